This is an optimization exercise on Yosys and OpenROAD, whose aim is small area and a short achievable clock period, not a production implementation.
Where RTL was checked, it was by simulation tests only, not by an equivalence proof against the original.
The runs stand in the order in which they began. Some may have run side by side, so a run need not build on the results above it, and the first need not be the original design.
The series may have gaps, and a smaller design here may also do less where the tests do not look.
For runs 2 to 6, 10 to 12 and 15, only the layout was checked, not whether the RTL still works.
No activity file was given, so power comes from the tool's default toggle rates.

==> design.v <==
module Unid_Control (
input wire          clk,
input wire          Reset_In,
input wire [5:0]    Opcode,
input wire [15:0]   IMMEDIATE,
input wire          Overflow,
input wire          Zero_Div,
input wire          MultStop,
input wire          DivStop,
input wire          DivZero,
output reg          Mux_WD_Memory,
output reg          Mux_High,
output reg          Mux_Low,
output reg          Mux_Extend,
output reg          Mux_B,
output reg          Mux_Entrada,
output reg          Mux_N,
output reg [1:0]    Mux_A,                
output reg [1:0]    Mux_ALU1,             
output reg [1:0]    Mux_ALU2,             
output reg [1:0]    Mux_PC,               
output reg [1:0]    Mux_WR_Registers,     
output reg [2:0]    Mux_Address,          
output reg [2:0]    Mux_WD_Registers,     
output reg          Adress_RG_Load,
output reg          EPC_Load,
output reg          MDR_Load,
output reg          IR_Load,
output reg          High_Load,
output reg          Low_Load,
output reg          A_Load,
output reg          B_Load,
output reg          ALUOut_Load,
output reg          Store_Size,
output reg [1:0]    Load_Size,
output reg          Memory_WR,
output reg          Reg_WR,
output reg          PCWrite,
output reg          IsBEQ,               
output reg          IsBNE,
output reg          IsBLE,
output reg          IsBGT,
output reg [2:0]    ULA,
output reg [2:0]    Shift,
output reg          MultInit,
output reg          DivInit,
output wire [5:0]   State_Out,
output wire [4:0]   Counter_Out
);
reg [5:0] states;  
reg [4:0] counter;  
wire [5:0] Funct;
assign Funct = IMMEDIATE[5:0];
assign State_Out = states;
assign Counter_Out = counter;
parameter State_Reset       =       6'b000000;
parameter State_Fetch       =       6'b000001;
parameter State_Decode      =       6'b000010;
parameter State_Overflow    =       6'b000011;
parameter State_Opcode404   =       6'b000100;
parameter State_Div0        =       6'b000101;
parameter State_Add         =       6'b000110;
parameter State_And         =       6'b000111;
parameter State_Div         =       6'b001000;
parameter State_Mult        =       6'b001001;
parameter State_Jr          =       6'b001010;
parameter State_Mfhi        =       6'b001011;
parameter State_Mflo        =       6'b001100;
parameter State_Sll         =       6'b001101;
parameter State_Sllv        =       6'b001110;
parameter State_Slt         =       6'b001111;
parameter State_Sra         =       6'b010000;
parameter State_Srav        =       6'b010001;
parameter State_Srl         =       6'b010010;
parameter State_Sub         =       6'b010011;
parameter State_Break       =       6'b010100;
parameter State_RTE         =       6'b010101;
parameter State_Addm        =       6'b010110;
parameter State_Addi        =       6'b010111;
parameter State_Addiu       =       6'b011000;
parameter State_Beq         =       6'b011001;
parameter State_Bne         =       6'b011010;
parameter State_Ble         =       6'b011011;
parameter State_Bgt         =       6'b011100;
parameter State_Sllm        =       6'b011101;
parameter State_Lb          =       6'b011110;
parameter State_Lh          =       6'b011111;
parameter State_Lui         =       6'b100000;
parameter State_Lw          =       6'b100001;
parameter State_Sb          =       6'b100010;
parameter State_Sh          =       6'b100011;
parameter State_Slti        =       6'b100100;
parameter State_Sw          =       6'b100101;
parameter State_J           =       6'b100110;
parameter State_Jal         =       6'b100111;
parameter Op_Type_r         =       6'b000000;
parameter Op_Addi           =       6'b001000;
parameter Op_Addiu          =       6'b001001;
parameter Op_Beq            =       6'b000100;
parameter Op_Bne            =       6'b000101;
parameter Op_Ble            =       6'b000110;
parameter Op_Bgt            =       6'b000111;
parameter Op_Sllm           =       6'b000001;
parameter Op_Lb             =       6'b100000;
parameter Op_Lh             =       6'b100001;
parameter Op_Lui            =       6'b001111;
parameter Op_Lw             =       6'b100011;
parameter Op_Sb             =       6'b101000;
parameter Op_Sh             =       6'b101001;
parameter Op_Slti           =       6'b001010; 
parameter Op_Sw             =       6'b101011;
parameter Op_J              =       6'b000010;
parameter Op_Jal            =       6'b000011;
parameter Funct_Add         =       6'b100000;
parameter Funct_And         =       6'b100100;
parameter Funct_Div         =       6'b011010;
parameter Funct_Mult        =       6'b011000;
parameter Funct_Jr          =       6'b001000;
parameter Funct_Mfhi        =       6'b010000;
parameter Funct_Mflo        =       6'b010010; 
parameter Funct_Sll         =       6'b000000;
parameter Funct_Sllv        =       6'b000100;
parameter Funct_Slt         =       6'b101010;
parameter Funct_Sra         =       6'b000011;
parameter Funct_Srav        =       6'b000111;
parameter Funct_Srl         =       6'b000010;
parameter Funct_Sub         =       6'b100010;
parameter Funct_Break       =       6'b001101; 
parameter Funct_RTE         =       6'b010011;
parameter Funct_Addm        =       6'b000101;
always @(posedge clk) begin
    if ((Reset_In == 1'b1)) begin
        Mux_WR_Registers    <=   2'b01;        
        Mux_WD_Registers    <=   3'b000;       
        Adress_RG_Load      <=   1'b0;
        EPC_Load            <=   1'b0;
        MDR_Load            <=   1'b0;
        IR_Load             <=   1'b0;
        High_Load           <=   1'b0;
        Low_Load            <=   1'b0;
        A_Load              <=   1'b0;
        B_Load              <=   1'b0;
        ALUOut_Load         <=   1'b0;
        Memory_WR           <=   1'b0;
        Reg_WR              <=   1'b1;         
        PCWrite             <=   1'b0;
        IsBEQ               <=   1'b0;
        IsBNE               <=   1'b0;
        IsBLE               <=   1'b0;
        IsBGT               <=   1'b0;
        MultInit            <=   1'b0;
        DivInit             <=   1'b0;
        Mux_Address         <=   3'b000;
        states <= State_Fetch;
        counter <= 5'b00000;
    end else begin
        case (states)  
            State_Fetch: begin
                if (counter == 5'b00000 || counter == 5'b00001 || counter == 5'b00010) begin
                    Mux_Address         <=   3'b000;  
                    Mux_ALU1            <=   2'b00;  
                    Mux_ALU2            <=   2'b01;  
                    ULA                 <=   3'b001;  
                    Adress_RG_Load      <=   1'b1;  
                    EPC_Load            <=   1'b0;
                    MDR_Load            <=   1'b0;
                    IR_Load             <=   1'b0;
                    High_Load           <=   1'b0;
                    Low_Load            <=   1'b0;
                    A_Load              <=   1'b0;
                    B_Load              <=   1'b0;
                    ALUOut_Load         <=   1'b1;  
                    Memory_WR           <=   1'b0;
                    Reg_WR              <=   1'b0;
                    PCWrite             <=   1'b0;
                    IsBEQ               <=   1'b0;
                    IsBNE               <=   1'b0;
                    IsBLE               <=   1'b0;
                    IsBGT               <=   1'b0;
                    MultInit            <=   1'b0;
                    DivInit             <=   1'b0;
                    states <= State_Fetch;
                    counter <= counter + 5'b00001;
                end else if (counter == 5'b00011) begin
                    Mux_PC              <=   2'b10;  
                    Adress_RG_Load      <=   1'b0;
                    EPC_Load            <=   1'b0;
                    MDR_Load            <=   1'b0;
                    IR_Load             <=   1'b1;  
                    High_Load           <=   1'b0;
                    Low_Load            <=   1'b0;
                    A_Load              <=   1'b0;
                    B_Load              <=   1'b0;
                    ALUOut_Load         <=   1'b0;
                    Memory_WR           <=   1'b0;
                    Reg_WR              <=   1'b0;
                    PCWrite             <=   1'b1;  
                    IsBEQ               <=   1'b0;
                    IsBNE               <=   1'b0;
                    IsBLE               <=   1'b0;
                    IsBGT               <=   1'b0;
                    MultInit            <=   1'b0;
                    DivInit             <=   1'b0;
                    states <= State_Decode;
                    counter <= 5'b00000;
                    end
            end 
            State_Decode: begin
                if (counter == 5'b00000) begin
                    Mux_Extend          <=   1'b1;  
                    Mux_ALU1            <=   2'b00;  
                    Mux_ALU2            <=   2'b11;  
                    ULA                 <=   3'b001;  
                    Adress_RG_Load      <=   1'b0;
                    EPC_Load            <=   1'b0;
                    MDR_Load            <=   1'b0;
                    IR_Load             <=   1'b0;
                    High_Load           <=   1'b0;
                    Low_Load            <=   1'b0;
                    A_Load              <=   1'b0;
                    B_Load              <=   1'b0;
                    ALUOut_Load         <=   1'b1;  
                    Memory_WR           <=   1'b0;
                    Reg_WR              <=   1'b0;
                    PCWrite             <=   1'b0;
                    IsBEQ               <=   1'b0;
                    IsBNE               <=   1'b0;
                    IsBLE               <=   1'b0;
                    IsBGT               <=   1'b0;
                    MultInit            <=   1'b0;
                    DivInit             <=   1'b0;
                    states <= State_Decode;
                    counter <= counter + 5'b00001;
                end else if (counter == 5'b00001) begin
                    Mux_A               <=   2'b01;  
                    Mux_B               <=   1'b0;  
                    Adress_RG_Load      <=   1'b0;
                    EPC_Load            <=   1'b0;
                    MDR_Load            <=   1'b0;
                    IR_Load             <=   1'b0;
                    High_Load           <=   1'b0;
                    Low_Load            <=   1'b0;
                    A_Load              <=   1'b1;  
                    B_Load              <=   1'b1;  
                    ALUOut_Load         <=   1'b0;
                    Memory_WR           <=   1'b0;
                    Reg_WR              <=   1'b0;
                    PCWrite             <=   1'b0;
                    IsBEQ               <=   1'b0;
                    IsBNE               <=   1'b0;
                    IsBLE               <=   1'b0;
                    IsBGT               <=   1'b0;
                    MultInit            <=   1'b0;
                    DivInit             <=   1'b0;
                    counter <= 5'b00000;
                    case (Opcode)  
                        Op_Type_r: begin
                            case (Funct)  
                                Funct_Add: begin
                                    states <= State_Add;
                                end
                                Funct_And: begin
                                    states <= State_And;
                                end
                                Funct_Div: begin
                                    states <= State_Div;
                                end
                                Funct_Mult: begin
                                    states <= State_Mult;
                                end
                                Funct_Jr: begin
                                    states <= State_Jr;
                                end
                                Funct_Mfhi: begin
                                    states <= State_Mfhi;
                                end
                                Funct_Mflo: begin
                                    states <= State_Mflo;
                                end
                                Funct_Sll: begin
                                    states <= State_Sll;
                                end
                                Funct_Sllv: begin
                                    states <= State_Sllv;
                                end
                                Funct_Slt: begin
                                    states <= State_Slt;
                                end
                                Funct_Sra: begin
                                    states <= State_Sra;
                                end
                                Funct_Srav: begin
                                    states <= State_Srav;
                                end
                                Funct_Srl: begin
                                    states <= State_Srl;
                                end
                                Funct_Sub: begin
                                    states <= State_Sub;
                                end
                                Funct_Break: begin
                                    states <= State_Break;
                                end
                                Funct_RTE: begin
                                    states <= State_RTE;
                                end
                                Funct_Addm: begin
                                    states <= State_Addm;
                                end
                                default:  
                                    states <= State_Opcode404;
                            endcase
                        end
                        Op_Addi: begin
                            states <= State_Addi;
                        end
                        Op_Addiu: begin
                            states <= State_Addiu;
                        end
                        Op_Beq: begin
                            states <= State_Beq;
                        end
                        Op_Bne: begin
                            states <= State_Bne;
                        end
                        Op_Ble: begin
                            states <= State_Ble;
                        end
                        Op_Bgt: begin
                            states <= State_Bgt;
                        end
                        Op_Sllm: begin
                            states <= State_Sllm;
                        end
                        Op_Lb: begin
                            states <= State_Lb;
                        end
                        Op_Lh: begin
                            states <= State_Lh;
                        end
                        Op_Lui: begin
                            states <= State_Lui;
                        end
                        Op_Lw: begin
                            states <= State_Lw;
                        end
                        Op_Sb: begin
                            states <= State_Sb;
                        end
                        Op_Sh: begin
                            states <= State_Sh;
                        end
                        Op_Slti: begin
                            states <= State_Slti;
                        end
                        Op_Sw: begin
                            states <= State_Sw;
                        end
                        Op_J: begin
                            states <= State_J;
                        end
                        Op_Jal: begin
                            states <= State_Jal;
                        end
                        default:
                            states <= State_Opcode404;
                    endcase
                end
            end
            State_Overflow: begin
                if (counter == 5'b00000 || counter == 5'b00001 || counter == 5'b00010) begin
                    Mux_Address         <=   3'b011;  
                    Adress_RG_Load      <=   1'b0;
                    EPC_Load            <=   1'b0;
                    MDR_Load            <=   1'b0;
                    IR_Load             <=   1'b0;
                    High_Load           <=   1'b0;
                    Low_Load            <=   1'b0;
                    A_Load              <=   1'b0;
                    B_Load              <=   1'b0;
                    ALUOut_Load         <=   1'b0;
                    Memory_WR           <=   1'b0;
                    Reg_WR              <=   1'b0;
                    PCWrite             <=   1'b0;
                    IsBEQ               <=   1'b0;
                    IsBNE               <=   1'b0;
                    IsBLE               <=   1'b0;
                    IsBGT               <=   1'b0;
                    MultInit            <=   1'b0;
                    DivInit             <=   1'b0;
                    states <= State_Overflow;
                    counter <= counter + 5'b00001;
                end else if (counter == 5'b00011) begin
                    Adress_RG_Load      <=   1'b0;
                    EPC_Load            <=   1'b1;  
                    MDR_Load            <=   1'b1;  
                    IR_Load             <=   1'b0;
                    High_Load           <=   1'b0;
                    Low_Load            <=   1'b0;
                    A_Load              <=   1'b0;
                    B_Load              <=   1'b0;
                    ALUOut_Load         <=   1'b0;
                    Memory_WR           <=   1'b0;
                    Reg_WR              <=   1'b0;
                    PCWrite             <=   1'b0;
                    IsBEQ               <=   1'b0;
                    IsBNE               <=   1'b0;
                    IsBLE               <=   1'b0;
                    IsBGT               <=   1'b0;
                    MultInit            <=   1'b0;
                    DivInit             <=   1'b0;
                    states <= State_Overflow;
                    counter <= counter + 5'b00001;
                end else if (counter == 5'b00100) begin
                    Mux_Extend          <=   1'b0;  
                    Mux_ALU1            <=   2'b10;  
                    Mux_ALU2            <=   2'b10;  
                    Mux_PC              <=   2'b01;  
                    ULA                 <=   3'b001;  
                    Adress_RG_Load      <=   1'b0;
                    EPC_Load            <=   1'b0;
                    MDR_Load            <=   1'b0;
                    IR_Load             <=   1'b0;
                    High_Load           <=   1'b0;
                    Low_Load            <=   1'b0;
                    A_Load              <=   1'b0;
                    B_Load              <=   1'b0;
                    ALUOut_Load         <=   1'b0;
                    Memory_WR           <=   1'b0;
                    Reg_WR              <=   1'b0;
                    PCWrite             <=   1'b1;  
                    IsBEQ               <=   1'b0;
                    IsBNE               <=   1'b0;
                    IsBLE               <=   1'b0;
                    IsBGT               <=   1'b0;
                    MultInit            <=   1'b0;
                    DivInit             <=   1'b0;
                    states <= State_Fetch;
                    counter <= 5'b00000;
                end
            end
            State_Opcode404: begin
                if (counter == 5'b00000 || counter == 5'b00001 || counter == 5'b00010) begin
                    Mux_Address         <=   3'b010;  
                    Adress_RG_Load      <=   1'b0;
                    EPC_Load            <=   1'b0;
                    MDR_Load            <=   1'b0;
                    IR_Load             <=   1'b0;
                    High_Load           <=   1'b0;
                    Low_Load            <=   1'b0;
                    A_Load              <=   1'b0;
                    B_Load              <=   1'b0;
                    ALUOut_Load         <=   1'b0;
                    Memory_WR           <=   1'b0;
                    Reg_WR              <=   1'b0;
                    PCWrite             <=   1'b0;
                    IsBEQ               <=   1'b0;
                    IsBNE               <=   1'b0;
                    IsBLE               <=   1'b0;
                    IsBGT               <=   1'b0;
                    MultInit            <=   1'b0;
                    DivInit             <=   1'b0;
                    states <= State_Opcode404;
                    counter <= counter + 5'b00001;
                end else if (counter == 5'b00011) begin
                    Adress_RG_Load      <=   1'b0;
                    EPC_Load            <=   1'b1;  
                    MDR_Load            <=   1'b1;  
                    IR_Load             <=   1'b0;
                    High_Load           <=   1'b0;
                    Low_Load            <=   1'b0;
                    A_Load              <=   1'b0;
                    B_Load              <=   1'b0;
                    ALUOut_Load         <=   1'b0;
                    Memory_WR           <=   1'b0;
                    Reg_WR              <=   1'b0;
                    PCWrite             <=   1'b0;
                    IsBEQ               <=   1'b0;
                    IsBNE               <=   1'b0;
                    IsBLE               <=   1'b0;
                    IsBGT               <=   1'b0;
                    MultInit            <=   1'b0;
                    DivInit             <=   1'b0;
                    states <= State_Opcode404;
                    counter <= counter + 5'b00001;
                end else if (counter == 5'b00100) begin
                    Mux_Extend          <=   1'b0;  
                    Mux_ALU1            <=   2'b10;  
                    Mux_ALU2            <=   2'b10;  
                    Mux_PC              <=   2'b01;  
                    ULA                 <=   3'b001;  
                    Adress_RG_Load      <=   1'b0;
                    EPC_Load            <=   1'b0;
                    MDR_Load            <=   1'b0;
                    IR_Load             <=   1'b0;
                    High_Load           <=   1'b0;
                    Low_Load            <=   1'b0;
                    A_Load              <=   1'b0;
                    B_Load              <=   1'b0;
                    ALUOut_Load         <=   1'b0;
                    Memory_WR           <=   1'b0;
                    Reg_WR              <=   1'b0;
                    PCWrite             <=   1'b1;  
                    IsBEQ               <=   1'b0;
                    IsBNE               <=   1'b0;
                    IsBLE               <=   1'b0;
                    IsBGT               <=   1'b0;
                    MultInit            <=   1'b0;
                    DivInit             <=   1'b0;
                    states <= State_Fetch;
                    counter <= 5'b00000;
                end
            end
            State_Div0: begin
                if (counter == 5'b00000 || counter == 5'b00001 || counter == 5'b00010) begin
                    Mux_Address         <=   3'b100;  
                    Adress_RG_Load      <=   1'b0;
                    EPC_Load            <=   1'b0;
                    MDR_Load            <=   1'b0;
                    IR_Load             <=   1'b0;
                    High_Load           <=   1'b0;
                    Low_Load            <=   1'b0;
                    A_Load              <=   1'b0;
                    B_Load              <=   1'b0;
                    ALUOut_Load         <=   1'b0;
                    Memory_WR           <=   1'b0;
                    Reg_WR              <=   1'b0;
                    PCWrite             <=   1'b0;
                    IsBEQ               <=   1'b0;
                    IsBNE               <=   1'b0;
                    IsBLE               <=   1'b0;
                    IsBGT               <=   1'b0;
                    MultInit            <=   1'b0;
                    DivInit             <=   1'b0;
                    states <= State_Div0;
                    counter <= counter + 5'b00001;
                end else if (counter == 5'b00011) begin
                    Adress_RG_Load      <=   1'b0;
                    EPC_Load            <=   1'b1;  
                    MDR_Load            <=   1'b1;  
                    IR_Load             <=   1'b0;
                    High_Load           <=   1'b0;
                    Low_Load            <=   1'b0;
                    A_Load              <=   1'b0;
                    B_Load              <=   1'b0;
                    ALUOut_Load         <=   1'b0;
                    Memory_WR           <=   1'b0;
                    Reg_WR              <=   1'b0;
                    PCWrite             <=   1'b0;
                    IsBEQ               <=   1'b0;
                    IsBNE               <=   1'b0;
                    IsBLE               <=   1'b0;
                    IsBGT               <=   1'b0;
                    MultInit            <=   1'b0;
                    DivInit             <=   1'b0;
                    states <= State_Div0;
                    counter <= counter + 5'b00001;
                end else if (counter == 5'b00100) begin
                    Mux_Extend          <=   1'b0;  
                    Mux_ALU1            <=   2'b10;  
                    Mux_ALU2            <=   2'b10;  
                    Mux_PC              <=   2'b01;  
                    ULA                 <=   3'b001;  
                    Adress_RG_Load      <=   1'b0;
                    EPC_Load            <=   1'b0;
                    MDR_Load            <=   1'b0;
                    IR_Load             <=   1'b0;
                    High_Load           <=   1'b0;
                    Low_Load            <=   1'b0;
                    A_Load              <=   1'b0;
                    B_Load              <=   1'b0;
                    ALUOut_Load         <=   1'b0;
                    Memory_WR           <=   1'b0;
                    Reg_WR              <=   1'b0;
                    PCWrite             <=   1'b1;  
                    IsBEQ               <=   1'b0;
                    IsBNE               <=   1'b0;
                    IsBLE               <=   1'b0;
                    IsBGT               <=   1'b0;
                    MultInit            <=   1'b0;
                    DivInit             <=   1'b0;
                    states <= State_Fetch;
                    counter <= 5'b00000;
                end
            end
            State_Add: begin
                if (counter == 5'b00000) begin
                    Mux_ALU1            <=   2'b01;  
                    Mux_ALU2            <=   2'b00;  
                    ULA                 <=   3'b001;  
                    Adress_RG_Load      <=   1'b0;
                    EPC_Load            <=   1'b0;
                    MDR_Load            <=   1'b0;
                    IR_Load             <=   1'b0;
                    High_Load           <=   1'b0;
                    Low_Load            <=   1'b0;
                    A_Load              <=   1'b0;
                    B_Load              <=   1'b0;
                    ALUOut_Load         <=   1'b1;  
                    Memory_WR           <=   1'b0;
                    Reg_WR              <=   1'b0;
                    PCWrite             <=   1'b0;
                    IsBEQ               <=   1'b0;
                    IsBNE               <=   1'b0;
                    IsBLE               <=   1'b0;
                    IsBGT               <=   1'b0;
                    MultInit            <=   1'b0;
                    DivInit             <=   1'b0;
                    states <= State_Add;
                    counter <= counter + 5'b00001;
                end else if (Overflow && counter == 5'b00001) begin
                    states <= State_Overflow;
                    counter <= 5'b00000;
                end else if (counter == 5'b00001) begin
                    Mux_WR_Registers    <=   2'b11;  
                    Mux_WD_Registers    <=   3'b010;  
                    Adress_RG_Load      <=   1'b0;
                    EPC_Load            <=   1'b0;
                    MDR_Load            <=   1'b0;
                    IR_Load             <=   1'b0;
                    High_Load           <=   1'b0;
                    Low_Load            <=   1'b0;
                    A_Load              <=   1'b0;
                    B_Load              <=   1'b0;
                    ALUOut_Load         <=   1'b0;
                    Memory_WR           <=   1'b0;
                    Reg_WR              <=   1'b1;  
                    PCWrite             <=   1'b0;
                    IsBEQ               <=   1'b0;
                    IsBNE               <=   1'b0;
                    IsBLE               <=   1'b0;
                    IsBGT               <=   1'b0;
                    MultInit            <=   1'b0;
                    DivInit             <=   1'b0;
                    states <= State_Fetch;
                    counter <= 5'b00000;
                end
            end
            State_And: begin
                if (counter == 5'b00000) begin
                    Mux_ALU1            <=   2'b01;  
                    Mux_ALU2            <=   2'b00;  
                    ULA                 <=   3'b011;  
                    Adress_RG_Load      <=   1'b0;
                    EPC_Load            <=   1'b0;
                    MDR_Load            <=   1'b0;
                    IR_Load             <=   1'b0;
                    High_Load           <=   1'b0;
                    Low_Load            <=   1'b0;
                    A_Load              <=   1'b0;
                    B_Load              <=   1'b0;
                    ALUOut_Load         <=   1'b1;  
                    Memory_WR           <=   1'b0;
                    Reg_WR              <=   1'b0;
                    PCWrite             <=   1'b0;
                    IsBEQ               <=   1'b0;
                    IsBNE               <=   1'b0;
                    IsBLE               <=   1'b0;
                    IsBGT               <=   1'b0;
                    MultInit            <=   1'b0;
                    DivInit             <=   1'b0;
                    states <= State_And;
                    counter <= counter + 5'b00001;
                end else if (counter == 5'b00001) begin
                    Mux_WR_Registers    <=   2'b11;  
                    Mux_WD_Registers    <=   3'b010;  
                    Adress_RG_Load      <=   1'b0;
                    EPC_Load            <=   1'b0;
                    MDR_Load            <=   1'b0;
                    IR_Load             <=   1'b0;
                    High_Load           <=   1'b0;
                    Low_Load            <=   1'b0;
                    A_Load              <=   1'b0;
                    B_Load              <=   1'b0;
                    ALUOut_Load         <=   1'b0;
                    Memory_WR           <=   1'b0;
                    Reg_WR              <=   1'b1;  
                    PCWrite             <=   1'b0;
                    IsBEQ               <=   1'b0;
                    IsBNE               <=   1'b0;
                    IsBLE               <=   1'b0;
                    IsBGT               <=   1'b0;
                    MultInit            <=   1'b0;
                    DivInit             <=   1'b0;
                    states <= State_Fetch;
                    counter <= 5'b00000;
                end
            end
            State_Div: begin
                Mux_ALU1            <=   2'b00;
                Mux_ALU2            <=   2'b00;
                ULA                 <=   3'b000;
                Mux_PC              <=   2'b00;
                Adress_RG_Load      <=   1'b0;
                EPC_Load            <=   1'b0;
                MDR_Load            <=   1'b0;
                IR_Load             <=   1'b0;
                High_Load           <=   1'b0;
                Low_Load            <=   1'b0;
                A_Load              <=   1'b0;
                B_Load              <=   1'b0;
                ALUOut_Load         <=   1'b0; 
                Memory_WR           <=   1'b0;
                Reg_WR              <=   1'b0;
                PCWrite             <=   1'b0;
                IsBEQ               <=   1'b0;
                IsBNE               <=   1'b0;
                IsBLE               <=   1'b0;
                IsBGT               <=   1'b0;
                MultInit            <=   1'b0;
                DivInit             <=   1'b1;
                if(DivZero)begin
                    DivInit             <=   1'b0;
                    states <= State_Div0;
                end
                else if(!DivStop)begin
                    states <= State_Div;
                end
                else begin
                    Mux_High            <=   1'b1;
                    Mux_Low             <=   1'b1;
                    High_Load           <=   1'b1;
                    Low_Load            <=   1'b1;
                    DivInit             <=   1'b0;
                    states              <=   State_Fetch;
                end
            end
            State_Mult: begin
                Mux_ALU1            <=   2'b00;
                Mux_ALU2            <=   2'b00;
                ULA                 <=   3'b000;
                Mux_PC              <=   2'b00;
                Adress_RG_Load      <=   1'b0;
                EPC_Load            <=   1'b0;
                MDR_Load            <=   1'b0;
                IR_Load             <=   1'b0;
                High_Load           <=   1'b0;
                Low_Load            <=   1'b0;
                A_Load              <=   1'b0;
                B_Load              <=   1'b0;
                ALUOut_Load         <=   1'b0; 
                Memory_WR           <=   1'b0;
                Reg_WR              <=   1'b0;
                PCWrite             <=   1'b0;
                IsBEQ               <=   1'b0;
                IsBNE               <=   1'b0;
                IsBLE               <=   1'b0;
                IsBGT               <=   1'b0;
                MultInit            <=   1'b1;
                DivInit             <=   1'b0;
                states <= State_Mult;
                if (!MultStop)begin
                    states <= State_Mult;
                end
                else begin
                    Mux_High            <=   1'b0;
                    Mux_Low             <=   1'b0;
                    High_Load           <=   1'b1;
                    Low_Load            <=   1'b1;
                    MultInit            <=   1'b0;
                    states              <=   State_Fetch;
                end
            end
            State_Jr: begin
                if (counter == 5'b00000) begin
                    Mux_ALU1            <=   2'b01;  
                    Mux_ALU2            <=   2'b00;  
                    ULA                 <=   3'b000;  
                    Mux_PC              <=   2'b01;  
                    Adress_RG_Load      <=   1'b0;
                    EPC_Load            <=   1'b0;
                    MDR_Load            <=   1'b0;
                    IR_Load             <=   1'b0;
                    High_Load           <=   1'b0;
                    Low_Load            <=   1'b0;
                    A_Load              <=   1'b0;
                    B_Load              <=   1'b0;
                    ALUOut_Load         <=   1'b0; 
                    Memory_WR           <=   1'b0;
                    Reg_WR              <=   1'b0;
                    PCWrite             <=   1'b1;  
                    IsBEQ               <=   1'b0;
                    IsBNE               <=   1'b0;
                    IsBLE               <=   1'b0;
                    IsBGT               <=   1'b0;
                    MultInit            <=   1'b0;
                    DivInit             <=   1'b0;
                    states <= State_Fetch;
                    counter <= 5'b00000;
                end 
            end
            State_Mfhi: begin
                if (counter == 5'b00000) begin
                    Mux_WR_Registers    <=   2'b11;  
                    Mux_WD_Registers    <=   3'b100;  
                    Adress_RG_Load      <=   1'b0;
                    EPC_Load            <=   1'b0;
                    MDR_Load            <=   1'b0;
                    IR_Load             <=   1'b0;
                    High_Load           <=   1'b0;
                    Low_Load            <=   1'b0;
                    A_Load              <=   1'b0;
                    B_Load              <=   1'b0;
                    ALUOut_Load         <=   1'b0;
                    Memory_WR           <=   1'b0;
                    Reg_WR              <=   1'b1;  
                    PCWrite             <=   1'b0;
                    IsBEQ               <=   1'b0;
                    IsBNE               <=   1'b0;
                    IsBLE               <=   1'b0;
                    IsBGT               <=   1'b0;
                    MultInit            <=   1'b0;
                    DivInit             <=   1'b0;
                    states <= State_Fetch;
                    counter <= 5'b00000;
                end
            end
            State_Mflo: begin
                if (counter == 5'b00000) begin
                    Mux_WR_Registers    <=   2'b11;  
                    Mux_WD_Registers    <=   3'b011;  
                    Adress_RG_Load      <=   1'b0;
                    EPC_Load            <=   1'b0;
                    MDR_Load            <=   1'b0;
                    IR_Load             <=   1'b0;
                    High_Load           <=   1'b0;
                    Low_Load            <=   1'b0;
                    A_Load              <=   1'b0;
                    B_Load              <=   1'b0;
                    ALUOut_Load         <=   1'b0;
                    Memory_WR           <=   1'b0;
                    Reg_WR              <=   1'b1;  
                    PCWrite             <=   1'b0;
                    IsBEQ               <=   1'b0;
                    IsBNE               <=   1'b0;
                    IsBLE               <=   1'b0;
                    IsBGT               <=   1'b0;
                    MultInit            <=   1'b0;
                    DivInit             <=   1'b0;
                    states <= State_Fetch;
                    counter <= 5'b00000;
                end
            end
            State_Sll: begin
                if (counter == 5'b00000) begin
                    Mux_Entrada         <=   1'b1;  
                    Mux_N               <=   1'b1;  
                    Shift               <=   3'b001;  
                    Adress_RG_Load      <=   1'b0;
                    EPC_Load            <=   1'b0;
                    MDR_Load            <=   1'b0;
                    IR_Load             <=   1'b0;
                    High_Load           <=   1'b0;
                    Low_Load            <=   1'b0;
                    A_Load              <=   1'b0;
                    B_Load              <=   1'b0;
                    ALUOut_Load         <=   1'b0;
                    Memory_WR           <=   1'b0;
                    Reg_WR              <=   1'b0;
                    PCWrite             <=   1'b0;
                    IsBEQ               <=   1'b0;
                    IsBNE               <=   1'b0;
                    IsBLE               <=   1'b0;
                    IsBGT               <=   1'b0;
                    MultInit            <=   1'b0;
                    DivInit             <=   1'b0;
                    states <= State_Sll;
                    counter <= counter + 5'b00001;
                end else if (counter == 5'b00001) begin
                    Mux_WR_Registers    <=   2'b11;  
                    Mux_WD_Registers    <=   3'b101;  
                    Shift               <=   3'b010;  
                    Adress_RG_Load      <=   1'b0;
                    EPC_Load            <=   1'b0;
                    MDR_Load            <=   1'b0;
                    IR_Load             <=   1'b0;
                    High_Load           <=   1'b0;
                    Low_Load            <=   1'b0;
                    A_Load              <=   1'b0;
                    B_Load              <=   1'b0;
                    ALUOut_Load         <=   1'b0;
                    Memory_WR           <=   1'b0;
                    Reg_WR              <=   1'b0;  
                    PCWrite             <=   1'b0;
                    IsBEQ               <=   1'b0;
                    IsBNE               <=   1'b0;
                    IsBLE               <=   1'b0;
                    IsBGT               <=   1'b0;
                    MultInit            <=   1'b0;
                    DivInit             <=   1'b0;
                    states <= State_Sll;
                    counter <= counter + 5'b00001;
                end else if (counter == 5'b00010) begin
                    Shift               <=   3'b000;  
                    Adress_RG_Load      <=   1'b0;
                    EPC_Load            <=   1'b0;
                    MDR_Load            <=   1'b0;
                    IR_Load             <=   1'b0;
                    High_Load           <=   1'b0;
                    Low_Load            <=   1'b0;
                    A_Load              <=   1'b0;
                    B_Load              <=   1'b0;
                    ALUOut_Load         <=   1'b0;
                    Memory_WR           <=   1'b0;
                    Reg_WR              <=   1'b1;
                    PCWrite             <=   1'b0;
                    IsBEQ               <=   1'b0;
                    IsBNE               <=   1'b0;
                    IsBLE               <=   1'b0;
                    IsBGT               <=   1'b0;
                    MultInit            <=   1'b0;
                    DivInit             <=   1'b0;
                    states <= State_Fetch;
                    counter <= 5'b00000;
                end
            end
            State_Sllv: begin
                if (counter == 5'b00000) begin
                    Mux_Entrada         <=   1'b0;  
                    Mux_N               <=   1'b0;  
                    Shift               <=   3'b001;  
                    Adress_RG_Load      <=   1'b0;
                    EPC_Load            <=   1'b0;
                    MDR_Load            <=   1'b0;
                    IR_Load             <=   1'b0;
                    High_Load           <=   1'b0;
                    Low_Load            <=   1'b0;
                    A_Load              <=   1'b0;
                    B_Load              <=   1'b0;
                    ALUOut_Load         <=   1'b0;
                    Memory_WR           <=   1'b0;
                    Reg_WR              <=   1'b0;
                    PCWrite             <=   1'b0;
                    IsBEQ               <=   1'b0;
                    IsBNE               <=   1'b0;
                    IsBLE               <=   1'b0;
                    IsBGT               <=   1'b0;
                    MultInit            <=   1'b0;
                    DivInit             <=   1'b0;
                    states <= State_Sllv;
                    counter <= counter + 5'b00001;
                end else if (counter == 5'b00001) begin
                    Mux_WR_Registers    <=   2'b11;  
                    Mux_WD_Registers    <=   3'b101;  
                    Shift               <=   3'b010;  
                    Adress_RG_Load      <=   1'b0;
                    EPC_Load            <=   1'b0;
                    MDR_Load            <=   1'b0;
                    IR_Load             <=   1'b0;
                    High_Load           <=   1'b0;
                    Low_Load            <=   1'b0;
                    A_Load              <=   1'b0;
                    B_Load              <=   1'b0;
                    ALUOut_Load         <=   1'b0;
                    Memory_WR           <=   1'b0;
                    Reg_WR              <=   1'b0; 
                    PCWrite             <=   1'b0;
                    IsBEQ               <=   1'b0;
                    IsBNE               <=   1'b0;
                    IsBLE               <=   1'b0;
                    IsBGT               <=   1'b0;
                    MultInit            <=   1'b0;
                    DivInit             <=   1'b0;
                    states <= State_Sllv;
                    counter <= counter + 5'b00001;
                end else if (counter == 5'b00010) begin
                    Shift               <=   3'b000;  
                    Adress_RG_Load      <=   1'b0;
                    EPC_Load            <=   1'b0;
                    MDR_Load            <=   1'b0;
                    IR_Load             <=   1'b0;
                    High_Load           <=   1'b0;
                    Low_Load            <=   1'b0;
                    A_Load              <=   1'b0;
                    B_Load              <=   1'b0;
                    ALUOut_Load         <=   1'b0;
                    Memory_WR           <=   1'b0;
                    Reg_WR              <=   1'b1; 
                    PCWrite             <=   1'b0;
                    IsBEQ               <=   1'b0;
                    IsBNE               <=   1'b0;
                    IsBLE               <=   1'b0;
                    IsBGT               <=   1'b0;
                    MultInit            <=   1'b0;
                    DivInit             <=   1'b0;
                    states <= State_Fetch;
                    counter <= 5'b00000;
                end
            end
            State_Slt: begin
                if (counter == 5'b00000) begin
                    Mux_ALU1            <=   2'b01;  
                    Mux_ALU2            <=   2'b00;  
                    ULA                 <=   3'b111;  
                    Adress_RG_Load      <=   1'b0;
                    EPC_Load            <=   1'b0;
                    MDR_Load            <=   1'b0;
                    IR_Load             <=   1'b0;
                    High_Load           <=   1'b0;
                    Low_Load            <=   1'b0;
                    A_Load              <=   1'b0;
                    B_Load              <=   1'b0;
                    ALUOut_Load         <=   1'b0;
                    Memory_WR           <=   1'b0;
                    Reg_WR              <=   1'b0;
                    PCWrite             <=   1'b0;
                    IsBEQ               <=   1'b0;
                    IsBNE               <=   1'b0;
                    IsBLE               <=   1'b0;
                    IsBGT               <=   1'b0;
                    MultInit            <=   1'b0;
                    DivInit             <=   1'b0;
                    states <= State_Slt;
                    counter <= counter + 5'b00001;
                end else if (counter == 5'b00001) begin
                    Mux_WR_Registers    <=   2'b11;  
                    Mux_WD_Registers    <=   3'b110;  
                    Adress_RG_Load      <=   1'b0;
                    EPC_Load            <=   1'b0;
                    MDR_Load            <=   1'b0;
                    IR_Load             <=   1'b0;
                    High_Load           <=   1'b0;
                    Low_Load            <=   1'b0;
                    A_Load              <=   1'b0;
                    B_Load              <=   1'b0;
                    ALUOut_Load         <=   1'b0;
                    Memory_WR           <=   1'b0;
                    Reg_WR              <=   1'b1;  
                    PCWrite             <=   1'b0;
                    IsBEQ               <=   1'b0;
                    IsBNE               <=   1'b0;
                    IsBLE               <=   1'b0;
                    IsBGT               <=   1'b0;
                    MultInit            <=   1'b0;
                    DivInit             <=   1'b0;
                    states <= State_Fetch;
                    counter <= 5'b00000;
                end
            end
            State_Sra: begin
                if (counter == 5'b00000) begin
                    Mux_Entrada         <=   1'b1;  
                    Mux_N               <=   1'b1;  
                    Shift               <=   3'b001;  
                    Adress_RG_Load      <=   1'b0;
                    EPC_Load            <=   1'b0;
                    MDR_Load            <=   1'b0;
                    IR_Load             <=   1'b0;
                    High_Load           <=   1'b0;
                    Low_Load            <=   1'b0;
                    A_Load              <=   1'b0;
                    B_Load              <=   1'b0;
                    ALUOut_Load         <=   1'b0;
                    Memory_WR           <=   1'b0;
                    Reg_WR              <=   1'b0;
                    PCWrite             <=   1'b0;
                    IsBEQ               <=   1'b0;
                    IsBNE               <=   1'b0;
                    IsBLE               <=   1'b0;
                    IsBGT               <=   1'b0;
                    MultInit            <=   1'b0;
                    DivInit             <=   1'b0;
                    states <= State_Sra;
                    counter <= counter + 5'b00001;
                end else if (counter == 5'b00001) begin
                    Mux_WR_Registers    <=   2'b11;  
                    Mux_WD_Registers    <=   3'b101;  
                    Shift               <=   3'b100;  
                    Adress_RG_Load      <=   1'b0;
                    EPC_Load            <=   1'b0;
                    MDR_Load            <=   1'b0;
                    IR_Load             <=   1'b0;
                    High_Load           <=   1'b0;
                    Low_Load            <=   1'b0;
                    A_Load              <=   1'b0;
                    B_Load              <=   1'b0;
                    ALUOut_Load         <=   1'b0;
                    Memory_WR           <=   1'b0;
                    Reg_WR              <=   1'b0;
                    PCWrite             <=   1'b0;
                    IsBEQ               <=   1'b0;
                    IsBNE               <=   1'b0;
                    IsBLE               <=   1'b0;
                    IsBGT               <=   1'b0;
                    MultInit            <=   1'b0;
                    DivInit             <=   1'b0;
                    states <= State_Sra;
                    counter <= counter + 5'b00001;
                end else if (counter == 5'b00010) begin
                    Shift               <=   3'b000;  
                    Adress_RG_Load      <=   1'b0;
                    EPC_Load            <=   1'b0;
                    MDR_Load            <=   1'b0;
                    IR_Load             <=   1'b0;
                    High_Load           <=   1'b0;
                    Low_Load            <=   1'b0;
                    A_Load              <=   1'b0;
                    B_Load              <=   1'b0;
                    ALUOut_Load         <=   1'b0;
                    Memory_WR           <=   1'b0;
                    Reg_WR              <=   1'b1;  
                    PCWrite             <=   1'b0;
                    IsBEQ               <=   1'b0;
                    IsBNE               <=   1'b0;
                    IsBLE               <=   1'b0;
                    IsBGT               <=   1'b0;
                    MultInit            <=   1'b0;
                    DivInit             <=   1'b0;
                    states <= State_Fetch;
                    counter <= 5'b00000;
                end
            end
            State_Srav: begin
                if (counter == 5'b00000) begin 
                    Mux_Entrada         <=   1'b0;  
                    Mux_N               <=   1'b0;  
                    Shift               <=   3'b001;  
                    Adress_RG_Load      <=   1'b0;
                    EPC_Load            <=   1'b0;
                    MDR_Load            <=   1'b0;
                    IR_Load             <=   1'b0;
                    High_Load           <=   1'b0;
                    Low_Load            <=   1'b0;
                    A_Load              <=   1'b0;
                    B_Load              <=   1'b0;
                    ALUOut_Load         <=   1'b0;
                    Memory_WR           <=   1'b0;
                    Reg_WR              <=   1'b0;
                    PCWrite             <=   1'b0;
                    IsBEQ               <=   1'b0;
                    IsBNE               <=   1'b0;
                    IsBLE               <=   1'b0;
                    IsBGT               <=   1'b0;
                    MultInit            <=   1'b0;
                    DivInit             <=   1'b0;
                    states <= State_Srav;
                    counter <= counter + 5'b00001;
                end else if (counter == 5'b00001) begin
                    Mux_WR_Registers    <=   2'b11;  
                    Mux_WD_Registers    <=   3'b101;  
                    Shift               <=   3'b100;  
                    Adress_RG_Load      <=   1'b0;
                    EPC_Load            <=   1'b0;
                    MDR_Load            <=   1'b0;
                    IR_Load             <=   1'b0;
                    High_Load           <=   1'b0;
                    Low_Load            <=   1'b0;
                    A_Load              <=   1'b0;
                    B_Load              <=   1'b0;
                    ALUOut_Load         <=   1'b0;
                    Memory_WR           <=   1'b0;
                    Reg_WR              <=   1'b0;
                    PCWrite             <=   1'b0;
                    IsBEQ               <=   1'b0;
                    IsBNE               <=   1'b0;
                    IsBLE               <=   1'b0;
                    IsBGT               <=   1'b0;
                    MultInit            <=   1'b0;
                    DivInit             <=   1'b0;
                    states <= State_Srav;
                    counter <= counter + 5'b00001;
                end else if (counter == 5'b00010) begin
                    Shift               <=   3'b000;  
                    Adress_RG_Load      <=   1'b0;
                    EPC_Load            <=   1'b0;
                    MDR_Load            <=   1'b0;
                    IR_Load             <=   1'b0;
                    High_Load           <=   1'b0;
                    Low_Load            <=   1'b0;
                    A_Load              <=   1'b0;
                    B_Load              <=   1'b0;
                    ALUOut_Load         <=   1'b0;
                    Memory_WR           <=   1'b0;
                    Reg_WR              <=   1'b1;  
                    PCWrite             <=   1'b0;
                    IsBEQ               <=   1'b0;
                    IsBNE               <=   1'b0;
                    IsBLE               <=   1'b0;
                    IsBGT               <=   1'b0;
                    MultInit            <=   1'b0;
                    DivInit             <=   1'b0;
                    states <= State_Fetch;
                    counter <= 5'b00000;
                end
            end
            State_Srl: begin
                if (counter == 5'b00000) begin
                    Mux_Entrada         <=   1'b1;  
                    Mux_N               <=   1'b1;  
                    Shift               <=   3'b001;  
                    Adress_RG_Load      <=   1'b0;
                    EPC_Load            <=   1'b0;
                    MDR_Load            <=   1'b0;
                    IR_Load             <=   1'b0;
                    High_Load           <=   1'b0;
                    Low_Load            <=   1'b0;
                    A_Load              <=   1'b0;
                    B_Load              <=   1'b0;
                    ALUOut_Load         <=   1'b0;
                    Memory_WR           <=   1'b0;
                    Reg_WR              <=   1'b0;
                    PCWrite             <=   1'b0;
                    IsBEQ               <=   1'b0;
                    IsBNE               <=   1'b0;
                    IsBLE               <=   1'b0;
                    IsBGT               <=   1'b0;
                    MultInit            <=   1'b0;
                    DivInit             <=   1'b0;
                    states <= State_Srl;
                    counter <= counter + 5'b00001;
                end else if (counter == 5'b00001) begin
                    Mux_WR_Registers    <=   2'b11;  
                    Mux_WD_Registers    <=   3'b101;  
                    Shift               <=   3'b011;  
                    Adress_RG_Load      <=   1'b0;
                    EPC_Load            <=   1'b0;
                    MDR_Load            <=   1'b0;
                    IR_Load             <=   1'b0;
                    High_Load           <=   1'b0;
                    Low_Load            <=   1'b0;
                    A_Load              <=   1'b0;
                    B_Load              <=   1'b0;
                    ALUOut_Load         <=   1'b0;
                    Memory_WR           <=   1'b0;
                    Reg_WR              <=   1'b0;  
                    PCWrite             <=   1'b0;
                    IsBEQ               <=   1'b0;
                    IsBNE               <=   1'b0;
                    IsBLE               <=   1'b0;
                    IsBGT               <=   1'b0;
                    MultInit            <=   1'b0;
                    DivInit             <=   1'b0;
                    states <= State_Srl;
                    counter <= counter + 5'b00001;
                end else if (counter == 5'b00010) begin
                    Shift               <=   3'b000;  
                    Adress_RG_Load      <=   1'b0;
                    EPC_Load            <=   1'b0;
                    MDR_Load            <=   1'b0;
                    IR_Load             <=   1'b0;
                    High_Load           <=   1'b0;
                    Low_Load            <=   1'b0;
                    A_Load              <=   1'b0;
                    B_Load              <=   1'b0;
                    ALUOut_Load         <=   1'b0;
                    Memory_WR           <=   1'b0;
                    Reg_WR              <=   1'b1;  
                    PCWrite             <=   1'b0;
                    IsBEQ               <=   1'b0;
                    IsBNE               <=   1'b0;
                    IsBLE               <=   1'b0;
                    IsBGT               <=   1'b0;
                    MultInit            <=   1'b0;
                    DivInit             <=   1'b0;
                    states <= State_Fetch;
                    counter <= 5'b00000;
                end
            end
            State_Sub: begin
                if (counter == 5'b00000) begin
                    Mux_ALU1            <=   2'b01;  
                    Mux_ALU2            <=   2'b00;  
                    ULA                 <=   3'b010;  
                    Adress_RG_Load      <=   1'b0;
                    EPC_Load            <=   1'b0;
                    MDR_Load            <=   1'b0;
                    IR_Load             <=   1'b0;
                    High_Load           <=   1'b0;
                    Low_Load            <=   1'b0;
                    A_Load              <=   1'b0;
                    B_Load              <=   1'b0;
                    ALUOut_Load         <=   1'b1;  
                    Memory_WR           <=   1'b0;
                    Reg_WR              <=   1'b0;
                    PCWrite             <=   1'b0;
                    IsBEQ               <=   1'b0;
                    IsBNE               <=   1'b0;
                    IsBLE               <=   1'b0;
                    IsBGT               <=   1'b0;
                    MultInit            <=   1'b0;
                    DivInit             <=   1'b0;
                    states <= State_Sub;
                    counter <= counter + 5'b00001;
                end else if (Overflow && counter == 5'b00001) begin
                    states <= State_Overflow;
                    counter <= 5'b00000;
                end else if (counter == 5'b00001) begin
                    Mux_WR_Registers    <=   2'b11;  
                    Mux_WD_Registers    <=   3'b010;  
                    Adress_RG_Load      <=   1'b0;
                    EPC_Load            <=   1'b0;
                    MDR_Load            <=   1'b0;
                    IR_Load             <=   1'b0;
                    High_Load           <=   1'b0;
                    Low_Load            <=   1'b0;
                    A_Load              <=   1'b0;
                    B_Load              <=   1'b0;
                    ALUOut_Load         <=   1'b0;
                    Memory_WR           <=   1'b0;
                    Reg_WR              <=   1'b1;  
                    PCWrite             <=   1'b0;
                    IsBEQ               <=   1'b0;
                    IsBNE               <=   1'b0;
                    IsBLE               <=   1'b0;
                    IsBGT               <=   1'b0;
                    MultInit            <=   1'b0;
                    DivInit             <=   1'b0;
                    states <= State_Fetch;
                    counter <= 5'b00000;
                end
            end
            State_Break: begin
                if (counter == 5'b00000) begin
                    Mux_ALU1            <=   2'b00;  
                    Mux_ALU2            <=   2'b01;  
                    Mux_PC              <=   2'b01;  
                    ULA                 <=   3'b010;  
                    Adress_RG_Load      <=   1'b0;
                    EPC_Load            <=   1'b0;
                    MDR_Load            <=   1'b0;
                    IR_Load             <=   1'b0;
                    High_Load           <=   1'b0;
                    Low_Load            <=   1'b0;
                    A_Load              <=   1'b0;
                    B_Load              <=   1'b0;
                    ALUOut_Load         <=   1'b0;
                    Memory_WR           <=   1'b0;
                    Reg_WR              <=   1'b0;
                    PCWrite             <=   1'b1;  
                    IsBEQ               <=   1'b0;
                    IsBNE               <=   1'b0;
                    IsBLE               <=   1'b0;
                    IsBGT               <=   1'b0;
                    MultInit            <=   1'b0;
                    DivInit             <=   1'b0;
                    states <= State_Fetch;
                    counter <= 5'b00000;
                end
            end
            State_RTE: begin
                if (counter == 5'b00000) begin
                    Mux_PC              <=   2'b00;  
                    Adress_RG_Load      <=   1'b0;
                    EPC_Load            <=   1'b0;
                    MDR_Load            <=   1'b0;
                    IR_Load             <=   1'b0;
                    High_Load           <=   1'b0;
                    Low_Load            <=   1'b0;
                    A_Load              <=   1'b0;
                    B_Load              <=   1'b0;
                    ALUOut_Load         <=   1'b0;
                    Memory_WR           <=   1'b0;
                    Reg_WR              <=   1'b0;
                    PCWrite             <=   1'b1;  
                    IsBEQ               <=   1'b0;
                    IsBNE               <=   1'b0;
                    IsBLE               <=   1'b0;
                    IsBGT               <=   1'b0;
                    MultInit            <=   1'b0;
                    DivInit             <=   1'b0;
                    states <= State_Fetch;
                    counter <= 5'b00000;
                end
            end
            State_Addm: begin
                if (counter == 5'b00000) begin
                    Mux_ALU1            <=   2'b01;  
                    Mux_ALU2            <=   2'b00;  
                    ULA                 <=   3'b000;  
                    Adress_RG_Load      <=   1'b0;
                    EPC_Load            <=   1'b0;
                    MDR_Load            <=   1'b0;
                    IR_Load             <=   1'b0;
                    High_Load           <=   1'b0;
                    Low_Load            <=   1'b0;
                    A_Load              <=   1'b0;
                    B_Load              <=   1'b0;
                    ALUOut_Load         <=   1'b1;  
                    Memory_WR           <=   1'b0;
                    Reg_WR              <=   1'b0;
                    PCWrite             <=   1'b0;
                    IsBEQ               <=   1'b0;
                    IsBNE               <=   1'b0;
                    IsBLE               <=   1'b0;
                    IsBGT               <=   1'b0;
                    MultInit            <=   1'b0;
                    DivInit             <=   1'b0;
                    states <= State_Addm;
                    counter <= counter + 5'b00001;
                end else if (counter == 5'b00001 || counter == 5'b00010 || counter == 5'b00011) begin
                    Mux_Address         <=   3'b001;  
                    Adress_RG_Load      <=   1'b0;
                    EPC_Load            <=   1'b0;
                    MDR_Load            <=   1'b0;
                    IR_Load             <=   1'b0;
                    High_Load           <=   1'b0;
                    Low_Load            <=   1'b0;
                    A_Load              <=   1'b0;
                    B_Load              <=   1'b0;
                    ALUOut_Load         <=   1'b0;
                    Memory_WR           <=   1'b0;
                    Reg_WR              <=   1'b0;
                    PCWrite             <=   1'b0;
                    IsBEQ               <=   1'b0;
                    IsBNE               <=   1'b0;
                    IsBLE               <=   1'b0;
                    IsBGT               <=   1'b0;
                    MultInit            <=   1'b0;
                    DivInit             <=   1'b0;
                    states <= State_Addm;
                    counter <= counter + 5'b00001;
                end else if (counter == 5'b00100) begin
                    Mux_A               <=   2'b00;  
                    Adress_RG_Load      <=   1'b0;
                    EPC_Load            <=   1'b0;
                    MDR_Load            <=   1'b0;
                    IR_Load             <=   1'b0;
                    High_Load           <=   1'b0;
                    Low_Load            <=   1'b0;
                    A_Load              <=   1'b1;  
                    B_Load              <=   1'b0;
                    ALUOut_Load         <=   1'b0;
                    Memory_WR           <=   1'b0;
                    Reg_WR              <=   1'b0;
                    PCWrite             <=   1'b0;
                    IsBEQ               <=   1'b0;
                    IsBNE               <=   1'b0;
                    IsBLE               <=   1'b0;
                    IsBGT               <=   1'b0;
                    MultInit            <=   1'b0;
                    DivInit             <=   1'b0;
                    states <= State_Addm;
                    counter <= counter + 5'b00001;
                end else if (counter == 5'b00101) begin
                    Mux_ALU1            <=   2'b10;  
                    Mux_ALU2            <=   2'b00;  
                    ULA                 <=   3'b001;  
                    Adress_RG_Load      <=   1'b0;
                    EPC_Load            <=   1'b0;
                    MDR_Load            <=   1'b0;
                    IR_Load             <=   1'b0;
                    High_Load           <=   1'b0;
                    Low_Load            <=   1'b0;
                    A_Load              <=   1'b0;
                    B_Load              <=   1'b0;
                    ALUOut_Load         <=   1'b1;  
                    Memory_WR           <=   1'b0;
                    Reg_WR              <=   1'b0;
                    PCWrite             <=   1'b0;
                    IsBEQ               <=   1'b0;
                    IsBNE               <=   1'b0;
                    IsBLE               <=   1'b0;
                    IsBGT               <=   1'b0;
                    MultInit            <=   1'b0;
                    DivInit             <=   1'b0;
                    states <= State_Addm;
                    counter <= counter + 5'b00001;
                end else if (counter == 5'b00110 || counter == 5'b00111 || counter == 5'b01000) begin
                    Mux_Address         <=   3'b001;  
                    Adress_RG_Load      <=   1'b0;
                    EPC_Load            <=   1'b0;
                    MDR_Load            <=   1'b0;
                    IR_Load             <=   1'b0;
                    High_Load           <=   1'b0;
                    Low_Load            <=   1'b0;
                    A_Load              <=   1'b0;
                    B_Load              <=   1'b0;
                    ALUOut_Load         <=   1'b0;
                    Memory_WR           <=   1'b0;
                    Reg_WR              <=   1'b0;
                    PCWrite             <=   1'b0;
                    IsBEQ               <=   1'b0;
                    IsBNE               <=   1'b0;
                    IsBLE               <=   1'b0;
                    IsBGT               <=   1'b0;
                    MultInit            <=   1'b0;
                    DivInit             <=   1'b0;
                    states <= State_Addm;
                    counter <= counter + 5'b00001;
                end else if (counter == 5'b01001) begin
                    Mux_B               <=   1'b1;  
                    Adress_RG_Load      <=   1'b0;
                    EPC_Load            <=   1'b0;
                    MDR_Load            <=   1'b0;
                    IR_Load             <=   1'b0;
                    High_Load           <=   1'b0;
                    Low_Load            <=   1'b0;
                    A_Load              <=   1'b0;
                    B_Load              <=   1'b1;  
                    ALUOut_Load         <=   1'b0;
                    Memory_WR           <=   1'b0;
                    Reg_WR              <=   1'b0;
                    PCWrite             <=   1'b0;
                    IsBEQ               <=   1'b0;
                    IsBNE               <=   1'b0;
                    IsBLE               <=   1'b0;
                    IsBGT               <=   1'b0;
                    MultInit            <=   1'b0;
                    DivInit             <=   1'b0;
                    states <= State_Addm;
                    counter <= counter + 5'b00001;
                end else if (counter == 5'b01010) begin
                    Mux_ALU1            <=   2'b01;  
                    Mux_ALU2            <=   2'b00;  
                    ULA                 <=   3'b001;  
                    Adress_RG_Load      <=   1'b0;
                    EPC_Load            <=   1'b0;
                    MDR_Load            <=   1'b0;
                    IR_Load             <=   1'b0;
                    High_Load           <=   1'b0;
                    Low_Load            <=   1'b0;
                    A_Load              <=   1'b0;
                    B_Load              <=   1'b0;
                    ALUOut_Load         <=   1'b1;  
                    Memory_WR           <=   1'b0;
                    Reg_WR              <=   1'b0;
                    PCWrite             <=   1'b0;
                    IsBEQ               <=   1'b0;
                    IsBNE               <=   1'b0;
                    IsBLE               <=   1'b0;
                    IsBGT               <=   1'b0;
                    MultInit            <=   1'b0;
                    DivInit             <=   1'b0;
                    states <= State_Addm;
                    counter <= counter + 5'b00001;
                end else if (Overflow && counter == 5'b01011) begin
                    states <= State_Overflow;
                    counter <= 5'b00000;
                end else if (counter == 5'b01011) begin
                    Mux_WR_Registers    <=   2'b11;  
                    Mux_WD_Registers    <=   3'b010;  
                    Adress_RG_Load      <=   1'b0;
                    EPC_Load            <=   1'b0;
                    MDR_Load            <=   1'b0;
                    IR_Load             <=   1'b0;
                    High_Load           <=   1'b0;
                    Low_Load            <=   1'b0;
                    A_Load              <=   1'b0;
                    B_Load              <=   1'b0;
                    ALUOut_Load         <=   1'b0;
                    Memory_WR           <=   1'b0;
                    Reg_WR              <=   1'b1;  
                    PCWrite             <=   1'b0;
                    IsBEQ               <=   1'b0;
                    IsBNE               <=   1'b0;
                    IsBLE               <=   1'b0;
                    IsBGT               <=   1'b0;
                    MultInit            <=   1'b0;
                    DivInit             <=   1'b0;
                    states <= State_Fetch;
                    counter <= 5'b00000;
                end
            end
            State_Addi: begin
                if (counter == 5'b00000) begin
                    Mux_ALU1            <=   2'b01;  
                    Mux_ALU2            <=   2'b10;  
                    Mux_Extend          <=   1'b1;  
                    ULA                 <=   3'b001;  
                    Adress_RG_Load      <=   1'b0;
                    EPC_Load            <=   1'b0;
                    MDR_Load            <=   1'b0;
                    IR_Load             <=   1'b0;
                    High_Load           <=   1'b0;
                    Low_Load            <=   1'b0;
                    A_Load              <=   1'b0;
                    B_Load              <=   1'b0;
                    ALUOut_Load         <=   1'b1;  
                    Memory_WR           <=   1'b0;
                    Reg_WR              <=   1'b0;
                    PCWrite             <=   1'b0;
                    IsBEQ               <=   1'b0;
                    IsBNE               <=   1'b0;
                    IsBLE               <=   1'b0;
                    IsBGT               <=   1'b0;
                    MultInit            <=   1'b0;
                    DivInit             <=   1'b0;
                    states <= State_Addi;
                    counter <= counter + 5'b00001;
                end else if (Overflow && counter == 5'b00001) begin
                    states <= State_Overflow;
                    counter <= 5'b00000;
                end else if (counter == 5'b00001) begin
                    Mux_WR_Registers    <=   2'b00;  
                    Mux_WD_Registers    <=   3'b010;  
                    Adress_RG_Load      <=   1'b0;
                    EPC_Load            <=   1'b0;
                    MDR_Load            <=   1'b0;
                    IR_Load             <=   1'b0;
                    High_Load           <=   1'b0;
                    Low_Load            <=   1'b0;
                    A_Load              <=   1'b0;
                    B_Load              <=   1'b0;
                    ALUOut_Load         <=   1'b0;
                    Memory_WR           <=   1'b0;
                    Reg_WR              <=   1'b1;  
                    PCWrite             <=   1'b0;
                    IsBEQ               <=   1'b0;
                    IsBNE               <=   1'b0;
                    IsBLE               <=   1'b0;
                    IsBGT               <=   1'b0;
                    MultInit            <=   1'b0;
                    DivInit             <=   1'b0;
                    states <= State_Fetch;
                    counter <= 5'b00000;
                end
            end
            State_Addiu: begin
                if (counter == 5'b00000) begin
                    Mux_ALU1            <=   2'b01;  
                    Mux_ALU2            <=   2'b10;  
                    Mux_Extend          <=   1'b1;  
                    ULA                 <=   3'b001;  
                    Adress_RG_Load      <=   1'b0;
                    EPC_Load            <=   1'b0;
                    MDR_Load            <=   1'b0;
                    IR_Load             <=   1'b0;
                    High_Load           <=   1'b0;
                    Low_Load            <=   1'b0;
                    A_Load              <=   1'b0;
                    B_Load              <=   1'b0;
                    ALUOut_Load         <=   1'b1;  
                    Memory_WR           <=   1'b0;
                    Reg_WR              <=   1'b0;
                    PCWrite             <=   1'b0;
                    IsBEQ               <=   1'b0;
                    IsBNE               <=   1'b0;
                    IsBLE               <=   1'b0;
                    IsBGT               <=   1'b0;
                    MultInit            <=   1'b0;
                    DivInit             <=   1'b0;
                    states <= State_Addiu;
                    counter <= counter + 5'b00001;
                end else if (counter == 5'b00001) begin
                    Mux_WR_Registers    <=   2'b00;  
                    Mux_WD_Registers    <=   3'b010;  
                    Adress_RG_Load      <=   1'b0;
                    EPC_Load            <=   1'b0;
                    MDR_Load            <=   1'b0;
                    IR_Load             <=   1'b0;
                    High_Load           <=   1'b0;
                    Low_Load            <=   1'b0;
                    A_Load              <=   1'b0;
                    B_Load              <=   1'b0;
                    ALUOut_Load         <=   1'b0;
                    Memory_WR           <=   1'b0;
                    Reg_WR              <=   1'b1;  
                    PCWrite             <=   1'b0;
                    IsBEQ               <=   1'b0;
                    IsBNE               <=   1'b0;
                    IsBLE               <=   1'b0;
                    IsBGT               <=   1'b0;
                    MultInit            <=   1'b0;
                    DivInit             <=   1'b0;
                    states <= State_Fetch;
                    counter <= 5'b00000;
                end
            end
            State_Beq: begin
                if (counter == 5'b00000) begin
                    Mux_ALU1            <=   2'b01;  
                    Mux_ALU2            <=   2'b00;  
                    Mux_PC              <=   2'b10;  
                    ULA                 <=   3'b010;  
                    Adress_RG_Load      <=   1'b0;
                    EPC_Load            <=   1'b0;
                    MDR_Load            <=   1'b0;
                    IR_Load             <=   1'b0;
                    High_Load           <=   1'b0;
                    Low_Load            <=   1'b0;
                    A_Load              <=   1'b0;
                    B_Load              <=   1'b0;
                    ALUOut_Load         <=   1'b0;
                    Memory_WR           <=   1'b0;
                    Reg_WR              <=   1'b0;
                    PCWrite             <=   1'b0;
                    IsBEQ               <=   1'b1;  
                    IsBNE               <=   1'b0;
                    IsBLE               <=   1'b0;
                    IsBGT               <=   1'b0;
                    MultInit            <=   1'b0;
                    DivInit             <=   1'b0;
                    states <= State_Fetch;
                    counter <= 5'b00000;
                end
            end
            State_Bne: begin
                if (counter == 5'b00000) begin
                    Mux_ALU1            <=   2'b01;  
                    Mux_ALU2            <=   2'b00;  
                    Mux_PC              <=   2'b10;  
                    ULA                 <=   3'b010;  
                    Adress_RG_Load      <=   1'b0;
                    EPC_Load            <=   1'b0;
                    MDR_Load            <=   1'b0;
                    IR_Load             <=   1'b0;
                    High_Load           <=   1'b0;
                    Low_Load            <=   1'b0;
                    A_Load              <=   1'b0;
                    B_Load              <=   1'b0;
                    ALUOut_Load         <=   1'b0;
                    Memory_WR           <=   1'b0;
                    Reg_WR              <=   1'b0;
                    PCWrite             <=   1'b0;
                    IsBEQ               <=   1'b0;
                    IsBNE               <=   1'b1;  
                    IsBLE               <=   1'b0;
                    IsBGT               <=   1'b0;
                    MultInit            <=   1'b0;
                    DivInit             <=   1'b0;
                    states <= State_Fetch;
                    counter <= 5'b00000;
                end
            end
            State_Ble: begin
                if (counter == 5'b00000) begin
                    Mux_ALU1            <=   2'b01;  
                    Mux_ALU2            <=   2'b00;  
                    Mux_PC              <=   2'b10;  
                    ULA                 <=   3'b111;  
                    Adress_RG_Load      <=   1'b0;
                    EPC_Load            <=   1'b0;
                    MDR_Load            <=   1'b0;
                    IR_Load             <=   1'b0;
                    High_Load           <=   1'b0;
                    Low_Load            <=   1'b0;
                    A_Load              <=   1'b0;
                    B_Load              <=   1'b0;
                    ALUOut_Load         <=   1'b0;
                    Memory_WR           <=   1'b0;
                    Reg_WR              <=   1'b0;
                    PCWrite             <=   1'b0;
                    IsBEQ               <=   1'b0;
                    IsBNE               <=   1'b0;
                    IsBLE               <=   1'b1;  
                    IsBGT               <=   1'b0;
                    MultInit            <=   1'b0;
                    DivInit             <=   1'b0;
                    states <= State_Fetch;
                    counter <= 5'b00000;
                end
            end
            State_Bgt: begin
                if (counter == 5'b00000) begin
                    Mux_ALU1            <=   2'b01;  
                    Mux_ALU2            <=   2'b00;  
                    Mux_PC              <=   2'b10;  
                    ULA                 <=   3'b111;  
                    Adress_RG_Load      <=   1'b0;
                    EPC_Load            <=   1'b0;
                    MDR_Load            <=   1'b0;
                    IR_Load             <=   1'b0;
                    High_Load           <=   1'b0;
                    Low_Load            <=   1'b0;
                    A_Load              <=   1'b0;
                    B_Load              <=   1'b0;
                    ALUOut_Load         <=   1'b0;
                    Memory_WR           <=   1'b0;
                    Reg_WR              <=   1'b0;
                    PCWrite             <=   1'b0;
                    IsBEQ               <=   1'b0;
                    IsBNE               <=   1'b0;
                    IsBLE               <=   1'b0;
                    IsBGT               <=   1'b1;  
                    MultInit            <=   1'b0;
                    DivInit             <=   1'b0;
                    states <= State_Fetch;
                    counter <= 5'b00000;
                end
            end
            State_Sllm: begin
                if (counter == 5'b00000) begin
                    Mux_ALU1            <=   2'b01;  
                    Mux_ALU2            <=   2'b10;  
                    Mux_Extend          <=   1'b1;  
                    ULA                 <=   3'b001;  
                    Adress_RG_Load      <=   1'b0;
                    EPC_Load            <=   1'b0;
                    MDR_Load            <=   1'b0;
                    IR_Load             <=   1'b0;
                    High_Load           <=   1'b0;
                    Low_Load            <=   1'b0;
                    A_Load              <=   1'b0;
                    B_Load              <=   1'b0;
                    ALUOut_Load         <=   1'b1;  
                    Memory_WR           <=   1'b0;
                    Reg_WR              <=   1'b0;
                    PCWrite             <=   1'b0;
                    IsBEQ               <=   1'b0;
                    IsBNE               <=   1'b0;
                    IsBLE               <=   1'b0;
                    IsBGT               <=   1'b0;
                    MultInit            <=   1'b0;
                    DivInit             <=   1'b0;
                    states <= State_Sllm;
                    counter <= counter + 5'b00001;
                end else if (Overflow && counter == 5'b00001) begin
                    states <= State_Overflow;
                    counter <= 5'b00000;
                end else if (counter == 5'b00001 || counter == 5'b00010 || counter == 5'b00011) begin
                    Mux_Address         <=   3'b001;  
                    Adress_RG_Load      <=   1'b0;
                    EPC_Load            <=   1'b0;
                    MDR_Load            <=   1'b0;
                    IR_Load             <=   1'b0;
                    High_Load           <=   1'b0;
                    Low_Load            <=   1'b0;
                    A_Load              <=   1'b0;
                    B_Load              <=   1'b0;
                    ALUOut_Load         <=   1'b0;
                    Memory_WR           <=   1'b0;
                    Reg_WR              <=   1'b0;
                    PCWrite             <=   1'b0;
                    IsBEQ               <=   1'b0;
                    IsBNE               <=   1'b0;
                    IsBLE               <=   1'b0;
                    IsBGT               <=   1'b0;
                    MultInit            <=   1'b0;
                    DivInit             <=   1'b0;
                    states <= State_Sllm;
                    counter <= counter + 5'b00001;
                end else if (counter == 5'b00100) begin
                    Mux_A               <=   2'b10;  
                    Mux_B               <=   1'b1;  
                    Adress_RG_Load      <=   1'b0;
                    EPC_Load            <=   1'b0;
                    MDR_Load            <=   1'b0;
                    IR_Load             <=   1'b0;
                    High_Load           <=   1'b0;
                    Low_Load            <=   1'b0;
                    A_Load              <=   1'b1;  
                    B_Load              <=   1'b1;  
                    ALUOut_Load         <=   1'b0;
                    Memory_WR           <=   1'b0;
                    Reg_WR              <=   1'b0;
                    PCWrite             <=   1'b0;
                    IsBEQ               <=   1'b0;
                    IsBNE               <=   1'b0;
                    IsBLE               <=   1'b0;
                    IsBGT               <=   1'b0;
                    MultInit            <=   1'b0;
                    DivInit             <=   1'b0;
                    states <= State_Sllm;
                    counter <= counter + 5'b00001;
                end else if (counter == 5'b00101) begin
                    Mux_Entrada         <=   1'b0;  
                    Mux_N               <=   1'b0;  
                    Shift               <=   3'b001;  
                    Adress_RG_Load      <=   1'b0;
                    EPC_Load            <=   1'b0;
                    MDR_Load            <=   1'b0;
                    IR_Load             <=   1'b0;
                    High_Load           <=   1'b0;
                    Low_Load            <=   1'b0;
                    A_Load              <=   1'b0;
                    B_Load              <=   1'b0; 
                    ALUOut_Load         <=   1'b0;
                    Memory_WR           <=   1'b0;
                    Reg_WR              <=   1'b0;
                    PCWrite             <=   1'b0;
                    IsBEQ               <=   1'b0;
                    IsBNE               <=   1'b0;
                    IsBLE               <=   1'b0;
                    IsBGT               <=   1'b0;
                    MultInit            <=   1'b0;
                    DivInit             <=   1'b0;
                    states <= State_Sllm;
                    counter <= counter + 5'b00001;
                end else if (counter == 5'b00110) begin
                    Mux_WR_Registers    <=   2'b00;  
                    Mux_WD_Registers    <=   3'b101;  
                    Shift               <=   3'b010;  
                    Adress_RG_Load      <=   1'b0;
                    EPC_Load            <=   1'b0;
                    MDR_Load            <=   1'b0;
                    IR_Load             <=   1'b0;
                    High_Load           <=   1'b0;
                    Low_Load            <=   1'b0;
                    A_Load              <=   1'b0;
                    B_Load              <=   1'b0;
                    ALUOut_Load         <=   1'b0;
                    Memory_WR           <=   1'b0;
                    Reg_WR              <=   1'b0;  
                    PCWrite             <=   1'b0;
                    IsBEQ               <=   1'b0;
                    IsBNE               <=   1'b0;
                    IsBLE               <=   1'b0;
                    IsBGT               <=   1'b0;
                    MultInit            <=   1'b0;
                    DivInit             <=   1'b0;
                    states <= State_Sllm;
                    counter <= counter + 5'b00001;
                end else if (counter == 5'b00111) begin
                    Shift               <=   3'b000;  
                    Adress_RG_Load      <=   1'b0;
                    EPC_Load            <=   1'b0;
                    MDR_Load            <=   1'b0;
                    IR_Load             <=   1'b0;
                    High_Load           <=   1'b0;
                    Low_Load            <=   1'b0;
                    A_Load              <=   1'b0;
                    B_Load              <=   1'b0;
                    ALUOut_Load         <=   1'b0;
                    Memory_WR           <=   1'b0;
                    Reg_WR              <=   1'b1;  
                    PCWrite             <=   1'b0;
                    IsBEQ               <=   1'b0;
                    IsBNE               <=   1'b0;
                    IsBLE               <=   1'b0;
                    IsBGT               <=   1'b0;
                    MultInit            <=   1'b0;
                    DivInit             <=   1'b0;
                    states <= State_Fetch;
                    counter <= 5'b00000;
                end
            end
            State_Lb: begin
                if (counter == 5'b00000) begin
                    Mux_ALU1            <=   2'b01;  
                    Mux_ALU2            <=   2'b10;  
                    Mux_Extend          <=   1'b1;  
                    ULA                 <=   3'b001;  
                    Adress_RG_Load      <=   1'b0;
                    EPC_Load            <=   1'b0;
                    MDR_Load            <=   1'b0;
                    IR_Load             <=   1'b0;
                    High_Load           <=   1'b0;
                    Low_Load            <=   1'b0;
                    A_Load              <=   1'b0;
                    B_Load              <=   1'b0;
                    ALUOut_Load         <=   1'b1;  
                    Memory_WR           <=   1'b0;
                    Reg_WR              <=   1'b0;
                    PCWrite             <=   1'b0;
                    IsBEQ               <=   1'b0;
                    IsBNE               <=   1'b0;
                    IsBLE               <=   1'b0;
                    IsBGT               <=   1'b0;
                    MultInit            <=   1'b0;
                    DivInit             <=   1'b0;
                    states <= State_Lb;
                    counter <= counter + 5'b00001;
                end else if (Overflow && counter == 5'b00001) begin
                    states <= State_Overflow;
                    counter <= 5'b00000;
                end else if (counter == 5'b00001 || counter == 5'b00010 || counter == 5'b00011) begin
                    Mux_Address         <=   3'b001;  
                    Adress_RG_Load      <=   1'b0;
                    EPC_Load            <=   1'b0;
                    MDR_Load            <=   1'b0;
                    IR_Load             <=   1'b0;
                    High_Load           <=   1'b0;
                    Low_Load            <=   1'b0;
                    A_Load              <=   1'b0;
                    B_Load              <=   1'b0;
                    ALUOut_Load         <=   1'b0;
                    Memory_WR           <=   1'b0;
                    Reg_WR              <=   1'b0;
                    PCWrite             <=   1'b0;
                    IsBEQ               <=   1'b0;
                    IsBNE               <=   1'b0;
                    IsBLE               <=   1'b0;
                    IsBGT               <=   1'b0;
                    MultInit            <=   1'b0;
                    DivInit             <=   1'b0;
                    states <= State_Lb;
                    counter <= counter + 5'b00001;
                end else if (counter == 5'b00100) begin
                    Adress_RG_Load      <=   1'b0;
                    EPC_Load            <=   1'b0;
                    MDR_Load            <=   1'b1;  
                    IR_Load             <=   1'b0;
                    High_Load           <=   1'b0;
                    Low_Load            <=   1'b0;
                    A_Load              <=   1'b0;
                    B_Load              <=   1'b0;
                    ALUOut_Load         <=   1'b0;
                    Memory_WR           <=   1'b0;
                    Reg_WR              <=   1'b0;
                    PCWrite             <=   1'b0;
                    IsBEQ               <=   1'b0;
                    IsBNE               <=   1'b0;
                    IsBLE               <=   1'b0;
                    IsBGT               <=   1'b0;
                    MultInit            <=   1'b0;
                    DivInit             <=   1'b0;
                    states <= State_Lb;
                    counter <= counter + 5'b00001;
                end else if (counter == 5'b00101) begin
                    Load_Size           <=   2'b00;  
                    Mux_WR_Registers    <=   2'b00;  
                    Mux_WD_Registers    <=   3'b001;  
                    Adress_RG_Load      <=   1'b0;
                    EPC_Load            <=   1'b0;
                    MDR_Load            <=   1'b0;
                    IR_Load             <=   1'b0;
                    High_Load           <=   1'b0;
                    Low_Load            <=   1'b0;
                    A_Load              <=   1'b0;
                    B_Load              <=   1'b0;
                    ALUOut_Load         <=   1'b0;
                    Memory_WR           <=   1'b0;
                    Reg_WR              <=   1'b1;  
                    PCWrite             <=   1'b0;
                    IsBEQ               <=   1'b0;
                    IsBNE               <=   1'b0;
                    IsBLE               <=   1'b0;
                    IsBGT               <=   1'b0;
                    MultInit            <=   1'b0;
                    DivInit             <=   1'b0;
                    states <= State_Fetch;
                    counter <= 5'b00000;
                end
            end
            State_Lh: begin
                if (counter == 5'b00000) begin
                    Mux_ALU1            <=   2'b01;  
                    Mux_ALU2            <=   2'b10;  
                    Mux_Extend          <=   1'b1;  
                    ULA                 <=   3'b001;  
                    Adress_RG_Load      <=   1'b0;
                    EPC_Load            <=   1'b0;
                    MDR_Load            <=   1'b0;
                    IR_Load             <=   1'b0;
                    High_Load           <=   1'b0;
                    Low_Load            <=   1'b0;
                    A_Load              <=   1'b0;
                    B_Load              <=   1'b0;
                    ALUOut_Load         <=   1'b1;  
                    Memory_WR           <=   1'b0;
                    Reg_WR              <=   1'b0;
                    PCWrite             <=   1'b0;
                    IsBEQ               <=   1'b0;
                    IsBNE               <=   1'b0;
                    IsBLE               <=   1'b0;
                    IsBGT               <=   1'b0;
                    MultInit            <=   1'b0;
                    DivInit             <=   1'b0;
                    states <= State_Lh;
                    counter <= counter + 5'b00001;
                end else if (Overflow && counter == 5'b00001) begin
                    states <= State_Overflow;
                    counter <= 5'b00000;
                end else if (counter == 5'b00001 || counter == 5'b00010 || counter == 5'b00011) begin
                    Mux_Address         <=   3'b001;  
                    Adress_RG_Load      <=   1'b0;
                    EPC_Load            <=   1'b0;
                    MDR_Load            <=   1'b0;
                    IR_Load             <=   1'b0;
                    High_Load           <=   1'b0;
                    Low_Load            <=   1'b0;
                    A_Load              <=   1'b0;
                    B_Load              <=   1'b0;
                    ALUOut_Load         <=   1'b0;
                    Memory_WR           <=   1'b0;
                    Reg_WR              <=   1'b0;
                    PCWrite             <=   1'b0;
                    IsBEQ               <=   1'b0;
                    IsBNE               <=   1'b0;
                    IsBLE               <=   1'b0;
                    IsBGT               <=   1'b0;
                    MultInit            <=   1'b0;
                    DivInit             <=   1'b0;
                    states <= State_Lh;
                    counter <= counter + 5'b00001;
                end else if (counter == 5'b00100) begin
                    Adress_RG_Load      <=   1'b0;
                    EPC_Load            <=   1'b0;
                    MDR_Load            <=   1'b1;  
                    IR_Load             <=   1'b0;
                    High_Load           <=   1'b0;
                    Low_Load            <=   1'b0;
                    A_Load              <=   1'b0;
                    B_Load              <=   1'b0;
                    ALUOut_Load         <=   1'b0;
                    Memory_WR           <=   1'b0;
                    Reg_WR              <=   1'b0;
                    PCWrite             <=   1'b0;
                    IsBEQ               <=   1'b0;
                    IsBNE               <=   1'b0;
                    IsBLE               <=   1'b0;
                    IsBGT               <=   1'b0;
                    MultInit            <=   1'b0;
                    DivInit             <=   1'b0;
                    states <= State_Lh;
                    counter <= counter + 5'b00001;
                end else if (counter == 5'b00101) begin
                    Load_Size           <=   2'b01;  
                    Mux_WR_Registers    <=   2'b00;  
                    Mux_WD_Registers    <=   3'b001;  
                    Adress_RG_Load      <=   1'b0;
                    EPC_Load            <=   1'b0;
                    MDR_Load            <=   1'b0;
                    IR_Load             <=   1'b0;
                    High_Load           <=   1'b0;
                    Low_Load            <=   1'b0;
                    A_Load              <=   1'b0;
                    B_Load              <=   1'b0;
                    ALUOut_Load         <=   1'b0;
                    Memory_WR           <=   1'b0;
                    Reg_WR              <=   1'b1;  
                    PCWrite             <=   1'b0;
                    IsBEQ               <=   1'b0;
                    IsBNE               <=   1'b0;
                    IsBLE               <=   1'b0;
                    IsBGT               <=   1'b0;
                    MultInit            <=   1'b0;
                    DivInit             <=   1'b0;
                    states <= State_Fetch;
                    counter <= 5'b00000;
                end
            end
            State_Lui: begin
                if (counter == 5'b00000) begin
                    Mux_WR_Registers    <=   2'b00;  
                    Mux_WD_Registers    <=   3'b111;  
                    Adress_RG_Load      <=   1'b0;
                    EPC_Load            <=   1'b0;
                    MDR_Load            <=   1'b0;
                    IR_Load             <=   1'b0;
                    High_Load           <=   1'b0;
                    Low_Load            <=   1'b0;
                    A_Load              <=   1'b0;
                    B_Load              <=   1'b0;
                    ALUOut_Load         <=   1'b0;
                    Memory_WR           <=   1'b0;
                    Reg_WR              <=   1'b1;  
                    PCWrite             <=   1'b0;
                    IsBEQ               <=   1'b0;
                    IsBNE               <=   1'b0;
                    IsBLE               <=   1'b0;
                    IsBGT               <=   1'b0;
                    MultInit            <=   1'b0;
                    DivInit             <=   1'b0;
                    states <= State_Fetch;
                    counter <= 5'b00000;
                end
            end
            State_Lw: begin
                if (counter == 5'b00000) begin
                    Mux_ALU1            <=   2'b01;  
                    Mux_ALU2            <=   2'b10;  
                    Mux_Extend          <=   1'b1;  
                    ULA                 <=   3'b001;  
                    Adress_RG_Load      <=   1'b0;
                    EPC_Load            <=   1'b0;
                    MDR_Load            <=   1'b0;
                    IR_Load             <=   1'b0;
                    High_Load           <=   1'b0;
                    Low_Load            <=   1'b0;
                    A_Load              <=   1'b0;
                    B_Load              <=   1'b0;
                    ALUOut_Load         <=   1'b1;  
                    Memory_WR           <=   1'b0;
                    Reg_WR              <=   1'b0;
                    PCWrite             <=   1'b0;
                    IsBEQ               <=   1'b0;
                    IsBNE               <=   1'b0;
                    IsBLE               <=   1'b0;
                    IsBGT               <=   1'b0;
                    MultInit            <=   1'b0;
                    DivInit             <=   1'b0;
                    states <= State_Lw;
                    counter <= counter + 5'b00001;
                end else if (Overflow && counter == 5'b00001) begin
                    states <= State_Overflow;
                    counter <= 5'b00000;
                end else if (counter == 5'b00001 || counter == 5'b00010 || counter == 5'b00011) begin
                    Mux_Address         <=   3'b001;  
                    Adress_RG_Load      <=   1'b0;
                    EPC_Load            <=   1'b0;
                    MDR_Load            <=   1'b0;
                    IR_Load             <=   1'b0;
                    High_Load           <=   1'b0;
                    Low_Load            <=   1'b0;
                    A_Load              <=   1'b0;
                    B_Load              <=   1'b0;
                    ALUOut_Load         <=   1'b0;
                    Memory_WR           <=   1'b0;
                    Reg_WR              <=   1'b0;
                    PCWrite             <=   1'b0;
                    IsBEQ               <=   1'b0;
                    IsBNE               <=   1'b0;
                    IsBLE               <=   1'b0;
                    IsBGT               <=   1'b0;
                    MultInit            <=   1'b0;
                    DivInit             <=   1'b0;
                    states <= State_Lw;
                    counter <= counter + 5'b00001;
                end else if (counter == 5'b00100) begin
                    Adress_RG_Load      <=   1'b0;
                    EPC_Load            <=   1'b0;
                    MDR_Load            <=   1'b1;  
                    IR_Load             <=   1'b0;
                    High_Load           <=   1'b0;
                    Low_Load            <=   1'b0;
                    A_Load              <=   1'b0;
                    B_Load              <=   1'b0;
                    ALUOut_Load         <=   1'b0;
                    Memory_WR           <=   1'b0;
                    Reg_WR              <=   1'b0;
                    PCWrite             <=   1'b0;
                    IsBEQ               <=   1'b0;
                    IsBNE               <=   1'b0;
                    IsBLE               <=   1'b0;
                    IsBGT               <=   1'b0;
                    MultInit            <=   1'b0;
                    DivInit             <=   1'b0;
                    states <= State_Lw;
                    counter <= counter + 5'b00001;
                end else if (counter == 5'b00101) begin
                    Load_Size           <=   2'b10;  
                    Mux_WR_Registers    <=   2'b00;  
                    Mux_WD_Registers    <=   3'b001;  
                    Adress_RG_Load      <=   1'b0;
                    EPC_Load            <=   1'b0;
                    MDR_Load            <=   1'b0;
                    IR_Load             <=   1'b0;
                    High_Load           <=   1'b0;
                    Low_Load            <=   1'b0;
                    A_Load              <=   1'b0;
                    B_Load              <=   1'b0;
                    ALUOut_Load         <=   1'b0;
                    Memory_WR           <=   1'b0;
                    Reg_WR              <=   1'b1;  
                    PCWrite             <=   1'b0;
                    IsBEQ               <=   1'b0;
                    IsBNE               <=   1'b0;
                    IsBLE               <=   1'b0;
                    IsBGT               <=   1'b0;
                    MultInit            <=   1'b0;
                    DivInit             <=   1'b0;
                    states <= State_Fetch;
                    counter <= 5'b00000;
                end
            end
            State_Sb: begin
                if (counter == 5'b00000) begin
                    Mux_ALU1            <=   2'b01;  
                    Mux_ALU2            <=   2'b10;  
                    Mux_Extend          <=   1'b1;  
                    ULA                 <=   3'b001;  
                    Adress_RG_Load      <=   1'b0;
                    EPC_Load            <=   1'b0;
                    MDR_Load            <=   1'b0;
                    IR_Load             <=   1'b0;
                    High_Load           <=   1'b0;
                    Low_Load            <=   1'b0;
                    A_Load              <=   1'b0;
                    B_Load              <=   1'b0;
                    ALUOut_Load         <=   1'b1;  
                    Memory_WR           <=   1'b0;
                    Reg_WR              <=   1'b0;
                    PCWrite             <=   1'b0;
                    IsBEQ               <=   1'b0;
                    IsBNE               <=   1'b0;
                    IsBLE               <=   1'b0;
                    IsBGT               <=   1'b0;
                    MultInit            <=   1'b0;
                    DivInit             <=   1'b0;
                    states <= State_Sb;
                    counter <= counter + 5'b00001;
                end else if (Overflow && counter == 5'b00001) begin
                    states <= State_Overflow;
                    counter <= 5'b00000;
                end else if (counter == 5'b00001 || counter == 5'b00010 || counter == 5'b00011) begin
                    Mux_Address         <=   3'b001;  
                    Adress_RG_Load      <=   1'b0;
                    EPC_Load            <=   1'b0;
                    MDR_Load            <=   1'b0;
                    IR_Load             <=   1'b0;
                    High_Load           <=   1'b0;
                    Low_Load            <=   1'b0;
                    A_Load              <=   1'b0;
                    B_Load              <=   1'b0;
                    ALUOut_Load         <=   1'b0;
                    Memory_WR           <=   1'b0;
                    Reg_WR              <=   1'b0;
                    PCWrite             <=   1'b0;
                    IsBEQ               <=   1'b0;
                    IsBNE               <=   1'b0;
                    IsBLE               <=   1'b0;
                    IsBGT               <=   1'b0;
                    MultInit            <=   1'b0;
                    DivInit             <=   1'b0;
                    states <= State_Sb;
                    counter <= counter + 5'b00001;
                end else if (counter == 5'b00100) begin
                    Adress_RG_Load      <=   1'b0;
                    EPC_Load            <=   1'b0;
                    MDR_Load            <=   1'b1;  
                    IR_Load             <=   1'b0;
                    High_Load           <=   1'b0;
                    Low_Load            <=   1'b0;
                    A_Load              <=   1'b0;
                    B_Load              <=   1'b0;
                    ALUOut_Load         <=   1'b0;
                    Memory_WR           <=   1'b0;
                    Reg_WR              <=   1'b0;
                    PCWrite             <=   1'b0;
                    IsBEQ               <=   1'b0;
                    IsBNE               <=   1'b0;
                    IsBLE               <=   1'b0;
                    IsBGT               <=   1'b0;
                    MultInit            <=   1'b0;
                    DivInit             <=   1'b0;
                    states <= State_Sb;
                    counter <= counter + 5'b00001;
                end else if (counter == 5'b00101) begin
                    Mux_Address         <=   3'b001;  
                    Mux_WD_Memory       <=   1'b1;  
                    Store_Size          <=   1'b0;  
                    Adress_RG_Load      <=   1'b0;
                    EPC_Load            <=   1'b0;
                    MDR_Load            <=   1'b0;
                    IR_Load             <=   1'b0;
                    High_Load           <=   1'b0;
                    Low_Load            <=   1'b0;
                    A_Load              <=   1'b0;
                    B_Load              <=   1'b0;
                    ALUOut_Load         <=   1'b0;
                    Memory_WR           <=   1'b1;  
                    Reg_WR              <=   1'b0;
                    PCWrite             <=   1'b0;
                    IsBEQ               <=   1'b0;
                    IsBNE               <=   1'b0;
                    IsBLE               <=   1'b0;
                    IsBGT               <=   1'b0;
                    MultInit            <=   1'b0;
                    DivInit             <=   1'b0;
                    states <= State_Fetch;
                    counter <= 5'b00000;
                end
            end
            State_Sh: begin
                if (counter == 5'b00000) begin
                    Mux_ALU1            <=   2'b01;  
                    Mux_ALU2            <=   2'b10;  
                    Mux_Extend          <=   1'b1;  
                    ULA                 <=   3'b001;  
                    Adress_RG_Load      <=   1'b0;
                    EPC_Load            <=   1'b0;
                    MDR_Load            <=   1'b0;
                    IR_Load             <=   1'b0;
                    High_Load           <=   1'b0;
                    Low_Load            <=   1'b0;
                    A_Load              <=   1'b0;
                    B_Load              <=   1'b0;
                    ALUOut_Load         <=   1'b1;  
                    Memory_WR           <=   1'b0;
                    Reg_WR              <=   1'b0;
                    PCWrite             <=   1'b0;
                    IsBEQ               <=   1'b0;
                    IsBNE               <=   1'b0;
                    IsBLE               <=   1'b0;
                    IsBGT               <=   1'b0;
                    MultInit            <=   1'b0;
                    DivInit             <=   1'b0;
                    states <= State_Sh;
                    counter <= counter + 5'b00001;
                end else if (Overflow && counter == 5'b00001) begin
                    states <= State_Overflow;
                    counter <= 5'b00000;
                end else if (counter == 5'b00001 || counter == 5'b00010 || counter == 5'b00011) begin
                    Mux_Address         <=   3'b001;  
                    Adress_RG_Load      <=   1'b0;
                    EPC_Load            <=   1'b0;
                    MDR_Load            <=   1'b0;
                    IR_Load             <=   1'b0;
                    High_Load           <=   1'b0;
                    Low_Load            <=   1'b0;
                    A_Load              <=   1'b0;
                    B_Load              <=   1'b0;
                    ALUOut_Load         <=   1'b0;
                    Memory_WR           <=   1'b0;
                    Reg_WR              <=   1'b0;
                    PCWrite             <=   1'b0;
                    IsBEQ               <=   1'b0;
                    IsBNE               <=   1'b0;
                    IsBLE               <=   1'b0;
                    IsBGT               <=   1'b0;
                    MultInit            <=   1'b0;
                    DivInit             <=   1'b0;
                    states <= State_Sh;
                    counter <= counter + 5'b00001;
                end else if (counter == 5'b00100) begin
                    Adress_RG_Load      <=   1'b0;
                    EPC_Load            <=   1'b0;
                    MDR_Load            <=   1'b1;  
                    IR_Load             <=   1'b0;
                    High_Load           <=   1'b0;
                    Low_Load            <=   1'b0;
                    A_Load              <=   1'b0;
                    B_Load              <=   1'b0;
                    ALUOut_Load         <=   1'b0;
                    Memory_WR           <=   1'b0;
                    Reg_WR              <=   1'b0;
                    PCWrite             <=   1'b0;
                    IsBEQ               <=   1'b0;
                    IsBNE               <=   1'b0;
                    IsBLE               <=   1'b0;
                    IsBGT               <=   1'b0;
                    MultInit            <=   1'b0;
                    DivInit             <=   1'b0;
                    states <= State_Sh;
                    counter <= counter + 5'b00001;
                end else if (counter == 5'b00101) begin
                    Mux_Address         <=   3'b001;  
                    Mux_WD_Memory       <=   1'b1;  
                    Store_Size          <=   1'b1;  
                    Adress_RG_Load      <=   1'b0;
                    EPC_Load            <=   1'b0;
                    MDR_Load            <=   1'b0;
                    IR_Load             <=   1'b0;
                    High_Load           <=   1'b0;
                    Low_Load            <=   1'b0;
                    A_Load              <=   1'b0;
                    B_Load              <=   1'b0;
                    ALUOut_Load         <=   1'b0;
                    Memory_WR           <=   1'b1;  
                    Reg_WR              <=   1'b0;
                    PCWrite             <=   1'b0;
                    IsBEQ               <=   1'b0;
                    IsBNE               <=   1'b0;
                    IsBLE               <=   1'b0;
                    IsBGT               <=   1'b0;
                    MultInit            <=   1'b0;
                    DivInit             <=   1'b0;
                    states <= State_Fetch;
                    counter <= 5'b00000;
                end
            end
            State_Slti: begin
                if (counter == 5'b00000) begin
                    Mux_ALU1            <=   2'b01;  
                    Mux_ALU2            <=   2'b10;  
                    Mux_Extend          <=   1'b1;  
                    ULA                 <=   3'b111;  
                    Adress_RG_Load      <=   1'b0;
                    EPC_Load            <=   1'b0;
                    MDR_Load            <=   1'b0;
                    IR_Load             <=   1'b0;
                    High_Load           <=   1'b0;
                    Low_Load            <=   1'b0;
                    A_Load              <=   1'b0;
                    B_Load              <=   1'b0;
                    ALUOut_Load         <=   1'b0;
                    Memory_WR           <=   1'b0;
                    Reg_WR              <=   1'b0;
                    PCWrite             <=   1'b0;
                    IsBEQ               <=   1'b0;
                    IsBNE               <=   1'b0;
                    IsBLE               <=   1'b0;
                    IsBGT               <=   1'b0;
                    MultInit            <=   1'b0;
                    DivInit             <=   1'b0;
                    states <= State_Slti;
                    counter <= counter + 5'b00001;
                end else if (counter == 5'b00001) begin
                    Mux_WR_Registers    <=   2'b00;  
                    Mux_WD_Registers    <=   3'b110;  
                    Adress_RG_Load      <=   1'b0;
                    EPC_Load            <=   1'b0;
                    MDR_Load            <=   1'b0;
                    IR_Load             <=   1'b0;
                    High_Load           <=   1'b0;
                    Low_Load            <=   1'b0;
                    A_Load              <=   1'b0;
                    B_Load              <=   1'b0;
                    ALUOut_Load         <=   1'b0;
                    Memory_WR           <=   1'b0;
                    Reg_WR              <=   1'b1;  
                    PCWrite             <=   1'b0;
                    IsBEQ               <=   1'b0;
                    IsBNE               <=   1'b0;
                    IsBLE               <=   1'b0;
                    IsBGT               <=   1'b0;
                    MultInit            <=   1'b0;
                    DivInit             <=   1'b0;
                    states <= State_Fetch;
                    counter <= 5'b00000;
                end
            end
            State_Sw: begin
                if (counter == 5'b00000) begin
                    Mux_ALU1            <=   2'b01;  
                    Mux_ALU2            <=   2'b10;  
                    Mux_Extend          <=   1'b1;  
                    ULA                 <=   3'b001;  
                    Adress_RG_Load      <=   1'b0;
                    EPC_Load            <=   1'b0;
                    MDR_Load            <=   1'b0;
                    IR_Load             <=   1'b0;
                    High_Load           <=   1'b0;
                    Low_Load            <=   1'b0;
                    A_Load              <=   1'b0;
                    B_Load              <=   1'b0;
                    ALUOut_Load         <=   1'b1;  
                    Memory_WR           <=   1'b0;
                    Reg_WR              <=   1'b0;
                    PCWrite             <=   1'b0;
                    IsBEQ               <=   1'b0;
                    IsBNE               <=   1'b0;
                    IsBLE               <=   1'b0;
                    IsBGT               <=   1'b0;
                    MultInit            <=   1'b0;
                    DivInit             <=   1'b0;
                    states <= State_Sw;
                    counter <= counter + 5'b00001;
                end else if (Overflow && counter == 5'b00001) begin
                    states <= State_Overflow;
                    counter <= 5'b00000;
                end else if (counter == 5'b00001) begin
                    Mux_Address         <=   3'b001;  
                    Mux_WD_Memory       <=   1'b0;  
                    Adress_RG_Load      <=   1'b0;
                    EPC_Load            <=   1'b0;
                    MDR_Load            <=   1'b0;
                    IR_Load             <=   1'b0;
                    High_Load           <=   1'b0;
                    Low_Load            <=   1'b0;
                    A_Load              <=   1'b0;
                    B_Load              <=   1'b0;
                    ALUOut_Load         <=   1'b0;
                    Memory_WR           <=   1'b1;  
                    Reg_WR              <=   1'b0;
                    PCWrite             <=   1'b0;
                    IsBEQ               <=   1'b0;
                    IsBNE               <=   1'b0;
                    IsBLE               <=   1'b0;
                    IsBGT               <=   1'b0;
                    MultInit            <=   1'b0;
                    DivInit             <=   1'b0;
                    states <= State_Fetch;
                    counter <= 5'b00000;
                end
            end
            State_J: begin
                if (counter == 5'b00000) begin
                    Mux_PC              <=   2'b11;  
                    Adress_RG_Load      <=   1'b0;
                    EPC_Load            <=   1'b0;
                    MDR_Load            <=   1'b0;
                    IR_Load             <=   1'b0; 
                    High_Load           <=   1'b0;
                    Low_Load            <=   1'b0;
                    A_Load              <=   1'b0;
                    B_Load              <=   1'b0;
                    ALUOut_Load         <=   1'b0;
                    Memory_WR           <=   1'b0;
                    Reg_WR              <=   1'b0;
                    PCWrite             <=   1'b1;  
                    IsBEQ               <=   1'b0;
                    IsBNE               <=   1'b0;
                    IsBLE               <=   1'b0;
                    IsBGT               <=   1'b0;
                    MultInit            <=   1'b0;
                    DivInit             <=   1'b0;
                    states <= State_Fetch;
                    counter <= 5'b00000;
                end
            end
            State_Jal: begin
                if (counter == 5'b00000) begin
                    Mux_ALU1            <=   2'b00;  
                    Mux_ALU2            <=   2'b00;  
                    ULA                 <=   3'b000;   
                    Adress_RG_Load      <=   1'b0;
                    EPC_Load            <=   1'b0;
                    MDR_Load            <=   1'b0;
                    IR_Load             <=   1'b0; 
                    High_Load           <=   1'b0;
                    Low_Load            <=   1'b0;
                    A_Load              <=   1'b0;
                    B_Load              <=   1'b0;
                    ALUOut_Load         <=   1'b1;   
                    Memory_WR           <=   1'b0;
                    Reg_WR              <=   1'b0;
                    PCWrite             <=   1'b0;
                    IsBEQ               <=   1'b0;
                    IsBNE               <=   1'b0;
                    IsBLE               <=   1'b0;
                    IsBGT               <=   1'b0;
                    MultInit            <=   1'b0;
                    DivInit             <=   1'b0;
                    states <= State_Jal;
                    counter <= counter + 5'b00001;
                end else if (counter == 5'b00001) begin
                    Mux_PC              <=   2'b11;  
                    Mux_WD_Registers    <=   3'b010;  
                    Mux_WR_Registers    <=   2'b10;  
                    Adress_RG_Load      <=   1'b0;
                    EPC_Load            <=   1'b0;
                    MDR_Load            <=   1'b0;
                    IR_Load             <=   1'b0; 
                    High_Load           <=   1'b0;
                    Low_Load            <=   1'b0;
                    A_Load              <=   1'b0;
                    B_Load              <=   1'b0;
                    ALUOut_Load         <=   1'b0;
                    Memory_WR           <=   1'b0;
                    Reg_WR              <=   1'b1;  
                    PCWrite             <=   1'b1;  
                    IsBEQ               <=   1'b0;
                    IsBNE               <=   1'b0;
                    IsBLE               <=   1'b0;
                    IsBGT               <=   1'b0;
                    MultInit            <=   1'b0;
                    DivInit             <=   1'b0;
                    states <= State_Fetch;
                    counter <= 5'b00000;
                end
            end
        endcase
    end
end
endmodule
module ula32 (
    input  wire [31:0] A,
    input  wire [31:0] B,
    input  wire [2:0]  Seletor,
    output reg  [31:0] S,
    output wire        Overflow,
    output wire        Negativo,
    output wire        z,
    output wire        Igual,
    output wire        Maior,
    output wire        Menor
);
    reg  [31:0] novo_B;
    wire [31:0] soma_temp;
    wire        carry31;
    wire        carry30;
    always @(*) begin
        case (Seletor)
            3'b001:  novo_B = B;
            3'b100:  novo_B = 32'd1;
            default: novo_B = ~B;
        endcase
    end
    assign {carry31, soma_temp} = {1'b0, A} + {1'b0, novo_B} + {32'b0, Seletor[1]};
    assign carry30 = A[31] ^ novo_B[31] ^ soma_temp[31];
    always @(*) begin
        case (Seletor)
            3'b000:  S = A;
            3'b001:  S = soma_temp;
            3'b010:  S = soma_temp;
            3'b011:  S = A & B;
            3'b110:  S = A ^ B;
            3'b101:  S = ~A;
            3'b100:  S = soma_temp;
            default: S = 32'b0;
        endcase
    end
    assign Overflow = carry31 ^ carry30;
    assign Negativo = S[31];
    assign z        = (S == 32'b0);
    assign Igual    = (soma_temp == 32'b0) ? ~Overflow : 1'b0;
    assign Maior    = ((~soma_temp[31] & ~Overflow) | (Overflow & ~A[31])) & ~Igual;
    assign Menor    = (soma_temp[31] & ~Overflow) | (Overflow & A[31]);
endmodule
module cpu (
    input  wire        clk,
    input  wire        reset,
    output wire [7:0]  mem_addr,
    output wire [31:0] mem_wdata,
    output wire        mem_we,
    input  wire [31:0] mem_rdata
);
    localparam [5:0] ST_DECODE = 6'd2,  ST_SLL = 6'd13, ST_SLLV = 6'd14,
                     ST_SRA = 6'd16, ST_SRAV = 6'd17, ST_SRL = 6'd18,
                     ST_SLLM = 6'd29, ST_SB = 6'd34, ST_SH = 6'd35;
    wire        Mux_WD_Memory_selector, Mux_High_selector, Mux_Low_selector;
    wire        Mux_Extend_selector, Mux_B_selector, Mux_Entrada_selector, Mux_N_selector;
    wire [1:0]  Mux_A_selector, Mux_ALU1_selector, Mux_ALU2_selector;
    wire [1:0]  Mux_PC_selector, Mux_WR_Registers_selector;
    wire [2:0]  Mux_Address_selector, Mux_WD_Registers_selector;
    wire        Address_RG_Load, EPC_Load, MDR_Load, IR_Load, High_Load, Low_Load;
    wire        A_Load, B_Load, ALUOut_Load;
    wire        Store_Size_selector;
    wire [1:0]  Load_Size_selector;
    wire        Memory_WR, Reg_WR, PCWrite, IsBEQ, IsBNE, IsBLE, IsBGT;
    wire [2:0]  ALU_selector, Shift_selector;
    wire        MultInit, DivInit;
    wire [5:0]  st;
    wire [4:0]  cnt;
    wire        OVERFLOW, NEGATIVE, ZERO, EQUAL, GT, LESS;
    wire        MultStop, DivStop, DivZero;
    reg  [31:0] PC, EPC, ALUOut, A, B, IR;
    wire [5:0]  OPCODE    = IR[31:26];
    wire [4:0]  RS        = IR[25:21];
    wire [4:0]  RT        = IR[20:16];
    wire [15:0] IMMEDIATE = IR[15:0];
    Unid_Control unid_control_ (
        clk, reset, OPCODE, IMMEDIATE, OVERFLOW, 1'b0, MultStop, DivStop, DivZero,
        Mux_WD_Memory_selector, Mux_High_selector, Mux_Low_selector,
        Mux_Extend_selector, Mux_B_selector, Mux_Entrada_selector, Mux_N_selector,
        Mux_A_selector, Mux_ALU1_selector, Mux_ALU2_selector, Mux_PC_selector,
        Mux_WR_Registers_selector,
        Mux_Address_selector, Mux_WD_Registers_selector,
        Address_RG_Load, EPC_Load, MDR_Load, IR_Load, High_Load, Low_Load,
        A_Load, B_Load, ALUOut_Load,
        Store_Size_selector, Load_Size_selector, Memory_WR, Reg_WR,
        PCWrite, IsBEQ, IsBNE, IsBLE, IsBGT,
        ALU_selector, Shift_selector, MultInit, DivInit,
        st, cnt
    );
    reg  [31:0] rf [0:31];
    reg  [31:0] rf_valid;
    wire [4:0]  raddr = (st == ST_DECODE || Mux_A_selector[1]) ? RT : RS;
    wire [31:0] rdata = rf_valid[raddr] ? rf[raddr] : 32'd0;
    wire [4:0]  waddr = Mux_WR_Registers_selector[1]
                      ? (Mux_WR_Registers_selector[0] ? IMMEDIATE[15:11] : 5'd31)
                      : (Mux_WR_Registers_selector[0] ? 5'd29 : RT);
    reg  [1:0]  hl_src;
    reg  [31:0] m_acc, m_q;
    reg  [31:0] d_rem, d_dq;
    wire [31:0] HI = hl_src[0] ? m_acc : (hl_src[1] ? d_rem : 32'd0);
    wire [31:0] LO = hl_src[0] ? m_q   : (hl_src[1] ? d_dq  : 32'd0);
    reg  [31:0] load_data;
    always @(*) begin
        case (Load_Size_selector)
            2'b00:   load_data = {24'd0, B[7:0]};
            2'b01:   load_data = {16'd0, B[15:0]};
            default: load_data = B;
        endcase
    end
    reg  [31:0] wd;
    always @(*) begin
        case (Mux_WD_Registers_selector)
            3'b000: wd = 32'd227;
            3'b001: wd = load_data;
            3'b010: wd = ALUOut;
            3'b011: wd = LO;
            3'b100: wd = HI;
            3'b101: wd = B;
            3'b110: wd = {31'd0, LESS};
            default: wd = {IMMEDIATE, 16'd0};
        endcase
    end
    always @(posedge clk) begin
        if (Reg_WR)
            rf[waddr] <= wd;
    end
    always @(posedge clk) begin
        if (reset)
            rf_valid <= 32'd0;
        else if (Reg_WR)
            rf_valid[waddr] <= 1'b1;
    end
    wire [15:0] ext_in = Mux_Extend_selector ? IMMEDIATE : {8'd0, B[31:24]};
    wire [31:0] sext   = {{16{ext_in[15]}}, ext_in};
    wire [1:0]  a1sel  = EPC_Load ? 2'b00  : Mux_ALU1_selector;
    wire [1:0]  a2sel  = EPC_Load ? 2'b01  : Mux_ALU2_selector;
    wire [2:0]  ulasel = EPC_Load ? 3'b010 : ALU_selector;
    wire [31:0] alu_a = a1sel[1] ? 32'd0 : (a1sel[0] ? A : PC);
    wire [31:0] alu_b = a2sel[1] ? (a2sel[0] ? {sext[29:0], 2'b00} : sext)
                                 : (a2sel[0] ? 32'd4 : B);
    wire [31:0] ALU_Result;
    ula32 ALU_ (alu_a, alu_b, ulasel, ALU_Result, OVERFLOW, NEGATIVE, ZERO, EQUAL, GT, LESS);
    wire PC_Load = (ZERO && IsBEQ) || (!ZERO && IsBNE) || (!GT && IsBLE) || (GT && IsBGT) || PCWrite;
    reg  [31:0] pc_next;
    always @(*) begin
        case (Mux_PC_selector)
            2'b00:   pc_next = EPC;
            2'b01:   pc_next = ALU_Result;
            2'b10:   pc_next = ALUOut;
            default: pc_next = {PC[31:28], IR[25:0], 2'b00};
        endcase
    end
    wire sh_var   = (st == ST_SLLV) || (st == ST_SRAV) || (st == ST_SLLM);
    wire sh_left  = (st == ST_SLL) || (st == ST_SLLV) || (st == ST_SLLM);
    wire sh_arith = (st == ST_SRA) || (st == ST_SRAV);
    wire sh_now   = (((st == ST_SLL) || (st == ST_SLLV) || (st == ST_SRA) ||
                      (st == ST_SRAV) || (st == ST_SRL)) && cnt == 5'd2) ||
                    ((st == ST_SLLM) && cnt == 5'd7);
    wire [31:0] sh_in = sh_var ? A : B;
    wire [4:0]  sh_n  = sh_var ? B[4:0] : IMMEDIATE[10:6];
    wire [31:0] sh_sra = $signed(sh_in) >>> sh_n;
    wire [31:0] sh_res = sh_left ? (sh_in << sh_n) : (sh_arith ? sh_sra : (sh_in >> sh_n));
    always @(posedge clk) begin
        if (reset)
            PC <= 32'd0;
        else if (PC_Load)
            PC <= pc_next;
        if (reset)
            EPC <= 32'd0;
        else if (EPC_Load)
            EPC <= ALU_Result;
        if (ALUOut_Load)
            ALUOut <= ALU_Result;
        if (IR_Load)
            IR <= mem_rdata;
        if (A_Load)
            A <= (Mux_A_selector == 2'b00) ? mem_rdata : rdata;
        if (st == ST_DECODE && cnt == 5'd1)
            B <= rdata;
        else if (B_Load && Mux_B_selector)
            B <= mem_rdata;
        else if (sh_now)
            B <= sh_res;
        else if (MDR_Load) begin
            B[31:16] <= mem_rdata[31:16];
            if (st != ST_SH)
                B[15:8] <= mem_rdata[15:8];
            if (st != ST_SH && st != ST_SB)
                B[7:0] <= mem_rdata[7:0];
        end
        if (reset)
            hl_src <= 2'd0;
        else if (High_Load)
            hl_src <= Mux_High_selector ? 2'd2 : 2'd1;
    end
    reg        m_q1, m_run, m_fim, m_stop;
    reg        d_run, d_fim, d_stop, d_zero;
    reg  [5:0] md_cnt;
    assign MultStop = m_stop;
    assign DivStop  = d_stop;
    assign DivZero  = d_zero;
    wire [31:0] m_sum = m_acc + ((m_q[0] & ~m_q1) ? ~A : A) + {31'd0, m_q[0] & ~m_q1};
    wire [31:0] m_new = (m_q[0] != m_q1) ? m_sum : m_acc;
    wire [31:0] d_sh  = {d_rem[30:0], d_dq[31]};
    wire [32:0] d_sub = {1'b0, d_sh} - {1'b0, B};
    wire        d_ge  = ~d_sub[32];
    always @(posedge clk) begin
        if (reset) begin
            m_run  <= 1'b0;
            m_fim  <= 1'b0;
            m_stop <= 1'b0;
        end else if (MultInit) begin
            if (m_run) begin
                if (!md_cnt[5]) begin
                    m_acc  <= {m_new[31], m_new[31:1]};
                    m_q    <= {m_new[0], m_q[31:1]};
                    m_q1   <= m_q[0];
                    md_cnt <= md_cnt + 6'd1;
                end else begin
                    m_run  <= 1'b0;
                    m_fim  <= 1'b1;
                    m_stop <= 1'b1;
                end
            end else if (!m_fim) begin
                m_acc  <= 32'd0;
                m_q    <= B;
                m_q1   <= 1'b0;
                md_cnt <= 6'd0;
                m_run  <= 1'b1;
            end else begin
                m_fim  <= 1'b0;
            end
        end
        if (d_zero) begin
            d_zero <= 1'b0;
        end else if (d_stop) begin
            d_stop <= 1'b0;
        end else if (reset) begin
            d_rem  <= 32'd0;
            d_fim  <= 1'b0;
            d_run  <= 1'b0;
            d_stop <= 1'b0;
        end else if (DivInit) begin
            if (d_run) begin
                if (!md_cnt[5]) begin
                    d_rem  <= d_ge ? d_sub[31:0] : d_sh;
                    d_dq   <= {d_dq[30:0], d_ge};
                    md_cnt <= md_cnt + 6'd1;
                end else begin
                    d_run  <= 1'b0;
                    d_fim  <= 1'b1;
                    d_stop <= 1'b1;
                end
            end else if (!d_fim) begin
                if (B == 32'd0) begin
                    d_zero <= 1'b1;
                end else begin
                    d_dq   <= A;
                    md_cnt <= 6'd0;
                    d_run  <= 1'b1;
                end
            end else begin
                d_fim  <= 1'b0;
            end
        end
    end
    wire       addr_const = Mux_Address_selector[2] | Mux_Address_selector[1];
    wire [7:0] addr_sel   = Mux_Address_selector[2] ? 8'd255
                          : Mux_Address_selector[1] ? (Mux_Address_selector[0] ? 8'd254 : 8'd253)
                          : (Mux_Address_selector[0] ? ALUOut[7:0] : PC[7:0]);
    assign mem_addr  = (reset && !addr_const) ? 8'd0 : addr_sel;
    assign mem_we    = Memory_WR;
    assign mem_wdata = reset ? 32'd0 : B;
endmodule
==> run.sh <==
#!/bin/bash
# synth_recipe.tcl (not shown) runs the flow's synth.tcl, then flattens the netlist and writes it again
# the make line also repeats each setting of config.mk as NAME=value (left out here)
make -C /OpenROAD-flow-scripts/flow DESIGN_CONFIG=/design/flow/config.mk WORK_HOME=/design/flow/orfs CLKGATE_MAP_FILE= SYNTH_SCRIPT=/design/flow/synth_recipe.tcl finish
==> config.mk <==
export PLATFORM = sky130hd
export DESIGN_NAME = cpu
export DESIGN_NICKNAME = cpu
export VERILOG_FILES = /design/flow/design.v
export SDC_FILE = /design/flow/constraint.sdc
export NUM_CORES = 4
export LEC_CHECK = 0
export CAP_MARGIN = 20
export CORE_MARGIN = 2
export CORE_UTILIZATION = 35
export SLEW_MARGIN = 20
==> constraint.sdc <==
create_clock -name core_clock -period 8.0 [get_ports {clk}]
set_input_delay 1.6000 -clock core_clock [delete_from_list [all_inputs] [get_ports {clk}]]
set_output_delay 1.6000 -clock core_clock [all_outputs]
set_load 0.01 [all_outputs]
==> results of run 1 <==
worst max-delay path, cell delays in order, from the launching register on:
cell and delay [ns]:
sky130_fd_sc_hd__edfxtp_1 0.72, sky130_fd_sc_hd__inv_1 0.21, sky130_fd_sc_hd__a2111oi_0 0.55, sky130_fd_sc_hd__nor2_1 0.21, sky130_fd_sc_hd__mux2i_1 0.19, sky130_fd_sc_hd__fa_1 0.47
sky130_fd_sc_hd__fa_1 0.43, sky130_fd_sc_hd__nand2b_1 0.20, sky130_fd_sc_hd__a21boi_1 0.37, sky130_fd_sc_hd__o21a_1 0.24, sky130_fd_sc_hd__a211oi_2 0.13, sky130_fd_sc_hd__a2111oi_1 0.39
sky130_fd_sc_hd__buf_4 0.21, sky130_fd_sc_hd__a211o_1 0.14, sky130_fd_sc_hd__nand2_1 0.34, sky130_fd_sc_hd__and4_1 0.39, sky130_fd_sc_hd__a221oi_1 0.56, sky130_fd_sc_hd__nand2_1 0.53
sky130_fd_sc_hd__or3_1 0.49, sky130_fd_sc_hd__a21oi_1 0.14
cell families after synthesis:
kind of cell | Yosys count | share of synthesized area
AO/OA/AOI/OAI | 1681 | 0.1471
flip-flops | 1447 | 0.5565
adder cells (fa/ha/maj) | 147 | 0.02472
AND/OR/NAND/NOR | 1956 | 0.1171
buffers and inverters | 591 | 0.03129
XOR/XNOR | 107 | 0.01243
multiplexers | 474 | 0.1108
sequential cells by signal, indices dropped and copies added, names as in the netlist, 3 cells and up, named ones only:
name	cells
B	32
m_q	32
PC	32
ALUOut	32
unid_control_.states	6
unid_control_.counter	5
rf_valid	32
A	32
EPC	32
m_acc	31
d_rem	32
unid_control_.Mux_Address	3
unid_control_.ULA	3
unid_control_.Mux_WD_Registers	3
rf	1024
d_dq	32
IR	32
md_cnt	6
metal layers:
metal,GRT usage,vias to the layer above,share of wire
met5,0,-,0.00016
met4,0.1340,8,0.056
met3,0.05202,596,0.10
met2,0.3937,3511,0.44
met1,0.3611,29440,0.40
li1,-,24790,-
worst min path at each step:
stage,depth (start not counted),to,start
2_1_floorplan,2,rf_valid[13],rf_valid[13]
3_3_place_gp,2,rf_valid[31],rf_valid[31]
3_5_place_dp,2,rf_valid[9],rf_valid[9]
4_1_cts,2,rf_valid[9],rf_valid[9]
5_1_grt,2,rf_valid[9],rf_valid[9]
6_report,2,rf_valid[9],rf_valid[9]
power by group through the flow:
stage / combinational, mW / clock [mW] / sequential, mW
after floorplan: 7.47 / 0 / 10.2
after global placement: 11.8 / 0 / 10.5
after detailed placement: 11.8 / 0 / 10.5
after CTS: 11.9 / 7.46 / 10.4
after global routing: 12.9 / 7.76 / 10.4
final: 12.2 / 7.37 / 10.4
placed cells by master (no fill, tap or decap), types with 45 or more instances in the layout:
cell and n:
sky130_fd_sc_hd__edfxtp_1 1299, sky130_fd_sc_hd__nand2_1 708, sky130_fd_sc_hd__nor2_1 532, sky130_fd_sc_hd__a21oi_1 428, sky130_fd_sc_hd__mux4_2 282, sky130_fd_sc_hd__o21ai_0 279
sky130_fd_sc_hd__buf_4 222, sky130_fd_sc_hd__nand3_1 194, sky130_fd_sc_hd__clkbuf_16 157, sky130_fd_sc_hd__dfxtp_1 141, sky130_fd_sc_hd__ha_1 140, sky130_fd_sc_hd__inv_1 121
sky130_fd_sc_hd__mux2i_1 119, sky130_fd_sc_hd__a211oi_1 116, sky130_fd_sc_hd__nor3_1 99, sky130_fd_sc_hd__a31oi_1 95, sky130_fd_sc_hd__a22oi_1 84, sky130_fd_sc_hd__a21o_1 79
sky130_fd_sc_hd__clkdlybuf4s50_1 73, sky130_fd_sc_hd__and3_1 70, sky130_fd_sc_hd__mux2_2 65, sky130_fd_sc_hd__o31ai_1 62, sky130_fd_sc_hd__o22ai_1 58, sky130_fd_sc_hd__o211ai_1 55
sky130_fd_sc_hd__xor2_1 54, sky130_fd_sc_hd__xnor2_1 53, sky130_fd_sc_hd__nor4_1 51, sky130_fd_sc_hd__a311oi_1 47, sky130_fd_sc_hd__nor2b_1 45
cell type report:
cell class	instances	area, sq um
multi-input combinational	4365	31750
sequential	1447	41980
tap	2838	3551
timing repair buffer	314	2784
clock inverter	93	1101
antenna	8	20.02
clock buffer	192	4110
inverter	125	471.7
fill	20240	128600
stage by stage:
step                      setup WS, ns    util
after floorplan                  2.272       -
after global placement           1.201  0.3753
after detailed placement         1.119  0.3756
after CTS                        1.117  0.3999
after global routing            0.4648  0.4000
final                           0.9615  0.4001
==> run notes, run 1 <==
The capture point of the worst reg-to-reg path is unid_control_.IsBLE. Counting the buffers created by CTS gives 156. For the initial antenna violation count, the log shows 22. The wire length reported by the detailed router was 294700 um; the highest clock rate was 142.1 MHz. The most used flip-flop cell after synthesis is sky130_fd_sc_hd__edfxtp_1. In this run the critical register-to-register path is launched from unid_control_.Mux_ALU2[1]. For this run the aggregate overflow at the end of global routing stands at 0.

Routability-driven placement finished with a final weighted congestion of 1.030. The number of warning messages in the yosys log is 3, and the total count of max-transition violations in the final report is 0. The floorplan step defined a die boundary enclosing 219200 sq um. The run finished with no timing, DRC or antenna violations. The setup slack of the worst register-to-register path is 0.96 ns. The floorplan row count was 170; the global-route wire length before repair was 415400 um. In this run, the number of DRC markers left after iteration 0 of detailed routing was 8811.

The synthesized netlist occupies a cell area of 75420 sq um. After synthesis the netlist holds a flip-flop and latch count of 1447. No sink is reached through more buffers than the 3 on the longest clock path. For the combinational share of power, the log shows 0.407. Across the run, the number of max-cap violations was 0. Layout cell share with drive strength beyond 1: 0.1504.

The number of ports placed on the die boundary is 75. The run gives 0 as the post-route antenna net violation count. For the number of standard cells after synthesis, the log shows 6403.

The final hold slack was 0.4632 ns. The number of synthesized flops with an enable pin works out to 1299. The net switching share of the total power was 0.4083.

The largest total area in the synthesized netlist belongs to sky130_fd_sc_hd__edfxtp_1. The area of all placed cells without fillers is 85770 sq um. The start point of the critical path is unid_control_.Mux_ALU2[1]. The hold buffer count at cts was 0; the total chip power was 29.96 mW. For the worst setup path, the data required time is 8.69 ns.

Measured in cells, the most critical reg-to-reg path has a length of 19. Entering global routing, the biggest net connects 129 pins. The share of power burned in registers is 0.347. Once placement finished, the instance area stood at 80540 sq um. The transition time at the pin with the least slew margin is 1.201 ns, and the die boundary width is 468.2 um. The number of input and output port buffers inserted came out at 74. After synthesis, the netlist uses 103 different library cells. The tools report the cell count after placement as 9089. Gates resized during post-CTS repair numbered 0. The clock reaches the later pin of the worst-skew pair after 0.84 ns. A synthesized cell averages 11.78 sq um.

Worst min-delay path category: reg2reg. Of all nets on the critical path, the largest fanout is 19. Clock share of power: 0.246.

The internal portion of the total power is 17.73 mW. Before antenna repair, the detailed router went through 9 iterations. Sorting the synthesized cells by area gives the leading types as sky130_fd_sc_hd__edfxtp_1, sky130_fd_sc_hd__mux4_2, sky130_fd_sc_hd__dfxtp_1. The class of the most critical setup path is reg2reg. The portion of the clock cycle consumed by the worst path in the final layout is 0.8798. The worst endpoint data arrival time is 7.73 ns, and the vertical die dimension is 468.2 um. Setup repair after global routing left no endpoint under its margin. The total setup buffers inserted after CTS is 0. In the routed layout, each cell is associated on average with a via count of 6.219. The core region is 214400 sq um. The tools report the overall global routing resource usage as 0.2628. The share of the synthesized area in the top cell type is 0.5172. TritonCTS built the clock tree. The non-filler instance count after layout is 9382, and the post-synthesis net count is 6582.

The type of destination of the critical path is a register. The proportion of synthesized chip area in sequential cells was 0.5565; the tightest slew margin relative to the limit was 0.1908. In the synthesized netlist, the cells that appear most often are sky130_fd_sc_hd__edfxtp_1, sky130_fd_sc_hd__nand2_1, sky130_fd_sc_hd__nor2_1. The power density over cell area is 349.3 nW/um^2.

From synthesis to final layout, the design area changed by 13.73%. CTS placed an instance of sky130_fd_sc_hd__clkbuf_16 at the clock tree root. Starting utilization of the core area: 0.3518.

The critical path ends at unid_control_.IsBLE. The detailed-route via count was 58350; the async set-reset flop share out of synthesis was 0. The tools report the total half-perimeter wirelength after legalization and detailed placement as 199000 um. For the number of endpoints with negative hold slack in the final report, the log shows 0. The library cell with the highest instance count after synthesis was sky130_fd_sc_hd__edfxtp_1.

For this design the static power due to leakage is 28.93 nW. Across the routed clock network, the largest skew measured is 0.08088 ns. IR analysis of the VDD net gives a maximum drop of 0.2170 mV. Setup total negative slack on the finished layout was measured at 0 ns.

The category of the worst setup path launch point was a register. The clock net in this run drives a total of 1447 sinks. The analysis attributes to net switching a power of 12.23 mW. The number of global-route vias before repair was 54890; the post-route DRC violation count was 0. Clock-pin slew was measured on the worst setup and hold paths at 0.06 ns. The routed length per instance was 31.42 um; the final net count was 6588.

After layout, the minimum clock period comes to 7.038 ns. Setup violations remaining at the end of the flow were counted as 0. The H-tree was split into 4 levels.
==> inputs of run 2 (changes only) <==
--- a/design.v
+++ b/design.v
@@ -2616,48 +2616,4 @@
 end
 endmodule
-module ula32 (
-    input  wire [31:0] A,
-    input  wire [31:0] B,
-    input  wire [2:0]  Seletor,
-    output reg  [31:0] S,
-    output wire        Overflow,
-    output wire        Negativo,
-    output wire        z,
-    output wire        Igual,
-    output wire        Maior,
-    output wire        Menor
-);
-    reg  [31:0] novo_B;
-    wire [31:0] soma_temp;
-    wire        carry31;
-    wire        carry30;
-    always @(*) begin
-        case (Seletor)
-            3'b001:  novo_B = B;
-            3'b100:  novo_B = 32'd1;
-            default: novo_B = ~B;
-        endcase
-    end
-    assign {carry31, soma_temp} = {1'b0, A} + {1'b0, novo_B} + {32'b0, Seletor[1]};
-    assign carry30 = A[31] ^ novo_B[31] ^ soma_temp[31];
-    always @(*) begin
-        case (Seletor)
-            3'b000:  S = A;
-            3'b001:  S = soma_temp;
-            3'b010:  S = soma_temp;
-            3'b011:  S = A & B;
-            3'b110:  S = A ^ B;
-            3'b101:  S = ~A;
-            3'b100:  S = soma_temp;
-            default: S = 32'b0;
-        endcase
-    end
-    assign Overflow = carry31 ^ carry30;
-    assign Negativo = S[31];
-    assign z        = (S == 32'b0);
-    assign Igual    = (soma_temp == 32'b0) ? ~Overflow : 1'b0;
-    assign Maior    = ((~soma_temp[31] & ~Overflow) | (Overflow & ~A[31])) & ~Igual;
-    assign Menor    = (soma_temp[31] & ~Overflow) | (Overflow & A[31]);
-endmodule
 module cpu (
     input  wire        clk,
@@ -2668,5 +2624,5 @@
     input  wire [31:0] mem_rdata
 );
-    localparam [5:0] ST_DECODE = 6'd2,  ST_SLL = 6'd13, ST_SLLV = 6'd14,
+    localparam [5:0] ST_FETCH = 6'd1, ST_DECODE = 6'd2, ST_SLT = 6'd15, ST_SLTI = 6'd36,  ST_SLL = 6'd13, ST_SLLV = 6'd14,
                      ST_SRA = 6'd16, ST_SRAV = 6'd17, ST_SRL = 6'd18,
                      ST_SLLM = 6'd29, ST_SB = 6'd34, ST_SH = 6'd35;
@@ -2685,5 +2641,5 @@
     wire [5:0]  st;
     wire [4:0]  cnt;
-    wire        OVERFLOW, NEGATIVE, ZERO, EQUAL, GT, LESS;
+    wire        OVERFLOW, ZERO, GT, LESS;
     wire        MultStop, DivStop, DivZero;
     reg  [31:0] PC, EPC, ALUOut, A, B, IR;
@@ -2706,11 +2662,27 @@
         st, cnt
     );
-    reg  [31:0] rf [0:31];
+    reg  [31:0] ring [0:31];
     reg  [31:0] rf_valid;
+    reg  [4:0]  phase;
+    reg         wpend;
     wire [4:0]  raddr = (st == ST_DECODE || Mux_A_selector[1]) ? RT : RS;
-    wire [31:0] rdata = rf_valid[raddr] ? rf[raddr] : 32'd0;
+    wire [4:0]  rpos  = raddr + phase;
+    reg  [31:0] rsel;
+    reg  [31:0] rword;
+    integer q;
+    always @(*) begin
+        rsel  = 32'd0;
+        rsel[rpos] = 1'b1;
+        rword = 32'd0;
+        for (q = 0; q < 32; q = q + 1)
+            rword = rword | (ring[q] & {32{rsel[q]}});
+    end
+    wire [31:0] rdata = rf_valid[raddr] ? rword : 32'd0;
     wire [4:0]  waddr = Mux_WR_Registers_selector[1]
                       ? (Mux_WR_Registers_selector[0] ? IMMEDIATE[15:11] : 5'd31)
                       : (Mux_WR_Registers_selector[0] ? 5'd29 : RT);
+    wire [4:0]  wpos  = waddr + phase + 5'd1;
+    wire        wreq  = Reg_WR | wpend;
+    wire        wcommit = wreq && (wpos[1:0] == 2'b00);
     reg  [1:0]  hl_src;
     reg  [31:0] m_acc, m_q;
@@ -2735,17 +2707,27 @@
             3'b100: wd = HI;
             3'b101: wd = B;
-            3'b110: wd = {31'd0, LESS};
+            3'b110: wd = ALUOut;    
             default: wd = {IMMEDIATE, 16'd0};
         endcase
     end
+    integer p;
     always @(posedge clk) begin
-        if (Reg_WR)
-            rf[waddr] <= wd;
+        phase <= phase + 5'd1;
+        for (p = 0; p < 32; p = p + 1) begin
+            if (p % 4 == 0 && wcommit && wpos[4:2] == p / 4)
+                ring[p] <= wd;
+            else
+                ring[p] <= ring[(p + 31) % 32];
+        end
     end
     always @(posedge clk) begin
-        if (reset)
+        if (reset) begin
             rf_valid <= 32'd0;
-        else if (Reg_WR)
-            rf_valid[waddr] <= 1'b1;
+            wpend    <= 1'b0;
+        end else begin
+            if (wcommit)
+                rf_valid[waddr] <= 1'b1;
+            wpend <= wreq && !wcommit;
+        end
     end
     wire [15:0] ext_in = Mux_Extend_selector ? IMMEDIATE : {8'd0, B[31:24]};
@@ -2757,6 +2739,20 @@
     wire [31:0] alu_b = a2sel[1] ? (a2sel[0] ? {sext[29:0], 2'b00} : sext)
                                  : (a2sel[0] ? 32'd4 : B);
-    wire [31:0] ALU_Result;
-    ula32 ALU_ (alu_a, alu_b, ulasel, ALU_Result, OVERFLOW, NEGATIVE, ZERO, EQUAL, GT, LESS);
+    wire        alu_sub = ulasel[1];
+    wire [31:0] alu_bx  = alu_sub ? ~alu_b : alu_b;
+    wire [32:0] alu_sum = {1'b0, alu_a} + {1'b0, alu_bx} + {32'd0, alu_sub};
+    wire        alu_c30 = alu_a[31] ^ alu_bx[31] ^ alu_sum[31];
+    assign OVERFLOW = alu_sum[32] ^ alu_c30;
+    assign LESS     = (alu_sum[31] & ~OVERFLOW) | (OVERFLOW & alu_a[31]);
+    assign ZERO     = (A == B);
+    assign GT       = ~LESS & ~ZERO;
+    reg  [31:0] ALU_Result;
+    always @(*) begin
+        case (ulasel[1:0])
+            2'b00:   ALU_Result = alu_a;
+            2'b11:   ALU_Result = ulasel[2] ? {31'd0, LESS} : (alu_a & alu_b);
+            default: ALU_Result = alu_sum[31:0];
+        endcase
+    end
     wire PC_Load = (ZERO && IsBEQ) || (!ZERO && IsBNE) || (!GT && IsBLE) || (GT && IsBGT) || PCWrite;
     reg  [31:0] pc_next;
@@ -2783,10 +2779,11 @@
             PC <= 32'd0;
         else if (PC_Load)
-            PC <= pc_next;
+            PC <= (st == ST_DECODE) ? ALU_Result : pc_next;    
         if (reset)
             EPC <= 32'd0;
         else if (EPC_Load)
             EPC <= ALU_Result;
-        if (ALUOut_Load)
+        if ((ALUOut_Load && st != ST_FETCH) ||
+            ((st == ST_SLT || st == ST_SLTI) && cnt == 5'd1))
             ALUOut <= ALU_Result;
         if (IR_Load)
--- a/config.mk
+++ b/config.mk
@@ -6,6 +6,8 @@
 export NUM_CORES = 4
 export LEC_CHECK = 0
+export ABC_CLOCK_PERIOD_IN_PS = 4000
 export CAP_MARGIN = 20
 export CORE_MARGIN = 2
 export CORE_UTILIZATION = 35
+export SETUP_SLACK_MARGIN = 4.0
 export SLEW_MARGIN = 20
==> run 2 against run 1 <==
Core utilization grew 5.4 points; sequential share of layout area down 11 points; global-route usage up 5.1 points; first-iteration DRC count up 11%; die area down 14%; count of clock-buffer cells in the layout increased by 22.
==> run notes, run 2 <==
Data on the critical path is required at its endpoint by 8.55 ns. The worst hold path begins at ring[16][31]. The async set-reset flop share out of synthesis was 0.

Once placement finished, the instance area stood at 69070 sq um. The leading cell type in the layout, fill and taps excluded was sky130_fd_sc_hd__dfxtp_1. In this run, placement finished with an instance count of 9248.

The run gives 10 as the initial antenna violation count. After detailed routing, the average wire length per cell comes to 31.30 um. No sink is reached through more buffers than the 3 on the longest clock path. In the layout the commonest cells are sky130_fd_sc_hd__dfxtp_1, sky130_fd_sc_hd__nand2_1, sky130_fd_sc_hd__nor2_1. Once detail routing completed, the nets flagged for antenna violations numbered 0.

Counting flops and latches in the post-synthesis netlist gives 1453. At the later pin of the worst-skew pair, clock insertion delay measures 0.84 ns. The proportion of synthesized chip area in sequential cells is 0.4901, and the vertical die dimension is 434.8 um. Dividing total power by cell area gives a power density of 314.3 nW/um^2.

For the post-route DRC violation count, the log shows 0. STA classifies the critical path startpoint as a register. Clock tree synthesis selected as its root buffer the cell sky130_fd_sc_hd__clkbuf_16. The logs give 184800 sq um for the core footprint and 4 for the number of levels in the clock H-tree. The number of endpoints with negative hold slack in the final report is 0, and the final net count is 7611. The run gives 0.4545 as the final standard cell utilization of the core. After detailed routing, the total wire length is 315000 um. The endpoint identified for the worst register-to-register timing path is B[8]. The portion of the clock cycle consumed by the worst path in the final layout is 0.6224. In the routed layout, each cell is associated on average with a via count of 6.286. The reported max-cap violation count is 0, and the critical path buffer and inverter count is 4.

Type of destination of the critical path: a register. The mapped netlist covers 64960 sq um. Grouping stages by cell kind, the critical path spends the most delay in compound AO/OA/AOI/OAI gates. For the final RePlAce weighted congestion, the log shows 1.019.

The largest individual stage delay along the critical path comes from the cell sky130_fd_sc_hd__or4_4. For the clock skew, the log shows 0.06723 ns. The worst reg2reg path startpoint is unid_control_.states[0]. Setup repair after global routing could not meet its margin everywhere. Pin count of the biggest net entering global routing: 72.

Ranked by flip-flop count, first place goes to ring. Share of the synthesized area in the top cell type: 0.3630. Buffers inserted during clock tree synthesis total 153. The finished layout holds 10060 standard cells, fillers aside.

Pin placement for this block handled 75 I/O pins. The run gives 59080 as the number of global-route vias before repair. The HPWL after detailed placement is 197500 um. The number of distinct library cell variants in the gate-level netlist after synthesis was 96. The cell depth of the worst flop-to-flop path was 17; the leakage power summed over all cells was 31.46 nW. Final hold slack: 0.3336 ns. Along the worst path, the maximum fanout reaches 17. A synthesized cell averages 9.230 sq um. The first global-routing pass estimated 435900 um of wire.

TritonCTS built the clock tree. The class of the most critical setup path is reg2reg. The total count of max-transition violations in the final report came out at 0. The floorplan step defined a die boundary enclosing 189100 sq um. The transition time at the pin with the least slew margin was 1.303 ns. Walking the worst path, the cells encountered are nor2_2, a31oi_4, buf_12, mux2i_4, inv_2, ha_4, fa_2, inv_2, ha_2, and3_4, a32oi_4, nor2_4, buf_12, a222oi_1, nand3_1, or4_4, a221o_1.

At the worst endpoint, the arrival time is 5.53 ns. Adding up every negative setup slack in the final design gives 0 ns. Overall global routing resource usage: 0.3137.

The run finished with no timing, DRC or antenna violations. Number of warning messages in the yosys log: 3. The total chip power was 26.40 mW. The starting utilization of the core area was 0.3515.

Number of input and output port buffers inserted: 74. The tools report the number of clock sinks as 1453. By area the synthesized netlist is led by sky130_fd_sc_hd__dfxtp_1, sky130_fd_sc_hd__edfxtp_1, sky130_fd_sc_hd__a21oi_1. The total congestion overflow after global routing is 0. Setup violations remaining at the end of the flow were counted as 0.

For this run, the top clock speed supported by timing is 200.8 MHz. The largest total area in the synthesized netlist belongs to sky130_fd_sc_hd__dfxtp_1. After layout, the minimum clock period comes to 4.979 ns.

The tightest slew margin relative to the limit was 0.1295. Among all flip-flop cells after synthesis, the most frequent one is sky130_fd_sc_hd__dfxtp_1. Ranked by instance count, the synthesized netlist is headed by sky130_fd_sc_hd__dfxtp_1, sky130_fd_sc_hd__nand2_1, sky130_fd_sc_hd__nor2_1.

The number of cells on the worst hold path was 0; the worst setup timing slack at the placement stage was 1.453 ns. The worst hold path belongs to the class reg2reg. Summing over every cut layer, the via total after detailed routing is 63250. The layout cell share with drive strength beyond 1 was 0.2269; the number of synthesized flops with an enable pin was 275. The register with the most flip-flops in the layout has 1024 of them. The most common cell in the synthesized netlist is sky130_fd_sc_hd__dfxtp_1. Final setup slack of the worst path: 3.021 ns.

The setup slack of the worst register-to-register path was 3.02 ns; the layout overhead on the synthesized area was 29.32%. The logs give 7199 for the post-synthesis net count and 7038 for the number of standard cells after synthesis. Summing all non-filler instances in the final layout gives an area of 84010 sq um. The total of fill cells in the finished design came out at 17090.

The peak ir drop on the vdd network came out at 0.2101 mV. The clock-pin slew of the registers on the worst-case setup and hold paths was 0.07 ns; the floorplan row count was 158. Endpoint of the worst hold path: ring[17][31]. In this design, the stage delay of the slowest critical-path cell is 0.61 ns.

Number of DRC markers in iteration 0: 9771. The floorplan step set the die width to 434.8 um. The pre-antenna-repair detailed-routing pass consisted of 10 iterations.
run 2: routing by layer:
metal / GRT usage / wire length, um
met1: 0.3924 / 118500
met2: 0.4706 / 134500
met3: 0.08602 / 36380
met4: 0.2115 / 25550
met5: 0 / 32
run 2: cells by family (layout without fill, tap and decap cells):
group	count (synthesis)	count (layout)	share of synthesized area
fa+ha+maj	127	127	0.02492
simple gates	2060	2070	0.1435
buf+inv	663	1185	0.03912
compound gates	2310	2312	0.2364
flops	1453	1453	0.4901
xor+xnor	187	187	0.02604
mux	238	239	0.03993
other cells	0	9	0
run 2: worst max-delay path by stage:
stage | start | endpoint | slack [ns] | depth (start not counted)
finish | unid_control_.states[0] | B[8] | 3.02 | 17
global route | unid_control_.Mux_A[1] | B[8] | 2.96 | 16
CTS | unid_control_.Mux_A[1] | B[8] | 3.15 | 19
detailed placement | unid_control_.Mux_Extend | PC[31] | 1.45 | 17
global placement | unid_control_.Mux_Extend | PC[31] | 1.49 | 18
floorplan | unid_control_.states[1] | A[24] | 3.26 | 20
run 2: final cells by class:
class / count / area, sq um / area share
timing repair buffer: 776 / 8414 / 0.1002
multi-input combinational: 4935 / 34670 / 0.4126
antenna: 9 / 22.52 / 0.0002681
sequential: 1453 / 31860 / 0.3793
clock buffer: 214 / 4436 / 0.05280
tap: 2480 / 3103 / 0.03694
clock inverter: 64 / 984.7 / 0.01172
inverter: 131 / 521.8 / 0.006211
run 2: report_power, final:
part / internal, mW / switching [mW] / total [mW]
Sequential: 7.90 / 0.456 / 8.35
Clock: 4.42 / 3.22 / 7.63
Combinational: 3.99 / 6.42 / 10.4
Total: 16.3 / 10.1 / 26.4
run 2: timing repair:
action	in CTS	in global routing
buffers inserted	347	138
hold buffers	0	0
endpoints found under the setup margin	472	471
gates resized for setup	686	381
gates cloned	35	6
pin swaps	241	254
run 2: worst register-to-register path, delay by kind of cell, from the launching register on:
family,cells,cell delay [ns]
flops,1,0.38
simple gates,5,1.22
fa+ha+maj,3,1.03
mux,1,0.28
compound gates,4,1.26
buf+inv,4,0.52
==> inputs of run 3 (changes only) <==
==> design.v (replaced) <==
module cpu (
    input  wire        clk,
    input  wire        reset,
    output wire [7:0]  mem_addr,
    output wire [31:0] mem_wdata,
    output wire        mem_we,
    input  wire [31:0] mem_rdata
);
    localparam [5:0] S_RESET = 6'd0,  S_FETCH = 6'd1,  S_DECODE = 6'd2,
                     S_OVF   = 6'd3,  S_404   = 6'd4,  S_DIV0   = 6'd5,
                     S_ADD   = 6'd6,  S_AND   = 6'd7,  S_DIV    = 6'd8,
                     S_MULT  = 6'd9,  S_JR    = 6'd10, S_MFHI   = 6'd11,
                     S_MFLO  = 6'd12, S_SLL   = 6'd13, S_SLLV   = 6'd14,
                     S_SLT   = 6'd15, S_SRA   = 6'd16, S_SRAV   = 6'd17,
                     S_SRL   = 6'd18, S_SUB   = 6'd19, S_BREAK  = 6'd20,
                     S_RTE   = 6'd21, S_ADDM  = 6'd22, S_ADDI   = 6'd23,
                     S_ADDIU = 6'd24, S_BEQ   = 6'd25, S_BNE    = 6'd26,
                     S_BLE   = 6'd27, S_BGT   = 6'd28, S_SLLM   = 6'd29,
                     S_LB    = 6'd30, S_LH    = 6'd31, S_LUI    = 6'd32,
                     S_LW    = 6'd33, S_SB    = 6'd34, S_SH     = 6'd35,
                     S_SLTI  = 6'd36, S_SW    = 6'd37, S_J      = 6'd38,
                     S_JAL   = 6'd39;
    reg  [5:0]  st;       
    reg  [3:0]  cnt;      
    reg  [5:0]  last;     
    reg  [31:0] PC, EPC, ALUOut, A, B, IR;
    wire [5:0]  OPCODE = IR[31:26];
    wire [4:0]  RS     = IR[25:21];
    wire [4:0]  RT     = IR[20:16];
    wire [4:0]  RD     = IR[15:11];
    wire [15:0] IMM    = IR[15:0];
    wire [5:0]  FUNCT  = IR[5:0];
    wire        OVERFLOW, LESS, GT, ZERO;
    wire        MultStop, DivStop, DivZero;
    wire c0 = (cnt == 4'd0);
    wire c1 = (cnt == 4'd1);
    wire c2 = (cnt == 4'd2);
    wire c4 = (cnt == 4'd4);
    wire c5 = (cnt == 4'd5);
    wire f0  = (st == S_FETCH) && c0;
    wire d0  = (st == S_DECODE) && c0;
    wire d1  = (st == S_DECODE) && c1;
    wire exc = (st == S_OVF) || (st == S_404) || (st == S_DIV0);
    wire st_ldst  = (st == S_LB) || (st == S_LH) || (st == S_LW) || (st == S_SB) || (st == S_SH);
    wire st_immop = st_ldst || (st == S_ADDI) || (st == S_ADDIU) || (st == S_SLTI) ||
                    (st == S_SW) || (st == S_SLLM);
    wire st_shift = (st == S_SLL) || (st == S_SLLV) || (st == S_SRA) || (st == S_SRAV) || (st == S_SRL);
    wire l_rd   = (last == S_ADD) || (last == S_AND) || (last == S_SUB) || (last == S_ADDM) ||
                  (last == S_SLT) || (last == S_MFHI) || (last == S_MFLO) || (last == S_SLL) ||
                  (last == S_SLLV) || (last == S_SRA) || (last == S_SRAV) || (last == S_SRL);
    wire l_rt   = (last == S_ADDI) || (last == S_ADDIU) || (last == S_SLTI) || (last == S_SLLM) ||
                  (last == S_LB) || (last == S_LH) || (last == S_LW) || (last == S_LUI);
    wire l_aluo = (last == S_ADD) || (last == S_AND) || (last == S_SUB) || (last == S_ADDM) ||
                  (last == S_ADDI) || (last == S_ADDIU) || (last == S_SLT) || (last == S_SLTI) ||
                  (last == S_JAL);
    wire l_b    = (last == S_SLL) || (last == S_SLLV) || (last == S_SRA) || (last == S_SRAV) ||
                  (last == S_SRL) || (last == S_SLLM) || (last == S_LW);
    wire l_store = (last == S_SB) || (last == S_SH) || (last == S_SW);
    wire l_exc  = (last == S_OVF) || (last == S_404) || (last == S_DIV0);
    wire l_maddr = (last == S_ADDM) || (last == S_SLLM) || (last == S_LB) || (last == S_LH) ||
                   (last == S_LW) || (last == S_SB) || (last == S_SH) || (last == S_SW);
    wire l_write = l_rd || l_rt || (last == S_JAL) || (last == S_RESET);
    reg  [5:0] st_n;
    reg  [3:0] cnt_n;
    reg  [5:0] dec_st;
    always @(*) begin
        case (OPCODE)
            6'b000000:
                case (FUNCT)
                    6'b100000: dec_st = S_ADD;
                    6'b100100: dec_st = S_AND;
                    6'b011010: dec_st = S_DIV;
                    6'b011000: dec_st = S_MULT;
                    6'b001000: dec_st = S_JR;
                    6'b010000: dec_st = S_MFHI;
                    6'b010010: dec_st = S_MFLO;
                    6'b000000: dec_st = S_SLL;
                    6'b000100: dec_st = S_SLLV;
                    6'b101010: dec_st = S_SLT;
                    6'b000011: dec_st = S_SRA;
                    6'b000111: dec_st = S_SRAV;
                    6'b000010: dec_st = S_SRL;
                    6'b100010: dec_st = S_SUB;
                    6'b001101: dec_st = S_BREAK;
                    6'b010011: dec_st = S_RTE;
                    6'b000101: dec_st = S_ADDM;
                    default:   dec_st = S_404;
                endcase
            6'b001000: dec_st = S_ADDI;
            6'b001001: dec_st = S_ADDIU;
            6'b000100: dec_st = S_BEQ;
            6'b000101: dec_st = S_BNE;
            6'b000110: dec_st = S_BLE;
            6'b000111: dec_st = S_BGT;
            6'b000001: dec_st = S_SLLM;
            6'b100000: dec_st = S_LB;
            6'b100001: dec_st = S_LH;
            6'b001111: dec_st = S_LUI;
            6'b100011: dec_st = S_LW;
            6'b101000: dec_st = S_SB;
            6'b101001: dec_st = S_SH;
            6'b001010: dec_st = S_SLTI;
            6'b101011: dec_st = S_SW;
            6'b000010: dec_st = S_J;
            6'b000011: dec_st = S_JAL;
            default:   dec_st = S_404;
        endcase
    end
    always @(*) begin
        st_n  = st;
        cnt_n = cnt + 4'd1;
        case (st)
            S_FETCH:
                if (cnt == 4'd3) begin st_n = S_DECODE; cnt_n = 4'd0; end
            S_DECODE:
                if (c1) begin st_n = dec_st; cnt_n = 4'd0; end
            S_OVF, S_404, S_DIV0:
                if (c4) begin st_n = S_FETCH; cnt_n = 4'd0; end
            S_ADD, S_SUB, S_ADDI, S_SW:
                if (c1) begin st_n = OVERFLOW ? S_OVF : S_FETCH; cnt_n = 4'd0; end
            S_AND, S_SLT, S_SLTI, S_ADDIU, S_JAL:
                if (c1) begin st_n = S_FETCH; cnt_n = 4'd0; end
            S_DIV: begin
                cnt_n = 4'd1;
                if (DivZero)      begin st_n = S_DIV0;  cnt_n = 4'd0; end
                else if (DivStop) begin st_n = S_FETCH; cnt_n = 4'd0; end
            end
            S_MULT: begin
                cnt_n = 4'd1;
                if (MultStop) begin st_n = S_FETCH; cnt_n = 4'd0; end
            end
            S_JR, S_MFHI, S_MFLO, S_BREAK, S_RTE, S_BEQ, S_BNE, S_BLE, S_BGT, S_LUI, S_J:
                begin st_n = S_FETCH; cnt_n = 4'd0; end
            S_SLL, S_SLLV, S_SRA, S_SRAV, S_SRL:
                if (c2) begin st_n = S_FETCH; cnt_n = 4'd0; end
            S_ADDM:
                if (cnt == 4'd11) begin st_n = OVERFLOW ? S_OVF : S_FETCH; cnt_n = 4'd0; end
            S_SLLM:
                if (c1 && OVERFLOW)     begin st_n = S_OVF;   cnt_n = 4'd0; end
                else if (cnt == 4'd7)   begin st_n = S_FETCH; cnt_n = 4'd0; end
            S_LB, S_LH, S_LW, S_SB, S_SH:
                if (c1 && OVERFLOW)     begin st_n = S_OVF;   cnt_n = 4'd0; end
                else if (c5)            begin st_n = S_FETCH; cnt_n = 4'd0; end
            default: begin st_n = st; cnt_n = cnt; end
        endcase
    end
    always @(posedge clk) begin
        if (reset) begin
            st   <= S_FETCH;
            cnt  <= 4'd0;
            last <= S_RESET;
        end else begin
            st   <= st_n;
            cnt  <= cnt_n;
            if (st != S_FETCH && st != S_DECODE)
                last <= st;
        end
    end
    reg  [32:0] ring [0:31];
    reg  [4:0]  phase;
    reg  [4:0]  rpos;     
    reg         wpend;
    wire [4:0]  rp_field = d0 ? mem_rdata[20:16] : ((st == S_SLLM && cnt == 4'd4) ? RT : RS);
    reg  [31:0] rsel;
    reg  [32:0] rword;
    integer q;
    always @(*) begin
        rsel  = 32'd0;
        rsel[rpos] = 1'b1;
        rword = 33'd0;
        for (q = 0; q < 32; q = q + 1)
            rword = rword | (ring[q] & {33{rsel[q]}});
    end
    wire [31:0] rdata = rword[32] ? rword[31:0] : 32'd0;
    wire [4:0]  waddr = l_rd ? RD : l_rt ? RT : (last == S_JAL) ? 5'd31 : 5'd29;
    wire [4:0]  wpos  = waddr + phase + 5'd1;
    wire        wreq  = (f0 && l_write) || wpend;
    wire        wcommit = wreq && (wpos[1:0] == 2'b00);
    reg  [1:0]  hl_src;
    reg  [31:0] m_acc, m_q;
    reg  [31:0] d_rem, d_dq;
    wire [31:0] HI = hl_src[0] ? m_acc : (hl_src[1] ? d_rem : 32'd0);
    wire [31:0] LO = hl_src[0] ? m_q   : (hl_src[1] ? d_dq  : 32'd0);
    wire [31:0] wd = l_aluo            ? ALUOut :
                     l_b               ? B :
                     (last == S_LB)    ? {24'd0, B[7:0]} :
                     (last == S_LH)    ? {16'd0, B[15:0]} :
                     (last == S_MFHI)  ? HI :
                     (last == S_MFLO)  ? LO :
                     (last == S_LUI)   ? {IMM, 16'd0} : 32'd227;
    integer p;
    always @(posedge clk) begin
        phase <= phase + 5'd1;
        rpos  <= rp_field + phase + 5'd1;
        for (p = 0; p < 32; p = p + 1) begin
            if (p % 4 == 0 && wcommit && wpos[4:2] == p / 4)
                ring[p] <= {!reset, wd};
            else
                ring[p] <= {ring[(p + 31) % 32][32] && !reset, ring[(p + 31) % 32][31:0]};
        end
    end
    always @(posedge clk) begin
        if (reset)
            wpend <= 1'b0;
        else
            wpend <= wreq && !wcommit;
    end
    wire [31:0] sext = {{16{IMM[15]}}, IMM};
    wire l_break = (last == S_BREAK);
    wire n_d0    = (st == S_FETCH) && (cnt == 4'd3);
    wire n_pcm4  = (exc && (cnt == 4'd3)) || ((st == S_BREAK) && c0);
    wire n_x1    = c0 && (st >= S_ADD);
    reg  a_pc, a_zero, b_4, b_sx2, b_sx, op_sub, op_and, op_a, op_lt, m_step, d_step;
    reg  aluout_ld, ir_ld, epc_ld, a_ld_rf, a_ld_mem, b_ld_rf, b_ld_mem, b_ld_sh, b_mdr;
    reg  mdr_sb, mdr_sh, sh_var, sh_left, sh_arith;
    always @(posedge clk) begin
        a_pc      <= n_d0 || d0 || (n_x1 && st == S_JAL) || n_pcm4;
        a_zero    <= (st == S_ADDM) && c5;
        b_4       <= n_d0 || n_pcm4;
        b_sx2     <= d0;
        b_sx      <= n_x1 && st_immop;
        op_sub    <= (n_x1 && (st == S_SUB || st == S_SLT || st == S_SLTI ||
                               st == S_BLE || st == S_BGT)) || n_pcm4;
        op_and    <= n_x1 && (st == S_AND);
        op_a      <= n_x1 && (st == S_JAL || st == S_ADDM);
        op_lt     <= n_x1 && (st == S_SLT || st == S_SLTI);
        aluout_ld <= d0 || (n_x1 && (st == S_ADD || st == S_SUB || st == S_AND || st == S_ADDIU ||
                                     st == S_SLT || st == S_JAL || st == S_ADDM || st_immop)) ||
                     ((st == S_ADDM) && (c5 || cnt == 4'd10));
        ir_ld     <= n_d0;
        a_ld_rf   <= d1 || ((st == S_SLLM) && c4);
        a_ld_mem  <= (st == S_ADDM) && c4;
        b_ld_rf   <= d0;
        b_ld_mem  <= ((st == S_ADDM) && cnt == 4'd9) || ((st == S_SLLM) && c4);
        b_ld_sh   <= (st_shift && c1) || ((st == S_SLLM) && cnt == 4'd6);
        mdr_sb    <= (st == S_SB);
        mdr_sh    <= (st == S_SH);
        sh_var    <= (st == S_SLLV) || (st == S_SRAV) || (st == S_SLLM);
        sh_left   <= (st == S_SLL) || (st == S_SLLV) || (st == S_SLLM);
        sh_arith  <= (st == S_SRA) || (st == S_SRAV);
        if (reset) begin
            m_step <= 1'b0;
            d_step <= 1'b0;
            epc_ld <= 1'b0;
            b_mdr  <= 1'b0;
        end else begin
            m_step <= (st == S_MULT) && !MultStop;
            d_step <= (st == S_DIV) && !DivZero && !DivStop;
            epc_ld <= exc && (cnt == 4'd3);
            b_mdr  <= (exc && (cnt == 4'd3)) || (st_ldst && c4);
        end
    end
    wire        m_add  = m_q[0] ^ m_q1;             
    wire        m_sub  = m_q[0] & ~m_q1;
    wire [31:0] d_sh   = {d_rem[30:0], d_dq[31]};
    wire        a_a    = !a_pc && !a_zero && !m_step && !d_step;
    wire [31:0] alu_a  = ({32{a_pc}} & PC) | ({32{a_a}} & A) |
                         ({32{m_step}} & m_acc) | ({32{d_step}} & d_sh);
    wire        b_b    = !b_4 && !b_sx2 && !b_sx && !m_step;
    wire [31:0] alu_b  = ({32{b_4}} & 32'd4) | ({32{b_sx2}} & {sext[29:0], 2'b00}) |
                         ({32{b_sx}} & sext) | ({32{b_b}} & B) | ({32{m_step && m_add}} & A);
    wire        a_sub  = op_sub || (m_step && m_sub) || d_step;
    wire [31:0] alu_bx  = a_sub ? ~alu_b : alu_b;
    wire [32:0] alu_sum = {1'b0, alu_a} + {1'b0, alu_bx} + {32'd0, a_sub};
    wire        alu_c30 = alu_a[31] ^ alu_bx[31] ^ alu_sum[31];
    assign OVERFLOW = alu_sum[32] ^ alu_c30;
    assign LESS     = (alu_sum[31] & ~OVERFLOW) | (OVERFLOW & alu_a[31]);
    assign ZERO     = (A == B);
    assign GT       = ~LESS & ~ZERO;
    wire [31:0] ALU_Result = op_a   ? alu_a :
                             op_and ? (alu_a & alu_b) :
                             op_lt  ? {31'd0, LESS} : alu_sum[31:0];
    wire [31:0] sh_in  = sh_var ? A : B;
    wire [4:0]  sh_n   = sh_var ? B[4:0] : IMM[10:6];
    wire [31:0] sh_x, sh_res;
    genvar g;
    generate
        for (g = 0; g < 32; g = g + 1) begin : shrev
            assign sh_x[g]   = sh_left ? sh_in[31 - g] : sh_in[g];
            assign sh_res[g] = sh_left ? sh_r[31 - g] : sh_r[g];
        end
    endgenerate
    wire        sh_fill = sh_arith & sh_in[31];
    wire [63:0] sh_ext  = {{32{sh_fill}}, sh_x};
    wire [63:0] sh_r64  = sh_ext >> sh_n;
    wire [31:0] sh_r    = sh_r64[31:0];
    wire br_take = (last == S_BEQ && ZERO) || (last == S_BNE && !ZERO) ||
                   (last == S_BLE && !GT)  || (last == S_BGT && GT);
    wire pc_jump = (last == S_J) || (last == S_JAL);
    wire pc_ld   = d0 || (f0 && (br_take || pc_jump || l_exc || l_break ||
                                 last == S_JR || last == S_RTE));
    wire [31:0] pc_next = d0 || l_break      ? ALU_Result :
                          (last == S_JR)     ? A :
                          (last == S_RTE)    ? EPC :
                          pc_jump            ? {PC[31:28], IR[25:0], 2'b00} :
                          l_exc              ? {24'd0, B[31:24]} : ALUOut;
    always @(posedge clk) begin
        if (reset)
            PC <= 32'd0;
        else if (pc_ld)
            PC <= pc_next;
        if (reset)
            EPC <= 32'd0;
        else if (epc_ld)
            EPC <= ALU_Result;
        if (aluout_ld)
            ALUOut <= ALU_Result;
        if (ir_ld)
            IR <= mem_rdata;
        if (a_ld_mem)
            A <= mem_rdata;
        else if (a_ld_rf)
            A <= rdata;
        if (b_ld_rf)
            B <= rdata;
        else if (b_ld_mem)
            B <= mem_rdata;
        else if (b_ld_sh)
            B <= sh_res;
        else if (b_mdr) begin
            B[31:16] <= mem_rdata[31:16];
            if (!mdr_sh)
                B[15:8] <= mem_rdata[15:8];
            if (!mdr_sh && !mdr_sb)
                B[7:0] <= mem_rdata[7:0];
        end
        if (reset)
            hl_src <= 2'd0;
        else if (f0 && last == S_MULT)
            hl_src <= 2'd1;
        else if (f0 && last == S_DIV)
            hl_src <= 2'd2;
    end
    wire       MultInit = m_step;
    wire       DivInit  = d_step;
    reg        m_q1, m_run, m_fim, m_stop;
    reg        d_run, d_fim, d_stop, d_zero;
    reg  [5:0] md_cnt;
    assign MultStop = m_stop;
    assign DivStop  = d_stop;
    assign DivZero  = d_zero;
    wire [31:0] m_new = alu_sum[31:0];
    wire        d_ge  = alu_sum[32];
    always @(posedge clk) begin
        if (reset) begin
            m_run  <= 1'b0;
            m_fim  <= 1'b0;
            m_stop <= 1'b0;
        end else if (MultInit) begin
            if (m_run) begin
                if (!md_cnt[5]) begin
                    m_acc  <= {m_new[31], m_new[31:1]};
                    m_q    <= {m_new[0], m_q[31:1]};
                    m_q1   <= m_q[0];
                    md_cnt <= md_cnt + 6'd1;
                end else begin
                    m_run  <= 1'b0;
                    m_fim  <= 1'b1;
                    m_stop <= 1'b1;
                end
            end else if (!m_fim) begin
                m_acc  <= 32'd0;
                m_q    <= B;
                m_q1   <= 1'b0;
                md_cnt <= 6'd0;
                m_run  <= 1'b1;
            end else begin
                m_fim  <= 1'b0;
            end
        end
        if (d_zero) begin
            d_zero <= 1'b0;
        end else if (d_stop) begin
            d_stop <= 1'b0;
        end else if (reset) begin
            d_rem  <= 32'd0;
            d_fim  <= 1'b0;
            d_run  <= 1'b0;
            d_stop <= 1'b0;
        end else if (DivInit) begin
            if (d_run) begin
                if (!md_cnt[5]) begin
                    d_rem  <= d_ge ? alu_sum[31:0] : d_sh;
                    d_dq   <= {d_dq[30:0], d_ge};
                    md_cnt <= md_cnt + 6'd1;
                end else begin
                    d_run  <= 1'b0;
                    d_fim  <= 1'b1;
                    d_stop <= 1'b1;
                end
            end else if (!d_fim) begin
                if (B == 32'd0) begin
                    d_zero <= 1'b1;
                end else begin
                    d_dq   <= A;
                    md_cnt <= 6'd0;
                    d_run  <= 1'b1;
                end
            end else begin
                d_fim  <= 1'b0;
            end
        end
    end
    reg        am_ex, am_aluo, we_q;
    reg  [1:0] am_lo;
    reg        am_ex_n, am_aluo_n;
    reg  [1:0] am_lo_n;
    always @(*) begin
        am_ex_n   = exc;
        am_lo_n   = (st == S_404) ? 2'b01 : (st == S_OVF) ? 2'b10 : 2'b11;
        am_aluo_n = 1'b0;
        case (st)
            S_ADDM:                         am_aluo_n = !c0;
            S_SLLM, S_LB, S_LH, S_LW, S_SB, S_SH:
                                            am_aluo_n = (cnt >= 4'd2) || (c1 && !OVERFLOW);
            S_SW:                           am_aluo_n = c1 && !OVERFLOW;
            default:                        am_aluo_n = 1'b0;
        endcase
    end
    always @(posedge clk) begin
        if (reset) begin
            am_ex   <= 1'b0;
            am_aluo <= 1'b0;
            we_q    <= 1'b0;
        end else begin
            am_ex   <= am_ex_n;
            am_aluo <= am_aluo_n;
            we_q    <= ((st == S_SW) && c1 && !OVERFLOW) || ((st == S_SB || st == S_SH) && c5);
        end
        am_lo <= am_lo_n;
    end
    wire [7:0] addr_sel = am_ex ? {6'b111111, am_lo} : am_aluo ? ALUOut[7:0] : PC[7:0];
    assign mem_addr  = (reset && !am_ex) ? 8'd0 : addr_sel;
    assign mem_we    = we_q;
    assign mem_wdata = reset ? 32'd0 : B;
endmodule
--- a/config.mk
+++ b/config.mk
@@ -6,8 +6,9 @@
 export NUM_CORES = 4
 export LEC_CHECK = 0
-export ABC_CLOCK_PERIOD_IN_PS = 4000
 export CAP_MARGIN = 20
 export CORE_MARGIN = 2
-export CORE_UTILIZATION = 35
+export CORE_UTILIZATION = 50
+export CTS_BUF_LIST = sky130_fd_sc_hd__clkbuf_8
+export CTS_CLUSTER_SIZE = 30
 export SETUP_SLACK_MARGIN = 4.0
 export SLEW_MARGIN = 20
==> run 3 against run 2 <==
Still clean; global-route usage is 7.7 points higher; core utilization rose by 15 points; via count down 20%; clock power is 13% lower; sequential cell count fell by 1; register-to-register slack improved by 0.08 ns; synthesized cell count decreased by 21%; die area is 38% lower; wire length shrank 24%; cell area down 18%.
==> run notes, run 3 <==
Counting the buffers created by CTS gives 224. VDD sags by at most 0.1870 mV. For the worst flop-to-flop path, the logic depth is 20.

At the later pin of the worst-skew pair, clock insertion delay measures 0.96 ns. For the initial antenna violation count, the log shows 15. The number of nets in the synthesized netlist is 5621. The logs give 117200 sq um for the area enclosed by the die boundary and 0 for the number of endpoints with negative hold slack in the final report. The logs give 0 for the post-route antenna net violation count and 93 for the number of distinct library cell variants in the gate-level netlist after synthesis. Summed over all layers, the routed wires come to 239400 um. Layout overhead on the synthesized area: 20.21%. The synthesized netlist occupies a cell area of 57230 sq um. Across the run, the number of max-cap violations was 0. Data on the critical path is required at its endpoint by 8.75 ns. Highest clock rate: 204.1 MHz. Ranked by instance count, the synthesized netlist is headed by sky130_fd_sc_hd__dfxtp_1, sky130_fd_sc_hd__nand2_1, sky130_fd_sc_hd__o21ai_0. The layout cell share with drive strength beyond 1 was 0.1972; the final net count was 5877. The analysis attributes to cell leakage a power of 25.14 nW. The H-tree was split into 4 levels.

The flow ran to the end and the layout has no timing, DRC or antenna violations. Data on the critical path arrives at its endpoint at 5.65 ns. The number of clock sinks was 1452.

The routed design could run at a clock period as short as 4.898 ns. The length of the first detailed-routing pass in iterations is 8. Summing over every cut layer, the via total after detailed routing is 50400.

Summed over all nets, the half-perimeter wirelength after detailed placement is 143300 um. Sorting the synthesized cells by area gives the leading types as sky130_fd_sc_hd__dfxtp_1, sky130_fd_sc_hd__edfxtp_1, sky130_fd_sc_hd__a22oi_1. Pin count of the biggest net entering global routing: 73. Yosys printed 2 warnings.

The async set-reset flop share out of synthesis was 0. Category of the worst setup path launch point: a register. The run gives 0.5532 as the proportion of synthesized chip area in sequential cells. In this run the worst hold path is classified as reg2reg. The run gives 59990 sq um as the standard cell area after detailed placement. The leading cell type in the layout, fill and taps excluded was sky130_fd_sc_hd__dfxtp_1. The per-instance average area after synthesis came out at 10.35 sq um. TritonCTS built the clock tree.

The tools report the total setup violations reported at the end of the flow as 0. The die is 342.3 um wide. The library cells used most frequently in the layout, excluding fill and tap cells, are sky130_fd_sc_hd__dfxtp_1, sky130_fd_sc_hd__nand2_1, sky130_fd_sc_hd__o21ai_0. By instance count, the leading cell after synthesis is sky130_fd_sc_hd__dfxtp_1. The finished cells cover 68800 sq um. In this run the most critical hold path is launched from ring[20][24]. Final RePlAce weighted congestion: 0.9881.

The global-route wire length before repair was 332500 um. The post-route DRC violation count came out at 0. The most critical setup path has its startpoint at m_q[0].

Along the worst path, the maximum fanout reaches 19. The vertical die dimension was 342.3 um; the total count of max-transition violations in the final report was 0. In the synthesized netlist, the number of instances is 5530. Fill cells in the final layout number 9578.

The share of the synthesized area in the top cell type is 0.4173, and the total congestion overflow after global routing is 0. The number of DRC markers in iteration 0 is 8179, and the flip-flop count of the largest register after layout is 1056. The number of input and output port buffers inserted is 74, and the number of cells on the worst hold path is 0. The portion of the clock cycle consumed by the worst path in the final layout is 0.6123, and the core footprint is 113900 sq um.

Using the TritonRoute via totals, the vias-per-cell ratio works out to 6.727. Most flop-heavy register: ring. The worst setup path is of the reg2reg kind. Across the routed clock network, the largest skew measured is 0.06218 ns.

The clock-pin slew of the registers on the worst-case setup and hold paths is 0.06 ns. The total of flip-flops plus latches after synthesis came out at 1452. The starting utilization of the core area is 0.5026, and the sum of negative setup slack is 0 ns. Setup repair after global routing could not meet its margin everywhere. Dividing total power by cell area gives a power density of 275.7 nW/um^2. The most used flip-flop cell after synthesis is sky130_fd_sc_hd__dfxtp_1.

In the final routed layout, each cell accounts on average for 31.95 um. The overall global routing resource usage is 0.3905. The transition time at the pin with the least slew margin was 1.317 ns; the number of ports placed on the die boundary was 75. Counting flops with a built-in enable in the synthesized netlist gives 259. The clock root buffer is sky130_fd_sc_hd__clkbuf_8. The worst reg2reg path startpoint was m_q[0]. For the clock tree buffer depth, the log shows 3.

The worst setup path is captured at a register. The number of global-route vias before repair was 46670; the tightest slew margin relative to the limit was 0.1209. The synthesized design spends more area on one cell type than any other, namely sky130_fd_sc_hd__dfxtp_1. The tools report the floorplan row count as 124.
[run 3: where the power goes]
group | internal [mW] | switching (mW)
clock | 3.51 | 3.09
sequential | 7.60 | 0.145
combinational | 1.84 | 2.78
total | 13.0 | 6.02
[run 3: cells by family after synthesis]
group,share of synthesized area
AND/OR/NAND/NOR,0.1068
flip-flops,0.5532
multiplexers,0.05706
XOR/XNOR,0.01727
AO/OA/AOI/OAI,0.2158
buffers and inverters,0.03686
adder cells (fa/ha/maj),0.01307
[run 3: per-layer routing]
metal  wire length [um]  up-vias  global-route usage
li1                   -    21280                   -
met1              97210    24510              0.5541
met2              94510     3883              0.5275
met3              35530      707              0.1401
met4              11900       16              0.1735
met5                212        -            0.007353
[run 3: area by class of cell]
| type | instances | area (sq um) | share of cell area |
|---|---|---|---|
| Antenna cell | 6 | 15.01 | 0.0002182 |
| Clock buffer | 290 | 3991 | 0.05801 |
| Clock inverter | 124 | 847.1 | 0.01231 |
| Inverter | 99 | 377.9 | 0.005492 |
| Multi-Input combinational cell | 3548 | 25440 | 0.3698 |
| Sequential cell | 1452 | 31720 | 0.4611 |
| Tap cell | 1512 | 1892 | 0.02750 |
| Timing Repair Buffer | 461 | 4512 | 0.06558 |
[run 3: worst paths after layout]
check / end / slack [ns]
worst max-delay path: PC[16] / 3.10
worst min-delay path: ring[21][24] / 0.32
worst max register to register: PC[16] / 3.10
worst min register to register: ring[21][24] / 0.32
[run 3: timing repair]
action	4_1_cts	5_1_grt
hold buffers	0	0
pin swaps	87	75
setup buffers	152	42
setup endpoints to repair	525	469
gates cloned	18	7
resized for setup	292	169
[run 3: critical path, stage by stage, from the launching register on]
cell and delay, ns:
sky130_fd_sc_hd__edfxtp_1 0.44, sky130_fd_sc_hd__ha_4 0.33, sky130_fd_sc_hd__nor2b_4 0.07, sky130_fd_sc_hd__buf_6 0.13, sky130_fd_sc_hd__a222oi_1 0.44, sky130_fd_sc_hd__xor2_1 0.19
sky130_fd_sc_hd__fa_2 0.38, sky130_fd_sc_hd__a21o_1 0.19, sky130_fd_sc_hd__a221oi_2 0.26, sky130_fd_sc_hd__nand2b_4 0.19, sky130_fd_sc_hd__o21ai_2 0.06, sky130_fd_sc_hd__a211o_1 0.36
sky130_fd_sc_hd__o221ai_4 0.30, sky130_fd_sc_hd__buf_6 0.16, sky130_fd_sc_hd__buf_6 0.09, sky130_fd_sc_hd__mux2_4 0.29, sky130_fd_sc_hd__and4b_4 0.22, sky130_fd_sc_hd__o21a_4 0.24
sky130_fd_sc_hd__buf_12 0.17, sky130_fd_sc_hd__o211ai_1 0.09, sky130_fd_sc_hd__a21oi_1 0.09
[run 3: stage by stage]
step                      power, mW  hold slack (ns)  setup slack [ns]  cells  utilization
after detailed placement      11.08           0.3363             1.830   6853       0.5267
after global placement        11.09           0.3330             1.948   6852       0.5265
after global routing          19.47           0.3234             3.064   7488       0.6041
final                         18.97           0.3189             3.102   7492       0.6042
after floorplan               9.931           0.3298             3.614   5530            -
after CTS                     18.33           0.3212             3.367   7437       0.5935
==> inputs of run 4 (changes only) <==
--- a/config.mk
+++ b/config.mk
@@ -11,4 +11,4 @@
 export CTS_BUF_LIST = sky130_fd_sc_hd__clkbuf_8
 export CTS_CLUSTER_SIZE = 30
-export SETUP_SLACK_MARGIN = 4.0
+export SETUP_SLACK_MARGIN = 3.0
 export SLEW_MARGIN = 20
==> run 4 against run 3 <==
Still clean on timing, DRC and antenna; cell count decreased by 2.4%; sequential cell count unchanged; clock power barely moved; core utilization shrank 3.0 points; critical path depth decreased by 1; wire length fell by 5.7%; count of clock-buffer cells in the layout decreased by 4; area after synthesis did not move; setup slack lost 0.096 ns; synthesized cell count did not move; global-route usage down 1.8 points; critical endpoint is now st[5]; largest cell class unchanged.
==> run notes, run 4 <==
The cell depth of the worst flop-to-flop path was 19; the largest stage delay on the critical path was 0.47 ns. Setup slack on the worst reg-to-reg path comes out at 3.01 ns. For the tightest slew margin relative to the limit, the log shows 0.1202. At the pin with the least slew margin, the transition time is 1.313 ns.

The tools report the post-route DRC violation count as 0. Hold path startpoint: ring[25][9]. Along the worst hold path, the cell count comes to 0. Summed over all instances, the cell type with the most area after synthesis is sky130_fd_sc_hd__dfxtp_1. The final period demand of the worst path is 4.995 ns, and the hold buffer count at cts is 0.

The number of levels in the clock H-tree was 4. Yosys instantiated no cell more often than sky130_fd_sc_hd__dfxtp_1. Slowest cell on the critical path: sky130_fd_sc_hd__a221o_1. The run gives 0.3723 as the overall global routing resource usage. The async set-reset flop share out of synthesis came out at 0. The run gives 84 as the pin count of the biggest net entering global routing.

The root buffer cell chosen for the clock tree is sky130_fd_sc_hd__clkbuf_8. The run gives 0.5026 as the starting utilization of the core area. Synthesis inferred 1452 register bits.

The worst setup path is captured at a register. The tools report the post-synthesis net count as 5621. The power density over cell area was 272.0 nW/um^2; the final net count was 5685. Yosys attributes the largest share of cell area to sky130_fd_sc_hd__dfxtp_1, sky130_fd_sc_hd__edfxtp_1, sky130_fd_sc_hd__a22oi_1.

The design draws 17.80 mW. TritonCTS built the clock tree. Leaving out fill and tap cells, the most frequent cells in the layout are sky130_fd_sc_hd__dfxtp_1, sky130_fd_sc_hd__nand2_1, sky130_fd_sc_hd__o21ai_0.

Layout cell share with drive strength beyond 1: 0.1385. The mapped netlist covers 57230 sq um. At the later pin of the worst-skew pair, clock insertion delay measures 0.97 ns.

The sum of negative setup slack came out at 0 ns. Routability-driven placement finished with a final weighted congestion of 1.012. The number of clock sinks is 1452, and the floorplan row count is 124. The logs give 2 for the number of warning messages in the yosys log and 23.72 nW for the leakage power summed over all cells. The final hold slack came out at 0.3069 ns. Reported max-cap violation count: 0. The library cell used most frequently in the layout, excluding fill and tap cells, is sky130_fd_sc_hd__dfxtp_1. For this run, the detailed router's first-pass iteration total came to 9. The number of different library cells used by synthesis comes to 93. For the number of global-route vias before repair, the log shows 45860.

The logs give 117200 sq um for the area enclosed by the die boundary and 0 for the total setup violations reported at the end of the flow. The share of the synthesized area in the top cell type is 0.4173. Class of the most critical setup path: reg2reg. The number of endpoints with negative hold slack in the final report was 0. Dividing the detail-routed wire length by the instance count gives 30.89 um. The portion of the clock cycle consumed by the worst path in the final layout came out at 0.6243. In the synthesized netlist the dominant register cell turns out to be sky130_fd_sc_hd__dfxtp_1. Peak ir drop on the vdd network: 0.1940 mV. Setup repair after global routing left no endpoint under its margin.

Number of ports placed on the die boundary: 75. The register with the most flip-flops in the final layout is ring. The logs give 0 for the total count of max-transition violations in the final report and 0 for the total congestion overflow after global routing. The tools report the number of standard cells after synthesis as 5530.

The endpoint of the worst hold path is ring[26][9]. The logs give 0.08016 ns for the clock skew and 3 for the clock tree buffer depth. The tools report the worst reg2reg path startpoint as m_q[0]. The die is 342.3 um tall. Summed over all layers, the routed wires come to 225700 um.

The critical path required time was 8.83 ns. The post-route antenna net violation count was 0. The final standard cell utilization of the core came out at 0.5745. The top fanout value on the critical path was 15; the total half-perimeter wirelength after legalization and detailed placement was 142900 um. The critical path goes through ha_4, nor2b_4, buf_4, a221o_1, xnor2_1, ha_1, o21ai_0, o21bai_1, a2111oi_1, o21bai_1, a211o_2, o221ai_4, buf_12, xor2_4, buf_12, nand3_4, a221o_1, nor2_4, mux2i_1. The run gives 0.5532 as the proportion of synthesized chip area in sequential cells. The number of synthesized flops with an enable pin works out to 259. The total of fill cells in the finished design came out at 10020.

The floorplan step set the die width to 342.3 um. Dividing the synthesized area by the synthesized cell count gives 10.35 sq um. The number of vias per cell is 6.656.

Detailed routing inserted a total of 48650 vias. Based on the critical path, the design can be clocked at up to 200.2 MHz. The area growth from synthesis to layout is 14.32%. The number of input and output port buffers inserted came out at 74. Worst min-delay path category: reg2reg. After the first detailed-routing iteration, the DRC count stood at 6987. In this run the critical register-to-register path is captured at st[5]. The global-route wire length before repair is 320200 um, and the flip-flop count of the largest register after layout is 1056. For the worst setup path, the data arrival time is 5.83 ns. The run finished with no timing, DRC or antenna violations.

The core footprint came out at 113900 sq um. The tools report the category of the worst setup path launch point as a register. The commonest cells after synthesis are sky130_fd_sc_hd__dfxtp_1, sky130_fd_sc_hd__nand2_1, sky130_fd_sc_hd__o21ai_0. After clock tree synthesis, the clock-pin slew on the worst setup and hold paths is 0.07 ns. For the initial antenna violation count, the log shows 13. The CTS buffer count came out at 227.
run 4: cell counts after synthesis:
No cell type changed its count.
run 4: power by group:
group | internal, mW | leakage [nW] | total (mW) | switching (mW)
registers | 7.60 | 12.0 | 7.78 | 0.175
clock network | 3.48 | 2.84 | 6.61 | 3.13
logic | 1.18 | 8.88 | 3.41 | 2.23
run 4: metrics by stage:
| stage | cell area (sq um) | std cells | setup WS, ns |
|---|---|---|---|
| 6_report | 65430 | 7309 | 3.005 |
| 5_1_grt | 65420 | 7304 | 2.942 |
| 3_3_place_gp | 59800 | 6841 | 1.572 |
| 2_1_floorplan | 57230 | 5530 | 3.125 |
| 3_5_place_dp | 59810 | 6842 | 1.493 |
| 4_1_cts | 65050 | 7286 | 2.857 |
run 4: what timing repair did:
action	4_1_cts	5_1_grt
cloned	3	3
pin swaps	10	15
gates resized for setup	32	39
buffers inserted	16	13
setup endpoints to repair	175	291
run 4: layout make-up:
cell class,instances,area (sq um),share of cell area
Sequential cell,1452,31690,0.4844
Tap cell,1512,1892,0.02891
Inverter,99,372.9,0.005699
Multi-Input combinational cell,3542,24200,0.3699
Antenna cell,7,17.52,0.0002677
Timing Repair Buffer,272,2380,0.03637
Clock inverter,139,935.9,0.01430
Clock buffer,286,3936,0.06016
run 4: kinds of logic after synthesis:
| kind of cell | after synthesis | synth area share |
|---|---|---|
| fa+ha+maj | 59 | 0.01307 |
| mux | 273 | 0.05706 |
| xor+xnor | 112 | 0.01727 |
| simple gates | 1323 | 0.1068 |
| flops | 1452 | 0.5532 |
| buf+inv | 541 | 0.03686 |
| compound gates | 1770 | 0.2158 |
run 4: how the worst max path moves through the flow:
stage          cells past startpoint            to  startpoint
4_1_cts                           16  ring[12][24]     last[4]
6_report                          19         st[5]      m_q[0]
3_3_place_gp                      17         PC[0]      d_step
5_1_grt                           19         st[5]      m_q[0]
2_1_floorplan                      3      d_rem[0]       reset
3_5_place_dp                      17         PC[0]      d_step
run 4: metal layers:
| metal | vias to the layer above | wire [um] | track usage |
|---|---|---|---|
| li1 | 20870 | - | - |
| met1 | 23950 | 94520 | 0.5339 |
| met2 | 3296 | 91120 | 0.5142 |
| met3 | 522 | 30850 | 0.1221 |
| met4 | 6 | 9219 | 0.1475 |
| met5 | - | 42 | 0 |
run 4: worst max-delay path, delay by kind of cell, from the launching register on:
kind	cells	cell delay (ns)
flip-flops	1	0.46
adder cells (fa/ha/maj)	2	0.74
multiplexers	1	0.20
XOR/XNOR	2	0.30
AO/OA/AOI/OAI	8	2.27
AND/OR/NAND/NOR	3	0.38
buffers and inverters	3	0.50
==> inputs of run 5 (changes only) <==
--- a/design.v
+++ b/design.v
@@ -251,6 +251,5 @@
         end
     end
-    wire        m_add  = m_q[0] ^ m_q1;             
-    wire        m_sub  = m_q[0] & ~m_q1;
+    reg         ms_add, ms_sub;
     wire [31:0] d_sh   = {d_rem[30:0], d_dq[31]};
     wire        a_a    = !a_pc && !a_zero && !m_step && !d_step;
@@ -259,16 +258,37 @@
     wire        b_b    = !b_4 && !b_sx2 && !b_sx && !m_step;
     wire [31:0] alu_b  = ({32{b_4}} & 32'd4) | ({32{b_sx2}} & {sext[29:0], 2'b00}) |
-                         ({32{b_sx}} & sext) | ({32{b_b}} & B) | ({32{m_step && m_add}} & A);
-    wire        a_sub  = op_sub || (m_step && m_sub) || d_step;
+                         ({32{b_sx}} & sext) | ({32{b_b}} & B) | ({32{ms_add}} & A);
+    wire        a_sub  = op_sub || ms_sub || d_step;
     wire [31:0] alu_bx  = a_sub ? ~alu_b : alu_b;
-    wire [32:0] alu_sum = {1'b0, alu_a} + {1'b0, alu_bx} + {32'd0, a_sub};
-    wire        alu_c30 = alu_a[31] ^ alu_bx[31] ^ alu_sum[31];
-    assign OVERFLOW = alu_sum[32] ^ alu_c30;
+    wire [31:0] ag = alu_a & alu_bx;
+    wire [31:0] ap = alu_a ^ alu_bx;
+    wire [31:0] pg [0:5];
+    wire [31:0] pp [0:5];
+    assign pg[0] = {ag[31:1], ag[0] | (ap[0] & a_sub)};
+    assign pp[0] = ap;
+    genvar lv, bi;
+    generate
+        for (lv = 0; lv < 5; lv = lv + 1) begin : sk
+            for (bi = 0; bi < 32; bi = bi + 1) begin : bt
+                if ((bi >> lv) & 1) begin : comb
+                    localparam integer J = ((bi >> lv) << lv) - 1;
+                    assign pg[lv + 1][bi] = pg[lv][bi] | (pp[lv][bi] & pg[lv][J]);
+                    assign pp[lv + 1][bi] = pp[lv][bi] & pp[lv][J];
+                end else begin : pass
+                    assign pg[lv + 1][bi] = pg[lv][bi];
+                    assign pp[lv + 1][bi] = pp[lv][bi];
+                end
+            end
+        end
+    endgenerate
+    wire [32:0] ac = {pg[5], a_sub};
+    wire [32:0] alu_sum = {ac[32], ap ^ ac[31:0]};
+    assign OVERFLOW = ac[32] ^ ac[31];
     assign LESS     = (alu_sum[31] & ~OVERFLOW) | (OVERFLOW & alu_a[31]);
     assign ZERO     = (A == B);
-    assign GT       = ~LESS & ~ZERO;
-    wire [31:0] ALU_Result = op_a   ? alu_a :
-                             op_and ? (alu_a & alu_b) :
-                             op_lt  ? {31'd0, LESS} : alu_sum[31:0];
+    assign GT       = (A[31] != B[31]) ? B[31] : (A[30:0] > B[30:0]);
+    wire        op_sum = !op_a && !op_and && !op_lt;
+    wire [31:0] ALU_Result = ({32{op_sum}} & alu_sum[31:0]) | ({32{op_a}} & alu_a) |
+                             ({32{op_and}} & alu_a & alu_b) | {31'd0, op_lt & LESS};
     wire [31:0] sh_in  = sh_var ? A : B;
     wire [4:0]  sh_n   = sh_var ? B[4:0] : IMM[10:6];
@@ -342,5 +362,11 @@
     wire [31:0] m_new = alu_sum[31:0];
     wire        d_ge  = alu_sum[32];
+    wire m_do_step = MultInit && m_run && !md_cnt[5];
+    wire m_do_load = MultInit && !m_run && !m_fim;
+    wire m_q0_n    = m_do_step ? m_q[1] : m_do_load ? B[0] : m_q[0];
+    wire m_q1_n    = m_do_step ? m_q[0] : m_do_load ? 1'b0 : m_q1;
     always @(posedge clk) begin
+        ms_add <= !reset && (st == S_MULT) && !MultStop && (m_q0_n ^ m_q1_n);
+        ms_sub <= !reset && (st == S_MULT) && !MultStop && (m_q0_n & ~m_q1_n);
         if (reset) begin
             m_run  <= 1'b0;
==> run 5 against run 4 <==
Largest cell class unchanged; sequential cell count increased by 2; first-iteration DRC count rose by 11%; clock skew is 0.018 ns lower; via count up 6.6%; highest routed layer unchanged; die area up 2.9%; cell area is 2.5% higher; count of clock-buffer cells in the layout is 6 higher; global-route usage grew 3.6 points; clock power increased by 2%; setup slack worse by 0.069 ns.
==> run notes, run 5 <==
The flow ran to the end and the layout has no timing, DRC or antenna violations. The tools report the final RePlAce weighted congestion as 1.054. Ranked by total cell area, the synthesized netlist is headed by sky130_fd_sc_hd__dfxtp_1, sky130_fd_sc_hd__edfxtp_1, sky130_fd_sc_hd__nand2_1. The clock share of power is 0.382, and the overall global routing resource usage is 0.4084.

The vertical die dimension was 347.2 um; the final standard cell utilization of the core was 0.5753. The share of the synthesized area in the top cell type works out to 0.4062. The detailed router put a total of 97630 um of wire on met1. Pin count of the biggest net entering global routing: 72.

In this run the count of I/O pins placed on the die edge is 75. In this run the standard cell core region covers 116500 sq um. Sorting the synthesized cells by how often they occur yields sky130_fd_sc_hd__dfxtp_1, sky130_fd_sc_hd__nand2_1, sky130_fd_sc_hd__o21ai_0.

Synthesis handed over a netlist of 5925 instances. Dividing the detail-routed wire length by the instance count gives 32.73 um. The routed design has 253200 um of wire.

The proportion of synthesized chip area in sequential cells is 0.5382, and the transition time at the pin with the least slew margin is 1.207 ns. IR analysis of the VDD net gives a maximum drop of 0.2200 mV. Tightest slew margin relative to the limit: 0.1956. Synthesis produced a netlist with a net count of 6050.

The run gives 0.5055 as the starting utilization of the core area. The netlist uses 107 different library cells. Uppermost signal routing layer after detailed routing: met5. For the clock tree buffer depth, the log shows 3. The internal power of the cells totals 12.14 mW. The tools report the clock root buffer as sky130_fd_sc_hd__clkbuf_8. The switching power summed over all nets was 5.475 mW; the flip-flop count of the largest register after layout was 1056. The layout overhead on the synthesized area is 13.82%. The clock arrives with 0.06214 ns of skew. Synthesis inferred 1454 register bits. For this block, the initial DRC count from the detailed router was 7770. In the layout the commonest cells are sky130_fd_sc_hd__dfxtp_1, sky130_fd_sc_hd__nand2_1, sky130_fd_sc_hd__o21ai_0.

At the worst endpoint, the required time is 8.89 ns. The synthesized design spends more area on one cell type than any other, namely sky130_fd_sc_hd__dfxtp_1. The detailed-route via count is 51870, and the number of global-route vias before repair is 48740. The tools report the post-route antenna net violation count as 0. The clock tree synthesis step divided the H-tree into 4 levels. The number of input and output port buffers inserted was 74. After clock tree synthesis, the clock-pin slew on the worst setup and hold paths is 0.07 ns.

Summing every instance area after synthesis gives 58900 sq um. The net switching share of the total power is 0.3108, and the hold buffer count at cts is 0. The logs give 0 for the number of endpoints with negative hold slack in the final report and 10 for the length of the first detailed-routing pass in iterations.

The logs give 0.177 for the combinational share of power and 197.5 MHz for the highest clock rate. Library cell with the highest instance count after synthesis: sky130_fd_sc_hd__dfxtp_1. The leading cell type in the layout, fill and taps excluded is sky130_fd_sc_hd__dfxtp_1.

Summed over all nets, wire length on met2 after detailed routing comes to 109200 um. The type of destination of the critical path is a register. The most flop-heavy register is ring.

Setup repair after global routing could not meet its margin everywhere. The layout cell share with drive strength beyond 1 was 0.1267. For this run the aggregate overflow at the end of global routing stands at 0.

The clock net in this run drives a total of 1454 sinks. For this run, design rule violations remaining after detail routing come to 0. The floorplan row count was 125.

The run gives 0 ns as the sum of negative setup slack. Detailed placement finished with a half-perimeter wire length of 169400 um. The clock reaches the later pin of the worst-skew pair after 0.99 ns. TritonCTS built the clock tree.

The initial antenna violation count was 11. The share of power burned in registers is 0.441, and the portion of the clock cycle consumed by the worst path in the final layout is 0.6329. The per-instance average area after synthesis came out at 9.941 sq um. Class of the most critical setup path: reg2reg. The area enclosed by the die boundary is 120600 sq um, and the number of warning messages in the yosys log is 2.

The tightest min-delay check is of the reg2reg type. The async set-reset flop share out of synthesis is 0, and the total setup violations reported at the end of the flow is 0. Counting flops with a built-in enable in the synthesized netlist gives 259. The total count of max-transition violations in the final report is 0, and the die boundary width is 347.2 um.

The power density over cell area was 262.8 nW/um^2. The number of clock buffers added by TritonCTS is 226. Along the worst path, the maximum fanout reaches 36. After the last flow step, the layout net total stands at 6130. STA classifies the critical path startpoint as a register. The run gives 24.59 nW as the leakage power summed over all cells. For the worst endpoint data arrival time, the log shows 5.95 ns. The first global-routing pass estimated 356400 um of wire. Across the run, the number of max-cap violations was 0.

The met3 routed wirelength is 26510 um, and the number of vias per cell is 6.706. For this run, the leading register cell type out of synthesis is sky130_fd_sc_hd__dfxtp_1. The clock period could shrink to 5.063 ns.
==> run 5: changes by cell type after synthesis, sizes merged, moves of 44 or more <==
cell,change
nand2,+193
o21ai,+89
a22oi,+85
a221oi,-84
nand3,+72
clkbuf,-54
o22ai,+47
a22o,-44
==> run 5: kinds of logic after synthesis <==
kind of cell	count (synthesis)	share of synthesized area
and+or+nand+nor	1647	0.1280
muxes	223	0.04421
xor gates and xnor gates	75	0.01177
AOI/OAI and AO/OA	1882	0.2199
adders and majority gates	93	0.02046
buffers and inverters	551	0.03747
DFF	1454	0.5382
==> run 5: metal layers <==
metal  vias to the layer above  global-route usage
met2                      3429              0.6185
met1                     25290              0.5206
met4                         4              0.2787
met5                         -                   0
met3                       839             0.09177
li1                      22300                   -
==> run 5: layout make-up <==
type / count / area, sq um
Multi-Input combinational cell: 3920 / 25590
Antenna cell: 7 / 17.52
Fill cell: 10180 / 49480
Clock inverter: 134 / 954.7
Tap cell: 1524 / 1907
Timing Repair Buffer: 283 / 2380
Clock buffer: 292 / 4019
Sequential cell: 1454 / 31720
Inverter: 120 / 450.4
==> run 5: timing repair <==
| item | in CTS | in global routing |
|---|---|---|
| pin swaps | 5 | 2 |
| hold endpoints to repair | 0 | 0 |
| gates cloned | 0 | 1 |
| endpoints found under the setup margin | 181 | 204 |
| gates resized for setup | 14 | 30 |
| setup buffers | 6 | 0 |
==> run 5: power by group through the flow <==
stage | clock (mW) | sequential, mW | combinational [mW]
2_1_floorplan | 0 | 7.82 | 1.82
3_3_place_gp | 0 | 7.91 | 2.93
3_5_place_dp | 0 | 7.91 | 2.93
4_1_cts | 6.76 | 7.76 | 2.98
5_1_grt | 7.09 | 7.77 | 3.25
6_report | 6.73 | 7.77 | 3.12
==> run 5: worst paths after layout <==
check                    start  slack (ns)  cells past startpoint           end
setup / recovery       last[5]        2.94                     16    ring[8][5]
hold / removal    ring[14][21]        0.32                      0  ring[15][21]
setup reg to reg       last[5]        2.94                     16    ring[8][5]
hold reg to reg   ring[14][21]        0.32                      0  ring[15][21]
==> run 5: worst max-delay path, stage by stage, from the launching register on <==
cell                        delay, ns
sky130_fd_sc_hd__dfxtp_2         0.53
sky130_fd_sc_hd__inv_1           0.21
sky130_fd_sc_hd__or3_1           0.45
sky130_fd_sc_hd__nor2_1          0.10
sky130_fd_sc_hd__buf_4           0.32
sky130_fd_sc_hd__nand2_1         0.10
sky130_fd_sc_hd__a31oi_1         0.25
sky130_fd_sc_hd__ha_1            0.31
sky130_fd_sc_hd__a21o_1          0.24
sky130_fd_sc_hd__a21o_1          0.20
sky130_fd_sc_hd__a21oi_1         0.22
sky130_fd_sc_hd__xor3_1          0.27
sky130_fd_sc_hd__o2111ai_1       0.21
sky130_fd_sc_hd__or2_2           0.74
sky130_fd_sc_hd__buf_4           0.58
sky130_fd_sc_hd__nand2_1         0.13
sky130_fd_sc_hd__o21ai_0         0.09
==> run 5: metrics by stage <==
| stage | worst slack, ns | cells | hold slack [ns] | cell area, sq um | total power [mW] |
|---|---|---|---|---|---|
| after floorplan | 3.099 | 5925 | 0.3231 | 58900 | 9.636 |
| after global placement | 2.426 | 7294 | 0.3302 | 61750 | 10.84 |
| after detailed placement | 2.380 | 7294 | 0.3320 | 61760 | 10.84 |
| after CTS | 2.996 | 7726 | 0.3151 | 66880 | 17.49 |
| after global routing | 2.776 | 7730 | 0.3333 | 67030 | 18.10 |
| final | 2.937 | 7734 | 0.3203 | 67040 | 17.61 |
==> inputs of run 6 (changes only) <==
--- a/config.mk
+++ b/config.mk
@@ -11,4 +11,4 @@
 export CTS_BUF_LIST = sky130_fd_sc_hd__clkbuf_8
 export CTS_CLUSTER_SIZE = 30
-export SETUP_SLACK_MARGIN = 3.0
+export SETUP_SLACK_MARGIN = 3.6
 export SLEW_MARGIN = 20
==> run 6 against run 5 <==
Still clean; critical path type unchanged; global-route usage up 0.77 points; wire length up 3.7%; area after synthesis unchanged; total power up 0.23%; core utilization up 1.1 points.
==> run notes, run 6 <==
The flow ran to the end and the layout has no timing, DRC or antenna violations. The async set-reset flop share out of synthesis is 0, and the number of global-route vias before repair is 49720. The layout cell share with drive strength beyond 1 was 0.1467. By instance count, the leading cell after synthesis is sky130_fd_sc_hd__dfxtp_1. The top fanout value on the critical path was 36. The tightest min-delay check is of the reg2reg type. More flip-flops sit in one register than any other, and that register is ring. After technology mapping, the gate count stands at 5925. The wire length reported by the detailed router is 262400 um, and the pin count of the biggest net entering global routing is 73.

The starting utilization of the core area is 0.5055, and the total of flip-flops plus latches after synthesis is 1454. The register with the most flip-flops in the layout has 1056 of them. Summed over all instances, the cell type with the most area after synthesis is sky130_fd_sc_hd__dfxtp_1.

Total count of max-transition violations in the final report: 0. No sink is reached through more buffers than the 3 on the longest clock path. The clock drives 1454 sinks. Max-cap violations in this run came to 0. The first detailed-routing pass ran for 13 iterations. For this run the aggregate overflow at the end of global routing stands at 0. The most frequently used flop master after synthesis was sky130_fd_sc_hd__dfxtp_1. Measured along the y axis, the die boundary spans 347.2 um. The hold path startpoint is ring[17][2].

Input and output buffers added on the ports amount to 74. The leading cell type in the layout, fill and taps excluded was sky130_fd_sc_hd__dfxtp_1. Highest clock rate: 215.3 MHz. For the clock latency reported for the late side of the worst-skew pair, the log shows 0.98 ns.

Traced cell by cell, the critical path runs through inv_1, o32ai_1, a32oi_2, o22ai_1, a31oi_1, ha_1, a21o_1, xnor2_1, or3_4, buf_6, o21ai_0. Along the worst hold path, the cell count comes to 0. Clock root buffer: sky130_fd_sc_hd__clkbuf_8.

The overall global routing resource usage is 0.4161. Post-route antenna net violation count: 0. The number of warning messages in the yosys log was 2. The routed layout has 53030 vias. The worst endpoint data arrival time is 5.45 ns, and the cell count after placement is 7300.

The number of nets in the synthesized netlist is 6050. In the final design database the tool counted 6231 nets. Layout overhead on the synthesized area: 16.06%. In this run the worst setup path begins at last[5]. Setup repair after global routing could not meet its margin everywhere. The tools report the number of endpoints with negative hold slack in the final report as 0. The critical path required time was 8.80 ns; the total half-perimeter wirelength after legalization and detailed placement was 169500 um. The startpoint identified for the worst register-to-register timing path is last[5]. The number of synthesized flops with an enable pin is 259. The first routing iteration left 7909 violations. The worst-case IR drop observed on VDD is 0.2420 mV. The transition time at the pin with the least slew margin is 1.408 ns, and the global-route wire length before repair is 363000 um.

TritonCTS built the clock tree. The tools report the post-route DRC violation count as 0. Counting both buffers and inverters, the worst setup path holds a total of 2. The class of the most critical setup path was reg2reg. The largest individual stage delay along the critical path comes from the cell sky130_fd_sc_hd__xnor2_1.

The portion of the clock cycle consumed by the worst path in the final layout was 0.5806. The library cells used most frequently in the layout, excluding fill and tap cells, are sky130_fd_sc_hd__dfxtp_1, sky130_fd_sc_hd__nand2_1, sky130_fd_sc_hd__o21ai_0. In this run the critical register-to-register path is captured at ring[28][27]. Averaged over all synthesized cells, the footprint is 9.941 sq um. Counting instances in the post-synthesis netlist gives the leading cell types as sky130_fd_sc_hd__dfxtp_1, sky130_fd_sc_hd__nand2_1, sky130_fd_sc_hd__o21ai_0. The number of ports placed on the die boundary is 75, and the area of the mapped netlist is 58900 sq um. Hold buffer count at cts: 0. Yosys attributes the largest share of cell area to sky130_fd_sc_hd__dfxtp_1, sky130_fd_sc_hd__edfxtp_1, sky130_fd_sc_hd__nand2_1.

The logs give 25.27 nW for the leakage power summed over all cells and 1.056 for the final RePlAce weighted congestion. The cell family contributing the most delay on the critical path is compound AO/OA/AOI/OAI gates. The clock-pin slew of the registers on the worst-case setup and hold paths is 0.06 ns. The number of levels in the clock H-tree was 4; the setup slack of the worst register-to-register path was 3.36 ns.

Between clock sinks in the finished design, the worst skew comes to 0.06239 ns. Dividing the detail-routed wire length by the instance count gives 33.59 um. The initial antenna violation count was 12. The run gives 0.5382 as the proportion of synthesized chip area in sequential cells.

For the CTS buffer count, the log shows 226. The path with the worst hold slack has its endpoint at ring[18][2]. The category of the worst setup path launch point is a register.

The non-filler instance count after layout came out at 7813. The final period demand of the worst path works out to 4.645 ns. Using the TritonRoute via totals, the vias-per-cell ratio works out to 6.787.

The floorplan row count was 125. The sum of negative setup slack is 0 ns, and the number of distinct library cell variants in the gate-level netlist after synthesis is 107. Setup violations remaining at the end of the flow were counted as 0. The area enclosed by the die boundary is 120600 sq um. After floorplanning, the core was sized to cover 116500 sq um. The die boundary width is 347.2 um, and the power density over cell area is 258.3 nW/um^2. The share of the synthesized area in the top cell type works out to 0.4062. Type of destination of the critical path: a register.

Counting cells, the worst reg-to-reg path comes to 11. For this run, the slowest stage of the critical path takes 1.10 ns. The tightest slew margin relative to the limit came out at 0.05444.
## run 6: changes by cell type in the layout (fill, tap and decap cells not counted), sizes merged, moves of 4 or more
cell,before,now
buf,207,298
bufinv,9,5
clkbuf,295,290
clkdlybuf4s50,73,58
clkinv,46,34
dlygate4sd2,0,10
inv,196,201
or3,15,19
## run 6: area by class of cell
type | count | area (sq um)
Antenna cell | 4 | 10.01
Multi-Input combinational cell | 3927 | 26050
Timing Repair Buffer | 377 | 3430
Sequential cell | 1454 | 31740
Inverter | 120 | 450.4
Clock buffer | 285 | 3923
Tap cell | 1524 | 1907
Fill cell | 10070 | 48160
Clock inverter | 122 | 849.6
## run 6: metrics by stage
| step | hold WS [ns] | utilization | setup slack, ns | power, mW | instance area, sq um |
|---|---|---|---|---|---|
| floorplan | 0.3231 | - | 3.634 | 9.639 | 58920 |
| global placement | 0.3274 | 0.5306 | 2.101 | 10.89 | 61820 |
| detailed placement | 0.3307 | 0.5308 | 1.961 | 10.88 | 61840 |
| CTS | 0.3054 | 0.5789 | 3.496 | 17.42 | 67460 |
| global route | 0.3093 | 0.5866 | 3.325 | 18.12 | 68350 |
| finish | 0.3068 | 0.5867 | 3.355 | 17.65 | 68360 |
## run 6: where the power goes
group          leakage, nW  total (mW)  internal, mW  switching [mW]
clock                 2.73        6.53          3.40            3.13
sequential            12.0        7.74          7.60           0.134
combinational         10.6        3.38          1.04            2.34
total                 25.3        17.7          12.0            5.61
## run 6: worst max path at each step
stage	end	slack, ns	cells past startpoint
3_3_place_gp	d_rem[13]	2.10	14
6_report	ring[28][27]	3.36	11
2_1_floorplan	st[0]	3.63	15
4_1_cts	ring[8][17]	3.50	14
3_5_place_dp	d_rem[9]	1.96	14
5_1_grt	ring[28][27]	3.32	11
## run 6: logic make-up (layout without fill, tap and decap cells)
family,count (synthesis),in the layout,share of synthesized area
xor gates and xnor gates,75,75,0.01177
buffers and inverters,551,904,0.03747
other,0,4,0
muxes,223,223,0.04421
adders and majority gates,93,93,0.02046
and+or+nand+nor,1647,1653,0.1280
DFF,1454,1454,0.5382
AOI/OAI and AO/OA,1882,1883,0.2199
## run 6: worst reg2reg max path, cell delays in order (launching register included)
cell and delay [ns]:
sky130_fd_sc_hd__dfxtp_4 0.46, sky130_fd_sc_hd__inv_1 0.17, sky130_fd_sc_hd__o32ai_1 0.37, sky130_fd_sc_hd__a32oi_2 0.16, sky130_fd_sc_hd__o22ai_1 0.24, sky130_fd_sc_hd__a31oi_1 0.09
sky130_fd_sc_hd__ha_1 0.38, sky130_fd_sc_hd__a21o_1 0.26, sky130_fd_sc_hd__xnor2_1 1.10, sky130_fd_sc_hd__or3_4 0.65, sky130_fd_sc_hd__buf_6 0.46, sky130_fd_sc_hd__o21ai_0 0.19
## run 6: timing repair
item                                    4_1_cts  5_1_grt
gates resized for setup                     118       85
endpoints found under the setup margin      490      314
endpoints found under the hold margin         0        0
cloned                                        4       10
setup buffers                                40       48
pin swaps                                    19       22
## run 6: layer usage
layer	up-vias	share of wire	track usage
met5	-	0.00057	0
met3	995	0.11	0.1119
met2	3826	0.44	0.6362
met1	25670	0.37	0.5135
li1	22530	-	-
met4	14	0.082	0.2836
==> inputs of run 7 (changes only) <==
--- a/design.v
+++ b/design.v
@@ -159,13 +159,11 @@
     reg  [32:0] ring [0:31];
     reg  [4:0]  phase;
-    reg  [4:0]  rpos;     
+    reg  [31:0] rsel;     
     reg         wpend;
     wire [4:0]  rp_field = d0 ? mem_rdata[20:16] : ((st == S_SLLM && cnt == 4'd4) ? RT : RS);
-    reg  [31:0] rsel;
+    wire [4:0]  rp_next  = rp_field + phase + 5'd1;
     reg  [32:0] rword;
     integer q;
     always @(*) begin
-        rsel  = 32'd0;
-        rsel[rpos] = 1'b1;
         rword = 33'd0;
         for (q = 0; q < 32; q = q + 1)
@@ -173,8 +171,34 @@
     end
     wire [31:0] rdata = rword[32] ? rword[31:0] : 32'd0;
-    wire [4:0]  waddr = l_rd ? RD : l_rt ? RT : (last == S_JAL) ? 5'd31 : 5'd29;
-    wire [4:0]  wpos  = waddr + phase + 5'd1;
-    wire        wreq  = (f0 && l_write) || wpend;
-    wire        wcommit = wreq && (wpos[1:0] == 2'b00);
+    wire [5:0]  ci    = (st >= S_ADD) ? st : last;
+    wire ci_rd   = (ci == S_ADD) || (ci == S_AND) || (ci == S_SUB) || (ci == S_ADDM) ||
+                   (ci == S_SLT) || (ci == S_MFHI) || (ci == S_MFLO) || (ci == S_SLL) ||
+                   (ci == S_SLLV) || (ci == S_SRA) || (ci == S_SRAV) || (ci == S_SRL);
+    wire ci_rt   = (ci == S_ADDI) || (ci == S_ADDIU) || (ci == S_SLTI) || (ci == S_SLLM) ||
+                   (ci == S_LB) || (ci == S_LH) || (ci == S_LW) || (ci == S_LUI);
+    wire ci_aluo = (ci == S_ADD) || (ci == S_AND) || (ci == S_SUB) || (ci == S_ADDM) ||
+                   (ci == S_ADDI) || (ci == S_ADDIU) || (ci == S_SLT) || (ci == S_SLTI) ||
+                   (ci == S_JAL);
+    wire ci_b    = (ci == S_SLL) || (ci == S_SLLV) || (ci == S_SRA) || (ci == S_SRAV) ||
+                   (ci == S_SRL) || (ci == S_SLLM) || (ci == S_LW);
+    wire [4:0]  waddr_c = reset ? 5'd29 : ci_rd ? RD : ci_rt ? RT : (ci == S_JAL) ? 5'd31 : 5'd29;
+    wire [4:0]  wtap_c  = waddr_c + phase + 5'd2;    
+    reg  [7:0]  tsel;     
+    reg         ws_aluo, ws_b, ws_lb, ws_lh, ws_hi, ws_lo, ws_lui, ws_227;
+    integer k;
+    always @(posedge clk) begin
+        for (k = 0; k < 8; k = k + 1)
+            tsel[k] <= (wtap_c == 4 * k);
+        ws_aluo <= !reset && ci_aluo;
+        ws_b    <= !reset && ci_b;
+        ws_lb   <= !reset && (ci == S_LB);
+        ws_lh   <= !reset && (ci == S_LH);
+        ws_hi   <= !reset && (ci == S_MFHI);
+        ws_lo   <= !reset && (ci == S_MFLO);
+        ws_lui  <= !reset && (ci == S_LUI);
+        ws_227  <= reset || (ci == S_RESET);
+    end
+    wire        wreq = (f0 && l_write) || wpend;
+    wire [7:0]  wcommit = {8{wreq}} & tsel;
     reg  [1:0]  hl_src;
     reg  [31:0] m_acc, m_q;
@@ -182,17 +206,15 @@
     wire [31:0] HI = hl_src[0] ? m_acc : (hl_src[1] ? d_rem : 32'd0);
     wire [31:0] LO = hl_src[0] ? m_q   : (hl_src[1] ? d_dq  : 32'd0);
-    wire [31:0] wd = l_aluo            ? ALUOut :
-                     l_b               ? B :
-                     (last == S_LB)    ? {24'd0, B[7:0]} :
-                     (last == S_LH)    ? {16'd0, B[15:0]} :
-                     (last == S_MFHI)  ? HI :
-                     (last == S_MFLO)  ? LO :
-                     (last == S_LUI)   ? {IMM, 16'd0} : 32'd227;
+    wire [31:0] wd = ({32{ws_aluo}} & ALUOut) | ({32{ws_b}} & B) |
+                     ({32{ws_lb}} & {24'd0, B[7:0]}) | ({32{ws_lh}} & {16'd0, B[15:0]}) |
+                     ({32{ws_hi}} & HI) | ({32{ws_lo}} & LO) |
+                     ({32{ws_lui}} & {IMM, 16'd0}) | ({32{ws_227}} & 32'd227);
     integer p;
     always @(posedge clk) begin
         phase <= phase + 5'd1;
-        rpos  <= rp_field + phase + 5'd1;
+        for (q = 0; q < 32; q = q + 1)
+            rsel[q] <= (rp_next == q);
         for (p = 0; p < 32; p = p + 1) begin
-            if (p % 4 == 0 && wcommit && wpos[4:2] == p / 4)
+            if (p % 4 == 0 && wcommit[p / 4])
                 ring[p] <= {!reset, wd};
             else
@@ -204,5 +226,5 @@
             wpend <= 1'b0;
         else
-            wpend <= wreq && !wcommit;
+            wpend <= wreq && !(|tsel);
     end
     wire [31:0] sext = {{16{IMM[15]}}, IMM};
--- a/config.mk
+++ b/config.mk
@@ -8,5 +8,5 @@
 export CAP_MARGIN = 20
 export CORE_MARGIN = 2
-export CORE_UTILIZATION = 50
+export CORE_UTILIZATION = 55
 export CTS_BUF_LIST = sky130_fd_sc_hd__clkbuf_8
 export CTS_CLUSTER_SIZE = 30
==> run 7 against run 6 <==
Still clean; global-route usage up 0.86 points; count of clock-buffer cells in the layout down 1; register-to-register slack better by 0.26 ns; synthesized cell count down 3.9%.
==> run notes, run 7 <==
The flow ran to the end and the layout has no timing, DRC or antenna violations. The run gives 1.001 as the final RePlAce weighted congestion. The run gives 75 as the number of ports placed on the die boundary. The run gives 0.347 as the clock share of power. The most common cell in the synthesized netlist is sky130_fd_sc_hd__dfxtp_1. For the initial antenna violation count, the log shows 4. The critical path is of the in2out type. Endpoint of the worst hold path: ring[13][21]. The worst register-to-register path ends at PC[11]. From bottom edge to top edge, the die measures 329.1 um.

Global routing finished with a remaining overflow of 0. The critical path goes through buf_12, nor2b_1, clkdlybuf4s50_1. The worst min-delay path category is reg2reg.

After detailed routing, the number of remaining DRC violations is 0. The core footprint was 105100 sq um; the setup slack of the worst register-to-register path was 3.62 ns. The number of clock sinks is 1497. The logs give 0.4247 for the overall global routing resource usage and 5819 for the post-synthesis net count.

The share of the synthesized area in the top cell type was 0.4263; the leakage power summed over all cells was 24.43 nW. The starting utilization of the core area is 0.5531, and the worst endpoint data arrival time is 2.82 ns. After detailed routing, the average wire length per cell comes to 32.08 um. Buffers placed on the I/O ports in this run total 74. The pin count of the biggest net entering global routing is 66, and the number of endpoints with negative hold slack in the final report is 0. Layout cell share with drive strength beyond 1: 0.1335. The tools report the category of the worst setup path launch point as an input pin.

For this design the total switching power over the nets is 6.030 mW. The number of global-route vias before repair was 46940; the detailed-route via count was 50300. The portion of the clock cycle consumed by the worst path in the final layout was 0.5528.

The die boundary width came out at 329.1 um. For this run, the leading register cell type out of synthesis is sky130_fd_sc_hd__dfxtp_1. In this run the power density over the cells is 282.1 nW/um^2. The tools report the reported max-cap violation count as 0.

Row generation in the floorplan step produced 119 rows. Data on the critical path is required at its endpoint by 6.40 ns. For the final routed database, the setup TNS stands at 0 ns.

ring holds more flip-flops than any other register. Measured in cells, the most critical reg-to-reg path has a length of 12. CTS buffer count: 225. The share of power burned in registers is 0.443, and the flip-flop count of the largest register after layout is 1056. The root buffer cell chosen for the clock tree is sky130_fd_sc_hd__clkbuf_8.

The count of cells in the finished layout, fillers not included, comes to 7376. The worst register-to-register path begins at B[26]. From synthesis to final layout, the design area changed by 13.86%. In the layout the commonest cells are sky130_fd_sc_hd__dfxtp_1, sky130_fd_sc_hd__nand2_1, sky130_fd_sc_hd__o21ai_0. For the area of the mapped netlist, the log shows 58140 sq um. The run gives 0.06938 ns as the clock skew. The tools report the type of destination of the critical path as an output port.

The clock-pin slew of the registers on the worst-case setup and hold paths is 0.07 ns, and the total setup violations reported at the end of the flow is 0. The async set-reset flop share out of synthesis was 0; the peak ir drop on the vdd network was 0.1992 mV. Counting along the longest clock path gives a buffer depth of 3. By area the synthesized netlist is led by sky130_fd_sc_hd__dfxtp_1, sky130_fd_sc_hd__edfxtp_1, sky130_fd_sc_hd__a22oi_1. The number of DRC markers in iteration 0 came out at 8306.

Total power for the finished layout comes to 18.68 mW. The top fanout value on the critical path was 43. The post-route antenna net violation count was 0.

The per-instance average area after synthesis was 10.21 sq um; the tightest slew margin relative to the limit was 0.09009. TritonCTS built the clock tree. Synthesis handed over a netlist of 5693 instances. The first TritonRoute pass finished after 13 iterations. The proportion of synthesized chip area in sequential cells was 0.5600.

The net switching share of the total power is 0.3229, and the number of distinct library cell variants in the gate-level netlist after synthesis is 86. The logs give 0 for the total count of max-transition violations in the final report and 236600 um for the wire length reported by the detailed router. The final standard cell utilization of the core came out at 0.6298. Transition time at the pin with the least slew margin: 1.347 ns. In the synthesized netlist, the cells that appear most often are sky130_fd_sc_hd__dfxtp_1, sky130_fd_sc_hd__nand2_1, sky130_fd_sc_hd__o21ai_0. Hold path startpoint: ring[12][21].

The worst path in the final design needs a cycle of 4.423 ns, including I/O delays and setup. The later pin in the worst-skew pair is clocked with a latency of 0.95 ns. During synthesis, Yosys emitted a total of 2 warnings. The biggest area contributor in the post-synthesis netlist is sky130_fd_sc_hd__dfxtp_1. The largest stage delay on the critical path was 0.63 ns; the number of levels in the clock H-tree was 4. The synthesized design contains 1497 register bits. Leaving out fill and tap cells, the most frequent cell in the layout is sky130_fd_sc_hd__dfxtp_1.

Static timing analysis puts the maximum clock frequency at 226.1 MHz. The worst hold path passes through 0 cells. Setup repair after global routing left no endpoint under its margin. In this run, synthesis inferred 259 flip-flops with an integrated enable. The filler cells instantiated in the layout total 8750. On the critical path, the stage with the largest delay is an instance of sky130_fd_sc_hd__clkdlybuf4s50_1.

The first global-routing pass estimated 333500 um of wire. Area enclosed by the die boundary: 108300 sq um. The number of vias per cell was 6.820; the design internal power was 12.65 mW.

The final net count was 5908; the combinational share of power was 0.210. Hold is met by 0.3226 ns. The number of placed instances, taps included, is 6904.

The total half-perimeter wirelength after legalization and detailed placement was 151700 um.
run 7: changes by cell type after synthesis, sizes merged, moves of 43 or more:
cell,before,now
a22o,62,140
nand2,726,651
o21ai,487,436
a22oi,354,414
mux2i,142,92
dfxtp,1195,1238
o22ai,86,18
run 7: worst max-delay path by stage:
stage | start | to | cells past startpoint
finish | reset | mem_wdata[0] | 3
global route | b_4 | PC[17] | 19
CTS | st[2] | tsel[7] | 16
detailed placement | a_pc | d_rem[18] | 16
global placement | a_pc | d_rem[18] | 16
floorplan | d_step | PC[17] | 18
run 7: logic make-up after synthesis:
group                    synth area share
flip-flops                         0.5600
buffers and inverters             0.03404
multiplexers                      0.03985
adder cells (fa/ha/maj)           0.02107
XOR/XNOR                         0.009490
AO/OA/AOI/OAI                      0.2219
AND/OR/NAND/NOR                    0.1137
run 7: power groups by stage:
stage / Combinational [mW] / Sequential [mW] / Clock, mW
floorplan: 2.36 / 8.22 / 0
global placement: 3.49 / 8.40 / 0
detailed placement: 3.51 / 8.41 / 0
CTS: 3.64 / 8.25 / 6.47
global route: 4.15 / 8.27 / 6.81
finish: 3.93 / 8.28 / 6.47
run 7: worst max-delay path, delay by kind of cell:
family	cells	cell delay, ns
buffers and inverters	2	0.79
AND/OR/NAND/NOR	1	0.38
run 7: timing repair:
item / in CTS / in global routing
cloned: 2 / 1
resized for setup: 60 / 51
pin swaps: 6 / 10
hold buffers: 0 / 0
buffers inserted: 12 / 27
endpoints found under the setup margin: 215 / 123
run 7: cell type report:
class                      count  area (sq um)  area share
clock buffer                 284          3909     0.05904
sequential                  1497         32640      0.4930
multi-input combinational   3677         24260      0.3664
clock inverter               129         793.3     0.01198
timing repair buffer         272          2409     0.03638
tap                         1391          1740     0.02629
antenna                       17         42.54   0.0006426
inverter                     109         416.7    0.006294
run 7: per-stage QoR:
| stage | setup WS [ns] | instance area (sq um) |
|---|---|---|
| 6_report | 3.577 | 66200 |
| 5_1_grt | 3.581 | 66160 |
| 4_1_cts | 3.545 | 65710 |
| 3_5_place_dp | 1.918 | 60590 |
| 3_3_place_gp | 2.147 | 60560 |
| 2_1_floorplan | 3.616 | 58150 |
run 7: metal layers:
layer	share of wire	global-route usage	up-vias	routed length (um)
met5	0.00058	0.008261	-	138
met2	0.40	0.5877	3704	95780
met4	0.044	0.1743	2	10430
met1	0.40	0.5950	24550	95410
li1	-	-	21460	-
met3	0.15	0.1585	585	34870
==> inputs of run 8 (changes only) <==
--- a/config.mk
+++ b/config.mk
@@ -11,4 +11,4 @@
 export CTS_BUF_LIST = sky130_fd_sc_hd__clkbuf_8
 export CTS_CLUSTER_SIZE = 30
-export SETUP_SLACK_MARGIN = 3.6
+export SETUP_SLACK_MARGIN = 4.2
 export SLEW_MARGIN = 20
==> run 8 against run 7 <==
Sequential cell count is the same; sequential power decreased by 0.6%; setup slack better by 0.31 ns; count of clock-buffer cells in the layout grew 6.
==> run notes, run 8 <==
By instance count, the leading cell after synthesis is sky130_fd_sc_hd__dfxtp_1. The top fanout value on the critical path was 8; the leakage power summed over all cells was 25.94 nW. The clock latency reported for the late side of the worst-skew pair is 0.95 ns, and the power density over cell area is 290.0 nW/um^2. The layout overhead on the synthesized area was 19.92%.

For this run, design rule violations remaining after detail routing come to 0. The critical path is of the reg2reg type. Clock-pin slew was measured on the worst setup and hold paths at 0.07 ns. For the post-synthesis net count, the log shows 5819. The tools report the type of destination of the critical path as a register. The tools report the wire length reported by the detailed router as 248900 um. The total overflow left after global routing is 0. The run finished with no timing, DRC or antenna violations. From left edge to right edge, the die measures 329.1 um. For the starting utilization of the core area, the log shows 0.5531. The total of flip-flops plus latches after synthesis works out to 1497. The tools report the final standard cell utilization of the core as 0.6633.

The tightest hold path in the finished design has a slack of 0.3158 ns. At the worst endpoint, the arrival time is 4.80 ns. Setup violations remaining at the end of the flow were counted as 0.

Setup repair after global routing could not meet its margin everywhere. Across the routed clock network, the largest skew measured is 0.05659 ns. Leaving out fill and tap cells, the most frequent cells in the layout are sky130_fd_sc_hd__dfxtp_1, sky130_fd_sc_hd__nand2_1, sky130_fd_sc_hd__o21ai_0.

The CTS buffer count is 228. The largest area contributor in the netlist is sky130_fd_sc_hd__dfxtp_1. The total half-perimeter wirelength after legalization and detailed placement is 153000 um, and the standard cell area after detailed placement is 60940 sq um. The proportion of synthesized chip area in sequential cells was 0.5600; the overall global routing resource usage was 0.4417.

Dividing the synthesized area by the synthesized cell count gives 10.21 sq um. The worst-case IR drop observed on VDD is 0.2418 mV. The clock passes through at most 3 buffers.

Sorting the synthesized cells by area gives the leading types as sky130_fd_sc_hd__dfxtp_1, sky130_fd_sc_hd__edfxtp_1, sky130_fd_sc_hd__a22oi_1. 75 I/O pins were placed. The routed length per instance came out at 32.93 um. After detailed routing, the number of vias per cell comes to 6.940. After the last flow step, the layout net total stands at 6095. The async set-reset flop share out of synthesis was 0; the number of endpoints with negative hold slack in the final report was 0.

The length of the first detailed-routing pass in iterations is 14. Counting instances in the post-synthesis netlist gives the leading cell types as sky130_fd_sc_hd__dfxtp_1, sky130_fd_sc_hd__nand2_1, sky130_fd_sc_hd__o21ai_0. The number of hold buffers added after CTS was 0. The tools report the post-route antenna net violation count as 0. More flip-flops sit in one register than any other, and that register is ring. The final period demand of the worst path is 4.110 ns, and the area of all placed cells without fillers is 69720 sq um. For the initial antenna violation count, the log shows 11. Layout cell share with drive strength beyond 1: 0.2013. For flop-to-flop paths, the worst setup slack is 3.89 ns. The most frequently used flop master after synthesis is sky130_fd_sc_hd__dfxtp_1. In this run, synthesis inferred 259 flip-flops with an integrated enable.

Final setup slack of the worst path: 3.890 ns. Leaving out fill and tap cells, the most frequent cell in the layout is sky130_fd_sc_hd__dfxtp_1. The number of input and output port buffers inserted is 74, and the global-route wire length before repair is 345500 um. In this run the worst hold path is classified as reg2reg. Data on the critical path is required at its endpoint by 8.69 ns. For this run, the top clock speed supported by timing is 243.3 MHz. TritonCTS built the clock tree. In this run the vertical extent of the chip is 329.1 um.

The final route contains 52450 vias. Synthesis produced 5693 cells. For the tightest slew margin relative to the limit, the log shows 0.1378. For this design, the sink count on the clock tree is 1497.

At the pin with the least slew margin, the transition time is 1.277 ns. The area enclosed by the die boundary was 108300 sq um. Worst setup timing slack at the placement stage: 2.824 ns.

The portion of the clock cycle consumed by the worst path in the final layout was 0.5138. The number of warning messages in the yosys log was 2; the number of levels in the clock H-tree was 4. The number of DRC markers in iteration 0 was 8840; the floorplan row count was 119.

The logs give 0 ns for the sum of negative setup slack and 48740 for the number of global-route vias before repair. CTS placed an instance of sky130_fd_sc_hd__clkbuf_8 at the clock tree root. The worst setup path is launched from a register. The logs give 105100 sq um for the core footprint and 58140 sq um for the area of the mapped netlist.

The reported max-cap violation count was 0; the final RePlAce weighted congestion was 1.026. The register with the most flip-flops in the layout has 1056 of them. The share of the synthesized area in the top cell type is 0.4263, and the total count of max-transition violations in the final report is 0. The pin count of the biggest net entering global routing was 76. The number of distinct library cell variants in the gate-level netlist after synthesis is 86.
run 8: path summary, 6_finish.rpt:
path	start	to	depth (start not counted)
max reg2reg	b_sx	d_rem[9]	19
max	b_sx	d_rem[9]	19
min reg2reg	ring[6][0]	ring[7][0]	0
min	ring[6][0]	ring[7][0]	0
run 8: cell families after synthesis:
| logic type | share of synthesized area |
|---|---|
| buffers and inverters | 0.03404 |
| muxes | 0.03985 |
| DFF | 0.5600 |
| xor gates and xnor gates | 0.009490 |
| AOI/OAI and AO/OA | 0.2219 |
| and+or+nand+nor | 0.1137 |
| adders and majority gates | 0.02107 |
run 8: what timing repair did:
| action | CTS | global route |
|---|---|---|
| gates cloned | 20 | 4 |
| gates resized for setup | 409 | 218 |
| buffers inserted | 119 | 78 |
| pin swaps | 76 | 119 |
| endpoints found under the setup margin | 246 | 199 |
run 8: stage by stage:
stage,cells,total power [mW]
final,7558,20.22
after floorplan,5693,10.66
after CTS,7468,18.99
after detailed placement,6908,11.97
after global routing,7553,20.69
after global placement,6907,11.95
run 8: report_power, final:
part / internal [mW] / switching [mW] / total (mW)
logic: 2.20 / 3.32 / 5.53
clock network: 3.33 / 3.12 / 6.45
registers: 7.95 / 0.283 / 8.23
run 8: layer usage:
metal | track usage | routed length [um] | vias to the layer above
li1 | - | - | 21880
met1 | 0.6028 | 96420 | 25500
met2 | 0.6065 | 99200 | 4223
met3 | 0.1760 | 38890 | 837
met4 | 0.2131 | 14020 | 8
met5 | 0.008696 | 336 | -
run 8: critical path: stages (launching register included):
cell and delay (ns):
sky130_fd_sc_hd__dfxtp_4 0.36, sky130_fd_sc_hd__nor4_4 0.29, sky130_fd_sc_hd__buf_4 0.16, sky130_fd_sc_hd__buf_6 0.10, sky130_fd_sc_hd__buf_6 0.14, sky130_fd_sc_hd__a221o_1 0.21
sky130_fd_sc_hd__xnor2_1 0.16, sky130_fd_sc_hd__ha_1 0.29, sky130_fd_sc_hd__and3_4 0.18, sky130_fd_sc_hd__and2_4 0.16, sky130_fd_sc_hd__a221o_1 0.40, sky130_fd_sc_hd__and3_4 0.21
sky130_fd_sc_hd__a211oi_4 0.16, sky130_fd_sc_hd__buf_6 0.16, sky130_fd_sc_hd__a21boi_4 0.08, sky130_fd_sc_hd__or2_4 0.34, sky130_fd_sc_hd__buf_12 0.19, sky130_fd_sc_hd__buf_12 0.14
sky130_fd_sc_hd__nor2_4 0.07, sky130_fd_sc_hd__nor3_2 0.04
run 8: area by class of cell:
class	count	area (sq um)
inverter	109	440.4
tap	1391	1740
antenna	7	17.52
clock inverter	131	696.9
timing repair buffer	455	4395
multi-input combinational	3678	25790
sequential	1497	32650
clock buffer	290	3991
fill	8455	35390
==> inputs of run 9 (changes only) <==
==> flow/run.sh (new file) <==
#!/bin/bash
# Own flow: the standard layout (standard synthesis, floorplan, power grid,
# placement, CTS, routing), with two changes to how cells are chosen:
#  - timing repair may resize cells to other footprints (MATCH_CELL_FOOTPRINT=0),
#  - ports are buffered with sky130_fd_sc_hd__buf_4 instead of a delay cell.
# make's full output goes to standard_make.log; ORFS keeps each step's log
# under orfs/logs/.
set -euo pipefail
bash standard.sh MATCH_CELL_FOOTPRINT=0 \
    'BUFFER_PORTS_ARGS=-buffer_cell sky130_fd_sc_hd__buf_4' \
    finish > standard_make.log 2>&1
==> standard.sh (new file) <==
#!/bin/bash
# synth_recipe.tcl (not shown) runs the flow's synth.tcl, then flattens the netlist and writes it again
# the make line also repeats each setting of config.mk as NAME=value (left out here)
make -C /OpenROAD-flow-scripts/flow DESIGN_CONFIG=/design/flow/config.mk WORK_HOME=/design/flow/orfs CLKGATE_MAP_FILE= SYNTH_SCRIPT=/design/flow/synth_recipe.tcl "${@:-finish}"
--- a/config.mk
+++ b/config.mk
@@ -11,4 +11,4 @@
 export CTS_BUF_LIST = sky130_fd_sc_hd__clkbuf_8
 export CTS_CLUSTER_SIZE = 30
-export SETUP_SLACK_MARGIN = 4.2
+export SETUP_SLACK_MARGIN = 3.6
 export SLEW_MARGIN = 20
removed: run.sh
==> run 9 against run 8 <==
Clock skew is 0.0092 ns higher; setup slack worse by 0.33 ns; total power fell by 8.1%; first-iteration DRC count is 7.4% lower; critical path depth down 15; largest power group unchanged; cell area fell by 5.9%; critical path type is now in2out; hold slack improved by 0.0081 ns; clock power shrank 2%; critical endpoint is now mem_wdata[26].
==> run notes, run 9 <==
Async set-reset flop share out of synthesis: 0. The initial antenna violation count is 5, and the final period demand of the worst path is 4.436 ns. The floorplan step set the die width to 329.1 um. sky130_fd_sc_hd__dfxtp_1 takes more of the synthesized area than any other cell. In this run the count of I/O pins placed on the die edge is 75. The share of the synthesized area in the top cell type was 0.4263; the floorplan row count was 119. The logs give 58140 sq um for the area of the mapped netlist and 0.1696 for the tightest slew margin relative to the limit.

At the pin with the least slew margin, the transition time is 1.229 ns. The tightest min-delay check is of the reg2reg type. The number of clock sinks was 1497; the power density over cell area was 283.4 nW/um^2. The type of destination of the critical path was an output port. The run gives 236600 um as the wire length reported by the detailed router. For this run the aggregate overflow at the end of global routing stands at 0. The analysis attributes to cell leakage a power of 24.29 nW. The first global-routing pass estimated 335100 um of wire. By count the netlist is led by sky130_fd_sc_hd__dfxtp_1, sky130_fd_sc_hd__nand2_1, sky130_fd_sc_hd__o21ai_0.

The die covers 108300 sq um. In the synthesized netlist, the number of instances is 5693. The vertical die dimension came out at 329.1 um.

The library cells used most frequently in the layout, excluding fill and tap cells, are sky130_fd_sc_hd__dfxtp_1, sky130_fd_sc_hd__nand2_1, sky130_fd_sc_hd__o21ai_0. In the final timing run, aggregate negative setup slack is 0 ns. More flip-flops sit in one register than any other, and that register is ring.

The run gives 0 as the number of endpoints with negative hold slack in the final report. The critical path required time was 6.40 ns. The logs give 0.5531 for the starting utilization of the core area and 0 for the reported max-cap violation count. The layout cell share with drive strength beyond 1 was 0.1412. Clock-pin slew was measured on the worst setup and hold paths at 0.06 ns. The number of global-route vias before repair is 47320, and the routed length per instance is 32.22 um. Clock root buffer: sky130_fd_sc_hd__clkbuf_8. In this run, the number of DRC markers left after iteration 0 of detailed routing was 8188. Yosys printed 2 warnings. The final route contains 50420 vias. The number of vias per cell was 6.865. The number of distinct library cell variants in the gate-level netlist after synthesis is 86. Before CTS, the worst setup slack after placement is 2.144 ns. The run finished with no timing, DRC or antenna violations. The number of levels in the clock H-tree came out at 4. The total count of max-transition violations in the final report was 0; the per-instance average area after synthesis was 10.21 sq um.

For this run, the leading register cell type out of synthesis is sky130_fd_sc_hd__dfxtp_1. After the last flow step, the layout net total stands at 5895. Derived from the worst setup path, the maximum achievable clock frequency is 225.4 MHz.

The setup slack of the worst register-to-register path is 3.66 ns, and the pin count of the biggest net entering global routing is 72. The portion of the clock cycle consumed by the worst path in the final layout came out at 0.5545. The layout overhead on the synthesized area was 12.82%. The class of the most critical setup path is in2out. The final setup slack of the worst path is 3.564 ns. TritonCTS built the clock tree.

The tools report the proportion of synthesized chip area in sequential cells as 0.5600. By instance count, the leading cell after synthesis is sky130_fd_sc_hd__dfxtp_1. The top fanout value on the critical path is 54, and the final RePlAce weighted congestion is 1.004.

The run gives 14 as the length of the first detailed-routing pass in iterations. The clock latency reported for the late side of the worst-skew pair is 0.93 ns, and the CTS buffer count is 227. The post-synthesis net count was 5819; the total setup violations reported at the end of the flow was 0. Setup repair after global routing could not meet its margin everywhere. The run gives 0 as the post-route DRC violation count.

During placement, the flow inserted port buffers numbering 74. The overall global routing resource usage is 0.4255. No sink is reached through more buffers than the 3 on the longest clock path. The peak ir drop on the vdd network came out at 0.2107 mV. In this run, synthesis inferred 259 flip-flops with an integrated enable. The region available for standard cell placement spans 105100 sq um. The flip-flop count of the largest register after layout was 1056; the worst endpoint data arrival time was 2.84 ns. For the post-route antenna net violation count, the log shows 0. Leading cell type in the layout, fill and taps excluded: sky130_fd_sc_hd__dfxtp_1. The worst setup path is launched from an input pin. Ranked by total cell area, the synthesized netlist is headed by sky130_fd_sc_hd__dfxtp_1, sky130_fd_sc_hd__edfxtp_1, sky130_fd_sc_hd__a22oi_1.

The HPWL after detailed placement is 149500 um. For the final database, setup skew stands at 0.06574 ns. After clock tree synthesis, the flow added hold-fix buffers numbering 0. The total of flip-flops plus latches after synthesis works out to 1497.
[run 9: cell counts after synthesis]
No cell type changed its count.
[run 9: cell type report]
| cell class | instances | area [sq um] |
|---|---|---|
| fill | 8796 | 39520 |
| tap | 1391 | 1740 |
| inverter | 109 | 415.4 |
| clock buffer | 273 | 3757 |
| antenna | 4 | 10.01 |
| sequential | 1497 | 32640 |
| multi-input combinational | 3680 | 24260 |
| timing repair buffer | 254 | 1986 |
| clock inverter | 137 | 789.5 |
[run 9: cell families (layout without fill, tap and decap cells)]
group	Yosys count	in the layout	synth area share
AOI/OAI and AO/OA	1856	1858	0.2219
xor gates and xnor gates	63	63	0.009490
adders and majority gates	94	94	0.02107
buffers and inverters	519	773	0.03404
DFF	1497	1497	0.5600
muxes	184	184	0.03985
other	0	4	0
and+or+nand+nor	1480	1481	0.1137
[run 9: per-stage QoR]
stage,hold WS [ns],util,power [mW],area (sq um),instances
floorplan,0.3308,-,10.59,58150,5693
global placement,0.3322,0.5729,11.89,60220,6887
detailed placement,0.3364,0.5731,11.90,60240,6887
CTS,0.3262,0.6206,18.28,65230,7320
global route,0.3249,0.6240,19.14,65590,7342
finish,0.3238,0.6240,18.59,65600,7345
[run 9: report_power, final]
group / total (mW) / internal [mW] / switching [mW]
registers: 8.31 / 7.95 / 0.357
logic: 3.95 / 1.32 / 2.62
clock network: 6.33 / 3.23 / 3.10
total: 18.6 / 12.5 / 6.09
[run 9: worst paths after layout]
check	start	cells past startpoint	to
max	reset	4	mem_wdata[26]
min	ring[29][1]	0	ring[30][1]
max reg2reg	B[28]	14	PC[18]
min reg2reg	ring[29][1]	0	ring[30][1]
[run 9: metal layers]
layer | global-route usage | share of wire | vias to the layer above
li1 | - | - | 21430
met1 | 0.5920 | 0.40 | 24690
met2 | 0.5850 | 0.40 | 3694
met3 | 0.1629 | 0.15 | 607
met4 | 0.1879 | 0.048 | 10
met5 | 0 | 0.00032 | -
[run 9: critical path: stages]
cell and delay [ns]:
sky130_fd_sc_hd__buf_6 0.37, sky130_fd_sc_hd__buf_12 0.34, sky130_fd_sc_hd__nor2_1 0.22, sky130_fd_sc_hd__buf_4 0.21
[run 9: repair_timing]
item	in CTS	in global routing
endpoints found under the setup margin	213	144
gates cloned	5	0
pin swaps	8	12
resized for setup	61	49
buffers inserted	18	21
==> inputs of run 10 (changes only) <==
--- a/design.v
+++ b/design.v
@@ -183,11 +183,17 @@
                    (ci == S_SRL) || (ci == S_SLLM) || (ci == S_LW);
     wire [4:0]  waddr_c = reset ? 5'd29 : ci_rd ? RD : ci_rt ? RT : (ci == S_JAL) ? 5'd31 : 5'd29;
-    wire [4:0]  wtap_c  = waddr_c + phase + 5'd2;    
-    reg  [7:0]  tsel;     
+    reg  [4:0]  waddr;    
+    wire [4:0]  wtap = waddr + phase + 5'd1;    
+    wire [7:0]  tsel;     
+    genvar tk;
+    generate
+        for (tk = 0; tk < 8; tk = tk + 1) begin : taps
+            assign tsel[tk] = (wtap == 4 * tk);
+        end
+    endgenerate
     reg         ws_aluo, ws_b, ws_lb, ws_lh, ws_hi, ws_lo, ws_lui, ws_227;
     integer k;
     always @(posedge clk) begin
-        for (k = 0; k < 8; k = k + 1)
-            tsel[k] <= (wtap_c == 4 * k);
+        waddr   <= waddr_c;
         ws_aluo <= !reset && ci_aluo;
         ws_b    <= !reset && ci_b;
@@ -236,10 +242,19 @@
     reg  aluout_ld, ir_ld, epc_ld, a_ld_rf, a_ld_mem, b_ld_rf, b_ld_mem, b_ld_sh, b_mdr;
     reg  mdr_sb, mdr_sh, sh_var, sh_left, sh_arith;
+    reg  a_a, b_b;        
+    wire n_a_pc   = n_d0 || d0 || (n_x1 && st == S_JAL) || n_pcm4;
+    wire n_a_zero = (st == S_ADDM) && c5;
+    wire n_b_4    = n_d0 || n_pcm4;
+    wire n_b_sx   = n_x1 && st_immop;
+    wire n_m_step = !reset && (st == S_MULT) && !MultStop;
+    wire n_d_step = !reset && (st == S_DIV) && !DivZero && !DivStop;
     always @(posedge clk) begin
-        a_pc      <= n_d0 || d0 || (n_x1 && st == S_JAL) || n_pcm4;
-        a_zero    <= (st == S_ADDM) && c5;
-        b_4       <= n_d0 || n_pcm4;
+        a_pc      <= n_a_pc;
+        a_zero    <= n_a_zero;
+        b_4       <= n_b_4;
         b_sx2     <= d0;
-        b_sx      <= n_x1 && st_immop;
+        b_sx      <= n_b_sx;
+        a_a       <= !(n_a_pc || n_a_zero || n_m_step || n_d_step);
+        b_b       <= !(n_b_4 || d0 || n_b_sx || n_m_step);
         op_sub    <= (n_x1 && (st == S_SUB || st == S_SLT || st == S_SLTI ||
                                st == S_BLE || st == S_BGT)) || n_pcm4;
@@ -261,12 +276,10 @@
         sh_left   <= (st == S_SLL) || (st == S_SLLV) || (st == S_SLLM);
         sh_arith  <= (st == S_SRA) || (st == S_SRAV);
+        m_step    <= n_m_step;
+        d_step    <= n_d_step;
         if (reset) begin
-            m_step <= 1'b0;
-            d_step <= 1'b0;
             epc_ld <= 1'b0;
             b_mdr  <= 1'b0;
         end else begin
-            m_step <= (st == S_MULT) && !MultStop;
-            d_step <= (st == S_DIV) && !DivZero && !DivStop;
             epc_ld <= exc && (cnt == 4'd3);
             b_mdr  <= (exc && (cnt == 4'd3)) || (st_ldst && c4);
@@ -275,8 +288,6 @@
     reg         ms_add, ms_sub;
     wire [31:0] d_sh   = {d_rem[30:0], d_dq[31]};
-    wire        a_a    = !a_pc && !a_zero && !m_step && !d_step;
     wire [31:0] alu_a  = ({32{a_pc}} & PC) | ({32{a_a}} & A) |
                          ({32{m_step}} & m_acc) | ({32{d_step}} & d_sh);
-    wire        b_b    = !b_4 && !b_sx2 && !b_sx && !m_step;
     wire [31:0] alu_b  = ({32{b_4}} & 32'd4) | ({32{b_sx2}} & {sext[29:0], 2'b00}) |
                          ({32{b_sx}} & sext) | ({32{b_b}} & B) | ({32{ms_add}} & A);
@@ -308,6 +319,11 @@
     assign OVERFLOW = ac[32] ^ ac[31];
     assign LESS     = (alu_sum[31] & ~OVERFLOW) | (OVERFLOW & alu_a[31]);
-    assign ZERO     = (A == B);
-    assign GT       = (A[31] != B[31]) ? B[31] : (A[30:0] > B[30:0]);
+    reg  br_eq, br_gt;
+    always @(posedge clk) begin
+        br_eq <= (rdata == B);
+        br_gt <= (rdata[31] != B[31]) ? B[31] : (rdata[30:0] > B[30:0]);
+    end
+    assign ZERO     = br_eq;
+    assign GT       = br_gt;
     wire        op_sum = !op_a && !op_and && !op_lt;
     wire [31:0] ALU_Result = ({32{op_sum}} & alu_sum[31:0]) | ({32{op_a}} & alu_a) |
@@ -383,5 +399,5 @@
     assign DivZero  = d_zero;
     wire [31:0] m_new = alu_sum[31:0];
-    wire        d_ge  = alu_sum[32];
+    wire        d_ge  = (d_sh >= B);    
     wire m_do_step = MultInit && m_run && !md_cnt[5];
     wire m_do_load = MultInit && !m_run && !m_fim;
==> run.sh (new file) <==
#!/bin/bash
# synth_recipe.tcl (not shown) runs the flow's synth.tcl, then flattens the netlist and writes it again
# the make line also repeats each setting of config.mk as NAME=value (left out here)
make -C /OpenROAD-flow-scripts/flow DESIGN_CONFIG=/design/flow/config.mk WORK_HOME=/design/flow/orfs CLKGATE_MAP_FILE= SYNTH_SCRIPT=/design/flow/synth_recipe.tcl finish
--- a/config.mk
+++ b/config.mk
@@ -11,4 +11,4 @@
 export CTS_BUF_LIST = sky130_fd_sc_hd__clkbuf_8
 export CTS_CLUSTER_SIZE = 30
-export SETUP_SLACK_MARGIN = 3.6
+export SETUP_SLACK_MARGIN = 3.9
 export SLEW_MARGIN = 20
removed: flow/run.sh
removed: standard.sh
==> run 10 against run 9 <==
Synthesized cell count is 1.3% higher; via count grew 2.1%; critical path type is now reg2reg; maximum frequency is 6.0% higher; critical endpoint is now br_gt; count of clock-buffer cells in the layout is 13 higher; clock power is 3.6% higher; clock skew rose by 0.0045 ns.
==> run notes, run 10 <==
For this run the aggregate overflow at the end of global routing stands at 0. The number of distinct library cell variants in the gate-level netlist after synthesis is 98, and the layout overhead on the synthesized area is 14.70%. The portion of the clock cycle consumed by the worst path in the final layout was 0.5232. The register with the most flip-flops in the layout has 1056 of them.

The combinational share of power was 0.193. Counting flops and latches in the post-synthesis netlist gives 1497. The proportion of synthesized chip area in sequential cells was 0.5506. For the pin count of the biggest net entering global routing, the log shows 74. The critical path in this run is classified as reg2reg. The post-route DRC violation count is 0, and the wire length reported by the detailed router is 247400 um. The async set-reset flop share out of synthesis was 0; the number of warning messages in the yosys log was 2.

The final period demand of the worst path works out to 4.185 ns. Clock root buffer: sky130_fd_sc_hd__clkbuf_8. The cell count after synthesis came out at 5767. The run gives 1497 as the number of clock sinks. The starting utilization of the core area was 0.5532; the clock tree buffer depth was 3. The endpoint identified for the worst register-to-register timing path is br_gt. Buffers inserted during clock tree synthesis total 232. The setup slack of the worst register-to-register path is 3.81 ns, and the global-route wire length before repair is 348200 um.

The worst setup path is captured at a register. The path class of the tightest hold or removal check is reg2reg. The number of endpoints with negative hold slack in the final report was 0; the clock share of power was 0.361. In the final routed layout, each cell accounts on average for 32.80 um. For the final net count, the log shows 6095.

After synthesis, the cell types taking the most area are sky130_fd_sc_hd__dfxtp_1, sky130_fd_sc_hd__edfxtp_1, sky130_fd_sc_hd__a22oi_1. The top cell types in the final layout, fill and taps aside, are sky130_fd_sc_hd__dfxtp_1, sky130_fd_sc_hd__nand2_1, sky130_fd_sc_hd__a22oi_1. The die is 331.9 um wide. The most flop-heavy register was ring.

The H-tree was split into 4 levels. Buffers inserted to repair hold after CTS numbered 0. The number of ports placed on the die boundary was 75; the number of vias per cell was 6.824. The per-instance average area after synthesis came out at 10.26 sq um.

The first TritonRoute pass finished after 9 iterations. The clock latency reported for the late side of the worst-skew pair was 0.95 ns. Net switching share of the total power: 0.3140.

For the overall global routing resource usage, the log shows 0.4350. The path with the worst hold slack has its endpoint at ring[25][0]. Clock skew: 0.07028 ns. Static timing analysis puts the maximum clock frequency at 238.9 MHz.

The cell depth of the worst flop-to-flop path is 12. The total half-perimeter wirelength after legalization and detailed placement is 158700 um. The initial antenna violation count was 11; the number of global-route vias before repair was 48590.

The final RePlAce weighted congestion is 1.037, and the clock-pin slew of the registers on the worst-case setup and hold paths is 0.07 ns. In this run the most critical hold path is launched from ring[24][0]. Leaving out fill and tap cells, the most frequent cell in the layout is sky130_fd_sc_hd__dfxtp_1. The run gives 0 as the total setup violations reported at the end of the flow. The number of nets handed over by synthesis was 5921.

The count of nets left with antenna violations once routing finished came out at 0. For the total count of max-transition violations in the final report, the log shows 0. The share of the synthesized area in the top cell type was 0.4191. Counting instances in the post-synthesis netlist gives the leading cell types as sky130_fd_sc_hd__dfxtp_1, sky130_fd_sc_hd__nand2_1, sky130_fd_sc_hd__a22oi_1. The tightest slew margin relative to the limit is 0.1588.

The reported max-cap violation count was 0. In this run the critical register-to-register path is launched from rsel[1]. The tools report the worst endpoint data arrival time as 4.98 ns. The share of power burned in registers was 0.446. The number of cells on the worst hold path is 0, and the design internal power is 12.48 mW. The transition time at the pin with the least slew margin was 1.248 ns; the power density over cell area was 268.1 nW/um^2. The tools report the area enclosed by the die boundary as 110200 sq um. Hold is met by 0.2901 ns. The die is 331.9 um tall.

The largest area contributor in the netlist was sky130_fd_sc_hd__dfxtp_1. The core region is 106900 sq um. The total chip power is 18.19 mW. Number of input and output port buffers inserted: 74. The peak ir drop on the vdd network was 0.2204 mV; the layout cell share with drive strength beyond 1 was 0.1451. TritonCTS built the clock tree. The first routing iteration left 6931 violations.

The leakage power summed over all cells is 26.00 nW, and the standard cell area after detailed placement is 61300 sq um. Library cell with the highest instance count after synthesis: sky130_fd_sc_hd__dfxtp_1. For the detailed-route via count, the log shows 51480. The category of the worst setup path launch point was a register. Yosys mapped a number of flops with a built-in enable equal to 259. The switching power summed over all nets is 5.710 mW, and the area of the mapped netlist is 59140 sq um. For the sum of negative setup slack, the log shows 0 ns. Setup repair after global routing could not meet its margin everywhere. With fillers left out, the area of the finished cells amounts to 67840 sq um. Of all nets on the critical path, the largest fanout is 19.

Row generation in the floorplan step produced 120 rows. STA puts the critical path data required time at 8.79 ns. The most frequently used flop master after synthesis was sky130_fd_sc_hd__dfxtp_1. The run finished with no timing, DRC or antenna violations.
[run 10: cell types whose count changed in the layout (fill, tap and decap cells not counted), moves of 23 or more]
cell / before / now
sky130_fd_sc_hd__a21o_1: 24 / 61
sky130_fd_sc_hd__a21oi_1: 281 / 210
sky130_fd_sc_hd__a222oi_1: 75 / 20
sky130_fd_sc_hd__a22oi_1: 413 / 485
sky130_fd_sc_hd__clkdlybuf4s50_1: 0 / 33
sky130_fd_sc_hd__dlygate4sd2_1: 0 / 39
sky130_fd_sc_hd__ha_1: 84 / 113
sky130_fd_sc_hd__mux2i_1: 84 / 107
sky130_fd_sc_hd__nand2_1: 642 / 616
sky130_fd_sc_hd__nor3_1: 52 / 76
sky130_fd_sc_hd__o21ai_0: 432 / 315
sky130_fd_sc_hd__o21ai_1: 1 / 102
[run 10: final cells by class]
class                   instances  area (sq um)
fillers                      9088         39070
inverters                     107         439.2
well taps                    1403          1755
diodes                          6         15.01
clock buffers                 286          3936
repair buffers                343          3049
multi-input cells            3760         25140
flip-flops and latches       1497         32640
clock inverters               142         857.1
[run 10: critical path, cell delays in order (launching register included)]
cell and delay (ns):
sky130_fd_sc_hd__dfxtp_2 0.53, sky130_fd_sc_hd__buf_4 0.37, sky130_fd_sc_hd__a22o_1 0.27, sky130_fd_sc_hd__a221oi_1 0.20, sky130_fd_sc_hd__nand3_1 0.12, sky130_fd_sc_hd__o41ai_2 1.06, sky130_fd_sc_hd__inv_1 0.11, sky130_fd_sc_hd__ha_1 0.41
sky130_fd_sc_hd__nand4_1 0.11, sky130_fd_sc_hd__nor2_1 0.20, sky130_fd_sc_hd__nand3_1 0.12, sky130_fd_sc_hd__a21boi_0 0.15, sky130_fd_sc_hd__maj3_1 0.35
[run 10: through the flow]
stage | std cells | util | setup slack [ns]
after global routing | 7539 | 0.6344 | 3.731
after global placement | 6988 | 0.5732 | 3.168
final | 7544 | 0.6346 | 3.815
after floorplan | 5767 | - | 3.888
after detailed placement | 6989 | 0.5734 | 3.078
after CTS | 7467 | 0.6249 | 3.638
[run 10: worst max-delay path by stage]
stage / endpoint / startpoint / cells after the start / slack (ns)
after CTS: br_gt / rsel[23] / 14 / 3.64
after detailed placement: br_gt / rsel[13] / 19 / 3.08
after floorplan: mem_addr[0] / reset / 4 / 3.89
after global routing: br_gt / rsel[7] / 16 / 3.73
after global placement: mem_addr[5] / reset / 4 / 3.17
final: br_gt / rsel[1] / 12 / 3.81
[run 10: what timing repair did]
item                                    CTS  global route
endpoints found under the setup margin  217           108
gates cloned                              5             2
pin swaps                                 9            34
gates resized for setup                 109            75
setup buffers                            45            69
[run 10: logic make-up after synthesis]
| kind of cell | synth area share |
|---|---|
| buffers and inverters | 0.03618 |
| muxes | 0.04394 |
| xor gates and xnor gates | 0.009922 |
| AOI/OAI and AO/OA | 0.2156 |
| DFF | 0.5506 |
| and+or+nand+nor | 0.1175 |
| adders and majority gates | 0.02632 |
[run 10: power by group through the flow]
stage	clock (mW)	sequential, mW	combinational [mW]
after floorplan	0	8.14	2.14
after global placement	0	8.28	3.14
after detailed placement	0	8.28	3.15
after CTS	6.58	8.11	3.23
after global routing	6.90	8.11	3.69
final	6.56	8.12	3.51
[run 10: per-layer routing]
layer	wire length [um]	part of all wire	global-route usage	vias up
li1	-	-	-	21920
met1	92350	0.37	0.5528	24950
met2	106600	0.43	0.6603	3696
met3	28620	0.12	0.1020	909
met4	19810	0.080	0.2956	8
met5	46	0.00019	0	-
==> inputs of run 11 (changes only) <==
--- a/config.mk
+++ b/config.mk
@@ -11,4 +11,4 @@
 export CTS_BUF_LIST = sky130_fd_sc_hd__clkbuf_8
 export CTS_CLUSTER_SIZE = 30
-export SETUP_SLACK_MARGIN = 3.9
+export SETUP_SLACK_MARGIN = 4.4
 export SLEW_MARGIN = 20
==> run 11 against run 10 <==
Cell area increased by 5.1%; core utilization increased by 3.2 points; setup slack improved by 0.11 ns; count of clock-buffer cells in the layout increased by 4; largest power group unchanged; critical path type unchanged; clock power increased by 4.1%; synthesized cell count unchanged; cell count increased by 1.9%.
==> run notes, run 11 <==
The flow ran to the end and the layout has no timing, DRC or antenna violations. At the end of the flow, the number of nets in the layout was 6224. The post-synthesis share of cell area spent on xor and xnor gates came out at 0.009922.

The highest clock rate was 245.3 MHz. The library cell used most frequently in the layout, excluding fill and tap cells, is sky130_fd_sc_hd__dfxtp_1. The routed design could run at a clock period as short as 4.077 ns. Relative to the synthesized area, the layout overhead comes to 20.56%. The initial antenna violation count was 15. The tools report the wire length reported by the detailed router as 260600 um. Once routing completed, OpenROAD measured the worst setup slack at 3.923 ns. The per-instance average area after synthesis is 10.26 sq um.

In this run, CTS created clock tree buffers numbering 231. The share of synthesized area spent on multiplexers is 0.04394. The post-route DRC violation count came out at 0. The core region is 106900 sq um.

The hold buffer count at cts is 0, and the number of input and output port buffers inserted is 74. The run gives 59140 sq um as the area of the mapped netlist. At the worst endpoint, the required time is 8.86 ns. Yosys mapped a number of flops with a built-in enable equal to 259. The clock-pin slew of the registers on the worst-case setup and hold paths came out at 0.06 ns.

After detailed routing, the average wire length per cell comes to 33.89 um. The floorplan step set the die width to 331.9 um. The main combinational cell family by area after synthesis was compound AO/OA/AOI/OAI gates. In this run the static leakage power is 27.34 nW. The total half-perimeter wirelength after legalization and detailed placement is 160100 um. The run gives 0 ns as the sum of negative setup slack. TritonCTS built the clock tree.

The reported max-cap violation count was 0. The total setup violations reported at the end of the flow was 0. The run gives 0.5506 as the proportion of synthesized chip area in sequential cells. By area the synthesized netlist is led by sky130_fd_sc_hd__dfxtp_1, sky130_fd_sc_hd__edfxtp_1, sky130_fd_sc_hd__a22oi_1. Across the routed clock network, the largest skew measured is 0.09478 ns. The die covers 110200 sq um.

The total congestion overflow after global routing was 0; the number of DRC markers in iteration 0 was 7859. Clock latency reported for the late side of the worst-skew pair: 0.99 ns. The tightest slew margin relative to the limit is 0.08689. Type of destination of the critical path: a register. For the total count of max-transition violations in the final report, the log shows 0. OpenSTA, run right after detailed placement, puts the worst setup slack at 2.997 ns. The detailed router placed 52990 vias in this run. The most flop-heavy register was ring. The longest clock path from root to sink contains 3 buffers. The starting utilization of the core area was 0.5532. Across the VDD grid, the largest voltage drop is 0.2483 mV. From bottom edge to top edge, the die measures 331.9 um. Class of the most critical setup path: reg2reg.

Counting instances in the post-synthesis netlist gives the leading cell types as sky130_fd_sc_hd__dfxtp_1, sky130_fd_sc_hd__nand2_1, sky130_fd_sc_hd__a22oi_1. The tools report the clock root buffer as sky130_fd_sc_hd__clkbuf_8. The global-route wire length before repair is 362000 um, and the number of vias per cell is 6.890. The count of nets left with antenna violations once routing finished came out at 0.

The area of all placed cells without fillers is 71300 sq um. Power density over cell area: 275.6 nW/um^2. The netlist uses 98 different library cells.

The library cells used most frequently in the layout, excluding fill and tap cells, are sky130_fd_sc_hd__dfxtp_1, sky130_fd_sc_hd__nand2_1, sky130_fd_sc_hd__a22oi_1. The share of the synthesized area in the top cell type came out at 0.4191. By instance count, the leading cell after synthesis is sky130_fd_sc_hd__dfxtp_1. The portion of the clock cycle consumed by the worst path in the final layout was 0.5096.

The area fraction in compound gates after synthesis is 0.2156, and the number of clock sinks is 1497. Number of endpoints with negative hold slack in the final report: 0. The tools report the number of global-route vias before repair as 50340.

Number of levels in the clock H-tree: 4. The first detailed-routing pass took 10 iterations. Entering global routing, the biggest net connects 92 pins.

The worst hold path belongs to the class reg2reg. Setup repair after global routing could not meet its margin everywhere. Once placement finished, the instance area stood at 61660 sq um. Layout cell share with drive strength beyond 1: 0.2019. After technology mapping, the gate count stands at 5767. The adder-cell area share of the yosys netlist is 0.02632. The floorplan row count is 120. The simple-gate area share of the yosys netlist was 0.1175. The logs give 75 for the number of ports placed on the die boundary and 0.4532 for the overall global routing resource usage.

The tools report the final standard cell utilization of the core as 0.6669. The total of flip-flops plus latches after synthesis was 1497; the flip-flop count of the largest register after layout was 1056. The tools report the category of the worst setup path launch point as a register.

The most frequently used flop master after synthesis was sky130_fd_sc_hd__dfxtp_1. The top fanout value on the critical path was 17. Yosys printed 2 warnings. The async set-reset flop share out of synthesis was 0.

The transition time at the pin with the least slew margin was 1.370 ns. When the netlist entered floorplanning its net count stood at 5921. The biggest area contributor in the post-synthesis netlist is sky130_fd_sc_hd__dfxtp_1. The run gives 4.94 ns as the worst endpoint data arrival time. The congestion estimate from routability-driven global placement came to 1.015.
run 11: cell counts after synthesis:
No cell type changed its count.
run 11: per-layer routing:
metal	wire [um]	share of wire	vias to the layer above	track usage
met4	23930	0.092	6	0.3348
met5	50	0.00019	-	0
met2	112200	0.43	4110	0.6900
met1	92590	0.36	25540	0.5496
met3	31820	0.12	1167	0.1278
li1	-	-	22170	-
run 11: what timing repair did:
action                                  in CTS  in global routing
endpoints found under the setup margin     311                274
setup buffers                              161                 74
hold endpoints to repair                     0                  0
gates cloned                                14                  5
pin swaps                                  127                111
gates resized for setup                    506                175
run 11: per-stage QoR:
step | total power, mW | cells | hold slack [ns]
6_report | 19.65 | 7691 | 0.3154
2_1_floorplan | 10.35 | 5767 | 0.3308
3_5_place_dp | 11.53 | 6986 | 0.3354
5_1_grt | 20.14 | 7685 | 0.3180
4_1_cts | 18.97 | 7603 | 0.3100
3_3_place_gp | 11.52 | 6985 | 0.3326
run 11: critical path: stages, from the launching register on:
cell and delay, ns:
sky130_fd_sc_hd__dfxtp_1 0.32, sky130_fd_sc_hd__buf_12 0.16, sky130_fd_sc_hd__a222oi_1 0.50, sky130_fd_sc_hd__nand2_1 0.21, sky130_fd_sc_hd__xnor2_2 0.18, sky130_fd_sc_hd__ha_1 0.34
sky130_fd_sc_hd__a211oi_2 0.10, sky130_fd_sc_hd__o21a_2 0.26, sky130_fd_sc_hd__nor3_4 0.31, sky130_fd_sc_hd__o211ai_4 0.15, sky130_fd_sc_hd__a211oi_4 0.27, sky130_fd_sc_hd__buf_12 0.17
sky130_fd_sc_hd__buf_6 0.10, sky130_fd_sc_hd__nor4b_4 0.04, sky130_fd_sc_hd__buf_4 0.16, sky130_fd_sc_hd__o31ai_4 0.39, sky130_fd_sc_hd__nor3_2 0.06, sky130_fd_sc_hd__a31o_2 0.23
run 11: cell type report:
class	instances	area, sq um
multi-input cells	3762	26480
diodes	9	22.52
clock buffers	290	3991
inverters	107	429.2
fillers	8466	35600
clock inverters	152	1052
well taps	1403	1755
repair buffers	471	4875
flip-flops and latches	1497	32690
run 11: final timing paths:
path,from,end,cells after the start,slack [ns]
worst max-delay path,b_sx,st[5],17,3.92
worst min-delay path,ring[16][2],ring[17][2],0,0.32
worst max register to register,b_sx,st[5],17,3.92
worst min register to register,ring[16][2],ring[17][2],0,0.32
run 11: kinds of logic (layout without fill, tap and decap cells):
| logic type | count (synthesis) | in the layout |
|---|---|---|
| simple gates | 1536 | 1538 |
| fa+ha+maj | 121 | 121 |
| compound gates | 1826 | 1826 |
| buf+inv | 510 | 1020 |
| other cells | 0 | 9 |
| mux | 210 | 210 |
| flops | 1497 | 1497 |
| xor+xnor | 67 | 67 |
run 11: power by group:
group	internal, mW	switching [mW]	leakage, nW
Clock	3.58	3.26	2.93
Combinational	1.91	2.78	12.0
Sequential	7.88	0.240	12.4
Total	13.4	6.28	27.3
==> inputs of run 12 (changes only) <==
==> flow/run.sh (new file) <==
#!/bin/bash
# Own flow: the standard layout (standard synthesis, floorplan, power grid,
# placement, CTS, routing), with two changes to how cells are chosen:
#  - timing repair may resize cells to other footprints (MATCH_CELL_FOOTPRINT=0),
#  - ports are buffered with sky130_fd_sc_hd__buf_4 instead of a delay cell.
# make's full output goes to standard_make.log; ORFS keeps each step's log
# under orfs/logs/.
set -euo pipefail
bash standard.sh MATCH_CELL_FOOTPRINT=0 \
    'BUFFER_PORTS_ARGS=-buffer_cell sky130_fd_sc_hd__buf_4' \
    finish > standard_make.log 2>&1
==> standard.sh (new file) <==
#!/bin/bash
# synth_recipe.tcl (not shown) runs the flow's synth.tcl, then flattens the netlist and writes it again
# the make line also repeats each setting of config.mk as NAME=value (left out here)
make -C /OpenROAD-flow-scripts/flow DESIGN_CONFIG=/design/flow/config.mk WORK_HOME=/design/flow/orfs CLKGATE_MAP_FILE= SYNTH_SCRIPT=/design/flow/synth_recipe.tcl "${@:-finish}"
--- a/config.mk
+++ b/config.mk
@@ -11,4 +11,4 @@
 export CTS_BUF_LIST = sky130_fd_sc_hd__clkbuf_8
 export CTS_CLUSTER_SIZE = 30
-export SETUP_SLACK_MARGIN = 4.4
+export SETUP_SLACK_MARGIN = 4.2
 export SLEW_MARGIN = 20
removed: run.sh
==> run 12 against run 11 <==
Clock power increased by 1%; synthesized cell count unchanged; die area unchanged; critical endpoint is now mem_addr[0]; hold slack improved by 0.0033 ns; setup slack improved by 0.15 ns; global-route usage decreased by 0.13 points; cell count decreased by 0.36%; sequential share of layout area increased by 0.82 points; core utilization decreased by 1.3 points.
==> run notes, run 12 <==
The first global-routing pass estimated 360200 um of wire. The number of warning messages in the yosys log was 2; the initial antenna violation count was 12. The region available for standard cell placement spans 106900 sq um.

In this run the static leakage power is 26.84 nW. The clock latency reported for the late side of the worst-skew pair is 0.98 ns, and the total of flip-flops plus latches after synthesis is 1497. The worst setup path is captured at an output port. TritonCTS created 233 clock buffers. After clock tree synthesis, the flow added hold-fix buffers numbering 0. Setup repair after global routing could not meet its margin everywhere. The non-filler instance count after layout is 7663. Port buffering added 74 buffers. The worst endpoint data arrival time came out at 2.33 ns. The startpoint identified for the worst hold timing path is ring[12][28].

For the total congestion overflow after global routing, the log shows 0. Adding up every negative setup slack in the final design gives 0 ns. The flip-flop count of the largest register after layout came out at 1056. For the detailed-route via count, the log shows 52520.

The transition time at the pin with the least slew margin works out to 1.151 ns. Counting cells, the worst reg-to-reg path comes to 16. A synthesized cell averages 10.26 sq um. After technology mapping, the gate count stands at 5767.

Clock root buffer: sky130_fd_sc_hd__clkbuf_8. The run gives 4 as the number of levels in the clock H-tree. TritonCTS built the clock tree. The layout overhead on the synthesized area was 18.28%; the number of DRC markers in iteration 0 was 7736. The final period demand of the worst path came out at 3.929 ns.

In the layout the commonest cells are sky130_fd_sc_hd__dfxtp_1, sky130_fd_sc_hd__nand2_1, sky130_fd_sc_hd__a22oi_1. The run gives 0.2012 mV as the peak ir drop on the vdd network. The largest area contributor in the netlist is sky130_fd_sc_hd__dfxtp_1. The number of different library cells used by synthesis comes to 98.

At the placement stage, the worst setup path has a slack of 3.212 ns. Measured along the y axis, the die boundary spans 331.9 um. In the post-synthesis netlist, the cell with the most instances is sky130_fd_sc_hd__dfxtp_1. The routed design has 257400 um of wire. Entering global routing, the biggest net connects 93 pins. In the final routed layout, each cell accounts on average for 33.59 um. The highest clock rate is 254.5 MHz.

Class of the most critical setup path: in2out. In this run the critical register-to-register path is launched from A[2]. Final standard cell utilization of the core: 0.6544. For the final RePlAce weighted congestion, the log shows 1.009.

The first detailed-routing pass took 9 iterations. The detail route stage leaves a number of antenna-violating nets equal to 0. Post-synthesis net count: 5921. The clock tree buffer depth is 3, and the floorplan row count is 120. The leading cell type in the layout, fill and taps excluded was sky130_fd_sc_hd__dfxtp_1. The layout cell share with drive strength beyond 1 works out to 0.1856. Measured along the x axis, the die boundary spans 331.9 um.

The die covers 110200 sq um. After detailed routing, the number of vias per cell comes to 6.854. The number of ports placed on the die boundary is 75. The tools report the proportion of synthesized chip area in sequential cells as 0.5506. At the end of the flow, the number of nets in the layout was 6190. Counting flops per register, the top entry is ring.

The run gives 49830 as the number of global-route vias before repair. The number of clock sinks came out at 1497. The standard cell area after detailed placement was 61420 sq um. Summing internal, switching and leakage power gives 18.95 mW.

The share of the synthesized area in the top cell type was 0.4191; the area of the mapped netlist was 59140 sq um. The flow ran to the end and the layout has no timing, DRC or antenna violations. The worst hold path belongs to the class reg2reg.

The tool flagged a number of max-cap violations equal to 0. The finished cells cover 69950 sq um. The async set-reset flop share out of synthesis was 0; the post-route DRC violation count was 0. The overall global routing resource usage was 0.4519. The category of the worst setup path launch point is an input pin. The number of endpoints with negative hold slack in the final report was 0; the power density over cell area was 270.9 nW/um^2. By area the synthesized netlist is led by sky130_fd_sc_hd__dfxtp_1, sky130_fd_sc_hd__edfxtp_1, sky130_fd_sc_hd__a22oi_1. The clock skew was 0.07582 ns; the critical path required time was 6.40 ns.

The starting utilization of the core area came out at 0.5532. The total setup violations reported at the end of the flow is 0, and the clock-pin slew of the registers on the worst-case setup and hold paths is 0.07 ns. In this run the worst path has a maximum fanout of 6. The run gives 6984 as the cell count after placement. The most frequently used flop master after synthesis was sky130_fd_sc_hd__dfxtp_1. Setup slack on the critical path of the routed design comes to 4.071 ns. The synthesized design contains 259 enable-type register cells.

Tightest slew margin relative to the limit: 0.2324. Across all hold checks on the routed design, the worst slack comes to 0.3188 ns. The critical path starts at reset. The portion of the clock cycle consumed by the worst path in the final layout is 0.4911. The number of cells on the worst hold path is 0, and the total half-perimeter wirelength after legalization and detailed placement is 159100 um. Total count of max-transition violations in the final report: 0.

Ranked by instance count, the synthesized netlist is headed by sky130_fd_sc_hd__dfxtp_1, sky130_fd_sc_hd__nand2_1, sky130_fd_sc_hd__a22oi_1.
[run 12: routing by layer]
metal / vias to the layer above / global-route usage / share of wire
met2: 3899 / 0.6846 / 0.43
met3: 1103 / 0.1314 / 0.12
met4: 8 / 0.3321 / 0.089
li1: 22110 / - / -
met5: - / 0 / 0.00018
met1: 25400 / 0.5490 / 0.36
[run 12: worst max-delay path, stage by stage]
cell and delay [ns]:
sky130_fd_sc_hd__buf_16 0.15, sky130_fd_sc_hd__clkbuf_16 0.22, sky130_fd_sc_hd__o31ai_4 0.19, sky130_fd_sc_hd__buf_6 0.13
[run 12: timing repair]
action / CTS / global route
pin swaps: 55 / 53
setup buffers: 144 / 55
cloned: 17 / 4
resized for setup: 157 / 118
endpoints found under the setup margin: 216 / 159
[run 12: cells by family (layout without fill, tap and decap cells)]
family / count (synthesis) / in the layout / synth area share
AO/OA/AOI/OAI: 1826 / 1829 / 0.2156
AND/OR/NAND/NOR: 1536 / 1536 / 0.1175
flip-flops: 1497 / 1497 / 0.5506
buffers and inverters: 510 / 979 / 0.03618
multiplexers: 210 / 210 / 0.04394
adder cells (fa/ha/maj): 121 / 121 / 0.02632
XOR/XNOR: 67 / 67 / 0.009922
other: 0 / 21 / 0
[run 12: layout make-up]
type / count / area, sq um
inverter: 107 / 454.2
antenna: 21 / 52.55
sequential: 1497 / 32650
timing repair buffer: 434 / 4163
multi-input combinational: 3763 / 25780
clock inverter: 133 / 897.1
tap: 1403 / 1755
clock buffer: 305 / 4198
fill: 8677 / 36950
[run 12: final timing paths]
| check | end | slack, ns |
|---|---|---|
| max | mem_addr[0] | 4.07 |
| min | ring[13][28] | 0.32 |
| max reg2reg | st[3] | 4.09 |
| min reg2reg | ring[13][28] | 0.32 |
[run 12: power by group]
group | internal [mW] | switching [mW] | leakage, nW
combinational | 1.44 | 2.50 | 11.5
sequential | 7.89 | 0.216 | 12.4
clock | 3.67 | 3.23 | 2.95
==> inputs of run 13 (changes only) <==
--- a/design.v
+++ b/design.v
@@ -24,4 +24,6 @@
     reg  [3:0]  cnt;      
     reg  [5:0]  last;     
+    reg         ovf_chk;  
+    wire        ovf_trap;
     reg  [31:0] PC, EPC, ALUOut, A, B, IR;
     wire [5:0]  OPCODE = IR[31:26];
@@ -118,5 +120,5 @@
                 if (c4) begin st_n = S_FETCH; cnt_n = 4'd0; end
             S_ADD, S_SUB, S_ADDI, S_SW:
-                if (c1) begin st_n = OVERFLOW ? S_OVF : S_FETCH; cnt_n = 4'd0; end
+                if (c1) begin st_n = S_FETCH; cnt_n = 4'd0; end
             S_AND, S_SLT, S_SLTI, S_ADDIU, S_JAL:
                 if (c1) begin st_n = S_FETCH; cnt_n = 4'd0; end
@@ -135,11 +137,9 @@
                 if (c2) begin st_n = S_FETCH; cnt_n = 4'd0; end
             S_ADDM:
-                if (cnt == 4'd11) begin st_n = OVERFLOW ? S_OVF : S_FETCH; cnt_n = 4'd0; end
+                if (cnt == 4'd11) begin st_n = S_FETCH; cnt_n = 4'd0; end
             S_SLLM:
-                if (c1 && OVERFLOW)     begin st_n = S_OVF;   cnt_n = 4'd0; end
-                else if (cnt == 4'd7)   begin st_n = S_FETCH; cnt_n = 4'd0; end
+                if (cnt == 4'd7)        begin st_n = S_FETCH; cnt_n = 4'd0; end
             S_LB, S_LH, S_LW, S_SB, S_SH:
-                if (c1 && OVERFLOW)     begin st_n = S_OVF;   cnt_n = 4'd0; end
-                else if (c5)            begin st_n = S_FETCH; cnt_n = 4'd0; end
+                if (c5)                 begin st_n = S_FETCH; cnt_n = 4'd0; end
             default: begin st_n = st; cnt_n = cnt; end
         endcase
@@ -151,6 +151,6 @@
             last <= S_RESET;
         end else begin
-            st   <= st_n;
-            cnt  <= cnt_n;
+            st   <= ovf_trap ? S_OVF : st_n;
+            cnt  <= ovf_trap ? 4'd0 : cnt_n;
             if (st != S_FETCH && st != S_DECODE)
                 last <= st;
@@ -239,8 +239,9 @@
     wire n_pcm4  = (exc && (cnt == 4'd3)) || ((st == S_BREAK) && c0);
     wire n_x1    = c0 && (st >= S_ADD);
-    reg  a_pc, a_zero, b_4, b_sx2, b_sx, op_sub, op_and, op_a, op_lt, m_step, d_step;
+    reg  a_pc, a_zero, b_4, b_sx2, b_sx, op_and, op_a, op_lt, m_step, d_step;
     reg  aluout_ld, ir_ld, epc_ld, a_ld_rf, a_ld_mem, b_ld_rf, b_ld_mem, b_ld_sh, b_mdr;
-    reg  mdr_sb, mdr_sh, sh_var, sh_left, sh_arith;
-    reg  a_a, b_b;        
+    reg  mdr_sb, mdr_sh, sh_var, sh_left, sh_arith, b_prep;
+    reg  a_a;             
+    reg  bp_b, bn_b, bp_4, bn_4, bp_sx, bn_sx, a_sub;
     wire n_a_pc   = n_d0 || d0 || (n_x1 && st == S_JAL) || n_pcm4;
     wire n_a_zero = (st == S_ADDM) && c5;
@@ -256,7 +257,7 @@
         b_sx      <= n_b_sx;
         a_a       <= !(n_a_pc || n_a_zero || n_m_step || n_d_step);
-        b_b       <= !(n_b_4 || d0 || n_b_sx || n_m_step);
-        op_sub    <= (n_x1 && (st == S_SUB || st == S_SLT || st == S_SLTI ||
-                               st == S_BLE || st == S_BGT)) || n_pcm4;
+        ovf_chk   <= !reset && ((n_x1 && (st == S_ADD || st == S_SUB || st == S_ADDI || st == S_SW ||
+                                              st == S_SLLM || st_ldst)) ||
+                                    ((st == S_ADDM) && cnt == 4'd10));
         op_and    <= n_x1 && (st == S_AND);
         op_a      <= n_x1 && (st == S_JAL || st == S_ADDM);
@@ -271,4 +272,5 @@
         b_ld_mem  <= ((st == S_ADDM) && cnt == 4'd9) || ((st == S_SLLM) && c4);
         b_ld_sh   <= (st_shift && c1) || ((st == S_SLLM) && cnt == 4'd6);
+        b_prep    <= (st_shift && c0) || ((st == S_SLLM) && c5);
         mdr_sb    <= (st == S_SB);
         mdr_sh    <= (st == S_SH);
@@ -290,8 +292,9 @@
     wire [31:0] alu_a  = ({32{a_pc}} & PC) | ({32{a_a}} & A) |
                          ({32{m_step}} & m_acc) | ({32{d_step}} & d_sh);
-    wire [31:0] alu_b  = ({32{b_4}} & 32'd4) | ({32{b_sx2}} & {sext[29:0], 2'b00}) |
-                         ({32{b_sx}} & sext) | ({32{b_b}} & B) | ({32{ms_add}} & A);
-    wire        a_sub  = op_sub || ms_sub || d_step;
-    wire [31:0] alu_bx  = a_sub ? ~alu_b : alu_b;
+    wire [31:0] alu_bx = ({32{bp_b}} & B) | ({32{bn_b}} & ~B) |
+                         ({32{bp_4}} & 32'd4) | ({32{bn_4}} & ~32'd4) |
+                         ({32{bp_sx}} & sext) | ({32{bn_sx}} & ~sext) |
+                         ({32{b_sx2}} & {sext[29:0], 2'b00}) |
+                         ({32{ms_add}} & A) | ({32{ms_sub}} & ~A);
     wire [31:0] ag = alu_a & alu_bx;
     wire [31:0] ap = alu_a ^ alu_bx;
@@ -325,10 +328,13 @@
     end
     assign ZERO     = br_eq;
+    assign ovf_trap = ovf_chk && OVERFLOW;
     assign GT       = br_gt;
     wire        op_sum = !op_a && !op_and && !op_lt;
     wire [31:0] ALU_Result = ({32{op_sum}} & alu_sum[31:0]) | ({32{op_a}} & alu_a) |
-                             ({32{op_and}} & alu_a & alu_b) | {31'd0, op_lt & LESS};
+                             ({32{op_and}} & alu_a & B) | {31'd0, op_lt & LESS};
     wire [31:0] sh_in  = sh_var ? A : B;
     wire [4:0]  sh_n   = sh_var ? B[4:0] : IMM[10:6];
+    reg  [4:0]  sh_amt;
+    reg         sh_fill;
     wire [31:0] sh_x, sh_res;
     genvar g;
@@ -339,7 +345,6 @@
         end
     endgenerate
-    wire        sh_fill = sh_arith & sh_in[31];
-    wire [63:0] sh_ext  = {{32{sh_fill}}, sh_x};
-    wire [63:0] sh_r64  = sh_ext >> sh_n;
+    wire [63:0] sh_ext  = {{32{sh_fill}}, B};
+    wire [63:0] sh_r64  = sh_ext >> sh_amt;
     wire [31:0] sh_r    = sh_r64[31:0];
     wire br_take = (last == S_BEQ && ZERO) || (last == S_BNE && !ZERO) ||
@@ -374,6 +379,12 @@
         else if (b_ld_mem)
             B <= mem_rdata;
+        else if (b_prep)
+            B <= sh_x;
         else if (b_ld_sh)
             B <= sh_res;
+        if (b_prep) begin
+            sh_amt  <= sh_n;
+            sh_fill <= sh_arith & sh_in[31];
+        end
         else if (b_mdr) begin
             B[31:16] <= mem_rdata[31:16];
@@ -404,7 +415,20 @@
     wire m_q0_n    = m_do_step ? m_q[1] : m_do_load ? B[0] : m_q[0];
     wire m_q1_n    = m_do_step ? m_q[0] : m_do_load ? 1'b0 : m_q1;
+    wire n_ms_add  = n_m_step && !m_q0_n && m_q1_n;    
+    wire n_ms_sub  = n_m_step && m_q0_n && !m_q1_n;    
+    wire n_b_b     = !(n_b_4 || d0 || n_b_sx || n_m_step);
+    wire n_op_sub  = (n_x1 && (st == S_SUB || st == S_SLT || st == S_SLTI ||
+                               st == S_BLE || st == S_BGT)) || n_pcm4;
+    wire n_sub     = n_op_sub || n_ms_sub || n_d_step;
     always @(posedge clk) begin
-        ms_add <= !reset && (st == S_MULT) && !MultStop && (m_q0_n ^ m_q1_n);
-        ms_sub <= !reset && (st == S_MULT) && !MultStop && (m_q0_n & ~m_q1_n);
+        ms_add <= n_ms_add;
+        ms_sub <= n_ms_sub;
+        bp_b   <= n_b_b && !n_sub;
+        bn_b   <= n_b_b && n_sub;
+        bp_4   <= n_b_4 && !n_sub;
+        bn_4   <= n_b_4 && n_sub;
+        bp_sx  <= n_b_sx && !n_sub;
+        bn_sx  <= n_b_sx && n_sub;
+        a_sub  <= n_sub;
         if (reset) begin
             m_run  <= 1'b0;
@@ -477,6 +501,6 @@
             S_ADDM:                         am_aluo_n = !c0;
             S_SLLM, S_LB, S_LH, S_LW, S_SB, S_SH:
-                                            am_aluo_n = (cnt >= 4'd2) || (c1 && !OVERFLOW);
-            S_SW:                           am_aluo_n = c1 && !OVERFLOW;
+                                            am_aluo_n = (cnt >= 4'd2) || (c1 && !ovf_trap);
+            S_SW:                           am_aluo_n = c1 && !ovf_trap;
             default:                        am_aluo_n = 1'b0;
         endcase
@@ -490,5 +514,5 @@
             am_ex   <= am_ex_n;
             am_aluo <= am_aluo_n;
-            we_q    <= ((st == S_SW) && c1 && !OVERFLOW) || ((st == S_SB || st == S_SH) && c5);
+            we_q    <= ((st == S_SW) && c1 && !ovf_trap) || ((st == S_SB || st == S_SH) && c5);
         end
         am_lo <= am_lo_n;
--- a/config.mk
+++ b/config.mk
@@ -9,6 +9,7 @@
 export CORE_MARGIN = 2
 export CORE_UTILIZATION = 55
-export CTS_BUF_LIST = sky130_fd_sc_hd__clkbuf_8
-export CTS_CLUSTER_SIZE = 30
-export SETUP_SLACK_MARGIN = 4.2
+export CTS_BUF_LIST = sky130_fd_sc_hd__clkbuf_16
+export CTS_CLUSTER_DIAMETER = 100
+export CTS_CLUSTER_SIZE = 20
+export SETUP_SLACK_MARGIN = 4.0
 export SLEW_MARGIN = 20
==> run 13 against run 12 <==
Still clean on timing, DRC and antenna; maximum frequency down 4.6%; area after synthesis is 1.7% higher; wire length is 4.4% lower; critical path type is now reg2reg.
==> run notes, run 13 <==
In this run the most critical hold path is launched from ring[29][15]. STA classifies the critical path endpoint as a register. Library cell with the highest instance count after synthesis: sky130_fd_sc_hd__dfxtp_1.

Setup slack on the worst reg-to-reg path comes out at 3.88 ns. Largest area contributor in the netlist: sky130_fd_sc_hd__dfxtp_1. The async set-reset flop share out of synthesis is 0, and the final period demand of the worst path is 4.121 ns. Synthesis produced a netlist with a net count of 6020. The longest clock path from root to sink contains 3 buffers.

For the final database, setup skew stands at 0.06658 ns. The floorplan row count is 121. The average instance in the mapped netlist occupies 10.25 sq um. The flow ran to the end and the layout has no timing, DRC or antenna violations. The leading cell type in the layout, fill and taps excluded is sky130_fd_sc_hd__dfxtp_1.

The logs give 0.434 for the share of power burned in registers and 3.879 ns for the final setup slack of the worst path. The initial antenna violation count is 9. For this run, the detailed router's first-pass iteration total came to 9. Dividing the detail-routed wire length by the instance count gives 33.94 um. The first global-routing pass estimated 347700 um of wire. The tools report the number of endpoints with negative hold slack in the final report as 0. The cell family contributing the most delay on the critical path was compound AO/OA/AOI/OAI gates. Along the worst path, the maximum fanout reaches 25. The register with the most flip-flops in the layout has 1056 of them. The total congestion overflow after global routing is 0. In this run the critical register-to-register path is launched from B[12]. The most flop-heavy register is ring. Summed over all layers, the routed wires come to 246100 um. TritonCTS built the clock tree.

The logs give 60150 sq um for the area of the mapped netlist and 24.51 nW for the leakage power summed over all cells. For this run, design rule violations remaining after detail routing come to 0. The switching power summed over all nets is 7.328 mW. The run gives 3 as the number of levels in the clock H-tree. In this run the power density over the cells is 298.1 nW/um^2.

The library cells used most frequently in the layout, excluding fill and tap cells, are sky130_fd_sc_hd__dfxtp_1, sky130_fd_sc_hd__nand2_1, sky130_fd_sc_hd__o21ai_0. IR analysis of the VDD net gives a maximum drop of 0.2699 mV. The proportion of synthesized chip area in sequential cells was 0.5407.

Setup repair after global routing could not meet its margin everywhere. In this run, synthesis inferred 233 flip-flops with an integrated enable. Entering global routing, the biggest net connects 81 pins. In this run the worst setup path begins at B[12]. The detailed-route via count was 51380.

The clock share of power was 0.234. In this run the vertical extent of the chip is 334.7 um. The number of global-route vias before repair came out at 48490. The share of the synthesized area in the top cell type was 0.4244; the layout overhead on the synthesized area was 10.12%. For this run, the top clock speed supported by timing is 242.7 MHz. The worst hold path belongs to the class reg2reg. The number of DRC markers in iteration 0 is 7734, and the final RePlAce weighted congestion is 0.9968. The internal portion of the total power is 12.42 mW.

The net switching share of the total power is 0.3712, and the total count of max-transition violations in the final report is 0. In this run the count of I/O pins placed on the die edge is 75. Summed over all failing endpoints, the final setup total negative slack is 0 ns. For the worst setup path, the data arrival time is 4.61 ns.

Once detailed placement completed, the half-perimeter wirelength came to 153400 um. The CTS buffer count is 86. For the pin with the worst max-slew slack, the measured transition is 1.175 ns. The final standard cell utilization of the core is 0.6093, and the final net count is 5961. The layout cell share with drive strength beyond 1 is 0.1297.

The most frequently used flop master after synthesis was sky130_fd_sc_hd__dfxtp_1. The run gives 108700 sq um as the core footprint. The critical path goes through buf_4, inv_1, ha_1, nand4_1, nor2_1, o21ai_0, a21oi_1, o31a_1, o31ai_4, buf_12, buf_6, and4_1, a31o_2.

The total setup violations reported at the end of the flow is 0, and the standard cell area after detailed placement is 62320 sq um. For this run, the slowest stage of the critical path takes 0.48 ns. The tools report the tightest slew margin relative to the limit as 0.2167. The tools report the category of the worst setup path launch point as a register. The root buffer cell chosen for the clock tree is sky130_fd_sc_hd__clkbuf_16.

The number of clock sinks came out at 1508. Sorting the synthesized cells by area gives the leading types as sky130_fd_sc_hd__dfxtp_1, sky130_fd_sc_hd__edfxtp_1, sky130_fd_sc_hd__a22oi_1. After clock tree synthesis, the clock-pin slew on the worst setup and hold paths is 0.09 ns. The number of antenna repair diodes was 0.

Ranked by instance count, the synthesized netlist is headed by sky130_fd_sc_hd__dfxtp_1, sky130_fd_sc_hd__nand2_1, sky130_fd_sc_hd__o21ai_0. The number of warning messages in the yosys log came out at 2. The portion of the clock cycle consumed by the worst path in the final layout is 0.5151. On the critical path, the stage with the largest delay is an instance of sky130_fd_sc_hd__a21oi_1. The synthesized design contains 1508 register bits. The floorplan step set the die width to 334.7 um. By startpoint and endpoint, the worst setup path is classified as reg2reg.

Using the TritonRoute via totals, the vias-per-cell ratio works out to 7.086. Before CTS, the worst setup slack after placement is 3.191 ns. Max-cap violations in this run came to 0. The starting utilization of the core area is 0.5533, and the critical path required time is 8.48 ns. Counting both buffers and inverters, the worst setup path holds a total of 4. The number of different library cells used by synthesis comes to 99.

The overall global routing resource usage was 0.4264. The total chip power is 19.75 mW. The die covers 112000 sq um. Clock latency on the worst-skew pair, taken at its later pin, is 0.75 ns. The run gives 5866 as the number of standard cells after synthesis. The area of all placed cells without fillers was 66240 sq um; the post-route antenna net violation count was 0. The count of buffers added on input and output ports is 74.

For the combinational share of power, the log shows 0.332.
[run 13: changes by cell type in the layout (fill, tap and decap cells not counted), sizes merged, moves of 36 or more]
cell    delta
clkbuf   -221
buf      -115
a22oi    -107
nand2    -102
o21ai     +88
nor2      -78
a21oi     +44
mux4      +39
dfxtp     +37
mux2i     +36
[run 13: repair_timing]
action,4_1_cts,5_1_grt
hold buffers,0,0
pin swaps,9,18
hold endpoints to repair,0,0
endpoints found under the setup margin,191,118
cloned,4,5
resized for setup,102,81
setup buffers,21,42
[run 13: worst register-to-register path: stages, from the launching register on]
cell and delay [ns]:
sky130_fd_sc_hd__dfxtp_1 0.32, sky130_fd_sc_hd__buf_4 0.29, sky130_fd_sc_hd__inv_1 0.27, sky130_fd_sc_hd__ha_1 0.36, sky130_fd_sc_hd__nand4_1 0.18, sky130_fd_sc_hd__nor2_1 0.45
sky130_fd_sc_hd__o21ai_0 0.19, sky130_fd_sc_hd__a21oi_1 0.48, sky130_fd_sc_hd__o31a_1 0.36, sky130_fd_sc_hd__o31ai_4 0.12, sky130_fd_sc_hd__buf_12 0.19, sky130_fd_sc_hd__buf_6 0.22
sky130_fd_sc_hd__and4_1 0.24, sky130_fd_sc_hd__a31o_2 0.20
[run 13: logic make-up (layout without fill, tap and decap cells)]
family | after synthesis | in the layout | synth area share
AOI/OAI and AO/OA | 1918 | 1918 | 0.2174
DFF | 1508 | 1508 | 0.5407
and+or+nand+nor | 1396 | 1396 | 0.1082
buffers and inverters | 601 | 571 | 0.03848
muxes | 285 | 285 | 0.06380
adders and majority gates | 123 | 123 | 0.02634
xor gates and xnor gates | 35 | 35 | 0.005097
[run 13: area by class of cell]
class / instances / area [sq um]
fill: 9230 / 42470
sequential: 1508 / 32620
multi-input combinational: 3757 / 26160
timing repair buffer: 315 / 2748
clock buffer: 88 / 2202
tap: 1414 / 1769
inverter: 139 / 523.0
clock inverter: 29 / 211.5
[run 13: worst paths after layout]
check | end | cells past startpoint
worst max-delay path | d_rem[29] | 13
worst min-delay path | ring[30][15] | 0
worst max register to register | d_rem[29] | 13
worst min register to register | ring[30][15] | 0
[run 13: metrics by stage]
step,std cells,hold slack [ns]
floorplan,5866,0.3308
global placement,7058,0.3325
detailed placement,7060,0.3359
CTS,7202,0.3359
global route,7250,0.3448
finish,7250,0.3308
[run 13: per-layer routing]
| metal | up-vias | global-route usage | part of all wire |
|---|---|---|---|
| li1 | 21740 | - | - |
| met1 | 24990 | 0.5553 | 0.38 |
| met2 | 3711 | 0.6442 | 0.43 |
| met3 | 930 | 0.1009 | 0.12 |
| met4 | 8 | 0.2599 | 0.074 |
| met5 | - | 0 | 0.00018 |
[run 13: power by group through the flow]
stage          registers (mW)  clock network (mW)  logic [mW]
3_3_place_gp             8.71                   0        5.87
6_report                 8.57                4.61        6.56
3_5_place_dp             8.71                   0        5.90
5_1_grt                  8.57                4.89        6.92
2_1_floorplan            8.40                   0        3.95
4_1_cts                  8.54                4.60        6.05
==> inputs of run 14 (changes only) <==
--- a/config.mk
+++ b/config.mk
@@ -10,6 +10,6 @@
 export CORE_UTILIZATION = 55
 export CTS_BUF_LIST = sky130_fd_sc_hd__clkbuf_16
-export CTS_CLUSTER_DIAMETER = 100
-export CTS_CLUSTER_SIZE = 20
-export SETUP_SLACK_MARGIN = 4.0
+export CTS_CLUSTER_DIAMETER = 80
+export CTS_CLUSTER_SIZE = 16
+export SETUP_SLACK_MARGIN = 4.2
 export SLEW_MARGIN = 20
==> run 14 against run 13 <==
Combinational power grew 6.1%; register-to-register slack better by 0.26 ns; sequential share of layout area decreased by 1.2 points; critical endpoint is now mem_addr[3].
==> run notes, run 14 <==
The proportion of synthesized chip area in sequential cells came out at 0.5407. Once routing completed, OpenROAD measured the worst setup slack at 4.082 ns. The number of ports placed on the die boundary is 75. Counting flops with a built-in enable in the synthesized netlist gives 233.

From left edge to right edge, the die measures 334.7 um. Across all register-to-register paths, the minimum setup slack is 4.14 ns. The wire length reported by the detailed router was 249900 um. The critical path is of the reg2out type. Sorting the synthesized cells by how often they occur yields sky130_fd_sc_hd__dfxtp_1, sky130_fd_sc_hd__nand2_1, sky130_fd_sc_hd__o21ai_0. For the length of the first detailed-routing pass in iterations, the log shows 7. The number of clock sinks came out at 1508. Setup violations remaining at the end of the flow were counted as 0. The net count of the finished layout is 6023. For the area of the mapped netlist, the log shows 60150 sq um.

The run finished with no timing, DRC or antenna violations. Along the worst path, the maximum fanout reaches 8. The design internal power is 13.16 mW, and the floorplan row count is 121.

The initial antenna violation count came out at 12. The register with the most flip-flops in the layout has 1056 of them. sky130_fd_sc_hd__dfxtp_1 takes more of the synthesized area than any other cell. The worst setup timing slack at the placement stage was 3.165 ns. The number of hold buffers added after CTS was 0. The async set-reset flop share out of synthesis was 0; the final RePlAce weighted congestion was 1.033. Counting along the longest clock path gives a buffer depth of 3. The slowest cell on the critical path is sky130_fd_sc_hd__dfxtp_2.

TritonCTS created 106 clock buffers. The transition time at the pin with the least slew margin is 1.268 ns, and the clock latency reported for the late side of the worst-skew pair is 0.74 ns. Clock tree synthesis selected as its root buffer the cell sky130_fd_sc_hd__clkbuf_16. TritonCTS built the clock tree. The layout cell share with drive strength beyond 1 was 0.1539. By instance count, the leading cell after synthesis is sky130_fd_sc_hd__dfxtp_1.

Input and output buffers added on the ports amount to 74. The run gives 49690 as the number of global-route vias before repair. Worst min-delay path category: reg2reg.

Data arrives at the worst endpoint at 2.32 ns. The run gives 0.1545 as the tightest slew margin relative to the limit. The logs give 3 for the number of levels in the clock H-tree and 255.3 MHz for the highest clock rate. Counting flops and latches in the post-synthesis netlist gives 1508. Entering global routing, the biggest net connects 72 pins.

The clock skew is 0.03836 ns, and the number of DRC markers in iteration 0 is 7954. The largest stage delay on the critical path was 0.64 ns; the number of endpoints with negative hold slack in the final report was 0. The clock-pin slew of the registers on the worst-case setup and hold paths is 0.07 ns, and the share of power burned in registers is 0.412.

Overall global routing resource usage: 0.4331. Type of destination of the critical path: an output port. Detailed placement finished with a half-perimeter wire length of 153800 um.

The logs give 112000 sq um for the area enclosed by the die boundary and 0 ns for the sum of negative setup slack. The routed length per instance works out to 34.08 um. The tools report the clock share of power as 0.252. The area growth from synthesis to layout is 13.00%.

The post-synthesis net count was 6020. The total area inside the core boundary comes to 108700 sq um. The share of the synthesized area in the top cell type was 0.4244; the starting utilization of the core area was 0.5533. After global routing the overflow that remains totals 0.

Ranked by total cell area, the synthesized netlist is headed by sky130_fd_sc_hd__dfxtp_1, sky130_fd_sc_hd__edfxtp_1, sky130_fd_sc_hd__a22oi_1. The vertical die dimension is 334.7 um. The number of vias per cell was 7.098; the portion of the clock cycle consumed by the worst path in the final layout was 0.4897.

The worst-case IR drop observed on VDD is 0.3042 mV. Power spread over the standard cell area amounts to 304.8 nW/um^2. The total count of max-transition violations in the final report was 0; the net switching share of the total power was 0.3648.

The post-route antenna net violation count came out at 0. Among all flip-flop cells after synthesis, the most frequent one is sky130_fd_sc_hd__dfxtp_1. Synthesis produced 5866 cells.

The number of warning messages in the yosys log was 2. Ranked by flip-flop count, first place goes to ring. Final period demand of the worst path: 3.918 ns. The per-instance average area after synthesis was 10.25 sq um.

The leading cell type in the layout, fill and taps excluded was sky130_fd_sc_hd__dfxtp_1. For the switching power summed over all nets, the log shows 7.557 mW. The tools report the number of distinct library cell variants in the gate-level netlist after synthesis as 99.

Walking the worst path, the cells encountered are mux2i_1, o21bai_1, buf_4. The worst setup path is launched from a register. The top cell types in the final layout, fill and taps aside, are sky130_fd_sc_hd__dfxtp_1, sky130_fd_sc_hd__nand2_1, sky130_fd_sc_hd__o21ai_0. The combinational share of power was 0.336; the reported max-cap violation count was 0.

For this design the static power due to leakage is 25.23 nW. The run gives 52050 as the detailed-route via count. Setup repair after global routing could not meet its margin everywhere. The global-route wire length before repair was 352700 um; the post-route DRC violation count was 0. For the critical path required time, the log shows 6.40 ns.
## run 14: kinds of logic after synthesis
group / share of synthesized area
compound gates: 0.2174
xor+xnor: 0.005097
fa+ha+maj: 0.02634
buf+inv: 0.03848
flops: 0.5407
mux: 0.06380
simple gates: 0.1082
## run 14: stage by stage
step | hold WS (ns) | util | instances | instance area, sq um | power (mW)
floorplan | 0.3308 | - | 5866 | 60340 | 12.40
global placement | 0.3319 | 0.5740 | 7057 | 62400 | 14.63
detailed placement | 0.3354 | 0.5743 | 7060 | 62430 | 14.66
CTS | 0.3350 | 0.6150 | 7272 | 66850 | 20.03
global route | 0.3386 | 0.6250 | 7323 | 67940 | 21.37
finish | 0.3285 | 0.6252 | 7333 | 67960 | 20.72
## run 14: final timing paths
kind,startpoint,to,cells past startpoint
worst max-delay path,am_aluo,mem_addr[3],3
worst min-delay path,ring[28][11],ring[29][11],0
worst max register to register,B[25],d_rem[29],10
worst min register to register,ring[28][11],ring[29][11],0
## run 14: critical path: cells and delay by family, from the launching register on
| kind | cells | cell delay (ns) |
|---|---|---|
| compound gates | 1 | 0.16 |
| flops | 1 | 0.64 |
| mux | 1 | 0.59 |
| buf+inv | 1 | 0.17 |
## run 14: timing repair
item,4_1_cts,5_1_grt
resized for setup,159,158
cloned,12,1
buffers inserted,54,46
pin swaps,28,36
setup endpoints to repair,209,150
## run 14: routing by layer
| metal | vias to the layer above | GRT usage | part of all wire |
|---|---|---|---|
| li1 | 21920 | - | - |
| met1 | 25270 | 0.5515 | 0.37 |
| met2 | 3869 | 0.6557 | 0.43 |
| met3 | 994 | 0.1133 | 0.12 |
| met4 | 4 | 0.2750 | 0.076 |
| met5 | - | 0 | 0.00011 |
## run 14: final cells by class
class / count / area [sq um]
clock buffer: 111 / 2778
sequential: 1508 / 32630
multi-input combinational: 3757 / 26750
clock inverter: 35 / 254.0
tap: 1414 / 1769
timing repair buffer: 357 / 3219
antenna: 12 / 30.03
fill: 9027 / 40740
inverter: 139 / 540.5
## run 14: power by group through the flow
stage	registers (mW)	clock network [mW]	logic, mW
after floorplan	8.40	0	4.00
after global placement	8.67	0	5.96
after detailed placement	8.67	0	5.99
after CTS	8.49	5.21	6.33
after global routing	8.53	5.51	7.33
final	8.53	5.22	6.96
==> inputs of run 15 (changes only) <==
--- a/design.v
+++ b/design.v
@@ -66,8 +66,15 @@
     reg  [3:0] cnt_n;
     reg  [5:0] dec_st;
+    wire [5:0] d_op = mem_rdata[31:26];
+    wire [5:0] d_fn = mem_rdata[5:0];
+    reg  [5:0] dec_q;
+    always @(posedge clk) begin
+        if (d0)
+            dec_q <= dec_st;
+    end
     always @(*) begin
-        case (OPCODE)
+        case (d_op)
             6'b000000:
-                case (FUNCT)
+                case (d_fn)
                     6'b100000: dec_st = S_ADD;
                     6'b100100: dec_st = S_AND;
@@ -116,5 +123,5 @@
                 if (cnt == 4'd3) begin st_n = S_DECODE; cnt_n = 4'd0; end
             S_DECODE:
-                if (c1) begin st_n = dec_st; cnt_n = 4'd0; end
+                if (c1) begin st_n = dec_q; cnt_n = 4'd0; end
             S_OVF, S_404, S_DIV0:
                 if (c4) begin st_n = S_FETCH; cnt_n = 4'd0; end
--- a/config.mk
+++ b/config.mk
@@ -10,6 +10,6 @@
 export CORE_UTILIZATION = 55
 export CTS_BUF_LIST = sky130_fd_sc_hd__clkbuf_16
-export CTS_CLUSTER_DIAMETER = 80
-export CTS_CLUSTER_SIZE = 16
+export CTS_CLUSTER_DIAMETER = 100
+export CTS_CLUSTER_SIZE = 20
 export SETUP_SLACK_MARGIN = 4.2
 export SLEW_MARGIN = 20
==> run 15 against run 14 <==
Still clean on timing, DRC and antenna; global-route usage is 0.087 points lower; sequential cell count shrank 5; cell area rose by 0.32%; first-iteration DRC count down 1.6%; wire length is 0.30% higher; register-to-register slack got worse by 0.17 ns; synthesized cell count grew 0.24%; maximum frequency decreased by 2.8%; combinational power up 17%; setup slack got worse by 0.11 ns; total power is 2.8% higher; die area is 0.45% higher; critical endpoint is now PC[22]; largest cell class unchanged.
==> run notes, run 15 <==
The proportion of synthesized chip area in sequential cells was 0.5366. The die boundary width works out to 335.4 um. After legalization and detailed placement, the total HPWL measured 160400 um. The number of cells on the worst hold path was 0. Walking the worst path, the cells encountered are a22o_1, a221oi_1, inv_1, ha_1, a21o_1, a21o_1, a21oi_4, o21ai_1, or4_4, nand3_4, a21oi_4, a2111oi_2. The clock root buffer is sky130_fd_sc_hd__clkbuf_16. By count the netlist is led by sky130_fd_sc_hd__dfxtp_1, sky130_fd_sc_hd__nand2_1, sky130_fd_sc_hd__o21ai_0.

The first global-routing pass estimated 352700 um of wire. Of all nets on the critical path, the largest fanout is 6. STA puts the critical path data arrival time at 4.65 ns. CTS built an H-tree with a depth of 3. The number of cells on the worst reg-to-reg path is 12. The run gives 70 as the pin count of the biggest net entering global routing. In this run the register-to-register setup slack is 3.97 ns.

For the number of global-route vias before repair, the log shows 48990. The post-synthesis net count was 6033. The logs give 0 for the total congestion overflow after global routing and 0.2574 mV for the peak ir drop on the vdd network. The combinational share of power was 0.383; the final net count was 6035. Clock share of power: 0.215.

In the post-synthesis netlist, the biggest area contributors are sky130_fd_sc_hd__dfxtp_1, sky130_fd_sc_hd__edfxtp_1, sky130_fd_sc_hd__a22oi_1. The run finished with no timing, DRC or antenna violations. By instance count, the leading cell after synthesis is sky130_fd_sc_hd__dfxtp_1. The tightest slew margin relative to the limit came out at 0.1826.

The layout cell share with drive strength beyond 1 came out at 0.1594. The number of vias per cell was 7.100. In this run the power spent charging and discharging nets is 8.103 mW.

Across the run, the number of max-cap violations was 0. The overall global routing resource usage was 0.4322. At the worst endpoint, the required time is 8.62 ns. In this run, synthesis produced a sequential element count of 1503. The library cell used most frequently in the layout, excluding fill and tap cells, is sky130_fd_sc_hd__dfxtp_1. Cell internal power was estimated by the tool at 13.20 mW. The run gives 62750 sq um as the standard cell area after detailed placement. The total of fill cells in the finished design is 8925. The initial antenna violation count was 3; the clock-pin slew of the registers on the worst-case setup and hold paths was 0.10 ns. The transition time at the pin with the least slew margin is 1.226 ns. The share of power burned in registers was 0.402.

For this design the static power due to leakage is 24.85 nW. At the later pin of the worst-skew pair, clock insertion delay measures 0.74 ns. Leaving out fill and tap cells, the most frequent cells in the layout are sky130_fd_sc_hd__dfxtp_1, sky130_fd_sc_hd__nand2_1, sky130_fd_sc_hd__o21ai_0.

For this design the top-level I/O count stands at 75. Adding up every negative setup slack in the final design gives 0 ns. The worst setup path is captured at a register. The async set-reset flop share out of synthesis was 0; the number of warning messages in the yosys log was 2.

STA classifies the critical path startpoint as a register. The detailed router placed 52050 vias in this run. Clock tree buffer depth: 3.

The worst hold path begins at ring[13][5]. In this design, the stage delay of the slowest critical-path cell is 0.62 ns. The synthesized netlist occupies a cell area of 60420 sq um. The class of the most critical setup path was reg2reg. The portion of the clock cycle consumed by the worst path in the final layout is 0.5036, and the highest clock rate is 248.2 MHz. Among all stages on the critical path, the largest delay is contributed by sky130_fd_sc_hd__edfxtp_1.

The per-instance average area after synthesis is 10.28 sq um. The detailed router finished its first iteration with 7824 violations. For this design, the sink count on the clock tree is 1503. The logs give 0.5551 for the starting utilization of the core area and 0 for the post-route DRC violation count. Dividing the detail-routed wire length by the instance count gives 34.20 um. The sequential cell area is 32550 sq um, and the post-route antenna net violation count is 0.

Setup repair after global routing could not meet its margin everywhere. After synthesis, the netlist uses 106 different library cells. At the end of routability-driven placement, the weighted congestion stood at 0.9986. Worst reg2reg path startpoint: A[12]. Dividing total power by cell area gives a power density of 312.4 nW/um^2. The most used flip-flop cell after synthesis is sky130_fd_sc_hd__dfxtp_1. The total count of max-transition violations in the final report was 0.

The die covers 112500 sq um. Number of endpoints with negative hold slack in the final report: 0. Final period demand of the worst path: 4.029 ns. The share of the synthesized area in the top cell type is 0.4208. For this block, the routed nets add up to 250700 um of wire. The clock skew is 0.04946 ns. The initialized floorplan defines 121 standard-cell rows.

Layout overhead on the synthesized area: 12.85%. The net switching share of the total power was 0.3804; the core footprint was 108900 sq um. ring holds more flip-flops than any other register. Hold buffer count at cts: 0. After routing the design area is 68180 sq um. In this run the tool buffered the top-level ports with 74 buffer cells. The register with the most flip-flops in the layout has 1056 of them. Counting every instance in the synthesized netlist gives 5880. In this run, synthesis inferred 233 flip-flops with an integrated enable. The area of combinational cells with multiple inputs came out at 27340 sq um.

TritonCTS built the clock tree. The tools report the length of the first detailed-routing pass in iterations as 9. The path class of the tightest hold or removal check is reg2reg. The CTS buffer count was 85; the vertical die dimension was 335.4 um.

The tools report the capture point of the worst reg-to-reg path as PC[22]. The largest area contributor in the netlist is sky130_fd_sc_hd__dfxtp_1. Setup violations remaining at the end of the flow were counted as 0.

The worst hold path terminates at ring[14][5].
[run 15: routing by layer]
metal	share of wire	vias up	global-route usage
met4	0.073	2	0.2561
li1	-	22020	-
met2	0.43	3874	0.6460
met5	0.000052	-	0
met1	0.38	25280	0.5689
met3	0.12	870	0.1055
[run 15: power groups by stage]
stage | sequential [mW] | clock, mW | combinational (mW)
global placement | 8.71 | 0 | 6.51
floorplan | 8.42 | 0 | 4.36
finish | 8.55 | 4.59 | 8.16
CTS | 8.54 | 4.57 | 6.94
global route | 8.56 | 4.84 | 8.51
detailed placement | 8.71 | 0 | 6.53
[run 15: worst max path at each step]
stage	slack, ns	endpoint	start	cells past startpoint
finish	3.97	PC[22]	A[12]	12
global route	3.79	PC[16]	A[0]	17
CTS	4.05	PC[16]	A[0]	17
detailed placement	3.44	mem_addr[1]	reset	4
global placement	3.43	mem_wdata[0]	reset	4
floorplan	4.15	mem_wdata[11]	reset	5
[run 15: timing repair]
action	CTS	global route
cloned	12	5
gates resized for setup	158	237
pin swaps	18	86
setup endpoints to repair	165	165
setup buffers	49	65
[run 15: per-stage QoR]
step / hold WS, ns / worst slack, ns / instances / power [mW] / util
3_5_place_dp: 0.3355 / 3.435 / 7075 / 15.24 / 0.5765
5_1_grt: 0.3425 / 3.794 / 7324 / 21.91 / 0.6262
4_1_cts: 0.3368 / 4.049 / 7251 / 20.04 / 0.6106
6_report: 0.3404 / 3.971 / 7330 / 21.30 / 0.6264
2_1_floorplan: 0.3308 / 4.155 / 5880 / 12.78 / -
3_3_place_gp: 0.3323 / 3.432 / 7075 / 15.22 / 0.5765
[run 15: final cells by class]
class,instances,share of cell area
inverter,131,0.007359
multi-input combinational,3791,0.4010
timing repair inverter,1,0.00007340
antenna,6,0.0002202
tap,1414,0.02595
clock inverter,27,0.002899
timing repair buffer,369,0.05278
sequential,1503,0.4774
clock buffer,88,0.03230
[run 15: critical path, delay by kind of cell, from the launching register on]
family,cells,cell delay (ns)
fa+ha+maj,1,0.26
compound gates,8,2.21
buf+inv,1,0.14
flops,1,0.62
simple gates,2,0.70
[run 15: cell families after synthesis]
kind of cell	share of synthesized area
XOR/XNOR	0.005198
multiplexers	0.06482
AO/OA/AOI/OAI	0.2184
AND/OR/NAND/NOR	0.1110
flip-flops	0.5366
adder cells (fa/ha/maj)	0.02601
buffers and inverters	0.03790
==> inputs of run 16 (changes only) <==
--- a/design.v
+++ b/design.v
@@ -225,5 +225,5 @@
     integer p;
     always @(posedge clk) begin
-        phase <= phase + 5'd1;
+        phase <= reset ? 5'd0 : phase + 5'd1;    
         for (q = 0; q < 32; q = q + 1)
             rsel[q] <= (rp_next == q);
@@ -473,4 +473,5 @@
             d_run  <= 1'b0;
             d_stop <= 1'b0;
+            d_zero <= 1'b0;    
         end else if (DivInit) begin
             if (d_run) begin
--- a/config.mk
+++ b/config.mk
@@ -10,6 +10,6 @@
 export CORE_UTILIZATION = 55
 export CTS_BUF_LIST = sky130_fd_sc_hd__clkbuf_16
-export CTS_CLUSTER_DIAMETER = 100
-export CTS_CLUSTER_SIZE = 20
+export CTS_CLUSTER_DIAMETER = 80
+export CTS_CLUSTER_SIZE = 16
 export SETUP_SLACK_MARGIN = 4.2
 export SLEW_MARGIN = 20
==> run 16 against run 15 <==
Register-to-register slack worse by 0.02 ns; first-iteration DRC count is 5.9% lower; cell count is 1.1% lower; clock skew is 0.033 ns higher; die area is 1.4% lower; critical path depth is 3 higher; largest cell class unchanged; clock power is 13% higher; core utilization is 0.88 points higher; hold slack worse by 0.036 ns; sequential power is 7.0% higher; via count is 2.0% lower; area after synthesis is 1.4% lower.
==> run notes, run 16 <==
By count the netlist is led by sky130_fd_sc_hd__dfxtp_1, sky130_fd_sc_hd__nand2_1, sky130_fd_sc_hd__o21ai_0. The logs give 0 for the post-route antenna net violation count and 244900 um for the wire length reported by the detailed router. The proportion of synthesized chip area in sequential cells was 0.5445. In the final routed layout, each cell accounts on average for 33.78 um. The floorplan row count is 120. On the critical path, the stage with the largest delay is an instance of sky130_fd_sc_hd__nor4b_4. The final net count is 5966, and the overall global routing resource usage is 0.4236.

The library cell with the highest instance count after synthesis was sky130_fd_sc_hd__dfxtp_1. In the synthesized netlist the dominant register cell turns out to be sky130_fd_sc_hd__dfxtp_1. Ranked by total cell area, the synthesized netlist is headed by sky130_fd_sc_hd__dfxtp_1, sky130_fd_sc_hd__edfxtp_1, sky130_fd_sc_hd__a22oi_1. The share of the synthesized area in the top cell type is 0.4270, and the flip-flop count of the largest register after layout is 1056. The die covers 110900 sq um. In this run the vertical extent of the chip is 333.0 um. The clock-pin slew of the registers on the worst-case setup and hold paths is 0.08 ns, and the number of ports placed on the die boundary is 75.

Yosys printed 2 warnings. Of all nets on the critical path, the largest fanout is 16. The logs give 0 for the total count of max-transition violations in the final report and 0 for the total setup violations reported at the end of the flow. The biggest area contributor in the post-synthesis netlist is sky130_fd_sc_hd__dfxtp_1. The async set-reset flop share out of synthesis is 0.

The clock skew is 0.08221 ns. Data on the critical path arrives at its endpoint at 4.58 ns. Post-route DRC violation count: 0.

The critical path required time is 8.53 ns. The tightest slew margin relative to the limit is 0.1686. Once layout is complete, the cells apart from fillers number 7250.

At the later pin of the worst-skew pair, clock insertion delay measures 0.77 ns. The cell area that synthesis handed to floorplanning was 59540 sq um. The cell count after synthesis came out at 5772. The run gives 0.3042 ns as the final hold slack. The routed design could run at a clock period as short as 4.052 ns.

The final standard cell utilization of the core is 0.6352. Leading cell type in the layout, fill and taps excluded: sky130_fd_sc_hd__dfxtp_1. Core footprint: 107200 sq um. TritonCTS built the clock tree. Number of endpoints with negative hold slack in the final report: 0. Number of global-route vias before repair: 48140. The critical path is of the reg2reg type.

The worst setup timing slack at the placement stage came out at 3.082 ns. The number of nets in the synthesized netlist is 5925. Type of destination of the critical path: a register. The layout cell share with drive strength beyond 1 came out at 0.1656.

The run finished with no timing, DRC or antenna violations. Averaged over all synthesized cells, the footprint is 10.32 sq um. Entering global routing, the biggest net connects 79 pins. Relative to the synthesized area, the layout overhead comes to 14.36%. The clock passes through at most 3 buffers.

STA classifies the critical path startpoint as a register. After detailed routing, the number of vias per cell comes to 7.033. For the pin with the worst max-slew slack, the measured transition is 1.247 ns. The global-route wire length before repair is 343200 um, and the final setup slack of the worst path is 3.948 ns. At the end of routability-driven placement, the weighted congestion stood at 0.9912.

The worst min-delay path category was reg2reg. The total chip power was 21.92 mW. IR analysis of the VDD net gives a maximum drop of 0.2411 mV. Number of DRC markers in iteration 0: 7361. The placed instances occupy a cell area of 61910 sq um. The critical path goes through buf_4, clkbuf_16, a22o_1, a221oi_2, inv_1, ha_4, o21ai_2, nor4b_4, buf_4, o311ai_4, a211o_4, a21boi_4, o21a_1, o31a_1, inv_1.

For the number of levels in the clock H-tree, the log shows 3. The largest stage delay on the critical path came out at 0.57 ns. The reported max-cap violation count was 0; the portion of the clock cycle consumed by the worst path in the final layout was 0.5066. The number of distinct library cell variants in the gate-level netlist after synthesis is 93. The total of flip-flops plus latches after synthesis is 1503, and the number of input and output port buffers inserted is 74. ring holds more flip-flops than any other register.

The tools report the initial antenna violation count as 7. In the layout the commonest cells are sky130_fd_sc_hd__dfxtp_1, sky130_fd_sc_hd__nand2_1, sky130_fd_sc_hd__o21ai_0. The die is 333.0 um wide. The tools report the sum of negative setup slack as 0 ns. For the starting utilization of the core area, the log shows 0.5554. After detailed placement, the design holds a cell count of 6964. Buffers inserted during clock tree synthesis total 105. Setup repair after global routing could not meet its margin everywhere. Global routing finished with a remaining overflow of 0.

The highest clock rate was 246.8 MHz. Power spread over the standard cell area amounts to 321.9 nW/um^2. After legalization and detailed placement, the total HPWL measured 153000 um. The run gives 3.95 ns as the setup slack of the worst register-to-register path. The tree is rooted in a sky130_fd_sc_hd__clkbuf_16.

The detailed-route via count was 50990. Hold repair after CTS inserted 0 buffers. For this design, the sink count on the clock tree is 1503. For this run, the detailed router's first-pass iteration total came to 9. Number of synthesized flops with an enable pin: 233. After routing the design area is 68100 sq um. The leakage power summed over all cells was 25.63 nW.
run 16: where the power goes:
part | switching, mW | internal [mW]
Combinational | 4.51 | 3.09
Sequential | 0.770 | 8.38
Clock | 2.73 | 2.44
Total | 8.01 | 13.9
run 16: logic make-up (layout without fill, tap and decap cells):
group,count (synthesis),in the layout,share of synthesized area
buffers and inverters,591,665,0.03805
adders and majority gates,120,120,0.02606
DFF,1503,1503,0.5445
other,0,1,0
muxes,315,315,0.06770
xor gates and xnor gates,34,34,0.005001
AOI/OAI and AO/OA,1832,1832,0.2122
and+or+nand+nor,1377,1377,0.1065
run 16: layout make-up:
type | instances | area (sq um)
sequential | 1503 | 32580
clock inverter | 35 | 347.8
clock buffer | 105 | 2628
fill | 8806 | 39110
multi-input combinational | 3678 | 26720
timing repair buffer | 372 | 3453
inverter | 152 | 610.6
antenna | 1 | 2.502
tap | 1403 | 1755
timing repair inverter | 1 | 5.005
run 16: routing by layer:
layer,up-vias,GRT usage,share of wire
met5,-,0,0.00016
met4,6,0.2610,0.077
met3,973,0.09942,0.11
met2,3543,0.6465,0.43
met1,24910,0.5455,0.38
li1,21560,-,-
run 16: final timing paths:
check,startpoint,to,depth (start not counted)
hold reg to reg,ring[0][1],ring[1][1],0
hold / removal,ring[0][1],ring[1][1],0
setup reg to reg,a_pc,ALUOut[28],15
setup / recovery,a_pc,ALUOut[28],15
run 16: repair_timing:
item,CTS,global route
endpoints found under the setup margin,217,196
pin swaps,59,82
gates cloned,6,6
buffers inserted,67,65
resized for setup,211,180
run 16: critical path, delay by kind of cell (launching register included):
kind,cells,cell delay (ns)
AO/OA/AOI/OAI,8,1.76
buffers and inverters,5,0.79
AND/OR/NAND/NOR,1,0.57
flip-flops,1,0.41
adder cells (fa/ha/maj),1,0.29
==> inputs of run 17 (changes only) <==
--- a/config.mk
+++ b/config.mk
@@ -8,5 +8,5 @@
 export CAP_MARGIN = 20
 export CORE_MARGIN = 2
-export CORE_UTILIZATION = 55
+export CORE_UTILIZATION = 62
 export CTS_BUF_LIST = sky130_fd_sc_hd__clkbuf_16
 export CTS_CLUSTER_DIAMETER = 80
==> run 17 against run 16 <==
Wire length shrank 1.0%; largest power group unchanged; die area shrank 11%; highest routed layer unchanged; largest cell class unchanged; maximum frequency shrank 2.3%; via count grew 2.5%; global-route usage grew 5.2 points; non-clock buffer count grew 19.
==> run notes, run 17 <==
Pin placement for this block handled 75 I/O pins. The die is 313.9 um tall. For the worst flop-to-flop path, the logic depth is 15.

The category of the worst setup path launch point is a register. The power density over cell area works out to 322.4 nW/um^2. The tree is rooted in a sky130_fd_sc_hd__clkbuf_16.

The tools report the highest clock rate as 241.2 MHz. The critical path in this run is classified as reg2reg. Async set-reset flop share out of synthesis: 0. The worst hold path terminates at ring[23][17].

The clock share of power came out at 0.233. Core footprint: 95150 sq um. The top fanout value on the critical path was 8; the die boundary width was 313.9 um. The run gives 0 as the number of endpoints with negative hold slack in the final report. The clock skew is 0.07129 ns. The sum of negative setup slack came out at 0 ns. Worst reg2reg path startpoint: a_pc. In this run the most critical hold path is launched from ring[22][17]. The logs give 0.415 for the share of power burned in registers and 3 for the number of levels in the clock H-tree. The capture point of the worst reg-to-reg path is EPC[29]. No sink is reached through more buffers than the 3 on the longest clock path.

The run gives 113 as the floorplan row count. After detailed routing, the average wire length per cell comes to 33.96 um. After synthesis, the mean cell area works out to 10.32 sq um. The run gives 52260 as the detailed-route via count.

The first global-routing pass estimated 341000 um of wire. The tools report the length of the first detailed-routing pass in iterations as 8. The worst hold path belongs to the class reg2reg.

The tree built by TritonCTS fans out to 1503 sinks. The worst hold path was traced through 0 stages. The tools report the total count of max-transition violations in the final report as 0. Clock-pin slew of the registers on the worst-case setup and hold paths: 0.08 ns.

Pin count of the biggest net entering global routing: 82. The number of nets in the synthesized netlist is 5925. The run gives 8.65 ns as the critical path required time. Tightest slew margin relative to the limit: 0.1731.

The area of the mapped netlist came out at 59540 sq um. The worst-case IR drop observed on VDD is 0.3927 mV. The CTS buffer count came out at 105. The later pin in the worst-skew pair is clocked with a latency of 0.74 ns. The run gives 98530 sq um as the area enclosed by the die boundary. The run gives 0.6258 as the starting utilization of the core area. The final net count was 5986; the number of warning messages in the yosys log was 2. The portion of the clock cycle consumed by the worst path in the final layout came out at 0.5183. The logs give 0 for the reported max-cap violation count and 0.4753 for the overall global routing resource usage. The combinational share of power is 0.353. The switching power summed over all nets is 8.017 mW.

The final RePlAce weighted congestion came out at 1.027. The detail route stage leaves a number of antenna-violating nets equal to 0. After detailed routing, the number of remaining DRC violations is 0. Total chip power: 21.90 mW. The net switching share of the total power is 0.3660, and the flip-flop count of the largest register after layout is 1056. In this run the worst setup path begins at a_pc. STA classifies the critical path endpoint as a register.

More flip-flops sit in one register than any other, and that register is ring. Proportion of synthesized chip area in sequential cells: 0.5445. The flow ran to the end and the layout has no timing, DRC or antenna violations.

The tools report the total congestion overflow after global routing as 0. The tools report the initial antenna violation count as 8. The worst endpoint data arrival time was 4.80 ns. Port buffering added 74 buffers.

In the synthesized netlist the dominant register cell turns out to be sky130_fd_sc_hd__dfxtp_1. By area the synthesized netlist is led by sky130_fd_sc_hd__dfxtp_1, sky130_fd_sc_hd__edfxtp_1, sky130_fd_sc_hd__a22oi_1. The area growth from synthesis to layout is 14.10%.

For the number of distinct library cell variants in the gate-level netlist after synthesis, the log shows 93. The wire-length estimate of the detail-placed layout is 149200 um. Synthesis produced a netlist whose cell count is 5772. Subtracting the final worst setup slack from the clock period gives 4.147 ns.

The leakage power summed over all cells came out at 25.64 nW. The leading cell type in the layout, fill and taps excluded is sky130_fd_sc_hd__dfxtp_1. Transition time at the pin with the least slew margin: 1.227 ns. The top cell types in the final layout, fill and taps aside, are sky130_fd_sc_hd__dfxtp_1, sky130_fd_sc_hd__nand2_1, sky130_fd_sc_hd__o21ai_0. The number of vias per cell was 7.321.

Setup violations remaining at the end of the flow were counted as 0. Summed over all instances, the cell type with the most area after synthesis is sky130_fd_sc_hd__dfxtp_1. TritonCTS built the clock tree. The layout cell share with drive strength beyond 1 is 0.1659, and the number of DRC markers in iteration 0 is 9062. The number of global-route vias before repair is 48790. The design internal power is 13.89 mW. Wire length reported by the detailed router: 242400 um. Setup repair after global routing could not meet its margin everywhere. The share of the synthesized area in the top cell type was 0.4270. The commonest cells after synthesis are sky130_fd_sc_hd__dfxtp_1, sky130_fd_sc_hd__nand2_1, sky130_fd_sc_hd__o21ai_0.

In this run, synthesis inferred 233 flip-flops with an integrated enable. Among all cell types in the netlist, the one instantiated most often is sky130_fd_sc_hd__dfxtp_1. The setup check on the worst reg-to-reg path leaves a slack of 3.85 ns. The total of flip-flops plus latches after synthesis was 1503.
run 17: cell counts after synthesis:
Identical to the previous run, type by type.
run 17: power groups by stage:
stage | logic, mW | registers [mW] | clock network (mW)
detailed placement | 6.03 | 9.17 | 0
finish | 7.73 | 9.08 | 5.09
floorplan | 4.14 | 8.77 | 0
CTS | 6.53 | 9.02 | 5.05
global route | 8.01 | 9.09 | 5.33
global placement | 5.97 | 9.16 | 0
run 17: critical path, cell delays in order (launching register included):
cell and delay [ns]:
sky130_fd_sc_hd__dfxtp_4 0.41, sky130_fd_sc_hd__buf_12 0.17, sky130_fd_sc_hd__a22o_1 0.25, sky130_fd_sc_hd__a221oi_2 0.31, sky130_fd_sc_hd__inv_1 0.11, sky130_fd_sc_hd__ha_2 0.43, sky130_fd_sc_hd__nand4_1 0.16, sky130_fd_sc_hd__nor4b_4 0.56
sky130_fd_sc_hd__buf_4 0.23, sky130_fd_sc_hd__o311ai_4 0.10, sky130_fd_sc_hd__a211o_1 0.40, sky130_fd_sc_hd__or4_1 0.50, sky130_fd_sc_hd__nand3_2 0.11, sky130_fd_sc_hd__buf_4 0.12, sky130_fd_sc_hd__nand2_1 0.04, sky130_fd_sc_hd__a21oi_1 0.14
run 17: layout make-up:
cell class	count	area (sq um)
Antenna cell	8	20.02
Clock buffer	108	2703
Clock inverter	32	249.0
Fill cell	6997	27210
Inverter	152	606.8
Multi-Input combinational cell	3679	26560
Sequential cell	1503	32560
Tap cell	1265	1583
Timing Repair Buffer	391	3660
Timing Repair inverter	1	5.005
run 17: routing by layer:
layer	vias to the layer above	track usage	part of all wire
met3	1275	0.1408	0.14
li1	21570	-	-
met1	24890	0.6009	0.35
met2	4515	0.6973	0.42
met4	14	0.3375	0.092
met5	-	0	0.00059
run 17: kinds of logic (layout without fill, tap and decap cells):
kind of cell,Yosys count,after routing,share of synthesized area
mux,315,315,0.06770
fa+ha+maj,120,120,0.02606
simple gates,1377,1377,0.1065
flops,1503,1503,0.5445
compound gates,1832,1833,0.2122
other cells,0,8,0
xor+xnor,34,34,0.005001
buf+inv,591,684,0.03805
run 17: stage by stage:
step	setup WS (ns)	hold WS, ns	cells	area (sq um)	utilization
4_1_cts	4.052	0.3349	7054	66410	0.6979
3_5_place_dp	3.318	0.3355	6833	61780	0.6493
3_3_place_gp	3.408	0.3328	6831	61750	0.6490
2_1_floorplan	4.090	0.3308	5772	59970	-
5_1_grt	3.836	0.3489	7131	67920	0.7138
6_report	3.853	0.3450	7139	67940	0.7140
run 17: repair_timing:
action | 4_1_cts | 5_1_grt
cloned | 12 | 3
pin swaps | 43 | 89
setup buffers | 69 | 73
hold buffers | 0 | 0
endpoints found under the setup margin | 212 | 178
resized for setup | 198 | 202
run 17: how the worst max path moves through the flow:
stage                     cells past startpoint           to
after global routing                         16    d_rem[28]
after detailed placement                     11    d_rem[12]
after CTS                                    15       PC[26]
after floorplan                               4  mem_addr[4]
after global placement                        4  mem_addr[7]
final                                        15      EPC[29]
==> inputs of run 18 (changes only) <==
--- a/design.v
+++ b/design.v
@@ -66,15 +66,8 @@
     reg  [3:0] cnt_n;
     reg  [5:0] dec_st;
-    wire [5:0] d_op = mem_rdata[31:26];
-    wire [5:0] d_fn = mem_rdata[5:0];
-    reg  [5:0] dec_q;
-    always @(posedge clk) begin
-        if (d0)
-            dec_q <= dec_st;
-    end
     always @(*) begin
-        case (d_op)
+        case (OPCODE)
             6'b000000:
-                case (d_fn)
+                case (FUNCT)
                     6'b100000: dec_st = S_ADD;
                     6'b100100: dec_st = S_AND;
@@ -123,5 +116,5 @@
                 if (cnt == 4'd3) begin st_n = S_DECODE; cnt_n = 4'd0; end
             S_DECODE:
-                if (c1) begin st_n = dec_q; cnt_n = 4'd0; end
+                if (c1) begin st_n = dec_st; cnt_n = 4'd0; end
             S_OVF, S_404, S_DIV0:
                 if (c4) begin st_n = S_FETCH; cnt_n = 4'd0; end
--- a/config.mk
+++ b/config.mk
@@ -8,5 +8,5 @@
 export CAP_MARGIN = 20
 export CORE_MARGIN = 2
-export CORE_UTILIZATION = 62
+export CORE_UTILIZATION = 55
 export CTS_BUF_LIST = sky130_fd_sc_hd__clkbuf_16
 export CTS_CLUSTER_DIAMETER = 80
==> run 18 against run 17 <==
Still clean on timing, DRC and antenna; combinational power grew 1%; wire length grew 5.4%; clock power grew 1%; sequential power is essentially flat; clock skew shrank 0.018 ns; first-iteration DRC count shrank 15%; hold slack lost 0.019 ns; via count grew 0.91%; setup slack gained 0.23 ns.
==> run notes, run 18 <==
The flow ran to the end and the layout has no timing, DRC or antenna violations. The net switching share of the total power is 0.3816, and the share of power burned in registers is 0.411. IR analysis of the VDD net gives a maximum drop of 0.3685 mV.

Across all hold checks on the routed design, the worst slack comes to 0.3261 ns. The largest stage delay on the critical path came out at 0.51 ns. The total routed wire length on the met1 layer was 93650 um; the number of input and output port buffers inserted was 74. The number of synthesized flops with an enable pin is 233, and the number of clock sinks is 1508.

The pin count of the biggest net entering global routing is 68, and the layout overhead on the synthesized area is 13.37%. The cell sitting at the root of the clock tree is a sky130_fd_sc_hd__clkbuf_16. For the number of DRC markers in iteration 0, the log shows 7673. The number of nets in the synthesized netlist is 6065.

The async set-reset flop share out of synthesis was 0. The worst register-to-register path begins at A[0]. The layout cell share with drive strength beyond 1 was 0.1506. Setup repair after global routing could not meet its margin everywhere. At the end of routability-driven placement, the weighted congestion stood at 1.001. Highest clock rate: 255.5 MHz. The overall global routing resource usage came out at 0.4388.

Among all flip-flop cells after synthesis, the most frequent one is sky130_fd_sc_hd__dfxtp_1. The internal portion of the total power is 13.66 mW. In this run the mean area of a mapped cell was 10.18 sq um. The critical path runs through a total of 17 cells. The analysis attributes to cell leakage a power of 25.13 nW. The end of the critical path was d_rem[9].

The portion of the clock cycle consumed by the worst path in the final layout works out to 0.4893. The final layout contains routed wiring with a total length of 255500 um. Summing over every cut layer, the via total after detailed routing is 52740. The global-route wire length before repair came out at 357400 um. For the final routed database, the setup TNS stands at 0 ns.

Pin placement for this block handled 75 I/O pins. Broken down by cell family, the worst path's largest delay share belongs to compound AO/OA/AOI/OAI gates. The run gives 4.38 ns as the worst endpoint data arrival time. The run gives 108700 sq um as the core footprint. Setup violations remaining at the end of the flow were counted as 0. The proportion of synthesized chip area in sequential cells came out at 0.5404.

The library cell with the highest instance count after synthesis was sky130_fd_sc_hd__dfxtp_1. Setup slack of the worst register-to-register path: 4.09 ns. After layout, the design draws a total of 22.09 mW. STA puts the critical path data required time at 8.47 ns. TritonCTS built the clock tree. Across the routed clock network, the largest skew measured is 0.05285 ns.

In this run, distinct cell masters in the synthesized netlist total 98. The power density over cell area was 323.8 nW/um^2; the combinational share of power was 0.355. The first detailed-routing pass ran for 7 iterations. The number of global-route vias before repair was 50080; the CTS buffer count was 106. Met3 routed wirelength: 31440 um. The register with the most flip-flops in the layout has 1056 of them. The starting utilization of the core area is 0.5537, and the share of the synthesized area in the top cell type is 0.4241. The post-route antenna net violation count came out at 0. Max-cap violations in this run came to 0. The most prevalent standard cell on the critical path was sky130_fd_sc_hd__fa_2. The die is 334.8 um wide. The tools report the total half-perimeter wirelength after legalization and detailed placement as 156900 um.

The tools report the type of destination of the critical path as a register. In this run the deepest clock path goes through 3 buffers. Summed over all layers, the global routing overflow is 0. The Yosys step of the flow raised 2 warnings. The run gives 6090 as the final net count. The run gives 3 as the number of levels in the clock H-tree. The tools report the capture point of the worst reg-to-reg path as d_rem[9]. The clock share of power came out at 0.234. Yosys attributes the largest share of cell area to sky130_fd_sc_hd__dfxtp_1, sky130_fd_sc_hd__edfxtp_1, sky130_fd_sc_hd__a22oi_1. For this design the total switching power over the nets is 8.431 mW.

After clock tree synthesis, the clock-pin slew on the worst setup and hold paths is 0.08 ns. The number of endpoints with negative hold slack in the final report was 0; the number of standard cells after synthesis was 5911. The tools report the floorplan row count as 121. The biggest area contributor in the post-synthesis netlist is sky130_fd_sc_hd__dfxtp_1. The total count of max-transition violations in the final report was 0.

The number of vias per cell was 7.135. The worst min-delay path category is reg2reg. The library cell used most frequently in the layout, excluding fill and tap cells, is sky130_fd_sc_hd__dfxtp_1.

The worst hold path begins at ring[28][0]. Clock latency on the worst-skew pair, taken at its later pin, is 0.75 ns. The synthesized netlist occupies a cell area of 60190 sq um.

Dividing the detail-routed wire length by the instance count gives 34.56 um. The final period demand of the worst path is 3.914 ns, and the area enclosed by the die boundary is 112100 sq um. Signal routing reaches up to met5. Traced cell by cell, the critical path runs through buf_6, a22o_1, a221oi_4, fa_2, inv_2, fa_2, a211oi_4, o21ai_4, buf_4, buf_6, a21oi_4, inv_2, fa_2, xor2_2, buf_4, a31oi_1, nor3_1.

The number of buffers and inverters on the critical path is 6. By count the netlist is led by sky130_fd_sc_hd__dfxtp_1, sky130_fd_sc_hd__nand2_1, sky130_fd_sc_hd__o21ai_0. The slowest cell on the critical path is sky130_fd_sc_hd__edfxtp_1. Total of flip-flops plus latches after synthesis: 1508.

The register with the most flip-flops in the final layout is ring. The vertical die dimension was 334.8 um; the transition time at the pin with the least slew margin was 1.296 ns. The run gives 109700 um as the met2 wirelength from detailed routing. STA classifies the critical path startpoint as a register.

The tools report the start point of the critical path as A[0]. For the initial antenna violation count, the log shows 13. The critical path in this run is classified as reg2reg. In the layout the commonest cells are sky130_fd_sc_hd__dfxtp_1, sky130_fd_sc_hd__nand2_1, sky130_fd_sc_hd__o21ai_0. In the routed design, unresolved DRC markers number 0. The tightest slew margin relative to the limit is 0.1361, and the top fanout value on the critical path is 5. The cell depth of the worst flop-to-flop path is 17.
[run 18: kinds of logic (layout without fill, tap and decap cells)]
kind of cell | count (synthesis) | after routing | share of synthesized area
AOI/OAI and AO/OA | 1889 | 1889 | 0.2165
and+or+nand+nor | 1514 | 1514 | 0.1170
DFF | 1508 | 1508 | 0.5404
buffers and inverters | 576 | 636 | 0.03698
muxes | 270 | 270 | 0.05838
adders and majority gates | 123 | 123 | 0.02632
xor gates and xnor gates | 31 | 31 | 0.004511
other | 0 | 7 | 0
[run 18: how the worst min path moves through the flow]
stage / endpoint / slack, ns / depth (start not counted)
global route: ring[13][23] / 0.33 / 0
finish: ring[29][0] / 0.33 / 0
CTS: ring[13][23] / 0.32 / 0
floorplan: ring[10][30] / 0.33 / 0
detailed placement: ring[7][22] / 0.34 / 0
global placement: ring[3][28] / 0.33 / 0
[run 18: layout make-up]
cell class | instances | area [sq um]
Fill cell | 9019 | 40470
Sequential cell | 1508 | 32660
Multi-Input combinational cell | 3827 | 26710
Timing Repair Buffer | 372 | 3637
Clock buffer | 108 | 2703
Tap cell | 1414 | 1769
Inverter | 121 | 464.2
Clock inverter | 35 | 274.0
Antenna cell | 7 | 17.52
[run 18: repair_timing]
item                       4_1_cts  5_1_grt
pin swaps                       35       50
buffers inserted                72       50
setup endpoints to repair      211      145
hold buffers                     0        0
gates cloned                    11        6
gates resized for setup        228      128
[run 18: per-stage QoR]
stage	area (sq um)	setup slack [ns]	utilization	cells
finish	68230	4.086	0.6277	7392
global route	68220	3.999	0.6276	7385
CTS	67140	4.195	0.6176	7329
detailed placement	62380	3.073	0.5739	7103
global placement	62370	3.144	0.5737	7103
floorplan	60380	4.086	-	5911
[run 18: power by group through the flow]
stage	sequential, mW	clock, mW	combinational [mW]
global route	9.11	5.42	8.22
CTS	9.05	5.15	7.05
detailed placement	9.25	0	6.56
global placement	9.25	0	6.54
floorplan	8.81	0	4.35
finish	9.08	5.16	7.84
[run 18: worst register-to-register path, cell delays in order, from the launching register on]
cell and delay, ns:
sky130_fd_sc_hd__edfxtp_1 0.51, sky130_fd_sc_hd__buf_6 0.18, sky130_fd_sc_hd__a22o_1 0.20, sky130_fd_sc_hd__a221oi_4 0.23, sky130_fd_sc_hd__fa_2 0.25, sky130_fd_sc_hd__inv_2 0.04
sky130_fd_sc_hd__fa_2 0.36, sky130_fd_sc_hd__a211oi_4 0.33, sky130_fd_sc_hd__o21ai_4 0.14, sky130_fd_sc_hd__buf_4 0.17, sky130_fd_sc_hd__buf_6 0.12, sky130_fd_sc_hd__a21oi_4 0.13
sky130_fd_sc_hd__inv_2 0.06, sky130_fd_sc_hd__fa_2 0.40, sky130_fd_sc_hd__xor2_2 0.19, sky130_fd_sc_hd__buf_4 0.14, sky130_fd_sc_hd__a31oi_1 0.15, sky130_fd_sc_hd__nor3_1 0.08
[run 18: metal layers]
| layer | vias up | global-route usage |
|---|---|---|
| met5 | - | 0 |
| met4 | 12 | 0.2986 |
| met3 | 1051 | 0.1222 |
| met2 | 3836 | 0.6619 |
| met1 | 25710 | 0.5475 |
| li1 | 22130 | - |
==> inputs of run 19 (changes only) <==
--- a/config.mk
+++ b/config.mk
@@ -12,4 +12,4 @@
 export CTS_CLUSTER_DIAMETER = 80
 export CTS_CLUSTER_SIZE = 16
-export SETUP_SLACK_MARGIN = 4.2
+export SETUP_SLACK_MARGIN = 4.4
 export SLEW_MARGIN = 20
==> run 19 against run 18 <==
Global-route usage increased by 0.64 points; via count rose by 1.8%; non-clock buffer count increased by 91; die area stayed put; first-iteration DRC count is 3.8% higher; sequential share of layout area down 1.7 points; largest cell class unchanged; clock skew up 0.032 ns; maximum frequency is 3.6% lower; still clean; setup slack worse by 0.15 ns; core utilization increased by 2.3 points; synthesized cell count did not move.
==> run notes, run 19 <==
The run finished with no timing, DRC or antenna violations. The total congestion overflow after global routing was 0; the core footprint was 108700 sq um. The worst setup path is captured at a register. Setup repair after global routing could not meet its margin everywhere.

The net count of the finished layout is 6181. Worst reg2reg path startpoint: IR[3]. The total count of max-transition violations in the final report was 0. The routed length per instance came out at 34.87 um.

Fill cells in the final layout number 8721. For the highest clock rate, the log shows 246.3 MHz. At the end of routability-driven placement, the weighted congestion stood at 0.9997. The clock root buffer is sky130_fd_sc_hd__clkbuf_16. The H-tree was split into 3 levels. The sum of negative setup slack came out at 0 ns. In this run the most critical hold path is launched from ring[4][25]. After detailed routing, the number of vias per cell comes to 7.171. By startpoint and endpoint, the worst setup path is classified as reg2reg.

The clock reaches the later pin of the worst-skew pair after 0.78 ns. The most common cell in the synthesized netlist is sky130_fd_sc_hd__dfxtp_1. After detailed routing, the number of remaining DRC violations is 0.

The die boundary width came out at 334.8 um. The number of input and output port buffers inserted came out at 74. Initial antenna violation count: 13.

The logs give 60190 sq um for the area of the mapped netlist and 6065 for the post-synthesis net count. The non-filler instance count after layout was 7484; the per-instance average area after synthesis was 10.18 sq um. The tools report the floorplan row count as 121.

The global-route wire length before repair is 361100 um, and the critical path required time is 8.46 ns. Layout overhead on the synthesized area: 17.51%. The length of the first detailed-routing pass in iterations was 9. The top fanout value on the critical path came out at 6.

The layout cell share with drive strength beyond 1 is 0.1856, and the number of ports placed on the die boundary is 75. The clock arrives with 0.08458 ns of skew. For this block, the initial DRC count from the detailed router was 7967. The clock period could shrink to 4.060 ns. The peak ir drop on the vdd network was 0.4486 mV; the hold buffer count at cts was 0.

The clock-pin slew of the registers on the worst-case setup and hold paths is 0.07 ns, and the number of endpoints with negative hold slack in the final report is 0. In this run the static leakage power is 26.06 nW. Most flop-heavy register: ring. The most frequently used flop master after synthesis is sky130_fd_sc_hd__dfxtp_1.

STA classifies the critical path startpoint as a register. The die is 334.8 um tall. The worst endpoint data arrival time is 4.52 ns, and the total chip power is 23.61 mW. The worst min-delay path category is reg2reg.

Number of standard cells after synthesis: 5911. The portion of the clock cycle consumed by the worst path in the final layout came out at 0.5075. For this design, the sink count on the clock tree is 1508.

The number of global-route vias before repair was 50020. By area the synthesized netlist is led by sky130_fd_sc_hd__dfxtp_1, sky130_fd_sc_hd__edfxtp_1, sky130_fd_sc_hd__a22oi_1. In this run, CTS created clock tree buffers numbering 106.

Once placement completed, the tool counted placed cells totaling 7098. Entering global routing, the biggest net connects 88 pins. The transition time at the pin with the least slew margin was 1.331 ns; the overall global routing resource usage was 0.4452. TritonCTS built the clock tree.

The logs give 0 for the total setup violations reported at the end of the flow and 0.1128 for the tightest slew margin relative to the limit. Across the run, the number of max-cap violations was 0. In this run, synthesis inferred 233 flip-flops with an integrated enable. The floorplan step defined a die boundary enclosing 112100 sq um.

The run gives 0.5537 as the starting utilization of the core area. Once detail routing completed, the nets flagged for antenna violations numbered 0. Counting instances in the post-synthesis netlist gives the leading cell types as sky130_fd_sc_hd__dfxtp_1, sky130_fd_sc_hd__nand2_1, sky130_fd_sc_hd__o21ai_0. No sink is reached through more buffers than the 3 on the longest clock path.

The total half-perimeter wirelength after legalization and detailed placement is 154400 um. Flip-flop count of the largest register after layout: 1056. Tracing the worst setup path back leads to its startpoint at IR[3]. In the layout the commonest cells are sky130_fd_sc_hd__dfxtp_1, sky130_fd_sc_hd__nand2_1, sky130_fd_sc_hd__o21ai_0. The library cell used most frequently in the layout, excluding fill and tap cells, is sky130_fd_sc_hd__dfxtp_1.

The routed design has 261000 um of wire. The number of warning messages in the yosys log is 2, and the power density over cell area is 333.8 nW/um^2. The final standard cell utilization of the core is 0.6506, and the share of the synthesized area in the top cell type is 0.4241.

For the number of distinct library cell variants in the gate-level netlist after synthesis, the log shows 98. The synthesized design spends more area on one cell type than any other, namely sky130_fd_sc_hd__dfxtp_1. Detailed routing inserted a total of 53670 vias. The proportion of synthesized chip area in sequential cells is 0.5404, and the total of flip-flops plus latches after synthesis is 1508. Async set-reset flop share out of synthesis: 0.
[run 19: changes by cell type in the layout (fill, tap and decap cells not counted), sizes merged]
cell | previous run | this run
inv | 143 | 140
clkbuf | 123 | 138
buf | 357 | 435
clkinvlp | 2 | 4
[run 19: cell type report]
cell class	instances	area, sq um	area share
Timing Repair Buffer	463	4977	0.07038
Multi-Input combinational cell	3827	27800	0.3930
Clock buffer	110	2753	0.03892
Clock inverter	34	254.0	0.003591
Antenna cell	7	17.52	0.0002477
Inverter	121	474.2	0.006705
Tap cell	1414	1769	0.02502
Sequential cell	1508	32680	0.4621
[run 19: power by group]
group | switching (mW) | internal [mW]
Clock | 2.74 | 2.47
Combinational | 5.66 | 3.63
Sequential | 0.701 | 8.41
[run 19: worst max-delay path, cell delays in order, from the launching register on]
cell and delay (ns):
sky130_fd_sc_hd__edfxtp_1 0.79, sky130_fd_sc_hd__mux2i_1 0.26, sky130_fd_sc_hd__nand4_1 0.11, sky130_fd_sc_hd__ha_1 0.35
sky130_fd_sc_hd__o21ai_1 0.15, sky130_fd_sc_hd__o21ai_4 0.39, sky130_fd_sc_hd__buf_12 0.19, sky130_fd_sc_hd__nand3_4 0.11
sky130_fd_sc_hd__buf_12 0.16, sky130_fd_sc_hd__buf_6 0.12, sky130_fd_sc_hd__a21boi_4 0.26, sky130_fd_sc_hd__o2111ai_4 0.20
sky130_fd_sc_hd__and4_1 0.27, sky130_fd_sc_hd__or3_1 0.38
[run 19: per-layer routing]
layer  GRT usage  share of wire
met2      0.6637           0.42
met3      0.1209           0.13
met1      0.5682           0.37
met5           0        0.00041
met4      0.2932          0.083
[run 19: per-stage QoR]
step / cell area (sq um) / worst slack (ns) / hold slack (ns)
4_1_cts: 68960 / 4.106 / 0.3045
2_1_floorplan: 60700 / 4.219 / 0.3308
6_report: 70720 / 3.940 / 0.3093
3_3_place_gp: 62580 / 3.232 / 0.3323
3_5_place_dp: 62590 / 3.121 / 0.3367
5_1_grt: 70710 / 3.963 / 0.3193
[run 19: final timing paths]
path,endpoint,slack (ns),depth (start not counted)
worst max-delay path,ALUOut[30],3.94,13
worst min-delay path,ring[5][25],0.31,0
worst max register to register,ALUOut[30],3.94,13
worst min register to register,ring[5][25],0.31,0
[run 19: logic make-up after synthesis]
group / synth area share
compound gates: 0.2165
xor+xnor: 0.004511
fa+ha+maj: 0.02632
buf+inv: 0.03698
flops: 0.5404
mux: 0.05838
simple gates: 0.1170
[run 19: timing repair]
action / CTS / global route
hold endpoints to repair: 0 / 0
buffers inserted: 134 / 75
pin swaps: 92 / 138
setup endpoints to repair: 361 / 225
cloned: 18 / 7
gates resized for setup: 433 / 217

==> what the ideal ports hide <==
The results above use ideal ports. As a check the final layouts listed here were re-extracted and re-timed, cells and wires unchanged.
Step 1 (the two cells are an assumption about what drives the block):
set clk [get_ports {clk}]
set_driving_cell -lib_cell sky130_fd_sc_hd__clkbuf_16 $clk
set_driving_cell -lib_cell sky130_fd_sc_hd__buf_2 [delete_from_list [all_inputs] $clk]
Step 2, shift: input delay + t, output delay - t, t = (earliest + latest rising clock arrival at the registers) / 2. This alone moves slack from input paths to output paths.
Slacks: no drivers / after step 1 / after step 2; pairs: no drivers / after step 1.
run	shift t [ns]	setup slack, ns	worst data-port slew with drivers (ns)
run 1	0.885	0.962 / 0.962 / 0.962	0.17
run 2	0.890	3.021 / 3.021 / 3.021	0.30
run 3	1.004	3.102 / 3.102 / 3.102	0.26
run 4	1.002	3.005 / 3.005 / 3.005	0.05
run 5	1.027	2.937 / 2.937 / 2.937	0.04
run 6	1.033	3.355 / 3.355 / 3.355	0.08
run 7	0.981	3.577 / 3.531 / 3.422	0.06
run 8	0.988	3.890 / 3.826 / 3.249	0.34
run 9	0.966	3.564 / 3.528 / 3.409	0.05
run 10	0.992	3.815 / 3.779 / 3.447	0.21
run 11	1.015	3.923 / 3.615 / 3.364	0.53
run 12	1.026	4.071 / 3.744 / 3.323	0.42
run 13	0.796	3.879 / 3.867 / 3.867	0.24
run 14	0.799	4.082 / 3.810 / 3.605	0.35
run 15	0.801	3.971 / 3.936 / 3.707	0.32
run 16	0.817	3.948 / 3.907 / 3.544	0.28
run 17	0.782	3.853 / 3.817 / 3.726	0.40
run 18	0.812	4.086 / 3.842 / 3.662	0.40
run 19	0.822	3.940 / 3.847 / 3.542	0.32
After both steps every run listed still meets setup and hold. For run 12, which loses most, drivers alone change the setup slack by -0.327 ns; drivers and shift together by -0.748 ns.
